Source: an optimization exercise on an open RTL-to-GDS flow (aim: small area and a short achievable clock period). Production flows keep margins and buffers that such runs may drop.
RTL that was checked went through simulation tests only; none was proved equivalent to the original.
Order is by start time. A run may have started before the one above it ended, and the first run may already hold edits.
Some runs may be left out. An edit can pass the tests and still lose a function that they never use.
Only the layout flow was run in runs 2 to 5, 7, 9 to 13 and 15 to 18; the RTL was not checked for function there.
No driver is modelled on the clock port, so clocking that relies on it looks cheaper here than on a real chip.
No activity file was given, so power comes from the tool's default toggle rates.

==> design.v <==
`timescale 1ns / 1ps
module fulladder(
    input   A,
    input   B,
    input   Cin,
    output  S,
    output  Cout
);
    assign S	= A ^ B ^ Cin;
	assign Cout	= (A & B) | ((A ^ B) & Cin);
endmodule
`timescale 1ns / 1ps
module rca(
    input   [31 : 0] A,
    input   [31 : 0] B,
    input            Cin,
    output  [31 : 0] S,
    output           Cout
);
    logic [31 : 0] CO;
	fulladder U0 (.A(A[0 ]), .B(B[0 ]), .Cin(Cin   ), .S(S[0 ]), .Cout(CO[0 ]));
	fulladder U1 (.A(A[1 ]), .B(B[1 ]), .Cin(CO[0 ]), .S(S[1 ]), .Cout(CO[1 ]));
	fulladder U2 (.A(A[2 ]), .B(B[2 ]), .Cin(CO[1 ]), .S(S[2 ]), .Cout(CO[2 ]));
	fulladder U3 (.A(A[3 ]), .B(B[3 ]), .Cin(CO[2 ]), .S(S[3 ]), .Cout(CO[3 ]));
	fulladder U4 (.A(A[4 ]), .B(B[4 ]), .Cin(CO[3 ]), .S(S[4 ]), .Cout(CO[4 ]));
	fulladder U5 (.A(A[5 ]), .B(B[5 ]), .Cin(CO[4 ]), .S(S[5 ]), .Cout(CO[5 ]));
	fulladder U6 (.A(A[6 ]), .B(B[6 ]), .Cin(CO[5 ]), .S(S[6 ]), .Cout(CO[6 ]));
	fulladder U7 (.A(A[7 ]), .B(B[7 ]), .Cin(CO[6 ]), .S(S[7 ]), .Cout(CO[7 ]));
	fulladder U8 (.A(A[8 ]), .B(B[8 ]), .Cin(CO[7 ]), .S(S[8 ]), .Cout(CO[8 ]));
	fulladder U9 (.A(A[9 ]), .B(B[9 ]), .Cin(CO[8 ]), .S(S[9 ]), .Cout(CO[9 ]));
	fulladder U10(.A(A[10]), .B(B[10]), .Cin(CO[9 ]), .S(S[10]), .Cout(CO[10]));
	fulladder U11(.A(A[11]), .B(B[11]), .Cin(CO[10]), .S(S[11]), .Cout(CO[11]));
	fulladder U12(.A(A[12]), .B(B[12]), .Cin(CO[11]), .S(S[12]), .Cout(CO[12]));
	fulladder U13(.A(A[13]), .B(B[13]), .Cin(CO[12]), .S(S[13]), .Cout(CO[13]));
	fulladder U14(.A(A[14]), .B(B[14]), .Cin(CO[13]), .S(S[14]), .Cout(CO[14]));
	fulladder U15(.A(A[15]), .B(B[15]), .Cin(CO[14]), .S(S[15]), .Cout(CO[15]));
	fulladder U16(.A(A[16]), .B(B[16]), .Cin(CO[15]), .S(S[16]), .Cout(CO[16]));
	fulladder U17(.A(A[17]), .B(B[17]), .Cin(CO[16]), .S(S[17]), .Cout(CO[17]));
	fulladder U18(.A(A[18]), .B(B[18]), .Cin(CO[17]), .S(S[18]), .Cout(CO[18]));
	fulladder U19(.A(A[19]), .B(B[19]), .Cin(CO[18]), .S(S[19]), .Cout(CO[19]));
	fulladder U20(.A(A[20]), .B(B[20]), .Cin(CO[19]), .S(S[20]), .Cout(CO[20]));
	fulladder U21(.A(A[21]), .B(B[21]), .Cin(CO[20]), .S(S[21]), .Cout(CO[21]));
	fulladder U22(.A(A[22]), .B(B[22]), .Cin(CO[21]), .S(S[22]), .Cout(CO[22]));
	fulladder U23(.A(A[23]), .B(B[23]), .Cin(CO[22]), .S(S[23]), .Cout(CO[23]));
	fulladder U24(.A(A[24]), .B(B[24]), .Cin(CO[23]), .S(S[24]), .Cout(CO[24]));
	fulladder U25(.A(A[25]), .B(B[25]), .Cin(CO[24]), .S(S[25]), .Cout(CO[25]));
	fulladder U26(.A(A[26]), .B(B[26]), .Cin(CO[25]), .S(S[26]), .Cout(CO[26]));
	fulladder U27(.A(A[27]), .B(B[27]), .Cin(CO[26]), .S(S[27]), .Cout(CO[27]));
	fulladder U28(.A(A[28]), .B(B[28]), .Cin(CO[27]), .S(S[28]), .Cout(CO[28]));
	fulladder U29(.A(A[29]), .B(B[29]), .Cin(CO[28]), .S(S[29]), .Cout(CO[29]));
	fulladder U30(.A(A[30]), .B(B[30]), .Cin(CO[29]), .S(S[30]), .Cout(CO[30]));
	fulladder U31(.A(A[31]), .B(B[31]), .Cin(CO[30]), .S(S[31]), .Cout(CO[31]));
	assign Cout = CO[31];
endmodule
`timescale 1ns / 1ps
module alu(
    input        [31 : 0] A,
    input        [31 : 0] B,
    input        [3  : 0] aluop,
    output logic [31 : 0] alures,
    output logic          ZF,
    output logic          OF
);
    localparam	AND   =	4'b0000;
	localparam	OR    =	4'b0001;
	localparam	XOR   =	4'b0010;
	localparam	NAND  =	4'b0011;
	localparam	NOT   =	4'b0100;
	localparam	SLL   =	4'b0101;
	localparam	SRL   =	4'b0110;
	localparam	SRA   =	4'b0111;
	localparam	MULU  =	4'b1000;
	localparam	MUL   =	4'b1001;
	localparam	ADD   =	4'b1010;
	localparam	ADDU  =	4'b1011;
	localparam	SUB   =	4'b1100;
	localparam	SUBU  =	4'b1101;
	localparam	SLT   =	4'b1110;
	localparam	SLTU  =	4'b1111;
    logic [31 : 0]   A_mux, B_mux;
	logic [63 : 0]   Prod_tmp;
	logic [63 : 0]   Prod;
	assign A_mux    = (aluop == MUL) ? ((A[31]) ? (~A + 1) : A) : A;
	assign B_mux    = (aluop == MUL) ? ((B[31]) ? (~B + 1) : B) : B;
	assign Prod_tmp = A_mux * B_mux;
	assign Prod     = (aluop == MUL) ? ((A[31] ^ B[31]) ? (~Prod_tmp + 1): Prod_tmp) : Prod_tmp;
	logic 		    Sub_judge, Cout;
	logic [31 : 0] 	B_temp, S;
	assign Sub_judge = (aluop == SUB | aluop == SUBU) ? 1'b1 : 1'b0; 
	assign B_temp    = (aluop == SUB | aluop == SUBU) ? ~B : B; 
    rca U0( .A(A), .B(B_temp), .Cin(Sub_judge), .S(S), .Cout(Cout));
	always @(*) begin
		case(aluop)
			AND             : alures = { A & B };
			OR              : alures = { A | B };
			XOR             : alures = { A ^ B };
			NAND            : alures = { ~(A & B) };
			NOT             : alures = { ~A };
			SLL             : alures = { A << B[4 : 0] };
			SRL             : alures = { A >> B[4 : 0] };
			SRA             : alures = { $signed(A) >>> B[4 : 0] };
			MULU            : alures = Prod[31 : 0];
			MUL             : alures = Prod[31 : 0];
			ADD             : alures = { S };
			ADDU            : alures = { S };
			SUB             : alures = { S };
			SUBU            : alures = { S };
			SLT             : alures = ($signed(A) < $signed(B)) ? 8'b00000001 : 8'b00000000;
			SLTU            : alures = (A < B) ? 8'b00000001 : 8'b00000000;	
			default 		: alures = 8'b00000000;
		endcase
	end
	always @(*) begin
		if (!alures) ZF = 1'b1;
		else ZF = 1'b0;
		case(aluop)
			ADD: begin
                if(((!A[31] && !B[31]) && S[31]) || ((A[31] && B[31]) && (!S[31]))) OF = 1'b1;
                else OF = 1'b0;
            end
            SUB: begin
                if(((!A[31] && !B_temp[31]) && S[31]) || ((A[31] && B_temp[31]) && (!S[31]))) OF = 1'b1;
                else OF = 1'b0;
            end
            default : OF = 1'b0;
		endcase
	end
endmodule
`timescale 1ns / 1ps
module alu_top(
    input                 clk,
    input        [31 : 0] A,
    input        [31 : 0] B,
    input        [3  : 0] aluop,
    output logic [31 : 0] alures,
    output logic          ZF,
    output logic          OF
);
    logic [31 : 0] A_r, B_r;
    logic [3  : 0] aluop_r;
    logic [31 : 0] alures_w;
    logic          ZF_w, OF_w;
    always_ff @(posedge clk) begin
        A_r     <= A;
        B_r     <= B;
        aluop_r <= aluop;
    end
    alu U_alu(
        .A      (A_r),
        .B      (B_r),
        .aluop  (aluop_r),
        .alures (alures_w),
        .ZF     (ZF_w),
        .OF     (OF_w)
    );
    always_ff @(posedge clk) begin
        alures <= alures_w;
        ZF     <= ZF_w;
        OF     <= OF_w;
    end
endmodule
==> run.sh <==
#!/bin/bash
# synth_recipe.tcl (not shown) runs the flow's synth.tcl, then flattens the netlist and writes it again
# the make line also repeats each setting of config.mk as NAME=value (left out here)
make -C /OpenROAD-flow-scripts/flow DESIGN_CONFIG=/design/flow/config.mk WORK_HOME=/design/flow/orfs CLKGATE_MAP_FILE= SYNTH_SCRIPT=/design/flow/synth_recipe.tcl finish
==> config.mk <==
export PLATFORM = sky130hd
export DESIGN_NAME = alu_top
export DESIGN_NICKNAME = alu_top
export VERILOG_FILES = /design/flow/design.v
export SDC_FILE = /design/flow/constraint.sdc
export NUM_CORES = 4
export LEC_CHECK = 0
export CAP_MARGIN = 20
export CORE_MARGIN = 2
export CORE_UTILIZATION = 40
export SLEW_MARGIN = 20
==> constraint.sdc <==
create_clock -name core_clock -period 15.0 [get_ports {clk}]
set_input_delay 3.0000 -clock core_clock [delete_from_list [all_inputs] [get_ports {clk}]]
set_output_delay 3.0000 -clock core_clock [all_outputs]
set_load 0.01 [all_outputs]
==> results of run 1 <==
## cells in the mapped netlist (20+ instances only)
cell type  count
a211oi_1      30
a21oi_1      109
a31oi_1       23
and2_1        75
buf_1         24
buf_2         24
clkbuf_1     159
dfxtp_1      102
fa_1         438
ha_1         225
inv_1        611
mux2_2        20
mux2i_1       50
mux4_2        50
nand2_1      506
nand3_1       53
nor2_1       208
nor2b_1       30
nor3_1        37
o211ai_1      22
o21ai_0       76
o22ai_1       33
o31ai_1       29
xnor2_1      153
xor2_1        23
## cells by family (layout without fill, tap and decap cells)
kind of cell	after synthesis	count (layout)
muxes	123	123
DFF	102	102
buffers and inverters	837	841
other	0	2
and+or+nand+nor	1031	1031
AOI/OAI and AO/OA	503	503
xor gates and xnor gates	188	188
adders and majority gates	663	663
## final cells by class
cell class                      instances  share of cell area
Antenna cell                            2            0.000158
Clock buffer                            9             0.00712
Clock inverter                          7             0.00289
Inverter                              616              0.0731
Multi-Input combinational cell       2508               0.756
Sequential cell                       102              0.0649
Tap cell                              950              0.0376
Timing Repair Buffer                  209              0.0583
## state kept, by name, indices dropped and copies added (netlist names)
register and flops:
B_r 32, alures 32, OF 1, A_r 32, ZF 1, aluop_r 4
## tightest hold or removal path, stage by stage, from the launching register on
cell and delay (ns):
dfxtp_1 0.31, buf_4 0.21, and3_1 0.19
## through the flow
step / setup slack [ns] / utilization / hold WS (ns) / instance area, µm² / cells
after floorplan: 0.0141 / - / 0.644 / 28900 / 3447
after global placement: 0.387 / 0.438 / 0.756 / 31300 / 4384
after detailed placement: 0.342 / 0.438 / 0.753 / 31300 / 4384
after CTS: 0.332 / 0.443 / 0.752 / 31600 / 4400
after global routing: 0.0416 / 0.443 / 0.786 / 31600 / 4401
final: 0.531 / 0.443 / 0.757 / 31600 / 4403
## worst paths after layout
check        slack (ns)  endpoint       start
max                0.53        ZF  aluop_r[1]
min                0.76        OF  aluop_r[3]
max reg2reg        0.53        ZF  aluop_r[1]
min reg2reg        0.76        OF  aluop_r[3]
## what timing repair did
action	in CTS	in global routing
resized for setup	0	4
hold buffers	0	0
endpoints found under the hold margin	0	0
endpoints found under the setup margin	0	1
## routing by layer
metal	vias to the layer above	track usage
met5	-	0
met4	2	0.144
met3	259	0.0530
met2	1284	0.460
met1	12798	0.395
li1	11083	-
==> flow_metrics.py, run 1 <==
metrics = {
    "outcome": {
        "run_status": "finished clean",
    },
    "floorplanning": {
        "rows": 98,
        "die_area_mm2": 0.0742,
        "die_y_um": 272,
        "ios": 103,
        "start_util": 0.404,
        "dieWidth_um": 272,
        "core_mm2": 0.0714,
    },
    "sta": {
        "slew_headroom": 0.182,
        "fin_skew_ns": 0.0193,
        "finalCriticalPeriod_ns": 14.47,
        "max_freq_mhz": 69.1,
        "tightest_slew_ns": 1.22,
        "maxSlewViolCount": 0,
        "rsz0062_at_grt": "false",
        "hold_violations": 0,
        "post-route-period-util": 0.965,
        "tns_ns": 0,
        "setup_violations": 0,
    },
    "synthesis": {
        "synth_mux_area_frac": 0.0670,
        "yosysSeqAreaShare": 0.0709,
        "yosysTopAreaCellShare": 0.304,
        "syn_area_mm2": 0.0288,
        "yosys.area_share.simple": 0.164,
        "async_flop_share": 0,
        "synthFlopType": "dfxtp_1",
        "synth_top_area_cell": "fa_1",
        "synth_compound_area_frac": 0.121,
        "yosys_warnings": 2,
        "synth_seq_cells": 102,
        "ys_types": 109,
        "syn_inst": 3447,
        "synthTopCellsByArea": "fa_1 (30%), ha_1 (9.8%), inv_1 (8.0%)",
        "synthAdderAreaFrac": 0.402,
        "synth_edf_count": 0,
        "syn_area_per_cell_um2": 8.36,
        "synth_top_family_by_area": "adder cells",
        "synthXorXnorAreaFrac": 0.0628,
    },
    "drt": {
        "dr.max_layer_used": "met5",
        "vias": 25426,
        "vias_per_cell": 5.77,
        "wl_met1_um": 43900,
        "drt_iter0_drc": 2749,
        "wl_per_cell_um": 24.5,
        "firstDrtPassIters": 6,
        "wl_met3_um": 9860,
        "wl_met2_um": 48000,
        "wl_um": 108000,
        "ant_nets": 0,
        "drc_errors": 0,
    },
    "cts": {
        "cts_setup_buffers": 0,
        "clkSlewWorstSetupHoldPaths_ns": 0.08,
        "cts_num_sinks": 102,
        "clk_latency_ns": 0.41,
        "clock-root-buffer": "clkbuf_16",
        "cts_buffer_depth": 2,
        "numCtsBuffers": 9,
        "htreeDepth": 3,
        "cts_tree": "built",
    },
    "worst_setup_path": {
        "cp-end-kind": "flip-flop",
        "critical_path_cell_count": 40,
        "cpMaxStageDelayCell": "fa_1",
        "cp_common_cell": "fa_1",
        "crit_type": "flip-flop to flip-flop",
        "cp_num_buf_inv": 0,
        "worstPathArrival_ns": 14.78,
        "cp-start-kind": "flip-flop",
        "crit_family": "adder cells",
        "cpPeakStageDelay_ns": 0.45,
        "reg2reg_depth": 40,
        "cp.required_ns": 15.31,
        "crit_fanout": 6,
    },
    "grt": {
        "grt_usage": 0.295,
        "grt_first_pass_wirelength_um": 164000,
        "antenna_found_initial": 5,
        "grt_max_degree": 68,
        "grt_remaining_overflow": 0,
        "grt_pass1_vias": 25684,
    },
    "layout": {
        "area_delta_synth_final_pct": 9.81,
        "regArea_mm2": 0.00205,
        "mostFrequentLayoutCell": "inv_1",
        "fillers": 7218,
        "nNetsFinal": 4178,
        "layout-drive-gt1-share": 0.0820,
        "multiInputGateArea_mm2": 0.0239,
        "final_cell_mix": "inv_1 (610), nand2_1 (506), fa_1 (426), ha_1 (225), nor2_1 (208)",
    },
    "placed_design": {
        "port_buffers": 102,
        "hpwl_um": 81800,
        "gp_congestion": 1.02,
    },
    "hold_path": {
        "hp-class": "flip-flop to flip-flop",
        "hold_depth": 2,
    },
    "run": {
        "drv_cap": 0,
    },
}
Power of run 1 is not shown: default switching activity piles up to over one toggle a cycle in this logic, so the estimate is an artifact.
==> run 2: changes to the inputs <==
==> design.v (replaced) <==
`timescale 1ns / 1ps
module alu(
    input        [31 : 0] A,
    input        [31 : 0] B,
    input        [3  : 0] aluop,
    output logic [31 : 0] alures,
    output logic          ZF,
    output logic          OF
);
    logic [31 : 0] prod;
    assign prod = A * B;
    logic          sub;
    logic [31 : 0] bx, S;
    logic          cout;
    assign sub = aluop[2];
    assign bx  = B ^ {32{sub}};
    assign {cout, S} = {1'b0, A} + {1'b0, bx} + {32'b0, sub};
    logic ovf, slt, sltu;
    assign ovf  = (A[31] == bx[31]) & (S[31] != A[31]);
    assign slt  = S[31] ^ ovf;
    assign sltu = ~cout;
    logic [31 : 0] shin, shout, rev_a, rev_o;
    logic          fill;
    genvar i;
    generate for (i = 0; i < 32; i++) begin : g_rev
        assign rev_a[i] = A[31 - i];
        assign rev_o[i] = shout[31 - i];
    end endgenerate
    assign shin  = (aluop[1:0] == 2'b01) ? rev_a : A;
    assign fill  = aluop[1] & aluop[0] & A[31];
    assign shout = $signed({fill, shin}) >>> B[4:0];
    always_comb begin
        case (aluop)
            4'b0000: alures = A & B;
            4'b0001: alures = A | B;
            4'b0010: alures = A ^ B;
            4'b0011: alures = ~(A & B);
            4'b0100: alures = ~A;
            4'b0101: alures = rev_o;
            4'b0110: alures = shout;
            4'b0111: alures = shout;
            4'b1000: alures = prod;
            4'b1001: alures = prod;
            4'b1010: alures = S;
            4'b1011: alures = S;
            4'b1100: alures = S;
            4'b1101: alures = S;
            4'b1110: alures = {31'b0, slt};
            default: alures = {31'b0, sltu};
        endcase
    end
    assign ZF = (alures == 32'b0);
    assign OF = ((aluop == 4'b1010) | (aluop == 4'b1100)) & ovf;
endmodule
`timescale 1ns / 1ps
module alu_top(
    input                 clk,
    input        [31 : 0] A,
    input        [31 : 0] B,
    input        [3  : 0] aluop,
    output logic [31 : 0] alures,
    output logic          ZF,
    output logic          OF
);
    logic [31 : 0] A_r, B_r;
    logic [3  : 0] aluop_r;
    logic [31 : 0] alures_w;
    logic          ZF_w, OF_w;
    always_ff @(posedge clk) begin
        A_r     <= A;
        B_r     <= B;
        aluop_r <= aluop;
    end
    alu U_alu(
        .A      (A_r),
        .B      (B_r),
        .aluop  (aluop_r),
        .alures (alures_w),
        .ZF     (ZF_w),
        .OF     (OF_w)
    );
    always_ff @(posedge clk) begin
        alures <= alures_w;
        ZF     <= ZF_w;
        OF     <= OF_w;
    end
endmodule
==> run 2 against run 1 <==
- final cell count decreased by 16%
- fmax grew 47%
- first-iteration DRC count rose by 3.4%
- register-to-register slack better by 4.6 ns
- worst hold slack better by 0.26 ns
- via count fell by 12%
- wire length up 2.1%
- sequential share of layout area increased by 1.1 points
- count of clock-buffer cells in the layout unchanged
- non-clock buffer count fell by 35
==> flow_metrics.py, run 2 <==
metrics = {
    "worst_setup_path": {
        "reg2reg_depth": 27,
        "crit_end": "ZF",
        "timing.rr.start": "B_r[2]",
        "cp-start-kind": "flip-flop",
        "r2r_setup_slack_ns": 5.13,
        "crit_fanout": 41,
        "crit_start": "B_r[2]",
        "cp-end-kind": "flip-flop",
        "cp.required_ns": 15.31,
        "crit_type": "flip-flop to flip-flop",
        "r2r_end": "ZF",
        "worstPathArrival_ns": 10.18,
    },
    "synthesis": {
        "syn_area_mm2": 0.0246,
        "yosysSeqAreaShare": 0.0830,
        "syn_inst": 2902,
        "synth_top_area_cell": "fa_1",
        "synth_edf_count": 0,
        "synthFlopType": "dfxtp_1",
        "yosysTopAreaCellShare": 0.333,
        "ys_types": 80,
        "async_flop_share": 0,
        "synthTopCellsByArea": "fa_1 (33%), ha_1 (11%), dfxtp_1 (8.3%)",
        "yosys_warnings": 2,
        "syn_area_per_cell_um2": 8.48,
        "synth_common_cells": "inv_1 (449), fa_1 (409), nor2_1 (409)",
        "synth_most_common_cell": "inv_1",
        "synth_seq_cells": 102,
    },
    "outcome": {
        "run_status": "finished clean",
    },
    "placed_design": {
        "port_buffers": 102,
        "hpwl_um": 87000,
        "dpl_cell_area_mm2": 0.0265,
        "gp_congestion": 0.999,
    },
    "sta": {
        "tns_ns": 0,
        "maxSlewViolCount": 0,
        "finalCriticalPeriod_ns": 9.87,
        "post-route-period-util": 0.658,
        "setup_violations": 0,
        "max_freq_mhz": 101,
        "tightest_slew_ns": 1.08,
        "hold_violations": 0,
        "fin_skew_ns": 0.0335,
        "slew_headroom": 0.269,
        "rsz0062_at_grt": "false",
    },
    "cts": {
        "cts_tree": "built",
        "cts_buffer_depth": 2,
        "htreeDepth": 3,
        "clkSlewWorstSetupHoldPaths_ns": 0.08,
        "clk_latency_ns": 0.42,
        "cts_setup_buffers": 0,
        "cts_num_sinks": 102,
        "numCtsBuffers": 9,
        "cts_hold_buf": 0,
        "clock-root-buffer": "clkbuf_16",
        "cts_resized": 0,
    },
    "run": {
        "drv_cap": 0,
    },
    "floorplanning": {
        "dieWidth_um": 252,
        "ios": 103,
        "die_area_mm2": 0.0635,
        "start_util": 0.406,
        "rows": 90,
        "core_mm2": 0.0606,
        "die_y_um": 252,
    },
    "layout": {
        "design_area_mm2": 0.0268,
        "final_cell_mix": "inv_1 (449), nor2_1 (409), fa_1 (409), nand2_1 (314), ha_1 (218)",
        "nNetsFinal": 3618,
        "fin_util": 0.443,
        "area_delta_synth_final_pct": 9.04,
        "top_regs": "A_r (32), B_r (32), alures (32)",
        "mostFrequentLayoutCell": "inv_1",
        "layout-drive-gt1-share": 0.0605,
    },
    "drt": {
        "wl_per_cell_um": 29.6,
        "vias_per_cell": 6.04,
        "ant_nets": 0,
        "drt_iter0_drc": 2843,
        "drc_errors": 0,
        "firstDrtPassIters": 7,
        "vias": 22440,
        "wl_um": 110000,
    },
    "grt": {
        "antenna_found_initial": 12,
        "grt_usage": 0.351,
        "grt_pass1_vias": 23101,
        "grt_first_pass_wirelength_um": 160000,
        "grt_remaining_overflow": 0,
        "grt_max_degree": 42,
    },
    "hold_path": {
        "hp-class": "flip-flop to flip-flop",
    },
}
run 2: changes by cell type after synthesis, moves of 29 or more:
cell	delta
clkbuf_1	-39
xor2_1	+36
fa_1	-29
nor2_1	+201
and2_1	-68
nand2_1	-192
inv_1	-162
xnor2_1	-84
run 2: final cells by class:
cell class,count,area [µm²]
fill,6029,33700
multi-input combinational,2168,20200
sequential,102,2050
inverter,467,1750
timing repair buffer,174,1560
tap,782,978
clock buffer,9,225
clock inverter,7,73.8
antenna,6,15.0
run 2: logic make-up after synthesis:
group | synth area share
mux | 0.0612
xor+xnor | 0.0455
compound gates | 0.118
buf+inv | 0.0978
fa+ha+maj | 0.443
simple gates | 0.151
flops | 0.0830
run 2: worst min-delay path by stage:
| stage | start | end | slack, ns | cells past startpoint |
|---|---|---|---|---|
| finish | B_r[31] | OF | 1.02 | 3 |
| global route | aluop_r[0] | OF | 1.03 | 2 |
| CTS | aluop_r[0] | OF | 0.98 | 2 |
| detailed placement | aluop_r[0] | OF | 0.97 | 2 |
| global placement | B_r[31] | OF | 0.96 | 3 |
| floorplan | A_r[9] | alures[9] | 0.68 | 3 |
run 2: routing by layer:
| layer | track usage | up-vias | part of all wire |
|---|---|---|---|
| met5 | 0 | - | 0.00048 |
| met4 | 0.174 | 8 | 0.058 |
| met3 | 0.0793 | 332 | 0.10 |
| met2 | 0.538 | 1411 | 0.44 |
| met1 | 0.468 | 11254 | 0.40 |
| li1 | - | 9435 | - |
run 2: critical path, stage by stage, from the launching register on:
cell and delay, ns:
dfxtp_1 0.30, buf_4 0.25, inv_1 0.10, buf_4 0.50, nor2_1 0.16, fa_1 0.57, inv_1 0.05, fa_1 0.49
fa_1 0.46, fa_1 0.55, inv_1 0.05, fa_1 0.49, inv_1 0.05, fa_1 0.52, inv_1 0.07, fa_1 0.50
fa_1 0.47, ha_1 0.31, nor4_1 0.42, o21ai_0 0.14, nor4_1 0.83, o311ai_0 0.57, a21oi_1 0.40, o31ai_1 0.15
xnor2_1 0.15, o21ai_0 0.29, or4b_1 0.63, nor4b_2 0.21
run 2: through the flow:
stage / hold WS (ns) / instances / setup slack, ns
after floorplan: 0.676 / 2902 / 6.02
after global placement: 0.965 / 3693 / 5.33
after detailed placement: 0.968 / 3693 / 5.30
after CTS: 0.979 / 3709 / 5.27
after global routing: 1.03 / 3709 / 4.71
final: 1.02 / 3715 / 5.13
Power of run 2 is left out for the same reason.
==> run 3: changes to the inputs <==
--- a/design.v
+++ b/design.v
@@ -1,4 +1,631 @@
 `timescale 1ns / 1ps
+module fa(
+    input  x,
+    input  y,
+    input  z,
+    output s,
+    output c
+);
+    assign s = x ^ y ^ z;
+    assign c = (x & y) | (x & z) | (y & z);
+endmodule
+module ha(
+    input  x,
+    input  y,
+    output s,
+    output c
+);
+    assign s = x ^ y;
+    assign c = x & y;
+endmodule
+module benc(
+    input  b2,
+    input  b1,
+    input  b0,
+    output one,
+    output two,
+    output neg
+);
+    assign one = b1 ^ b0;
+    assign two = (b2 & ~b1 & ~b0) | (~b2 & b1 & b0);
+    assign neg = b2;
+endmodule
+module bpp(
+    input  one,
+    input  two,
+    input  neg,
+    input  a1,
+    input  a0,
+    output pp
+);
+    assign pp = ((one & a1) | (two & a0)) ^ neg;
+endmodule
+module mul32lo(
+    input  [31 : 0] a,
+    input  [31 : 0] b,
+    output [31 : 0] x,
+    output [31 : 0] y
+);
+    wire [15 : 0] one, two, neg;
+    wire pp1, pp2, pp3, pp4, pp5, pp6, pp7, pp8, pp9, pp10, pp11, pp12, pp13, pp14, pp15, pp16;
+    wire pp17, pp18, pp19, pp20, pp21, pp22, pp23, pp24, pp25, pp26, pp27, pp28, pp29, pp30, pp31, pp32;
+    wire pp33, pp34, pp35, pp36, pp37, pp38, pp39, pp40, pp41, pp42, pp43, pp44, pp45, pp46, pp47, pp48;
+    wire pp49, pp50, pp51, pp52, pp53, pp54, pp55, pp56, pp57, pp58, pp59, pp60, pp61, pp62, pp63, pp64;
+    wire pp65, pp66, pp67, pp68, pp69, pp70, pp71, pp72, pp73, pp74, pp75, pp76, pp77, pp78, pp79, pp80;
+    wire pp81, pp82, pp83, pp84, pp85, pp86, pp87, pp88, pp89, pp90, pp91, pp92, pp93, pp94, pp95, pp96;
+    wire pp97, pp98, pp99, pp100, pp101, pp102, pp103, pp104, pp105, pp106, pp107, pp108, pp109, pp110, pp111, pp112;
+    wire pp113, pp114, pp115, pp116, pp117, pp118, pp119, pp120, pp121, pp122, pp123, pp124, pp125, pp126, pp127, pp128;
+    wire pp129, pp130, pp131, pp132, pp133, pp134, pp135, pp136, pp137, pp138, pp139, pp140, pp141, pp142, pp143, pp144;
+    wire pp145, pp146, pp147, pp148, pp149, pp150, pp151, pp152, pp153, pp154, pp155, pp156, pp157, pp158, pp159, pp160;
+    wire pp161, pp162, pp163, pp164, pp165, pp166, pp167, pp168, pp169, pp170, pp171, pp172, pp173, pp174, pp175, pp176;
+    wire pp177, pp178, pp179, pp180, pp181, pp182, pp183, pp184, pp185, pp186, pp187, pp188, pp189, pp190, pp191, pp192;
+    wire pp193, pp194, pp195, pp196, pp197, pp198, pp199, pp200, pp201, pp202, pp203, pp204, pp205, pp206, pp207, pp208;
+    wire pp209, pp210, pp211, pp212, pp213, pp214, pp215, pp216, pp217, pp218, pp219, pp220, pp221, pp222, pp223, pp224;
+    wire pp225, pp226, pp227, pp228, pp229, pp230, pp231, pp232, pp233, pp234, pp235, pp236, pp237, pp238, pp239, pp240;
+    wire pp241, pp242, pp243, pp244, pp245, pp246, pp247, pp248, pp249, pp250, pp251, pp252, pp253, pp254, pp255, pp256;
+    wire pp257, pp258, pp259, pp260, pp261, pp262, pp263, pp264, pp265, pp266, pp267, pp268, pp269, pp270, pp271, pp272;
+    wire s273, c274, s275, c276, s277, c278, s279, c280, s281, c282, s283, c284, s285, c286, s287, c288;
+    wire s289, c290, s291, c292, s293, c294, s295, c296, s297, c298, s299, c300, s301, c302, s303, c304;
+    wire s305, s306, s307, s308, s309, c310, s311, c312, s313, c314, s315, c316, s317, c318, s319, c320;
+    wire s321, c322, s323, c324, s325, c326, s327, c328, s329, c330, s331, c332, s333, c334, s335, c336;
+    wire s337, c338, s339, c340, s341, c342, s343, c344, s345, c346, s347, c348, s349, c350, s351, c352;
+    wire s353, c354, s355, c356, s357, c358, s359, c360, s361, c362, s363, c364, s365, c366, s367, c368;
+    wire s369, c370, s371, c372, s373, c374, s375, c376, s377, c378, s379, c380, s381, c382, s383, c384;
+    wire s385, c386, s387, c388, s389, c390, s391, c392, s393, c394, s395, c396, s397, c398, s399, c400;
+    wire s401, c402, s403, c404, s405, s406, s407, s408, s409, c410, s411, c412, s413, c414, s415, c416;
+    wire s417, c418, s419, c420, s421, c422, s423, c424, s425, c426, s427, c428, s429, c430, s431, c432;
+    wire s433, c434, s435, c436, s437, c438, s439, c440, s441, c442, s443, c444, s445, c446, s447, c448;
+    wire s449, c450, s451, c452, s453, c454, s455, c456, s457, c458, s459, c460, s461, c462, s463, c464;
+    wire s465, c466, s467, c468, s469, c470, s471, c472, s473, c474, s475, c476, s477, c478, s479, c480;
+    wire s481, c482, s483, c484, s485, c486, s487, c488, s489, c490, s491, c492, s493, c494, s495, c496;
+    wire s497, c498, s499, c500, s501, c502, s503, c504, s505, c506, s507, c508, s509, c510, s511, c512;
+    wire s513, c514, s515, c516, s517, c518, s519, c520, s521, c522, s523, s524, s525, s526, c527, s528;
+    wire c529, s530, c531, s532, c533, s534, c535, s536, c537, s538, c539, s540, c541, s542, c543, s544;
+    wire c545, s546, c547, s548, c549, s550, c551, s552, c553, s554, c555, s556, c557, s558, c559, s560;
+    wire c561, s562, c563, s564, c565, s566, c567, s568, c569, s570, c571, s572, c573, s574, c575, s576;
+    wire c577, s578, c579, s580, c581, s582, c583, s584, c585, s586, c587, s588, c589, s590, c591, s592;
+    wire c593, s594, c595, s596, c597, s598, c599, s600, c601, s602, c603, s604, c605, s606, c607, s608;
+    wire c609, s610, c611, s612, c613, s614, c615, s616, c617, s618, c619, s620, c621, s622, s623, s624;
+    wire c625, s626, c627, s628, c629, s630, c631, s632, c633, s634, c635, s636, c637, s638, c639, s640;
+    wire c641, s642, c643, s644, c645, s646, c647, s648, c649, s650, c651, s652, c653, s654, c655, s656;
+    wire c657, s658, c659, s660, c661, s662, c663, s664, c665, s666, c667, s668, c669, s670, c671, s672;
+    wire c673, s674, c675, s676, c677, s678, s679, c680, s681, c682, s683, c684, s685, c686, s687, c688;
+    wire s689, c690, s691, c692, s693, c694, s695, c696, s697, c698, s699, c700, s701, c702, s703, c704;
+    wire s705, c706, s707, c708, s709, c710, s711, c712, s713, c714, s715, c716, s717, c718, s719, c720;
+    wire s721, c722, s723, c724, s725, c726, s727, c728, s729, c730, s731, c732, s733, c734, s735, c736;
+    wire s737;
+    benc E0(.b2(b[1]), .b1(b[0]), .b0(1'b0), .one(one[0]), .two(two[0]), .neg(neg[0]));
+    bpp P0_0(.one(one[0]), .two(two[0]), .neg(neg[0]), .a1(a[0]), .a0(1'b0), .pp(pp1));
+    bpp P0_1(.one(one[0]), .two(two[0]), .neg(neg[0]), .a1(a[1]), .a0(a[0]), .pp(pp2));
+    bpp P0_2(.one(one[0]), .two(two[0]), .neg(neg[0]), .a1(a[2]), .a0(a[1]), .pp(pp3));
+    bpp P0_3(.one(one[0]), .two(two[0]), .neg(neg[0]), .a1(a[3]), .a0(a[2]), .pp(pp4));
+    bpp P0_4(.one(one[0]), .two(two[0]), .neg(neg[0]), .a1(a[4]), .a0(a[3]), .pp(pp5));
+    bpp P0_5(.one(one[0]), .two(two[0]), .neg(neg[0]), .a1(a[5]), .a0(a[4]), .pp(pp6));
+    bpp P0_6(.one(one[0]), .two(two[0]), .neg(neg[0]), .a1(a[6]), .a0(a[5]), .pp(pp7));
+    bpp P0_7(.one(one[0]), .two(two[0]), .neg(neg[0]), .a1(a[7]), .a0(a[6]), .pp(pp8));
+    bpp P0_8(.one(one[0]), .two(two[0]), .neg(neg[0]), .a1(a[8]), .a0(a[7]), .pp(pp9));
+    bpp P0_9(.one(one[0]), .two(two[0]), .neg(neg[0]), .a1(a[9]), .a0(a[8]), .pp(pp10));
+    bpp P0_10(.one(one[0]), .two(two[0]), .neg(neg[0]), .a1(a[10]), .a0(a[9]), .pp(pp11));
+    bpp P0_11(.one(one[0]), .two(two[0]), .neg(neg[0]), .a1(a[11]), .a0(a[10]), .pp(pp12));
+    bpp P0_12(.one(one[0]), .two(two[0]), .neg(neg[0]), .a1(a[12]), .a0(a[11]), .pp(pp13));
+    bpp P0_13(.one(one[0]), .two(two[0]), .neg(neg[0]), .a1(a[13]), .a0(a[12]), .pp(pp14));
+    bpp P0_14(.one(one[0]), .two(two[0]), .neg(neg[0]), .a1(a[14]), .a0(a[13]), .pp(pp15));
+    bpp P0_15(.one(one[0]), .two(two[0]), .neg(neg[0]), .a1(a[15]), .a0(a[14]), .pp(pp16));
+    bpp P0_16(.one(one[0]), .two(two[0]), .neg(neg[0]), .a1(a[16]), .a0(a[15]), .pp(pp17));
+    bpp P0_17(.one(one[0]), .two(two[0]), .neg(neg[0]), .a1(a[17]), .a0(a[16]), .pp(pp18));
+    bpp P0_18(.one(one[0]), .two(two[0]), .neg(neg[0]), .a1(a[18]), .a0(a[17]), .pp(pp19));
+    bpp P0_19(.one(one[0]), .two(two[0]), .neg(neg[0]), .a1(a[19]), .a0(a[18]), .pp(pp20));
+    bpp P0_20(.one(one[0]), .two(two[0]), .neg(neg[0]), .a1(a[20]), .a0(a[19]), .pp(pp21));
+    bpp P0_21(.one(one[0]), .two(two[0]), .neg(neg[0]), .a1(a[21]), .a0(a[20]), .pp(pp22));
+    bpp P0_22(.one(one[0]), .two(two[0]), .neg(neg[0]), .a1(a[22]), .a0(a[21]), .pp(pp23));
+    bpp P0_23(.one(one[0]), .two(two[0]), .neg(neg[0]), .a1(a[23]), .a0(a[22]), .pp(pp24));
+    bpp P0_24(.one(one[0]), .two(two[0]), .neg(neg[0]), .a1(a[24]), .a0(a[23]), .pp(pp25));
+    bpp P0_25(.one(one[0]), .two(two[0]), .neg(neg[0]), .a1(a[25]), .a0(a[24]), .pp(pp26));
+    bpp P0_26(.one(one[0]), .two(two[0]), .neg(neg[0]), .a1(a[26]), .a0(a[25]), .pp(pp27));
+    bpp P0_27(.one(one[0]), .two(two[0]), .neg(neg[0]), .a1(a[27]), .a0(a[26]), .pp(pp28));
+    bpp P0_28(.one(one[0]), .two(two[0]), .neg(neg[0]), .a1(a[28]), .a0(a[27]), .pp(pp29));
+    bpp P0_29(.one(one[0]), .two(two[0]), .neg(neg[0]), .a1(a[29]), .a0(a[28]), .pp(pp30));
+    bpp P0_30(.one(one[0]), .two(two[0]), .neg(neg[0]), .a1(a[30]), .a0(a[29]), .pp(pp31));
+    bpp P0_31(.one(one[0]), .two(two[0]), .neg(neg[0]), .a1(a[31]), .a0(a[30]), .pp(pp32));
+    benc E1(.b2(b[3]), .b1(b[2]), .b0(b[1]), .one(one[1]), .two(two[1]), .neg(neg[1]));
+    bpp P1_0(.one(one[1]), .two(two[1]), .neg(neg[1]), .a1(a[0]), .a0(1'b0), .pp(pp33));
+    bpp P1_1(.one(one[1]), .two(two[1]), .neg(neg[1]), .a1(a[1]), .a0(a[0]), .pp(pp34));
+    bpp P1_2(.one(one[1]), .two(two[1]), .neg(neg[1]), .a1(a[2]), .a0(a[1]), .pp(pp35));
+    bpp P1_3(.one(one[1]), .two(two[1]), .neg(neg[1]), .a1(a[3]), .a0(a[2]), .pp(pp36));
+    bpp P1_4(.one(one[1]), .two(two[1]), .neg(neg[1]), .a1(a[4]), .a0(a[3]), .pp(pp37));
+    bpp P1_5(.one(one[1]), .two(two[1]), .neg(neg[1]), .a1(a[5]), .a0(a[4]), .pp(pp38));
+    bpp P1_6(.one(one[1]), .two(two[1]), .neg(neg[1]), .a1(a[6]), .a0(a[5]), .pp(pp39));
+    bpp P1_7(.one(one[1]), .two(two[1]), .neg(neg[1]), .a1(a[7]), .a0(a[6]), .pp(pp40));
+    bpp P1_8(.one(one[1]), .two(two[1]), .neg(neg[1]), .a1(a[8]), .a0(a[7]), .pp(pp41));
+    bpp P1_9(.one(one[1]), .two(two[1]), .neg(neg[1]), .a1(a[9]), .a0(a[8]), .pp(pp42));
+    bpp P1_10(.one(one[1]), .two(two[1]), .neg(neg[1]), .a1(a[10]), .a0(a[9]), .pp(pp43));
+    bpp P1_11(.one(one[1]), .two(two[1]), .neg(neg[1]), .a1(a[11]), .a0(a[10]), .pp(pp44));
+    bpp P1_12(.one(one[1]), .two(two[1]), .neg(neg[1]), .a1(a[12]), .a0(a[11]), .pp(pp45));
+    bpp P1_13(.one(one[1]), .two(two[1]), .neg(neg[1]), .a1(a[13]), .a0(a[12]), .pp(pp46));
+    bpp P1_14(.one(one[1]), .two(two[1]), .neg(neg[1]), .a1(a[14]), .a0(a[13]), .pp(pp47));
+    bpp P1_15(.one(one[1]), .two(two[1]), .neg(neg[1]), .a1(a[15]), .a0(a[14]), .pp(pp48));
+    bpp P1_16(.one(one[1]), .two(two[1]), .neg(neg[1]), .a1(a[16]), .a0(a[15]), .pp(pp49));
+    bpp P1_17(.one(one[1]), .two(two[1]), .neg(neg[1]), .a1(a[17]), .a0(a[16]), .pp(pp50));
+    bpp P1_18(.one(one[1]), .two(two[1]), .neg(neg[1]), .a1(a[18]), .a0(a[17]), .pp(pp51));
+    bpp P1_19(.one(one[1]), .two(two[1]), .neg(neg[1]), .a1(a[19]), .a0(a[18]), .pp(pp52));
+    bpp P1_20(.one(one[1]), .two(two[1]), .neg(neg[1]), .a1(a[20]), .a0(a[19]), .pp(pp53));
+    bpp P1_21(.one(one[1]), .two(two[1]), .neg(neg[1]), .a1(a[21]), .a0(a[20]), .pp(pp54));
+    bpp P1_22(.one(one[1]), .two(two[1]), .neg(neg[1]), .a1(a[22]), .a0(a[21]), .pp(pp55));
+    bpp P1_23(.one(one[1]), .two(two[1]), .neg(neg[1]), .a1(a[23]), .a0(a[22]), .pp(pp56));
+    bpp P1_24(.one(one[1]), .two(two[1]), .neg(neg[1]), .a1(a[24]), .a0(a[23]), .pp(pp57));
+    bpp P1_25(.one(one[1]), .two(two[1]), .neg(neg[1]), .a1(a[25]), .a0(a[24]), .pp(pp58));
+    bpp P1_26(.one(one[1]), .two(two[1]), .neg(neg[1]), .a1(a[26]), .a0(a[25]), .pp(pp59));
+    bpp P1_27(.one(one[1]), .two(two[1]), .neg(neg[1]), .a1(a[27]), .a0(a[26]), .pp(pp60));
+    bpp P1_28(.one(one[1]), .two(two[1]), .neg(neg[1]), .a1(a[28]), .a0(a[27]), .pp(pp61));
+    bpp P1_29(.one(one[1]), .two(two[1]), .neg(neg[1]), .a1(a[29]), .a0(a[28]), .pp(pp62));
+    benc E2(.b2(b[5]), .b1(b[4]), .b0(b[3]), .one(one[2]), .two(two[2]), .neg(neg[2]));
+    bpp P2_0(.one(one[2]), .two(two[2]), .neg(neg[2]), .a1(a[0]), .a0(1'b0), .pp(pp63));
+    bpp P2_1(.one(one[2]), .two(two[2]), .neg(neg[2]), .a1(a[1]), .a0(a[0]), .pp(pp64));
+    bpp P2_2(.one(one[2]), .two(two[2]), .neg(neg[2]), .a1(a[2]), .a0(a[1]), .pp(pp65));
+    bpp P2_3(.one(one[2]), .two(two[2]), .neg(neg[2]), .a1(a[3]), .a0(a[2]), .pp(pp66));
+    bpp P2_4(.one(one[2]), .two(two[2]), .neg(neg[2]), .a1(a[4]), .a0(a[3]), .pp(pp67));
+    bpp P2_5(.one(one[2]), .two(two[2]), .neg(neg[2]), .a1(a[5]), .a0(a[4]), .pp(pp68));
+    bpp P2_6(.one(one[2]), .two(two[2]), .neg(neg[2]), .a1(a[6]), .a0(a[5]), .pp(pp69));
+    bpp P2_7(.one(one[2]), .two(two[2]), .neg(neg[2]), .a1(a[7]), .a0(a[6]), .pp(pp70));
+    bpp P2_8(.one(one[2]), .two(two[2]), .neg(neg[2]), .a1(a[8]), .a0(a[7]), .pp(pp71));
+    bpp P2_9(.one(one[2]), .two(two[2]), .neg(neg[2]), .a1(a[9]), .a0(a[8]), .pp(pp72));
+    bpp P2_10(.one(one[2]), .two(two[2]), .neg(neg[2]), .a1(a[10]), .a0(a[9]), .pp(pp73));
+    bpp P2_11(.one(one[2]), .two(two[2]), .neg(neg[2]), .a1(a[11]), .a0(a[10]), .pp(pp74));
+    bpp P2_12(.one(one[2]), .two(two[2]), .neg(neg[2]), .a1(a[12]), .a0(a[11]), .pp(pp75));
+    bpp P2_13(.one(one[2]), .two(two[2]), .neg(neg[2]), .a1(a[13]), .a0(a[12]), .pp(pp76));
+    bpp P2_14(.one(one[2]), .two(two[2]), .neg(neg[2]), .a1(a[14]), .a0(a[13]), .pp(pp77));
+    bpp P2_15(.one(one[2]), .two(two[2]), .neg(neg[2]), .a1(a[15]), .a0(a[14]), .pp(pp78));
+    bpp P2_16(.one(one[2]), .two(two[2]), .neg(neg[2]), .a1(a[16]), .a0(a[15]), .pp(pp79));
+    bpp P2_17(.one(one[2]), .two(two[2]), .neg(neg[2]), .a1(a[17]), .a0(a[16]), .pp(pp80));
+    bpp P2_18(.one(one[2]), .two(two[2]), .neg(neg[2]), .a1(a[18]), .a0(a[17]), .pp(pp81));
+    bpp P2_19(.one(one[2]), .two(two[2]), .neg(neg[2]), .a1(a[19]), .a0(a[18]), .pp(pp82));
+    bpp P2_20(.one(one[2]), .two(two[2]), .neg(neg[2]), .a1(a[20]), .a0(a[19]), .pp(pp83));
+    bpp P2_21(.one(one[2]), .two(two[2]), .neg(neg[2]), .a1(a[21]), .a0(a[20]), .pp(pp84));
+    bpp P2_22(.one(one[2]), .two(two[2]), .neg(neg[2]), .a1(a[22]), .a0(a[21]), .pp(pp85));
+    bpp P2_23(.one(one[2]), .two(two[2]), .neg(neg[2]), .a1(a[23]), .a0(a[22]), .pp(pp86));
+    bpp P2_24(.one(one[2]), .two(two[2]), .neg(neg[2]), .a1(a[24]), .a0(a[23]), .pp(pp87));
+    bpp P2_25(.one(one[2]), .two(two[2]), .neg(neg[2]), .a1(a[25]), .a0(a[24]), .pp(pp88));
+    bpp P2_26(.one(one[2]), .two(two[2]), .neg(neg[2]), .a1(a[26]), .a0(a[25]), .pp(pp89));
+    bpp P2_27(.one(one[2]), .two(two[2]), .neg(neg[2]), .a1(a[27]), .a0(a[26]), .pp(pp90));
+    benc E3(.b2(b[7]), .b1(b[6]), .b0(b[5]), .one(one[3]), .two(two[3]), .neg(neg[3]));
+    bpp P3_0(.one(one[3]), .two(two[3]), .neg(neg[3]), .a1(a[0]), .a0(1'b0), .pp(pp91));
+    bpp P3_1(.one(one[3]), .two(two[3]), .neg(neg[3]), .a1(a[1]), .a0(a[0]), .pp(pp92));
+    bpp P3_2(.one(one[3]), .two(two[3]), .neg(neg[3]), .a1(a[2]), .a0(a[1]), .pp(pp93));
+    bpp P3_3(.one(one[3]), .two(two[3]), .neg(neg[3]), .a1(a[3]), .a0(a[2]), .pp(pp94));
+    bpp P3_4(.one(one[3]), .two(two[3]), .neg(neg[3]), .a1(a[4]), .a0(a[3]), .pp(pp95));
+    bpp P3_5(.one(one[3]), .two(two[3]), .neg(neg[3]), .a1(a[5]), .a0(a[4]), .pp(pp96));
+    bpp P3_6(.one(one[3]), .two(two[3]), .neg(neg[3]), .a1(a[6]), .a0(a[5]), .pp(pp97));
+    bpp P3_7(.one(one[3]), .two(two[3]), .neg(neg[3]), .a1(a[7]), .a0(a[6]), .pp(pp98));
+    bpp P3_8(.one(one[3]), .two(two[3]), .neg(neg[3]), .a1(a[8]), .a0(a[7]), .pp(pp99));
+    bpp P3_9(.one(one[3]), .two(two[3]), .neg(neg[3]), .a1(a[9]), .a0(a[8]), .pp(pp100));
+    bpp P3_10(.one(one[3]), .two(two[3]), .neg(neg[3]), .a1(a[10]), .a0(a[9]), .pp(pp101));
+    bpp P3_11(.one(one[3]), .two(two[3]), .neg(neg[3]), .a1(a[11]), .a0(a[10]), .pp(pp102));
+    bpp P3_12(.one(one[3]), .two(two[3]), .neg(neg[3]), .a1(a[12]), .a0(a[11]), .pp(pp103));
+    bpp P3_13(.one(one[3]), .two(two[3]), .neg(neg[3]), .a1(a[13]), .a0(a[12]), .pp(pp104));
+    bpp P3_14(.one(one[3]), .two(two[3]), .neg(neg[3]), .a1(a[14]), .a0(a[13]), .pp(pp105));
+    bpp P3_15(.one(one[3]), .two(two[3]), .neg(neg[3]), .a1(a[15]), .a0(a[14]), .pp(pp106));
+    bpp P3_16(.one(one[3]), .two(two[3]), .neg(neg[3]), .a1(a[16]), .a0(a[15]), .pp(pp107));
+    bpp P3_17(.one(one[3]), .two(two[3]), .neg(neg[3]), .a1(a[17]), .a0(a[16]), .pp(pp108));
+    bpp P3_18(.one(one[3]), .two(two[3]), .neg(neg[3]), .a1(a[18]), .a0(a[17]), .pp(pp109));
+    bpp P3_19(.one(one[3]), .two(two[3]), .neg(neg[3]), .a1(a[19]), .a0(a[18]), .pp(pp110));
+    bpp P3_20(.one(one[3]), .two(two[3]), .neg(neg[3]), .a1(a[20]), .a0(a[19]), .pp(pp111));
+    bpp P3_21(.one(one[3]), .two(two[3]), .neg(neg[3]), .a1(a[21]), .a0(a[20]), .pp(pp112));
+    bpp P3_22(.one(one[3]), .two(two[3]), .neg(neg[3]), .a1(a[22]), .a0(a[21]), .pp(pp113));
+    bpp P3_23(.one(one[3]), .two(two[3]), .neg(neg[3]), .a1(a[23]), .a0(a[22]), .pp(pp114));
+    bpp P3_24(.one(one[3]), .two(two[3]), .neg(neg[3]), .a1(a[24]), .a0(a[23]), .pp(pp115));
+    bpp P3_25(.one(one[3]), .two(two[3]), .neg(neg[3]), .a1(a[25]), .a0(a[24]), .pp(pp116));
+    benc E4(.b2(b[9]), .b1(b[8]), .b0(b[7]), .one(one[4]), .two(two[4]), .neg(neg[4]));
+    bpp P4_0(.one(one[4]), .two(two[4]), .neg(neg[4]), .a1(a[0]), .a0(1'b0), .pp(pp117));
+    bpp P4_1(.one(one[4]), .two(two[4]), .neg(neg[4]), .a1(a[1]), .a0(a[0]), .pp(pp118));
+    bpp P4_2(.one(one[4]), .two(two[4]), .neg(neg[4]), .a1(a[2]), .a0(a[1]), .pp(pp119));
+    bpp P4_3(.one(one[4]), .two(two[4]), .neg(neg[4]), .a1(a[3]), .a0(a[2]), .pp(pp120));
+    bpp P4_4(.one(one[4]), .two(two[4]), .neg(neg[4]), .a1(a[4]), .a0(a[3]), .pp(pp121));
+    bpp P4_5(.one(one[4]), .two(two[4]), .neg(neg[4]), .a1(a[5]), .a0(a[4]), .pp(pp122));
+    bpp P4_6(.one(one[4]), .two(two[4]), .neg(neg[4]), .a1(a[6]), .a0(a[5]), .pp(pp123));
+    bpp P4_7(.one(one[4]), .two(two[4]), .neg(neg[4]), .a1(a[7]), .a0(a[6]), .pp(pp124));
+    bpp P4_8(.one(one[4]), .two(two[4]), .neg(neg[4]), .a1(a[8]), .a0(a[7]), .pp(pp125));
+    bpp P4_9(.one(one[4]), .two(two[4]), .neg(neg[4]), .a1(a[9]), .a0(a[8]), .pp(pp126));
+    bpp P4_10(.one(one[4]), .two(two[4]), .neg(neg[4]), .a1(a[10]), .a0(a[9]), .pp(pp127));
+    bpp P4_11(.one(one[4]), .two(two[4]), .neg(neg[4]), .a1(a[11]), .a0(a[10]), .pp(pp128));
+    bpp P4_12(.one(one[4]), .two(two[4]), .neg(neg[4]), .a1(a[12]), .a0(a[11]), .pp(pp129));
+    bpp P4_13(.one(one[4]), .two(two[4]), .neg(neg[4]), .a1(a[13]), .a0(a[12]), .pp(pp130));
+    bpp P4_14(.one(one[4]), .two(two[4]), .neg(neg[4]), .a1(a[14]), .a0(a[13]), .pp(pp131));
+    bpp P4_15(.one(one[4]), .two(two[4]), .neg(neg[4]), .a1(a[15]), .a0(a[14]), .pp(pp132));
+    bpp P4_16(.one(one[4]), .two(two[4]), .neg(neg[4]), .a1(a[16]), .a0(a[15]), .pp(pp133));
+    bpp P4_17(.one(one[4]), .two(two[4]), .neg(neg[4]), .a1(a[17]), .a0(a[16]), .pp(pp134));
+    bpp P4_18(.one(one[4]), .two(two[4]), .neg(neg[4]), .a1(a[18]), .a0(a[17]), .pp(pp135));
+    bpp P4_19(.one(one[4]), .two(two[4]), .neg(neg[4]), .a1(a[19]), .a0(a[18]), .pp(pp136));
+    bpp P4_20(.one(one[4]), .two(two[4]), .neg(neg[4]), .a1(a[20]), .a0(a[19]), .pp(pp137));
+    bpp P4_21(.one(one[4]), .two(two[4]), .neg(neg[4]), .a1(a[21]), .a0(a[20]), .pp(pp138));
+    bpp P4_22(.one(one[4]), .two(two[4]), .neg(neg[4]), .a1(a[22]), .a0(a[21]), .pp(pp139));
+    bpp P4_23(.one(one[4]), .two(two[4]), .neg(neg[4]), .a1(a[23]), .a0(a[22]), .pp(pp140));
+    benc E5(.b2(b[11]), .b1(b[10]), .b0(b[9]), .one(one[5]), .two(two[5]), .neg(neg[5]));
+    bpp P5_0(.one(one[5]), .two(two[5]), .neg(neg[5]), .a1(a[0]), .a0(1'b0), .pp(pp141));
+    bpp P5_1(.one(one[5]), .two(two[5]), .neg(neg[5]), .a1(a[1]), .a0(a[0]), .pp(pp142));
+    bpp P5_2(.one(one[5]), .two(two[5]), .neg(neg[5]), .a1(a[2]), .a0(a[1]), .pp(pp143));
+    bpp P5_3(.one(one[5]), .two(two[5]), .neg(neg[5]), .a1(a[3]), .a0(a[2]), .pp(pp144));
+    bpp P5_4(.one(one[5]), .two(two[5]), .neg(neg[5]), .a1(a[4]), .a0(a[3]), .pp(pp145));
+    bpp P5_5(.one(one[5]), .two(two[5]), .neg(neg[5]), .a1(a[5]), .a0(a[4]), .pp(pp146));
+    bpp P5_6(.one(one[5]), .two(two[5]), .neg(neg[5]), .a1(a[6]), .a0(a[5]), .pp(pp147));
+    bpp P5_7(.one(one[5]), .two(two[5]), .neg(neg[5]), .a1(a[7]), .a0(a[6]), .pp(pp148));
+    bpp P5_8(.one(one[5]), .two(two[5]), .neg(neg[5]), .a1(a[8]), .a0(a[7]), .pp(pp149));
+    bpp P5_9(.one(one[5]), .two(two[5]), .neg(neg[5]), .a1(a[9]), .a0(a[8]), .pp(pp150));
+    bpp P5_10(.one(one[5]), .two(two[5]), .neg(neg[5]), .a1(a[10]), .a0(a[9]), .pp(pp151));
+    bpp P5_11(.one(one[5]), .two(two[5]), .neg(neg[5]), .a1(a[11]), .a0(a[10]), .pp(pp152));
+    bpp P5_12(.one(one[5]), .two(two[5]), .neg(neg[5]), .a1(a[12]), .a0(a[11]), .pp(pp153));
+    bpp P5_13(.one(one[5]), .two(two[5]), .neg(neg[5]), .a1(a[13]), .a0(a[12]), .pp(pp154));
+    bpp P5_14(.one(one[5]), .two(two[5]), .neg(neg[5]), .a1(a[14]), .a0(a[13]), .pp(pp155));
+    bpp P5_15(.one(one[5]), .two(two[5]), .neg(neg[5]), .a1(a[15]), .a0(a[14]), .pp(pp156));
+    bpp P5_16(.one(one[5]), .two(two[5]), .neg(neg[5]), .a1(a[16]), .a0(a[15]), .pp(pp157));
+    bpp P5_17(.one(one[5]), .two(two[5]), .neg(neg[5]), .a1(a[17]), .a0(a[16]), .pp(pp158));
+    bpp P5_18(.one(one[5]), .two(two[5]), .neg(neg[5]), .a1(a[18]), .a0(a[17]), .pp(pp159));
+    bpp P5_19(.one(one[5]), .two(two[5]), .neg(neg[5]), .a1(a[19]), .a0(a[18]), .pp(pp160));
+    bpp P5_20(.one(one[5]), .two(two[5]), .neg(neg[5]), .a1(a[20]), .a0(a[19]), .pp(pp161));
+    bpp P5_21(.one(one[5]), .two(two[5]), .neg(neg[5]), .a1(a[21]), .a0(a[20]), .pp(pp162));
+    benc E6(.b2(b[13]), .b1(b[12]), .b0(b[11]), .one(one[6]), .two(two[6]), .neg(neg[6]));
+    bpp P6_0(.one(one[6]), .two(two[6]), .neg(neg[6]), .a1(a[0]), .a0(1'b0), .pp(pp163));
+    bpp P6_1(.one(one[6]), .two(two[6]), .neg(neg[6]), .a1(a[1]), .a0(a[0]), .pp(pp164));
+    bpp P6_2(.one(one[6]), .two(two[6]), .neg(neg[6]), .a1(a[2]), .a0(a[1]), .pp(pp165));
+    bpp P6_3(.one(one[6]), .two(two[6]), .neg(neg[6]), .a1(a[3]), .a0(a[2]), .pp(pp166));
+    bpp P6_4(.one(one[6]), .two(two[6]), .neg(neg[6]), .a1(a[4]), .a0(a[3]), .pp(pp167));
+    bpp P6_5(.one(one[6]), .two(two[6]), .neg(neg[6]), .a1(a[5]), .a0(a[4]), .pp(pp168));
+    bpp P6_6(.one(one[6]), .two(two[6]), .neg(neg[6]), .a1(a[6]), .a0(a[5]), .pp(pp169));
+    bpp P6_7(.one(one[6]), .two(two[6]), .neg(neg[6]), .a1(a[7]), .a0(a[6]), .pp(pp170));
+    bpp P6_8(.one(one[6]), .two(two[6]), .neg(neg[6]), .a1(a[8]), .a0(a[7]), .pp(pp171));
+    bpp P6_9(.one(one[6]), .two(two[6]), .neg(neg[6]), .a1(a[9]), .a0(a[8]), .pp(pp172));
+    bpp P6_10(.one(one[6]), .two(two[6]), .neg(neg[6]), .a1(a[10]), .a0(a[9]), .pp(pp173));
+    bpp P6_11(.one(one[6]), .two(two[6]), .neg(neg[6]), .a1(a[11]), .a0(a[10]), .pp(pp174));
+    bpp P6_12(.one(one[6]), .two(two[6]), .neg(neg[6]), .a1(a[12]), .a0(a[11]), .pp(pp175));
+    bpp P6_13(.one(one[6]), .two(two[6]), .neg(neg[6]), .a1(a[13]), .a0(a[12]), .pp(pp176));
+    bpp P6_14(.one(one[6]), .two(two[6]), .neg(neg[6]), .a1(a[14]), .a0(a[13]), .pp(pp177));
+    bpp P6_15(.one(one[6]), .two(two[6]), .neg(neg[6]), .a1(a[15]), .a0(a[14]), .pp(pp178));
+    bpp P6_16(.one(one[6]), .two(two[6]), .neg(neg[6]), .a1(a[16]), .a0(a[15]), .pp(pp179));
+    bpp P6_17(.one(one[6]), .two(two[6]), .neg(neg[6]), .a1(a[17]), .a0(a[16]), .pp(pp180));
+    bpp P6_18(.one(one[6]), .two(two[6]), .neg(neg[6]), .a1(a[18]), .a0(a[17]), .pp(pp181));
+    bpp P6_19(.one(one[6]), .two(two[6]), .neg(neg[6]), .a1(a[19]), .a0(a[18]), .pp(pp182));
+    benc E7(.b2(b[15]), .b1(b[14]), .b0(b[13]), .one(one[7]), .two(two[7]), .neg(neg[7]));
+    bpp P7_0(.one(one[7]), .two(two[7]), .neg(neg[7]), .a1(a[0]), .a0(1'b0), .pp(pp183));
+    bpp P7_1(.one(one[7]), .two(two[7]), .neg(neg[7]), .a1(a[1]), .a0(a[0]), .pp(pp184));
+    bpp P7_2(.one(one[7]), .two(two[7]), .neg(neg[7]), .a1(a[2]), .a0(a[1]), .pp(pp185));
+    bpp P7_3(.one(one[7]), .two(two[7]), .neg(neg[7]), .a1(a[3]), .a0(a[2]), .pp(pp186));
+    bpp P7_4(.one(one[7]), .two(two[7]), .neg(neg[7]), .a1(a[4]), .a0(a[3]), .pp(pp187));
+    bpp P7_5(.one(one[7]), .two(two[7]), .neg(neg[7]), .a1(a[5]), .a0(a[4]), .pp(pp188));
+    bpp P7_6(.one(one[7]), .two(two[7]), .neg(neg[7]), .a1(a[6]), .a0(a[5]), .pp(pp189));
+    bpp P7_7(.one(one[7]), .two(two[7]), .neg(neg[7]), .a1(a[7]), .a0(a[6]), .pp(pp190));
+    bpp P7_8(.one(one[7]), .two(two[7]), .neg(neg[7]), .a1(a[8]), .a0(a[7]), .pp(pp191));
+    bpp P7_9(.one(one[7]), .two(two[7]), .neg(neg[7]), .a1(a[9]), .a0(a[8]), .pp(pp192));
+    bpp P7_10(.one(one[7]), .two(two[7]), .neg(neg[7]), .a1(a[10]), .a0(a[9]), .pp(pp193));
+    bpp P7_11(.one(one[7]), .two(two[7]), .neg(neg[7]), .a1(a[11]), .a0(a[10]), .pp(pp194));
+    bpp P7_12(.one(one[7]), .two(two[7]), .neg(neg[7]), .a1(a[12]), .a0(a[11]), .pp(pp195));
+    bpp P7_13(.one(one[7]), .two(two[7]), .neg(neg[7]), .a1(a[13]), .a0(a[12]), .pp(pp196));
+    bpp P7_14(.one(one[7]), .two(two[7]), .neg(neg[7]), .a1(a[14]), .a0(a[13]), .pp(pp197));
+    bpp P7_15(.one(one[7]), .two(two[7]), .neg(neg[7]), .a1(a[15]), .a0(a[14]), .pp(pp198));
+    bpp P7_16(.one(one[7]), .two(two[7]), .neg(neg[7]), .a1(a[16]), .a0(a[15]), .pp(pp199));
+    bpp P7_17(.one(one[7]), .two(two[7]), .neg(neg[7]), .a1(a[17]), .a0(a[16]), .pp(pp200));
+    benc E8(.b2(b[17]), .b1(b[16]), .b0(b[15]), .one(one[8]), .two(two[8]), .neg(neg[8]));
+    bpp P8_0(.one(one[8]), .two(two[8]), .neg(neg[8]), .a1(a[0]), .a0(1'b0), .pp(pp201));
+    bpp P8_1(.one(one[8]), .two(two[8]), .neg(neg[8]), .a1(a[1]), .a0(a[0]), .pp(pp202));
+    bpp P8_2(.one(one[8]), .two(two[8]), .neg(neg[8]), .a1(a[2]), .a0(a[1]), .pp(pp203));
+    bpp P8_3(.one(one[8]), .two(two[8]), .neg(neg[8]), .a1(a[3]), .a0(a[2]), .pp(pp204));
+    bpp P8_4(.one(one[8]), .two(two[8]), .neg(neg[8]), .a1(a[4]), .a0(a[3]), .pp(pp205));
+    bpp P8_5(.one(one[8]), .two(two[8]), .neg(neg[8]), .a1(a[5]), .a0(a[4]), .pp(pp206));
+    bpp P8_6(.one(one[8]), .two(two[8]), .neg(neg[8]), .a1(a[6]), .a0(a[5]), .pp(pp207));
+    bpp P8_7(.one(one[8]), .two(two[8]), .neg(neg[8]), .a1(a[7]), .a0(a[6]), .pp(pp208));
+    bpp P8_8(.one(one[8]), .two(two[8]), .neg(neg[8]), .a1(a[8]), .a0(a[7]), .pp(pp209));
+    bpp P8_9(.one(one[8]), .two(two[8]), .neg(neg[8]), .a1(a[9]), .a0(a[8]), .pp(pp210));
+    bpp P8_10(.one(one[8]), .two(two[8]), .neg(neg[8]), .a1(a[10]), .a0(a[9]), .pp(pp211));
+    bpp P8_11(.one(one[8]), .two(two[8]), .neg(neg[8]), .a1(a[11]), .a0(a[10]), .pp(pp212));
+    bpp P8_12(.one(one[8]), .two(two[8]), .neg(neg[8]), .a1(a[12]), .a0(a[11]), .pp(pp213));
+    bpp P8_13(.one(one[8]), .two(two[8]), .neg(neg[8]), .a1(a[13]), .a0(a[12]), .pp(pp214));
+    bpp P8_14(.one(one[8]), .two(two[8]), .neg(neg[8]), .a1(a[14]), .a0(a[13]), .pp(pp215));
+    bpp P8_15(.one(one[8]), .two(two[8]), .neg(neg[8]), .a1(a[15]), .a0(a[14]), .pp(pp216));
+    benc E9(.b2(b[19]), .b1(b[18]), .b0(b[17]), .one(one[9]), .two(two[9]), .neg(neg[9]));
+    bpp P9_0(.one(one[9]), .two(two[9]), .neg(neg[9]), .a1(a[0]), .a0(1'b0), .pp(pp217));
+    bpp P9_1(.one(one[9]), .two(two[9]), .neg(neg[9]), .a1(a[1]), .a0(a[0]), .pp(pp218));
+    bpp P9_2(.one(one[9]), .two(two[9]), .neg(neg[9]), .a1(a[2]), .a0(a[1]), .pp(pp219));
+    bpp P9_3(.one(one[9]), .two(two[9]), .neg(neg[9]), .a1(a[3]), .a0(a[2]), .pp(pp220));
+    bpp P9_4(.one(one[9]), .two(two[9]), .neg(neg[9]), .a1(a[4]), .a0(a[3]), .pp(pp221));
+    bpp P9_5(.one(one[9]), .two(two[9]), .neg(neg[9]), .a1(a[5]), .a0(a[4]), .pp(pp222));
+    bpp P9_6(.one(one[9]), .two(two[9]), .neg(neg[9]), .a1(a[6]), .a0(a[5]), .pp(pp223));
+    bpp P9_7(.one(one[9]), .two(two[9]), .neg(neg[9]), .a1(a[7]), .a0(a[6]), .pp(pp224));
+    bpp P9_8(.one(one[9]), .two(two[9]), .neg(neg[9]), .a1(a[8]), .a0(a[7]), .pp(pp225));
+    bpp P9_9(.one(one[9]), .two(two[9]), .neg(neg[9]), .a1(a[9]), .a0(a[8]), .pp(pp226));
+    bpp P9_10(.one(one[9]), .two(two[9]), .neg(neg[9]), .a1(a[10]), .a0(a[9]), .pp(pp227));
+    bpp P9_11(.one(one[9]), .two(two[9]), .neg(neg[9]), .a1(a[11]), .a0(a[10]), .pp(pp228));
+    bpp P9_12(.one(one[9]), .two(two[9]), .neg(neg[9]), .a1(a[12]), .a0(a[11]), .pp(pp229));
+    bpp P9_13(.one(one[9]), .two(two[9]), .neg(neg[9]), .a1(a[13]), .a0(a[12]), .pp(pp230));
+    benc E10(.b2(b[21]), .b1(b[20]), .b0(b[19]), .one(one[10]), .two(two[10]), .neg(neg[10]));
+    bpp P10_0(.one(one[10]), .two(two[10]), .neg(neg[10]), .a1(a[0]), .a0(1'b0), .pp(pp231));
+    bpp P10_1(.one(one[10]), .two(two[10]), .neg(neg[10]), .a1(a[1]), .a0(a[0]), .pp(pp232));
+    bpp P10_2(.one(one[10]), .two(two[10]), .neg(neg[10]), .a1(a[2]), .a0(a[1]), .pp(pp233));
+    bpp P10_3(.one(one[10]), .two(two[10]), .neg(neg[10]), .a1(a[3]), .a0(a[2]), .pp(pp234));
+    bpp P10_4(.one(one[10]), .two(two[10]), .neg(neg[10]), .a1(a[4]), .a0(a[3]), .pp(pp235));
+    bpp P10_5(.one(one[10]), .two(two[10]), .neg(neg[10]), .a1(a[5]), .a0(a[4]), .pp(pp236));
+    bpp P10_6(.one(one[10]), .two(two[10]), .neg(neg[10]), .a1(a[6]), .a0(a[5]), .pp(pp237));
+    bpp P10_7(.one(one[10]), .two(two[10]), .neg(neg[10]), .a1(a[7]), .a0(a[6]), .pp(pp238));
+    bpp P10_8(.one(one[10]), .two(two[10]), .neg(neg[10]), .a1(a[8]), .a0(a[7]), .pp(pp239));
+    bpp P10_9(.one(one[10]), .two(two[10]), .neg(neg[10]), .a1(a[9]), .a0(a[8]), .pp(pp240));
+    bpp P10_10(.one(one[10]), .two(two[10]), .neg(neg[10]), .a1(a[10]), .a0(a[9]), .pp(pp241));
+    bpp P10_11(.one(one[10]), .two(two[10]), .neg(neg[10]), .a1(a[11]), .a0(a[10]), .pp(pp242));
+    benc E11(.b2(b[23]), .b1(b[22]), .b0(b[21]), .one(one[11]), .two(two[11]), .neg(neg[11]));
+    bpp P11_0(.one(one[11]), .two(two[11]), .neg(neg[11]), .a1(a[0]), .a0(1'b0), .pp(pp243));
+    bpp P11_1(.one(one[11]), .two(two[11]), .neg(neg[11]), .a1(a[1]), .a0(a[0]), .pp(pp244));
+    bpp P11_2(.one(one[11]), .two(two[11]), .neg(neg[11]), .a1(a[2]), .a0(a[1]), .pp(pp245));
+    bpp P11_3(.one(one[11]), .two(two[11]), .neg(neg[11]), .a1(a[3]), .a0(a[2]), .pp(pp246));
+    bpp P11_4(.one(one[11]), .two(two[11]), .neg(neg[11]), .a1(a[4]), .a0(a[3]), .pp(pp247));
+    bpp P11_5(.one(one[11]), .two(two[11]), .neg(neg[11]), .a1(a[5]), .a0(a[4]), .pp(pp248));
+    bpp P11_6(.one(one[11]), .two(two[11]), .neg(neg[11]), .a1(a[6]), .a0(a[5]), .pp(pp249));
+    bpp P11_7(.one(one[11]), .two(two[11]), .neg(neg[11]), .a1(a[7]), .a0(a[6]), .pp(pp250));
+    bpp P11_8(.one(one[11]), .two(two[11]), .neg(neg[11]), .a1(a[8]), .a0(a[7]), .pp(pp251));
+    bpp P11_9(.one(one[11]), .two(two[11]), .neg(neg[11]), .a1(a[9]), .a0(a[8]), .pp(pp252));
+    benc E12(.b2(b[25]), .b1(b[24]), .b0(b[23]), .one(one[12]), .two(two[12]), .neg(neg[12]));
+    bpp P12_0(.one(one[12]), .two(two[12]), .neg(neg[12]), .a1(a[0]), .a0(1'b0), .pp(pp253));
+    bpp P12_1(.one(one[12]), .two(two[12]), .neg(neg[12]), .a1(a[1]), .a0(a[0]), .pp(pp254));
+    bpp P12_2(.one(one[12]), .two(two[12]), .neg(neg[12]), .a1(a[2]), .a0(a[1]), .pp(pp255));
+    bpp P12_3(.one(one[12]), .two(two[12]), .neg(neg[12]), .a1(a[3]), .a0(a[2]), .pp(pp256));
+    bpp P12_4(.one(one[12]), .two(two[12]), .neg(neg[12]), .a1(a[4]), .a0(a[3]), .pp(pp257));
+    bpp P12_5(.one(one[12]), .two(two[12]), .neg(neg[12]), .a1(a[5]), .a0(a[4]), .pp(pp258));
+    bpp P12_6(.one(one[12]), .two(two[12]), .neg(neg[12]), .a1(a[6]), .a0(a[5]), .pp(pp259));
+    bpp P12_7(.one(one[12]), .two(two[12]), .neg(neg[12]), .a1(a[7]), .a0(a[6]), .pp(pp260));
+    benc E13(.b2(b[27]), .b1(b[26]), .b0(b[25]), .one(one[13]), .two(two[13]), .neg(neg[13]));
+    bpp P13_0(.one(one[13]), .two(two[13]), .neg(neg[13]), .a1(a[0]), .a0(1'b0), .pp(pp261));
+    bpp P13_1(.one(one[13]), .two(two[13]), .neg(neg[13]), .a1(a[1]), .a0(a[0]), .pp(pp262));
+    bpp P13_2(.one(one[13]), .two(two[13]), .neg(neg[13]), .a1(a[2]), .a0(a[1]), .pp(pp263));
+    bpp P13_3(.one(one[13]), .two(two[13]), .neg(neg[13]), .a1(a[3]), .a0(a[2]), .pp(pp264));
+    bpp P13_4(.one(one[13]), .two(two[13]), .neg(neg[13]), .a1(a[4]), .a0(a[3]), .pp(pp265));
+    bpp P13_5(.one(one[13]), .two(two[13]), .neg(neg[13]), .a1(a[5]), .a0(a[4]), .pp(pp266));
+    benc E14(.b2(b[29]), .b1(b[28]), .b0(b[27]), .one(one[14]), .two(two[14]), .neg(neg[14]));
+    bpp P14_0(.one(one[14]), .two(two[14]), .neg(neg[14]), .a1(a[0]), .a0(1'b0), .pp(pp267));
+    bpp P14_1(.one(one[14]), .two(two[14]), .neg(neg[14]), .a1(a[1]), .a0(a[0]), .pp(pp268));
+    bpp P14_2(.one(one[14]), .two(two[14]), .neg(neg[14]), .a1(a[2]), .a0(a[1]), .pp(pp269));
+    bpp P14_3(.one(one[14]), .two(two[14]), .neg(neg[14]), .a1(a[3]), .a0(a[2]), .pp(pp270));
+    benc E15(.b2(b[31]), .b1(b[30]), .b0(b[29]), .one(one[15]), .two(two[15]), .neg(neg[15]));
+    bpp P15_0(.one(one[15]), .two(two[15]), .neg(neg[15]), .a1(a[0]), .a0(1'b0), .pp(pp271));
+    bpp P15_1(.one(one[15]), .two(two[15]), .neg(neg[15]), .a1(a[1]), .a0(a[0]), .pp(pp272));
+    ha H1(.x(neg[12]), .y(pp109), .s(s273), .c(c274));
+    ha H2(.x(pp110), .y(pp134), .s(s275), .c(c276));
+    fa F3(.x(neg[13]), .y(pp111), .z(pp135), .s(s277), .c(c278));
+    ha H4(.x(pp157), .y(pp177), .s(s279), .c(c280));
+    fa F5(.x(pp112), .y(pp136), .z(pp158), .s(s281), .c(c282));
+    ha H6(.x(pp178), .y(pp196), .s(s283), .c(c284));
+    fa F7(.x(neg[14]), .y(pp113), .z(pp137), .s(s285), .c(c286));
+    fa F8(.x(pp159), .y(pp179), .z(pp197), .s(s287), .c(c288));
+    ha H9(.x(pp213), .y(pp227), .s(s289), .c(c290));
+    fa F10(.x(pp114), .y(pp138), .z(pp160), .s(s291), .c(c292));
+    fa F11(.x(pp180), .y(pp198), .z(pp214), .s(s293), .c(c294));
+    ha H12(.x(pp228), .y(pp240), .s(s295), .c(c296));
+    fa F13(.x(neg[15]), .y(pp115), .z(pp139), .s(s297), .c(c298));
+    fa F14(.x(pp161), .y(pp181), .z(pp199), .s(s299), .c(c300));
+    fa F15(.x(pp215), .y(pp229), .z(pp241), .s(s301), .c(c302));
+    ha H16(.x(pp251), .y(pp259), .s(s303), .c(c304));
+    fa F17(.x(pp116), .y(pp140), .z(pp162), .s(s305), .c());
+    fa F18(.x(pp182), .y(pp200), .z(pp216), .s(s306), .c());
+    fa F19(.x(pp230), .y(pp242), .z(pp252), .s(s307), .c());
+    assign s308 = pp260 ^ pp266;
+    ha H20(.x(neg[8]), .y(pp101), .s(s309), .c(c310));
+    ha H21(.x(pp102), .y(pp126), .s(s311), .c(c312));
+    fa F22(.x(neg[9]), .y(pp103), .z(pp127), .s(s313), .c(c314));
+    ha H23(.x(pp149), .y(pp169), .s(s315), .c(c316));
+    fa F24(.x(pp104), .y(pp128), .z(pp150), .s(s317), .c(c318));
+    ha H25(.x(pp170), .y(pp188), .s(s319), .c(c320));
+    fa F26(.x(neg[10]), .y(pp105), .z(pp129), .s(s321), .c(c322));
+    fa F27(.x(pp151), .y(pp171), .z(pp189), .s(s323), .c(c324));
+    ha H28(.x(pp205), .y(pp21), .s(s325), .c(c326));
+    fa F29(.x(pp106), .y(pp130), .z(pp152), .s(s327), .c(c328));
+    fa F30(.x(pp172), .y(pp190), .z(pp206), .s(s329), .c(c330));
+    ha H31(.x(pp22), .y(pp220), .s(s331), .c(c332));
+    fa F32(.x(neg[11]), .y(pp107), .z(pp131), .s(s333), .c(c334));
+    fa F33(.x(pp153), .y(pp173), .z(pp191), .s(s335), .c(c336));
+    fa F34(.x(pp207), .y(pp221), .z(pp23), .s(s337), .c(c338));
+    ha H35(.x(pp233), .y(pp243), .s(s339), .c(c340));
+    fa F36(.x(pp108), .y(pp132), .z(pp154), .s(s341), .c(c342));
+    fa F37(.x(pp174), .y(pp192), .z(pp208), .s(s343), .c(c344));
+    fa F38(.x(pp222), .y(pp234), .z(pp24), .s(s345), .c(c346));
+    ha H39(.x(pp244), .y(pp54), .s(s347), .c(c348));
+    fa F40(.x(pp133), .y(pp155), .z(pp175), .s(s349), .c(c350));
+    fa F41(.x(pp193), .y(pp209), .z(pp223), .s(s351), .c(c352));
+    fa F42(.x(pp235), .y(pp245), .z(pp25), .s(s353), .c(c354));
+    fa F43(.x(pp253), .y(pp55), .z(pp83), .s(s355), .c(c356));
+    fa F44(.x(pp156), .y(pp176), .z(pp194), .s(s357), .c(c358));
+    fa F45(.x(pp210), .y(pp224), .z(pp236), .s(s359), .c(c360));
+    fa F46(.x(pp246), .y(pp254), .z(pp26), .s(s361), .c(c362));
+    fa F47(.x(pp56), .y(pp84), .z(c274), .s(s363), .c(c364));
+    fa F48(.x(pp195), .y(pp211), .z(pp225), .s(s365), .c(c366));
+    fa F49(.x(pp237), .y(pp247), .z(pp255), .s(s367), .c(c368));
+    fa F50(.x(pp261), .y(pp27), .z(pp57), .s(s369), .c(c370));
+    fa F51(.x(pp85), .y(c276), .z(s279), .s(s371), .c(c372));
+    fa F52(.x(pp212), .y(pp226), .z(pp238), .s(s373), .c(c374));
+    fa F53(.x(pp248), .y(pp256), .z(pp262), .s(s375), .c(c376));
+    fa F54(.x(pp28), .y(pp58), .z(pp86), .s(s377), .c(c378));
+    fa F55(.x(c280), .y(s283), .z(c278), .s(s379), .c(c380));
+    fa F56(.x(pp239), .y(pp249), .z(pp257), .s(s381), .c(c382));
+    fa F57(.x(pp263), .y(pp267), .z(pp29), .s(s383), .c(c384));
+    fa F58(.x(pp59), .y(pp87), .z(c284), .s(s385), .c(c386));
+    fa F59(.x(s289), .y(c282), .z(s285), .s(s387), .c(c388));
+    fa F60(.x(pp250), .y(pp258), .z(pp264), .s(s389), .c(c390));
+    fa F61(.x(pp268), .y(pp30), .z(pp60), .s(s391), .c(c392));
+    fa F62(.x(pp88), .y(c290), .z(s295), .s(s393), .c(c394));
+    fa F63(.x(c286), .y(c288), .z(s291), .s(s395), .c(c396));
+    fa F64(.x(pp265), .y(pp269), .z(pp271), .s(s397), .c(c398));
+    fa F65(.x(pp31), .y(pp61), .z(pp89), .s(s399), .c(c400));
+    fa F66(.x(c296), .y(s303), .z(c292), .s(s401), .c(c402));
+    fa F67(.x(c294), .y(s297), .z(s299), .s(s403), .c(c404));
+    fa F68(.x(pp270), .y(pp272), .z(pp32), .s(s405), .c());
+    fa F69(.x(pp62), .y(pp90), .z(c304), .s(s406), .c());
+    fa F70(.x(s308), .y(c298), .z(c300), .s(s407), .c());
+    fa F71(.x(c302), .y(s305), .z(s306), .s(s408), .c());
+    ha H72(.x(neg[5]), .y(pp11), .s(s409), .c(c410));
+    ha H73(.x(pp12), .y(pp120), .s(s411), .c(c412));
+    fa F74(.x(neg[6]), .y(pp121), .z(pp13), .s(s413), .c(c414));
+    ha H75(.x(pp143), .y(pp163), .s(s415), .c(c416));
+    fa F76(.x(pp122), .y(pp14), .z(pp144), .s(s417), .c(c418));
+    ha H77(.x(pp164), .y(pp44), .s(s419), .c(c420));
+    fa F78(.x(neg[7]), .y(pp123), .z(pp145), .s(s421), .c(c422));
+    fa F79(.x(pp15), .y(pp165), .z(pp183), .s(s423), .c(c424));
+    ha H80(.x(pp45), .y(pp73), .s(s425), .c(c426));
+    fa F81(.x(pp100), .y(pp124), .z(pp146), .s(s427), .c(c428));
+    fa F82(.x(pp16), .y(pp166), .z(pp184), .s(s429), .c(c430));
+    ha H83(.x(pp46), .y(pp74), .s(s431), .c(c432));
+    fa F84(.x(pp125), .y(pp147), .z(pp167), .s(s433), .c(c434));
+    fa F85(.x(pp17), .y(pp185), .z(pp201), .s(s435), .c(c436));
+    fa F86(.x(pp47), .y(pp75), .z(s309), .s(s437), .c(c438));
+    fa F87(.x(pp148), .y(pp168), .z(pp18), .s(s439), .c(c440));
+    fa F88(.x(pp186), .y(pp202), .z(pp48), .s(s441), .c(c442));
+    fa F89(.x(pp76), .y(c310), .z(s311), .s(s443), .c(c444));
+    fa F90(.x(pp187), .y(pp19), .z(pp203), .s(s445), .c(c446));
+    fa F91(.x(pp217), .y(pp49), .z(pp77), .s(s447), .c(c448));
+    fa F92(.x(c312), .y(s315), .z(s313), .s(s449), .c(c450));
+    fa F93(.x(pp20), .y(pp204), .z(pp218), .s(s451), .c(c452));
+    fa F94(.x(pp50), .y(pp78), .z(c316), .s(s453), .c(c454));
+    fa F95(.x(s319), .y(c314), .z(s317), .s(s455), .c(c456));
+    fa F96(.x(pp219), .y(pp231), .z(pp51), .s(s457), .c(c458));
+    fa F97(.x(pp79), .y(c320), .z(s325), .s(s459), .c(c460));
+    fa F98(.x(c318), .y(s321), .z(s323), .s(s461), .c(c462));
+    fa F99(.x(pp232), .y(pp52), .z(pp80), .s(s463), .c(c464));
+    fa F100(.x(c326), .y(s331), .z(c322), .s(s465), .c(c466));
+    fa F101(.x(c324), .y(s327), .z(s329), .s(s467), .c(c468));
+    fa F102(.x(pp53), .y(pp81), .z(c332), .s(s469), .c(c470));
+    fa F103(.x(s339), .y(c328), .z(c330), .s(s471), .c(c472));
+    fa F104(.x(s333), .y(s335), .z(s337), .s(s473), .c(c474));
+    fa F105(.x(pp82), .y(c340), .z(s347), .s(s475), .c(c476));
+    fa F106(.x(c334), .y(c336), .z(c338), .s(s477), .c(c478));
+    fa F107(.x(s341), .y(s343), .z(s345), .s(s479), .c(c480));
+    fa F108(.x(c348), .y(s273), .z(c342), .s(s481), .c(c482));
+    fa F109(.x(c344), .y(c346), .z(s349), .s(s483), .c(c484));
+    fa F110(.x(s351), .y(s353), .z(s355), .s(s485), .c(c486));
+    fa F111(.x(s275), .y(c350), .z(c352), .s(s487), .c(c488));
+    fa F112(.x(c354), .y(c356), .z(s357), .s(s489), .c(c490));
+    fa F113(.x(s359), .y(s361), .z(s363), .s(s491), .c(c492));
+    fa F114(.x(c358), .y(c360), .z(c362), .s(s493), .c(c494));
+    fa F115(.x(s277), .y(s365), .z(s367), .s(s495), .c(c496));
+    fa F116(.x(s369), .y(c364), .z(s371), .s(s497), .c(c498));
+    fa F117(.x(c366), .y(c368), .z(c370), .s(s499), .c(c500));
+    fa F118(.x(s281), .y(s373), .z(s375), .s(s501), .c(c502));
+    fa F119(.x(s377), .y(c372), .z(s379), .s(s503), .c(c504));
+    fa F120(.x(c374), .y(c376), .z(c378), .s(s505), .c(c506));
+    fa F121(.x(s287), .y(s381), .z(s383), .s(s507), .c(c508));
+    fa F122(.x(s385), .y(c380), .z(s387), .s(s509), .c(c510));
+    fa F123(.x(c382), .y(c384), .z(s293), .s(s511), .c(c512));
+    fa F124(.x(s389), .y(s391), .z(c386), .s(s513), .c(c514));
+    fa F125(.x(s393), .y(c388), .z(s395), .s(s515), .c(c516));
+    fa F126(.x(c390), .y(c392), .z(s301), .s(s517), .c(c518));
+    fa F127(.x(s397), .y(s399), .z(c394), .s(s519), .c(c520));
+    fa F128(.x(c396), .y(s401), .z(s403), .s(s521), .c(c522));
+    fa F129(.x(c398), .y(c400), .z(s307), .s(s523), .c());
+    fa F130(.x(s405), .y(s406), .z(c402), .s(s524), .c());
+    fa F131(.x(c404), .y(s407), .z(s408), .s(s525), .c());
+    ha H132(.x(neg[3]), .y(pp37), .s(s526), .c(c527));
+    ha H133(.x(pp38), .y(pp66), .s(s528), .c(c529));
+    fa F134(.x(neg[4]), .y(pp117), .z(pp39), .s(s530), .c(c531));
+    ha H135(.x(pp67), .y(pp9), .s(s532), .c(c533));
+    fa F136(.x(pp10), .y(pp118), .z(pp40), .s(s534), .c(c535));
+    ha H137(.x(pp68), .y(pp94), .s(s536), .c(c537));
+    fa F138(.x(pp119), .y(pp141), .z(pp41), .s(s538), .c(c539));
+    fa F139(.x(pp69), .y(pp95), .z(s409), .s(s540), .c(c541));
+    fa F140(.x(pp142), .y(pp42), .z(pp70), .s(s542), .c(c543));
+    fa F141(.x(pp96), .y(c410), .z(s411), .s(s544), .c(c545));
+    fa F142(.x(pp43), .y(pp71), .z(pp97), .s(s546), .c(c547));
+    fa F143(.x(c412), .y(s415), .z(s413), .s(s548), .c(c549));
+    fa F144(.x(pp72), .y(pp98), .z(c416), .s(s550), .c(c551));
+    fa F145(.x(s419), .y(c414), .z(s417), .s(s552), .c(c553));
+    fa F146(.x(pp99), .y(c420), .z(s425), .s(s554), .c(c555));
+    fa F147(.x(c418), .y(s421), .z(s423), .s(s556), .c(c557));
+    fa F148(.x(c426), .y(s431), .z(c422), .s(s558), .c(c559));
+    fa F149(.x(c424), .y(s427), .z(s429), .s(s560), .c(c561));
+    fa F150(.x(c432), .y(c428), .z(c430), .s(s562), .c(c563));
+    fa F151(.x(s433), .y(s435), .z(s437), .s(s564), .c(c565));
+    fa F152(.x(c434), .y(c436), .z(s439), .s(s566), .c(c567));
+    fa F153(.x(s441), .y(c438), .z(s443), .s(s568), .c(c569));
+    fa F154(.x(c440), .y(c442), .z(s445), .s(s570), .c(c571));
+    fa F155(.x(s447), .y(c444), .z(s449), .s(s572), .c(c573));
+    fa F156(.x(c446), .y(c448), .z(s451), .s(s574), .c(c575));
+    fa F157(.x(s453), .y(c450), .z(s455), .s(s576), .c(c577));
+    fa F158(.x(c452), .y(s457), .z(c454), .s(s578), .c(c579));
+    fa F159(.x(s459), .y(c456), .z(s461), .s(s580), .c(c581));
+    fa F160(.x(c458), .y(s463), .z(c460), .s(s582), .c(c583));
+    fa F161(.x(c462), .y(s465), .z(s467), .s(s584), .c(c585));
+    fa F162(.x(c464), .y(s469), .z(c466), .s(s586), .c(c587));
+    fa F163(.x(c468), .y(s471), .z(s473), .s(s588), .c(c589));
+    fa F164(.x(c470), .y(s475), .z(c472), .s(s590), .c(c591));
+    fa F165(.x(c474), .y(s477), .z(s479), .s(s592), .c(c593));
+    fa F166(.x(c476), .y(c478), .z(c480), .s(s594), .c(c595));
+    fa F167(.x(s481), .y(s483), .z(s485), .s(s596), .c(c597));
+    fa F168(.x(c482), .y(c484), .z(c486), .s(s598), .c(c599));
+    fa F169(.x(s487), .y(s489), .z(s491), .s(s600), .c(c601));
+    fa F170(.x(c488), .y(c490), .z(s493), .s(s602), .c(c603));
+    fa F171(.x(s495), .y(c492), .z(s497), .s(s604), .c(c605));
+    fa F172(.x(c494), .y(c496), .z(s499), .s(s606), .c(c607));
+    fa F173(.x(s501), .y(c498), .z(s503), .s(s608), .c(c609));
+    fa F174(.x(c500), .y(c502), .z(s505), .s(s610), .c(c611));
+    fa F175(.x(s507), .y(c504), .z(s509), .s(s612), .c(c613));
+    fa F176(.x(c506), .y(c508), .z(s511), .s(s614), .c(c615));
+    fa F177(.x(s513), .y(c510), .z(s515), .s(s616), .c(c617));
+    fa F178(.x(c512), .y(s517), .z(c514), .s(s618), .c(c619));
+    fa F179(.x(s519), .y(c516), .z(s521), .s(s620), .c(c621));
+    fa F180(.x(c518), .y(s523), .z(c520), .s(s622), .c());
+    fa F181(.x(s524), .y(c522), .z(s525), .s(s623), .c());
+    ha H182(.x(neg[2]), .y(pp35), .s(s624), .c(c625));
+    ha H183(.x(pp36), .y(pp6), .s(s626), .c(c627));
+    fa F184(.x(pp65), .y(pp7), .z(pp91), .s(s628), .c(c629));
+    fa F185(.x(pp8), .y(pp92), .z(c527), .s(s630), .c(c631));
+    fa F186(.x(pp93), .y(c529), .z(s532), .s(s632), .c(c633));
+    fa F187(.x(c533), .y(s536), .z(c531), .s(s634), .c(c635));
+    fa F188(.x(c537), .y(c535), .z(s538), .s(s636), .c(c637));
+    fa F189(.x(c539), .y(s542), .z(c541), .s(s638), .c(c639));
+    fa F190(.x(c543), .y(s546), .z(c545), .s(s640), .c(c641));
+    fa F191(.x(c547), .y(s550), .z(c549), .s(s642), .c(c643));
+    fa F192(.x(c551), .y(s554), .z(c553), .s(s644), .c(c645));
+    fa F193(.x(c555), .y(c557), .z(s558), .s(s646), .c(c647));
+    fa F194(.x(c559), .y(c561), .z(s562), .s(s648), .c(c649));
+    fa F195(.x(c563), .y(s566), .z(c565), .s(s650), .c(c651));
+    fa F196(.x(c567), .y(s570), .z(c569), .s(s652), .c(c653));
+    fa F197(.x(c571), .y(s574), .z(c573), .s(s654), .c(c655));
+    fa F198(.x(c575), .y(s578), .z(c577), .s(s656), .c(c657));
+    fa F199(.x(c579), .y(s582), .z(c581), .s(s658), .c(c659));
+    fa F200(.x(c583), .y(s586), .z(c585), .s(s660), .c(c661));
+    fa F201(.x(c587), .y(s590), .z(c589), .s(s662), .c(c663));
+    fa F202(.x(c591), .y(c593), .z(s594), .s(s664), .c(c665));
+    fa F203(.x(c595), .y(c597), .z(s598), .s(s666), .c(c667));
+    fa F204(.x(c599), .y(s602), .z(c601), .s(s668), .c(c669));
+    fa F205(.x(c603), .y(s606), .z(c605), .s(s670), .c(c671));
+    fa F206(.x(c607), .y(s610), .z(c609), .s(s672), .c(c673));
+    fa F207(.x(c611), .y(s614), .z(c613), .s(s674), .c(c675));
+    fa F208(.x(c615), .y(s618), .z(c617), .s(s676), .c(c677));
+    fa F209(.x(c619), .y(s622), .z(c621), .s(s678), .c());
+    ha H210(.x(neg[1]), .y(pp3), .s(s679), .c(c680));
+    ha H211(.x(pp34), .y(pp4), .s(s681), .c(c682));
+    fa F212(.x(pp5), .y(pp63), .z(s624), .s(s683), .c(c684));
+    fa F213(.x(pp64), .y(c625), .z(s626), .s(s685), .c(c686));
+    fa F214(.x(c627), .y(s526), .z(s628), .s(s687), .c(c688));
+    fa F215(.x(s528), .y(c629), .z(s630), .s(s689), .c(c690));
+    fa F216(.x(s530), .y(c631), .z(s632), .s(s691), .c(c692));
+    fa F217(.x(s534), .y(c633), .z(s634), .s(s693), .c(c694));
+    fa F218(.x(s540), .y(c635), .z(s636), .s(s695), .c(c696));
+    fa F219(.x(s544), .y(c637), .z(s638), .s(s697), .c(c698));
+    fa F220(.x(s548), .y(c639), .z(s640), .s(s699), .c(c700));
+    fa F221(.x(s552), .y(c641), .z(s642), .s(s701), .c(c702));
+    fa F222(.x(s556), .y(c643), .z(s644), .s(s703), .c(c704));
+    fa F223(.x(s560), .y(c645), .z(s646), .s(s705), .c(c706));
+    fa F224(.x(s564), .y(c647), .z(s648), .s(s707), .c(c708));
+    fa F225(.x(s568), .y(c649), .z(s650), .s(s709), .c(c710));
+    fa F226(.x(s572), .y(c651), .z(s652), .s(s711), .c(c712));
+    fa F227(.x(s576), .y(c653), .z(s654), .s(s713), .c(c714));
+    fa F228(.x(s580), .y(c655), .z(s656), .s(s715), .c(c716));
+    fa F229(.x(s584), .y(c657), .z(s658), .s(s717), .c(c718));
+    fa F230(.x(s588), .y(c659), .z(s660), .s(s719), .c(c720));
+    fa F231(.x(s592), .y(c661), .z(s662), .s(s721), .c(c722));
+    fa F232(.x(s596), .y(c663), .z(s664), .s(s723), .c(c724));
+    fa F233(.x(s600), .y(c665), .z(s666), .s(s725), .c(c726));
+    fa F234(.x(s604), .y(c667), .z(s668), .s(s727), .c(c728));
+    fa F235(.x(s608), .y(c669), .z(s670), .s(s729), .c(c730));
+    fa F236(.x(s612), .y(c671), .z(s672), .s(s731), .c(c732));
+    fa F237(.x(s616), .y(c673), .z(s674), .s(s733), .c(c734));
+    fa F238(.x(s620), .y(c675), .z(s676), .s(s735), .c(c736));
+    fa F239(.x(s623), .y(c677), .z(s678), .s(s737), .c());
+    assign x = {c736, c734, c732, c730, c728, c726, c724, c722, c720, c718, c716, c714, c712, c710, c708, c706, c704, c702, c700, c698, c696, c694, c692, c690, c688, c686, c684, c682, c680, s679, pp2, neg[0]};
+    assign y = {s737, s735, s733, s731, s729, s727, s725, s723, s721, s719, s717, s715, s713, s711, s709, s707, s705, s703, s701, s699, s697, s695, s693, s691, s689, s687, s685, s683, s681, pp33, 1'b0, pp1};
+endmodule
+`timescale 1ns / 1ps
 module alu(
     input        [31 : 0] A,
     input        [31 : 0] B,
@@ -7,8 +634,9 @@
     output logic          ZF,
     output logic          OF
 );
-    logic [31 : 0] prod;
-    assign prod = A * B;
+    logic [31 : 0] mx, my, prod;
+    mul32lo U_mul(.a(A), .b(B), .x(mx), .y(my));
+    assign prod = mx + my;
     logic          sub;
     logic [31 : 0] bx, S;
     logic          cout;
--- a/config.mk
+++ b/config.mk
@@ -9,3 +9,4 @@
 export CORE_MARGIN = 2
 export CORE_UTILIZATION = 40
 export SLEW_MARGIN = 20
+export SYNTH_HIERARCHICAL = 1
==> run 3 against run 2 <==
- still clean
- area after synthesis decreased by 3.8%
- first-iteration DRC count decreased by 17%
- critical path depth decreased by 6
- non-clock buffer count increased by 13
- sequential share of layout area increased by 0.46 points
- critical path type unchanged
==> flow_metrics.py, run 3 <==
metrics = {
    "placed_design": {
        "port_buffers": 102,
        "gp_congestion": 1.01,
        "dpl_cell_area_mm2": 0.0254,
        "hpwl_um": 73100,
    },
    "floorplanning": {
        "dieWidth_um": 247,
        "die_area_mm2": 0.0612,
        "core_mm2": 0.0588,
        "die_y_um": 247,
        "start_util": 0.403,
        "rows": 89,
        "ios": 103,
    },
    "synthesis": {
        "yosysSeqAreaShare": 0.0862,
        "synth_seq_cells": 102,
        "synth_edf_count": 0,
        "ys_types": 95,
        "syn_area_mm2": 0.0237,
        "yosys_warnings": 8,
        "synthTopCellsByArea": "fa_1 (18%), a22oi_2 (14%), xnor2_1 (11%)",
        "synth_top_area_cell": "fa_1",
        "syn_inst": 2495,
        "yosysTopAreaCellShare": 0.179,
        "synthFlopType": "dfxtp_1",
        "async_flop_share": 0,
        "syn_area_per_cell_um2": 9.49,
        "synth_common_cells": "xnor2_1 (294), a22oi_2 (272), fa_1 (212)",
        "synth_most_common_cell": "xnor2_1",
    },
    "drt": {
        "drt_iter0_drc": 2358,
        "vias": 21783,
        "wl_met2_um": 45600,
        "wl_met3_um": 9650,
        "firstDrtPassIters": 5,
        "wl_met1_um": 41100,
        "ant_nets": 0,
        "wl_per_cell_um": 30.8,
        "dr.max_layer_used": "met5",
        "vias_per_cell": 6.58,
        "wl_um": 102000,
        "drc_errors": 0,
    },
    "worst_setup_path": {
        "timing.rr.start": "B_r[7]",
        "cp_cell_sequence": "nand2b_1 > o22ai_4 > a22oi_2 > xnor2_1 > ha_1 > fa_1 > fa_1 > fa_1 > fa_1 > ha_1 > nand2_1 > o21ai_0 > nor2_1 > a2bb2oi_1 > nand3_1 > nand2_1 > a21oi_1 > and3b_1 > o21ai_0 > nor4bb_1 > and3_1",
        "cp-end-kind": "flip-flop",
        "crit_family": "adder cells",
        "cpMaxStageDelayCell": "dfxtp_2",
        "cp_common_cell": "fa_1",
        "worstPathArrival_ns": 8.50,
        "cp-start-kind": "flip-flop",
        "reg2reg_depth": 21,
        "cpPeakStageDelay_ns": 1.09,
        "crit_start": "B_r[7]",
        "r2r_end": "ZF",
        "cp.required_ns": 15.35,
        "cp_num_buf_inv": 0,
        "crit_fanout": 35,
        "crit_type": "flip-flop to flip-flop",
        "r2r_setup_slack_ns": 6.85,
    },
    "cts": {
        "cts_tree": "built",
        "clock-root-buffer": "clkbuf_16",
        "cts_hold_buf": 0,
        "cts_resized": 0,
        "numCtsBuffers": 9,
        "cts_buffer_depth": 2,
        "cts_setup_buffers": 0,
        "clkSlewWorstSetupHoldPaths_ns": 0.09,
        "htreeDepth": 3,
        "cts_num_sinks": 102,
        "clk_latency_ns": 0.42,
    },
    "grt": {
        "grt_max_degree": 68,
        "grt_first_pass_wirelength_um": 149000,
        "antenna_found_initial": 4,
        "grt_remaining_overflow": 0,
        "grt_usage": 0.333,
        "grt_pass1_vias": 21648,
    },
    "layout": {
        "top_regs": "A_r (32), B_r (32), alures (32)",
        "mostFrequentLayoutCell": "xnor2_1",
        "nNetsFinal": 2967,
        "layout-drive-gt1-share": 0.194,
        "antenna_cells": 0,
        "area_delta_synth_final_pct": 8.56,
        "final_cell_mix": "xnor2_1 (294), a22oi_2 (272), fa_1 (212), nand2_1 (165), ha_1 (155)",
        "design_area_mm2": 0.0257,
    },
    "sta": {
        "setup_violations": 0,
        "tightest_slew_ns": 1.14,
        "maxSlewViolCount": 0,
        "hold_violations": 0,
        "slew_headroom": 0.243,
        "post-route-period-util": 0.543,
        "max_freq_mhz": 123,
        "finalCriticalPeriod_ns": 8.15,
        "rsz0062_at_grt": "false",
        "tns_ns": 0,
        "fin_skew_ns": 0.0170,
    },
    "hold_path": {
        "hold_depth": 5,
        "hp-class": "flip-flop to flip-flop",
        "hp-start": "aluop_r[3]",
        "hold-path-endpoint": "alures[12]",
    },
    "outcome": {
        "run_status": "finished clean",
    },
    "run": {
        "drv_cap": 0,
    },
}
==> run 3: changes by cell type in the layout (fill, tap and decap cells not counted), moves of 149 or more <==
cell | before | now
nor2_1 | 409 | 103
a22oi_2 | 0 | 272
inv_1 | 449 | 87
nand2_1 | 314 | 165
xnor2_1 | 69 | 294
fa_1 | 409 | 212
==> run 3: cells by family (layout without fill, tap and decap cells) <==
| family | count (synthesis) | count (layout) | share of synthesized area |
|---|---|---|---|
| other | 1 | 20 | 0.000158 |
| muxes | 103 | 103 | 0.0543 |
| and+or+nand+nor | 506 | 506 | 0.106 |
| adders and majority gates | 367 | 367 | 0.261 |
| buffers and inverters | 269 | 291 | 0.0632 |
| AOI/OAI and AO/OA | 783 | 783 | 0.295 |
| xor gates and xnor gates | 364 | 364 | 0.135 |
| DFF | 102 | 102 | 0.0862 |
==> run 3: worst max-delay path by stage <==
stage | to | cells after the start | slack, ns
after floorplan | ZF | 22 | 7.17
after global placement | ZF | 20 | 7.16
after detailed placement | ZF | 21 | 6.95
after CTS | ZF | 21 | 6.91
after global routing | ZF | 21 | 6.49
final | ZF | 21 | 6.85
==> run 3: worst register-to-register path: cells and delay by family, from the launching register on <==
family          cells  cell delay (ns)
flops               1             1.09
xor+xnor            1             0.18
simple gates        8             1.63
fa+ha+maj           6             2.73
compound gates      6             2.47
==> run 3: area by class of cell <==
type / count / area (µm²)
fill: 5774 / 33100
multi-input combinational: 2143 / 20400
sequential: 102 / 2080
timing repair buffer: 187 / 1660
tap: 773 / 967
inverter: 88 / 330
clock buffer: 9 / 225
clock inverter: 7 / 66.3
==> run 3: per-stage QoR <==
stage	cells	setup slack (ns)	hold slack, ns	utilization
floorplan	2514	7.17	0.735	-
global route	3309	6.49	1.08	0.437
CTS	3309	6.91	0.998	0.437
detailed placement	3293	6.95	0.998	0.432
finish	3309	6.85	1.01	0.437
global placement	3293	7.16	1.02	0.432
==> run 3: modules after synthesis (local to each module, per instance) <==
module   copies in the design  cells  flip-flops and latches  cell area [µm²]
alu                         1   1464                       0            10200
alu_top                     1    102                     102             2040
benc                       16      5                       0             38.8
bpp                       272      2                       0             21.3
fa                        210      1                       0             20.0
ha                         29      1                       0             12.5
mul32lo                     1     66                       0              493
==> run 3: routing by layer <==
| metal | GRT usage | vias to the layer above |
|---|---|---|
| met1 | 0.427 | 11026 |
| met3 | 0.0781 | 289 |
| met2 | 0.521 | 1254 |
| met4 | 0.170 | 6 |
| met5 | 0 | - |
| li1 | - | 9208 |
Power of run 3 is left out for the same reason.
--- run 4: outline of the changes from run 3 ---
design.v: 715 -> 777 lines; modules unchanged: 4
  benc: edited, 12 -> 13 lines
  benc0: new, 12 lines
  mac32: new, 628 lines, shown in part
  alu: edited, 54 -> 60 lines
  removed: mul32lo
==> module benc as of run 4 <==
module benc(
    input  m,
    input  b2,
    input  b1,
    input  b0,
    output one,
    output two,
    output neg
);
    assign one = m & (b1 ^ b0);
    assign two = m & ((b2 & ~b1 & ~b0) | (~b2 & b1 & b0));
    assign neg = m & b2;
endmodule
==> module benc0 as of run 4 <==
module benc0(
    input  m,
    input  b2,
    input  b1,
    output one,
    output two,
    output neg
);
    assign one = ~m | b1;
    assign two = m & b2 & ~b1;
    assign neg = m & b2;
endmodule
==> module mac32 as of run 4, first 24 of 628 lines <==
module mac32(
    input  [31 : 0] a,
    input  [31 : 0] b,
    input           m,
    input           sub,
    output [31 : 0] x,
    output [31 : 0] y
);
    wire [15 : 0] one, two, neg;
    wire [31 : 0] r;
    wire cin;
    wire pp1, pp2, pp3, pp4, pp5, pp6, pp7, pp8, pp9, pp10, pp11, pp12, pp13, pp14, pp15, pp16;
    wire pp17, pp18, pp19, pp20, pp21, pp22, pp23, pp24, pp25, pp26, pp27, pp28, pp29, pp30, pp31, pp32;
    wire pp33, pp34, pp35, pp36, pp37, pp38, pp39, pp40, pp41, pp42, pp43, pp44, pp45, pp46, pp47, pp48;
    wire pp49, pp50, pp51, pp52, pp53, pp54, pp55, pp56, pp57, pp58, pp59, pp60, pp61, pp62, pp63, pp64;
    wire pp65, pp66, pp67, pp68, pp69, pp70, pp71, pp72, pp73, pp74, pp75, pp76, pp77, pp78, pp79, pp80;
    wire pp81, pp82, pp83, pp84, pp85, pp86, pp87, pp88, pp89, pp90, pp91, pp92, pp93, pp94, pp95, pp96;
    wire pp97, pp98, pp99, pp100, pp101, pp102, pp103, pp104, pp105, pp106, pp107, pp108, pp109, pp110, pp111, pp112;
    wire pp113, pp114, pp115, pp116, pp117, pp118, pp119, pp120, pp121, pp122, pp123, pp124, pp125, pp126, pp127, pp128;
    wire pp129, pp130, pp131, pp132, pp133, pp134, pp135, pp136, pp137, pp138, pp139, pp140, pp141, pp142, pp143, pp144;
    wire pp145, pp146, pp147, pp148, pp149, pp150, pp151, pp152, pp153, pp154, pp155, pp156, pp157, pp158, pp159, pp160;
    wire pp161, pp162, pp163, pp164, pp165, pp166, pp167, pp168, pp169, pp170, pp171, pp172, pp173, pp174, pp175, pp176;
    wire pp177, pp178, pp179, pp180, pp181, pp182, pp183, pp184, pp185, pp186, pp187, pp188, pp189, pp190, pp191, pp192;
    wire pp193, pp194, pp195, pp196, pp197, pp198, pp199, pp200, pp201, pp202, pp203, pp204, pp205, pp206, pp207, pp208;
==> module alu as of run 4 <==
module alu(
    input        [31 : 0] A,
    input        [31 : 0] B,
    input        [3  : 0] aluop,
    output logic [31 : 0] alures,
    output logic          ZF,
    output logic          OF
);
    logic          m, sub;
    logic [31 : 0] x, y, S;
    assign m   = (aluop[3:1] == 3'b100);
    assign sub = aluop[2];
    mac32 U_mac(.a(A), .b(B), .m(m), .sub(sub), .x(x), .y(y));
    assign S = x + y;
    logic [31 : 0] px, ox;
    logic          zS;
    assign px = x ^ y;
    assign ox = x | y;
    assign zS = ~px[0] & ((px[31 : 1] ^ ox[30 : 0]) == 31'b0);
    logic bx31, ovf, lt;
    assign bx31 = B[31] ^ sub;
    assign ovf  = (A[31] == bx31) & (S[31] != A[31]);
    assign lt   = (A[31] ^ B[31]) ? (aluop[0] ? B[31] : A[31]) : S[31];
    logic [31 : 0] shin, shout, rev_a, rev_o;
    logic          fill;
    genvar i;
    generate for (i = 0; i < 32; i++) begin : g_rev
        assign rev_a[i] = A[31 - i];
        assign rev_o[i] = shout[31 - i];
    end endgenerate
    assign shin  = (aluop[1:0] == 2'b01) ? rev_a : A;
    assign fill  = aluop[1] & aluop[0] & A[31];
    assign shout = $signed({fill, shin}) >>> B[4:0];
    logic [31 : 0] lres;
    always_comb begin
        case (aluop[2:0])
            3'b000:  lres = A & B;
            3'b001:  lres = A | B;
            3'b010:  lres = A ^ B;
            3'b011:  lres = ~(A & B);
            3'b100:  lres = ~A;
            3'b101:  lres = rev_o;
            default: lres = shout;
        endcase
    end
    logic selS, selL;
    assign selS = aluop[3] & ~(aluop[2] & aluop[1]);
    assign selL = aluop[3] & aluop[2] & aluop[1];
    always_comb begin
        if (selS)      alures = S;
        else if (selL) alures = {31'b0, lt};
        else           alures = lres;
    end
    always_comb begin
        if (selS)      ZF = zS;
        else if (selL) ZF = ~lt;
        else           ZF = (lres == 32'b0);
    end
    assign OF = ((aluop == 4'b1010) | (aluop == 4'b1100)) & ovf;
endmodule
==> run 4 against run 3 <==
- die area rose by 1.6%
- non-clock buffer count fell by 19
- final cell count fell by 2.2%
- largest cell class unchanged
- synthesized cell count fell by 2.2%
- still clean on timing, DRC and antenna
- setup slack got worse by 1.1 ns
==> flow_metrics.py, run 4 <==
metrics = {
    "outcome": {
        "run_status": "finished clean",
    },
    "cts": {
        "clock-root-buffer": "clkbuf_16",
        "cts_hold_buf": 0,
        "numCtsBuffers": 9,
        "cts_resized": 0,
        "cts_tree": "built",
        "cts_buffer_depth": 2,
        "htreeDepth": 3,
        "clk_latency_ns": 0.43,
        "cts_num_sinks": 102,
        "cts_setup_buffers": 0,
        "clkSlewWorstSetupHoldPaths_ns": 0.09,
    },
    "synthesis": {
        "synthFlopType": "dfxtp_1",
        "synth_most_common_cell": "xnor2_1",
        "synth_seq_cells": 102,
        "synth_common_cells": "xnor2_1 (333), a22oi_2 (272), fa_1 (242)",
        "yosysTopAreaCellShare": 0.201,
        "syn_inst": 2439,
        "ys_types": 97,
        "yosys_warnings": 8,
        "yosysSeqAreaShare": 0.0848,
        "synth_edf_count": 0,
        "synth_top_area_cell": "fa_1",
        "syn_area_per_cell_um2": 9.87,
        "syn_area_mm2": 0.0241,
        "async_flop_share": 0,
        "synthTopCellsByArea": "fa_1 (20%), a22oi_2 (14%), xnor2_1 (12%)",
    },
    "layout": {
        "fillers": 5705,
        "area_delta_synth_final_pct": 8.03,
        "nNetsFinal": 2926,
        "fin_util": 0.439,
        "top_regs": "A_r (32), B_r (32), alures (32)",
        "final_cell_mix": "xnor2_1 (333), a22oi_2 (272), fa_1 (242), ha_1 (157), inv_1 (150)",
        "layout-drive-gt1-share": 0.200,
        "mostFrequentLayoutCell": "xnor2_1",
    },
    "worst_setup_path": {
        "cpMaxStageDelayCell": "dfxtp_1",
        "cp_common_cell": "fa_1",
        "reg2reg_depth": 25,
        "worstPathArrival_ns": 9.58,
        "cp.required_ns": 15.32,
        "timing.rr.start": "aluop_r[3]",
        "crit_fanout": 42,
        "crit_type": "flip-flop to flip-flop",
        "cp-end-kind": "flip-flop",
        "r2r_setup_slack_ns": 5.74,
        "cp-start-kind": "flip-flop",
        "r2r_end": "alures[0]",
        "cpPeakStageDelay_ns": 0.97,
    },
    "sta": {
        "post-route-period-util": 0.618,
        "tns_ns": 0,
        "tightest_slew_ns": 1.20,
        "slew_headroom": 0.200,
        "fin_skew_ns": 0.0458,
        "max_freq_mhz": 108,
        "hold_violations": 0,
        "maxSlewViolCount": 0,
        "setup_violations": 0,
        "rsz0062_at_grt": "false",
        "finalCriticalPeriod_ns": 9.26,
    },
    "floorplanning": {
        "die_y_um": 249,
        "ios": 103,
        "rows": 89,
        "dieWidth_um": 249,
        "core_mm2": 0.0592,
        "die_area_mm2": 0.0622,
        "start_util": 0.406,
    },
    "hold_path": {
        "hold-path-endpoint": "OF",
        "hp-class": "flip-flop to flip-flop",
        "hp-start": "B_r[31]",
        "hold_depth": 3,
    },
    "drt": {
        "firstDrtPassIters": 5,
        "ant_nets": 0,
        "drc_errors": 0,
        "vias_per_cell": 6.44,
        "wl_per_cell_um": 29.5,
        "wl_um": 95600,
        "drt_iter0_drc": 2482,
        "vias": 20861,
    },
    "pwr": {
        "p_per_area_mw_per_mm2": 156,
        "p_leak_nw": 9.91,
        "ir_drop_uv": 175,
    },
    "grt": {
        "grt_remaining_overflow": 0,
        "grt_max_degree": 78,
        "grt_usage": 0.304,
        "antenna_found_initial": 0,
        "grt_pass1_vias": 20956,
        "grt_first_pass_wirelength_um": 142000,
    },
    "placed_design": {
        "gp_congestion": 0.984,
        "hpwl_um": 69000,
        "port_buffers": 102,
    },
    "run": {
        "drv_cap": 0,
    },
}
run 4: per-layer routing:
layer	track usage	wire length (µm)	up-vias
met5	0	0	-
li1	-	-	8833
met1	0.420	40000	10565
met3	0.0649	9540	220
met2	0.459	41800	1243
met4	0.127	4250	0
run 4: cell type report:
type / instances / area (µm²) / area share
Timing Repair Buffer: 168 / 1530 / 0.0587
Multi-Input combinational cell: 2021 / 20500 / 0.790
Inverter: 156 / 612 / 0.0235
Sequential cell: 102 / 2070 / 0.0796
Clock buffer: 10 / 239 / 0.00919
Tap cell: 773 / 967 / 0.0372
Antenna cell: 1 / 2.50 / 0.0000962
Clock inverter: 6 / 53.8 / 0.00207
run 4: through the flow:
step / std cells / hold slack [ns] / setup WS, ns / power (mW) / instance area [µm²]
2_1_floorplan: 2454 / 0.643 / 4.29 / 2.78 / 24100
3_3_place_gp: 3217 / 0.844 / 6.08 / 3.68 / 25700
3_5_place_dp: 3218 / 0.849 / 5.92 / 3.72 / 25700
4_1_cts: 3234 / 0.895 / 5.88 / 4.00 / 26000
5_1_grt: 3236 / 0.960 / 5.21 / 4.30 / 26000
6_report: 3237 / 0.909 / 5.74 / 4.06 / 26000
run 4: report_power, final:
| group | switching [mW] | leakage, nW | internal, mW | total [mW] |
|---|---|---|---|---|
| combinational | 2.08 | 8.90 | 1.34 | 3.42 |
| clock | 0.138 | 0.147 | 0.120 | 0.259 |
| sequential | 0.0487 | 0.860 | 0.330 | 0.379 |
run 4: kinds of logic (layout without fill, tap and decap cells):
| group | count (synthesis) | after routing | share of synthesized area |
|---|---|---|---|
| DFF | 102 | 102 | 0.0848 |
| AOI/OAI and AO/OA | 714 | 714 | 0.270 |
| xor gates and xnor gates | 377 | 377 | 0.137 |
| adders and majority gates | 399 | 399 | 0.283 |
| buffers and inverters | 331 | 340 | 0.0706 |
| other | 1 | 17 | 0.000156 |
| and+or+nand+nor | 389 | 389 | 0.0834 |
| muxes | 126 | 126 | 0.0713 |
run 4: how the worst max path moves through the flow:
stage,slack [ns],from,endpoint
final,5.74,aluop_r[3],alures[0]
after global routing,5.21,aluop_r[3],OF
after CTS,5.88,aluop_r[3],alures[0]
after detailed placement,5.92,aluop_r[3],alures[0]
after global placement,6.08,aluop_r[3],alures[0]
after floorplan,4.29,aluop_r[2],alures[30]
run 4: critical path, delay by kind of cell (launching register included):
kind            cells  cell delay (ns)
buf+inv             5             1.99
compound gates      5             1.31
simple gates        8             1.72
xor+xnor            1             0.19
flops               1             0.97
fa+ha+maj           6             2.95
run 4: modules after synthesis (local to each module, per instance), excerpt:
module  cell area [µm²]  flops+latches  cells
fa                 20.0              0      1
ha                 12.5              0      1
bpp                21.3              0      2
alu                9440              0   1289
mac32               995              0    139
benc               38.8              0      6
==> run 5: changes to the inputs <==
==> flow/run.sh (new file) <==
#!/bin/bash
# The standard layout (standard.sh, standard synthesis unchanged), with the
# timing repair after CTS and global routing aiming for a larger setup margin.
set -euo pipefail
bash standard.sh SETUP_SLACK_MARGIN=9 finish > flow.log 2>&1
==> standard.sh (new file) <==
#!/bin/bash
# synth_recipe.tcl (not shown) runs the flow's synth.tcl, then flattens the netlist and writes it again
# the make line also repeats each setting of config.mk as NAME=value (left out here)
make -C /OpenROAD-flow-scripts/flow DESIGN_CONFIG=/design/flow/config.mk WORK_HOME=/design/flow/orfs CLKGATE_MAP_FILE= SYNTH_SCRIPT=/design/flow/synth_recipe.tcl "${@:-finish}"
removed: run.sh
==> run 5 against run 4 <==
- non-clock buffer count up 158
- clock power increased by 13%
- synthesized cell count unchanged
- wire length rose by 10%
- largest cell class unchanged
- setup slack gained 2.4 ns
- sequential share of layout area decreased by 0.91 points
- critical path depth up 3
- flip-flop and latch count did not move
- final cell count grew 4.9%
==> flow_metrics.py, run 5 <==
metrics = {
    "outcome": {
        "run_status": "finished clean",
    },
    "synthesis": {
        "syn_inst": 2439,
        "ys_types": 97,
        "syn_area_per_cell_um2": 9.87,
        "yosysSeqAreaShare": 0.0848,
        "yosysTopAreaCellShare": 0.201,
        "synthTopCellsByArea": "fa_1 (20%), a22oi_2 (14%), xnor2_1 (12%)",
        "synthFlopType": "dfxtp_1",
        "syn_area_mm2": 0.0241,
        "synth_seq_cells": 102,
        "synth_common_cells": "xnor2_1 (333), a22oi_2 (272), fa_1 (242)",
        "async_flop_share": 0,
        "synth_most_common_cell": "xnor2_1",
        "synth_edf_count": 0,
        "yosys_warnings": 8,
        "synth_top_area_cell": "fa_1",
    },
    "grt": {
        "grt_remaining_overflow": 0,
        "grt_max_degree": 82,
        "top_usage_layer": "met2",
        "grtUsageMet2": 0.496,
        "grt_util_met3": 0.0506,
        "grt_first_pass_wirelength_um": 151000,
        "grt_pass1_vias": 21669,
        "grt_usage": 0.327,
        "use_met1": 0.461,
        "antenna_found_initial": 2,
    },
    "sta": {
        "maxSlewViolCount": 0,
        "fin_hold_ws_ns": 0.789,
        "setup_violations": 0,
        "hold_violations": 0,
        "finalCriticalPeriod_ns": 6.87,
        "max_freq_mhz": 146,
        "slew_headroom": 0.315,
        "rsz0062_at_grt": "true",
        "tns_ns": 0,
        "fin_skew_ns": 0.0385,
        "post-route-period-util": 0.458,
        "tightest_slew_ns": 1.03,
    },
    "layout": {
        "fillers": 5339,
        "top_regs": "A_r (32), B_r (32), alures (32)",
        "layout-drive-gt1-share": 0.339,
        "antenna_cells": 0,
        "stdcell_count": 3395,
        "nNetsFinal": 3085,
        "mostFrequentLayoutCell": "xnor2_1",
        "area_delta_synth_final_pct": 22.0,
        "design_area_mm2": 0.0294,
        "final_cell_mix": "xnor2_1 (282), a22oi_2 (272), fa_1 (188), buf_4 (165), inv_1 (132)",
    },
    "drt": {
        "wl_um": 105000,
        "vias_per_cell": 6.51,
        "vias": 22117,
        "firstDrtPassIters": 6,
        "ant_nets": 0,
        "drc_errors": 0,
        "drt_iter0_drc": 2862,
        "wl_per_cell_um": 31.0,
    },
    "placed_design": {
        "dpl_cell_area_mm2": 0.0260,
        "port_buffers": 102,
        "gp_congestion": 0.994,
        "placed_cells": 3223,
        "hpwl_um": 71400,
    },
    "pwr": {
        "p_leak_nw": 11.3,
        "p_per_area_mw_per_mm2": 199,
        "p_clk_frac": 0.050,
        "pwr-share-seq": 0.065,
        "internal_power_mw": 2.84,
        "p_sw_mw": 3.02,
        "p_sw_frac": 0.516,
        "ir_drop_uv": 349,
        "p_total_mw": 5.86,
        "comb_power_share": 0.885,
    },
    "hold_path": {
        "hp-class": "flip-flop to flip-flop",
        "hp-start": "aluop_r[3]",
        "hold-path-endpoint": "alures[22]",
        "hold_depth": 2,
    },
    "cts": {
        "clkSlewWorstSetupHoldPaths_ns": 0.09,
        "numCtsBuffers": 9,
        "clk_latency_ns": 0.43,
        "clock-root-buffer": "clkbuf_16",
        "cts_hold_buf": 0,
        "cts_num_sinks": 102,
        "htreeDepth": 3,
        "cts_tree": "built",
        "cts_buffer_depth": 2,
    },
    "worst_setup_path": {
        "crit_fanout": 7,
        "cpMaxStageDelayCell": "fa_2",
        "timing.rr.start": "aluop_r[2]",
        "reg2reg_depth": 28,
        "cp_common_cell": "fa_2",
        "cpPeakStageDelay_ns": 0.59,
        "r2r_end": "OF",
        "cp.required_ns": 15.33,
        "crit_type": "flip-flop to flip-flop",
        "cp-end-kind": "flip-flop",
        "cp-start-kind": "flip-flop",
        "worstPathArrival_ns": 7.20,
        "r2r_setup_slack_ns": 8.13,
    },
    "floorplanning": {
        "die_area_mm2": 0.0622,
        "ios": 103,
        "core_mm2": 0.0592,
        "rows": 89,
        "start_util": 0.406,
        "die_y_um": 249,
        "dieWidth_um": 249,
    },
    "run": {
        "drv_cap": 0,
    },
}
## run 5: routing by layer
metal | vias to the layer above | wire length, µm | share of wire
met5 | - | 13 | 0.00012
met4 | 2 | 5170 | 0.049
met3 | 269 | 10200 | 0.097
met2 | 1431 | 46100 | 0.44
met1 | 11235 | 43600 | 0.41
li1 | 9180 | - | -
## run 5: modules after synthesis, one instance, submodules excluded
module	copies in the design	cells inside
mac32	1	139
ha	31	1
benc0	1	3
alu_top	1	102
alu	1	1289
fa	241	1
benc	15	6
bpp	272	2
## run 5: how the worst max path moves through the flow
stage          slack (ns)  startpoint         end  depth (start not counted)
2_1_floorplan        7.45  aluop_r[2]  alures[30]                         27
3_3_place_gp         6.08  aluop_r[3]   alures[0]                         22
3_5_place_dp         5.92  aluop_r[3]   alures[0]                         24
4_1_cts              8.25  aluop_r[1]          OF                         28
5_1_grt              7.90  aluop_r[2]   alures[0]                         28
6_report             8.13  aluop_r[2]          OF                         28
## run 5: kinds of logic after synthesis
family | Yosys count | synth area share
adders and majority gates | 399 | 0.283
and+or+nand+nor | 389 | 0.0834
xor gates and xnor gates | 377 | 0.137
muxes | 126 | 0.0713
DFF | 102 | 0.0848
other | 1 | 0.000156
buffers and inverters | 331 | 0.0706
AOI/OAI and AO/OA | 714 | 0.270
## run 5: through the flow
step	worst slack, ns	utilization
floorplan	7.45	-
global placement	6.08	0.439
detailed placement	5.92	0.439
CTS	8.25	0.481
global route	7.90	0.496
finish	8.13	0.496
## run 5: critical path: cells and delay by family, from the launching register on
family	cells	cell delay, ns
and+or+nand+nor	8	1.14
adders and majority gates	6	2.79
DFF	1	0.36
AOI/OAI and AO/OA	7	1.46
buffers and inverters	6	0.83
xor gates and xnor gates	1	0.19
## run 5: timing repair
item | CTS | global route
cloned | 12 | 2
setup buffers | 91 | 51
setup endpoints to repair | 31 | 22
resized for setup | 221 | 88
pin swaps | 143 | 69
## run 5: cell type report
class                           instances  area (µm²)  area share
Multi-Input combinational cell       2022       22000       0.749
Timing Repair Buffer                  326        3370       0.115
Sequential cell                       102        2070      0.0705
Tap cell                              773         967      0.0329
Inverter                              156         634      0.0216
Clock buffer                           10         250     0.00852
Clock inverter                          6        83.8     0.00285
## run 5: power groups by stage
stage | sequential [mW] | clock (mW) | combinational (mW)
3_3_place_gp | 0.387 | 0 | 3.55
2_1_floorplan | 0.410 | 0 | 2.65
6_report | 0.381 | 0.293 | 5.19
3_5_place_dp | 0.389 | 0 | 3.58
5_1_grt | 0.386 | 0.309 | 5.41
4_1_cts | 0.381 | 0.302 | 4.52
==> run 6: changes to the inputs <==
--- a/design.v
+++ b/design.v
@@ -23,24 +23,14 @@
     input  b2,
     input  b1,
     input  b0,
+    input  f1,
+    input  f2,
     output one,
     output two,
     output neg
 );
-    assign one = m & (b1 ^ b0);
-    assign two = m & ((b2 & ~b1 & ~b0) | (~b2 & b1 & b0));
-    assign neg = m & b2;
-endmodule
-module benc0(
-    input  m,
-    input  b2,
-    input  b1,
-    output one,
-    output two,
-    output neg
-);
-    assign one = ~m | b1;
-    assign two = m & b2 & ~b1;
+    assign one = m ? (b1 ^ b0) : f1;
+    assign two = m ? ((b2 & ~b1 & ~b0) | (~b2 & b1 & b0)) : f2;
     assign neg = m & b2;
 endmodule
 module bpp(
@@ -57,13 +47,14 @@
     input  [31 : 0] a,
     input  [31 : 0] b,
     input           m,
-    input           sub,
+    input  [15 : 0] f1,
+    input  [15 : 0] f2,
+    input  [31 : 0] r,
+    input           cin,
     output [31 : 0] x,
     output [31 : 0] y
 );
     wire [15 : 0] one, two, neg;
-    wire [31 : 0] r;
-    wire cin;
     wire pp1, pp2, pp3, pp4, pp5, pp6, pp7, pp8, pp9, pp10, pp11, pp12, pp13, pp14, pp15, pp16;
     wire pp17, pp18, pp19, pp20, pp21, pp22, pp23, pp24, pp25, pp26, pp27, pp28, pp29, pp30, pp31, pp32;
     wire pp33, pp34, pp35, pp36, pp37, pp38, pp39, pp40, pp41, pp42, pp43, pp44, pp45, pp46, pp47, pp48;
@@ -115,9 +106,7 @@
     wire c769, s770, c771, s772, c773, s774, c775, s776, c777, s778, c779, s780, c781, s782, c783, s784;
     wire c785, s786, c787, s788, c789, s790, c791, s792, c793, s794, c795, s796, c797, s798, c799, s800;
     wire c801, s802;
-    assign r = {32{~m}} & (b ^ {32{sub}});
-    assign cin = ~m & sub;
-    benc0 E0(.m(m), .b2(b[1]), .b1(b[0]), .one(one[0]), .two(two[0]), .neg(neg[0]));
+    benc E0(.m(m), .b2(b[1]), .b1(b[0]), .b0(1'b0), .f1(f1[0]), .f2(f2[0]), .one(one[0]), .two(two[0]), .neg(neg[0]));
     bpp P0_0(.one(one[0]), .two(two[0]), .neg(neg[0]), .a1(a[0]), .a0(1'b0), .pp(pp1));
     bpp P0_1(.one(one[0]), .two(two[0]), .neg(neg[0]), .a1(a[1]), .a0(a[0]), .pp(pp2));
     bpp P0_2(.one(one[0]), .two(two[0]), .neg(neg[0]), .a1(a[2]), .a0(a[1]), .pp(pp3));
@@ -150,7 +139,7 @@
     bpp P0_29(.one(one[0]), .two(two[0]), .neg(neg[0]), .a1(a[29]), .a0(a[28]), .pp(pp30));
     bpp P0_30(.one(one[0]), .two(two[0]), .neg(neg[0]), .a1(a[30]), .a0(a[29]), .pp(pp31));
     bpp P0_31(.one(one[0]), .two(two[0]), .neg(neg[0]), .a1(a[31]), .a0(a[30]), .pp(pp32));
-    benc E1(.m(m), .b2(b[3]), .b1(b[2]), .b0(b[1]), .one(one[1]), .two(two[1]), .neg(neg[1]));
+    benc E1(.m(m), .b2(b[3]), .b1(b[2]), .b0(b[1]), .f1(f1[1]), .f2(f2[1]), .one(one[1]), .two(two[1]), .neg(neg[1]));
     bpp P1_0(.one(one[1]), .two(two[1]), .neg(neg[1]), .a1(a[0]), .a0(1'b0), .pp(pp33));
     bpp P1_1(.one(one[1]), .two(two[1]), .neg(neg[1]), .a1(a[1]), .a0(a[0]), .pp(pp34));
     bpp P1_2(.one(one[1]), .two(two[1]), .neg(neg[1]), .a1(a[2]), .a0(a[1]), .pp(pp35));
@@ -181,7 +170,7 @@
     bpp P1_27(.one(one[1]), .two(two[1]), .neg(neg[1]), .a1(a[27]), .a0(a[26]), .pp(pp60));
     bpp P1_28(.one(one[1]), .two(two[1]), .neg(neg[1]), .a1(a[28]), .a0(a[27]), .pp(pp61));
     bpp P1_29(.one(one[1]), .two(two[1]), .neg(neg[1]), .a1(a[29]), .a0(a[28]), .pp(pp62));
-    benc E2(.m(m), .b2(b[5]), .b1(b[4]), .b0(b[3]), .one(one[2]), .two(two[2]), .neg(neg[2]));
+    benc E2(.m(m), .b2(b[5]), .b1(b[4]), .b0(b[3]), .f1(f1[2]), .f2(f2[2]), .one(one[2]), .two(two[2]), .neg(neg[2]));
     bpp P2_0(.one(one[2]), .two(two[2]), .neg(neg[2]), .a1(a[0]), .a0(1'b0), .pp(pp63));
     bpp P2_1(.one(one[2]), .two(two[2]), .neg(neg[2]), .a1(a[1]), .a0(a[0]), .pp(pp64));
     bpp P2_2(.one(one[2]), .two(two[2]), .neg(neg[2]), .a1(a[2]), .a0(a[1]), .pp(pp65));
@@ -210,7 +199,7 @@
     bpp P2_25(.one(one[2]), .two(two[2]), .neg(neg[2]), .a1(a[25]), .a0(a[24]), .pp(pp88));
     bpp P2_26(.one(one[2]), .two(two[2]), .neg(neg[2]), .a1(a[26]), .a0(a[25]), .pp(pp89));
     bpp P2_27(.one(one[2]), .two(two[2]), .neg(neg[2]), .a1(a[27]), .a0(a[26]), .pp(pp90));
-    benc E3(.m(m), .b2(b[7]), .b1(b[6]), .b0(b[5]), .one(one[3]), .two(two[3]), .neg(neg[3]));
+    benc E3(.m(m), .b2(b[7]), .b1(b[6]), .b0(b[5]), .f1(f1[3]), .f2(f2[3]), .one(one[3]), .two(two[3]), .neg(neg[3]));
     bpp P3_0(.one(one[3]), .two(two[3]), .neg(neg[3]), .a1(a[0]), .a0(1'b0), .pp(pp91));
     bpp P3_1(.one(one[3]), .two(two[3]), .neg(neg[3]), .a1(a[1]), .a0(a[0]), .pp(pp92));
     bpp P3_2(.one(one[3]), .two(two[3]), .neg(neg[3]), .a1(a[2]), .a0(a[1]), .pp(pp93));
@@ -237,7 +226,7 @@
     bpp P3_23(.one(one[3]), .two(two[3]), .neg(neg[3]), .a1(a[23]), .a0(a[22]), .pp(pp114));
     bpp P3_24(.one(one[3]), .two(two[3]), .neg(neg[3]), .a1(a[24]), .a0(a[23]), .pp(pp115));
     bpp P3_25(.one(one[3]), .two(two[3]), .neg(neg[3]), .a1(a[25]), .a0(a[24]), .pp(pp116));
-    benc E4(.m(m), .b2(b[9]), .b1(b[8]), .b0(b[7]), .one(one[4]), .two(two[4]), .neg(neg[4]));
+    benc E4(.m(m), .b2(b[9]), .b1(b[8]), .b0(b[7]), .f1(f1[4]), .f2(f2[4]), .one(one[4]), .two(two[4]), .neg(neg[4]));
     bpp P4_0(.one(one[4]), .two(two[4]), .neg(neg[4]), .a1(a[0]), .a0(1'b0), .pp(pp117));
     bpp P4_1(.one(one[4]), .two(two[4]), .neg(neg[4]), .a1(a[1]), .a0(a[0]), .pp(pp118));
     bpp P4_2(.one(one[4]), .two(two[4]), .neg(neg[4]), .a1(a[2]), .a0(a[1]), .pp(pp119));
@@ -262,7 +251,7 @@
     bpp P4_21(.one(one[4]), .two(two[4]), .neg(neg[4]), .a1(a[21]), .a0(a[20]), .pp(pp138));
     bpp P4_22(.one(one[4]), .two(two[4]), .neg(neg[4]), .a1(a[22]), .a0(a[21]), .pp(pp139));
     bpp P4_23(.one(one[4]), .two(two[4]), .neg(neg[4]), .a1(a[23]), .a0(a[22]), .pp(pp140));
-    benc E5(.m(m), .b2(b[11]), .b1(b[10]), .b0(b[9]), .one(one[5]), .two(two[5]), .neg(neg[5]));
+    benc E5(.m(m), .b2(b[11]), .b1(b[10]), .b0(b[9]), .f1(f1[5]), .f2(f2[5]), .one(one[5]), .two(two[5]), .neg(neg[5]));
     bpp P5_0(.one(one[5]), .two(two[5]), .neg(neg[5]), .a1(a[0]), .a0(1'b0), .pp(pp141));
     bpp P5_1(.one(one[5]), .two(two[5]), .neg(neg[5]), .a1(a[1]), .a0(a[0]), .pp(pp142));
     bpp P5_2(.one(one[5]), .two(two[5]), .neg(neg[5]), .a1(a[2]), .a0(a[1]), .pp(pp143));
@@ -285,7 +274,7 @@
     bpp P5_19(.one(one[5]), .two(two[5]), .neg(neg[5]), .a1(a[19]), .a0(a[18]), .pp(pp160));
     bpp P5_20(.one(one[5]), .two(two[5]), .neg(neg[5]), .a1(a[20]), .a0(a[19]), .pp(pp161));
     bpp P5_21(.one(one[5]), .two(two[5]), .neg(neg[5]), .a1(a[21]), .a0(a[20]), .pp(pp162));
-    benc E6(.m(m), .b2(b[13]), .b1(b[12]), .b0(b[11]), .one(one[6]), .two(two[6]), .neg(neg[6]));
+    benc E6(.m(m), .b2(b[13]), .b1(b[12]), .b0(b[11]), .f1(f1[6]), .f2(f2[6]), .one(one[6]), .two(two[6]), .neg(neg[6]));
     bpp P6_0(.one(one[6]), .two(two[6]), .neg(neg[6]), .a1(a[0]), .a0(1'b0), .pp(pp163));
     bpp P6_1(.one(one[6]), .two(two[6]), .neg(neg[6]), .a1(a[1]), .a0(a[0]), .pp(pp164));
     bpp P6_2(.one(one[6]), .two(two[6]), .neg(neg[6]), .a1(a[2]), .a0(a[1]), .pp(pp165));
@@ -306,7 +295,7 @@
     bpp P6_17(.one(one[6]), .two(two[6]), .neg(neg[6]), .a1(a[17]), .a0(a[16]), .pp(pp180));
     bpp P6_18(.one(one[6]), .two(two[6]), .neg(neg[6]), .a1(a[18]), .a0(a[17]), .pp(pp181));
     bpp P6_19(.one(one[6]), .two(two[6]), .neg(neg[6]), .a1(a[19]), .a0(a[18]), .pp(pp182));
-    benc E7(.m(m), .b2(b[15]), .b1(b[14]), .b0(b[13]), .one(one[7]), .two(two[7]), .neg(neg[7]));
+    benc E7(.m(m), .b2(b[15]), .b1(b[14]), .b0(b[13]), .f1(f1[7]), .f2(f2[7]), .one(one[7]), .two(two[7]), .neg(neg[7]));
     bpp P7_0(.one(one[7]), .two(two[7]), .neg(neg[7]), .a1(a[0]), .a0(1'b0), .pp(pp183));
     bpp P7_1(.one(one[7]), .two(two[7]), .neg(neg[7]), .a1(a[1]), .a0(a[0]), .pp(pp184));
     bpp P7_2(.one(one[7]), .two(two[7]), .neg(neg[7]), .a1(a[2]), .a0(a[1]), .pp(pp185));
@@ -325,7 +314,7 @@
     bpp P7_15(.one(one[7]), .two(two[7]), .neg(neg[7]), .a1(a[15]), .a0(a[14]), .pp(pp198));
     bpp P7_16(.one(one[7]), .two(two[7]), .neg(neg[7]), .a1(a[16]), .a0(a[15]), .pp(pp199));
     bpp P7_17(.one(one[7]), .two(two[7]), .neg(neg[7]), .a1(a[17]), .a0(a[16]), .pp(pp200));
-    benc E8(.m(m), .b2(b[17]), .b1(b[16]), .b0(b[15]), .one(one[8]), .two(two[8]), .neg(neg[8]));
+    benc E8(.m(m), .b2(b[17]), .b1(b[16]), .b0(b[15]), .f1(f1[8]), .f2(f2[8]), .one(one[8]), .two(two[8]), .neg(neg[8]));
     bpp P8_0(.one(one[8]), .two(two[8]), .neg(neg[8]), .a1(a[0]), .a0(1'b0), .pp(pp201));
     bpp P8_1(.one(one[8]), .two(two[8]), .neg(neg[8]), .a1(a[1]), .a0(a[0]), .pp(pp202));
     bpp P8_2(.one(one[8]), .two(two[8]), .neg(neg[8]), .a1(a[2]), .a0(a[1]), .pp(pp203));
@@ -342,7 +331,7 @@
     bpp P8_13(.one(one[8]), .two(two[8]), .neg(neg[8]), .a1(a[13]), .a0(a[12]), .pp(pp214));
     bpp P8_14(.one(one[8]), .two(two[8]), .neg(neg[8]), .a1(a[14]), .a0(a[13]), .pp(pp215));
     bpp P8_15(.one(one[8]), .two(two[8]), .neg(neg[8]), .a1(a[15]), .a0(a[14]), .pp(pp216));
-    benc E9(.m(m), .b2(b[19]), .b1(b[18]), .b0(b[17]), .one(one[9]), .two(two[9]), .neg(neg[9]));
+    benc E9(.m(m), .b2(b[19]), .b1(b[18]), .b0(b[17]), .f1(f1[9]), .f2(f2[9]), .one(one[9]), .two(two[9]), .neg(neg[9]));
     bpp P9_0(.one(one[9]), .two(two[9]), .neg(neg[9]), .a1(a[0]), .a0(1'b0), .pp(pp217));
     bpp P9_1(.one(one[9]), .two(two[9]), .neg(neg[9]), .a1(a[1]), .a0(a[0]), .pp(pp218));
     bpp P9_2(.one(one[9]), .two(two[9]), .neg(neg[9]), .a1(a[2]), .a0(a[1]), .pp(pp219));
@@ -357,7 +346,7 @@
     bpp P9_11(.one(one[9]), .two(two[9]), .neg(neg[9]), .a1(a[11]), .a0(a[10]), .pp(pp228));
     bpp P9_12(.one(one[9]), .two(two[9]), .neg(neg[9]), .a1(a[12]), .a0(a[11]), .pp(pp229));
     bpp P9_13(.one(one[9]), .two(two[9]), .neg(neg[9]), .a1(a[13]), .a0(a[12]), .pp(pp230));
-    benc E10(.m(m), .b2(b[21]), .b1(b[20]), .b0(b[19]), .one(one[10]), .two(two[10]), .neg(neg[10]));
+    benc E10(.m(m), .b2(b[21]), .b1(b[20]), .b0(b[19]), .f1(f1[10]), .f2(f2[10]), .one(one[10]), .two(two[10]), .neg(neg[10]));
     bpp P10_0(.one(one[10]), .two(two[10]), .neg(neg[10]), .a1(a[0]), .a0(1'b0), .pp(pp231));
     bpp P10_1(.one(one[10]), .two(two[10]), .neg(neg[10]), .a1(a[1]), .a0(a[0]), .pp(pp232));
     bpp P10_2(.one(one[10]), .two(two[10]), .neg(neg[10]), .a1(a[2]), .a0(a[1]), .pp(pp233));
@@ -370,7 +359,7 @@
     bpp P10_9(.one(one[10]), .two(two[10]), .neg(neg[10]), .a1(a[9]), .a0(a[8]), .pp(pp240));
     bpp P10_10(.one(one[10]), .two(two[10]), .neg(neg[10]), .a1(a[10]), .a0(a[9]), .pp(pp241));
     bpp P10_11(.one(one[10]), .two(two[10]), .neg(neg[10]), .a1(a[11]), .a0(a[10]), .pp(pp242));
-    benc E11(.m(m), .b2(b[23]), .b1(b[22]), .b0(b[21]), .one(one[11]), .two(two[11]), .neg(neg[11]));
+    benc E11(.m(m), .b2(b[23]), .b1(b[22]), .b0(b[21]), .f1(f1[11]), .f2(f2[11]), .one(one[11]), .two(two[11]), .neg(neg[11]));
     bpp P11_0(.one(one[11]), .two(two[11]), .neg(neg[11]), .a1(a[0]), .a0(1'b0), .pp(pp243));
     bpp P11_1(.one(one[11]), .two(two[11]), .neg(neg[11]), .a1(a[1]), .a0(a[0]), .pp(pp244));
     bpp P11_2(.one(one[11]), .two(two[11]), .neg(neg[11]), .a1(a[2]), .a0(a[1]), .pp(pp245));
@@ -381,7 +370,7 @@
     bpp P11_7(.one(one[11]), .two(two[11]), .neg(neg[11]), .a1(a[7]), .a0(a[6]), .pp(pp250));
     bpp P11_8(.one(one[11]), .two(two[11]), .neg(neg[11]), .a1(a[8]), .a0(a[7]), .pp(pp251));
     bpp P11_9(.one(one[11]), .two(two[11]), .neg(neg[11]), .a1(a[9]), .a0(a[8]), .pp(pp252));
-    benc E12(.m(m), .b2(b[25]), .b1(b[24]), .b0(b[23]), .one(one[12]), .two(two[12]), .neg(neg[12]));
+    benc E12(.m(m), .b2(b[25]), .b1(b[24]), .b0(b[23]), .f1(f1[12]), .f2(f2[12]), .one(one[12]), .two(two[12]), .neg(neg[12]));
     bpp P12_0(.one(one[12]), .two(two[12]), .neg(neg[12]), .a1(a[0]), .a0(1'b0), .pp(pp253));
     bpp P12_1(.one(one[12]), .two(two[12]), .neg(neg[12]), .a1(a[1]), .a0(a[0]), .pp(pp254));
     bpp P12_2(.one(one[12]), .two(two[12]), .neg(neg[12]), .a1(a[2]), .a0(a[1]), .pp(pp255));
@@ -390,19 +379,19 @@
     bpp P12_5(.one(one[12]), .two(two[12]), .neg(neg[12]), .a1(a[5]), .a0(a[4]), .pp(pp258));
     bpp P12_6(.one(one[12]), .two(two[12]), .neg(neg[12]), .a1(a[6]), .a0(a[5]), .pp(pp259));
     bpp P12_7(.one(one[12]), .two(two[12]), .neg(neg[12]), .a1(a[7]), .a0(a[6]), .pp(pp260));
-    benc E13(.m(m), .b2(b[27]), .b1(b[26]), .b0(b[25]), .one(one[13]), .two(two[13]), .neg(neg[13]));
+    benc E13(.m(m), .b2(b[27]), .b1(b[26]), .b0(b[25]), .f1(f1[13]), .f2(f2[13]), .one(one[13]), .two(two[13]), .neg(neg[13]));
     bpp P13_0(.one(one[13]), .two(two[13]), .neg(neg[13]), .a1(a[0]), .a0(1'b0), .pp(pp261));
     bpp P13_1(.one(one[13]), .two(two[13]), .neg(neg[13]), .a1(a[1]), .a0(a[0]), .pp(pp262));
     bpp P13_2(.one(one[13]), .two(two[13]), .neg(neg[13]), .a1(a[2]), .a0(a[1]), .pp(pp263));
     bpp P13_3(.one(one[13]), .two(two[13]), .neg(neg[13]), .a1(a[3]), .a0(a[2]), .pp(pp264));
     bpp P13_4(.one(one[13]), .two(two[13]), .neg(neg[13]), .a1(a[4]), .a0(a[3]), .pp(pp265));
     bpp P13_5(.one(one[13]), .two(two[13]), .neg(neg[13]), .a1(a[5]), .a0(a[4]), .pp(pp266));
-    benc E14(.m(m), .b2(b[29]), .b1(b[28]), .b0(b[27]), .one(one[14]), .two(two[14]), .neg(neg[14]));
+    benc E14(.m(m), .b2(b[29]), .b1(b[28]), .b0(b[27]), .f1(f1[14]), .f2(f2[14]), .one(one[14]), .two(two[14]), .neg(neg[14]));
     bpp P14_0(.one(one[14]), .two(two[14]), .neg(neg[14]), .a1(a[0]), .a0(1'b0), .pp(pp267));
     bpp P14_1(.one(one[14]), .two(two[14]), .neg(neg[14]), .a1(a[1]), .a0(a[0]), .pp(pp268));
     bpp P14_2(.one(one[14]), .two(two[14]), .neg(neg[14]), .a1(a[2]), .a0(a[1]), .pp(pp269));
     bpp P14_3(.one(one[14]), .two(two[14]), .neg(neg[14]), .a1(a[3]), .a0(a[2]), .pp(pp270));
-    benc E15(.m(m), .b2(b[31]), .b1(b[30]), .b0(b[29]), .one(one[15]), .two(two[15]), .neg(neg[15]));
+    benc E15(.m(m), .b2(b[31]), .b1(b[30]), .b0(b[29]), .f1(f1[15]), .f2(f2[15]), .one(one[15]), .two(two[15]), .neg(neg[15]));
     bpp P15_0(.one(one[15]), .two(two[15]), .neg(neg[15]), .a1(a[0]), .a0(1'b0), .pp(pp271));
     bpp P15_1(.one(one[15]), .two(two[15]), .neg(neg[15]), .a1(a[1]), .a0(a[0]), .pp(pp272));
     ha H1(.x(neg[11]), .y(r[22]), .s(s273), .c(c274));
@@ -690,12 +679,32 @@
     output logic          ZF,
     output logic          OF
 );
-    logic          m, sub;
-    logic [31 : 0] x, y, S;
-    assign m   = (aluop[3:1] == 3'b100);
-    assign sub = aluop[2];
-    mac32 U_mac(.a(A), .b(B), .m(m), .sub(sub), .x(x), .y(y));
+    logic          m, addm, shm, rv, sub;
+    assign m    = (aluop[3:1] == 3'b100);
+    assign addm = aluop[3] & (aluop[2] | aluop[1]);
+    assign shm  = ~aluop[3] & aluop[2] & (aluop[1] | aluop[0]);
+    assign rv   = ~aluop[3] & aluop[2] & aluop[1];
+    assign sub  = aluop[2];
+    logic [4 : 0]  t;
+    logic [15 : 0] f1, f2;
+    assign t = shm ? B[4:0] : 5'b0;
+    genvar i;
+    generate for (i = 0; i < 16; i++) begin : g_dig
+        assign f1[i] = (t[4:1] == i) & ~t[0];
+        assign f2[i] = (t[4:1] == i) & t[0];
+    end endgenerate
+    logic [31 : 0] rev_a, ma, r;
+    generate for (i = 0; i < 32; i++) begin : g_rev
+        assign rev_a[i] = A[31 - i];
+    end endgenerate
+    assign ma = rv ? rev_a : A;
+    assign r  = {32{addm}} & (B ^ {32{sub}});
+    logic [31 : 0] x, y, S, rev_s;
+    mac32 U_mac(.a(ma), .b(B), .m(m), .f1(f1), .f2(f2), .r(r), .cin(addm & sub), .x(x), .y(y));
     assign S = x + y;
+    generate for (i = 0; i < 32; i++) begin : g_revs
+        assign rev_s[i] = S[31 - i];
+    end endgenerate
     logic [31 : 0] px, ox;
     logic          zS;
     assign px = x ^ y;
@@ -705,40 +714,41 @@
     assign bx31 = B[31] ^ sub;
     assign ovf  = (A[31] == bx31) & (S[31] != A[31]);
     assign lt   = (A[31] ^ B[31]) ? (aluop[0] ? B[31] : A[31]) : S[31];
-    logic [31 : 0] shin, shout, rev_a, rev_o;
-    logic          fill;
-    genvar i;
-    generate for (i = 0; i < 32; i++) begin : g_rev
-        assign rev_a[i] = A[31 - i];
-        assign rev_o[i] = shout[31 - i];
-    end endgenerate
-    assign shin  = (aluop[1:0] == 2'b01) ? rev_a : A;
-    assign fill  = aluop[1] & aluop[0] & A[31];
-    assign shout = $signed({fill, shin}) >>> B[4:0];
+    logic          sfill;
+    logic [31 : 0] fmask;
+    assign sfill = rv & aluop[0] & A[31];
+    assign fmask = {32{sfill}} & ~(32'hffffffff >> B[4:0]);
+    logic [3 : 0]  tt;
     logic [31 : 0] lres;
     always_comb begin
         case (aluop[2:0])
-            3'b000:  lres = A & B;
-            3'b001:  lres = A | B;
-            3'b010:  lres = A ^ B;
-            3'b011:  lres = ~(A & B);
-            3'b100:  lres = ~A;
-            3'b101:  lres = rev_o;
-            default: lres = shout;
+            3'b000:  tt = 4'b1000;
+            3'b001:  tt = 4'b1110;
+            3'b010:  tt = 4'b0110;
+            3'b011:  tt = 4'b0111;
+            default: tt = 4'b0011;
         endcase
     end
-    logic selS, selL;
-    assign selS = aluop[3] & ~(aluop[2] & aluop[1]);
-    assign selL = aluop[3] & aluop[2] & aluop[1];
+    generate for (i = 0; i < 32; i++) begin : g_log
+        assign lres[i] = A[i] ? (B[i] ? tt[3] : tt[2]) : (B[i] ? tt[1] : tt[0]);
+    end endgenerate
+    logic selS, selR, selL, selG;
+    assign selS = aluop[3] & ~(aluop[2] & aluop[1]);        
+    assign selL = aluop[3] & aluop[2] & aluop[1];           
+    assign selR = rv;                                       
+    assign selG = ~aluop[3] & ~(aluop[2] & (aluop[1] | aluop[0]));   
+    logic [31 : 0] other;
+    assign other = ({32{selG}} & lres) | fmask | {31'b0, selL & lt};
     always_comb begin
-        if (selS)      alures = S;
-        else if (selL) alures = {31'b0, lt};
-        else           alures = lres;
+        if (selS | (aluop == 4'b0101)) alures = S;
+        else if (selR)                 alures = rev_s | fmask;
+        else                           alures = other;
     end
     always_comb begin
-        if (selS)      ZF = zS;
-        else if (selL) ZF = ~lt;
-        else           ZF = (lres == 32'b0);
+        if (selS | (aluop == 4'b0101)) ZF = zS;
+        else if (selR)                 ZF = zS & ~sfill;
+        else if (selL)                 ZF = ~lt;
+        else                           ZF = (lres == 32'b0);
     end
     assign OF = ((aluop == 4'b1010) | (aluop == 4'b1100)) & ovf;
 endmodule
==> run.sh (new file) <==
#!/bin/bash
# synth_recipe.tcl (not shown) runs the flow's synth.tcl, then flattens the netlist and writes it again
# the make line also repeats each setting of config.mk as NAME=value (left out here)
make -C /OpenROAD-flow-scripts/flow DESIGN_CONFIG=/design/flow/config.mk WORK_HOME=/design/flow/orfs CLKGATE_MAP_FILE= SYNTH_SCRIPT=/design/flow/synth_recipe.tcl finish
removed: flow/run.sh
removed: standard.sh
==> run 6 against run 5 <==
- still clean
- cell area down 20%
- via count down 15%
- register-to-register slack worse by 2.6 ns
- fmax down 28%
- setup slack worse by 2.6 ns
- area after synthesis down 12%
- sequential share of layout area up 1.7 points
- first-iteration DRC count down 23%
==> flow_metrics.py, run 6 <==
metrics = {
    "cts": {
        "cts_hold_buf": 0,
        "cts_buffer_depth": 2,
        "cts_resized": 0,
        "cts_tree": "built",
        "clock-root-buffer": "clkbuf_16",
        "cts_setup_buffers": 0,
        "cts_num_sinks": 102,
        "clkSlewWorstSetupHoldPaths_ns": 0.09,
        "htreeDepth": 3,
        "numCtsBuffers": 9,
        "clk_latency_ns": 0.39,
    },
    "floorplanning": {
        "rows": 84,
        "die_area_mm2": 0.0549,
        "start_util": 0.404,
        "dieWidth_um": 234,
        "ios": 103,
        "core_mm2": 0.0526,
        "die_y_um": 234,
    },
    "sta": {
        "maxSlewViolCount": 0,
        "fin_skew_ns": 0.0160,
        "setup_violations": 0,
        "slew_headroom": 0.237,
        "tns_ns": 0,
        "tightest_slew_ns": 1.14,
        "max_freq_mhz": 105,
        "finalCriticalPeriod_ns": 9.52,
        "rsz0062_at_grt": "false",
        "post-route-period-util": 0.634,
        "hold_violations": 0,
    },
    "worst_setup_path": {
        "cp_common_cell": "fa_1",
        "cp-end-kind": "flip-flop",
        "cpPeakStageDelay_ns": 0.79,
        "crit_family": "adder cells",
        "reg2reg_depth": 26,
        "cp-start-kind": "flip-flop",
        "timing.rr.start": "aluop_r[2]",
        "critical_path_cell_count": 26,
        "r2r_end": "alures[0]",
        "cp_num_buf_inv": 5,
        "cpMaxStageDelayCell": "buf_4",
        "cp.required_ns": 15.28,
        "crit_fanout": 80,
        "crit_type": "flip-flop to flip-flop",
        "r2r_setup_slack_ns": 5.48,
        "worstPathArrival_ns": 9.80,
    },
    "drt": {
        "drc_errors": 0,
        "vias": 18710,
        "ant_nets": 0,
        "vias_per_cell": 6.32,
        "drt_iter0_drc": 2207,
        "wl_per_cell_um": 28.8,
        "wl_um": 85300,
        "firstDrtPassIters": 6,
    },
    "synthesis": {
        "ys_types": 82,
        "yosysTopAreaCellShare": 0.228,
        "syn_area_mm2": 0.0212,
        "synth_common_cells": "xnor2_1 (348), a22oi_2 (272), fa_1 (242)",
        "synth_top_area_cell": "fa_1",
        "synthFlopType": "dfxtp_1",
        "synth_seq_cells": 102,
        "synth_edf_count": 0,
        "yosysSeqAreaShare": 0.0962,
        "syn_inst": 2237,
        "yosys_warnings": 8,
        "syn_area_per_cell_um2": 9.48,
        "async_flop_share": 0,
        "synthTopCellsByArea": "fa_1 (23%), a22oi_2 (16%), xnor2_1 (14%)",
        "synth_most_common_cell": "xnor2_1",
    },
    "hold_path": {
        "hold-path-endpoint": "OF",
        "hp-start": "aluop_r[3]",
        "hold_depth": 3,
        "hp-class": "flip-flop to flip-flop",
    },
    "grt": {
        "grt_first_pass_wirelength_um": 125000,
        "grt_remaining_overflow": 0,
        "grt_usage": 0.312,
        "grt_max_degree": 81,
        "antenna_found_initial": 0,
        "grt_pass1_vias": 18735,
    },
    "layout": {
        "regArea_mm2": 0.00205,
        "fillers": 5119,
        "antenna_cells": 0,
        "area_delta_synth_final_pct": 10.1,
        "multiInputGateArea_mm2": 0.0183,
        "nNetsFinal": 2673,
        "layout-drive-gt1-share": 0.182,
        "top_regs": "A_r (32), B_r (32), alures (32)",
        "mostFrequentLayoutCell": "xnor2_1",
        "final_cell_mix": "xnor2_1 (348), a22oi_2 (272), fa_1 (242), nor2_1 (163), nand2_1 (141)",
    },
    "placed_design": {
        "port_buffers": 102,
        "gp_congestion": 1.03,
        "hpwl_um": 62800,
    },
    "outcome": {
        "run_status": "finished clean",
    },
    "run": {
        "drv_cap": 0,
    },
}
## run 6: cell count changes after synthesis, sizes merged, moves of 19 or more
| cell | change |
|---|---|
| mux2i | -36 |
| maj3 | +23 |
| o22ai | -22 |
| nor2 | +56 |
| a21oi | +22 |
| ha | -64 |
| nand2 | +65 |
| mux4 | -29 |
| mux2 | -58 |
| a21o | +34 |
| o31ai | -19 |
| nand3b | +25 |
| inv | -77 |
## run 6: layer usage
layer  wire [µm]  track usage
met5           0            0
met2       38100        0.490
met3        8450       0.0699
met1       34400        0.411
met4        4280        0.136
## run 6: area by class of cell
type / count / area share
clock buffer: 10 / 0.0102
clock inverter: 6 / 0.00311
inverter: 76 / 0.0122
multi-input combinational: 1913 / 0.784
sequential: 102 / 0.0876
tap: 688 / 0.0368
timing repair buffer: 167 / 0.0663
## run 6: worst max path at each step
stage	startpoint	end	slack, ns
floorplan	aluop_r[1]	ZF	4.03
global placement	aluop_r[2]	alures[0]	5.82
detailed placement	aluop_r[2]	alures[0]	5.65
CTS	aluop_r[2]	alures[0]	5.67
global route	aluop_r[2]	ZF	5.06
finish	aluop_r[2]	alures[0]	5.48
## run 6: cell families (layout without fill, tap and decap cells)
kind of cell / after synthesis / after routing / synth area share
other cells: 1 / 19 / 0.000177
fa+ha+maj: 358 / 358 / 0.294
simple gates: 509 / 509 / 0.117
flops: 102 / 102 / 0.0962
xor+xnor: 390 / 390 / 0.161
buf+inv: 240 / 259 / 0.0565
compound gates: 634 / 634 / 0.274
mux: 3 / 3 / 0.00142
## run 6: Yosys stat by module (local to each module, per instance)
module,flip-flops and latches,cell area [µm²],cells
alu,0,6880,1125
alu_top,102,2040,102
benc,0,50.0,8
bpp,0,21.3,2
fa,0,20.0,1
ha,0,12.5,1
mac32,0,493,66
## run 6: worst min-delay path, delay by kind of cell (launching register included)
family                 cells  cell delay, ns
buffers and inverters      1            0.19
AOI/OAI and AO/OA          1            0.04
DFF                        1            0.31
and+or+nand+nor            1            0.11
## run 6: through the flow
stage	setup slack [ns]	std cells	utilization	area, µm²	hold slack, ns
final	5.48	2962	0.445	23400	0.694
after global routing	5.06	2962	0.445	23400	0.719
after CTS	5.67	2960	0.444	23300	0.682
after detailed placement	5.65	2944	0.438	23000	0.679
after global placement	5.82	2944	0.438	23000	0.670
after floorplan	4.03	2255	-	21300	0.654
Power of run 6 is not shown: the default activity estimate is doubtful for this run.
==> run 7: changes to the inputs <==
--- a/design.v
+++ b/design.v
@@ -20,17 +20,19 @@
 endmodule
 module benc(
     input  m,
+    input  s,
     input  b2,
     input  b1,
     input  b0,
-    input  f1,
-    input  f2,
+    input  d1,
+    input  d2,
+    input  c1,
     output one,
     output two,
     output neg
 );
-    assign one = m ? (b1 ^ b0) : f1;
-    assign two = m ? ((b2 & ~b1 & ~b0) | (~b2 & b1 & b0)) : f2;
+    assign one = m ? (b1 ^ b0) : (s ? d1 : c1);
+    assign two = m ? ((b2 & ~b1 & ~b0) | (~b2 & b1 & b0)) : (s & d2);
     assign neg = m & b2;
 endmodule
 module bpp(
@@ -47,8 +49,9 @@
     input  [31 : 0] a,
     input  [31 : 0] b,
     input           m,
-    input  [15 : 0] f1,
-    input  [15 : 0] f2,
+    input           s,
+    input  [15 : 0] d1,
+    input  [15 : 0] d2,
     input  [31 : 0] r,
     input           cin,
     output [31 : 0] x,
@@ -106,7 +109,7 @@
     wire c769, s770, c771, s772, c773, s774, c775, s776, c777, s778, c779, s780, c781, s782, c783, s784;
     wire c785, s786, c787, s788, c789, s790, c791, s792, c793, s794, c795, s796, c797, s798, c799, s800;
     wire c801, s802;
-    benc E0(.m(m), .b2(b[1]), .b1(b[0]), .b0(1'b0), .f1(f1[0]), .f2(f2[0]), .one(one[0]), .two(two[0]), .neg(neg[0]));
+    benc E0(.m(m), .s(s), .b2(b[1]), .b1(b[0]), .b0(1'b0), .d1(d1[0]), .d2(d2[0]), .c1(1'b1), .one(one[0]), .two(two[0]), .neg(neg[0]));
     bpp P0_0(.one(one[0]), .two(two[0]), .neg(neg[0]), .a1(a[0]), .a0(1'b0), .pp(pp1));
     bpp P0_1(.one(one[0]), .two(two[0]), .neg(neg[0]), .a1(a[1]), .a0(a[0]), .pp(pp2));
     bpp P0_2(.one(one[0]), .two(two[0]), .neg(neg[0]), .a1(a[2]), .a0(a[1]), .pp(pp3));
@@ -139,7 +142,7 @@
     bpp P0_29(.one(one[0]), .two(two[0]), .neg(neg[0]), .a1(a[29]), .a0(a[28]), .pp(pp30));
     bpp P0_30(.one(one[0]), .two(two[0]), .neg(neg[0]), .a1(a[30]), .a0(a[29]), .pp(pp31));
     bpp P0_31(.one(one[0]), .two(two[0]), .neg(neg[0]), .a1(a[31]), .a0(a[30]), .pp(pp32));
-    benc E1(.m(m), .b2(b[3]), .b1(b[2]), .b0(b[1]), .f1(f1[1]), .f2(f2[1]), .one(one[1]), .two(two[1]), .neg(neg[1]));
+    benc E1(.m(m), .s(s), .b2(b[3]), .b1(b[2]), .b0(b[1]), .d1(d1[1]), .d2(d2[1]), .c1(1'b0), .one(one[1]), .two(two[1]), .neg(neg[1]));
     bpp P1_0(.one(one[1]), .two(two[1]), .neg(neg[1]), .a1(a[0]), .a0(1'b0), .pp(pp33));
     bpp P1_1(.one(one[1]), .two(two[1]), .neg(neg[1]), .a1(a[1]), .a0(a[0]), .pp(pp34));
     bpp P1_2(.one(one[1]), .two(two[1]), .neg(neg[1]), .a1(a[2]), .a0(a[1]), .pp(pp35));
@@ -170,7 +173,7 @@
     bpp P1_27(.one(one[1]), .two(two[1]), .neg(neg[1]), .a1(a[27]), .a0(a[26]), .pp(pp60));
     bpp P1_28(.one(one[1]), .two(two[1]), .neg(neg[1]), .a1(a[28]), .a0(a[27]), .pp(pp61));
     bpp P1_29(.one(one[1]), .two(two[1]), .neg(neg[1]), .a1(a[29]), .a0(a[28]), .pp(pp62));
-    benc E2(.m(m), .b2(b[5]), .b1(b[4]), .b0(b[3]), .f1(f1[2]), .f2(f2[2]), .one(one[2]), .two(two[2]), .neg(neg[2]));
+    benc E2(.m(m), .s(s), .b2(b[5]), .b1(b[4]), .b0(b[3]), .d1(d1[2]), .d2(d2[2]), .c1(1'b0), .one(one[2]), .two(two[2]), .neg(neg[2]));
     bpp P2_0(.one(one[2]), .two(two[2]), .neg(neg[2]), .a1(a[0]), .a0(1'b0), .pp(pp63));
     bpp P2_1(.one(one[2]), .two(two[2]), .neg(neg[2]), .a1(a[1]), .a0(a[0]), .pp(pp64));
     bpp P2_2(.one(one[2]), .two(two[2]), .neg(neg[2]), .a1(a[2]), .a0(a[1]), .pp(pp65));
@@ -199,7 +202,7 @@
     bpp P2_25(.one(one[2]), .two(two[2]), .neg(neg[2]), .a1(a[25]), .a0(a[24]), .pp(pp88));
     bpp P2_26(.one(one[2]), .two(two[2]), .neg(neg[2]), .a1(a[26]), .a0(a[25]), .pp(pp89));
     bpp P2_27(.one(one[2]), .two(two[2]), .neg(neg[2]), .a1(a[27]), .a0(a[26]), .pp(pp90));
-    benc E3(.m(m), .b2(b[7]), .b1(b[6]), .b0(b[5]), .f1(f1[3]), .f2(f2[3]), .one(one[3]), .two(two[3]), .neg(neg[3]));
+    benc E3(.m(m), .s(s), .b2(b[7]), .b1(b[6]), .b0(b[5]), .d1(d1[3]), .d2(d2[3]), .c1(1'b0), .one(one[3]), .two(two[3]), .neg(neg[3]));
     bpp P3_0(.one(one[3]), .two(two[3]), .neg(neg[3]), .a1(a[0]), .a0(1'b0), .pp(pp91));
     bpp P3_1(.one(one[3]), .two(two[3]), .neg(neg[3]), .a1(a[1]), .a0(a[0]), .pp(pp92));
     bpp P3_2(.one(one[3]), .two(two[3]), .neg(neg[3]), .a1(a[2]), .a0(a[1]), .pp(pp93));
@@ -226,7 +229,7 @@
     bpp P3_23(.one(one[3]), .two(two[3]), .neg(neg[3]), .a1(a[23]), .a0(a[22]), .pp(pp114));
     bpp P3_24(.one(one[3]), .two(two[3]), .neg(neg[3]), .a1(a[24]), .a0(a[23]), .pp(pp115));
     bpp P3_25(.one(one[3]), .two(two[3]), .neg(neg[3]), .a1(a[25]), .a0(a[24]), .pp(pp116));
-    benc E4(.m(m), .b2(b[9]), .b1(b[8]), .b0(b[7]), .f1(f1[4]), .f2(f2[4]), .one(one[4]), .two(two[4]), .neg(neg[4]));
+    benc E4(.m(m), .s(s), .b2(b[9]), .b1(b[8]), .b0(b[7]), .d1(d1[4]), .d2(d2[4]), .c1(1'b0), .one(one[4]), .two(two[4]), .neg(neg[4]));
     bpp P4_0(.one(one[4]), .two(two[4]), .neg(neg[4]), .a1(a[0]), .a0(1'b0), .pp(pp117));
     bpp P4_1(.one(one[4]), .two(two[4]), .neg(neg[4]), .a1(a[1]), .a0(a[0]), .pp(pp118));
     bpp P4_2(.one(one[4]), .two(two[4]), .neg(neg[4]), .a1(a[2]), .a0(a[1]), .pp(pp119));
@@ -251,7 +254,7 @@
     bpp P4_21(.one(one[4]), .two(two[4]), .neg(neg[4]), .a1(a[21]), .a0(a[20]), .pp(pp138));
     bpp P4_22(.one(one[4]), .two(two[4]), .neg(neg[4]), .a1(a[22]), .a0(a[21]), .pp(pp139));
     bpp P4_23(.one(one[4]), .two(two[4]), .neg(neg[4]), .a1(a[23]), .a0(a[22]), .pp(pp140));
-    benc E5(.m(m), .b2(b[11]), .b1(b[10]), .b0(b[9]), .f1(f1[5]), .f2(f2[5]), .one(one[5]), .two(two[5]), .neg(neg[5]));
+    benc E5(.m(m), .s(s), .b2(b[11]), .b1(b[10]), .b0(b[9]), .d1(d1[5]), .d2(d2[5]), .c1(1'b0), .one(one[5]), .two(two[5]), .neg(neg[5]));
     bpp P5_0(.one(one[5]), .two(two[5]), .neg(neg[5]), .a1(a[0]), .a0(1'b0), .pp(pp141));
     bpp P5_1(.one(one[5]), .two(two[5]), .neg(neg[5]), .a1(a[1]), .a0(a[0]), .pp(pp142));
     bpp P5_2(.one(one[5]), .two(two[5]), .neg(neg[5]), .a1(a[2]), .a0(a[1]), .pp(pp143));
@@ -274,7 +277,7 @@
     bpp P5_19(.one(one[5]), .two(two[5]), .neg(neg[5]), .a1(a[19]), .a0(a[18]), .pp(pp160));
     bpp P5_20(.one(one[5]), .two(two[5]), .neg(neg[5]), .a1(a[20]), .a0(a[19]), .pp(pp161));
     bpp P5_21(.one(one[5]), .two(two[5]), .neg(neg[5]), .a1(a[21]), .a0(a[20]), .pp(pp162));
-    benc E6(.m(m), .b2(b[13]), .b1(b[12]), .b0(b[11]), .f1(f1[6]), .f2(f2[6]), .one(one[6]), .two(two[6]), .neg(neg[6]));
+    benc E6(.m(m), .s(s), .b2(b[13]), .b1(b[12]), .b0(b[11]), .d1(d1[6]), .d2(d2[6]), .c1(1'b0), .one(one[6]), .two(two[6]), .neg(neg[6]));
     bpp P6_0(.one(one[6]), .two(two[6]), .neg(neg[6]), .a1(a[0]), .a0(1'b0), .pp(pp163));
     bpp P6_1(.one(one[6]), .two(two[6]), .neg(neg[6]), .a1(a[1]), .a0(a[0]), .pp(pp164));
     bpp P6_2(.one(one[6]), .two(two[6]), .neg(neg[6]), .a1(a[2]), .a0(a[1]), .pp(pp165));
@@ -295,7 +298,7 @@
     bpp P6_17(.one(one[6]), .two(two[6]), .neg(neg[6]), .a1(a[17]), .a0(a[16]), .pp(pp180));
     bpp P6_18(.one(one[6]), .two(two[6]), .neg(neg[6]), .a1(a[18]), .a0(a[17]), .pp(pp181));
     bpp P6_19(.one(one[6]), .two(two[6]), .neg(neg[6]), .a1(a[19]), .a0(a[18]), .pp(pp182));
-    benc E7(.m(m), .b2(b[15]), .b1(b[14]), .b0(b[13]), .f1(f1[7]), .f2(f2[7]), .one(one[7]), .two(two[7]), .neg(neg[7]));
+    benc E7(.m(m), .s(s), .b2(b[15]), .b1(b[14]), .b0(b[13]), .d1(d1[7]), .d2(d2[7]), .c1(1'b0), .one(one[7]), .two(two[7]), .neg(neg[7]));
     bpp P7_0(.one(one[7]), .two(two[7]), .neg(neg[7]), .a1(a[0]), .a0(1'b0), .pp(pp183));
     bpp P7_1(.one(one[7]), .two(two[7]), .neg(neg[7]), .a1(a[1]), .a0(a[0]), .pp(pp184));
     bpp P7_2(.one(one[7]), .two(two[7]), .neg(neg[7]), .a1(a[2]), .a0(a[1]), .pp(pp185));
@@ -314,7 +317,7 @@
     bpp P7_15(.one(one[7]), .two(two[7]), .neg(neg[7]), .a1(a[15]), .a0(a[14]), .pp(pp198));
     bpp P7_16(.one(one[7]), .two(two[7]), .neg(neg[7]), .a1(a[16]), .a0(a[15]), .pp(pp199));
     bpp P7_17(.one(one[7]), .two(two[7]), .neg(neg[7]), .a1(a[17]), .a0(a[16]), .pp(pp200));
-    benc E8(.m(m), .b2(b[17]), .b1(b[16]), .b0(b[15]), .f1(f1[8]), .f2(f2[8]), .one(one[8]), .two(two[8]), .neg(neg[8]));
+    benc E8(.m(m), .s(s), .b2(b[17]), .b1(b[16]), .b0(b[15]), .d1(d1[8]), .d2(d2[8]), .c1(1'b0), .one(one[8]), .two(two[8]), .neg(neg[8]));
     bpp P8_0(.one(one[8]), .two(two[8]), .neg(neg[8]), .a1(a[0]), .a0(1'b0), .pp(pp201));
     bpp P8_1(.one(one[8]), .two(two[8]), .neg(neg[8]), .a1(a[1]), .a0(a[0]), .pp(pp202));
     bpp P8_2(.one(one[8]), .two(two[8]), .neg(neg[8]), .a1(a[2]), .a0(a[1]), .pp(pp203));
@@ -331,7 +334,7 @@
     bpp P8_13(.one(one[8]), .two(two[8]), .neg(neg[8]), .a1(a[13]), .a0(a[12]), .pp(pp214));
     bpp P8_14(.one(one[8]), .two(two[8]), .neg(neg[8]), .a1(a[14]), .a0(a[13]), .pp(pp215));
     bpp P8_15(.one(one[8]), .two(two[8]), .neg(neg[8]), .a1(a[15]), .a0(a[14]), .pp(pp216));
-    benc E9(.m(m), .b2(b[19]), .b1(b[18]), .b0(b[17]), .f1(f1[9]), .f2(f2[9]), .one(one[9]), .two(two[9]), .neg(neg[9]));
+    benc E9(.m(m), .s(s), .b2(b[19]), .b1(b[18]), .b0(b[17]), .d1(d1[9]), .d2(d2[9]), .c1(1'b0), .one(one[9]), .two(two[9]), .neg(neg[9]));
     bpp P9_0(.one(one[9]), .two(two[9]), .neg(neg[9]), .a1(a[0]), .a0(1'b0), .pp(pp217));
     bpp P9_1(.one(one[9]), .two(two[9]), .neg(neg[9]), .a1(a[1]), .a0(a[0]), .pp(pp218));
     bpp P9_2(.one(one[9]), .two(two[9]), .neg(neg[9]), .a1(a[2]), .a0(a[1]), .pp(pp219));
@@ -346,7 +349,7 @@
     bpp P9_11(.one(one[9]), .two(two[9]), .neg(neg[9]), .a1(a[11]), .a0(a[10]), .pp(pp228));
     bpp P9_12(.one(one[9]), .two(two[9]), .neg(neg[9]), .a1(a[12]), .a0(a[11]), .pp(pp229));
     bpp P9_13(.one(one[9]), .two(two[9]), .neg(neg[9]), .a1(a[13]), .a0(a[12]), .pp(pp230));
-    benc E10(.m(m), .b2(b[21]), .b1(b[20]), .b0(b[19]), .f1(f1[10]), .f2(f2[10]), .one(one[10]), .two(two[10]), .neg(neg[10]));
+    benc E10(.m(m), .s(s), .b2(b[21]), .b1(b[20]), .b0(b[19]), .d1(d1[10]), .d2(d2[10]), .c1(1'b0), .one(one[10]), .two(two[10]), .neg(neg[10]));
     bpp P10_0(.one(one[10]), .two(two[10]), .neg(neg[10]), .a1(a[0]), .a0(1'b0), .pp(pp231));
     bpp P10_1(.one(one[10]), .two(two[10]), .neg(neg[10]), .a1(a[1]), .a0(a[0]), .pp(pp232));
     bpp P10_2(.one(one[10]), .two(two[10]), .neg(neg[10]), .a1(a[2]), .a0(a[1]), .pp(pp233));
@@ -359,7 +362,7 @@
     bpp P10_9(.one(one[10]), .two(two[10]), .neg(neg[10]), .a1(a[9]), .a0(a[8]), .pp(pp240));
     bpp P10_10(.one(one[10]), .two(two[10]), .neg(neg[10]), .a1(a[10]), .a0(a[9]), .pp(pp241));
     bpp P10_11(.one(one[10]), .two(two[10]), .neg(neg[10]), .a1(a[11]), .a0(a[10]), .pp(pp242));
-    benc E11(.m(m), .b2(b[23]), .b1(b[22]), .b0(b[21]), .f1(f1[11]), .f2(f2[11]), .one(one[11]), .two(two[11]), .neg(neg[11]));
+    benc E11(.m(m), .s(s), .b2(b[23]), .b1(b[22]), .b0(b[21]), .d1(d1[11]), .d2(d2[11]), .c1(1'b0), .one(one[11]), .two(two[11]), .neg(neg[11]));
     bpp P11_0(.one(one[11]), .two(two[11]), .neg(neg[11]), .a1(a[0]), .a0(1'b0), .pp(pp243));
     bpp P11_1(.one(one[11]), .two(two[11]), .neg(neg[11]), .a1(a[1]), .a0(a[0]), .pp(pp244));
     bpp P11_2(.one(one[11]), .two(two[11]), .neg(neg[11]), .a1(a[2]), .a0(a[1]), .pp(pp245));
@@ -370,7 +373,7 @@
     bpp P11_7(.one(one[11]), .two(two[11]), .neg(neg[11]), .a1(a[7]), .a0(a[6]), .pp(pp250));
     bpp P11_8(.one(one[11]), .two(two[11]), .neg(neg[11]), .a1(a[8]), .a0(a[7]), .pp(pp251));
     bpp P11_9(.one(one[11]), .two(two[11]), .neg(neg[11]), .a1(a[9]), .a0(a[8]), .pp(pp252));
-    benc E12(.m(m), .b2(b[25]), .b1(b[24]), .b0(b[23]), .f1(f1[12]), .f2(f2[12]), .one(one[12]), .two(two[12]), .neg(neg[12]));
+    benc E12(.m(m), .s(s), .b2(b[25]), .b1(b[24]), .b0(b[23]), .d1(d1[12]), .d2(d2[12]), .c1(1'b0), .one(one[12]), .two(two[12]), .neg(neg[12]));
     bpp P12_0(.one(one[12]), .two(two[12]), .neg(neg[12]), .a1(a[0]), .a0(1'b0), .pp(pp253));
     bpp P12_1(.one(one[12]), .two(two[12]), .neg(neg[12]), .a1(a[1]), .a0(a[0]), .pp(pp254));
     bpp P12_2(.one(one[12]), .two(two[12]), .neg(neg[12]), .a1(a[2]), .a0(a[1]), .pp(pp255));
@@ -379,19 +382,19 @@
     bpp P12_5(.one(one[12]), .two(two[12]), .neg(neg[12]), .a1(a[5]), .a0(a[4]), .pp(pp258));
     bpp P12_6(.one(one[12]), .two(two[12]), .neg(neg[12]), .a1(a[6]), .a0(a[5]), .pp(pp259));
     bpp P12_7(.one(one[12]), .two(two[12]), .neg(neg[12]), .a1(a[7]), .a0(a[6]), .pp(pp260));
-    benc E13(.m(m), .b2(b[27]), .b1(b[26]), .b0(b[25]), .f1(f1[13]), .f2(f2[13]), .one(one[13]), .two(two[13]), .neg(neg[13]));
+    benc E13(.m(m), .s(s), .b2(b[27]), .b1(b[26]), .b0(b[25]), .d1(d1[13]), .d2(d2[13]), .c1(1'b0), .one(one[13]), .two(two[13]), .neg(neg[13]));
     bpp P13_0(.one(one[13]), .two(two[13]), .neg(neg[13]), .a1(a[0]), .a0(1'b0), .pp(pp261));
     bpp P13_1(.one(one[13]), .two(two[13]), .neg(neg[13]), .a1(a[1]), .a0(a[0]), .pp(pp262));
     bpp P13_2(.one(one[13]), .two(two[13]), .neg(neg[13]), .a1(a[2]), .a0(a[1]), .pp(pp263));
     bpp P13_3(.one(one[13]), .two(two[13]), .neg(neg[13]), .a1(a[3]), .a0(a[2]), .pp(pp264));
     bpp P13_4(.one(one[13]), .two(two[13]), .neg(neg[13]), .a1(a[4]), .a0(a[3]), .pp(pp265));
     bpp P13_5(.one(one[13]), .two(two[13]), .neg(neg[13]), .a1(a[5]), .a0(a[4]), .pp(pp266));
-    benc E14(.m(m), .b2(b[29]), .b1(b[28]), .b0(b[27]), .f1(f1[14]), .f2(f2[14]), .one(one[14]), .two(two[14]), .neg(neg[14]));
+    benc E14(.m(m), .s(s), .b2(b[29]), .b1(b[28]), .b0(b[27]), .d1(d1[14]), .d2(d2[14]), .c1(1'b0), .one(one[14]), .two(two[14]), .neg(neg[14]));
     bpp P14_0(.one(one[14]), .two(two[14]), .neg(neg[14]), .a1(a[0]), .a0(1'b0), .pp(pp267));
     bpp P14_1(.one(one[14]), .two(two[14]), .neg(neg[14]), .a1(a[1]), .a0(a[0]), .pp(pp268));
     bpp P14_2(.one(one[14]), .two(two[14]), .neg(neg[14]), .a1(a[2]), .a0(a[1]), .pp(pp269));
     bpp P14_3(.one(one[14]), .two(two[14]), .neg(neg[14]), .a1(a[3]), .a0(a[2]), .pp(pp270));
-    benc E15(.m(m), .b2(b[31]), .b1(b[30]), .b0(b[29]), .f1(f1[15]), .f2(f2[15]), .one(one[15]), .two(two[15]), .neg(neg[15]));
+    benc E15(.m(m), .s(s), .b2(b[31]), .b1(b[30]), .b0(b[29]), .d1(d1[15]), .d2(d2[15]), .c1(1'b0), .one(one[15]), .two(two[15]), .neg(neg[15]));
     bpp P15_0(.one(one[15]), .two(two[15]), .neg(neg[15]), .a1(a[0]), .a0(1'b0), .pp(pp271));
     bpp P15_1(.one(one[15]), .two(two[15]), .neg(neg[15]), .a1(a[1]), .a0(a[0]), .pp(pp272));
     ha H1(.x(neg[11]), .y(r[22]), .s(s273), .c(c274));
@@ -680,18 +683,16 @@
     output logic          OF
 );
     logic          m, addm, shm, rv, sub;
-    assign m    = (aluop[3:1] == 3'b100);
+    assign m    = aluop[3] & ~aluop[2] & ~aluop[1];
     assign addm = aluop[3] & (aluop[2] | aluop[1]);
     assign shm  = ~aluop[3] & aluop[2] & (aluop[1] | aluop[0]);
     assign rv   = ~aluop[3] & aluop[2] & aluop[1];
     assign sub  = aluop[2];
-    logic [4 : 0]  t;
-    logic [15 : 0] f1, f2;
-    assign t = shm ? B[4:0] : 5'b0;
+    logic [15 : 0] d1, d2;
     genvar i;
     generate for (i = 0; i < 16; i++) begin : g_dig
-        assign f1[i] = (t[4:1] == i) & ~t[0];
-        assign f2[i] = (t[4:1] == i) & t[0];
+        assign d1[i] = (B[4:1] == i) & ~B[0];
+        assign d2[i] = (B[4:1] == i) & B[0];
     end endgenerate
     logic [31 : 0] rev_a, ma, r;
     generate for (i = 0; i < 32; i++) begin : g_rev
@@ -700,7 +701,7 @@
     assign ma = rv ? rev_a : A;
     assign r  = {32{addm}} & (B ^ {32{sub}});
     logic [31 : 0] x, y, S, rev_s;
-    mac32 U_mac(.a(ma), .b(B), .m(m), .f1(f1), .f2(f2), .r(r), .cin(addm & sub), .x(x), .y(y));
+    mac32 U_mac(.a(ma), .b(B), .m(m), .s(shm), .d1(d1), .d2(d2), .r(r), .cin(addm & sub), .x(x), .y(y));
     assign S = x + y;
     generate for (i = 0; i < 32; i++) begin : g_revs
         assign rev_s[i] = S[31 - i];
==> run 7 against run 6 <==
- synthesized cell count is 1.2% higher
- die area increased by 1.2%
- area after synthesis increased by 1.2%
- highest routed layer unchanged
- via count fell by 0.29%
- critical endpoint is now OF
- sequential share of layout area decreased by 0.12 points
- worst hold slack improved by 0.030 ns
==> flow_metrics.py, run 7 <==
metrics = {
    "sta": {
        "slew_headroom": 0.221,
        "hold_violations": 0,
        "setup_violations": 0,
        "tightest_slew_ns": 1.14,
        "finalCriticalPeriod_ns": 8.85,
        "setup_ws_ns": 6.15,
        "max_freq_mhz": 113,
        "fin_hold_ws_ns": 0.724,
        "tns_ns": 0,
        "maxSlewViolCount": 0,
        "post-route-period-util": 0.590,
        "fin_skew_ns": 0.0179,
        "rsz0062_at_grt": "false",
    },
    "synthesis": {
        "synth_most_common_cell": "xnor2_1",
        "yosysTopAreaCellShare": 0.226,
        "synth_edf_count": 0,
        "syn_inst": 2263,
        "yosysSeqAreaShare": 0.0951,
        "yosys_warnings": 8,
        "ys_types": 74,
        "synth_common_cells": "xnor2_1 (342), a22oi_2 (272), fa_1 (242)",
        "async_flop_share": 0,
        "syn_area_mm2": 0.0215,
        "synthTopCellsByArea": "fa_1 (23%), a22oi_2 (16%), xnor2_1 (14%)",
        "syn_area_per_cell_um2": 9.49,
        "synth_seq_cells": 102,
        "synthFlopType": "dfxtp_1",
        "synth_top_area_cell": "fa_1",
    },
    "worst_setup_path": {
        "reg2reg_depth": 22,
        "cp-start-kind": "flip-flop",
        "worstPathArrival_ns": 9.15,
        "crit_fanout": 64,
        "cp-end-kind": "flip-flop",
        "cp.required_ns": 15.31,
        "crit_type": "flip-flop to flip-flop",
    },
    "drt": {
        "wl_met2_um": 37500,
        "wl_met3_um": 7320,
        "vias_per_cell": 6.21,
        "vias": 18655,
        "firstDrtPassIters": 6,
        "dr.max_layer_used": "met4",
        "wl_met1_um": 34400,
        "drc_errors": 0,
        "ant_nets": 0,
        "drt_iter0_drc": 2122,
        "wl_um": 82100,
        "wl_per_cell_um": 27.3,
    },
    "layout": {
        "top_regs": "A_r (32), B_r (32), alures (32)",
        "area_delta_synth_final_pct": 10.5,
        "final_cell_mix": "xnor2_1 (342), a22oi_2 (272), fa_1 (242), nor2_1 (165), inv_1 (119)",
        "mostFrequentLayoutCell": "xnor2_1",
        "antenna_cells": 0,
        "nNetsFinal": 2716,
        "layout-drive-gt1-share": 0.188,
        "design_area_mm2": 0.0237,
    },
    "cts": {
        "clkSlewWorstSetupHoldPaths_ns": 0.08,
        "numCtsBuffers": 9,
        "clk_latency_ns": 0.38,
        "cts_resized": 0,
        "htreeDepth": 3,
        "cts_tree": "built",
        "cts_setup_buffers": 0,
        "cts_buffer_depth": 2,
        "cts_num_sinks": 102,
        "clock-root-buffer": "clkbuf_16",
        "cts_hold_buf": 0,
    },
    "grt": {
        "grt_remaining_overflow": 0,
        "grt_max_degree": 83,
        "antenna_found_initial": 0,
        "grt_usage": 0.294,
        "grt_pass1_vias": 18591,
        "grt_first_pass_wirelength_um": 123000,
    },
    "floorplanning": {
        "die_area_mm2": 0.0555,
        "die_y_um": 236,
        "ios": 103,
        "rows": 84,
        "dieWidth_um": 236,
        "core_mm2": 0.0528,
        "start_util": 0.407,
    },
    "placed_design": {
        "dp_slack_ns": 6.27,
        "hpwl_um": 61400,
        "dpl_cell_area_mm2": 0.0234,
        "port_buffers": 102,
        "gp_congestion": 0.944,
    },
    "hold_path": {
        "hold_depth": 2,
        "hp-class": "flip-flop to flip-flop",
    },
    "outcome": {
        "run_status": "finished clean",
    },
    "run": {
        "drv_cap": 0,
    },
}
[run 7: cell count changes in the layout (fill, tap and decap cells not counted), moves of 21 or more]
cell / before / now
mux2i_1: 3 / 24
nand2_1: 141 / 107
inv_1: 76 / 119
a21o_1: 58 / 17
nor3_1: 24 / 45
o22ai_1: 16 / 38
[run 7: worst max-delay path: stages, from the launching register on]
cell and delay, ns:
dfxtp_1 0.61, inv_1 0.36, nor3_2 0.18, buf_4 0.69, mux2i_4 1.02, a22oi_2 0.21
xnor2_1 0.19, fa_1 0.45, fa_1 0.58, fa_1 0.44, fa_1 0.43, fa_1 0.50
fa_1 0.59, inv_1 0.07, ha_1 0.55, a21oi_1 0.13, o21ai_0 0.35, and4bb_2 0.34
nand3_1 0.09, a21oi_1 0.12, nor2_1 0.31, mux2_2 0.37, o22ai_1 0.15
[run 7: metal layers]
metal | GRT usage | vias up
li1 | - | 8030
met1 | 0.401 | 9451
met2 | 0.472 | 1018
met3 | 0.0524 | 156
met4 | 0.0938 | 0
met5 | 0 | -
[run 7: worst paths after layout]
path                                  end       start  slack, ns
worst max register to register         OF  aluop_r[3]       6.15
worst max-delay path                   OF  aluop_r[3]       6.15
worst min-delay path            alures[0]  aluop_r[3]       0.72
worst min register to register  alures[0]  aluop_r[3]       0.72
[run 7: metrics by stage]
step | std cells | utilization
detailed placement | 2989 | 0.444
global route | 3005 | 0.450
global placement | 2989 | 0.444
CTS | 3005 | 0.450
floorplan | 2296 | -
finish | 3005 | 0.450
[run 7: area by class of cell]
| type | count | area, µm² |
|---|---|---|
| Timing Repair Buffer | 171 | 1540 |
| Tap cell | 688 | 861 |
| Inverter | 120 | 450 |
| Sequential cell | 102 | 2050 |
| Clock buffer | 10 | 229 |
| Fill cell | 5045 | 29000 |
| Clock inverter | 6 | 55.1 |
| Multi-Input combinational cell | 1908 | 18500 |
[run 7: logic make-up (layout without fill, tap and decap cells)]
group / after synthesis / count (layout) / synth area share
AND/OR/NAND/NOR: 450 / 450 / 0.101
other: 2 / 35 / 0.000350
XOR/XNOR: 385 / 385 / 0.157
AO/OA/AOI/OAI: 635 / 635 / 0.272
buffers and inverters: 286 / 307 / 0.0632
flip-flops: 102 / 102 / 0.0951
multiplexers: 37 / 37 / 0.0174
adder cells (fa/ha/maj): 366 / 366 / 0.294
[run 7: modules after synthesis (local to each module, per instance)]
| module | cells | flops+latches |
|---|---|---|
| alu | 1150 | 0 |
| alu_top | 102 | 102 |
| mac32 | 67 | 0 |
| benc | 8 | 0 |
| bpp | 2 | 0 |
| fa | 1 | 0 |
| ha | 1 | 0 |
Power of run 7 is not shown: default switching activity piles up to over one toggle a cycle in this logic, so the estimate is an artifact.
==> run 8: changes to the inputs <==
==> design.v: back to that of run 6 <==
==> flow/run.sh (new file) <==
#!/bin/bash
# The standard layout (standard.sh, standard synthesis unchanged), with the
# timing repair after CTS and global routing aiming for a larger setup margin on the
# worst path only.
set -euo pipefail
bash standard.sh SETUP_SLACK_MARGIN=9 TNS_END_PERCENT=0 finish > flow.log 2>&1
==> standard.sh (new file) <==
#!/bin/bash
# synth_recipe.tcl (not shown) runs the flow's synth.tcl, then flattens the netlist and writes it again
# the make line also repeats each setting of config.mk as NAME=value (left out here)
make -C /OpenROAD-flow-scripts/flow DESIGN_CONFIG=/design/flow/config.mk WORK_HOME=/design/flow/orfs CLKGATE_MAP_FILE= SYNTH_SCRIPT=/design/flow/synth_recipe.tcl "${@:-finish}"
removed: run.sh
==> run 8 against run 7 <==
- still clean
- fmax grew 25%
- die area decreased by 1.2%
- critical path depth is 4 higher
- sequential share of layout area is 0.76 points lower
- area after synthesis decreased by 1.2%
- final cell count grew 3.0%
- register-to-register slack improved by 1.8 ns
- count of clock-buffer cells in the layout is 1 lower
- setup slack better by 1.8 ns
- critical endpoint is now alures[0]
==> flow_metrics.py, run 8 <==
metrics = {
    "worst_setup_path": {
        "worstPathArrival_ns": 7.36,
        "crit_fanout": 22,
        "reg2reg_depth": 26,
        "cp-start-kind": "flip-flop",
        "cp.required_ns": 15.27,
        "crit_type": "flip-flop to flip-flop",
        "cp-end-kind": "flip-flop",
    },
    "hold_path": {
        "hp-class": "flip-flop to flip-flop",
        "hold_depth": 3,
    },
    "cts": {
        "clk_latency_ns": 0.39,
        "cts_tree": "built",
        "cts_buffer_depth": 2,
        "clkSlewWorstSetupHoldPaths_ns": 0.08,
        "cts_num_sinks": 102,
        "numCtsBuffers": 9,
        "clock-root-buffer": "clkbuf_16",
        "htreeDepth": 3,
    },
    "synthesis": {
        "ys_types": 82,
        "synth_most_common_cell": "xnor2_1",
        "syn_inst": 2237,
        "synth_top_area_cell": "fa_1",
        "synth_seq_cells": 102,
        "yosysSeqAreaShare": 0.0962,
        "yosysTopAreaCellShare": 0.228,
        "syn_area_per_cell_um2": 9.48,
        "async_flop_share": 0,
        "yosys_warnings": 8,
        "synthFlopType": "dfxtp_1",
        "synth_edf_count": 0,
        "synthTopCellsByArea": "fa_1 (23%), a22oi_2 (16%), xnor2_1 (14%)",
        "synth_common_cells": "xnor2_1 (348), a22oi_2 (272), fa_1 (242)",
        "syn_area_mm2": 0.0212,
    },
    "grt": {
        "grt_remaining_overflow": 0,
        "grt_max_degree": 55,
        "grt_pass1_vias": 19971,
        "grt_first_pass_wirelength_um": 132000,
        "antenna_found_initial": 1,
        "grt_usage": 0.330,
    },
    "placed_design": {
        "port_buffers": 102,
        "dp_slack_ns": 5.94,
        "gp_congestion": 1.06,
        "hpwl_um": 61900,
        "placed_cells": 2949,
    },
    "layout": {
        "fillers": 4798,
        "final_cell_mix": "xnor2_1 (339), a22oi_2 (273), fa_1 (207), nor2_1 (154), nand2_1 (127)",
        "top_regs": "A_r (32), B_r (32), alures (32)",
        "layout-drive-gt1-share": 0.275,
        "stdcell_count": 3094,
        "area_delta_synth_final_pct": 23.2,
        "nNetsFinal": 2805,
        "antenna_cells": 0,
        "mostFrequentLayoutCell": "xnor2_1",
    },
    "floorplanning": {
        "dieWidth_um": 234,
        "die_area_mm2": 0.0549,
        "start_util": 0.404,
        "ios": 103,
        "core_mm2": 0.0526,
        "die_y_um": 234,
        "rows": 84,
    },
    "sta": {
        "setup_ws_ns": 7.92,
        "tns_ns": 0,
        "post-route-period-util": 0.472,
        "rsz0062_at_grt": "true",
        "tightest_slew_ns": 0.974,
        "setup_violations": 0,
        "slew_headroom": 0.344,
        "finalCriticalPeriod_ns": 7.08,
        "max_freq_mhz": 141,
        "fin_skew_ns": 0.0160,
        "maxSlewViolCount": 0,
        "hold_violations": 0,
    },
    "run": {
        "drv_cap": 0,
    },
    "outcome": {
        "run_status": "finished clean",
    },
    "drt": {
        "drt_iter0_drc": 2564,
        "wl_um": 91700,
        "vias_per_cell": 6.47,
        "wl_per_cell_um": 29.6,
        "firstDrtPassIters": 8,
        "ant_nets": 0,
        "vias": 20009,
        "drc_errors": 0,
    },
}
==> run 8: Yosys stat by module, one instance, submodules excluded <==
module,times used,area [µm²]
alu,1,6880
alu_top,1,2040
benc,16,50.0
bpp,272,21.3
fa,241,20.0
ha,31,12.5
mac32,1,493
==> run 8: path summary, 6_finish.rpt <==
| path | startpoint | end | slack (ns) |
|---|---|---|---|
| setup / recovery | aluop_r[2] | alures[0] | 7.92 |
| hold / removal | aluop_r[3] | OF | 0.69 |
| setup reg to reg | aluop_r[2] | alures[0] | 7.92 |
| hold reg to reg | aluop_r[3] | OF | 0.69 |
==> run 8: kinds of logic (layout without fill, tap and decap cells) <==
group	count (synthesis)	after routing	synth area share
multiplexers	3	3	0.00142
XOR/XNOR	390	390	0.161
AND/OR/NAND/NOR	509	511	0.117
adder cells (fa/ha/maj)	358	358	0.294
flip-flops	102	102	0.0962
AO/OA/AOI/OAI	634	634	0.274
buffers and inverters	240	389	0.0565
other	1	19	0.000177
==> run 8: stage by stage <==
stage / utilization / hold WS (ns) / cell area (µm²)
2_1_floorplan: - / 0.654 / 21600
3_3_place_gp: 0.441 / 0.700 / 23200
3_5_place_dp: 0.441 / 0.710 / 23200
6_report: 0.497 / 0.692 / 26100
5_1_grt: 0.497 / 0.726 / 26100
4_1_cts: 0.482 / 0.728 / 25300
==> run 8: metal layers <==
metal,GRT usage,vias to the layer above,routed length [µm]
li1,-,8197,-
met1,0.425,10047,35300
met2,0.507,1379,40000
met3,0.0812,384,10400
met4,0.180,2,6070
met5,0,-,13
==> run 8: what timing repair did <==
item / CTS / global route
gates resized for setup: 194 / 54
hold buffers: 0 / 0
cloned: 17 / 8
pin swaps: 33 / 28
setup buffers: 65 / 39
setup endpoints to repair: 34 / 34
==> run 8: worst max-delay path: stages (launching register included) <==
cell and delay (ns):
dfxtp_4 0.39, buf_12 0.13, buf_4 0.12, nand2_2 0.13, nor2_4 0.29, buf_12 0.23, nand2_1 0.16, nand2_8 0.24
a22oi_2 0.13, xnor2_2 0.17, fa_1 0.60, fa_1 0.46, fa_1 0.51, fa_2 0.39, fa_1 0.50, fa_2 0.69
inv_2 0.07, ha_4 0.26, nand3_4 0.10, nor2_4 0.05, and2_4 0.14, a22oi_2 0.22, nand4_1 0.19, buf_4 0.18
a41oi_2 0.16, a2111oi_4 0.12, or3_1 0.32
==> run 8: final cells by class <==
cell class / count / area, µm² / area share
clock inverter: 7 / 56.3 / 0.00215
tap: 688 / 861 / 0.0329
multi-input combinational: 1915 / 19000 / 0.728
clock buffer: 9 / 225 / 0.00862
inverter: 76 / 288 / 0.0110
timing repair buffer: 297 / 3620 / 0.138
sequential: 102 / 2060 / 0.0788
Power of run 8 is not shown: the default activity estimate is doubtful for this run.
==> run 9: changes to the inputs <==
==> design.v: back to that of run 7 <==
==> flow/run.sh (replaced) <==
#!/bin/bash
# The standard layout (standard.sh, standard synthesis unchanged), with the
# timing repair after CTS and global routing aiming for a larger setup margin on the
# worst path only.
set -euo pipefail
bash standard.sh SETUP_SLACK_MARGIN=10 TNS_END_PERCENT=0 finish > flow.log 2>&1
==> run 9 against run 8 <==
- sequential share of layout area fell by 0.085 points
- fmax grew 0.25%
- count of clock-buffer cells in the layout increased by 1
- still clean on timing, DRC and antenna
- final cell count up 1.1%
- via count grew 0.64%
==> flow_metrics.py, run 9 <==
metrics = {
    "layout": {
        "antenna_cells": 0,
        "final_cell_mix": "xnor2_1 (332), a22oi_2 (272), fa_1 (199), nor2_1 (163), inv_1 (112)",
        "area_delta_synth_final_pct": 22.9,
        "mostFrequentLayoutCell": "xnor2_1",
        "layout-drive-gt1-share": 0.279,
        "fillers": 4746,
        "multiInputGateArea_mm2": 0.0193,
        "nNetsFinal": 2839,
        "regArea_mm2": 0.00206,
        "top_regs": "A_r (32), B_r (32), alures (32)",
    },
    "sta": {
        "setup_violations": 0,
        "tns_ns": 0,
        "max_freq_mhz": 142,
        "tightest_slew_ns": 1.12,
        "maxSlewViolCount": 0,
        "fin_skew_ns": 0.0238,
        "post-route-period-util": 0.471,
        "hold_violations": 0,
        "slew_headroom": 0.255,
        "finalCriticalPeriod_ns": 7.07,
        "rsz0062_at_grt": "true",
    },
    "synthesis": {
        "syn_inst": 2263,
        "yosys.area_share.simple": 0.101,
        "synth_most_common_cell": "xnor2_1",
        "synth_mux_area_frac": 0.0174,
        "synth_common_cells": "xnor2_1 (342), a22oi_2 (272), fa_1 (242)",
        "synthAdderAreaFrac": 0.294,
        "yosys_warnings": 8,
        "async_flop_share": 0,
        "synth_top_area_cell": "fa_1",
        "synthXorXnorAreaFrac": 0.157,
        "synthFlopType": "dfxtp_1",
        "yosysSeqAreaShare": 0.0951,
        "synth_compound_area_frac": 0.272,
        "synth_edf_count": 0,
        "syn_area_mm2": 0.0215,
        "syn_area_per_cell_um2": 9.49,
        "synth_top_family_by_area": "adder cells",
        "yosysTopAreaCellShare": 0.226,
        "synth_seq_cells": 102,
        "ys_types": 74,
        "synthTopCellsByArea": "fa_1 (23%), a22oi_2 (16%), xnor2_1 (14%)",
    },
    "grt": {
        "grt_remaining_overflow": 0,
        "grt_max_degree": 80,
        "grt_pass1_vias": 20452,
        "antenna_found_initial": 0,
        "grt_usage": 0.326,
        "grt_first_pass_wirelength_um": 135000,
    },
    "run": {
        "drv_cap": 0,
    },
    "drt": {
        "vias_per_cell": 6.44,
        "vias": 20138,
        "drc_errors": 0,
        "drt_iter0_drc": 2792,
        "wl_um": 91800,
        "wl_per_cell_um": 29.3,
        "firstDrtPassIters": 8,
        "ant_nets": 0,
    },
    "hold_path": {
        "hp-class": "flip-flop to flip-flop",
    },
    "worst_setup_path": {
        "worstPathArrival_ns": 7.38,
        "cp-start-kind": "flip-flop",
        "cp.required_ns": 15.31,
        "cp_common_cell": "fa_2",
        "cp-end-kind": "flip-flop",
        "cp_num_buf_inv": 7,
        "cpPeakStageDelay_ns": 0.64,
        "crit_type": "flip-flop to flip-flop",
        "crit_fanout": 8,
        "crit_family": "adder cells",
        "cpMaxStageDelayCell": "fa_2",
    },
    "floorplanning": {
        "core_mm2": 0.0528,
        "die_y_um": 236,
        "ios": 103,
        "dieWidth_um": 236,
        "rows": 84,
        "die_area_mm2": 0.0555,
        "start_util": 0.407,
    },
    "placed_design": {
        "hpwl_um": 61100,
        "gp_congestion": 1.01,
        "port_buffers": 102,
    },
    "cts": {
        "cts_buffer_depth": 2,
        "cts_tree": "built",
        "cts_hold_buf": 0,
        "clock-root-buffer": "clkbuf_16",
        "clkSlewWorstSetupHoldPaths_ns": 0.07,
        "htreeDepth": 3,
        "cts_num_sinks": 102,
        "clk_latency_ns": 0.39,
        "numCtsBuffers": 9,
    },
    "outcome": {
        "run_status": "finished clean",
    },
}
## run 9: changes by cell type after synthesis, moves of 16 or more
cell,previous run,this run
a21o_1,58,17
and2_1,21,3
inv_1,76,120
mux2i_1,3,35
nand2_1,144,107
nand4b_1,2,18
nor3_1,24,46
o21ai_0,63,87
o22ai_1,16,38
or3b_1,16,0
## run 9: worst paths after layout
kind	from	endpoint	slack, ns	depth (start not counted)
setup reg to reg	aluop_r[3]	ZF	7.93	25
hold / removal	A_r[31]	OF	0.75	3
setup / recovery	aluop_r[3]	ZF	7.93	25
hold reg to reg	A_r[31]	OF	0.75	3
## run 9: metal layers
metal  part of all wire  up-vias  global-route usage
met2               0.43     1487               0.500
met5                  0        -                   0
met3               0.12      387              0.0898
met1               0.38     9981               0.417
li1                   -     8283                   -
met4              0.065        0               0.175
## run 9: modules after synthesis (local to each module, per instance)
| module | area, µm² | cells | flops+latches | times used |
|---|---|---|---|---|
| alu | 6830 | 1150 | 0 | 1 |
| alu_top | 2040 | 102 | 102 | 1 |
| mac32 | 497 | 67 | 0 | 1 |
| bpp | 21.3 | 2 | 0 | 272 |
| ha | 12.5 | 1 | 0 | 31 |
| benc | 68.8 | 8 | 0 | 16 |
| fa | 20.0 | 1 | 0 | 241 |
## run 9: worst reg2reg max path, cell delays in order, from the launching register on
cell and delay, ns:
dfxtp_4 0.38, inv_4 0.04, buf_8 0.12, nor3_4 0.22
buf_12 0.19, buf_16 0.16, nand2_4 0.06, o311ai_4 0.31
buf_6 0.17, bufbuf_16 0.29, a22oi_2 0.08, xnor2_2 0.16
fa_2 0.50, fa_2 0.56, fa_2 0.44, fa_2 0.36
fa_2 0.44, fa_2 0.64, inv_2 0.07, ha_4 0.30
xor2_2 0.20, nand4_1 0.13, nor4_2 0.31, nand4_1 0.24
o41ai_4 0.49, a41o_1 0.15
## run 9: area by class of cell
type / count / share of cell area
clock buffer: 10 / 0.00905
tap: 688 / 0.0326
multi-input combinational: 1909 / 0.730
timing repair buffer: 293 / 0.131
clock inverter: 6 / 0.00166
inverter: 120 / 0.0176
sequential: 102 / 0.0780
## run 9: timing repair
item                                    CTS  global route
cloned                                   20             1
pin swaps                                61            15
resized for setup                       199            26
buffers inserted                         70            27
endpoints found under the hold margin     0             0
endpoints found under the setup margin   34            34
## run 9: per-stage QoR
step	util	hold slack [ns]	worst slack [ns]	cells	instance area (µm²)
final	0.500	0.755	7.93	3128	26400
after global routing	0.500	0.775	7.76	3128	26400
after CTS	0.494	0.734	8.07	3100	26100
after detailed placement	0.448	0.717	6.09	2994	23600
after global placement	0.448	0.719	6.10	2994	23600
after floorplan	-	0.568	5.69	2296	21900
## run 9: cells by family after synthesis
family | count (synthesis)
XOR/XNOR | 385
buffers and inverters | 286
flip-flops | 102
adder cells (fa/ha/maj) | 366
AND/OR/NAND/NOR | 450
other | 2
AO/OA/AOI/OAI | 635
multiplexers | 37
Power of run 9 is left out: the tool's default activity adds up to more than one toggle a clock period on the data nets, which glitch-free logic cannot reach.
==> run 10: changes to the inputs <==
==> flow/run.sh (replaced) <==
#!/bin/bash
# The standard layout (standard.sh, standard synthesis unchanged), with the
# timing repair after CTS and global routing aiming for a larger setup margin on the
# worst path only.
set -euo pipefail
bash standard.sh SETUP_SLACK_MARGIN=9 TNS_END_PERCENT=0 finish > flow.log 2>&1
==> run 10 against run 9 <==
- critical path depth did not move
- critical endpoint unchanged
- setup slack did not move
- largest cell class unchanged
- utilization did not move
==> flow_metrics.py, run 10 <==
metrics = {
    "synthesis": {
        "synth_top_area_cell": "fa_1",
        "synth_edf_count": 0,
        "synth_seq_cells": 102,
        "synthFlopType": "dfxtp_1",
        "syn_area_per_cell_um2": 9.49,
        "yosysSeqAreaShare": 0.0951,
        "yosysTopAreaCellShare": 0.226,
        "async_flop_share": 0,
        "synth_most_common_cell": "xnor2_1",
        "syn_area_mm2": 0.0215,
        "syn_inst": 2263,
        "ys_types": 74,
        "yosys_warnings": 8,
        "synth_common_cells": "xnor2_1 (342), a22oi_2 (272), fa_1 (242)",
        "synthTopCellsByArea": "fa_1 (23%), a22oi_2 (16%), xnor2_1 (14%)",
    },
    "cts": {
        "clk_latency_ns": 0.39,
        "cts_buffer_depth": 2,
        "clock-root-buffer": "clkbuf_16",
        "cts_tree": "built",
        "cts_hold_buf": 0,
        "cts_num_sinks": 102,
        "clkSlewWorstSetupHoldPaths_ns": 0.07,
        "htreeDepth": 3,
        "numCtsBuffers": 9,
    },
    "floorplanning": {
        "rows": 84,
        "core_mm2": 0.0528,
        "ios": 103,
        "die_y_um": 236,
        "die_area_mm2": 0.0555,
        "start_util": 0.407,
        "dieWidth_um": 236,
    },
    "layout": {
        "fillers": 4746,
        "area_delta_synth_final_pct": 22.9,
        "final_cell_mix": "xnor2_1 (332), a22oi_2 (272), fa_1 (199), nor2_1 (163), inv_1 (112)",
        "nNetsFinal": 2839,
        "fin_util": 0.500,
        "design_area_mm2": 0.0264,
        "mostFrequentLayoutCell": "xnor2_1",
        "antenna_cells": 0,
        "top_regs": "A_r (32), B_r (32), alures (32)",
        "layout-drive-gt1-share": 0.279,
    },
    "worst_setup_path": {
        "cp-end-kind": "flip-flop",
        "cp_num_buf_inv": 7,
        "crit_start": "aluop_r[3]",
        "worstPathArrival_ns": 7.38,
        "cpPeakStageDelay_ns": 0.64,
        "cp-start-kind": "flip-flop",
        "cp.required_ns": 15.31,
        "cpMaxStageDelayCell": "fa_2",
        "timing.rr.start": "aluop_r[3]",
        "crit_family": "adder cells",
        "crit_type": "flip-flop to flip-flop",
        "cp_common_cell": "fa_2",
        "crit_fanout": 8,
    },
    "run": {
        "drv_cap": 0,
    },
    "placed_design": {
        "dpl_cell_area_mm2": 0.0236,
        "hpwl_um": 61100,
        "gp_congestion": 1.01,
        "dp_slack_ns": 6.09,
        "port_buffers": 102,
    },
    "sta": {
        "tns_ns": 0,
        "post-route-period-util": 0.471,
        "fin_skew_ns": 0.0238,
        "setup_ws_ns": 7.93,
        "setup_violations": 0,
        "maxSlewViolCount": 0,
        "tightest_slew_ns": 1.12,
        "finalCriticalPeriod_ns": 7.07,
        "slew_headroom": 0.255,
        "rsz0062_at_grt": "true",
        "hold_violations": 0,
        "max_freq_mhz": 142,
    },
    "hold_path": {
        "hp-start": "A_r[31]",
        "hp-class": "flip-flop to flip-flop",
    },
    "grt": {
        "antenna_found_initial": 0,
        "grt_usage": 0.326,
        "grt_first_pass_wirelength_um": 135000,
        "grt_remaining_overflow": 0,
        "grt_pass1_vias": 20452,
        "grt_max_degree": 80,
    },
    "drt": {
        "drt_iter0_drc": 2792,
        "vias": 20138,
        "ant_nets": 0,
        "wl_um": 91800,
        "wl_per_cell_um": 29.3,
        "firstDrtPassIters": 8,
        "vias_per_cell": 6.44,
        "drc_errors": 0,
    },
    "outcome": {
        "run_status": "finished clean",
    },
}
## run 10: cell counts in the layout (fill, tap and decap cells not counted)
Identical to the previous run, type by type.
## run 10: kinds of logic (layout without fill, tap and decap cells)
logic type / Yosys count / count (layout) / share of synthesized area
compound gates: 635 / 635 / 0.272
simple gates: 450 / 451 / 0.101
xor+xnor: 385 / 385 / 0.157
fa+ha+maj: 366 / 366 / 0.294
buf+inv: 286 / 429 / 0.0632
flops: 102 / 102 / 0.0951
mux: 37 / 37 / 0.0174
other cells: 2 / 35 / 0.000350
## run 10: what timing repair did
item | 4_1_cts | 5_1_grt
gates cloned | 20 | 1
pin swaps | 61 | 15
gates resized for setup | 199 | 26
setup endpoints to repair | 34 | 34
buffers inserted | 70 | 27
## run 10: worst paths after layout
kind | to | slack (ns) | cells past startpoint
min reg2reg | OF | 0.75 | 3
max reg2reg | ZF | 7.93 | 25
max | ZF | 7.93 | 25
min | OF | 0.75 | 3
## run 10: area by class of cell
| class | count | area, µm² | area share |
|---|---|---|---|
| Sequential cell | 102 | 2060 | 0.0780 |
| Clock inverter | 6 | 43.8 | 0.00166 |
| Clock buffer | 10 | 239 | 0.00905 |
| Timing Repair Buffer | 293 | 3470 | 0.131 |
| Multi-Input combinational cell | 1909 | 19300 | 0.730 |
| Tap cell | 688 | 861 | 0.0326 |
| Inverter | 120 | 464 | 0.0176 |
## run 10: metal layers
layer,track usage,vias up,share of wire
met5,0,-,0
met3,0.0898,387,0.12
met1,0.417,9981,0.38
li1,-,8283,-
met2,0.500,1487,0.43
met4,0.175,0,0.065
## run 10: stage by stage
stage | cells | hold WS [ns]
CTS | 3100 | 0.734
global placement | 2994 | 0.719
global route | 3128 | 0.775
detailed placement | 2994 | 0.717
finish | 3128 | 0.755
floorplan | 2296 | 0.568
## run 10: worst register-to-register path: cells and delay by family, from the launching register on
kind | cells | cell delay, ns
adder cells (fa/ha/maj) | 7 | 3.24
buffers and inverters | 7 | 1.04
AO/OA/AOI/OAI | 4 | 1.03
AND/OR/NAND/NOR | 5 | 0.96
flip-flops | 1 | 0.38
XOR/XNOR | 2 | 0.36
## run 10: modules after synthesis, one instance, submodules excluded
module	area [µm²]	flip-flops and latches	cells	copies in the design
mac32	497	0	67	1
alu	6830	0	1150	1
ha	12.5	0	1	31
fa	20.0	0	1	241
bpp	21.3	0	2	272
alu_top	2040	102	102	1
benc	68.8	0	8	16
Power of run 10 is left out for the same reason.
==> run 11: changes to the inputs <==
--- a/design.v
+++ b/design.v
@@ -26,15 +26,30 @@
     input  b0,
     input  d1,
     input  d2,
-    input  c1,
     output one,
     output two,
     output neg
 );
-    assign one = m ? (b1 ^ b0) : (s ? d1 : c1);
+    assign one = m ? (b1 ^ b0) : (s & d1);
     assign two = m ? ((b2 & ~b1 & ~b0) | (~b2 & b1 & b0)) : (s & d2);
     assign neg = m & b2;
 endmodule
+module benc0(
+    input  m,
+    input  s,
+    input  b2,
+    input  b1,
+    input  d1,
+    input  d2,
+    input  c1,
+    output one,
+    output two,
+    output neg
+);
+    assign one = m ? b1 : (s ? d1 : c1);
+    assign two = m ? (b2 & ~b1) : (s & d2);
+    assign neg = m & b2;
+endmodule
 module bpp(
     input  one,
     input  two,
@@ -52,6 +67,7 @@
     input           s,
     input  [15 : 0] d1,
     input  [15 : 0] d2,
+    input           c1,
     input  [31 : 0] r,
     input           cin,
     output [31 : 0] x,
@@ -109,7 +125,7 @@
     wire c769, s770, c771, s772, c773, s774, c775, s776, c777, s778, c779, s780, c781, s782, c783, s784;
     wire c785, s786, c787, s788, c789, s790, c791, s792, c793, s794, c795, s796, c797, s798, c799, s800;
     wire c801, s802;
-    benc E0(.m(m), .s(s), .b2(b[1]), .b1(b[0]), .b0(1'b0), .d1(d1[0]), .d2(d2[0]), .c1(1'b1), .one(one[0]), .two(two[0]), .neg(neg[0]));
+    benc0 E0(.m(m), .s(s), .b2(b[1]), .b1(b[0]), .d1(d1[0]), .d2(d2[0]), .c1(c1), .one(one[0]), .two(two[0]), .neg(neg[0]));
     bpp P0_0(.one(one[0]), .two(two[0]), .neg(neg[0]), .a1(a[0]), .a0(1'b0), .pp(pp1));
     bpp P0_1(.one(one[0]), .two(two[0]), .neg(neg[0]), .a1(a[1]), .a0(a[0]), .pp(pp2));
     bpp P0_2(.one(one[0]), .two(two[0]), .neg(neg[0]), .a1(a[2]), .a0(a[1]), .pp(pp3));
@@ -142,7 +158,7 @@
     bpp P0_29(.one(one[0]), .two(two[0]), .neg(neg[0]), .a1(a[29]), .a0(a[28]), .pp(pp30));
     bpp P0_30(.one(one[0]), .two(two[0]), .neg(neg[0]), .a1(a[30]), .a0(a[29]), .pp(pp31));
     bpp P0_31(.one(one[0]), .two(two[0]), .neg(neg[0]), .a1(a[31]), .a0(a[30]), .pp(pp32));
-    benc E1(.m(m), .s(s), .b2(b[3]), .b1(b[2]), .b0(b[1]), .d1(d1[1]), .d2(d2[1]), .c1(1'b0), .one(one[1]), .two(two[1]), .neg(neg[1]));
+    benc E1(.m(m), .s(s), .b2(b[3]), .b1(b[2]), .b0(b[1]), .d1(d1[1]), .d2(d2[1]), .one(one[1]), .two(two[1]), .neg(neg[1]));
     bpp P1_0(.one(one[1]), .two(two[1]), .neg(neg[1]), .a1(a[0]), .a0(1'b0), .pp(pp33));
     bpp P1_1(.one(one[1]), .two(two[1]), .neg(neg[1]), .a1(a[1]), .a0(a[0]), .pp(pp34));
     bpp P1_2(.one(one[1]), .two(two[1]), .neg(neg[1]), .a1(a[2]), .a0(a[1]), .pp(pp35));
@@ -173,7 +189,7 @@
     bpp P1_27(.one(one[1]), .two(two[1]), .neg(neg[1]), .a1(a[27]), .a0(a[26]), .pp(pp60));
     bpp P1_28(.one(one[1]), .two(two[1]), .neg(neg[1]), .a1(a[28]), .a0(a[27]), .pp(pp61));
     bpp P1_29(.one(one[1]), .two(two[1]), .neg(neg[1]), .a1(a[29]), .a0(a[28]), .pp(pp62));
-    benc E2(.m(m), .s(s), .b2(b[5]), .b1(b[4]), .b0(b[3]), .d1(d1[2]), .d2(d2[2]), .c1(1'b0), .one(one[2]), .two(two[2]), .neg(neg[2]));
+    benc E2(.m(m), .s(s), .b2(b[5]), .b1(b[4]), .b0(b[3]), .d1(d1[2]), .d2(d2[2]), .one(one[2]), .two(two[2]), .neg(neg[2]));
     bpp P2_0(.one(one[2]), .two(two[2]), .neg(neg[2]), .a1(a[0]), .a0(1'b0), .pp(pp63));
     bpp P2_1(.one(one[2]), .two(two[2]), .neg(neg[2]), .a1(a[1]), .a0(a[0]), .pp(pp64));
     bpp P2_2(.one(one[2]), .two(two[2]), .neg(neg[2]), .a1(a[2]), .a0(a[1]), .pp(pp65));
@@ -202,7 +218,7 @@
     bpp P2_25(.one(one[2]), .two(two[2]), .neg(neg[2]), .a1(a[25]), .a0(a[24]), .pp(pp88));
     bpp P2_26(.one(one[2]), .two(two[2]), .neg(neg[2]), .a1(a[26]), .a0(a[25]), .pp(pp89));
     bpp P2_27(.one(one[2]), .two(two[2]), .neg(neg[2]), .a1(a[27]), .a0(a[26]), .pp(pp90));
-    benc E3(.m(m), .s(s), .b2(b[7]), .b1(b[6]), .b0(b[5]), .d1(d1[3]), .d2(d2[3]), .c1(1'b0), .one(one[3]), .two(two[3]), .neg(neg[3]));
+    benc E3(.m(m), .s(s), .b2(b[7]), .b1(b[6]), .b0(b[5]), .d1(d1[3]), .d2(d2[3]), .one(one[3]), .two(two[3]), .neg(neg[3]));
     bpp P3_0(.one(one[3]), .two(two[3]), .neg(neg[3]), .a1(a[0]), .a0(1'b0), .pp(pp91));
     bpp P3_1(.one(one[3]), .two(two[3]), .neg(neg[3]), .a1(a[1]), .a0(a[0]), .pp(pp92));
     bpp P3_2(.one(one[3]), .two(two[3]), .neg(neg[3]), .a1(a[2]), .a0(a[1]), .pp(pp93));
@@ -229,7 +245,7 @@
     bpp P3_23(.one(one[3]), .two(two[3]), .neg(neg[3]), .a1(a[23]), .a0(a[22]), .pp(pp114));
     bpp P3_24(.one(one[3]), .two(two[3]), .neg(neg[3]), .a1(a[24]), .a0(a[23]), .pp(pp115));
     bpp P3_25(.one(one[3]), .two(two[3]), .neg(neg[3]), .a1(a[25]), .a0(a[24]), .pp(pp116));
-    benc E4(.m(m), .s(s), .b2(b[9]), .b1(b[8]), .b0(b[7]), .d1(d1[4]), .d2(d2[4]), .c1(1'b0), .one(one[4]), .two(two[4]), .neg(neg[4]));
+    benc E4(.m(m), .s(s), .b2(b[9]), .b1(b[8]), .b0(b[7]), .d1(d1[4]), .d2(d2[4]), .one(one[4]), .two(two[4]), .neg(neg[4]));
     bpp P4_0(.one(one[4]), .two(two[4]), .neg(neg[4]), .a1(a[0]), .a0(1'b0), .pp(pp117));
     bpp P4_1(.one(one[4]), .two(two[4]), .neg(neg[4]), .a1(a[1]), .a0(a[0]), .pp(pp118));
     bpp P4_2(.one(one[4]), .two(two[4]), .neg(neg[4]), .a1(a[2]), .a0(a[1]), .pp(pp119));
@@ -254,7 +270,7 @@
     bpp P4_21(.one(one[4]), .two(two[4]), .neg(neg[4]), .a1(a[21]), .a0(a[20]), .pp(pp138));
     bpp P4_22(.one(one[4]), .two(two[4]), .neg(neg[4]), .a1(a[22]), .a0(a[21]), .pp(pp139));
     bpp P4_23(.one(one[4]), .two(two[4]), .neg(neg[4]), .a1(a[23]), .a0(a[22]), .pp(pp140));
-    benc E5(.m(m), .s(s), .b2(b[11]), .b1(b[10]), .b0(b[9]), .d1(d1[5]), .d2(d2[5]), .c1(1'b0), .one(one[5]), .two(two[5]), .neg(neg[5]));
+    benc E5(.m(m), .s(s), .b2(b[11]), .b1(b[10]), .b0(b[9]), .d1(d1[5]), .d2(d2[5]), .one(one[5]), .two(two[5]), .neg(neg[5]));
     bpp P5_0(.one(one[5]), .two(two[5]), .neg(neg[5]), .a1(a[0]), .a0(1'b0), .pp(pp141));
     bpp P5_1(.one(one[5]), .two(two[5]), .neg(neg[5]), .a1(a[1]), .a0(a[0]), .pp(pp142));
     bpp P5_2(.one(one[5]), .two(two[5]), .neg(neg[5]), .a1(a[2]), .a0(a[1]), .pp(pp143));
@@ -277,7 +293,7 @@
     bpp P5_19(.one(one[5]), .two(two[5]), .neg(neg[5]), .a1(a[19]), .a0(a[18]), .pp(pp160));
     bpp P5_20(.one(one[5]), .two(two[5]), .neg(neg[5]), .a1(a[20]), .a0(a[19]), .pp(pp161));
     bpp P5_21(.one(one[5]), .two(two[5]), .neg(neg[5]), .a1(a[21]), .a0(a[20]), .pp(pp162));
-    benc E6(.m(m), .s(s), .b2(b[13]), .b1(b[12]), .b0(b[11]), .d1(d1[6]), .d2(d2[6]), .c1(1'b0), .one(one[6]), .two(two[6]), .neg(neg[6]));
+    benc E6(.m(m), .s(s), .b2(b[13]), .b1(b[12]), .b0(b[11]), .d1(d1[6]), .d2(d2[6]), .one(one[6]), .two(two[6]), .neg(neg[6]));
     bpp P6_0(.one(one[6]), .two(two[6]), .neg(neg[6]), .a1(a[0]), .a0(1'b0), .pp(pp163));
     bpp P6_1(.one(one[6]), .two(two[6]), .neg(neg[6]), .a1(a[1]), .a0(a[0]), .pp(pp164));
     bpp P6_2(.one(one[6]), .two(two[6]), .neg(neg[6]), .a1(a[2]), .a0(a[1]), .pp(pp165));
@@ -298,7 +314,7 @@
     bpp P6_17(.one(one[6]), .two(two[6]), .neg(neg[6]), .a1(a[17]), .a0(a[16]), .pp(pp180));
     bpp P6_18(.one(one[6]), .two(two[6]), .neg(neg[6]), .a1(a[18]), .a0(a[17]), .pp(pp181));
     bpp P6_19(.one(one[6]), .two(two[6]), .neg(neg[6]), .a1(a[19]), .a0(a[18]), .pp(pp182));
-    benc E7(.m(m), .s(s), .b2(b[15]), .b1(b[14]), .b0(b[13]), .d1(d1[7]), .d2(d2[7]), .c1(1'b0), .one(one[7]), .two(two[7]), .neg(neg[7]));
+    benc E7(.m(m), .s(s), .b2(b[15]), .b1(b[14]), .b0(b[13]), .d1(d1[7]), .d2(d2[7]), .one(one[7]), .two(two[7]), .neg(neg[7]));
     bpp P7_0(.one(one[7]), .two(two[7]), .neg(neg[7]), .a1(a[0]), .a0(1'b0), .pp(pp183));
     bpp P7_1(.one(one[7]), .two(two[7]), .neg(neg[7]), .a1(a[1]), .a0(a[0]), .pp(pp184));
     bpp P7_2(.one(one[7]), .two(two[7]), .neg(neg[7]), .a1(a[2]), .a0(a[1]), .pp(pp185));
@@ -317,7 +333,7 @@
     bpp P7_15(.one(one[7]), .two(two[7]), .neg(neg[7]), .a1(a[15]), .a0(a[14]), .pp(pp198));
     bpp P7_16(.one(one[7]), .two(two[7]), .neg(neg[7]), .a1(a[16]), .a0(a[15]), .pp(pp199));
     bpp P7_17(.one(one[7]), .two(two[7]), .neg(neg[7]), .a1(a[17]), .a0(a[16]), .pp(pp200));
-    benc E8(.m(m), .s(s), .b2(b[17]), .b1(b[16]), .b0(b[15]), .d1(d1[8]), .d2(d2[8]), .c1(1'b0), .one(one[8]), .two(two[8]), .neg(neg[8]));
+    benc E8(.m(m), .s(s), .b2(b[17]), .b1(b[16]), .b0(b[15]), .d1(d1[8]), .d2(d2[8]), .one(one[8]), .two(two[8]), .neg(neg[8]));
     bpp P8_0(.one(one[8]), .two(two[8]), .neg(neg[8]), .a1(a[0]), .a0(1'b0), .pp(pp201));
     bpp P8_1(.one(one[8]), .two(two[8]), .neg(neg[8]), .a1(a[1]), .a0(a[0]), .pp(pp202));
     bpp P8_2(.one(one[8]), .two(two[8]), .neg(neg[8]), .a1(a[2]), .a0(a[1]), .pp(pp203));
@@ -334,7 +350,7 @@
     bpp P8_13(.one(one[8]), .two(two[8]), .neg(neg[8]), .a1(a[13]), .a0(a[12]), .pp(pp214));
     bpp P8_14(.one(one[8]), .two(two[8]), .neg(neg[8]), .a1(a[14]), .a0(a[13]), .pp(pp215));
     bpp P8_15(.one(one[8]), .two(two[8]), .neg(neg[8]), .a1(a[15]), .a0(a[14]), .pp(pp216));
-    benc E9(.m(m), .s(s), .b2(b[19]), .b1(b[18]), .b0(b[17]), .d1(d1[9]), .d2(d2[9]), .c1(1'b0), .one(one[9]), .two(two[9]), .neg(neg[9]));
+    benc E9(.m(m), .s(s), .b2(b[19]), .b1(b[18]), .b0(b[17]), .d1(d1[9]), .d2(d2[9]), .one(one[9]), .two(two[9]), .neg(neg[9]));
     bpp P9_0(.one(one[9]), .two(two[9]), .neg(neg[9]), .a1(a[0]), .a0(1'b0), .pp(pp217));
     bpp P9_1(.one(one[9]), .two(two[9]), .neg(neg[9]), .a1(a[1]), .a0(a[0]), .pp(pp218));
     bpp P9_2(.one(one[9]), .two(two[9]), .neg(neg[9]), .a1(a[2]), .a0(a[1]), .pp(pp219));
@@ -349,7 +365,7 @@
     bpp P9_11(.one(one[9]), .two(two[9]), .neg(neg[9]), .a1(a[11]), .a0(a[10]), .pp(pp228));
     bpp P9_12(.one(one[9]), .two(two[9]), .neg(neg[9]), .a1(a[12]), .a0(a[11]), .pp(pp229));
     bpp P9_13(.one(one[9]), .two(two[9]), .neg(neg[9]), .a1(a[13]), .a0(a[12]), .pp(pp230));
-    benc E10(.m(m), .s(s), .b2(b[21]), .b1(b[20]), .b0(b[19]), .d1(d1[10]), .d2(d2[10]), .c1(1'b0), .one(one[10]), .two(two[10]), .neg(neg[10]));
+    benc E10(.m(m), .s(s), .b2(b[21]), .b1(b[20]), .b0(b[19]), .d1(d1[10]), .d2(d2[10]), .one(one[10]), .two(two[10]), .neg(neg[10]));
     bpp P10_0(.one(one[10]), .two(two[10]), .neg(neg[10]), .a1(a[0]), .a0(1'b0), .pp(pp231));
     bpp P10_1(.one(one[10]), .two(two[10]), .neg(neg[10]), .a1(a[1]), .a0(a[0]), .pp(pp232));
     bpp P10_2(.one(one[10]), .two(two[10]), .neg(neg[10]), .a1(a[2]), .a0(a[1]), .pp(pp233));
@@ -362,7 +378,7 @@
     bpp P10_9(.one(one[10]), .two(two[10]), .neg(neg[10]), .a1(a[9]), .a0(a[8]), .pp(pp240));
     bpp P10_10(.one(one[10]), .two(two[10]), .neg(neg[10]), .a1(a[10]), .a0(a[9]), .pp(pp241));
     bpp P10_11(.one(one[10]), .two(two[10]), .neg(neg[10]), .a1(a[11]), .a0(a[10]), .pp(pp242));
-    benc E11(.m(m), .s(s), .b2(b[23]), .b1(b[22]), .b0(b[21]), .d1(d1[11]), .d2(d2[11]), .c1(1'b0), .one(one[11]), .two(two[11]), .neg(neg[11]));
+    benc E11(.m(m), .s(s), .b2(b[23]), .b1(b[22]), .b0(b[21]), .d1(d1[11]), .d2(d2[11]), .one(one[11]), .two(two[11]), .neg(neg[11]));
     bpp P11_0(.one(one[11]), .two(two[11]), .neg(neg[11]), .a1(a[0]), .a0(1'b0), .pp(pp243));
     bpp P11_1(.one(one[11]), .two(two[11]), .neg(neg[11]), .a1(a[1]), .a0(a[0]), .pp(pp244));
     bpp P11_2(.one(one[11]), .two(two[11]), .neg(neg[11]), .a1(a[2]), .a0(a[1]), .pp(pp245));
@@ -373,7 +389,7 @@
     bpp P11_7(.one(one[11]), .two(two[11]), .neg(neg[11]), .a1(a[7]), .a0(a[6]), .pp(pp250));
     bpp P11_8(.one(one[11]), .two(two[11]), .neg(neg[11]), .a1(a[8]), .a0(a[7]), .pp(pp251));
     bpp P11_9(.one(one[11]), .two(two[11]), .neg(neg[11]), .a1(a[9]), .a0(a[8]), .pp(pp252));
-    benc E12(.m(m), .s(s), .b2(b[25]), .b1(b[24]), .b0(b[23]), .d1(d1[12]), .d2(d2[12]), .c1(1'b0), .one(one[12]), .two(two[12]), .neg(neg[12]));
+    benc E12(.m(m), .s(s), .b2(b[25]), .b1(b[24]), .b0(b[23]), .d1(d1[12]), .d2(d2[12]), .one(one[12]), .two(two[12]), .neg(neg[12]));
     bpp P12_0(.one(one[12]), .two(two[12]), .neg(neg[12]), .a1(a[0]), .a0(1'b0), .pp(pp253));
     bpp P12_1(.one(one[12]), .two(two[12]), .neg(neg[12]), .a1(a[1]), .a0(a[0]), .pp(pp254));
     bpp P12_2(.one(one[12]), .two(two[12]), .neg(neg[12]), .a1(a[2]), .a0(a[1]), .pp(pp255));
@@ -382,19 +398,19 @@
     bpp P12_5(.one(one[12]), .two(two[12]), .neg(neg[12]), .a1(a[5]), .a0(a[4]), .pp(pp258));
     bpp P12_6(.one(one[12]), .two(two[12]), .neg(neg[12]), .a1(a[6]), .a0(a[5]), .pp(pp259));
     bpp P12_7(.one(one[12]), .two(two[12]), .neg(neg[12]), .a1(a[7]), .a0(a[6]), .pp(pp260));
-    benc E13(.m(m), .s(s), .b2(b[27]), .b1(b[26]), .b0(b[25]), .d1(d1[13]), .d2(d2[13]), .c1(1'b0), .one(one[13]), .two(two[13]), .neg(neg[13]));
+    benc E13(.m(m), .s(s), .b2(b[27]), .b1(b[26]), .b0(b[25]), .d1(d1[13]), .d2(d2[13]), .one(one[13]), .two(two[13]), .neg(neg[13]));
     bpp P13_0(.one(one[13]), .two(two[13]), .neg(neg[13]), .a1(a[0]), .a0(1'b0), .pp(pp261));
     bpp P13_1(.one(one[13]), .two(two[13]), .neg(neg[13]), .a1(a[1]), .a0(a[0]), .pp(pp262));
     bpp P13_2(.one(one[13]), .two(two[13]), .neg(neg[13]), .a1(a[2]), .a0(a[1]), .pp(pp263));
     bpp P13_3(.one(one[13]), .two(two[13]), .neg(neg[13]), .a1(a[3]), .a0(a[2]), .pp(pp264));
     bpp P13_4(.one(one[13]), .two(two[13]), .neg(neg[13]), .a1(a[4]), .a0(a[3]), .pp(pp265));
     bpp P13_5(.one(one[13]), .two(two[13]), .neg(neg[13]), .a1(a[5]), .a0(a[4]), .pp(pp266));
-    benc E14(.m(m), .s(s), .b2(b[29]), .b1(b[28]), .b0(b[27]), .d1(d1[14]), .d2(d2[14]), .c1(1'b0), .one(one[14]), .two(two[14]), .neg(neg[14]));
+    benc E14(.m(m), .s(s), .b2(b[29]), .b1(b[28]), .b0(b[27]), .d1(d1[14]), .d2(d2[14]), .one(one[14]), .two(two[14]), .neg(neg[14]));
     bpp P14_0(.one(one[14]), .two(two[14]), .neg(neg[14]), .a1(a[0]), .a0(1'b0), .pp(pp267));
     bpp P14_1(.one(one[14]), .two(two[14]), .neg(neg[14]), .a1(a[1]), .a0(a[0]), .pp(pp268));
     bpp P14_2(.one(one[14]), .two(two[14]), .neg(neg[14]), .a1(a[2]), .a0(a[1]), .pp(pp269));
     bpp P14_3(.one(one[14]), .two(two[14]), .neg(neg[14]), .a1(a[3]), .a0(a[2]), .pp(pp270));
-    benc E15(.m(m), .s(s), .b2(b[31]), .b1(b[30]), .b0(b[29]), .d1(d1[15]), .d2(d2[15]), .c1(1'b0), .one(one[15]), .two(two[15]), .neg(neg[15]));
+    benc E15(.m(m), .s(s), .b2(b[31]), .b1(b[30]), .b0(b[29]), .d1(d1[15]), .d2(d2[15]), .one(one[15]), .two(two[15]), .neg(neg[15]));
     bpp P15_0(.one(one[15]), .two(two[15]), .neg(neg[15]), .a1(a[0]), .a0(1'b0), .pp(pp271));
     bpp P15_1(.one(one[15]), .two(two[15]), .neg(neg[15]), .a1(a[1]), .a0(a[0]), .pp(pp272));
     ha H1(.x(neg[11]), .y(r[22]), .s(s273), .c(c274));
@@ -682,11 +698,12 @@
     output logic          ZF,
     output logic          OF
 );
-    logic          m, addm, shm, rv, sub;
+    logic m, addm, shm, rv, sub, lgm;
     assign m    = aluop[3] & ~aluop[2] & ~aluop[1];
     assign addm = aluop[3] & (aluop[2] | aluop[1]);
     assign shm  = ~aluop[3] & aluop[2] & (aluop[1] | aluop[0]);
     assign rv   = ~aluop[3] & aluop[2] & aluop[1];
+    assign lgm  = ~aluop[3] & ~(aluop[2] & (aluop[1] | aluop[0]));
     assign sub  = aluop[2];
     logic [15 : 0] d1, d2;
     genvar i;
@@ -694,64 +711,51 @@
         assign d1[i] = (B[4:1] == i) & ~B[0];
         assign d2[i] = (B[4:1] == i) & B[0];
     end endgenerate
+    logic [3 : 0]  tt;
+    logic [31 : 0] lres;
+    always_comb begin
+        case (aluop[2:0])
+            3'b000:  tt = 4'b1000;
+            3'b001:  tt = 4'b1110;
+            3'b010:  tt = 4'b0110;
+            3'b011:  tt = 4'b0111;
+            default: tt = 4'b0011;
+        endcase
+    end
+    generate for (i = 0; i < 32; i++) begin : g_log
+        assign lres[i] = A[i] ? (B[i] ? tt[3] : tt[2]) : (B[i] ? tt[1] : tt[0]);
+    end endgenerate
     logic [31 : 0] rev_a, ma, r;
     generate for (i = 0; i < 32; i++) begin : g_rev
         assign rev_a[i] = A[31 - i];
     end endgenerate
     assign ma = rv ? rev_a : A;
-    assign r  = {32{addm}} & (B ^ {32{sub}});
-    logic [31 : 0] x, y, S, rev_s;
-    mac32 U_mac(.a(ma), .b(B), .m(m), .s(shm), .d1(d1), .d2(d2), .r(r), .cin(addm & sub), .x(x), .y(y));
+    assign r  = ({32{addm}} & (B ^ {32{sub}})) | ({32{lgm}} & lres);
+    logic [31 : 0] x, y, S;
+    mac32 U_mac(.a(ma), .b(B), .m(m), .s(shm), .d1(d1), .d2(d2), .c1(addm), .r(r),
+                .cin(addm & sub), .x(x), .y(y));
     assign S = x + y;
-    generate for (i = 0; i < 32; i++) begin : g_revs
-        assign rev_s[i] = S[31 - i];
-    end endgenerate
     logic [31 : 0] px, ox;
     logic          zS;
     assign px = x ^ y;
     assign ox = x | y;
     assign zS = ~px[0] & ((px[31 : 1] ^ ox[30 : 0]) == 31'b0);
-    logic bx31, ovf, lt;
+    logic bx31, lt, lts;
     assign bx31 = B[31] ^ sub;
-    assign ovf  = (A[31] == bx31) & (S[31] != A[31]);
     assign lt   = (A[31] ^ B[31]) ? (aluop[0] ? B[31] : A[31]) : S[31];
+    assign lts  = aluop[3] & aluop[2] & aluop[1];           
     logic          sfill;
     logic [31 : 0] fmask;
     assign sfill = rv & aluop[0] & A[31];
     assign fmask = {32{sfill}} & ~(32'hffffffff >> B[4:0]);
-    logic [3 : 0]  tt;
-    logic [31 : 0] lres;
-    always_comb begin
-        case (aluop[2:0])
-            3'b000:  tt = 4'b1000;
-            3'b001:  tt = 4'b1110;
-            3'b010:  tt = 4'b0110;
-            3'b011:  tt = 4'b0111;
-            default: tt = 4'b0011;
-        endcase
-    end
-    generate for (i = 0; i < 32; i++) begin : g_log
-        assign lres[i] = A[i] ? (B[i] ? tt[3] : tt[2]) : (B[i] ? tt[1] : tt[0]);
+    generate for (i = 0; i < 32; i++) begin : g_res
+        if (i == 0)
+            assign alures[i] = lts ? lt : (rv ? S[31 - i] | fmask[i] : S[i]);
+        else
+            assign alures[i] = ~lts & (rv ? S[31 - i] | fmask[i] : S[i]);
     end endgenerate
-    logic selS, selR, selL, selG;
-    assign selS = aluop[3] & ~(aluop[2] & aluop[1]);        
-    assign selL = aluop[3] & aluop[2] & aluop[1];           
-    assign selR = rv;                                       
-    assign selG = ~aluop[3] & ~(aluop[2] & (aluop[1] | aluop[0]));   
-    logic [31 : 0] other;
-    assign other = ({32{selG}} & lres) | fmask | {31'b0, selL & lt};
-    always_comb begin
-        if (selS | (aluop == 4'b0101)) alures = S;
-        else if (selR)                 alures = rev_s | fmask;
-        else                           alures = other;
-    end
-    always_comb begin
-        if (selS | (aluop == 4'b0101)) ZF = zS;
-        else if (selR)                 ZF = zS & ~sfill;
-        else if (selL)                 ZF = ~lt;
-        else                           ZF = (lres == 32'b0);
-    end
-    assign OF = ((aluop == 4'b1010) | (aluop == 4'b1100)) & ovf;
+    assign ZF = lts ? ~lt : (zS & ~sfill);
+    assign OF = ((aluop == 4'b1010) | (aluop == 4'b1100)) & (A[31] == bx31) & (S[31] != A[31]);
 endmodule
 `timescale 1ns / 1ps
 module alu_top(
==> run 11 against run 10 <==
- still clean
- utilization shrank 0.64 points
- worst hold slack improved by 0.060 ns
- fmax shrank 1.5%
- flip-flop and latch count is the same
- die area shrank 5.5%
- wire length shrank 9.2%
- setup slack lost 0.11 ns
- sequential share of layout area increased by 0.54 points
- non-clock buffer count shrank 36
- count of clock-buffer cells in the layout up 2
==> flow_metrics.py, run 11 <==
metrics = {
    "cts": {
        "htreeDepth": 3,
        "cts_tree": "built",
        "cts_num_sinks": 102,
        "cts_buffer_depth": 2,
        "clock-root-buffer": "clkbuf_16",
        "clk_latency_ns": 0.39,
        "numCtsBuffers": 9,
        "clkSlewWorstSetupHoldPaths_ns": 0.07,
    },
    "synthesis": {
        "syn_area_mm2": 0.0203,
        "syn_inst": 2098,
        "synthTopCellsByArea": "fa_1 (24%), a22oi_2 (17%), xnor2_1 (13%)",
        "ys_types": 65,
        "synth_top_area_cell": "fa_1",
        "synth_edf_count": 0,
        "yosysSeqAreaShare": 0.101,
        "yosysTopAreaCellShare": 0.239,
        "synth_seq_cells": 102,
        "synth_most_common_cell": "xnor2_1",
        "yosys_warnings": 8,
        "synthFlopType": "dfxtp_1",
        "async_flop_share": 0,
        "synth_common_cells": "xnor2_1 (311), a22oi_2 (272), fa_1 (242)",
        "syn_area_per_cell_um2": 9.66,
    },
    "sta": {
        "fin_skew_ns": 0.0168,
        "hold_violations": 0,
        "max_freq_mhz": 139,
        "fin_hold_ws_ns": 0.815,
        "setup_ws_ns": 7.82,
        "tightest_slew_ns": 0.867,
        "post-route-period-util": 0.478,
        "tns_ns": 0,
        "setup_violations": 0,
        "rsz0062_at_grt": "true",
        "maxSlewViolCount": 0,
        "slew_headroom": 0.416,
        "finalCriticalPeriod_ns": 7.18,
    },
    "worst_setup_path": {
        "cp.required_ns": 15.27,
        "r2r_setup_slack_ns": 7.82,
        "worstPathArrival_ns": 7.45,
        "cp-start-kind": "flip-flop",
        "crit_type": "flip-flop to flip-flop",
        "cpPeakStageDelay_ns": 0.63,
        "cp_common_cell": "fa_1",
        "crit_fanout": 10,
        "cp-end-kind": "flip-flop",
        "r2r_end": "alures[0]",
        "cpMaxStageDelayCell": "fa_2",
        "reg2reg_depth": 31,
        "crit_end": "alures[0]",
        "timing.rr.start": "aluop_r[3]",
        "crit_start": "aluop_r[3]",
    },
    "run": {
        "drv_cap": 0,
    },
    "floorplanning": {
        "start_util": 0.405,
        "ios": 103,
        "rows": 82,
        "core_mm2": 0.0501,
        "die_y_um": 229,
        "die_area_mm2": 0.0525,
        "dieWidth_um": 229,
    },
    "drt": {
        "wl_per_cell_um": 28.7,
        "firstDrtPassIters": 6,
        "drt_iter0_drc": 2518,
        "wl_um": 83400,
        "vias": 18570,
        "drc_errors": 0,
        "vias_per_cell": 6.39,
        "ant_nets": 0,
    },
    "placed_design": {
        "hpwl_um": 53800,
        "dpl_cell_area_mm2": 0.0222,
        "placed_cells": 2799,
        "dp_slack_ns": 6.36,
        "gp_congestion": 0.979,
        "port_buffers": 102,
    },
    "layout": {
        "stdcell_count": 2907,
        "antenna_cells": 0,
        "final_cell_mix": "xnor2_1 (298), a22oi_2 (272), fa_1 (201), nand2_1 (163), a21oi_1 (145)",
        "mostFrequentLayoutCell": "xnor2_1",
        "design_area_mm2": 0.0247,
        "layout-drive-gt1-share": 0.278,
        "fin_util": 0.494,
        "nNetsFinal": 2634,
        "top_regs": "A_r (32), B_r (32), alures (32)",
        "area_delta_synth_final_pct": 22.0,
    },
    "outcome": {
        "run_status": "finished clean",
    },
    "pwr": {
        "ir_drop_uv": 285,
        "p_per_area_mw_per_mm2": 209,
        "p_total_mw": 5.17,
        "p_leak_nw": 9.17,
    },
    "grt": {
        "grt_max_degree": 36,
        "grt_first_pass_wirelength_um": 123000,
        "grt_usage": 0.314,
        "antenna_found_initial": 1,
        "grt_remaining_overflow": 0,
        "grt_pass1_vias": 18851,
    },
    "hold_path": {
        "hp-class": "flip-flop to flip-flop",
    },
}
==> run 11: changes by cell type in the layout (fill, tap and decap cells not counted), sizes merged, moves of 30 or more <==
| cell | delta |
|---|---|
| xnor2 | -31 |
| o21ai | -39 |
| buf | -30 |
| nor2 | -77 |
| maj3 | -31 |
| nand2 | +73 |
| a21oi | +60 |
| inv | -36 |
==> run 11: per-module statistics from Yosys, one instance, submodules excluded <==
module / flip-flops and latches / copies in the design / area [µm²] / cells inside
alu: 0 / 1 / 5760 / 987
alu_top: 102 / 1 / 2040 / 102
mac32: 0 / 1 / 493 / 66
benc: 0 / 15 / 62.6 / 8
benc0: 0 / 1 / 36.3 / 7
bpp: 0 / 272 / 21.3 / 2
fa: 0 / 241 / 20.0 / 1
ha: 0 / 31 / 12.5 / 1
==> run 11: how the worst min path moves through the flow <==
stage	start	endpoint	slack, ns	depth (start not counted)
after CTS	B_r[4]	alures[9]	0.82	3
final	B_r[4]	alures[9]	0.81	3
after global placement	B_r[4]	alures[9]	0.77	3
after detailed placement	B_r[4]	alures[9]	0.79	3
after floorplan	aluop_r[0]	alures[31]	0.70	3
after global routing	B_r[4]	alures[9]	0.85	3
==> run 11: report_power, final <==
group / total, mW / switching [mW] / internal, mW
Clock: 0.248 / 0.113 / 0.135
Combinational: 4.53 / 2.60 / 1.94
Sequential: 0.386 / 0.0401 / 0.346
Total: 5.17 / 2.75 / 2.42
==> run 11: per-layer routing <==
layer | vias up | wire, µm | track usage
li1 | 7690 | - | -
met1 | 9216 | 31700 | 0.396
met2 | 1314 | 36300 | 0.480
met3 | 350 | 9320 | 0.0847
met4 | 0 | 6070 | 0.185
met5 | - | 0 | 0
==> run 11: final cells by class <==
class / instances / area [µm²]
tap: 672 / 841
clock buffer: 12 / 246
multi-input combinational: 1774 / 18100
timing repair buffer: 257 / 3130
clock inverter: 4 / 55.1
fill: 4604 / 25300
sequential: 102 / 2060
inverter: 86 / 342
==> run 11: kinds of logic (layout without fill, tap and decap cells) <==
group	Yosys count	after routing	synth area share
buffers and inverters	238	359	0.0561
multiplexers	18	18	0.00895
adder cells (fa/ha/maj)	335	335	0.296
XOR/XNOR	347	347	0.150
AND/OR/NAND/NOR	401	402	0.0920
other	1	16	0.000185
flip-flops	102	102	0.101
AO/OA/AOI/OAI	656	656	0.296
==> run 11: repair_timing <==
| action | in CTS | in global routing |
|---|---|---|
| gates resized for setup | 223 | 32 |
| pin swaps | 78 | 35 |
| setup buffers | 68 | 4 |
| hold buffers | 0 | 0 |
| setup endpoints to repair | 34 | 34 |
| cloned | 20 | 0 |
==> run 11: critical path: cells and delay by family, from the launching register on <==
family	cells	cell delay [ns]
fa+ha+maj	7	3.21
mux	1	0.18
simple gates	4	0.65
xor+xnor	1	0.14
buf+inv	11	1.33
compound gates	7	1.17
flops	1	0.36
==> run 12: changes to the inputs <==
--- a/design.v
+++ b/design.v
@@ -19,8 +19,7 @@
     assign c = x & y;
 endmodule
 module benc(
-    input  m,
-    input  s,
+    input  [3 : 0] op,
     input  b2,
     input  b1,
     input  b0,
@@ -30,23 +29,26 @@
     output two,
     output neg
 );
+    wire m = op[3] & ~op[2] & ~op[1];
+    wire s = ~op[3] & op[2] & (op[1] | op[0]);
     assign one = m ? (b1 ^ b0) : (s & d1);
     assign two = m ? ((b2 & ~b1 & ~b0) | (~b2 & b1 & b0)) : (s & d2);
     assign neg = m & b2;
 endmodule
 module benc0(
-    input  m,
-    input  s,
+    input  [3 : 0] op,
     input  b2,
     input  b1,
     input  d1,
     input  d2,
-    input  c1,
     output one,
     output two,
     output neg
 );
-    assign one = m ? b1 : (s ? d1 : c1);
+    wire m = op[3] & ~op[2] & ~op[1];
+    wire s = ~op[3] & op[2] & (op[1] | op[0]);
+    wire c = op[3] & (op[2] | op[1]);
+    assign one = m ? b1 : (s ? d1 : c);
     assign two = m ? (b2 & ~b1) : (s & d2);
     assign neg = m & b2;
 endmodule
@@ -63,11 +65,9 @@
 module mac32(
     input  [31 : 0] a,
     input  [31 : 0] b,
-    input           m,
-    input           s,
+    input  [3 : 0]  op,
     input  [15 : 0] d1,
     input  [15 : 0] d2,
-    input           c1,
     input  [31 : 0] r,
     input           cin,
     output [31 : 0] x,
@@ -125,7 +125,7 @@
     wire c769, s770, c771, s772, c773, s774, c775, s776, c777, s778, c779, s780, c781, s782, c783, s784;
     wire c785, s786, c787, s788, c789, s790, c791, s792, c793, s794, c795, s796, c797, s798, c799, s800;
     wire c801, s802;
-    benc0 E0(.m(m), .s(s), .b2(b[1]), .b1(b[0]), .d1(d1[0]), .d2(d2[0]), .c1(c1), .one(one[0]), .two(two[0]), .neg(neg[0]));
+    benc0 E0(.op(op), .b2(b[1]), .b1(b[0]), .d1(d1[0]), .d2(d2[0]), .one(one[0]), .two(two[0]), .neg(neg[0]));
     bpp P0_0(.one(one[0]), .two(two[0]), .neg(neg[0]), .a1(a[0]), .a0(1'b0), .pp(pp1));
     bpp P0_1(.one(one[0]), .two(two[0]), .neg(neg[0]), .a1(a[1]), .a0(a[0]), .pp(pp2));
     bpp P0_2(.one(one[0]), .two(two[0]), .neg(neg[0]), .a1(a[2]), .a0(a[1]), .pp(pp3));
@@ -158,7 +158,7 @@
     bpp P0_29(.one(one[0]), .two(two[0]), .neg(neg[0]), .a1(a[29]), .a0(a[28]), .pp(pp30));
     bpp P0_30(.one(one[0]), .two(two[0]), .neg(neg[0]), .a1(a[30]), .a0(a[29]), .pp(pp31));
     bpp P0_31(.one(one[0]), .two(two[0]), .neg(neg[0]), .a1(a[31]), .a0(a[30]), .pp(pp32));
-    benc E1(.m(m), .s(s), .b2(b[3]), .b1(b[2]), .b0(b[1]), .d1(d1[1]), .d2(d2[1]), .one(one[1]), .two(two[1]), .neg(neg[1]));
+    benc E1(.op(op), .b2(b[3]), .b1(b[2]), .b0(b[1]), .d1(d1[1]), .d2(d2[1]), .one(one[1]), .two(two[1]), .neg(neg[1]));
     bpp P1_0(.one(one[1]), .two(two[1]), .neg(neg[1]), .a1(a[0]), .a0(1'b0), .pp(pp33));
     bpp P1_1(.one(one[1]), .two(two[1]), .neg(neg[1]), .a1(a[1]), .a0(a[0]), .pp(pp34));
     bpp P1_2(.one(one[1]), .two(two[1]), .neg(neg[1]), .a1(a[2]), .a0(a[1]), .pp(pp35));
@@ -189,7 +189,7 @@
     bpp P1_27(.one(one[1]), .two(two[1]), .neg(neg[1]), .a1(a[27]), .a0(a[26]), .pp(pp60));
     bpp P1_28(.one(one[1]), .two(two[1]), .neg(neg[1]), .a1(a[28]), .a0(a[27]), .pp(pp61));
     bpp P1_29(.one(one[1]), .two(two[1]), .neg(neg[1]), .a1(a[29]), .a0(a[28]), .pp(pp62));
-    benc E2(.m(m), .s(s), .b2(b[5]), .b1(b[4]), .b0(b[3]), .d1(d1[2]), .d2(d2[2]), .one(one[2]), .two(two[2]), .neg(neg[2]));
+    benc E2(.op(op), .b2(b[5]), .b1(b[4]), .b0(b[3]), .d1(d1[2]), .d2(d2[2]), .one(one[2]), .two(two[2]), .neg(neg[2]));
     bpp P2_0(.one(one[2]), .two(two[2]), .neg(neg[2]), .a1(a[0]), .a0(1'b0), .pp(pp63));
     bpp P2_1(.one(one[2]), .two(two[2]), .neg(neg[2]), .a1(a[1]), .a0(a[0]), .pp(pp64));
     bpp P2_2(.one(one[2]), .two(two[2]), .neg(neg[2]), .a1(a[2]), .a0(a[1]), .pp(pp65));
@@ -218,7 +218,7 @@
     bpp P2_25(.one(one[2]), .two(two[2]), .neg(neg[2]), .a1(a[25]), .a0(a[24]), .pp(pp88));
     bpp P2_26(.one(one[2]), .two(two[2]), .neg(neg[2]), .a1(a[26]), .a0(a[25]), .pp(pp89));
     bpp P2_27(.one(one[2]), .two(two[2]), .neg(neg[2]), .a1(a[27]), .a0(a[26]), .pp(pp90));
-    benc E3(.m(m), .s(s), .b2(b[7]), .b1(b[6]), .b0(b[5]), .d1(d1[3]), .d2(d2[3]), .one(one[3]), .two(two[3]), .neg(neg[3]));
+    benc E3(.op(op), .b2(b[7]), .b1(b[6]), .b0(b[5]), .d1(d1[3]), .d2(d2[3]), .one(one[3]), .two(two[3]), .neg(neg[3]));
     bpp P3_0(.one(one[3]), .two(two[3]), .neg(neg[3]), .a1(a[0]), .a0(1'b0), .pp(pp91));
     bpp P3_1(.one(one[3]), .two(two[3]), .neg(neg[3]), .a1(a[1]), .a0(a[0]), .pp(pp92));
     bpp P3_2(.one(one[3]), .two(two[3]), .neg(neg[3]), .a1(a[2]), .a0(a[1]), .pp(pp93));
@@ -245,7 +245,7 @@
     bpp P3_23(.one(one[3]), .two(two[3]), .neg(neg[3]), .a1(a[23]), .a0(a[22]), .pp(pp114));
     bpp P3_24(.one(one[3]), .two(two[3]), .neg(neg[3]), .a1(a[24]), .a0(a[23]), .pp(pp115));
     bpp P3_25(.one(one[3]), .two(two[3]), .neg(neg[3]), .a1(a[25]), .a0(a[24]), .pp(pp116));
-    benc E4(.m(m), .s(s), .b2(b[9]), .b1(b[8]), .b0(b[7]), .d1(d1[4]), .d2(d2[4]), .one(one[4]), .two(two[4]), .neg(neg[4]));
+    benc E4(.op(op), .b2(b[9]), .b1(b[8]), .b0(b[7]), .d1(d1[4]), .d2(d2[4]), .one(one[4]), .two(two[4]), .neg(neg[4]));
     bpp P4_0(.one(one[4]), .two(two[4]), .neg(neg[4]), .a1(a[0]), .a0(1'b0), .pp(pp117));
     bpp P4_1(.one(one[4]), .two(two[4]), .neg(neg[4]), .a1(a[1]), .a0(a[0]), .pp(pp118));
     bpp P4_2(.one(one[4]), .two(two[4]), .neg(neg[4]), .a1(a[2]), .a0(a[1]), .pp(pp119));
@@ -270,7 +270,7 @@
     bpp P4_21(.one(one[4]), .two(two[4]), .neg(neg[4]), .a1(a[21]), .a0(a[20]), .pp(pp138));
     bpp P4_22(.one(one[4]), .two(two[4]), .neg(neg[4]), .a1(a[22]), .a0(a[21]), .pp(pp139));
     bpp P4_23(.one(one[4]), .two(two[4]), .neg(neg[4]), .a1(a[23]), .a0(a[22]), .pp(pp140));
-    benc E5(.m(m), .s(s), .b2(b[11]), .b1(b[10]), .b0(b[9]), .d1(d1[5]), .d2(d2[5]), .one(one[5]), .two(two[5]), .neg(neg[5]));
+    benc E5(.op(op), .b2(b[11]), .b1(b[10]), .b0(b[9]), .d1(d1[5]), .d2(d2[5]), .one(one[5]), .two(two[5]), .neg(neg[5]));
     bpp P5_0(.one(one[5]), .two(two[5]), .neg(neg[5]), .a1(a[0]), .a0(1'b0), .pp(pp141));
     bpp P5_1(.one(one[5]), .two(two[5]), .neg(neg[5]), .a1(a[1]), .a0(a[0]), .pp(pp142));
     bpp P5_2(.one(one[5]), .two(two[5]), .neg(neg[5]), .a1(a[2]), .a0(a[1]), .pp(pp143));
@@ -293,7 +293,7 @@
     bpp P5_19(.one(one[5]), .two(two[5]), .neg(neg[5]), .a1(a[19]), .a0(a[18]), .pp(pp160));
     bpp P5_20(.one(one[5]), .two(two[5]), .neg(neg[5]), .a1(a[20]), .a0(a[19]), .pp(pp161));
     bpp P5_21(.one(one[5]), .two(two[5]), .neg(neg[5]), .a1(a[21]), .a0(a[20]), .pp(pp162));
-    benc E6(.m(m), .s(s), .b2(b[13]), .b1(b[12]), .b0(b[11]), .d1(d1[6]), .d2(d2[6]), .one(one[6]), .two(two[6]), .neg(neg[6]));
+    benc E6(.op(op), .b2(b[13]), .b1(b[12]), .b0(b[11]), .d1(d1[6]), .d2(d2[6]), .one(one[6]), .two(two[6]), .neg(neg[6]));
     bpp P6_0(.one(one[6]), .two(two[6]), .neg(neg[6]), .a1(a[0]), .a0(1'b0), .pp(pp163));
     bpp P6_1(.one(one[6]), .two(two[6]), .neg(neg[6]), .a1(a[1]), .a0(a[0]), .pp(pp164));
     bpp P6_2(.one(one[6]), .two(two[6]), .neg(neg[6]), .a1(a[2]), .a0(a[1]), .pp(pp165));
@@ -314,7 +314,7 @@
     bpp P6_17(.one(one[6]), .two(two[6]), .neg(neg[6]), .a1(a[17]), .a0(a[16]), .pp(pp180));
     bpp P6_18(.one(one[6]), .two(two[6]), .neg(neg[6]), .a1(a[18]), .a0(a[17]), .pp(pp181));
     bpp P6_19(.one(one[6]), .two(two[6]), .neg(neg[6]), .a1(a[19]), .a0(a[18]), .pp(pp182));
-    benc E7(.m(m), .s(s), .b2(b[15]), .b1(b[14]), .b0(b[13]), .d1(d1[7]), .d2(d2[7]), .one(one[7]), .two(two[7]), .neg(neg[7]));
+    benc E7(.op(op), .b2(b[15]), .b1(b[14]), .b0(b[13]), .d1(d1[7]), .d2(d2[7]), .one(one[7]), .two(two[7]), .neg(neg[7]));
     bpp P7_0(.one(one[7]), .two(two[7]), .neg(neg[7]), .a1(a[0]), .a0(1'b0), .pp(pp183));
     bpp P7_1(.one(one[7]), .two(two[7]), .neg(neg[7]), .a1(a[1]), .a0(a[0]), .pp(pp184));
     bpp P7_2(.one(one[7]), .two(two[7]), .neg(neg[7]), .a1(a[2]), .a0(a[1]), .pp(pp185));
@@ -333,7 +333,7 @@
     bpp P7_15(.one(one[7]), .two(two[7]), .neg(neg[7]), .a1(a[15]), .a0(a[14]), .pp(pp198));
     bpp P7_16(.one(one[7]), .two(two[7]), .neg(neg[7]), .a1(a[16]), .a0(a[15]), .pp(pp199));
     bpp P7_17(.one(one[7]), .two(two[7]), .neg(neg[7]), .a1(a[17]), .a0(a[16]), .pp(pp200));
-    benc E8(.m(m), .s(s), .b2(b[17]), .b1(b[16]), .b0(b[15]), .d1(d1[8]), .d2(d2[8]), .one(one[8]), .two(two[8]), .neg(neg[8]));
+    benc E8(.op(op), .b2(b[17]), .b1(b[16]), .b0(b[15]), .d1(d1[8]), .d2(d2[8]), .one(one[8]), .two(two[8]), .neg(neg[8]));
     bpp P8_0(.one(one[8]), .two(two[8]), .neg(neg[8]), .a1(a[0]), .a0(1'b0), .pp(pp201));
     bpp P8_1(.one(one[8]), .two(two[8]), .neg(neg[8]), .a1(a[1]), .a0(a[0]), .pp(pp202));
     bpp P8_2(.one(one[8]), .two(two[8]), .neg(neg[8]), .a1(a[2]), .a0(a[1]), .pp(pp203));
@@ -350,7 +350,7 @@
     bpp P8_13(.one(one[8]), .two(two[8]), .neg(neg[8]), .a1(a[13]), .a0(a[12]), .pp(pp214));
     bpp P8_14(.one(one[8]), .two(two[8]), .neg(neg[8]), .a1(a[14]), .a0(a[13]), .pp(pp215));
     bpp P8_15(.one(one[8]), .two(two[8]), .neg(neg[8]), .a1(a[15]), .a0(a[14]), .pp(pp216));
-    benc E9(.m(m), .s(s), .b2(b[19]), .b1(b[18]), .b0(b[17]), .d1(d1[9]), .d2(d2[9]), .one(one[9]), .two(two[9]), .neg(neg[9]));
+    benc E9(.op(op), .b2(b[19]), .b1(b[18]), .b0(b[17]), .d1(d1[9]), .d2(d2[9]), .one(one[9]), .two(two[9]), .neg(neg[9]));
     bpp P9_0(.one(one[9]), .two(two[9]), .neg(neg[9]), .a1(a[0]), .a0(1'b0), .pp(pp217));
     bpp P9_1(.one(one[9]), .two(two[9]), .neg(neg[9]), .a1(a[1]), .a0(a[0]), .pp(pp218));
     bpp P9_2(.one(one[9]), .two(two[9]), .neg(neg[9]), .a1(a[2]), .a0(a[1]), .pp(pp219));
@@ -365,7 +365,7 @@
     bpp P9_11(.one(one[9]), .two(two[9]), .neg(neg[9]), .a1(a[11]), .a0(a[10]), .pp(pp228));
     bpp P9_12(.one(one[9]), .two(two[9]), .neg(neg[9]), .a1(a[12]), .a0(a[11]), .pp(pp229));
     bpp P9_13(.one(one[9]), .two(two[9]), .neg(neg[9]), .a1(a[13]), .a0(a[12]), .pp(pp230));
-    benc E10(.m(m), .s(s), .b2(b[21]), .b1(b[20]), .b0(b[19]), .d1(d1[10]), .d2(d2[10]), .one(one[10]), .two(two[10]), .neg(neg[10]));
+    benc E10(.op(op), .b2(b[21]), .b1(b[20]), .b0(b[19]), .d1(d1[10]), .d2(d2[10]), .one(one[10]), .two(two[10]), .neg(neg[10]));
     bpp P10_0(.one(one[10]), .two(two[10]), .neg(neg[10]), .a1(a[0]), .a0(1'b0), .pp(pp231));
     bpp P10_1(.one(one[10]), .two(two[10]), .neg(neg[10]), .a1(a[1]), .a0(a[0]), .pp(pp232));
     bpp P10_2(.one(one[10]), .two(two[10]), .neg(neg[10]), .a1(a[2]), .a0(a[1]), .pp(pp233));
@@ -378,7 +378,7 @@
     bpp P10_9(.one(one[10]), .two(two[10]), .neg(neg[10]), .a1(a[9]), .a0(a[8]), .pp(pp240));
     bpp P10_10(.one(one[10]), .two(two[10]), .neg(neg[10]), .a1(a[10]), .a0(a[9]), .pp(pp241));
     bpp P10_11(.one(one[10]), .two(two[10]), .neg(neg[10]), .a1(a[11]), .a0(a[10]), .pp(pp242));
-    benc E11(.m(m), .s(s), .b2(b[23]), .b1(b[22]), .b0(b[21]), .d1(d1[11]), .d2(d2[11]), .one(one[11]), .two(two[11]), .neg(neg[11]));
+    benc E11(.op(op), .b2(b[23]), .b1(b[22]), .b0(b[21]), .d1(d1[11]), .d2(d2[11]), .one(one[11]), .two(two[11]), .neg(neg[11]));
     bpp P11_0(.one(one[11]), .two(two[11]), .neg(neg[11]), .a1(a[0]), .a0(1'b0), .pp(pp243));
     bpp P11_1(.one(one[11]), .two(two[11]), .neg(neg[11]), .a1(a[1]), .a0(a[0]), .pp(pp244));
     bpp P11_2(.one(one[11]), .two(two[11]), .neg(neg[11]), .a1(a[2]), .a0(a[1]), .pp(pp245));
@@ -389,7 +389,7 @@
     bpp P11_7(.one(one[11]), .two(two[11]), .neg(neg[11]), .a1(a[7]), .a0(a[6]), .pp(pp250));
     bpp P11_8(.one(one[11]), .two(two[11]), .neg(neg[11]), .a1(a[8]), .a0(a[7]), .pp(pp251));
     bpp P11_9(.one(one[11]), .two(two[11]), .neg(neg[11]), .a1(a[9]), .a0(a[8]), .pp(pp252));
-    benc E12(.m(m), .s(s), .b2(b[25]), .b1(b[24]), .b0(b[23]), .d1(d1[12]), .d2(d2[12]), .one(one[12]), .two(two[12]), .neg(neg[12]));
+    benc E12(.op(op), .b2(b[25]), .b1(b[24]), .b0(b[23]), .d1(d1[12]), .d2(d2[12]), .one(one[12]), .two(two[12]), .neg(neg[12]));
     bpp P12_0(.one(one[12]), .two(two[12]), .neg(neg[12]), .a1(a[0]), .a0(1'b0), .pp(pp253));
     bpp P12_1(.one(one[12]), .two(two[12]), .neg(neg[12]), .a1(a[1]), .a0(a[0]), .pp(pp254));
     bpp P12_2(.one(one[12]), .two(two[12]), .neg(neg[12]), .a1(a[2]), .a0(a[1]), .pp(pp255));
@@ -398,19 +398,19 @@
     bpp P12_5(.one(one[12]), .two(two[12]), .neg(neg[12]), .a1(a[5]), .a0(a[4]), .pp(pp258));
     bpp P12_6(.one(one[12]), .two(two[12]), .neg(neg[12]), .a1(a[6]), .a0(a[5]), .pp(pp259));
     bpp P12_7(.one(one[12]), .two(two[12]), .neg(neg[12]), .a1(a[7]), .a0(a[6]), .pp(pp260));
-    benc E13(.m(m), .s(s), .b2(b[27]), .b1(b[26]), .b0(b[25]), .d1(d1[13]), .d2(d2[13]), .one(one[13]), .two(two[13]), .neg(neg[13]));
+    benc E13(.op(op), .b2(b[27]), .b1(b[26]), .b0(b[25]), .d1(d1[13]), .d2(d2[13]), .one(one[13]), .two(two[13]), .neg(neg[13]));
     bpp P13_0(.one(one[13]), .two(two[13]), .neg(neg[13]), .a1(a[0]), .a0(1'b0), .pp(pp261));
     bpp P13_1(.one(one[13]), .two(two[13]), .neg(neg[13]), .a1(a[1]), .a0(a[0]), .pp(pp262));
     bpp P13_2(.one(one[13]), .two(two[13]), .neg(neg[13]), .a1(a[2]), .a0(a[1]), .pp(pp263));
     bpp P13_3(.one(one[13]), .two(two[13]), .neg(neg[13]), .a1(a[3]), .a0(a[2]), .pp(pp264));
     bpp P13_4(.one(one[13]), .two(two[13]), .neg(neg[13]), .a1(a[4]), .a0(a[3]), .pp(pp265));
     bpp P13_5(.one(one[13]), .two(two[13]), .neg(neg[13]), .a1(a[5]), .a0(a[4]), .pp(pp266));
-    benc E14(.m(m), .s(s), .b2(b[29]), .b1(b[28]), .b0(b[27]), .d1(d1[14]), .d2(d2[14]), .one(one[14]), .two(two[14]), .neg(neg[14]));
+    benc E14(.op(op), .b2(b[29]), .b1(b[28]), .b0(b[27]), .d1(d1[14]), .d2(d2[14]), .one(one[14]), .two(two[14]), .neg(neg[14]));
     bpp P14_0(.one(one[14]), .two(two[14]), .neg(neg[14]), .a1(a[0]), .a0(1'b0), .pp(pp267));
     bpp P14_1(.one(one[14]), .two(two[14]), .neg(neg[14]), .a1(a[1]), .a0(a[0]), .pp(pp268));
     bpp P14_2(.one(one[14]), .two(two[14]), .neg(neg[14]), .a1(a[2]), .a0(a[1]), .pp(pp269));
     bpp P14_3(.one(one[14]), .two(two[14]), .neg(neg[14]), .a1(a[3]), .a0(a[2]), .pp(pp270));
-    benc E15(.m(m), .s(s), .b2(b[31]), .b1(b[30]), .b0(b[29]), .d1(d1[15]), .d2(d2[15]), .one(one[15]), .two(two[15]), .neg(neg[15]));
+    benc E15(.op(op), .b2(b[31]), .b1(b[30]), .b0(b[29]), .d1(d1[15]), .d2(d2[15]), .one(one[15]), .two(two[15]), .neg(neg[15]));
     bpp P15_0(.one(one[15]), .two(two[15]), .neg(neg[15]), .a1(a[0]), .a0(1'b0), .pp(pp271));
     bpp P15_1(.one(one[15]), .two(two[15]), .neg(neg[15]), .a1(a[1]), .a0(a[0]), .pp(pp272));
     ha H1(.x(neg[11]), .y(r[22]), .s(s273), .c(c274));
@@ -698,10 +698,8 @@
     output logic          ZF,
     output logic          OF
 );
-    logic m, addm, shm, rv, sub, lgm;
-    assign m    = aluop[3] & ~aluop[2] & ~aluop[1];
+    logic addm, rv, sub, lgm;
     assign addm = aluop[3] & (aluop[2] | aluop[1]);
-    assign shm  = ~aluop[3] & aluop[2] & (aluop[1] | aluop[0]);
     assign rv   = ~aluop[3] & aluop[2] & aluop[1];
     assign lgm  = ~aluop[3] & ~(aluop[2] & (aluop[1] | aluop[0]));
     assign sub  = aluop[2];
@@ -732,8 +730,8 @@
     assign ma = rv ? rev_a : A;
     assign r  = ({32{addm}} & (B ^ {32{sub}})) | ({32{lgm}} & lres);
     logic [31 : 0] x, y, S;
-    mac32 U_mac(.a(ma), .b(B), .m(m), .s(shm), .d1(d1), .d2(d2), .c1(addm), .r(r),
-                .cin(addm & sub), .x(x), .y(y));
+    mac32 U_mac(.a(ma), .b(B), .op(aluop), .d1(d1), .d2(d2), .r(r), .cin(addm & sub),
+                .x(x), .y(y));
     assign S = x + y;
     logic [31 : 0] px, ox;
     logic          zS;
==> run 12 against run 11 <==
- cell area grew 11%
- total power grew 2.4%
- flip-flop and latch count is the same
- area after synthesis grew 2.5%
- die area grew 2.5%
- utilization grew 4.0 points
- clock skew grew 0.0023 ns
- non-clock buffer count grew 126
- critical endpoint is now OF
- largest power group unchanged
==> flow_metrics.py, run 12 <==
metrics = {
    "outcome": {
        "run_status": "finished clean",
    },
    "synthesis": {
        "synth_edf_count": 0,
        "synth_top_area_cell": "fa_1",
        "syn_area_mm2": 0.0208,
        "yosysSeqAreaShare": 0.0982,
        "synth_seq_cells": 102,
        "synthFlopType": "dfxtp_1",
        "yosys_warnings": 8,
        "syn_inst": 2163,
        "syn_area_per_cell_um2": 9.61,
        "yosysTopAreaCellShare": 0.233,
        "synth_most_common_cell": "xnor2_1",
        "ys_types": 74,
        "synthTopCellsByArea": "fa_1 (23%), a22oi_2 (16%), xnor2_1 (13%)",
        "async_flop_share": 0,
        "synth_common_cells": "xnor2_1 (315), a22oi_2 (272), fa_1 (242)",
    },
    "cts": {
        "numCtsBuffers": 9,
        "cts_num_sinks": 102,
        "cts_buffer_depth": 2,
        "cts_tree": "built",
        "clkSlewWorstSetupHoldPaths_ns": 0.07,
        "htreeDepth": 3,
        "clock-root-buffer": "clkbuf_16",
        "clk_latency_ns": 0.39,
        "cts_hold_buf": 0,
    },
    "floorplanning": {
        "ios": 103,
        "die_y_um": 232,
        "core_mm2": 0.0513,
        "die_area_mm2": 0.0538,
        "dieWidth_um": 232,
        "rows": 83,
        "start_util": 0.405,
    },
    "hold_path": {
        "hp-class": "flip-flop to flip-flop",
    },
    "drt": {
        "wl_um": 106000,
        "wl_per_cell_um": 33.8,
        "firstDrtPassIters": 7,
        "drc_errors": 0,
        "vias_per_cell": 6.69,
        "vias": 20987,
        "ant_nets": 0,
        "drt_iter0_drc": 2831,
    },
    "worst_setup_path": {
        "worstPathArrival_ns": 6.95,
        "crit_fanout": 7,
        "cp-end-kind": "flip-flop",
        "crit_type": "flip-flop to flip-flop",
        "cp-start-kind": "flip-flop",
        "cp.required_ns": 15.26,
    },
    "pwr": {
        "p_clk_frac": 0.051,
        "internal_power_mw": 2.49,
        "p_sw_mw": 2.80,
        "p_per_area_mw_per_mm2": 193,
        "comb_power_share": 0.875,
        "ir_drop_uv": 246,
        "pwr-share-seq": 0.074,
        "p_leak_nw": 10.5,
        "p_sw_frac": 0.530,
    },
    "sta": {
        "hold_violations": 0,
        "tns_ns": 0,
        "setup_violations": 0,
        "maxSlewViolCount": 0,
        "rsz0062_at_grt": "true",
        "post-route-period-util": 0.446,
        "max_freq_mhz": 150,
        "slew_headroom": 0.342,
        "tightest_slew_ns": 0.983,
        "finalCriticalPeriod_ns": 6.68,
        "fin_skew_ns": 0.0191,
    },
    "layout": {
        "stdcell_count": 3139,
        "antenna_cells": 0,
        "layout-drive-gt1-share": 0.356,
        "fin_util": 0.534,
        "design_area_mm2": 0.0274,
        "top_regs": "A_r (32), B_r (32), alures (32)",
        "mostFrequentLayoutCell": "xnor2_1",
        "area_delta_synth_final_pct": 31.8,
        "final_cell_mix": "xnor2_1 (301), a22oi_2 (272), buf_4 (204), fa_1 (202), a21oi_1 (137)",
        "nNetsFinal": 2858,
    },
    "placed_design": {
        "dpl_cell_area_mm2": 0.0226,
        "hpwl_um": 58500,
        "port_buffers": 102,
        "gp_congestion": 0.956,
        "placed_cells": 2839,
    },
    "run": {
        "drv_cap": 0,
    },
    "grt": {
        "grt_remaining_overflow": 0,
        "grt_max_degree": 49,
        "grt_pass1_vias": 20974,
        "grt_first_pass_wirelength_um": 149000,
        "grt_usage": 0.387,
        "antenna_found_initial": 1,
    },
}
[run 12: cell types whose count changed after synthesis, sizes merged, moves of 12 or more]
cell,delta
o311ai,-16
nor3b,+30
o22ai,+14
nand3b,-12
mux2i,-14
nand2b,+15
nand2,-17
a22o,+29
nand4b,-15
[run 12: cells by family after synthesis]
logic type | after synthesis | synth area share
muxes | 3 | 0.00144
adders and majority gates | 335 | 0.289
AOI/OAI and AO/OA | 710 | 0.303
other | 1 | 0.000180
xor gates and xnor gates | 342 | 0.144
and+or+nand+nor | 447 | 0.112
buffers and inverters | 223 | 0.0519
DFF | 102 | 0.0982
[run 12: through the flow]
step / worst slack, ns / hold WS (ns) / power (mW)
after global placement: 7.15 / 0.563 / 4.28
final: 8.32 / 0.724 / 5.29
after global routing: 8.14 / 0.745 / 5.60
after floorplan: 8.54 / 0.586 / 3.40
after CTS: 8.49 / 0.714 / 5.00
after detailed placement: 7.10 / 0.567 / 4.31
[run 12: critical path, stage by stage, from the launching register on]
cell and delay, ns:
dfxtp_4 0.48, buf_16 0.17, nor2_4 0.04, nor3b_4 0.25, buf_4 0.17, a22o_4 0.25
buf_12 0.14, buf_6 0.10, a22oi_2 0.08, xnor2_2 0.15, fa_2 0.41, fa_1 0.59
fa_1 0.46, fa_2 0.36, fa_1 0.49, fa_2 0.59, inv_2 0.06, ha_4 0.28
nand2_1 0.06, o21ai_2 0.12, nand4_1 0.13, a21oi_2 0.26, inv_1 0.10, a41o_1 0.28
o22a_1 0.21, or3_1 0.31
[run 12: layout make-up]
| cell class | count | area, µm² |
|---|---|---|
| Fill cell | 4559 | 23900 |
| Tap cell | 680 | 851 |
| Clock inverter | 5 | 82.6 |
| Inverter | 78 | 295 |
| Multi-Input combinational cell | 1880 | 19600 |
| Sequential cell | 102 | 2080 |
| Clock buffer | 11 | 243 |
| Timing Repair Buffer | 383 | 4220 |
[run 12: power groups by stage]
stage               Clock, mW  Sequential [mW]  Combinational (mW)
detailed placement          0            0.395                3.91
floorplan                   0            0.407                2.99
global route            0.279            0.396                4.92
global placement            0            0.394                3.89
finish                  0.270            0.391                4.63
CTS                     0.270            0.388                4.34
[run 12: timing repair]
action	CTS	global route
gates resized for setup	251	49
cloned	41	5
buffers inserted	191	47
setup endpoints to repair	34	34
pin swaps	69	41
[run 12: final timing paths]
| kind | start | to | slack, ns | cells after the start |
|---|---|---|---|---|
| max | aluop_r[1] | OF | 8.32 | 25 |
| min | aluop_r[3] | alures[27] | 0.72 | 2 |
| max reg2reg | aluop_r[1] | OF | 8.32 | 25 |
| min reg2reg | aluop_r[3] | alures[27] | 0.72 | 2 |
[run 12: routing by layer]
metal,global-route usage,up-vias,routed length [µm]
met4,0.283,0,11000
met2,0.579,1738,43700
met3,0.146,623,14400
met5,0.0239,-,0
li1,-,8375,-
met1,0.449,10251,37000
[run 12: per-module statistics from Yosys (local to each module, per instance), excerpt]
module   flip-flops and latches  cells  area (µm²)
benc0                         0      8        60.1
ha                            0      1        12.5
alu_top                     102    102        2040
mac32                         0     66         493
benc                          0     10        78.8
bpp                           0      2        21.3
==> run 13: changes to the inputs <==
--- a/design.v
+++ b/design.v
@@ -62,6 +62,14 @@
 );
     assign pp = ((one & a1) | (two & a0)) ^ neg;
 endmodule
+module bpp0(
+    input  one,
+    input  neg,
+    input  a1,
+    output pp
+);
+    assign pp = (one & a1) ^ neg;
+endmodule
 module mac32(
     input  [31 : 0] a,
     input  [31 : 0] b,
@@ -126,7 +134,7 @@
     wire c785, s786, c787, s788, c789, s790, c791, s792, c793, s794, c795, s796, c797, s798, c799, s800;
     wire c801, s802;
     benc0 E0(.op(op), .b2(b[1]), .b1(b[0]), .d1(d1[0]), .d2(d2[0]), .one(one[0]), .two(two[0]), .neg(neg[0]));
-    bpp P0_0(.one(one[0]), .two(two[0]), .neg(neg[0]), .a1(a[0]), .a0(1'b0), .pp(pp1));
+    bpp0 P0_0(.one(one[0]), .neg(neg[0]), .a1(a[0]), .pp(pp1));
     bpp P0_1(.one(one[0]), .two(two[0]), .neg(neg[0]), .a1(a[1]), .a0(a[0]), .pp(pp2));
     bpp P0_2(.one(one[0]), .two(two[0]), .neg(neg[0]), .a1(a[2]), .a0(a[1]), .pp(pp3));
     bpp P0_3(.one(one[0]), .two(two[0]), .neg(neg[0]), .a1(a[3]), .a0(a[2]), .pp(pp4));
@@ -159,7 +167,7 @@
     bpp P0_30(.one(one[0]), .two(two[0]), .neg(neg[0]), .a1(a[30]), .a0(a[29]), .pp(pp31));
     bpp P0_31(.one(one[0]), .two(two[0]), .neg(neg[0]), .a1(a[31]), .a0(a[30]), .pp(pp32));
     benc E1(.op(op), .b2(b[3]), .b1(b[2]), .b0(b[1]), .d1(d1[1]), .d2(d2[1]), .one(one[1]), .two(two[1]), .neg(neg[1]));
-    bpp P1_0(.one(one[1]), .two(two[1]), .neg(neg[1]), .a1(a[0]), .a0(1'b0), .pp(pp33));
+    bpp0 P1_0(.one(one[1]), .neg(neg[1]), .a1(a[0]), .pp(pp33));
     bpp P1_1(.one(one[1]), .two(two[1]), .neg(neg[1]), .a1(a[1]), .a0(a[0]), .pp(pp34));
     bpp P1_2(.one(one[1]), .two(two[1]), .neg(neg[1]), .a1(a[2]), .a0(a[1]), .pp(pp35));
     bpp P1_3(.one(one[1]), .two(two[1]), .neg(neg[1]), .a1(a[3]), .a0(a[2]), .pp(pp36));
@@ -190,7 +198,7 @@
     bpp P1_28(.one(one[1]), .two(two[1]), .neg(neg[1]), .a1(a[28]), .a0(a[27]), .pp(pp61));
     bpp P1_29(.one(one[1]), .two(two[1]), .neg(neg[1]), .a1(a[29]), .a0(a[28]), .pp(pp62));
     benc E2(.op(op), .b2(b[5]), .b1(b[4]), .b0(b[3]), .d1(d1[2]), .d2(d2[2]), .one(one[2]), .two(two[2]), .neg(neg[2]));
-    bpp P2_0(.one(one[2]), .two(two[2]), .neg(neg[2]), .a1(a[0]), .a0(1'b0), .pp(pp63));
+    bpp0 P2_0(.one(one[2]), .neg(neg[2]), .a1(a[0]), .pp(pp63));
     bpp P2_1(.one(one[2]), .two(two[2]), .neg(neg[2]), .a1(a[1]), .a0(a[0]), .pp(pp64));
     bpp P2_2(.one(one[2]), .two(two[2]), .neg(neg[2]), .a1(a[2]), .a0(a[1]), .pp(pp65));
     bpp P2_3(.one(one[2]), .two(two[2]), .neg(neg[2]), .a1(a[3]), .a0(a[2]), .pp(pp66));
@@ -219,7 +227,7 @@
     bpp P2_26(.one(one[2]), .two(two[2]), .neg(neg[2]), .a1(a[26]), .a0(a[25]), .pp(pp89));
     bpp P2_27(.one(one[2]), .two(two[2]), .neg(neg[2]), .a1(a[27]), .a0(a[26]), .pp(pp90));
     benc E3(.op(op), .b2(b[7]), .b1(b[6]), .b0(b[5]), .d1(d1[3]), .d2(d2[3]), .one(one[3]), .two(two[3]), .neg(neg[3]));
-    bpp P3_0(.one(one[3]), .two(two[3]), .neg(neg[3]), .a1(a[0]), .a0(1'b0), .pp(pp91));
+    bpp0 P3_0(.one(one[3]), .neg(neg[3]), .a1(a[0]), .pp(pp91));
     bpp P3_1(.one(one[3]), .two(two[3]), .neg(neg[3]), .a1(a[1]), .a0(a[0]), .pp(pp92));
     bpp P3_2(.one(one[3]), .two(two[3]), .neg(neg[3]), .a1(a[2]), .a0(a[1]), .pp(pp93));
     bpp P3_3(.one(one[3]), .two(two[3]), .neg(neg[3]), .a1(a[3]), .a0(a[2]), .pp(pp94));
@@ -246,7 +254,7 @@
     bpp P3_24(.one(one[3]), .two(two[3]), .neg(neg[3]), .a1(a[24]), .a0(a[23]), .pp(pp115));
     bpp P3_25(.one(one[3]), .two(two[3]), .neg(neg[3]), .a1(a[25]), .a0(a[24]), .pp(pp116));
     benc E4(.op(op), .b2(b[9]), .b1(b[8]), .b0(b[7]), .d1(d1[4]), .d2(d2[4]), .one(one[4]), .two(two[4]), .neg(neg[4]));
-    bpp P4_0(.one(one[4]), .two(two[4]), .neg(neg[4]), .a1(a[0]), .a0(1'b0), .pp(pp117));
+    bpp0 P4_0(.one(one[4]), .neg(neg[4]), .a1(a[0]), .pp(pp117));
     bpp P4_1(.one(one[4]), .two(two[4]), .neg(neg[4]), .a1(a[1]), .a0(a[0]), .pp(pp118));
     bpp P4_2(.one(one[4]), .two(two[4]), .neg(neg[4]), .a1(a[2]), .a0(a[1]), .pp(pp119));
     bpp P4_3(.one(one[4]), .two(two[4]), .neg(neg[4]), .a1(a[3]), .a0(a[2]), .pp(pp120));
@@ -271,7 +279,7 @@
     bpp P4_22(.one(one[4]), .two(two[4]), .neg(neg[4]), .a1(a[22]), .a0(a[21]), .pp(pp139));
     bpp P4_23(.one(one[4]), .two(two[4]), .neg(neg[4]), .a1(a[23]), .a0(a[22]), .pp(pp140));
     benc E5(.op(op), .b2(b[11]), .b1(b[10]), .b0(b[9]), .d1(d1[5]), .d2(d2[5]), .one(one[5]), .two(two[5]), .neg(neg[5]));
-    bpp P5_0(.one(one[5]), .two(two[5]), .neg(neg[5]), .a1(a[0]), .a0(1'b0), .pp(pp141));
+    bpp0 P5_0(.one(one[5]), .neg(neg[5]), .a1(a[0]), .pp(pp141));
     bpp P5_1(.one(one[5]), .two(two[5]), .neg(neg[5]), .a1(a[1]), .a0(a[0]), .pp(pp142));
     bpp P5_2(.one(one[5]), .two(two[5]), .neg(neg[5]), .a1(a[2]), .a0(a[1]), .pp(pp143));
     bpp P5_3(.one(one[5]), .two(two[5]), .neg(neg[5]), .a1(a[3]), .a0(a[2]), .pp(pp144));
@@ -294,7 +302,7 @@
     bpp P5_20(.one(one[5]), .two(two[5]), .neg(neg[5]), .a1(a[20]), .a0(a[19]), .pp(pp161));
     bpp P5_21(.one(one[5]), .two(two[5]), .neg(neg[5]), .a1(a[21]), .a0(a[20]), .pp(pp162));
     benc E6(.op(op), .b2(b[13]), .b1(b[12]), .b0(b[11]), .d1(d1[6]), .d2(d2[6]), .one(one[6]), .two(two[6]), .neg(neg[6]));
-    bpp P6_0(.one(one[6]), .two(two[6]), .neg(neg[6]), .a1(a[0]), .a0(1'b0), .pp(pp163));
+    bpp0 P6_0(.one(one[6]), .neg(neg[6]), .a1(a[0]), .pp(pp163));
     bpp P6_1(.one(one[6]), .two(two[6]), .neg(neg[6]), .a1(a[1]), .a0(a[0]), .pp(pp164));
     bpp P6_2(.one(one[6]), .two(two[6]), .neg(neg[6]), .a1(a[2]), .a0(a[1]), .pp(pp165));
     bpp P6_3(.one(one[6]), .two(two[6]), .neg(neg[6]), .a1(a[3]), .a0(a[2]), .pp(pp166));
@@ -315,7 +323,7 @@
     bpp P6_18(.one(one[6]), .two(two[6]), .neg(neg[6]), .a1(a[18]), .a0(a[17]), .pp(pp181));
     bpp P6_19(.one(one[6]), .two(two[6]), .neg(neg[6]), .a1(a[19]), .a0(a[18]), .pp(pp182));
     benc E7(.op(op), .b2(b[15]), .b1(b[14]), .b0(b[13]), .d1(d1[7]), .d2(d2[7]), .one(one[7]), .two(two[7]), .neg(neg[7]));
-    bpp P7_0(.one(one[7]), .two(two[7]), .neg(neg[7]), .a1(a[0]), .a0(1'b0), .pp(pp183));
+    bpp0 P7_0(.one(one[7]), .neg(neg[7]), .a1(a[0]), .pp(pp183));
     bpp P7_1(.one(one[7]), .two(two[7]), .neg(neg[7]), .a1(a[1]), .a0(a[0]), .pp(pp184));
     bpp P7_2(.one(one[7]), .two(two[7]), .neg(neg[7]), .a1(a[2]), .a0(a[1]), .pp(pp185));
     bpp P7_3(.one(one[7]), .two(two[7]), .neg(neg[7]), .a1(a[3]), .a0(a[2]), .pp(pp186));
@@ -334,7 +342,7 @@
     bpp P7_16(.one(one[7]), .two(two[7]), .neg(neg[7]), .a1(a[16]), .a0(a[15]), .pp(pp199));
     bpp P7_17(.one(one[7]), .two(two[7]), .neg(neg[7]), .a1(a[17]), .a0(a[16]), .pp(pp200));
     benc E8(.op(op), .b2(b[17]), .b1(b[16]), .b0(b[15]), .d1(d1[8]), .d2(d2[8]), .one(one[8]), .two(two[8]), .neg(neg[8]));
-    bpp P8_0(.one(one[8]), .two(two[8]), .neg(neg[8]), .a1(a[0]), .a0(1'b0), .pp(pp201));
+    bpp0 P8_0(.one(one[8]), .neg(neg[8]), .a1(a[0]), .pp(pp201));
     bpp P8_1(.one(one[8]), .two(two[8]), .neg(neg[8]), .a1(a[1]), .a0(a[0]), .pp(pp202));
     bpp P8_2(.one(one[8]), .two(two[8]), .neg(neg[8]), .a1(a[2]), .a0(a[1]), .pp(pp203));
     bpp P8_3(.one(one[8]), .two(two[8]), .neg(neg[8]), .a1(a[3]), .a0(a[2]), .pp(pp204));
@@ -351,7 +359,7 @@
     bpp P8_14(.one(one[8]), .two(two[8]), .neg(neg[8]), .a1(a[14]), .a0(a[13]), .pp(pp215));
     bpp P8_15(.one(one[8]), .two(two[8]), .neg(neg[8]), .a1(a[15]), .a0(a[14]), .pp(pp216));
     benc E9(.op(op), .b2(b[19]), .b1(b[18]), .b0(b[17]), .d1(d1[9]), .d2(d2[9]), .one(one[9]), .two(two[9]), .neg(neg[9]));
-    bpp P9_0(.one(one[9]), .two(two[9]), .neg(neg[9]), .a1(a[0]), .a0(1'b0), .pp(pp217));
+    bpp0 P9_0(.one(one[9]), .neg(neg[9]), .a1(a[0]), .pp(pp217));
     bpp P9_1(.one(one[9]), .two(two[9]), .neg(neg[9]), .a1(a[1]), .a0(a[0]), .pp(pp218));
     bpp P9_2(.one(one[9]), .two(two[9]), .neg(neg[9]), .a1(a[2]), .a0(a[1]), .pp(pp219));
     bpp P9_3(.one(one[9]), .two(two[9]), .neg(neg[9]), .a1(a[3]), .a0(a[2]), .pp(pp220));
@@ -366,7 +374,7 @@
     bpp P9_12(.one(one[9]), .two(two[9]), .neg(neg[9]), .a1(a[12]), .a0(a[11]), .pp(pp229));
     bpp P9_13(.one(one[9]), .two(two[9]), .neg(neg[9]), .a1(a[13]), .a0(a[12]), .pp(pp230));
     benc E10(.op(op), .b2(b[21]), .b1(b[20]), .b0(b[19]), .d1(d1[10]), .d2(d2[10]), .one(one[10]), .two(two[10]), .neg(neg[10]));
-    bpp P10_0(.one(one[10]), .two(two[10]), .neg(neg[10]), .a1(a[0]), .a0(1'b0), .pp(pp231));
+    bpp0 P10_0(.one(one[10]), .neg(neg[10]), .a1(a[0]), .pp(pp231));
     bpp P10_1(.one(one[10]), .two(two[10]), .neg(neg[10]), .a1(a[1]), .a0(a[0]), .pp(pp232));
     bpp P10_2(.one(one[10]), .two(two[10]), .neg(neg[10]), .a1(a[2]), .a0(a[1]), .pp(pp233));
     bpp P10_3(.one(one[10]), .two(two[10]), .neg(neg[10]), .a1(a[3]), .a0(a[2]), .pp(pp234));
@@ -379,7 +387,7 @@
     bpp P10_10(.one(one[10]), .two(two[10]), .neg(neg[10]), .a1(a[10]), .a0(a[9]), .pp(pp241));
     bpp P10_11(.one(one[10]), .two(two[10]), .neg(neg[10]), .a1(a[11]), .a0(a[10]), .pp(pp242));
     benc E11(.op(op), .b2(b[23]), .b1(b[22]), .b0(b[21]), .d1(d1[11]), .d2(d2[11]), .one(one[11]), .two(two[11]), .neg(neg[11]));
-    bpp P11_0(.one(one[11]), .two(two[11]), .neg(neg[11]), .a1(a[0]), .a0(1'b0), .pp(pp243));
+    bpp0 P11_0(.one(one[11]), .neg(neg[11]), .a1(a[0]), .pp(pp243));
     bpp P11_1(.one(one[11]), .two(two[11]), .neg(neg[11]), .a1(a[1]), .a0(a[0]), .pp(pp244));
     bpp P11_2(.one(one[11]), .two(two[11]), .neg(neg[11]), .a1(a[2]), .a0(a[1]), .pp(pp245));
     bpp P11_3(.one(one[11]), .two(two[11]), .neg(neg[11]), .a1(a[3]), .a0(a[2]), .pp(pp246));
@@ -390,7 +398,7 @@
     bpp P11_8(.one(one[11]), .two(two[11]), .neg(neg[11]), .a1(a[8]), .a0(a[7]), .pp(pp251));
     bpp P11_9(.one(one[11]), .two(two[11]), .neg(neg[11]), .a1(a[9]), .a0(a[8]), .pp(pp252));
     benc E12(.op(op), .b2(b[25]), .b1(b[24]), .b0(b[23]), .d1(d1[12]), .d2(d2[12]), .one(one[12]), .two(two[12]), .neg(neg[12]));
-    bpp P12_0(.one(one[12]), .two(two[12]), .neg(neg[12]), .a1(a[0]), .a0(1'b0), .pp(pp253));
+    bpp0 P12_0(.one(one[12]), .neg(neg[12]), .a1(a[0]), .pp(pp253));
     bpp P12_1(.one(one[12]), .two(two[12]), .neg(neg[12]), .a1(a[1]), .a0(a[0]), .pp(pp254));
     bpp P12_2(.one(one[12]), .two(two[12]), .neg(neg[12]), .a1(a[2]), .a0(a[1]), .pp(pp255));
     bpp P12_3(.one(one[12]), .two(two[12]), .neg(neg[12]), .a1(a[3]), .a0(a[2]), .pp(pp256));
@@ -399,19 +407,19 @@
     bpp P12_6(.one(one[12]), .two(two[12]), .neg(neg[12]), .a1(a[6]), .a0(a[5]), .pp(pp259));
     bpp P12_7(.one(one[12]), .two(two[12]), .neg(neg[12]), .a1(a[7]), .a0(a[6]), .pp(pp260));
     benc E13(.op(op), .b2(b[27]), .b1(b[26]), .b0(b[25]), .d1(d1[13]), .d2(d2[13]), .one(one[13]), .two(two[13]), .neg(neg[13]));
-    bpp P13_0(.one(one[13]), .two(two[13]), .neg(neg[13]), .a1(a[0]), .a0(1'b0), .pp(pp261));
+    bpp0 P13_0(.one(one[13]), .neg(neg[13]), .a1(a[0]), .pp(pp261));
     bpp P13_1(.one(one[13]), .two(two[13]), .neg(neg[13]), .a1(a[1]), .a0(a[0]), .pp(pp262));
     bpp P13_2(.one(one[13]), .two(two[13]), .neg(neg[13]), .a1(a[2]), .a0(a[1]), .pp(pp263));
     bpp P13_3(.one(one[13]), .two(two[13]), .neg(neg[13]), .a1(a[3]), .a0(a[2]), .pp(pp264));
     bpp P13_4(.one(one[13]), .two(two[13]), .neg(neg[13]), .a1(a[4]), .a0(a[3]), .pp(pp265));
     bpp P13_5(.one(one[13]), .two(two[13]), .neg(neg[13]), .a1(a[5]), .a0(a[4]), .pp(pp266));
     benc E14(.op(op), .b2(b[29]), .b1(b[28]), .b0(b[27]), .d1(d1[14]), .d2(d2[14]), .one(one[14]), .two(two[14]), .neg(neg[14]));
-    bpp P14_0(.one(one[14]), .two(two[14]), .neg(neg[14]), .a1(a[0]), .a0(1'b0), .pp(pp267));
+    bpp0 P14_0(.one(one[14]), .neg(neg[14]), .a1(a[0]), .pp(pp267));
     bpp P14_1(.one(one[14]), .two(two[14]), .neg(neg[14]), .a1(a[1]), .a0(a[0]), .pp(pp268));
     bpp P14_2(.one(one[14]), .two(two[14]), .neg(neg[14]), .a1(a[2]), .a0(a[1]), .pp(pp269));
     bpp P14_3(.one(one[14]), .two(two[14]), .neg(neg[14]), .a1(a[3]), .a0(a[2]), .pp(pp270));
     benc E15(.op(op), .b2(b[31]), .b1(b[30]), .b0(b[29]), .d1(d1[15]), .d2(d2[15]), .one(one[15]), .two(two[15]), .neg(neg[15]));
-    bpp P15_0(.one(one[15]), .two(two[15]), .neg(neg[15]), .a1(a[0]), .a0(1'b0), .pp(pp271));
+    bpp0 P15_0(.one(one[15]), .neg(neg[15]), .a1(a[0]), .pp(pp271));
     bpp P15_1(.one(one[15]), .two(two[15]), .neg(neg[15]), .a1(a[1]), .a0(a[0]), .pp(pp272));
     ha H1(.x(neg[11]), .y(r[22]), .s(s273), .c(c274));
     ha H2(.x(r[23]), .y(pp108), .s(s275), .c(c276));
@@ -709,26 +717,29 @@
         assign d1[i] = (B[4:1] == i) & ~B[0];
         assign d2[i] = (B[4:1] == i) & B[0];
     end endgenerate
-    logic [3 : 0]  tt;
-    logic [31 : 0] lres;
+    logic [3 : 0] tt;
     always_comb begin
-        case (aluop[2:0])
-            3'b000:  tt = 4'b1000;
-            3'b001:  tt = 4'b1110;
-            3'b010:  tt = 4'b0110;
-            3'b011:  tt = 4'b0111;
-            default: tt = 4'b0011;
-        endcase
+        if (addm)
+            tt = sub ? 4'b0101 : 4'b1010;
+        else if (lgm) begin
+            case (aluop[2:0])
+                3'b000:  tt = 4'b1000;
+                3'b001:  tt = 4'b1110;
+                3'b010:  tt = 4'b0110;
+                3'b011:  tt = 4'b0111;
+                default: tt = 4'b0011;
+            endcase
+        end else
+            tt = 4'b0000;
     end
-    generate for (i = 0; i < 32; i++) begin : g_log
-        assign lres[i] = A[i] ? (B[i] ? tt[3] : tt[2]) : (B[i] ? tt[1] : tt[0]);
-    end endgenerate
     logic [31 : 0] rev_a, ma, r;
     generate for (i = 0; i < 32; i++) begin : g_rev
         assign rev_a[i] = A[31 - i];
     end endgenerate
     assign ma = rv ? rev_a : A;
-    assign r  = ({32{addm}} & (B ^ {32{sub}})) | ({32{lgm}} & lres);
+    generate for (i = 0; i < 32; i++) begin : g_r
+        assign r[i] = A[i] ? (B[i] ? tt[3] : tt[2]) : (B[i] ? tt[1] : tt[0]);
+    end endgenerate
     logic [31 : 0] x, y, S;
     mac32 U_mac(.a(ma), .b(B), .op(aluop), .d1(d1), .d2(d2), .r(r), .cin(addm & sub),
                 .x(x), .y(y));
==> flow/run.sh (replaced) <==
#!/bin/bash
# The standard layout (standard.sh, standard synthesis unchanged), with the
# timing repair after CTS and global routing aiming for a larger setup margin on the
# worst path only, and the smallest buffer as the buffer on each port.
set -euo pipefail
bash standard.sh SETUP_SLACK_MARGIN=8 TNS_END_PERCENT=0 \
    "BUFFER_PORTS_ARGS=-buffer_cell sky130_fd_sc_hd__buf_1" finish > flow.log 2>&1
==> run 13 against run 12 <==
- still clean on timing, DRC and antenna
- critical path type unchanged
- non-clock buffer count decreased by 78
- via count decreased by 9.1%
- count of clock-buffer cells in the layout decreased by 2
- first-iteration DRC count decreased by 25%
- clock power decreased by 8.9%
- critical endpoint is now alures[0]
- critical path depth increased by 3
- register-to-register slack got worse by 0.36 ns
- setup slack got worse by 0.36 ns
- worst hold slack got worse by 0.016 ns
- fmax decreased by 5.1%
- clock skew decreased by 0.0022 ns
- largest cell class unchanged
==> flow_metrics.py, run 13 <==
metrics = {
    "synthesis": {
        "synth_edf_count": 0,
        "synth_seq_cells": 102,
        "async_flop_share": 0,
        "synth_top_area_cell": "fa_1",
        "ys_types": 74,
        "synthFlopType": "dfxtp_1",
        "syn_inst": 2166,
        "synthTopCellsByArea": "fa_1 (23%), a22oi_2 (15%), xnor2_1 (13%)",
        "yosysTopAreaCellShare": 0.233,
        "yosys_warnings": 8,
        "syn_area_per_cell_um2": 9.58,
        "yosysSeqAreaShare": 0.0984,
        "synth_most_common_cell": "xnor2_1",
        "synth_common_cells": "xnor2_1 (298), a22oi_2 (256), fa_1 (242)",
        "syn_area_mm2": 0.0208,
    },
    "drt": {
        "firstDrtPassIters": 5,
        "ant_nets": 0,
        "wl_per_cell_um": 27.2,
        "wl_um": 82100,
        "drc_errors": 0,
        "vias_per_cell": 6.32,
        "vias": 19079,
        "drt_iter0_drc": 2134,
    },
    "worst_setup_path": {
        "cp_common_cell": "fa_1",
        "cpMaxStageDelayCell": "fa_1",
        "cp_num_buf_inv": 8,
        "crit_type": "flip-flop to flip-flop",
        "crit_fanout": 13,
        "cp.required_ns": 15.30,
        "crit_family": "adder cells",
        "cp-start-kind": "flip-flop",
        "cpPeakStageDelay_ns": 0.64,
        "worstPathArrival_ns": 7.34,
        "cp-end-kind": "flip-flop",
    },
    "sta": {
        "tns_ns": 0,
        "finalCriticalPeriod_ns": 7.04,
        "rsz0062_at_grt": "true",
        "tightest_slew_ns": 1.11,
        "slew_headroom": 0.259,
        "max_freq_mhz": 142,
        "post-route-period-util": 0.469,
        "hold_violations": 0,
        "setup_ws_ns": 7.96,
        "fin_skew_ns": 0.0169,
        "maxSlewViolCount": 0,
        "setup_violations": 0,
    },
    "cts": {
        "cts_tree": "built",
        "numCtsBuffers": 9,
        "cts_num_sinks": 102,
        "clock-root-buffer": "clkbuf_16",
        "clkSlewWorstSetupHoldPaths_ns": 0.08,
        "htreeDepth": 3,
        "cts_buffer_depth": 2,
        "clk_latency_ns": 0.42,
    },
    "placed_design": {
        "gp_congestion": 0.956,
        "port_buffers": 102,
        "hpwl_um": 52400,
        "dp_slack_ns": 6.15,
    },
    "pwr": {
        "ir_drop_uv": 274,
        "p_per_area_mw_per_mm2": 189,
        "p_leak_nw": 9.22,
    },
    "grt": {
        "grt_first_pass_wirelength_um": 117000,
        "grt_usage": 0.290,
        "grt_pass1_vias": 18370,
        "grt_max_degree": 71,
        "antenna_found_initial": 2,
        "grt_remaining_overflow": 0,
    },
    "layout": {
        "antenna_cells": 0,
        "area_delta_synth_final_pct": 18.3,
        "top_regs": "A_r (32), B_r (32), alures (32)",
        "final_cell_mix": "xnor2_1 (285), a22oi_2 (256), fa_1 (225), nand2_1 (148), buf_4 (146)",
        "fillers": 4776,
        "nNetsFinal": 2738,
        "layout-drive-gt1-share": 0.291,
        "mostFrequentLayoutCell": "xnor2_1",
    },
    "floorplanning": {
        "dieWidth_um": 232,
        "start_util": 0.405,
        "core_mm2": 0.0513,
        "rows": 83,
        "die_y_um": 232,
        "die_area_mm2": 0.0537,
        "ios": 103,
    },
    "outcome": {
        "run_status": "finished clean",
    },
    "run": {
        "drv_cap": 0,
    },
    "hold_path": {
        "hp-class": "flip-flop to flip-flop",
    },
}
==> run 13: Yosys stat by module (local to each module, per instance) <==
module,copies in the design,cell area (µm²),flip-flops and latches,cells
alu,1,6130,0,1025
mac32,1,489,0,65
alu_top,1,2040,102,102
bpp,256,21.3,0,2
benc,15,78.8,0,10
ha,31,12.5,0,1
bpp0,16,12.5,0,2
benc0,1,60.1,0,8
fa,241,20.0,0,1
==> run 13: tightest hold or removal path: stages (launching register included) <==
cell and delay [ns]:
dfxtp_1 0.33, buf_12 0.18, nand2_1 0.07, a31oi_1 0.07
==> run 13: area by class of cell <==
| type | instances | area [µm²] | area share |
|---|---|---|---|
| repair buffers | 305 | 2480 | 0.101 |
| inverters | 96 | 360 | 0.0147 |
| well taps | 680 | 851 | 0.0347 |
| clock buffers | 9 | 225 | 0.00917 |
| multi-input cells | 1820 | 18500 | 0.754 |
| flip-flops and latches | 102 | 2060 | 0.0841 |
| clock inverters | 7 | 61.3 | 0.00250 |
==> run 13: logic make-up after synthesis <==
kind of cell             count (synthesis)  share of synthesized area
AND/OR/NAND/NOR                        408                      0.102
XOR/XNOR                               349                      0.147
flip-flops                             102                     0.0984
multiplexers                             2                    0.00115
AO/OA/AOI/OAI                          715                      0.301
buffers and inverters                  255                     0.0610
adder cells (fa/ha/maj)                335                      0.289
==> run 13: layer usage <==
metal | share of wire | vias to the layer above | global-route usage
met4 | 0.060 | 4 | 0.150
met1 | 0.39 | 9508 | 0.373
met3 | 0.11 | 280 | 0.0663
met5 | 0.00037 | - | 0
met2 | 0.45 | 1235 | 0.454
li1 | - | 8052 | -
==> run 13: timing repair <==
item                                    in CTS  in global routing
endpoints found under the setup margin      34                 26
hold buffers                                 0                  0
resized for setup                          107                104
gates cloned                                10                  7
buffers inserted                            79                 81
pin swaps                                   31                 49
==> run 13: worst paths after layout <==
path | startpoint | to | slack [ns] | cells after the start
hold reg to reg | B_r[4] | alures[4] | 0.71 | 3
hold / removal | B_r[4] | alures[4] | 0.71 | 3
setup reg to reg | aluop_r[3] | alures[0] | 7.96 | 28
setup / recovery | aluop_r[3] | alures[0] | 7.96 | 28
==> run 13: per-stage QoR <==
stage | instances | hold WS [ns] | util | area, µm² | total power, mW
2_1_floorplan | 2166 | 0.680 | - | 21100 | 3.04
3_3_place_gp | 2826 | 0.757 | 0.423 | 21700 | 3.77
3_5_place_dp | 2826 | 0.775 | 0.423 | 21700 | 3.81
4_1_cts | 2931 | 0.729 | 0.455 | 23300 | 4.33
5_1_grt | 3019 | 0.756 | 0.479 | 24500 | 4.91
6_report | 3019 | 0.708 | 0.479 | 24500 | 4.64
==> run 13: power by group <==
part           switching, mW  total, mW  leakage [nW]  internal [mW]
Combinational           2.36       4.01          8.21           1.65
Clock                  0.130      0.246         0.143          0.116
Sequential            0.0402      0.390         0.862          0.349
==> run 14: changes to the inputs <==
--- a/design.v
+++ b/design.v
@@ -717,29 +717,26 @@
         assign d1[i] = (B[4:1] == i) & ~B[0];
         assign d2[i] = (B[4:1] == i) & B[0];
     end endgenerate
-    logic [3 : 0] tt;
+    logic [3 : 0]  tt;
+    logic [31 : 0] lres;
     always_comb begin
-        if (addm)
-            tt = sub ? 4'b0101 : 4'b1010;
-        else if (lgm) begin
-            case (aluop[2:0])
-                3'b000:  tt = 4'b1000;
-                3'b001:  tt = 4'b1110;
-                3'b010:  tt = 4'b0110;
-                3'b011:  tt = 4'b0111;
-                default: tt = 4'b0011;
-            endcase
-        end else
-            tt = 4'b0000;
+        case (aluop[2:0])
+            3'b000:  tt = 4'b1000;
+            3'b001:  tt = 4'b1110;
+            3'b010:  tt = 4'b0110;
+            3'b011:  tt = 4'b0111;
+            default: tt = 4'b0011;
+        endcase
     end
+    generate for (i = 0; i < 32; i++) begin : g_log
+        assign lres[i] = A[i] ? (B[i] ? tt[3] : tt[2]) : (B[i] ? tt[1] : tt[0]);
+    end endgenerate
     logic [31 : 0] rev_a, ma, r;
     generate for (i = 0; i < 32; i++) begin : g_rev
         assign rev_a[i] = A[31 - i];
     end endgenerate
     assign ma = rv ? rev_a : A;
-    generate for (i = 0; i < 32; i++) begin : g_r
-        assign r[i] = A[i] ? (B[i] ? tt[3] : tt[2]) : (B[i] ? tt[1] : tt[0]);
-    end endgenerate
+    assign r  = ({32{addm}} & (B ^ {32{sub}})) | ({32{lgm}} & lres);
     logic [31 : 0] x, y, S;
     mac32 U_mac(.a(ma), .b(B), .op(aluop), .d1(d1), .d2(d2), .r(r), .cin(addm & sub),
                 .x(x), .y(y));
==> flow/run.sh (replaced) <==
#!/bin/bash
# The standard layout (standard.sh, standard synthesis unchanged), with the
# timing repair after CTS and global routing aiming for a larger setup margin on the
# worst path only, and the smallest buffer as the buffer on each port.
set -euo pipefail
bash standard.sh SETUP_SLACK_MARGIN=9 TNS_END_PERCENT=0 \
    "BUFFER_PORTS_ARGS=-buffer_cell sky130_fd_sc_hd__buf_1" finish > flow.log 2>&1
==> run 14 against run 13 <==
- still clean on timing, DRC and antenna
- total power rose by 10%
- via count rose by 5.7%
- critical path depth fell by 8
- flip-flop and latch count did not move
- synthesized cell count fell by 0.18%
- clock power fell by 2%
- fmax rose by 5.4%
- area after synthesis fell by 0.57%
- largest cell class unchanged
==> flow_metrics.py, run 14 <==
metrics = {
    "grt": {
        "grt_pass1_vias": 20273,
        "grt_max_degree": 55,
        "antenna_found_initial": 0,
        "grt_first_pass_wirelength_um": 142000,
        "grt_remaining_overflow": 0,
        "grt_usage": 0.368,
    },
    "floorplanning": {
        "start_util": 0.403,
        "die_area_mm2": 0.0534,
        "ios": 103,
        "core_mm2": 0.0512,
        "dieWidth_um": 231,
        "rows": 83,
        "die_y_um": 231,
    },
    "sta": {
        "rsz0062_at_grt": "true",
        "fin_skew_ns": 0.0130,
        "tns_ns": 0,
        "post-route-period-util": 0.445,
        "maxSlewViolCount": 0,
        "slew_headroom": 0.423,
        "hold_violations": 0,
        "finalCriticalPeriod_ns": 6.68,
        "tightest_slew_ns": 0.857,
        "setup_violations": 0,
        "max_freq_mhz": 150,
    },
    "pwr": {
        "p_clk_frac": 0.047,
        "internal_power_mw": 2.32,
        "p_leak_nw": 9.44,
        "ir_drop_uv": 177,
        "pwr-share-seq": 0.077,
        "p_sw_mw": 2.80,
        "p_total_mw": 5.13,
        "p_per_area_mw_per_mm2": 201,
        "p_sw_frac": 0.547,
        "comb_power_share": 0.877,
    },
    "drt": {
        "vias": 20172,
        "dr.max_layer_used": "met4",
        "wl_um": 98200,
        "ant_nets": 0,
        "vias_per_cell": 6.69,
        "drc_errors": 0,
        "wl_met1_um": 34700,
        "firstDrtPassIters": 6,
        "wl_met2_um": 41700,
        "drt_iter0_drc": 2419,
        "wl_per_cell_um": 32.6,
        "wl_met3_um": 13000,
    },
    "worst_setup_path": {
        "cp_common_cell": "fa_1",
        "cp-start-kind": "flip-flop",
        "cp-end-kind": "flip-flop",
        "crit_type": "flip-flop to flip-flop",
        "crit_fanout": 10,
        "crit_family": "adder cells",
        "cpPeakStageDelay_ns": 0.64,
        "worstPathArrival_ns": 6.95,
        "cp_cell_sequence": "nand2_1 > o22ai_2 > a22o_4 > buf_12 > a22oi_2 > xnor2_2 > fa_1 > fa_1 > fa_1 > fa_2 > fa_1 > fa_2 > inv_1 > ha_4 > nand4_1 > a21oi_2 > inv_1 > a41o_1 > o22a_1 > or3_1",
        "cpMaxStageDelayCell": "fa_2",
        "cp.required_ns": 15.27,
        "cp_num_buf_inv": 3,
    },
    "layout": {
        "layout-drive-gt1-share": 0.333,
        "top_regs": "A_r (32), B_r (32), alures (32)",
        "stdcell_count": 3017,
        "nNetsFinal": 2736,
        "fillers": 4646,
        "mostFrequentLayoutCell": "xnor2_1",
        "area_delta_synth_final_pct": 23.9,
        "antenna_cells": 0,
        "final_cell_mix": "xnor2_1 (299), a22oi_2 (256), fa_1 (201), a21oi_1 (133), buf_4 (118)",
    },
    "synthesis": {
        "synth_top_area_cell": "fa_1",
        "yosysTopAreaCellShare": 0.235,
        "syn_area_mm2": 0.0206,
        "syn_area_per_cell_um2": 9.55,
        "synth_common_cells": "xnor2_1 (315), a22oi_2 (256), fa_1 (242)",
        "syn_inst": 2162,
        "synthFlopType": "dfxtp_1",
        "synth_most_common_cell": "xnor2_1",
        "ys_types": 73,
        "yosys_warnings": 8,
        "async_flop_share": 0,
        "synthTopCellsByArea": "fa_1 (23%), a22oi_2 (16%), xnor2_1 (13%)",
        "synth_seq_cells": 102,
        "yosysSeqAreaShare": 0.0989,
        "synth_edf_count": 0,
    },
    "cts": {
        "clkSlewWorstSetupHoldPaths_ns": 0.08,
        "numCtsBuffers": 9,
        "htreeDepth": 3,
        "clk_latency_ns": 0.39,
        "cts_buffer_depth": 2,
        "clock-root-buffer": "clkbuf_16",
        "cts_num_sinks": 102,
        "cts_tree": "built",
        "cts_hold_buf": 0,
    },
    "placed_design": {
        "hpwl_um": 57500,
        "port_buffers": 102,
        "placed_cells": 2822,
        "gp_congestion": 0.984,
    },
    "hold_path": {
        "hp-class": "flip-flop to flip-flop",
    },
    "outcome": {
        "run_status": "finished clean",
    },
    "run": {
        "drv_cap": 0,
    },
}
==> run 14: Yosys stat by module, one instance, submodules excluded, a selection <==
module	cells inside	times used
benc	10	15
fa	1	241
bpp0	2	16
alu_top	102	1
alu	1021	1
bpp	2	256
ha	1	31
==> run 14: what timing repair did <==
item / 4_1_cts / 5_1_grt
resized for setup: 216 / 34
endpoints found under the setup margin: 34 / 34
cloned: 37 / 0
pin swaps: 66 / 15
hold endpoints to repair: 0 / 0
buffers inserted: 129 / 13
==> run 14: worst register-to-register path, cell delays in order (launching register included) <==
cell	delay [ns]
dfxtp_1	0.62
nand2_1	0.12
o22ai_2	0.46
a22o_4	0.30
buf_12	0.18
a22oi_2	0.09
xnor2_2	0.16
fa_1	0.58
fa_1	0.44
fa_1	0.47
fa_2	0.36
fa_1	0.47
fa_2	0.64
inv_1	0.10
ha_4	0.31
nand4_1	0.14
a21oi_2	0.25
inv_1	0.13
a41o_1	0.28
o22a_1	0.21
or3_1	0.29
==> run 14: path summary, 6_finish.rpt <==
check / cells past startpoint / startpoint / slack (ns) / to
max: 20 / B_r[7] / 8.32 / OF
min: 2 / B_r[4] / 0.73 / alures[10]
max reg2reg: 20 / B_r[7] / 8.32 / OF
min reg2reg: 2 / B_r[4] / 0.73 / alures[10]
==> run 14: logic make-up (layout without fill, tap and decap cells) <==
kind of cell,Yosys count,after routing,synth area share
DFF,102,102,0.0989
adders and majority gates,335,335,0.291
and+or+nand+nor,463,478,0.116
AOI/OAI and AO/OA,694,706,0.296
xor gates and xnor gates,342,342,0.145
buffers and inverters,223,371,0.0523
muxes,3,3,0.00145
==> run 14: final cells by class <==
type	count	area (µm²)	area share
Timing Repair Buffer	277	2490	0.0974
Multi-Input combinational cell	1864	19600	0.765
Clock buffer	10	239	0.00935
Inverter	78	305	0.0119
Clock inverter	6	52.6	0.00205
Tap cell	680	851	0.0333
Sequential cell	102	2080	0.0812
==> run 14: metrics by stage <==
stage	util	cell area, µm²	worst slack, ns	hold slack [ns]
after floorplan	-	21700	8.63	0.589
after global placement	0.431	22100	7.34	0.683
after detailed placement	0.431	22100	7.29	0.685
after CTS	0.494	25300	8.50	0.723
after global routing	0.499	25600	8.21	0.750
final	0.499	25600	8.32	0.729
==> run 14: power by group through the flow <==
| stage | Clock [mW] | Combinational (mW) | Sequential, mW |
|---|---|---|---|
| floorplan | 0 | 2.98 | 0.408 |
| global placement | 0 | 3.79 | 0.398 |
| detailed placement | 0 | 3.82 | 0.398 |
| CTS | 0.245 | 4.24 | 0.391 |
| global route | 0.253 | 4.78 | 0.397 |
| finish | 0.241 | 4.49 | 0.393 |
==> run 14: routing by layer <==
metal	track usage	vias to the layer above
li1	-	8110
met1	0.433	9976
met2	0.555	1627
met3	0.137	459
met4	0.256	0
met5	0	-
==> run 15: changes to the inputs <==
--- a/design.v
+++ b/design.v
@@ -717,33 +717,54 @@
         assign d1[i] = (B[4:1] == i) & ~B[0];
         assign d2[i] = (B[4:1] == i) & B[0];
     end endgenerate
-    logic [3 : 0]  tt;
-    logic [31 : 0] lres;
+    logic [3 : 0] tt;
     always_comb begin
-        case (aluop[2:0])
-            3'b000:  tt = 4'b1000;
-            3'b001:  tt = 4'b1110;
-            3'b010:  tt = 4'b0110;
-            3'b011:  tt = 4'b0111;
-            default: tt = 4'b0011;
-        endcase
+        if (addm)
+            tt = sub ? 4'b0101 : 4'b1010;
+        else if (lgm) begin
+            case (aluop[2:0])
+                3'b000:  tt = 4'b1000;
+                3'b001:  tt = 4'b1110;
+                3'b010:  tt = 4'b0110;
+                3'b011:  tt = 4'b0111;
+                default: tt = 4'b0011;
+            endcase
+        end else
+            tt = 4'b0000;
     end
-    generate for (i = 0; i < 32; i++) begin : g_log
-        assign lres[i] = A[i] ? (B[i] ? tt[3] : tt[2]) : (B[i] ? tt[1] : tt[0]);
-    end endgenerate
     logic [31 : 0] rev_a, ma, r;
     generate for (i = 0; i < 32; i++) begin : g_rev
         assign rev_a[i] = A[31 - i];
     end endgenerate
     assign ma = rv ? rev_a : A;
-    assign r  = ({32{addm}} & (B ^ {32{sub}})) | ({32{lgm}} & lres);
+    generate for (i = 0; i < 32; i++) begin : g_r
+        assign r[i] = A[i] ? (B[i] ? tt[3] : tt[2]) : (B[i] ? tt[1] : tt[0]);
+    end endgenerate
     logic [31 : 0] x, y, S;
     mac32 U_mac(.a(ma), .b(B), .op(aluop), .d1(d1), .d2(d2), .r(r), .cin(addm & sub),
                 .x(x), .y(y));
-    assign S = x + y;
-    logic [31 : 0] px, ox;
-    logic          zS;
+    logic [31 : 0] px, gx, ox;
+    logic [31 : 0] pg [0 : 5];
+    logic [31 : 0] gg [0 : 5];
     assign px = x ^ y;
+    assign gx = x & y;
+    assign pg[0] = px;
+    assign gg[0] = gx;
+    genvar l;
+    generate for (l = 0; l < 5; l++) begin : g_lvl
+        for (i = 0; i < 32; i++) begin : g_bit
+            if (i & (1 << l)) begin : g_node
+                localparam integer J = ((i >> l) << l) - 1;
+                assign gg[l + 1][i] = gg[l][i] | (pg[l][i] & gg[l][J]);
+                assign pg[l + 1][i] = pg[l][i] & pg[l][J];
+            end else begin : g_pass
+                assign gg[l + 1][i] = gg[l][i];
+                assign pg[l + 1][i] = pg[l][i];
+            end
+        end
+    end endgenerate
+    assign S = px ^ {gg[5][30 : 0], 1'b0};
+    logic          zS;
     assign ox = x | y;
     assign zS = ~px[0] & ((px[31 : 1] ^ ox[30 : 0]) == 31'b0);
     logic bx31, lt, lts;
==> flow/run.sh (replaced) <==
#!/bin/bash
# The standard layout (standard.sh, standard synthesis unchanged), with the
# timing repair after CTS and global routing aiming for a larger setup margin on the
# worst path only, and the smallest buffer as the buffer on each port.
set -euo pipefail
bash standard.sh SETUP_SLACK_MARGIN=8 TNS_END_PERCENT=0 \
    "BUFFER_PORTS_ARGS=-buffer_cell sky130_fd_sc_hd__buf_1" finish > flow.log 2>&1
--- a/config.mk
+++ b/config.mk
@@ -7,6 +7,7 @@
 export LEC_CHECK = 0
 export CAP_MARGIN = 20
 export CORE_MARGIN = 2
-export CORE_UTILIZATION = 40
+export CORE_UTILIZATION = 60
+export PLACE_DENSITY = 0.7
 export SLEW_MARGIN = 20
 export SYNTH_HIERARCHICAL = 1
==> run 15 against run 14 <==
- still clean on timing, DRC and antenna
- sequential power is 2% lower
- flip-flop and latch count unchanged
- wire length fell by 13%
- clock skew rose by 0.0040 ns
- register-to-register slack got worse by 0.70 ns
- non-clock buffer count rose by 54
- area after synthesis shrank 1.9%
- synthesized cell count fell by 4.2%
- clock power up 21%
- final cell count shrank 9.0%
- combinational power shrank 25%
- largest power group unchanged
==> flow_metrics.py, run 15 <==
metrics = {
    "floorplanning": {
        "start_util": 0.607,
        "core_mm2": 0.0334,
        "rows": 67,
        "die_area_mm2": 0.0352,
        "die_y_um": 188,
        "ios": 103,
        "dieWidth_um": 188,
    },
    "drt": {
        "dr.max_layer_used": "met5",
        "wl_met2_um": 35700,
        "vias": 19782,
        "wl_um": 85600,
        "vias_per_cell": 7.21,
        "ant_nets": 0,
        "firstDrtPassIters": 9,
        "wl_met1_um": 28700,
        "drt_iter0_drc": 3067,
        "wl_met3_um": 13100,
        "wl_per_cell_um": 31.2,
        "drc_errors": 0,
    },
    "cts": {
        "htreeDepth": 3,
        "cts_hold_buf": 0,
        "clock-root-buffer": "clkbuf_16",
        "cts_num_sinks": 102,
        "clk_latency_ns": 0.39,
        "cts_tree": "built",
        "cts_buffer_depth": 2,
        "numCtsBuffers": 9,
        "clkSlewWorstSetupHoldPaths_ns": 0.08,
    },
    "synthesis": {
        "yosysTopAreaCellShare": 0.243,
        "yosysSeqAreaShare": 0.101,
        "syn_area_mm2": 0.0202,
        "synthFlopType": "dfxtp_1",
        "async_flop_share": 0,
        "synth_common_cells": "xnor2_1 (314), a22oi_2 (256), fa_1 (246)",
        "synth_most_common_cell": "xnor2_1",
        "yosys_warnings": 10,
        "synthTopCellsByArea": "fa_1 (24%), a22oi_2 (16%), xnor2_1 (14%)",
        "ys_types": 71,
        "syn_area_per_cell_um2": 9.77,
        "synth_top_area_cell": "fa_1",
        "synth_edf_count": 0,
        "synth_seq_cells": 102,
        "syn_inst": 2072,
    },
    "worst_setup_path": {
        "cp-end-kind": "flip-flop",
        "worstPathArrival_ns": 7.67,
        "crit_fanout": 25,
        "crit_type": "flip-flop to flip-flop",
        "r2r_setup_slack_ns": 7.62,
        "cp-start-kind": "flip-flop",
        "cp.required_ns": 15.29,
    },
    "layout": {
        "area_delta_synth_final_pct": 19.9,
        "layout-drive-gt1-share": 0.298,
        "nNetsFinal": 2697,
        "design_area_mm2": 0.0243,
        "final_cell_mix": "xnor2_1 (302), a22oi_2 (256), fa_1 (243), buf_4 (166), o21ai_0 (133)",
        "fin_util": 0.728,
        "multiInputGateArea_mm2": 0.0181,
        "mostFrequentLayoutCell": "xnor2_1",
        "regArea_mm2": 0.00206,
        "top_regs": "A_r (32), B_r (32), alures (32)",
        "fillers": 2423,
    },
    "placed_design": {
        "gp_congestion": 0.994,
        "dp_slack_ns": 6.50,
        "hpwl_um": 49700,
        "port_buffers": 102,
        "dpl_cell_area_mm2": 0.0210,
    },
    "pwr": {
        "comb_power_share": 0.832,
        "p_leak_nw": 9.32,
        "internal_power_mw": 1.83,
        "p_per_area_mw_per_mm2": 166,
        "p_sw_mw": 2.20,
        "ir_drop_uv": 214,
        "pwr-share-seq": 0.096,
        "p_sw_frac": 0.547,
        "p_clk_frac": 0.072,
    },
    "sta": {
        "maxSlewViolCount": 0,
        "hold_violations": 0,
        "slew_headroom": 0.337,
        "rsz0062_at_grt": "false",
        "post-route-period-util": 0.492,
        "tightest_slew_ns": 0.994,
        "fin_hold_ws_ns": 0.718,
        "setup_violations": 0,
        "finalCriticalPeriod_ns": 7.38,
        "fin_skew_ns": 0.0170,
        "tns_ns": 0,
        "setup_ws_ns": 7.62,
        "max_freq_mhz": 136,
    },
    "grt": {
        "grt_pass1_vias": 18741,
        "grt_max_degree": 67,
        "grt_remaining_overflow": 0,
        "antenna_found_initial": 3,
        "grt_usage": 0.446,
        "grt_first_pass_wirelength_um": 117000,
    },
    "outcome": {
        "run_status": "finished clean",
    },
    "hold_path": {
        "hp-class": "flip-flop to flip-flop",
    },
    "run": {
        "drv_cap": 0,
    },
}
## run 15: power by group through the flow
| stage | logic, mW | registers [mW] | clock network [mW] |
|---|---|---|---|
| floorplan | 2.37 | 0.408 | 0 |
| global placement | 2.95 | 0.392 | 0 |
| detailed placement | 3.01 | 0.394 | 0 |
| CTS | 3.09 | 0.383 | 0.290 |
| global route | 3.53 | 0.391 | 0.303 |
| finish | 3.35 | 0.385 | 0.291 |
## run 15: per-layer routing
metal,global-route usage,vias up
met1,0.551,9434
li1,-,7829
met5,0,-
met2,0.678,1874
met3,0.130,643
met4,0.297,2
## run 15: layout make-up
type / instances / area share
multi-input combinational: 1750 / 0.745
clock buffer: 9 / 0.00928
antenna: 2 / 0.000206
tap: 448 / 0.0231
timing repair buffer: 331 / 0.118
clock inverter: 7 / 0.00531
inverter: 96 / 0.0149
sequential: 102 / 0.0848
## run 15: per-module statistics from Yosys, one instance, submodules excluded, excerpt
module / cells / times used
alu_top: 102 / 1
mac32: 65 / 1
benc: 10 / 15
alu: 931 / 1
ha: 1 / 31
benc0: 8 / 1
bpp0: 2 / 16
fa: 1 / 241
## run 15: path summary, 6_finish.rpt
check / cells past startpoint / from / endpoint
setup / recovery: 22 / B_r[4] / ZF
hold / removal: 2 / A_r[31] / alures[0]
setup reg to reg: 22 / B_r[4] / ZF
hold reg to reg: 2 / A_r[31] / alures[0]
## run 15: cell families after synthesis
logic type / synth area share
buffers and inverters: 0.0572
DFF: 0.101
xor gates and xnor gates: 0.149
and+or+nand+nor: 0.0940
adders and majority gates: 0.301
muxes: 0.000494
AOI/OAI and AO/OA: 0.298
## run 15: worst max-delay path, cell delays in order, from the launching register on
cell,delay [ns]
dfxtp_1,0.36
buf_12,0.21
or3b_2,0.55
nor2_2,0.27
a22o_4,0.29
a22oi_2,0.10
xnor2_2,0.18
fa_1,0.80
fa_1,0.63
fa_1,0.49
fa_1,0.50
fa_1,0.57
inv_1,0.06
ha_2,0.34
a21oi_2,0.16
o21ai_2,0.09
a311o_1,0.36
a21oi_4,0.21
a211oi_4,0.11
o31a_1,0.33
nor3_4,0.25
o21ai_1,0.14
a31o_1,0.24
## run 15: timing repair
action                     in CTS  in global routing
gates resized for setup       112                 85
buffers inserted              105                 76
pin swaps                      26                 28
setup endpoints to repair      34                 18
cloned                         18                  9
## run 15: metrics by stage
step | total power, mW | std cells
2_1_floorplan | 2.77 | 2072
3_3_place_gp | 3.34 | 2519
6_report | 4.03 | 2745
4_1_cts | 3.77 | 2658
3_5_place_dp | 3.40 | 2519
5_1_grt | 4.23 | 2743
--- run 16: outline of the changes from run 15 ---
design.v: 819 -> 835 lines; modules unchanged: 7
  bpp: edited, 10 -> 12 lines
  bsel: new, 9 lines
  bneg: new, 7 lines
  mac32: edited, 627 -> 625 lines, shown in part
==> module bpp as of run 16 <==
module bpp(
    input  one,
    input  two,
    input  neg,
    input  a1,
    input  a0,
    output pp
);
    wire m;
    bsel U_sel(.one(one), .two(two), .a1(a1), .a0(a0), .y(m));
    bneg U_neg(.y(m), .neg(neg), .pp(pp));
endmodule
==> module bsel as of run 16 <==
module bsel(
    input  one,
    input  two,
    input  a1,
    input  a0,
    output y
);
    assign y = (one & a1) | (two & a0);
endmodule
==> module bneg as of run 16 <==
module bneg(
    input  y,
    input  neg,
    output pp
);
    assign pp = y ^ neg;
endmodule
==> module mac32 as of run 16, first 26 of 625 lines <==
module mac32(
    input  [31 : 0] a,
    input  [31 : 0] b,
    input  [3 : 0]  op,
    input  [15 : 0] d1,
    input  [15 : 0] d2,
    input  [31 : 0] r,
    input           cin,
    output [31 : 0] x,
    output [31 : 0] y
);
    wire [15 : 0] one, two, neg;
    wire [31 : 0] rr;
    wire pp1, pp2, pp3, pp4, pp5, pp6, pp7, pp8, pp9, pp10, pp11, pp12, pp13, pp14, pp15, pp16;
    wire pp17, pp18, pp19, pp20, pp21, pp22, pp23, pp24, pp25, pp26, pp27, pp28, pp29, pp30, pp31, pp32;
    wire pp33, pp34, pp35, pp36, pp37, pp38, pp39, pp40, pp41, pp42, pp43, pp44, pp45, pp46, pp47, pp48;
    wire pp49, pp50, pp51, pp52, pp53, pp54, pp55, pp56, pp57, pp58, pp59, pp60, pp61, pp62, pp63, pp64;
    wire pp65, pp66, pp67, pp68, pp69, pp70, pp71, pp72, pp73, pp74, pp75, pp76, pp77, pp78, pp79, pp80;
    wire pp81, pp82, pp83, pp84, pp85, pp86, pp87, pp88, pp89, pp90, pp91, pp92, pp93, pp94, pp95, pp96;
    wire pp97, pp98, pp99, pp100, pp101, pp102, pp103, pp104, pp105, pp106, pp107, pp108, pp109, pp110, pp111, pp112;
    wire pp113, pp114, pp115, pp116, pp117, pp118, pp119, pp120, pp121, pp122, pp123, pp124, pp125, pp126, pp127, pp128;
    wire pp129, pp130, pp131, pp132, pp133, pp134, pp135, pp136, pp137, pp138, pp139, pp140, pp141, pp142, pp143, pp144;
    wire pp145, pp146, pp147, pp148, pp149, pp150, pp151, pp152, pp153, pp154, pp155, pp156, pp157, pp158, pp159, pp160;
    wire pp161, pp162, pp163, pp164, pp165, pp166, pp167, pp168, pp169, pp170, pp171, pp172, pp173, pp174, pp175, pp176;
    wire pp177, pp178, pp179, pp180, pp181, pp182, pp183, pp184, pp185, pp186, pp187, pp188, pp189, pp190, pp191, pp192;
    wire pp193, pp194, pp195, pp196, pp197, pp198, pp199, pp200, pp201, pp202, pp203, pp204, pp205, pp206, pp207, pp208;
--- a/config.mk
+++ b/config.mk
@@ -7,7 +7,6 @@
 export LEC_CHECK = 0
 export CAP_MARGIN = 20
 export CORE_MARGIN = 2
-export CORE_UTILIZATION = 60
-export PLACE_DENSITY = 0.7
+export CORE_UTILIZATION = 40
 export SLEW_MARGIN = 20
 export SYNTH_HIERARCHICAL = 1
==> run 16 against run 15 <==
- die area grew 39%
- critical endpoint is now alures[4]
- fmax rose by 4.9%
- global-route usage shrank 14 points
- count of clock-buffer cells in the layout unchanged
- still clean on timing, DRC and antenna
- via count fell by 8.4%
- largest power group unchanged
- flip-flop and latch count did not move
- cell area shrank 6.8%
- critical path depth unchanged
- wire length shrank 8.0%
==> flow_metrics.py, run 16 <==
metrics = {
    "sta": {
        "maxSlewViolCount": 0,
        "finalCriticalPeriod_ns": 7.03,
        "max_freq_mhz": 142,
        "fin_skew_ns": 0.0109,
        "setup_violations": 0,
        "fin_hold_ws_ns": 0.711,
        "post-route-period-util": 0.469,
        "tns_ns": 0,
        "slew_headroom": 0.418,
        "rsz0062_at_grt": "false",
        "tightest_slew_ns": 0.863,
        "hold_violations": 0,
    },
    "layout": {
        "nNetsFinal": 2588,
        "mostFrequentLayoutCell": "xor2_1",
        "design_area_mm2": 0.0226,
        "final_cell_mix": "xor2_1 (285), a22o_1 (256), fa_1 (192), o21ai_0 (128), nand2_1 (125)",
        "top_regs": "A_r (32), B_r (32), alures (32)",
        "fillers": 4368,
        "antenna_cells": 0,
        "area_delta_synth_final_pct": 19.7,
        "layout-drive-gt1-share": 0.182,
        "fin_util": 0.485,
    },
    "placed_design": {
        "dpl_cell_area_mm2": 0.0197,
        "gp_congestion": 0.963,
        "hpwl_um": 50300,
        "port_buffers": 102,
    },
    "worst_setup_path": {
        "cp-start-kind": "flip-flop",
        "worstPathArrival_ns": 7.32,
        "cp.required_ns": 15.28,
        "cp_num_buf_inv": 4,
        "crit_end": "alures[4]",
        "timing.rr.start": "B_r[1]",
        "r2r_end": "alures[4]",
        "r2r_setup_slack_ns": 7.97,
        "crit_type": "flip-flop to flip-flop",
        "crit_fanout": 19,
        "crit_start": "B_r[1]",
        "cp-end-kind": "flip-flop",
        "reg2reg_depth": 22,
        "crit_family": "adder cells",
        "cp_common_cell": "fa_1",
        "critical_path_cell_count": 22,
        "cp_cell_sequence": "buf_12 > or3_4 > nor3b_2 > a22o_4 > bufbuf_16 > a22o_1 > xor2_2 > fa_1 > fa_1 > fa_1 > fa_1 > fa_2 > inv_1 > ha_2 > nand4_1 > inv_1 > a221oi_2 > o211ai_4 > a2111oi_1 > nor3_1 > xnor2_1 > a221oi_1",
        "cpPeakStageDelay_ns": 0.64,
        "cpMaxStageDelayCell": "fa_2",
    },
    "floorplanning": {
        "die_area_mm2": 0.0491,
        "ios": 103,
        "start_util": 0.406,
        "core_mm2": 0.0467,
        "die_y_um": 221,
        "dieWidth_um": 221,
        "rows": 79,
    },
    "pwr": {
        "p_clk_frac": 0.062,
        "pwr-share-seq": 0.096,
        "p_sw_frac": 0.530,
        "p_sw_mw": 2.13,
        "comb_power_share": 0.843,
        "ir_drop_uv": 206,
        "p_per_area_mw_per_mm2": 178,
        "p_leak_nw": 10.6,
        "internal_power_mw": 1.89,
    },
    "cts": {
        "cts_tree": "built",
        "clk_latency_ns": 0.40,
        "cts_hold_buf": 0,
        "clock-root-buffer": "clkbuf_16",
        "cts_num_sinks": 102,
        "numCtsBuffers": 9,
        "clkSlewWorstSetupHoldPaths_ns": 0.07,
        "htreeDepth": 3,
        "cts_buffer_depth": 2,
    },
    "synthesis": {
        "synth_seq_cells": 102,
        "yosys_warnings": 10,
        "syn_area_per_cell_um2": 9.14,
        "synthAdderAreaFrac": 0.296,
        "synth_compound_area_frac": 0.269,
        "async_flop_share": 0,
        "synth_top_area_cell": "fa_1",
        "yosysSeqAreaShare": 0.108,
        "synth_most_common_cell": "xor2_1",
        "yosys.area_share.simple": 0.105,
        "synth_mux_area_frac": 0.00106,
        "synth_top_family_by_area": "adder cells",
        "synthFlopType": "dfxtp_1",
        "syn_inst": 2071,
        "synth_common_cells": "xor2_1 (302), a22o_1 (271), fa_1 (231)",
        "syn_area_mm2": 0.0189,
        "synthTopCellsByArea": "fa_1 (24%), xor2_1 (14%), a22o_1 (13%)",
        "yosysTopAreaCellShare": 0.244,
        "ys_types": 65,
        "synthXorXnorAreaFrac": 0.160,
        "synth_edf_count": 0,
    },
    "grt": {
        "antenna_found_initial": 2,
        "grt_max_degree": 58,
        "grt_first_pass_wirelength_um": 113000,
        "grt_usage": 0.304,
        "grt_pass1_vias": 17362,
        "grt_remaining_overflow": 0,
    },
    "drt": {
        "drt_iter0_drc": 2174,
        "firstDrtPassIters": 17,
        "vias": 18120,
        "ant_nets": 0,
        "drc_errors": 0,
        "wl_um": 78800,
        "wl_per_cell_um": 27.9,
        "vias_per_cell": 6.42,
    },
    "run": {
        "drv_cap": 0,
    },
    "hold_path": {
        "hp-class": "flip-flop to flip-flop",
        "hp-start": "B_r[2]",
    },
    "outcome": {
        "run_status": "finished clean",
    },
}
## run 16: changes by cell type after synthesis, moves of 6 or more
| cell | change |
|---|---|
| a22o_1 | +256 |
| a22oi_2 | -256 |
| nor2_1 | +11 |
| xor2_1 | +272 |
| ha_1 | -15 |
| o22ai_1 | +6 |
| nand2_1 | -7 |
| or2_1 | +16 |
| a21oi_1 | -6 |
| xnor2_1 | -273 |
| nand4_1 | +8 |
| o21ai_0 | -7 |
| fa_1 | -15 |
## run 16: kinds of logic after synthesis
logic type | after synthesis
XOR/XNOR | 344
flip-flops | 102
AND/OR/NAND/NOR | 378
multiplexers | 2
buffers and inverters | 244
adder cells (fa/ha/maj) | 309
AO/OA/AOI/OAI | 692
## run 16: power groups by stage
stage | Clock (mW) | Combinational (mW) | Sequential [mW]
2_1_floorplan | 0 | 2.22 | 0.407
5_1_grt | 0.266 | 3.61 | 0.392
4_1_cts | 0.258 | 3.09 | 0.385
3_3_place_gp | 0 | 2.86 | 0.395
6_report | 0.249 | 3.39 | 0.385
3_5_place_dp | 0 | 2.90 | 0.396
## run 16: per-stage QoR
stage | cells | power (mW) | setup slack [ns]
after floorplan | 2071 | 2.62 | 8.01
after global placement | 2676 | 3.25 | 6.45
after detailed placement | 2676 | 3.30 | 6.36
after CTS | 2754 | 3.73 | 8.00
after global routing | 2823 | 4.26 | 7.83
final | 2823 | 4.03 | 7.97
## run 16: area by class of cell
| class | count | area (µm²) | share of cell area |
|---|---|---|---|
| Clock buffer | 9 | 225 | 0.00995 |
| Clock inverter | 7 | 81.3 | 0.00359 |
| Tap cell | 607 | 759 | 0.0335 |
| Sequential cell | 102 | 2070 | 0.0914 |
| Timing Repair Buffer | 258 | 2200 | 0.0973 |
| Multi-Input combinational cell | 1740 | 16900 | 0.747 |
| Inverter | 100 | 379 | 0.0167 |
## run 16: worst min path at each step
stage	to	slack [ns]	cells past startpoint
after floorplan	alures[30]	0.68	3
after global placement	alures[2]	0.77	3
after detailed placement	alures[5]	0.79	3
after CTS	alures[2]	0.73	3
after global routing	alures[2]	0.76	3
final	alures[2]	0.71	3
## run 16: routing by layer
metal	up-vias	share of wire	global-route usage
li1	7634	-	-
met1	8925	0.39	0.396
met2	1291	0.44	0.470
met3	268	0.13	0.0843
met4	2	0.053	0.139
met5	-	0.000063	0
## run 16: per-module statistics from Yosys, one instance, submodules excluded, a selection
module,copies in the design,area (µm²)
ha,16,12.5
alu,1,5650
bsel,256,8.76
bpp0,16,12.5
alu_top,1,2040
fa,226,20.0
mac32,1,581
benc0,1,60.1
bneg,256,8.76
benc,15,78.8
## run 16: repair_timing
item | in CTS | in global routing
buffers inserted | 46 | 60
resized for setup | 140 | 133
setup endpoints to repair | 34 | 18
cloned | 16 | 9
pin swaps | 43 | 88
## run 16: tightest hold or removal path, delay by kind of cell (launching register included)
kind | cells | cell delay, ns
AO/OA/AOI/OAI | 1 | 0.08
flip-flops | 1 | 0.33
buffers and inverters | 1 | 0.18
AND/OR/NAND/NOR | 1 | 0.08
==> run 17: changes to the inputs <==
==> flow/run.sh (replaced) <==
#!/bin/bash
# The standard layout (standard.sh, standard synthesis unchanged), with the
# timing repair after CTS and global routing aiming for a larger setup margin on the
# worst path only, and the smallest buffer as the buffer on each port.
set -euo pipefail
bash standard.sh SETUP_SLACK_MARGIN=9 TNS_END_PERCENT=0 \
    "BUFFER_PORTS_ARGS=-buffer_cell sky130_fd_sc_hd__buf_1" finish > flow.log 2>&1
==> run 17 against run 16 <==
- critical path depth is 1 lower
- sequential share of layout area shrank 0.15 points
- still clean on timing, DRC and antenna
- critical endpoint is now alures[0]
- non-clock buffer count rose by 17
- area after synthesis is the same
- final cell count rose by 0.96%
- count of clock-buffer cells in the layout unchanged
- setup slack improved by 0.30 ns
- clock skew shrank 0.0026 ns
- largest power group unchanged
- wire length is 2.4% higher
==> flow_metrics.py, run 17 <==
metrics = {
    "synthesis": {
        "ys_types": 65,
        "synth_common_cells": "xor2_1 (302), a22o_1 (271), fa_1 (231)",
        "yosysTopAreaCellShare": 0.244,
        "syn_area_per_cell_um2": 9.14,
        "async_flop_share": 0,
        "syn_inst": 2071,
        "synth_top_area_cell": "fa_1",
        "syn_area_mm2": 0.0189,
        "synthTopCellsByArea": "fa_1 (24%), xor2_1 (14%), a22o_1 (13%)",
        "synthFlopType": "dfxtp_1",
        "synth_seq_cells": 102,
        "synth_edf_count": 0,
        "yosysSeqAreaShare": 0.108,
        "yosys_warnings": 10,
        "synth_most_common_cell": "xor2_1",
    },
    "worst_setup_path": {
        "cp-start-kind": "flip-flop",
        "cpPeakStageDelay_ns": 0.60,
        "cpMaxStageDelayCell": "fa_2",
        "crit_family": "adder cells",
        "cp_common_cell": "fa_2",
        "worstPathArrival_ns": 7.01,
        "crit_type": "flip-flop to flip-flop",
        "r2r_end": "alures[0]",
        "reg2reg_depth": 21,
        "cp_cell_sequence": "or2_2 > nor2_1 > o21a_1 > o22a_4 > a22o_1 > xor2_1 > fa_2 > fa_2 > fa_2 > fa_2 > fa_1 > inv_2 > ha_4 > a21o_1 > a21o_1 > a2111oi_4 > nor3_4 > a221oi_4 > xor2_2 > o21a_2 > o31a_1",
        "r2r_setup_slack_ns": 8.26,
        "crit_fanout": 19,
        "crit_start": "B_r[3]",
        "cp_num_buf_inv": 1,
        "cp-end-kind": "flip-flop",
        "timing.rr.start": "B_r[3]",
        "cp.required_ns": 15.27,
    },
    "floorplanning": {
        "start_util": 0.406,
        "dieWidth_um": 221,
        "die_area_mm2": 0.0491,
        "ios": 103,
        "core_mm2": 0.0467,
        "die_y_um": 221,
        "rows": 79,
    },
    "drt": {
        "drc_errors": 0,
        "ant_nets": 0,
        "wl_per_cell_um": 28.3,
        "vias": 18479,
        "firstDrtPassIters": 23,
        "wl_um": 80700,
        "vias_per_cell": 6.48,
        "drt_iter0_drc": 2430,
    },
    "layout": {
        "area_delta_synth_final_pct": 22.0,
        "top_regs": "A_r (32), B_r (32), alures (32)",
        "fillers": 4288,
        "layout-drive-gt1-share": 0.201,
        "mostFrequentLayoutCell": "xor2_1",
        "final_cell_mix": "xor2_1 (293), a22o_1 (258), fa_1 (191), o21ai_0 (128), nand2_1 (120)",
        "nNetsFinal": 2614,
        "fin_util": 0.495,
    },
    "cts": {
        "htreeDepth": 3,
        "cts_buffer_depth": 2,
        "cts_num_sinks": 102,
        "clkSlewWorstSetupHoldPaths_ns": 0.08,
        "cts_hold_buf": 0,
        "clk_latency_ns": 0.38,
        "clock-root-buffer": "clkbuf_16",
        "cts_tree": "built",
        "numCtsBuffers": 9,
    },
    "grt": {
        "grtUsageMet2": 0.471,
        "top_usage_layer": "met2",
        "grt_first_pass_wirelength_um": 117000,
        "grt_pass1_vias": 17883,
        "grt_util_met3": 0.118,
        "grt_usage": 0.316,
        "use_met1": 0.398,
        "grt_remaining_overflow": 0,
        "grt_max_degree": 61,
        "antenna_found_initial": 2,
    },
    "pwr": {
        "p_per_area_mw_per_mm2": 184,
        "ir_drop_uv": 185,
        "p_total_mw": 4.24,
        "p_leak_nw": 10.8,
    },
    "sta": {
        "setup_violations": 0,
        "hold_violations": 0,
        "tns_ns": 0,
        "tightest_slew_ns": 1.07,
        "finalCriticalPeriod_ns": 6.74,
        "rsz0062_at_grt": "true",
        "fin_hold_ws_ns": 0.771,
        "post-route-period-util": 0.449,
        "slew_headroom": 0.285,
        "max_freq_mhz": 148,
        "fin_skew_ns": 0.00826,
        "maxSlewViolCount": 0,
    },
    "hold_path": {
        "hp-class": "flip-flop to flip-flop",
        "hold_depth": 3,
        "hold-path-endpoint": "alures[0]",
        "hp-start": "aluop_r[2]",
    },
    "outcome": {
        "run_status": "finished clean",
    },
    "placed_design": {
        "gp_congestion": 0.979,
        "hpwl_um": 47800,
        "port_buffers": 102,
    },
    "run": {
        "drv_cap": 0,
    },
}
run 17: layer usage:
metal / share of wire / wire length (µm)
met1: 0.37 / 29900
met2: 0.42 / 34300
met3: 0.14 / 11500
met4: 0.062 / 5010
met5: 0 / 0
run 17: Yosys stat by module (local to each module, per instance), a selection:
module	cells	times used	flops+latches
bneg	1	256	0
alu	945	1	0
ha	1	16	0
bsel	1	256	0
benc	10	15	0
benc0	8	1	0
mac32	80	1	0
bpp0	2	16	0
fa	1	226	0
alu_top	102	1	102
run 17: cells by family (layout without fill, tap and decap cells):
kind of cell	count (synthesis)	after routing	synth area share
compound gates	692	712	0.269
other cells	0	1	0
mux	2	2	0.00106
buf+inv	244	391	0.0614
simple gates	378	382	0.105
flops	102	102	0.108
xor+xnor	344	344	0.160
fa+ha+maj	309	309	0.296
run 17: worst max path at each step:
stage	to	slack (ns)	cells after the start
2_1_floorplan	alures[0]	8.56	26
3_3_place_gp	alures[0]	6.84	22
3_5_place_dp	alures[0]	6.70	22
4_1_cts	alures[0]	8.40	23
5_1_grt	alures[0]	8.14	23
6_report	alures[0]	8.26	21
run 17: cell type report:
cell class	instances	area, µm²	area share
antenna	1	2.50	0.000108
multi-input combinational	1749	17200	0.745
timing repair buffer	275	2350	0.102
inverter	100	379	0.0164
clock buffer	9	225	0.00976
clock inverter	7	87.6	0.00379
tap	607	759	0.0329
sequential	102	2080	0.0899
run 17: repair_timing:
action | in CTS | in global routing
endpoints found under the hold margin | 0 | 0
resized for setup | 152 | 49
gates cloned | 26 | 6
pin swaps | 64 | 52
setup endpoints to repair | 34 | 34
buffers inserted | 116 | 23
run 17: metrics by stage:
step | std cells | instance area (µm²) | setup WS (ns)
6_report | 2850 | 23100 | 8.26
5_1_grt | 2849 | 23100 | 8.14
4_1_cts | 2820 | 22500 | 8.40
3_5_place_dp | 2662 | 20000 | 6.70
3_3_place_gp | 2662 | 20000 | 6.84
2_1_floorplan | 2071 | 19600 | 8.56
run 17: where the power goes:
group / internal [mW] / switching (mW) / leakage, nW
combinational: 1.56 / 2.04 / 9.80
sequential: 0.348 / 0.0383 / 0.863
clock: 0.133 / 0.120 / 0.156
total: 2.04 / 2.19 / 10.8
run 17: worst register-to-register path: cells and delay by family, from the launching register on:
kind / cells / cell delay, ns
fa+ha+maj: 6 / 2.78
compound gates: 9 / 2.30
simple gates: 3 / 0.60
flops: 1 / 0.55
xor+xnor: 2 / 0.34
buf+inv: 1 / 0.06
==> run 18: changes to the inputs <==
--- a/design.v
+++ b/design.v
@@ -19,7 +19,8 @@
     assign c = x & y;
 endmodule
 module benc(
-    input  [3 : 0] op,
+    input  m,
+    input  s,
     input  b2,
     input  b1,
     input  b0,
@@ -29,14 +30,14 @@
     output two,
     output neg
 );
-    wire m = op[3] & ~op[2] & ~op[1];
-    wire s = ~op[3] & op[2] & (op[1] | op[0]);
     assign one = m ? (b1 ^ b0) : (s & d1);
     assign two = m ? ((b2 & ~b1 & ~b0) | (~b2 & b1 & b0)) : (s & d2);
     assign neg = m & b2;
 endmodule
 module benc0(
-    input  [3 : 0] op,
+    input  m,
+    input  s,
+    input  c,
     input  b2,
     input  b1,
     input  d1,
@@ -45,9 +46,6 @@
     output two,
     output neg
 );
-    wire m = op[3] & ~op[2] & ~op[1];
-    wire s = ~op[3] & op[2] & (op[1] | op[0]);
-    wire c = op[3] & (op[2] | op[1]);
     assign one = m ? b1 : (s ? d1 : c);
     assign two = m ? (b2 & ~b1) : (s & d2);
     assign neg = m & b2;
@@ -91,7 +89,9 @@
 module mac32(
     input  [31 : 0] a,
     input  [31 : 0] b,
-    input  [3 : 0]  op,
+    input           m,
+    input           s,
+    input           c,
     input  [15 : 0] d1,
     input  [15 : 0] d2,
     input  [31 : 0] r,
@@ -180,7 +180,7 @@
     assign rr[29] = r[29];
     assign rr[30] = r[30] | neg[15];
     assign rr[31] = r[31];
-    benc0 E0(.op(op), .b2(b[1]), .b1(b[0]), .d1(d1[0]), .d2(d2[0]), .one(one[0]), .two(two[0]), .neg(neg[0]));
+    benc0 E0(.m(m), .s(s), .c(c), .b2(b[1]), .b1(b[0]), .d1(d1[0]), .d2(d2[0]), .one(one[0]), .two(two[0]), .neg(neg[0]));
     bpp0 P0_0(.one(one[0]), .neg(neg[0]), .a1(a[0]), .pp(pp1));
     bpp P0_1(.one(one[0]), .two(two[0]), .neg(neg[0]), .a1(a[1]), .a0(a[0]), .pp(pp2));
     bpp P0_2(.one(one[0]), .two(two[0]), .neg(neg[0]), .a1(a[2]), .a0(a[1]), .pp(pp3));
@@ -213,7 +213,7 @@
     bpp P0_29(.one(one[0]), .two(two[0]), .neg(neg[0]), .a1(a[29]), .a0(a[28]), .pp(pp30));
     bpp P0_30(.one(one[0]), .two(two[0]), .neg(neg[0]), .a1(a[30]), .a0(a[29]), .pp(pp31));
     bpp P0_31(.one(one[0]), .two(two[0]), .neg(neg[0]), .a1(a[31]), .a0(a[30]), .pp(pp32));
-    benc E1(.op(op), .b2(b[3]), .b1(b[2]), .b0(b[1]), .d1(d1[1]), .d2(d2[1]), .one(one[1]), .two(two[1]), .neg(neg[1]));
+    benc E1(.m(m), .s(s), .b2(b[3]), .b1(b[2]), .b0(b[1]), .d1(d1[1]), .d2(d2[1]), .one(one[1]), .two(two[1]), .neg(neg[1]));
     bpp0 P1_0(.one(one[1]), .neg(neg[1]), .a1(a[0]), .pp(pp33));
     bpp P1_1(.one(one[1]), .two(two[1]), .neg(neg[1]), .a1(a[1]), .a0(a[0]), .pp(pp34));
     bpp P1_2(.one(one[1]), .two(two[1]), .neg(neg[1]), .a1(a[2]), .a0(a[1]), .pp(pp35));
@@ -244,7 +244,7 @@
     bpp P1_27(.one(one[1]), .two(two[1]), .neg(neg[1]), .a1(a[27]), .a0(a[26]), .pp(pp60));
     bpp P1_28(.one(one[1]), .two(two[1]), .neg(neg[1]), .a1(a[28]), .a0(a[27]), .pp(pp61));
     bpp P1_29(.one(one[1]), .two(two[1]), .neg(neg[1]), .a1(a[29]), .a0(a[28]), .pp(pp62));
-    benc E2(.op(op), .b2(b[5]), .b1(b[4]), .b0(b[3]), .d1(d1[2]), .d2(d2[2]), .one(one[2]), .two(two[2]), .neg(neg[2]));
+    benc E2(.m(m), .s(s), .b2(b[5]), .b1(b[4]), .b0(b[3]), .d1(d1[2]), .d2(d2[2]), .one(one[2]), .two(two[2]), .neg(neg[2]));
     bpp0 P2_0(.one(one[2]), .neg(neg[2]), .a1(a[0]), .pp(pp63));
     bpp P2_1(.one(one[2]), .two(two[2]), .neg(neg[2]), .a1(a[1]), .a0(a[0]), .pp(pp64));
     bpp P2_2(.one(one[2]), .two(two[2]), .neg(neg[2]), .a1(a[2]), .a0(a[1]), .pp(pp65));
@@ -273,7 +273,7 @@
     bpp P2_25(.one(one[2]), .two(two[2]), .neg(neg[2]), .a1(a[25]), .a0(a[24]), .pp(pp88));
     bpp P2_26(.one(one[2]), .two(two[2]), .neg(neg[2]), .a1(a[26]), .a0(a[25]), .pp(pp89));
     bpp P2_27(.one(one[2]), .two(two[2]), .neg(neg[2]), .a1(a[27]), .a0(a[26]), .pp(pp90));
-    benc E3(.op(op), .b2(b[7]), .b1(b[6]), .b0(b[5]), .d1(d1[3]), .d2(d2[3]), .one(one[3]), .two(two[3]), .neg(neg[3]));
+    benc E3(.m(m), .s(s), .b2(b[7]), .b1(b[6]), .b0(b[5]), .d1(d1[3]), .d2(d2[3]), .one(one[3]), .two(two[3]), .neg(neg[3]));
     bpp0 P3_0(.one(one[3]), .neg(neg[3]), .a1(a[0]), .pp(pp91));
     bpp P3_1(.one(one[3]), .two(two[3]), .neg(neg[3]), .a1(a[1]), .a0(a[0]), .pp(pp92));
     bpp P3_2(.one(one[3]), .two(two[3]), .neg(neg[3]), .a1(a[2]), .a0(a[1]), .pp(pp93));
@@ -300,7 +300,7 @@
     bpp P3_23(.one(one[3]), .two(two[3]), .neg(neg[3]), .a1(a[23]), .a0(a[22]), .pp(pp114));
     bpp P3_24(.one(one[3]), .two(two[3]), .neg(neg[3]), .a1(a[24]), .a0(a[23]), .pp(pp115));
     bpp P3_25(.one(one[3]), .two(two[3]), .neg(neg[3]), .a1(a[25]), .a0(a[24]), .pp(pp116));
-    benc E4(.op(op), .b2(b[9]), .b1(b[8]), .b0(b[7]), .d1(d1[4]), .d2(d2[4]), .one(one[4]), .two(two[4]), .neg(neg[4]));
+    benc E4(.m(m), .s(s), .b2(b[9]), .b1(b[8]), .b0(b[7]), .d1(d1[4]), .d2(d2[4]), .one(one[4]), .two(two[4]), .neg(neg[4]));
     bpp0 P4_0(.one(one[4]), .neg(neg[4]), .a1(a[0]), .pp(pp117));
     bpp P4_1(.one(one[4]), .two(two[4]), .neg(neg[4]), .a1(a[1]), .a0(a[0]), .pp(pp118));
     bpp P4_2(.one(one[4]), .two(two[4]), .neg(neg[4]), .a1(a[2]), .a0(a[1]), .pp(pp119));
@@ -325,7 +325,7 @@
     bpp P4_21(.one(one[4]), .two(two[4]), .neg(neg[4]), .a1(a[21]), .a0(a[20]), .pp(pp138));
     bpp P4_22(.one(one[4]), .two(two[4]), .neg(neg[4]), .a1(a[22]), .a0(a[21]), .pp(pp139));
     bpp P4_23(.one(one[4]), .two(two[4]), .neg(neg[4]), .a1(a[23]), .a0(a[22]), .pp(pp140));
-    benc E5(.op(op), .b2(b[11]), .b1(b[10]), .b0(b[9]), .d1(d1[5]), .d2(d2[5]), .one(one[5]), .two(two[5]), .neg(neg[5]));
+    benc E5(.m(m), .s(s), .b2(b[11]), .b1(b[10]), .b0(b[9]), .d1(d1[5]), .d2(d2[5]), .one(one[5]), .two(two[5]), .neg(neg[5]));
     bpp0 P5_0(.one(one[5]), .neg(neg[5]), .a1(a[0]), .pp(pp141));
     bpp P5_1(.one(one[5]), .two(two[5]), .neg(neg[5]), .a1(a[1]), .a0(a[0]), .pp(pp142));
     bpp P5_2(.one(one[5]), .two(two[5]), .neg(neg[5]), .a1(a[2]), .a0(a[1]), .pp(pp143));
@@ -348,7 +348,7 @@
     bpp P5_19(.one(one[5]), .two(two[5]), .neg(neg[5]), .a1(a[19]), .a0(a[18]), .pp(pp160));
     bpp P5_20(.one(one[5]), .two(two[5]), .neg(neg[5]), .a1(a[20]), .a0(a[19]), .pp(pp161));
     bpp P5_21(.one(one[5]), .two(two[5]), .neg(neg[5]), .a1(a[21]), .a0(a[20]), .pp(pp162));
-    benc E6(.op(op), .b2(b[13]), .b1(b[12]), .b0(b[11]), .d1(d1[6]), .d2(d2[6]), .one(one[6]), .two(two[6]), .neg(neg[6]));
+    benc E6(.m(m), .s(s), .b2(b[13]), .b1(b[12]), .b0(b[11]), .d1(d1[6]), .d2(d2[6]), .one(one[6]), .two(two[6]), .neg(neg[6]));
     bpp0 P6_0(.one(one[6]), .neg(neg[6]), .a1(a[0]), .pp(pp163));
     bpp P6_1(.one(one[6]), .two(two[6]), .neg(neg[6]), .a1(a[1]), .a0(a[0]), .pp(pp164));
     bpp P6_2(.one(one[6]), .two(two[6]), .neg(neg[6]), .a1(a[2]), .a0(a[1]), .pp(pp165));
@@ -369,7 +369,7 @@
     bpp P6_17(.one(one[6]), .two(two[6]), .neg(neg[6]), .a1(a[17]), .a0(a[16]), .pp(pp180));
     bpp P6_18(.one(one[6]), .two(two[6]), .neg(neg[6]), .a1(a[18]), .a0(a[17]), .pp(pp181));
     bpp P6_19(.one(one[6]), .two(two[6]), .neg(neg[6]), .a1(a[19]), .a0(a[18]), .pp(pp182));
-    benc E7(.op(op), .b2(b[15]), .b1(b[14]), .b0(b[13]), .d1(d1[7]), .d2(d2[7]), .one(one[7]), .two(two[7]), .neg(neg[7]));
+    benc E7(.m(m), .s(s), .b2(b[15]), .b1(b[14]), .b0(b[13]), .d1(d1[7]), .d2(d2[7]), .one(one[7]), .two(two[7]), .neg(neg[7]));
     bpp0 P7_0(.one(one[7]), .neg(neg[7]), .a1(a[0]), .pp(pp183));
     bpp P7_1(.one(one[7]), .two(two[7]), .neg(neg[7]), .a1(a[1]), .a0(a[0]), .pp(pp184));
     bpp P7_2(.one(one[7]), .two(two[7]), .neg(neg[7]), .a1(a[2]), .a0(a[1]), .pp(pp185));
@@ -388,7 +388,7 @@
     bpp P7_15(.one(one[7]), .two(two[7]), .neg(neg[7]), .a1(a[15]), .a0(a[14]), .pp(pp198));
     bpp P7_16(.one(one[7]), .two(two[7]), .neg(neg[7]), .a1(a[16]), .a0(a[15]), .pp(pp199));
     bpp P7_17(.one(one[7]), .two(two[7]), .neg(neg[7]), .a1(a[17]), .a0(a[16]), .pp(pp200));
-    benc E8(.op(op), .b2(b[17]), .b1(b[16]), .b0(b[15]), .d1(d1[8]), .d2(d2[8]), .one(one[8]), .two(two[8]), .neg(neg[8]));
+    benc E8(.m(m), .s(s), .b2(b[17]), .b1(b[16]), .b0(b[15]), .d1(d1[8]), .d2(d2[8]), .one(one[8]), .two(two[8]), .neg(neg[8]));
     bpp0 P8_0(.one(one[8]), .neg(neg[8]), .a1(a[0]), .pp(pp201));
     bpp P8_1(.one(one[8]), .two(two[8]), .neg(neg[8]), .a1(a[1]), .a0(a[0]), .pp(pp202));
     bpp P8_2(.one(one[8]), .two(two[8]), .neg(neg[8]), .a1(a[2]), .a0(a[1]), .pp(pp203));
@@ -405,7 +405,7 @@
     bpp P8_13(.one(one[8]), .two(two[8]), .neg(neg[8]), .a1(a[13]), .a0(a[12]), .pp(pp214));
     bpp P8_14(.one(one[8]), .two(two[8]), .neg(neg[8]), .a1(a[14]), .a0(a[13]), .pp(pp215));
     bpp P8_15(.one(one[8]), .two(two[8]), .neg(neg[8]), .a1(a[15]), .a0(a[14]), .pp(pp216));
-    benc E9(.op(op), .b2(b[19]), .b1(b[18]), .b0(b[17]), .d1(d1[9]), .d2(d2[9]), .one(one[9]), .two(two[9]), .neg(neg[9]));
+    benc E9(.m(m), .s(s), .b2(b[19]), .b1(b[18]), .b0(b[17]), .d1(d1[9]), .d2(d2[9]), .one(one[9]), .two(two[9]), .neg(neg[9]));
     bpp0 P9_0(.one(one[9]), .neg(neg[9]), .a1(a[0]), .pp(pp217));
     bpp P9_1(.one(one[9]), .two(two[9]), .neg(neg[9]), .a1(a[1]), .a0(a[0]), .pp(pp218));
     bpp P9_2(.one(one[9]), .two(two[9]), .neg(neg[9]), .a1(a[2]), .a0(a[1]), .pp(pp219));
@@ -420,7 +420,7 @@
     bpp P9_11(.one(one[9]), .two(two[9]), .neg(neg[9]), .a1(a[11]), .a0(a[10]), .pp(pp228));
     bpp P9_12(.one(one[9]), .two(two[9]), .neg(neg[9]), .a1(a[12]), .a0(a[11]), .pp(pp229));
     bpp P9_13(.one(one[9]), .two(two[9]), .neg(neg[9]), .a1(a[13]), .a0(a[12]), .pp(pp230));
-    benc E10(.op(op), .b2(b[21]), .b1(b[20]), .b0(b[19]), .d1(d1[10]), .d2(d2[10]), .one(one[10]), .two(two[10]), .neg(neg[10]));
+    benc E10(.m(m), .s(s), .b2(b[21]), .b1(b[20]), .b0(b[19]), .d1(d1[10]), .d2(d2[10]), .one(one[10]), .two(two[10]), .neg(neg[10]));
     bpp0 P10_0(.one(one[10]), .neg(neg[10]), .a1(a[0]), .pp(pp231));
     bpp P10_1(.one(one[10]), .two(two[10]), .neg(neg[10]), .a1(a[1]), .a0(a[0]), .pp(pp232));
     bpp P10_2(.one(one[10]), .two(two[10]), .neg(neg[10]), .a1(a[2]), .a0(a[1]), .pp(pp233));
@@ -433,7 +433,7 @@
     bpp P10_9(.one(one[10]), .two(two[10]), .neg(neg[10]), .a1(a[9]), .a0(a[8]), .pp(pp240));
     bpp P10_10(.one(one[10]), .two(two[10]), .neg(neg[10]), .a1(a[10]), .a0(a[9]), .pp(pp241));
     bpp P10_11(.one(one[10]), .two(two[10]), .neg(neg[10]), .a1(a[11]), .a0(a[10]), .pp(pp242));
-    benc E11(.op(op), .b2(b[23]), .b1(b[22]), .b0(b[21]), .d1(d1[11]), .d2(d2[11]), .one(one[11]), .two(two[11]), .neg(neg[11]));
+    benc E11(.m(m), .s(s), .b2(b[23]), .b1(b[22]), .b0(b[21]), .d1(d1[11]), .d2(d2[11]), .one(one[11]), .two(two[11]), .neg(neg[11]));
     bpp0 P11_0(.one(one[11]), .neg(neg[11]), .a1(a[0]), .pp(pp243));
     bpp P11_1(.one(one[11]), .two(two[11]), .neg(neg[11]), .a1(a[1]), .a0(a[0]), .pp(pp244));
     bpp P11_2(.one(one[11]), .two(two[11]), .neg(neg[11]), .a1(a[2]), .a0(a[1]), .pp(pp245));
@@ -444,7 +444,7 @@
     bpp P11_7(.one(one[11]), .two(two[11]), .neg(neg[11]), .a1(a[7]), .a0(a[6]), .pp(pp250));
     bpp P11_8(.one(one[11]), .two(two[11]), .neg(neg[11]), .a1(a[8]), .a0(a[7]), .pp(pp251));
     bpp P11_9(.one(one[11]), .two(two[11]), .neg(neg[11]), .a1(a[9]), .a0(a[8]), .pp(pp252));
-    benc E12(.op(op), .b2(b[25]), .b1(b[24]), .b0(b[23]), .d1(d1[12]), .d2(d2[12]), .one(one[12]), .two(two[12]), .neg(neg[12]));
+    benc E12(.m(m), .s(s), .b2(b[25]), .b1(b[24]), .b0(b[23]), .d1(d1[12]), .d2(d2[12]), .one(one[12]), .two(two[12]), .neg(neg[12]));
     bpp0 P12_0(.one(one[12]), .neg(neg[12]), .a1(a[0]), .pp(pp253));
     bpp P12_1(.one(one[12]), .two(two[12]), .neg(neg[12]), .a1(a[1]), .a0(a[0]), .pp(pp254));
     bpp P12_2(.one(one[12]), .two(two[12]), .neg(neg[12]), .a1(a[2]), .a0(a[1]), .pp(pp255));
@@ -453,19 +453,19 @@
     bpp P12_5(.one(one[12]), .two(two[12]), .neg(neg[12]), .a1(a[5]), .a0(a[4]), .pp(pp258));
     bpp P12_6(.one(one[12]), .two(two[12]), .neg(neg[12]), .a1(a[6]), .a0(a[5]), .pp(pp259));
     bpp P12_7(.one(one[12]), .two(two[12]), .neg(neg[12]), .a1(a[7]), .a0(a[6]), .pp(pp260));
-    benc E13(.op(op), .b2(b[27]), .b1(b[26]), .b0(b[25]), .d1(d1[13]), .d2(d2[13]), .one(one[13]), .two(two[13]), .neg(neg[13]));
+    benc E13(.m(m), .s(s), .b2(b[27]), .b1(b[26]), .b0(b[25]), .d1(d1[13]), .d2(d2[13]), .one(one[13]), .two(two[13]), .neg(neg[13]));
     bpp0 P13_0(.one(one[13]), .neg(neg[13]), .a1(a[0]), .pp(pp261));
     bpp P13_1(.one(one[13]), .two(two[13]), .neg(neg[13]), .a1(a[1]), .a0(a[0]), .pp(pp262));
     bpp P13_2(.one(one[13]), .two(two[13]), .neg(neg[13]), .a1(a[2]), .a0(a[1]), .pp(pp263));
     bpp P13_3(.one(one[13]), .two(two[13]), .neg(neg[13]), .a1(a[3]), .a0(a[2]), .pp(pp264));
     bpp P13_4(.one(one[13]), .two(two[13]), .neg(neg[13]), .a1(a[4]), .a0(a[3]), .pp(pp265));
     bpp P13_5(.one(one[13]), .two(two[13]), .neg(neg[13]), .a1(a[5]), .a0(a[4]), .pp(pp266));
-    benc E14(.op(op), .b2(b[29]), .b1(b[28]), .b0(b[27]), .d1(d1[14]), .d2(d2[14]), .one(one[14]), .two(two[14]), .neg(neg[14]));
+    benc E14(.m(m), .s(s), .b2(b[29]), .b1(b[28]), .b0(b[27]), .d1(d1[14]), .d2(d2[14]), .one(one[14]), .two(two[14]), .neg(neg[14]));
     bpp0 P14_0(.one(one[14]), .neg(neg[14]), .a1(a[0]), .pp(pp267));
     bpp P14_1(.one(one[14]), .two(two[14]), .neg(neg[14]), .a1(a[1]), .a0(a[0]), .pp(pp268));
     bpp P14_2(.one(one[14]), .two(two[14]), .neg(neg[14]), .a1(a[2]), .a0(a[1]), .pp(pp269));
     bpp P14_3(.one(one[14]), .two(two[14]), .neg(neg[14]), .a1(a[3]), .a0(a[2]), .pp(pp270));
-    benc E15(.op(op), .b2(b[31]), .b1(b[30]), .b0(b[29]), .d1(d1[15]), .d2(d2[15]), .one(one[15]), .two(two[15]), .neg(neg[15]));
+    benc E15(.m(m), .s(s), .b2(b[31]), .b1(b[30]), .b0(b[29]), .d1(d1[15]), .d2(d2[15]), .one(one[15]), .two(two[15]), .neg(neg[15]));
     bpp0 P15_0(.one(one[15]), .neg(neg[15]), .a1(a[0]), .pp(pp271));
     bpp P15_1(.one(one[15]), .two(two[15]), .neg(neg[15]), .a1(a[1]), .a0(a[0]), .pp(pp272));
     ha H1(.x(rr[24]), .y(pp109), .s(s273), .c(c274));
@@ -757,32 +757,16 @@
         assign r[i] = A[i] ? (B[i] ? tt[3] : tt[2]) : (B[i] ? tt[1] : tt[0]);
     end endgenerate
     logic [31 : 0] x, y, S;
-    mac32 U_mac(.a(ma), .b(B), .op(aluop), .d1(d1), .d2(d2), .r(r), .cin(addm & sub),
-                .x(x), .y(y));
-    logic [31 : 0] px, gx, ox;
-    logic [31 : 0] pg [0 : 5];
-    logic [31 : 0] gg [0 : 5];
-    assign px = x ^ y;
-    assign gx = x & y;
-    assign pg[0] = px;
-    assign gg[0] = gx;
-    genvar l;
-    generate for (l = 0; l < 5; l++) begin : g_lvl
-        for (i = 0; i < 32; i++) begin : g_bit
-            if (i & (1 << l)) begin : g_node
-                localparam integer J = ((i >> l) << l) - 1;
-                assign gg[l + 1][i] = gg[l][i] | (pg[l][i] & gg[l][J]);
-                assign pg[l + 1][i] = pg[l][i] & pg[l][J];
-            end else begin : g_pass
-                assign gg[l + 1][i] = gg[l][i];
-                assign pg[l + 1][i] = pg[l][i];
-            end
-        end
-    end endgenerate
-    assign S = px ^ {gg[5][30 : 0], 1'b0};
+    logic m, shm;
+    assign m   = aluop[3] & ~aluop[2] & ~aluop[1];
+    assign shm = ~aluop[3] & aluop[2] & (aluop[1] | aluop[0]);
+    mac32 U_mac(.a(ma), .b(B), .m(m), .s(shm), .c(addm), .d1(d1), .d2(d2), .r(r),
+                .cin(addm & sub), .x(x), .y(y));
+    logic [31 : 0] px, gx;
     logic          zS;
-    assign ox = x | y;
-    assign zS = ~px[0] & ((px[31 : 1] ^ ox[30 : 0]) == 31'b0);
+    pgen  U_pg (.x(x), .y(y), .p(px), .g(gx));
+    sksum U_sum(.p(px), .g(gx), .s(S));
+    zdet  U_z  (.p(px), .g(gx), .z(zS));
     logic bx31, lt, lts;
     assign bx31 = B[31] ^ sub;
     assign lt   = (A[31] ^ B[31]) ? (aluop[0] ? B[31] : A[31]) : S[31];
@@ -800,6 +784,46 @@
     assign ZF = lts ? ~lt : (zS & ~sfill);
     assign OF = ((aluop == 4'b1010) | (aluop == 4'b1100)) & (A[31] == bx31) & (S[31] != A[31]);
 endmodule
+module pgen(
+    input  [31 : 0] x,
+    input  [31 : 0] y,
+    output [31 : 0] p,
+    output [31 : 0] g
+);
+    assign p = x ^ y;
+    assign g = x & y;
+endmodule
+module sksum(
+    input  [31 : 0] p,
+    input  [31 : 0] g,
+    output [31 : 0] s
+);
+    logic [31 : 0] pg [0 : 5];
+    logic [31 : 0] gg [0 : 5];
+    assign pg[0] = p;
+    assign gg[0] = g;
+    genvar l, i;
+    generate for (l = 0; l < 5; l++) begin : g_lvl
+        for (i = 0; i < 32; i++) begin : g_bit
+            if (i & (1 << l)) begin : g_node
+                localparam integer J = ((i >> l) << l) - 1;
+                assign gg[l + 1][i] = gg[l][i] | (pg[l][i] & gg[l][J]);
+                assign pg[l + 1][i] = pg[l][i] & pg[l][J];
+            end else begin : g_pass
+                assign gg[l + 1][i] = gg[l][i];
+                assign pg[l + 1][i] = pg[l][i];
+            end
+        end
+    end endgenerate
+    assign s = p ^ {gg[5][30 : 0], 1'b0};
+endmodule
+module zdet(
+    input  [31 : 0] p,
+    input  [31 : 0] g,
+    output          z
+);
+    assign z = ~p[0] & ((p[31 : 1] ^ (g[30 : 0] | p[30 : 0])) == 31'b0);
+endmodule
 `timescale 1ns / 1ps
 module alu_top(
     input                 clk,
==> run 18 against run 17 <==
- first-iteration DRC count is 12% lower
- total power grew 8.3%
- utilization is 2.9 points lower
- combinational power is 9.7% higher
- register-to-register slack worse by 0.19 ns
- synthesized cell count down 4.9%
- highest routed layer unchanged
- sequential share of layout area up 0.77 points
- wire length decreased by 9.1%
- largest power group unchanged
==> flow_metrics.py, run 18 <==
metrics = {
    "worst_setup_path": {
        "r2r_end": "ZF",
        "r2r_setup_slack_ns": 8.07,
        "crit_type": "flip-flop to flip-flop",
        "worstPathArrival_ns": 7.24,
        "timing.rr.start": "B_r[4]",
        "cp-end-kind": "flip-flop",
        "reg2reg_depth": 25,
        "cp-start-kind": "flip-flop",
        "cp.required_ns": 15.31,
        "crit_fanout": 16,
    },
    "layout": {
        "mostFrequentLayoutCell": "xor2_1",
        "fillers": 4295,
        "layout-drive-gt1-share": 0.144,
        "regArea_mm2": 0.00205,
        "multiInputGateArea_mm2": 0.0159,
        "final_cell_mix": "xor2_1 (263), a22o_1 (256), fa_1 (192), nand2_1 (158), buf_1 (102)",
        "stdcell_count": 2680,
        "nNetsFinal": 2423,
        "area_delta_synth_final_pct": 15.2,
        "antenna_cells": 0,
        "top_regs": "A_r (32), B_r (32), alures (32)",
        "design_area_mm2": 0.0210,
    },
    "synthesis": {
        "synthTopCellsByArea": "fa_1 (25%), xor2_1 (13%), a22o_1 (12%)",
        "synth_most_common_cell": "xor2_1",
        "syn_inst": 1969,
        "yosysSeqAreaShare": 0.112,
        "async_flop_share": 0,
        "syn_area_mm2": 0.0183,
        "syn_area_per_cell_um2": 9.27,
        "synth_common_cells": "xor2_1 (268), a22o_1 (256), fa_1 (226)",
        "yosys_warnings": 11,
        "synth_edf_count": 0,
        "synth_seq_cells": 102,
        "synth_top_area_cell": "fa_1",
        "ys_types": 73,
        "synthFlopType": "dfxtp_1",
        "yosysTopAreaCellShare": 0.248,
    },
    "placed_design": {
        "dpl_cell_area_mm2": 0.0195,
        "placed_cells": 2606,
        "gp_congestion": 0.967,
        "hpwl_um": 51500,
        "port_buffers": 102,
    },
    "drt": {
        "wl_met1_um": 28400,
        "vias_per_cell": 6.47,
        "firstDrtPassIters": 6,
        "wl_met3_um": 8240,
        "wl_per_cell_um": 27.4,
        "drc_errors": 0,
        "wl_met2_um": 32000,
        "dr.max_layer_used": "met4",
        "drt_iter0_drc": 2145,
        "vias": 17327,
        "ant_nets": 0,
        "wl_um": 73300,
    },
    "pwr": {
        "p_per_area_mw_per_mm2": 218,
        "p_leak_nw": 9.92,
        "ir_drop_uv": 286,
        "p_total_mw": 4.59,
    },
    "cts": {
        "cts_tree": "built",
        "clk_latency_ns": 0.42,
        "cts_num_sinks": 102,
        "numCtsBuffers": 9,
        "cts_buffer_depth": 2,
        "htreeDepth": 3,
        "clkSlewWorstSetupHoldPaths_ns": 0.08,
        "clock-root-buffer": "clkbuf_16",
    },
    "grt": {
        "antenna_found_initial": 0,
        "grt_max_degree": 75,
        "grt_usage": 0.310,
        "grt_remaining_overflow": 0,
        "grt_pass1_vias": 16941,
        "grt_first_pass_wirelength_um": 109000,
    },
    "sta": {
        "finalCriticalPeriod_ns": 6.93,
        "tns_ns": 0,
        "max_freq_mhz": 144,
        "tightest_slew_ns": 0.966,
        "fin_skew_ns": 0.0175,
        "post-route-period-util": 0.462,
        "setup_violations": 0,
        "hold_violations": 0,
        "rsz0062_at_grt": "true",
        "maxSlewViolCount": 0,
        "fin_hold_ws_ns": 0.688,
        "slew_headroom": 0.349,
    },
    "floorplanning": {
        "ios": 103,
        "core_mm2": 0.0452,
        "die_y_um": 218,
        "rows": 78,
        "start_util": 0.404,
        "dieWidth_um": 218,
        "die_area_mm2": 0.0474,
    },
    "outcome": {
        "run_status": "finished clean",
    },
    "hold_path": {
        "hold_depth": 2,
        "hp-class": "flip-flop to flip-flop",
        "hp-start": "A_r[31]",
        "hold-path-endpoint": "OF",
    },
    "run": {
        "drv_cap": 0,
    },
}
[run 18: cell types whose count changed after synthesis, moves of 26 or more]
cell and delta:
clkbuf_1 -33, nand2_1 +29, a22oi_1 +29, a211oi_1 -47, inv_1 -48, xor2_1 -34
nor3b_2 -30, buf_2 +26, o21ai_0 -57
[run 18: timing repair]
action	in CTS	in global routing
resized for setup	111	13
setup endpoints to repair	34	34
cloned	10	1
buffers inserted	46	1
hold buffers	0	0
pin swaps	44	1
[run 18: logic make-up after synthesis]
family	share of synthesized area
adders and majority gates	0.284
buffers and inverters	0.0570
DFF	0.112
xor gates and xnor gates	0.159
and+or+nand+nor	0.108
muxes	0.00939
AOI/OAI and AO/OA	0.271
[run 18: area by class of cell]
type,instances,area share
clock buffer,9,0.0107
clock inverter,7,0.00387
inverter,52,0.0109
timing repair buffer,230,0.0851
multi-input combinational,1680,0.756
sequential,102,0.0976
tap,600,0.0357
[run 18: through the flow]
step	utilization	setup WS (ns)
6_report	0.465	8.07
5_1_grt	0.465	7.94
4_1_cts	0.463	8.16
3_3_place_gp	0.432	6.88
2_1_floorplan	-	6.83
3_5_place_dp	0.432	6.70
[run 18: Yosys stat by module, one instance, submodules excluded, a selection]
module | times used | flops+latches
sksum | 1 | 0
mac32 | 1 | 0
zdet | 1 | 0
pgen | 1 | 0
benc | 15 | 0
benc0 | 1 | 0
fa | 226 | 0
ha | 16 | 0
bsel | 256 | 0
[run 18: routing by layer]
metal | vias to the layer above | global-route usage
met1 | 8581 | 0.407
met4 | 0 | 0.182
met5 | - | 0
li1 | 7337 | -
met3 | 245 | 0.0709
met2 | 1164 | 0.467
[run 18: worst max path at each step]
stage | from | end | slack (ns) | cells after the start
3_3_place_gp | aluop_r[3] | alures[0] | 6.88 | 24
2_1_floorplan | aluop_r[1] | ZF | 6.83 | 25
5_1_grt | aluop_r[3] | ZF | 7.94 | 26
3_5_place_dp | aluop_r[3] | alures[0] | 6.70 | 24
6_report | B_r[4] | ZF | 8.07 | 25
4_1_cts | aluop_r[3] | ZF | 8.16 | 26
[run 18: critical path, cell delays in order, from the launching register on]
cell and delay, ns:
dfxtp_1 0.32, buf_4 0.27, clkinvlp_4 0.24, nand2_4 0.22
nor2_1 0.08, nand3b_1 0.14, o311ai_4 0.13, buf_6 0.16
bufbuf_16 0.27, a22o_1 0.23, xor2_2 0.16, fa_1 0.57
fa_1 0.43, fa_1 0.51, fa_2 0.36, fa_1 0.52
fa_1 0.46, ha_4 0.32, inv_1 0.08, or3_1 0.34
a211o_4 0.33, o311ai_4 0.12, nor2b_1 0.18, a211o_1 0.13
nand2_1 0.06, a21bo_2 0.19
[run 18: where the power goes]
group,leakage (nW),switching [mW],internal (mW)
clock,0.150,0.133,0.120
sequential,0.860,0.0393,0.344
combinational,8.91,2.32,1.63
==> run 19: changes to the inputs <==
--- a/design.v
+++ b/design.v
@@ -19,8 +19,7 @@
     assign c = x & y;
 endmodule
 module benc(
-    input  m,
-    input  s,
+    input  [3 : 0] op,
     input  b2,
     input  b1,
     input  b0,
@@ -30,14 +29,14 @@
     output two,
     output neg
 );
+    wire m = op[3] & ~op[2] & ~op[1];
+    wire s = ~op[3] & op[2] & (op[1] | op[0]);
     assign one = m ? (b1 ^ b0) : (s & d1);
     assign two = m ? ((b2 & ~b1 & ~b0) | (~b2 & b1 & b0)) : (s & d2);
     assign neg = m & b2;
 endmodule
 module benc0(
-    input  m,
-    input  s,
-    input  c,
+    input  [3 : 0] op,
     input  b2,
     input  b1,
     input  d1,
@@ -46,6 +45,9 @@
     output two,
     output neg
 );
+    wire m = op[3] & ~op[2] & ~op[1];
+    wire s = ~op[3] & op[2] & (op[1] | op[0]);
+    wire c = op[3] & (op[2] | op[1]);
     assign one = m ? b1 : (s ? d1 : c);
     assign two = m ? (b2 & ~b1) : (s & d2);
     assign neg = m & b2;
@@ -89,9 +91,7 @@
 module mac32(
     input  [31 : 0] a,
     input  [31 : 0] b,
-    input           m,
-    input           s,
-    input           c,
+    input  [3 : 0]  op,
     input  [15 : 0] d1,
     input  [15 : 0] d2,
     input  [31 : 0] r,
@@ -180,7 +180,7 @@
     assign rr[29] = r[29];
     assign rr[30] = r[30] | neg[15];
     assign rr[31] = r[31];
-    benc0 E0(.m(m), .s(s), .c(c), .b2(b[1]), .b1(b[0]), .d1(d1[0]), .d2(d2[0]), .one(one[0]), .two(two[0]), .neg(neg[0]));
+    benc0 E0(.op(op), .b2(b[1]), .b1(b[0]), .d1(d1[0]), .d2(d2[0]), .one(one[0]), .two(two[0]), .neg(neg[0]));
     bpp0 P0_0(.one(one[0]), .neg(neg[0]), .a1(a[0]), .pp(pp1));
     bpp P0_1(.one(one[0]), .two(two[0]), .neg(neg[0]), .a1(a[1]), .a0(a[0]), .pp(pp2));
     bpp P0_2(.one(one[0]), .two(two[0]), .neg(neg[0]), .a1(a[2]), .a0(a[1]), .pp(pp3));
@@ -213,7 +213,7 @@
     bpp P0_29(.one(one[0]), .two(two[0]), .neg(neg[0]), .a1(a[29]), .a0(a[28]), .pp(pp30));
     bpp P0_30(.one(one[0]), .two(two[0]), .neg(neg[0]), .a1(a[30]), .a0(a[29]), .pp(pp31));
     bpp P0_31(.one(one[0]), .two(two[0]), .neg(neg[0]), .a1(a[31]), .a0(a[30]), .pp(pp32));
-    benc E1(.m(m), .s(s), .b2(b[3]), .b1(b[2]), .b0(b[1]), .d1(d1[1]), .d2(d2[1]), .one(one[1]), .two(two[1]), .neg(neg[1]));
+    benc E1(.op(op), .b2(b[3]), .b1(b[2]), .b0(b[1]), .d1(d1[1]), .d2(d2[1]), .one(one[1]), .two(two[1]), .neg(neg[1]));
     bpp0 P1_0(.one(one[1]), .neg(neg[1]), .a1(a[0]), .pp(pp33));
     bpp P1_1(.one(one[1]), .two(two[1]), .neg(neg[1]), .a1(a[1]), .a0(a[0]), .pp(pp34));
     bpp P1_2(.one(one[1]), .two(two[1]), .neg(neg[1]), .a1(a[2]), .a0(a[1]), .pp(pp35));
@@ -244,7 +244,7 @@
     bpp P1_27(.one(one[1]), .two(two[1]), .neg(neg[1]), .a1(a[27]), .a0(a[26]), .pp(pp60));
     bpp P1_28(.one(one[1]), .two(two[1]), .neg(neg[1]), .a1(a[28]), .a0(a[27]), .pp(pp61));
     bpp P1_29(.one(one[1]), .two(two[1]), .neg(neg[1]), .a1(a[29]), .a0(a[28]), .pp(pp62));
-    benc E2(.m(m), .s(s), .b2(b[5]), .b1(b[4]), .b0(b[3]), .d1(d1[2]), .d2(d2[2]), .one(one[2]), .two(two[2]), .neg(neg[2]));
+    benc E2(.op(op), .b2(b[5]), .b1(b[4]), .b0(b[3]), .d1(d1[2]), .d2(d2[2]), .one(one[2]), .two(two[2]), .neg(neg[2]));
     bpp0 P2_0(.one(one[2]), .neg(neg[2]), .a1(a[0]), .pp(pp63));
     bpp P2_1(.one(one[2]), .two(two[2]), .neg(neg[2]), .a1(a[1]), .a0(a[0]), .pp(pp64));
     bpp P2_2(.one(one[2]), .two(two[2]), .neg(neg[2]), .a1(a[2]), .a0(a[1]), .pp(pp65));
@@ -273,7 +273,7 @@
     bpp P2_25(.one(one[2]), .two(two[2]), .neg(neg[2]), .a1(a[25]), .a0(a[24]), .pp(pp88));
     bpp P2_26(.one(one[2]), .two(two[2]), .neg(neg[2]), .a1(a[26]), .a0(a[25]), .pp(pp89));
     bpp P2_27(.one(one[2]), .two(two[2]), .neg(neg[2]), .a1(a[27]), .a0(a[26]), .pp(pp90));
-    benc E3(.m(m), .s(s), .b2(b[7]), .b1(b[6]), .b0(b[5]), .d1(d1[3]), .d2(d2[3]), .one(one[3]), .two(two[3]), .neg(neg[3]));
+    benc E3(.op(op), .b2(b[7]), .b1(b[6]), .b0(b[5]), .d1(d1[3]), .d2(d2[3]), .one(one[3]), .two(two[3]), .neg(neg[3]));
     bpp0 P3_0(.one(one[3]), .neg(neg[3]), .a1(a[0]), .pp(pp91));
     bpp P3_1(.one(one[3]), .two(two[3]), .neg(neg[3]), .a1(a[1]), .a0(a[0]), .pp(pp92));
     bpp P3_2(.one(one[3]), .two(two[3]), .neg(neg[3]), .a1(a[2]), .a0(a[1]), .pp(pp93));
@@ -300,7 +300,7 @@
     bpp P3_23(.one(one[3]), .two(two[3]), .neg(neg[3]), .a1(a[23]), .a0(a[22]), .pp(pp114));
     bpp P3_24(.one(one[3]), .two(two[3]), .neg(neg[3]), .a1(a[24]), .a0(a[23]), .pp(pp115));
     bpp P3_25(.one(one[3]), .two(two[3]), .neg(neg[3]), .a1(a[25]), .a0(a[24]), .pp(pp116));
-    benc E4(.m(m), .s(s), .b2(b[9]), .b1(b[8]), .b0(b[7]), .d1(d1[4]), .d2(d2[4]), .one(one[4]), .two(two[4]), .neg(neg[4]));
+    benc E4(.op(op), .b2(b[9]), .b1(b[8]), .b0(b[7]), .d1(d1[4]), .d2(d2[4]), .one(one[4]), .two(two[4]), .neg(neg[4]));
     bpp0 P4_0(.one(one[4]), .neg(neg[4]), .a1(a[0]), .pp(pp117));
     bpp P4_1(.one(one[4]), .two(two[4]), .neg(neg[4]), .a1(a[1]), .a0(a[0]), .pp(pp118));
     bpp P4_2(.one(one[4]), .two(two[4]), .neg(neg[4]), .a1(a[2]), .a0(a[1]), .pp(pp119));
@@ -325,7 +325,7 @@
     bpp P4_21(.one(one[4]), .two(two[4]), .neg(neg[4]), .a1(a[21]), .a0(a[20]), .pp(pp138));
     bpp P4_22(.one(one[4]), .two(two[4]), .neg(neg[4]), .a1(a[22]), .a0(a[21]), .pp(pp139));
     bpp P4_23(.one(one[4]), .two(two[4]), .neg(neg[4]), .a1(a[23]), .a0(a[22]), .pp(pp140));
-    benc E5(.m(m), .s(s), .b2(b[11]), .b1(b[10]), .b0(b[9]), .d1(d1[5]), .d2(d2[5]), .one(one[5]), .two(two[5]), .neg(neg[5]));
+    benc E5(.op(op), .b2(b[11]), .b1(b[10]), .b0(b[9]), .d1(d1[5]), .d2(d2[5]), .one(one[5]), .two(two[5]), .neg(neg[5]));
     bpp0 P5_0(.one(one[5]), .neg(neg[5]), .a1(a[0]), .pp(pp141));
     bpp P5_1(.one(one[5]), .two(two[5]), .neg(neg[5]), .a1(a[1]), .a0(a[0]), .pp(pp142));
     bpp P5_2(.one(one[5]), .two(two[5]), .neg(neg[5]), .a1(a[2]), .a0(a[1]), .pp(pp143));
@@ -348,7 +348,7 @@
     bpp P5_19(.one(one[5]), .two(two[5]), .neg(neg[5]), .a1(a[19]), .a0(a[18]), .pp(pp160));
     bpp P5_20(.one(one[5]), .two(two[5]), .neg(neg[5]), .a1(a[20]), .a0(a[19]), .pp(pp161));
     bpp P5_21(.one(one[5]), .two(two[5]), .neg(neg[5]), .a1(a[21]), .a0(a[20]), .pp(pp162));
-    benc E6(.m(m), .s(s), .b2(b[13]), .b1(b[12]), .b0(b[11]), .d1(d1[6]), .d2(d2[6]), .one(one[6]), .two(two[6]), .neg(neg[6]));
+    benc E6(.op(op), .b2(b[13]), .b1(b[12]), .b0(b[11]), .d1(d1[6]), .d2(d2[6]), .one(one[6]), .two(two[6]), .neg(neg[6]));
     bpp0 P6_0(.one(one[6]), .neg(neg[6]), .a1(a[0]), .pp(pp163));
     bpp P6_1(.one(one[6]), .two(two[6]), .neg(neg[6]), .a1(a[1]), .a0(a[0]), .pp(pp164));
     bpp P6_2(.one(one[6]), .two(two[6]), .neg(neg[6]), .a1(a[2]), .a0(a[1]), .pp(pp165));
@@ -369,7 +369,7 @@
     bpp P6_17(.one(one[6]), .two(two[6]), .neg(neg[6]), .a1(a[17]), .a0(a[16]), .pp(pp180));
     bpp P6_18(.one(one[6]), .two(two[6]), .neg(neg[6]), .a1(a[18]), .a0(a[17]), .pp(pp181));
     bpp P6_19(.one(one[6]), .two(two[6]), .neg(neg[6]), .a1(a[19]), .a0(a[18]), .pp(pp182));
-    benc E7(.m(m), .s(s), .b2(b[15]), .b1(b[14]), .b0(b[13]), .d1(d1[7]), .d2(d2[7]), .one(one[7]), .two(two[7]), .neg(neg[7]));
+    benc E7(.op(op), .b2(b[15]), .b1(b[14]), .b0(b[13]), .d1(d1[7]), .d2(d2[7]), .one(one[7]), .two(two[7]), .neg(neg[7]));
     bpp0 P7_0(.one(one[7]), .neg(neg[7]), .a1(a[0]), .pp(pp183));
     bpp P7_1(.one(one[7]), .two(two[7]), .neg(neg[7]), .a1(a[1]), .a0(a[0]), .pp(pp184));
     bpp P7_2(.one(one[7]), .two(two[7]), .neg(neg[7]), .a1(a[2]), .a0(a[1]), .pp(pp185));
@@ -388,7 +388,7 @@
     bpp P7_15(.one(one[7]), .two(two[7]), .neg(neg[7]), .a1(a[15]), .a0(a[14]), .pp(pp198));
     bpp P7_16(.one(one[7]), .two(two[7]), .neg(neg[7]), .a1(a[16]), .a0(a[15]), .pp(pp199));
     bpp P7_17(.one(one[7]), .two(two[7]), .neg(neg[7]), .a1(a[17]), .a0(a[16]), .pp(pp200));
-    benc E8(.m(m), .s(s), .b2(b[17]), .b1(b[16]), .b0(b[15]), .d1(d1[8]), .d2(d2[8]), .one(one[8]), .two(two[8]), .neg(neg[8]));
+    benc E8(.op(op), .b2(b[17]), .b1(b[16]), .b0(b[15]), .d1(d1[8]), .d2(d2[8]), .one(one[8]), .two(two[8]), .neg(neg[8]));
     bpp0 P8_0(.one(one[8]), .neg(neg[8]), .a1(a[0]), .pp(pp201));
     bpp P8_1(.one(one[8]), .two(two[8]), .neg(neg[8]), .a1(a[1]), .a0(a[0]), .pp(pp202));
     bpp P8_2(.one(one[8]), .two(two[8]), .neg(neg[8]), .a1(a[2]), .a0(a[1]), .pp(pp203));
@@ -405,7 +405,7 @@
     bpp P8_13(.one(one[8]), .two(two[8]), .neg(neg[8]), .a1(a[13]), .a0(a[12]), .pp(pp214));
     bpp P8_14(.one(one[8]), .two(two[8]), .neg(neg[8]), .a1(a[14]), .a0(a[13]), .pp(pp215));
     bpp P8_15(.one(one[8]), .two(two[8]), .neg(neg[8]), .a1(a[15]), .a0(a[14]), .pp(pp216));
-    benc E9(.m(m), .s(s), .b2(b[19]), .b1(b[18]), .b0(b[17]), .d1(d1[9]), .d2(d2[9]), .one(one[9]), .two(two[9]), .neg(neg[9]));
+    benc E9(.op(op), .b2(b[19]), .b1(b[18]), .b0(b[17]), .d1(d1[9]), .d2(d2[9]), .one(one[9]), .two(two[9]), .neg(neg[9]));
     bpp0 P9_0(.one(one[9]), .neg(neg[9]), .a1(a[0]), .pp(pp217));
     bpp P9_1(.one(one[9]), .two(two[9]), .neg(neg[9]), .a1(a[1]), .a0(a[0]), .pp(pp218));
     bpp P9_2(.one(one[9]), .two(two[9]), .neg(neg[9]), .a1(a[2]), .a0(a[1]), .pp(pp219));
@@ -420,7 +420,7 @@
     bpp P9_11(.one(one[9]), .two(two[9]), .neg(neg[9]), .a1(a[11]), .a0(a[10]), .pp(pp228));
     bpp P9_12(.one(one[9]), .two(two[9]), .neg(neg[9]), .a1(a[12]), .a0(a[11]), .pp(pp229));
     bpp P9_13(.one(one[9]), .two(two[9]), .neg(neg[9]), .a1(a[13]), .a0(a[12]), .pp(pp230));
-    benc E10(.m(m), .s(s), .b2(b[21]), .b1(b[20]), .b0(b[19]), .d1(d1[10]), .d2(d2[10]), .one(one[10]), .two(two[10]), .neg(neg[10]));
+    benc E10(.op(op), .b2(b[21]), .b1(b[20]), .b0(b[19]), .d1(d1[10]), .d2(d2[10]), .one(one[10]), .two(two[10]), .neg(neg[10]));
     bpp0 P10_0(.one(one[10]), .neg(neg[10]), .a1(a[0]), .pp(pp231));
     bpp P10_1(.one(one[10]), .two(two[10]), .neg(neg[10]), .a1(a[1]), .a0(a[0]), .pp(pp232));
     bpp P10_2(.one(one[10]), .two(two[10]), .neg(neg[10]), .a1(a[2]), .a0(a[1]), .pp(pp233));
@@ -433,7 +433,7 @@
     bpp P10_9(.one(one[10]), .two(two[10]), .neg(neg[10]), .a1(a[9]), .a0(a[8]), .pp(pp240));
     bpp P10_10(.one(one[10]), .two(two[10]), .neg(neg[10]), .a1(a[10]), .a0(a[9]), .pp(pp241));
     bpp P10_11(.one(one[10]), .two(two[10]), .neg(neg[10]), .a1(a[11]), .a0(a[10]), .pp(pp242));
-    benc E11(.m(m), .s(s), .b2(b[23]), .b1(b[22]), .b0(b[21]), .d1(d1[11]), .d2(d2[11]), .one(one[11]), .two(two[11]), .neg(neg[11]));
+    benc E11(.op(op), .b2(b[23]), .b1(b[22]), .b0(b[21]), .d1(d1[11]), .d2(d2[11]), .one(one[11]), .two(two[11]), .neg(neg[11]));
     bpp0 P11_0(.one(one[11]), .neg(neg[11]), .a1(a[0]), .pp(pp243));
     bpp P11_1(.one(one[11]), .two(two[11]), .neg(neg[11]), .a1(a[1]), .a0(a[0]), .pp(pp244));
     bpp P11_2(.one(one[11]), .two(two[11]), .neg(neg[11]), .a1(a[2]), .a0(a[1]), .pp(pp245));
@@ -444,7 +444,7 @@
     bpp P11_7(.one(one[11]), .two(two[11]), .neg(neg[11]), .a1(a[7]), .a0(a[6]), .pp(pp250));
     bpp P11_8(.one(one[11]), .two(two[11]), .neg(neg[11]), .a1(a[8]), .a0(a[7]), .pp(pp251));
     bpp P11_9(.one(one[11]), .two(two[11]), .neg(neg[11]), .a1(a[9]), .a0(a[8]), .pp(pp252));
-    benc E12(.m(m), .s(s), .b2(b[25]), .b1(b[24]), .b0(b[23]), .d1(d1[12]), .d2(d2[12]), .one(one[12]), .two(two[12]), .neg(neg[12]));
+    benc E12(.op(op), .b2(b[25]), .b1(b[24]), .b0(b[23]), .d1(d1[12]), .d2(d2[12]), .one(one[12]), .two(two[12]), .neg(neg[12]));
     bpp0 P12_0(.one(one[12]), .neg(neg[12]), .a1(a[0]), .pp(pp253));
     bpp P12_1(.one(one[12]), .two(two[12]), .neg(neg[12]), .a1(a[1]), .a0(a[0]), .pp(pp254));
     bpp P12_2(.one(one[12]), .two(two[12]), .neg(neg[12]), .a1(a[2]), .a0(a[1]), .pp(pp255));
@@ -453,19 +453,19 @@
     bpp P12_5(.one(one[12]), .two(two[12]), .neg(neg[12]), .a1(a[5]), .a0(a[4]), .pp(pp258));
     bpp P12_6(.one(one[12]), .two(two[12]), .neg(neg[12]), .a1(a[6]), .a0(a[5]), .pp(pp259));
     bpp P12_7(.one(one[12]), .two(two[12]), .neg(neg[12]), .a1(a[7]), .a0(a[6]), .pp(pp260));
-    benc E13(.m(m), .s(s), .b2(b[27]), .b1(b[26]), .b0(b[25]), .d1(d1[13]), .d2(d2[13]), .one(one[13]), .two(two[13]), .neg(neg[13]));
+    benc E13(.op(op), .b2(b[27]), .b1(b[26]), .b0(b[25]), .d1(d1[13]), .d2(d2[13]), .one(one[13]), .two(two[13]), .neg(neg[13]));
     bpp0 P13_0(.one(one[13]), .neg(neg[13]), .a1(a[0]), .pp(pp261));
     bpp P13_1(.one(one[13]), .two(two[13]), .neg(neg[13]), .a1(a[1]), .a0(a[0]), .pp(pp262));
     bpp P13_2(.one(one[13]), .two(two[13]), .neg(neg[13]), .a1(a[2]), .a0(a[1]), .pp(pp263));
     bpp P13_3(.one(one[13]), .two(two[13]), .neg(neg[13]), .a1(a[3]), .a0(a[2]), .pp(pp264));
     bpp P13_4(.one(one[13]), .two(two[13]), .neg(neg[13]), .a1(a[4]), .a0(a[3]), .pp(pp265));
     bpp P13_5(.one(one[13]), .two(two[13]), .neg(neg[13]), .a1(a[5]), .a0(a[4]), .pp(pp266));
-    benc E14(.m(m), .s(s), .b2(b[29]), .b1(b[28]), .b0(b[27]), .d1(d1[14]), .d2(d2[14]), .one(one[14]), .two(two[14]), .neg(neg[14]));
+    benc E14(.op(op), .b2(b[29]), .b1(b[28]), .b0(b[27]), .d1(d1[14]), .d2(d2[14]), .one(one[14]), .two(two[14]), .neg(neg[14]));
     bpp0 P14_0(.one(one[14]), .neg(neg[14]), .a1(a[0]), .pp(pp267));
     bpp P14_1(.one(one[14]), .two(two[14]), .neg(neg[14]), .a1(a[1]), .a0(a[0]), .pp(pp268));
     bpp P14_2(.one(one[14]), .two(two[14]), .neg(neg[14]), .a1(a[2]), .a0(a[1]), .pp(pp269));
     bpp P14_3(.one(one[14]), .two(two[14]), .neg(neg[14]), .a1(a[3]), .a0(a[2]), .pp(pp270));
-    benc E15(.m(m), .s(s), .b2(b[31]), .b1(b[30]), .b0(b[29]), .d1(d1[15]), .d2(d2[15]), .one(one[15]), .two(two[15]), .neg(neg[15]));
+    benc E15(.op(op), .b2(b[31]), .b1(b[30]), .b0(b[29]), .d1(d1[15]), .d2(d2[15]), .one(one[15]), .two(two[15]), .neg(neg[15]));
     bpp0 P15_0(.one(one[15]), .neg(neg[15]), .a1(a[0]), .pp(pp271));
     bpp P15_1(.one(one[15]), .two(two[15]), .neg(neg[15]), .a1(a[1]), .a0(a[0]), .pp(pp272));
     ha H1(.x(rr[24]), .y(pp109), .s(s273), .c(c274));
@@ -757,11 +757,8 @@
         assign r[i] = A[i] ? (B[i] ? tt[3] : tt[2]) : (B[i] ? tt[1] : tt[0]);
     end endgenerate
     logic [31 : 0] x, y, S;
-    logic m, shm;
-    assign m   = aluop[3] & ~aluop[2] & ~aluop[1];
-    assign shm = ~aluop[3] & aluop[2] & (aluop[1] | aluop[0]);
-    mac32 U_mac(.a(ma), .b(B), .m(m), .s(shm), .c(addm), .d1(d1), .d2(d2), .r(r),
-                .cin(addm & sub), .x(x), .y(y));
+    mac32 U_mac(.a(ma), .b(B), .op(aluop), .d1(d1), .d2(d2), .r(r), .cin(addm & sub),
+                .x(x), .y(y));
     logic [31 : 0] px, gx;
     logic          zS;
     pgen  U_pg (.x(x), .y(y), .p(px), .g(gx));
==> flow/run.sh (replaced) <==
#!/bin/bash
# The standard layout (standard.sh, standard synthesis unchanged), with the
# timing repair after CTS and global routing aiming for a larger setup margin on the
# worst path only, and the smallest buffer as the buffer on each port.
set -euo pipefail
bash standard.sh SETUP_SLACK_MARGIN=8 TNS_END_PERCENT=0 \
    "BUFFER_PORTS_ARGS=-buffer_cell sky130_fd_sc_hd__buf_1" finish > flow.log 2>&1
==> run 19 against run 18 <==
- still clean on timing, DRC and antenna
- synthesized cell count rose by 0.81%
- non-clock buffer count fell by 16
- cell area fell by 0.15%
- setup slack improved by 0.079 ns
- critical endpoint unchanged
==> flow_metrics.py, run 19 <==
metrics = {
    "sta": {
        "max_freq_mhz": 146,
        "rsz0062_at_grt": "false",
        "slew_headroom": 0.338,
        "post-route-period-util": 0.457,
        "hold_violations": 0,
        "tns_ns": 0,
        "maxSlewViolCount": 0,
        "setup_violations": 0,
        "tightest_slew_ns": 0.982,
        "setup_ws_ns": 8.15,
        "finalCriticalPeriod_ns": 6.85,
        "fin_skew_ns": 0.0107,
    },
    "cts": {
        "clock-root-buffer": "clkbuf_16",
        "clk_latency_ns": 0.37,
        "clkSlewWorstSetupHoldPaths_ns": 0.08,
        "cts_hold_buf": 0,
        "numCtsBuffers": 9,
        "cts_num_sinks": 102,
        "cts_tree": "built",
        "cts_buffer_depth": 2,
        "htreeDepth": 3,
    },
    "worst_setup_path": {
        "worstPathArrival_ns": 7.17,
        "cp.required_ns": 15.32,
        "crit_fanout": 25,
        "cp-start-kind": "flip-flop",
        "cpPeakStageDelay_ns": 0.70,
        "crit_type": "flip-flop to flip-flop",
        "cp_cell_sequence": "buf_16 > nor3b_4 > and2_1 > buf_4 > xor2_1 > fa_1 > fa_1 > fa_1 > fa_1 > fa_1 > fa_1 > ha_4 > xor2_1 > o41ai_2 > nand4_1 > nor4_4 > o21ai_0 > nand2_1",
        "cpMaxStageDelayCell": "fa_1",
        "cp-end-kind": "flip-flop",
        "cp_common_cell": "fa_1",
        "crit_family": "adder cells",
        "cp_num_buf_inv": 2,
    },
    "floorplanning": {
        "core_mm2": 0.0454,
        "dieWidth_um": 218,
        "ios": 103,
        "rows": 78,
        "die_y_um": 218,
        "start_util": 0.405,
        "die_area_mm2": 0.0477,
    },
    "grt": {
        "antenna_found_initial": 1,
        "grt_usage": 0.300,
        "grt_max_degree": 77,
        "grt_pass1_vias": 16760,
        "grt_remaining_overflow": 0,
        "grt_first_pass_wirelength_um": 107000,
    },
    "pwr": {
        "internal_power_mw": 1.75,
        "comb_power_share": 0.841,
        "ir_drop_uv": 275,
        "p_leak_nw": 9.98,
        "p_per_area_mw_per_mm2": 186,
        "p_sw_mw": 2.15,
        "p_clk_frac": 0.061,
        "p_sw_frac": 0.550,
        "pwr-share-seq": 0.098,
    },
    "synthesis": {
        "synth_most_common_cell": "xor2_1",
        "synthFlopType": "dfxtp_1",
        "syn_area_per_cell_um2": 9.26,
        "synth_seq_cells": 102,
        "syn_inst": 1985,
        "yosys_warnings": 11,
        "yosysTopAreaCellShare": 0.246,
        "async_flop_share": 0,
        "synthTopCellsByArea": "fa_1 (25%), xor2_1 (14%), a22o_1 (13%)",
        "synth_common_cells": "xor2_1 (298), a22o_1 (271), fa_1 (226)",
        "ys_types": 73,
        "yosysSeqAreaShare": 0.111,
        "syn_area_mm2": 0.0184,
        "synth_top_area_cell": "fa_1",
        "synth_edf_count": 0,
    },
    "drt": {
        "drc_errors": 0,
        "vias": 17491,
        "wl_um": 75500,
        "wl_per_cell_um": 28.1,
        "firstDrtPassIters": 6,
        "drt_iter0_drc": 2260,
        "ant_nets": 0,
        "vias_per_cell": 6.51,
    },
    "layout": {
        "area_delta_synth_final_pct": 14.3,
        "mostFrequentLayoutCell": "xor2_1",
        "regArea_mm2": 0.00206,
        "nNetsFinal": 2431,
        "multiInputGateArea_mm2": 0.0161,
        "layout-drive-gt1-share": 0.136,
        "fillers": 4268,
        "fin_util": 0.463,
        "final_cell_mix": "xor2_1 (296), a22o_1 (264), fa_1 (226), nand2_1 (159), buf_1 (102)",
        "top_regs": "A_r (32), B_r (32), alures (32)",
        "antenna_cells": 0,
    },
    "run": {
        "drv_cap": 0,
    },
    "outcome": {
        "run_status": "finished clean",
    },
    "placed_design": {
        "dp_slack_ns": 6.14,
        "hpwl_um": 49000,
        "gp_congestion": 0.919,
        "port_buffers": 102,
    },
    "hold_path": {
        "hp-class": "flip-flop to flip-flop",
    },
}
run 19: cell count changes in the layout (fill, tap and decap cells not counted), sizes merged, moves of 17 or more:
cell    previous run  this run
o22a              26         1
nand2            162       190
nand3b            31         8
buf              224       206
and2               0        17
nor3b              4        30
xor2             268       298
inv               47        19
a22o             256       290
run 19: what timing repair did:
action,CTS,global route
gates resized for setup,104,89
endpoints found under the setup margin,34,17
pin swaps,7,23
endpoints found under the hold margin,0,0
buffers inserted,11,58
gates cloned,5,10
run 19: worst paths after layout:
| check | startpoint | to | slack [ns] | cells after the start |
|---|---|---|---|---|
| worst max-delay path | aluop_r[3] | ZF | 8.15 | 18 |
| worst max register to register | aluop_r[3] | ZF | 8.15 | 18 |
| worst min-delay path | B_r[3] | alures[2] | 0.70 | 3 |
| worst min register to register | B_r[3] | alures[2] | 0.70 | 3 |
run 19: metal layers:
| metal | wire (µm) | share of wire | GRT usage |
|---|---|---|---|
| met4 | 5230 | 0.069 | 0.174 |
| met5 | 11 | 0.00015 | 0 |
| met3 | 9450 | 0.13 | 0.0827 |
| met1 | 28800 | 0.38 | 0.392 |
| met2 | 32000 | 0.42 | 0.444 |
run 19: final cells by class:
type | count | share of cell area
multi-input combinational | 1738 | 0.768
tap | 600 | 0.0357
sequential | 102 | 0.0982
inverter | 18 | 0.00369
clock buffer | 9 | 0.0107
timing repair buffer | 214 | 0.0804
clock inverter | 7 | 0.00316
run 19: cell families (layout without fill, tap and decap cells):
logic type | count (synthesis) | after routing | share of synthesized area
DFF | 102 | 102 | 0.111
muxes | 1 | 1 | 0.000545
buffers and inverters | 153 | 248 | 0.0494
adders and majority gates | 292 | 292 | 0.289
xor gates and xnor gates | 345 | 345 | 0.164
and+or+nand+nor | 470 | 474 | 0.130
AOI/OAI and AO/OA | 622 | 626 | 0.255
run 19: worst register-to-register path, stage by stage (launching register included):
cell	delay [ns]
dfxtp_4	0.43
buf_16	0.19
nor3b_4	0.51
and2_1	0.22
buf_4	0.45
xor2_1	0.28
fa_1	0.48
fa_1	0.62
fa_1	0.46
fa_1	0.43
fa_1	0.50
fa_1	0.70
ha_4	0.29
xor2_1	0.15
o41ai_2	0.33
nand4_1	0.21
nor4_4	0.27
o21ai_0	0.19
nand2_1	0.08
run 19: through the flow:
stage	instances	cell area (µm²)	hold WS (ns)	power, mW
5_1_grt	2688	21000	0.743	4.15
2_1_floorplan	1985	18400	0.641	2.62
4_1_cts	2620	19900	0.668	3.72
6_report	2688	21000	0.699	3.90
3_5_place_dp	2588	19000	0.723	3.32
3_3_place_gp	2587	19000	0.716	3.30
run 19: power by group through the flow:
stage | combinational, mW | sequential, mW | clock (mW)
after CTS | 3.09 | 0.384 | 0.241
after global routing | 3.51 | 0.388 | 0.254
after floorplan | 2.21 | 0.403 | 0
after detailed placement | 2.93 | 0.392 | 0
after global placement | 2.91 | 0.389 | 0
final | 3.28 | 0.384 | 0.236
run 19: Yosys stat by module (local to each module, per instance), excerpt:
module	times used	cell area, µm²
benc0	1	60.1
sksum	1	957
bpp0	16	12.5
benc	15	78.8
alu	1	3270
alu_top	1	2040
fa	226	20.0
bsel	256	8.76
ha	16	12.5
mac32	1	581
bneg	256	8.76
zdet	1	468
pgen	1	400
==> run 20: changes to the inputs <==
--- a/design.v
+++ b/design.v
@@ -753,8 +753,11 @@
         assign rev_a[i] = A[31 - i];
     end endgenerate
     assign ma = rv ? rev_a : A;
+    logic sfill;
+    assign sfill = rv & aluop[0] & A[31];
     generate for (i = 0; i < 32; i++) begin : g_r
-        assign r[i] = A[i] ? (B[i] ? tt[3] : tt[2]) : (B[i] ? tt[1] : tt[0]);
+        assign r[i] = (A[i] ? (B[i] ? tt[3] : tt[2]) : (B[i] ? tt[1] : tt[0]))
+                    | (sfill & (B[4:0] > i));
     end endgenerate
     logic [31 : 0] x, y, S;
     mac32 U_mac(.a(ma), .b(B), .op(aluop), .d1(d1), .d2(d2), .r(r), .cin(addm & sub),
@@ -768,17 +771,13 @@
     assign bx31 = B[31] ^ sub;
     assign lt   = (A[31] ^ B[31]) ? (aluop[0] ? B[31] : A[31]) : S[31];
     assign lts  = aluop[3] & aluop[2] & aluop[1];           
-    logic          sfill;
-    logic [31 : 0] fmask;
-    assign sfill = rv & aluop[0] & A[31];
-    assign fmask = {32{sfill}} & ~(32'hffffffff >> B[4:0]);
     generate for (i = 0; i < 32; i++) begin : g_res
         if (i == 0)
-            assign alures[i] = lts ? lt : (rv ? S[31 - i] | fmask[i] : S[i]);
+            assign alures[i] = lts ? lt : (rv ? S[31 - i] : S[i]);
         else
-            assign alures[i] = ~lts & (rv ? S[31 - i] | fmask[i] : S[i]);
+            assign alures[i] = ~lts & (rv ? S[31 - i] : S[i]);
     end endgenerate
-    assign ZF = lts ? ~lt : (zS & ~sfill);
+    assign ZF = lts ? ~lt : zS;
     assign OF = ((aluop == 4'b1010) | (aluop == 4'b1100)) & (A[31] == bx31) & (S[31] != A[31]);
 endmodule
 module pgen(
==> run 20 against run 19 <==
- still clean on timing, DRC and antenna
- final cell count fell by 0.93%
- worst hold slack gained 0.059 ns
- global-route usage up 1.0 points
- flip-flop and latch count stayed put
- die area increased by 0.79%
- critical path depth up 6
- largest power group unchanged
==> flow_metrics.py, run 20 <==
metrics = {
    "drt": {
        "wl_met2_um": 33700,
        "drc_errors": 0,
        "wl_um": 81200,
        "dr.max_layer_used": "met4",
        "firstDrtPassIters": 9,
        "vias_per_cell": 6.72,
        "ant_nets": 0,
        "vias": 17901,
        "wl_per_cell_um": 30.5,
        "drt_iter0_drc": 2721,
        "wl_met1_um": 30200,
        "wl_met3_um": 10800,
    },
    "pwr": {
        "internal_power_mw": 2.10,
        "comb_power_share": 0.856,
        "pwr-share-seq": 0.088,
        "p_clk_frac": 0.056,
        "p_sw_frac": 0.531,
        "p_per_area_mw_per_mm2": 201,
        "ir_drop_uv": 333,
        "p_total_mw": 4.46,
        "p_leak_nw": 10.5,
        "p_sw_mw": 2.37,
    },
    "cts": {
        "clk_latency_ns": 0.39,
        "cts_hold_buf": 0,
        "htreeDepth": 3,
        "cts_buffer_depth": 2,
        "clock-root-buffer": "clkbuf_16",
        "cts_num_sinks": 102,
        "numCtsBuffers": 9,
        "clkSlewWorstSetupHoldPaths_ns": 0.09,
        "cts_tree": "built",
    },
    "placed_design": {
        "gp_congestion": 0.934,
        "port_buffers": 102,
        "dpl_cell_area_mm2": 0.0191,
        "hpwl_um": 47200,
        "dp_slack_ns": 6.63,
    },
    "grt": {
        "antenna_found_initial": 3,
        "grt_usage": 0.311,
        "grt_pass1_vias": 16834,
        "grt_remaining_overflow": 0,
        "grt_first_pass_wirelength_um": 111000,
        "grt_max_degree": 69,
    },
    "sta": {
        "maxSlewViolCount": 0,
        "slew_headroom": 0.344,
        "rsz0062_at_grt": "false",
        "post-route-period-util": 0.456,
        "tightest_slew_ns": 0.969,
        "max_freq_mhz": 146,
        "hold_violations": 0,
        "finalCriticalPeriod_ns": 6.84,
        "setup_violations": 0,
        "tns_ns": 0,
        "fin_skew_ns": 0.0154,
        "setup_ws_ns": 8.16,
    },
    "synthesis": {
        "syn_area_mm2": 0.0185,
        "synthTopCellsByArea": "fa_1 (24%), a22o_1 (14%), xor2_1 (13%)",
        "yosysTopAreaCellShare": 0.244,
        "async_flop_share": 0,
        "synth_edf_count": 0,
        "syn_inst": 1903,
        "ys_types": 76,
        "synth_top_area_cell": "fa_1",
        "yosysSeqAreaShare": 0.110,
        "synth_seq_cells": 102,
        "syn_area_per_cell_um2": 9.73,
        "yosys_warnings": 11,
        "synth_most_common_cell": "a22o_1",
        "synthFlopType": "dfxtp_1",
        "synth_common_cells": "a22o_1 (302), xor2_1 (283), fa_1 (226)",
    },
    "layout": {
        "mostFrequentLayoutCell": "a22o_1",
        "fin_util": 0.486,
        "final_cell_mix": "a22o_1 (295), xor2_1 (267), fa_1 (209), buf_1 (102), buf_4 (100)",
        "top_regs": "A_r (32), B_r (32), alures (32)",
        "layout-drive-gt1-share": 0.194,
        "fillers": 4179,
        "area_delta_synth_final_pct": 19.7,
        "nNetsFinal": 2404,
        "design_area_mm2": 0.0222,
    },
    "worst_setup_path": {
        "cpPeakStageDelay_ns": 0.61,
        "worstPathArrival_ns": 7.14,
        "crit_type": "flip-flop to flip-flop",
        "crit_fanout": 12,
        "cp-end-kind": "flip-flop",
        "cp_common_cell": "fa_1",
        "crit_family": "adder cells",
        "cp_cell_sequence": "and3b_4 > buf_12 > buf_16 > mux2_4 > buf_4 > a22o_1 > xor2_1 > fa_1 > fa_1 > fa_1 > fa_1 > fa_1 > ha_4 > a21oi_2 > o21bai_4 > a21oi_1 > o21bai_2 > a211o_2 > o311ai_4 > buf_12 > nor2b_1 > o21ai_1 > o21ai_0 > mux2_2",
        "cp-start-kind": "flip-flop",
        "cp_num_buf_inv": 4,
        "cp.required_ns": 15.30,
        "cpMaxStageDelayCell": "fa_1",
    },
    "run": {
        "drv_cap": 0,
    },
    "floorplanning": {
        "die_y_um": 219,
        "rows": 78,
        "core_mm2": 0.0456,
        "start_util": 0.406,
        "dieWidth_um": 219,
        "die_area_mm2": 0.0480,
        "ios": 103,
    },
    "outcome": {
        "run_status": "finished clean",
    },
    "hold_path": {
        "hp-class": "flip-flop to flip-flop",
    },
}
## run 20: changes by cell type in the layout (fill, tap and decap cells not counted), sizes merged, moves of 12 or more
cell | previous run | this run
buf | 206 | 244
a22o | 290 | 323
maj3 | 13 | 0
mux2 | 0 | 31
o31a | 17 | 0
nor3 | 34 | 15
o211ai | 6 | 18
xor2 | 298 | 283
o22a | 1 | 23
a21oi | 76 | 54
o21ai | 90 | 51
mux2i | 1 | 24
nand2 | 190 | 91
a31oi | 19 | 4
## run 20: area by class of cell
type | instances | area [µm²] | share of cell area
Timing Repair Buffer | 254 | 2160 | 0.0975
Antenna cell | 2 | 5.00 | 0.000226
Clock inverter | 7 | 83.8 | 0.00378
Sequential cell | 102 | 2070 | 0.0933
Multi-Input combinational cell | 1662 | 16800 | 0.756
Tap cell | 600 | 751 | 0.0339
Inverter | 27 | 113 | 0.00508
Clock buffer | 9 | 225 | 0.0102
## run 20: timing repair
item                                    4_1_cts  5_1_grt
resized for setup                           110      137
setup buffers                                48       64
pin swaps                                    14       49
cloned                                       16       14
endpoints found under the setup margin       30        6
## run 20: per-layer routing
| layer | vias up | global-route usage |
|---|---|---|
| met5 | - | 0 |
| met4 | 0 | 0.166 |
| met3 | 416 | 0.0839 |
| met2 | 1460 | 0.468 |
| met1 | 8752 | 0.405 |
| li1 | 7273 | - |
## run 20: stage by stage
step	hold slack, ns	instances
detailed placement	0.867	2503
global placement	0.849	2503
floorplan	0.769	1903
finish	0.758	2663
global route	0.800	2661
CTS	0.852	2583
## run 20: modules after synthesis, one instance, submodules excluded, a selection
module / flops+latches / cells / copies in the design
zdet: 0 / 70 / 1
alu_top: 102 / 102 / 1
ha: 0 / 1 / 16
bneg: 0 / 1 / 256
sksum: 0 / 146 / 1
pgen: 0 / 32 / 1
benc0: 0 / 8 / 1
alu: 0 / 529 / 1
mac32: 0 / 80 / 1
benc: 0 / 10 / 15
bpp0: 0 / 2 / 16
## run 20: cell families after synthesis
logic type,Yosys count,share of synthesized area
multiplexers,49,0.0282
AND/OR/NAND/NOR,390,0.117
flip-flops,102,0.110
XOR/XNOR,332,0.157
buffers and inverters,158,0.0504
AO/OA/AOI/OAI,593,0.257
adder cells (fa/ha/maj),279,0.280
## run 20: worst reg2reg max path: cells and delay by family (launching register included)
family                   cells  cell delay (ns)
buffers and inverters        4             0.73
XOR/XNOR                     1             0.15
AO/OA/AOI/OAI                9             1.50
adder cells (fa/ha/maj)      6             2.85
AND/OR/NAND/NOR              2             0.49
multiplexers                 2             0.66
flip-flops                   1             0.38
## run 20: path summary, 6_finish.rpt
check	end	slack (ns)	from	cells after the start
setup / recovery	ZF	8.16	aluop_r[3]	24
setup reg to reg	ZF	8.16	aluop_r[3]	24
hold / removal	OF	0.76	A_r[31]	2
hold reg to reg	OF	0.76	A_r[31]	2
## run 20: power groups by stage
stage | Sequential (mW) | Clock (mW) | Combinational, mW
3_3_place_gp | 0.393 | 0 | 3.09
5_1_grt | 0.395 | 0.265 | 4.04
4_1_cts | 0.387 | 0.255 | 3.45
3_5_place_dp | 0.395 | 0 | 3.14
6_report | 0.391 | 0.250 | 3.82
2_1_floorplan | 0.407 | 0 | 2.33
==> run 21: changes to the inputs <==
==> flow/run.sh (replaced) <==
#!/bin/bash
# The standard layout (standard.sh, standard synthesis unchanged), with the
# timing repair after CTS and global routing aiming for a larger setup margin on the
# worst path only, and the smallest buffer as the buffer on each port.
set -euo pipefail
bash standard.sh SETUP_SLACK_MARGIN=9 TNS_END_PERCENT=0 \
    "BUFFER_PORTS_ARGS=-buffer_cell sky130_fd_sc_hd__buf_1" finish > flow.log 2>&1
==> run 21 against run 20 <==
- the flow now stops in 5_1_grt
- synthesized cell count did not move
- area after synthesis unchanged
==> flow_metrics.py, run 21 <==
metrics = {
    "outcome": {
        "run_status": "did not finish",
        "stop_stage": "5_1_grt",
        "firstError": "[ERROR GRT-0232] Routing congestion too high. Check the congestion heatmap in the GUI.",
    },
    "synthesis": {
        "ys_types": 76,
        "synth_top_area_cell": "fa_1",
        "synthTopCellsByArea": "fa_1 (24%), a22o_1 (14%), xor2_1 (13%)",
        "synth_common_cells": "a22o_1 (302), xor2_1 (283), fa_1 (226)",
        "syn_inst": 1903,
        "yosysTopAreaCellShare": 0.244,
        "yosysSeqAreaShare": 0.110,
        "async_flop_share": 0,
        "synth_most_common_cell": "a22o_1",
        "synth_edf_count": 0,
        "synthFlopType": "dfxtp_1",
        "synth_seq_cells": 102,
        "syn_area_mm2": 0.0185,
        "yosys_warnings": 11,
        "syn_area_per_cell_um2": 9.73,
    },
    "sta": {
        "endpoint_type": "register input",
        "crit_endpoint": "ZF$_DFF_P_/D",
    },
    "cts": {
        "cts_num_sinks": 102,
        "cts_buffer_depth": 2,
        "cts_hold_buf": 0,
        "numCtsBuffers": 9,
        "clock-root-buffer": "clkbuf_16",
        "htreeDepth": 3,
    },
    "placed_design": {
        "gp_congestion": 0.938,
        "hpwl_um": 47600,
        "dpl_cell_area_mm2": 0.0195,
        "dp_slack_ns": 6.77,
        "port_buffers": 102,
    },
    "floorplanning": {
        "ios": 103,
        "die_y_um": 219,
        "rows": 78,
        "dieWidth_um": 219,
        "start_util": 0.406,
    },
    "grt": {
        "grt_usage": 0.347,
        "grt_max_degree": 54,
        "grt_remaining_overflow": 1,
    },
}
==> run 21: cell counts after synthesis <==
No cell type changed its count.
==> run 21: worst max path at each step <==
stage | endpoint | start | cells past startpoint | slack [ns]
CTS | ZF | B_r[1] | 24 | 8.23
detailed placement | ZF | aluop_r[2] | 23 | 6.77
global placement | ZF | aluop_r[2] | 23 | 6.88
floorplan | ZF | aluop_r[3] | 23 | 8.54
==> run 21: through the flow <==
| step | utilization | std cells |
|---|---|---|
| 2_1_floorplan | - | 1903 |
| 3_3_place_gp | 0.427 | 2496 |
| 4_1_cts | 0.479 | 2635 |
| 3_5_place_dp | 0.427 | 2496 |
==> run 21: metal layers <==
metal,overflow,global-route usage
met1,0,0.419
met2,0,0.507
met3,0,0.138
met4,1,0.233
met5,0,0.0104
==> run 21: kinds of logic after synthesis <==
family,share of synthesized area
fa+ha+maj,0.280
flops,0.110
simple gates,0.117
xor+xnor,0.157
compound gates,0.257
mux,0.0282
buf+inv,0.0504
==> run 21: repair_timing <==
action / in CTS
pin swaps: 40
setup buffers: 97
gates resized for setup: 143
setup endpoints to repair: 34
cloned: 26
==> run 21: modules after synthesis (local to each module, per instance), a selection <==
module,times used,cells
alu,1,529
alu_top,1,102
benc,15,10
benc0,1,8
bneg,256,1
fa,226,1
ha,16,1
zdet,1,70
==> run 22: changes to the inputs <==
==> flow/run.sh (replaced) <==
#!/bin/bash
# The standard layout (standard.sh, standard synthesis unchanged) with:
# - after CTS, flow/skew.tcl instead of the standard timing repair: the result registers'
#   clock is delayed (useful skew for the register-to-register paths), then setup and
#   hold repair;
# - timing repair after global routing aiming for a larger setup margin, on the worst
#   path only;
# - the smallest buffer as the buffer on each port.
set -euo pipefail
bash standard.sh SETUP_SLACK_MARGIN=10 TNS_END_PERCENT=0 \
    "BUFFER_PORTS_ARGS=-buffer_cell sky130_fd_sc_hd__buf_1" \
    SKIP_CTS_REPAIR_TIMING=1 "POST_CTS_TCL=$PWD/flow/skew.tcl" finish > flow.log 2>&1
==> flow/skew.tcl (new file) <==
set skew_block [ord::get_db_block]
set skew_db [ord::get_db]
set skew_chain [list sky130_fd_sc_hd__dlygate4sd3_1 sky130_fd_sc_hd__dlygate4sd3_1 \
  sky130_fd_sc_hd__clkbuf_8]
# setup repair aims for this slack (the clock period less the period it aims for)
set skew_setup_margin 10

set skew_groups [dict create]
foreach inst [$skew_block getInsts] {
  if { [regexp {^(alures\\?\[[0-9]+\\?\]|ZF|OF)\$_DFF_P_$} [$inst getName]] } {
    set net [[$inst findITerm CLK] getNet]
    dict lappend skew_groups [$net getName] $inst
  }
}
set k 0
foreach netname [dict keys $skew_groups] {
  set insts [dict get $skew_groups $netname]
  set sx 0
  set sy 0
  foreach inst $insts {
    lassign [$inst getLocation] x y
    set sx [expr { $sx + $x }]
    set sy [expr { $sy + $y }]
  }
  set cx [expr { int($sx / [llength $insts]) }]
  set cy [expr { int($sy / [llength $insts]) }]
  set prev [$skew_block findNet $netname]
  set j 0
  foreach mname $skew_chain {
    set master [$skew_db findMaster $mname]
    set cell [odb::dbInst_create $skew_block $master "skew_${k}_${j}"]
    set out [odb::dbNet_create $skew_block "skew_net_${k}_${j}"]
    $out setSigType CLOCK
    set in_term ""
    set out_term ""
    foreach mt [$master getMTerms] {
      if { [$mt getSigType] != "SIGNAL" } { continue }
      if { [$mt getIoType] == "INPUT" } { set in_term [$mt getName] }
      if { [$mt getIoType] == "OUTPUT" } { set out_term [$mt getName] }
    }
    [$cell findITerm $in_term] connect $prev
    [$cell findITerm $out_term] connect $out
    $cell setLocation $cx $cy
    $cell setPlacementStatus PLACED
    set prev $out
    incr j
  }
  foreach inst $insts {
    set ck [$inst findITerm CLK]
    $ck disconnect
    $ck connect $prev
  }
  puts "skew: [llength $insts] result registers on $netname now behind [llength $skew_chain] cells"
  incr k
}

detailed_placement
estimate_parasitics -placement
report_clock_skew
repair_timing -setup -setup_margin $skew_setup_margin -repair_tns 0 -match_cell_footprint -verbose
# hold repair may use setup slack only down to just below what setup repair reached
set skew_wns [sta::worst_slack -max]
puts "skew: worst setup slack $skew_wns"
repair_timing -hold -setup_margin [expr { $skew_wns - 0.05 }] -hold_margin 0.2 -match_cell_footprint -verbose
detailed_placement
estimate_parasitics -placement

# Hold paths left: put a delay cell in front of the input pin nearest the endpoint
# that lies on no setup-critical path.
set skew_n 0
for { set it 0 } { $it < 8 } { incr it } {
  set pes [find_timing_paths -path_delay min -group_path_count 100 -slack_max 0.15]
  if { [llength $pes] == 0 } { break }
  set done_pins [dict create]
  foreach pe $pes {
    set need [expr { 0.15 - [get_property $pe slack] }]
    set pts [lreverse [get_property $pe points]]
    foreach pt [lrange $pts 1 end] {
      set pin [get_property $pt pin]
      if { [get_property $pin direction] != "input" } { continue }
      if { [get_property $pin slack_max] < $skew_wns + $need + 0.5 } { continue }
      set pname [get_full_name $pin]
      if { [dict exists $done_pins $pname] } { break }
      dict set done_pins $pname 1
      set slash [string last "/" $pname]
      set inst [$skew_block findInst [string range $pname 0 [expr { $slash - 1 }]]]
      set iterm [$inst findITerm [string range $pname [expr { $slash + 1 }] end]]
      set net [$iterm getNet]
      set mname sky130_fd_sc_hd__dlygate4sd1_1
      if { $need > 0.35 } { set mname sky130_fd_sc_hd__dlygate4sd3_1 }
      set master [$skew_db findMaster $mname]
      set cell [odb::dbInst_create $skew_block $master "holdfix_$skew_n"]
      set out [odb::dbNet_create $skew_block "holdfix_net_$skew_n"]
      $iterm disconnect
      [$cell findITerm A] connect $net
      [$cell findITerm X] connect $out
      $iterm connect $out
      lassign [$inst getLocation] x y
      $cell setLocation $x $y
      $cell setPlacementStatus PLACED
      puts "skew: hold delay $mname in front of $pname (needed [format %.3f $need])"
      incr skew_n
      break
    }
  }
  detailed_placement
  estimate_parasitics -placement
}
check_placement -verbose
report_clock_skew
report_checks -path_delay max -format end -group_path_count 5
report_checks -path_delay min -format end -group_path_count 5
==> run 22 against run 21 <==
- now clean on timing, DRC and antenna
- synthesized cell count is the same
- area after synthesis did not move
==> flow_metrics.py, run 22 <==
metrics = {
    "grt": {
        "antenna_found_initial": 3,
        "grt_first_pass_wirelength_um": 119000,
        "grt_remaining_overflow": 0,
        "grt_pass1_vias": 17934,
        "grt_max_degree": 53,
        "grt_usage": 0.340,
    },
    "run": {
        "drv_cap": 0,
    },
    "drt": {
        "drt_iter0_drc": 3058,
        "ant_nets": 0,
        "wl_um": 84600,
        "wl_per_cell_um": 31.2,
        "drc_errors": 0,
        "vias": 18428,
        "firstDrtPassIters": 10,
        "vias_per_cell": 6.80,
    },
    "layout": {
        "fillers": 4099,
        "final_cell_mix": "a22o_1 (286), xor2_1 (269), fa_1 (189), buf_4 (109), buf_1 (102)",
        "layout-drive-gt1-share": 0.223,
        "area_delta_synth_final_pct": 23.9,
        "design_area_mm2": 0.0229,
        "regArea_mm2": 0.00207,
        "multiInputGateArea_mm2": 0.0171,
        "nNetsFinal": 2450,
        "top_regs": "A_r (32), B_r (32), alures (32)",
        "mostFrequentLayoutCell": "a22o_1",
    },
    "floorplanning": {
        "core_mm2": 0.0456,
        "start_util": 0.406,
        "die_area_mm2": 0.0480,
        "dieWidth_um": 219,
        "rows": 78,
        "die_y_um": 219,
        "ios": 103,
    },
    "pwr": {
        "p_per_area_mw_per_mm2": 201,
        "ir_drop_uv": 358,
        "p_total_mw": 4.62,
        "p_leak_nw": 10.7,
    },
    "hold_path": {
        "hp-class": "flip-flop to flip-flop",
    },
    "placed_design": {
        "port_buffers": 102,
        "hpwl_um": 47600,
        "gp_congestion": 0.938,
        "dpl_cell_area_mm2": 0.0195,
    },
    "worst_setup_path": {
        "cp.required_ns": 16.54,
        "cp-end-kind": "flip-flop",
        "crit_fanout": 14,
        "crit_type": "flip-flop to flip-flop",
        "worstPathArrival_ns": 7.21,
        "cp-start-kind": "flip-flop",
    },
    "sta": {
        "tightest_slew_ns": 1.01,
        "post-route-period-util": 0.378,
        "hold_violations": 0,
        "slew_headroom": 0.327,
        "setup_violations": 0,
        "finalCriticalPeriod_ns": 5.66,
        "fin_skew_ns": 1.25,
        "maxSlewViolCount": 0,
        "rsz0062_at_grt": "true",
        "max_freq_mhz": 177,
        "tns_ns": 0,
    },
    "synthesis": {
        "synth_edf_count": 0,
        "syn_area_per_cell_um2": 9.73,
        "ys_types": 76,
        "syn_area_mm2": 0.0185,
        "syn_inst": 1903,
        "yosysTopAreaCellShare": 0.244,
        "synthFlopType": "dfxtp_1",
        "synth_seq_cells": 102,
        "synth_top_area_cell": "fa_1",
        "synth_common_cells": "a22o_1 (302), xor2_1 (283), fa_1 (226)",
        "yosysSeqAreaShare": 0.110,
        "synthTopCellsByArea": "fa_1 (24%), a22o_1 (14%), xor2_1 (13%)",
        "yosys_warnings": 11,
        "async_flop_share": 0,
        "synth_most_common_cell": "a22o_1",
    },
    "cts": {
        "cts_num_sinks": 102,
        "clkSlewWorstSetupHoldPaths_ns": 0.08,
        "clk_latency_ns": 1.65,
        "cts_tree": "built",
    },
    "outcome": {
        "run_status": "finished clean",
    },
}
==> run 22: layer usage <==
metal  wire, µm  GRT usage  vias to the layer above
li1           -          -                     7403
met5        152    0.00729                        -
met1      30100      0.411                     8846
met3      12300      0.135                      554
met2      34200      0.500                     1617
met4       7820      0.215                        8
==> run 22: worst paths after layout <==
check / start / end / slack [ns] / depth (start not counted)
worst max-delay path: B_r[1] / ZF / 9.34 / 23
worst min-delay path: aluop_r[3] / alures[0] / 0.24 / 6
worst max register to register: B_r[1] / ZF / 9.34 / 23
worst min register to register: aluop_r[3] / alures[0] / 0.24 / 6
==> run 22: power breakdown <==
part	switching, mW	total (mW)	leakage, nW	internal (mW)
combinational	2.18	3.90	9.65	1.72
clock	0.143	0.325	0.229	0.182
sequential	0.0419	0.388	0.862	0.347
==> run 22: logic make-up (layout without fill, tap and decap cells) <==
logic type | after synthesis | in the layout | synth area share
buffers and inverters | 158 | 339 | 0.0504
DFF | 102 | 102 | 0.110
AOI/OAI and AO/OA | 593 | 610 | 0.257
adders and majority gates | 279 | 279 | 0.280
muxes | 49 | 52 | 0.0282
and+or+nand+nor | 390 | 393 | 0.117
other | 0 | 2 | 0
xor gates and xnor gates | 332 | 332 | 0.157
==> run 22: per-stage QoR <==
stage | utilization | worst slack, ns | hold WS [ns] | std cells
floorplan | - | 8.54 | 0.775 | 1903
global placement | 0.427 | 6.88 | 0.914 | 2496
detailed placement | 0.427 | 6.77 | 0.918 | 2496
global route | 0.503 | 9.31 | 0.214 | 2708
finish | 0.503 | 9.34 | 0.235 | 2709
==> run 22: per-module statistics from Yosys (local to each module, per instance), excerpt <==
module	flops+latches	cell area (µm²)	cells	times used
bneg	0	8.76	1	256
bpp0	0	12.5	2	16
sksum	0	957	146	1
benc	0	78.8	10	15
zdet	0	468	70	1
alu	0	3420	529	1
==> run 22: critical path, cell delays in order, from the launching register on <==
cell and delay (ns):
dfxtp_4 0.38, buf_12 0.15, or3_4 0.46, nor2_4 0.16, a22o_4 0.22, buf_12 0.17, a22o_1 0.16, xor2_1 0.21
fa_1 0.48, fa_1 0.53, fa_2 0.39, fa_2 0.42, fa_1 0.58, fa_1 0.47, ha_4 0.33, inv_1 0.08
or3_1 0.33, a211o_4 0.33, o311ai_4 0.09, buf_12 0.17, nor2b_1 0.06, o21ai_1 0.19, o21ai_1 0.14, mux2_2 0.28
==> run 22: layout make-up, without the clock buffers <==
| type | count | share of cell area |
|---|---|---|
| Multi-Input combinational cell | 1666 | 0.744 |
| Sequential cell | 102 | 0.0904 |
| Antenna cell | 2 | 0.000218 |
| Timing Repair Buffer | 281 | 0.107 |
| Tap cell | 600 | 0.0327 |
| Clock inverter | 7 | 0.00376 |
| Inverter | 27 | 0.00458 |
| Buffer | 15 | 0.00736 |
==> run 23: changes to the inputs <==
--- a/flow/skew.tcl
+++ b/flow/skew.tcl
@@ -1,7 +1,7 @@
 set skew_block [ord::get_db_block]
 set skew_db [ord::get_db]
 set skew_chain [list sky130_fd_sc_hd__dlygate4sd3_1 sky130_fd_sc_hd__dlygate4sd3_1 \
-  sky130_fd_sc_hd__clkbuf_8]
+  sky130_fd_sc_hd__dlygate4sd1_1 sky130_fd_sc_hd__clkbuf_8]
 # setup repair aims for this slack (the clock period less the period it aims for)
 set skew_setup_margin 10
 
==> run 23 against run 22 <==
- die area stayed put
- first-iteration DRC count is 9.5% lower
- highest routed layer unchanged
- cell area is 0.29% lower
- critical endpoint unchanged
- still clean on timing, DRC and antenna
- clock skew is 0.20 ns higher
- largest cell class unchanged
- largest power group unchanged
- critical path type unchanged
- area after synthesis stayed put
==> flow_metrics.py, run 23 <==
metrics = {
    "worst_setup_path": {
        "cp.required_ns": 16.73,
        "cp_common_cell": "fa_1",
        "reg2reg_depth": 24,
        "crit_fanout": 26,
        "r2r_end": "ZF",
        "cp-end-kind": "flip-flop",
        "cp-start-kind": "flip-flop",
        "cpMaxStageDelayCell": "dlygate4sd3_1",
        "cp_cell_sequence": "buf_16 > clkinvlp_4 > buf_4 > dlygate4sd3_1 > buf_4 > o221ai_1 > a21o_1 > fa_1 > fa_1 > fa_1 > fa_1 > ha_4 > and3_4 > and4_1 > a221o_1 > o21a_1 > o21ba_4 > a211o_4 > o311ai_4 > buf_12 > nor2b_1 > o21ai_1 > o21ai_1 > mux2_2",
        "worstPathArrival_ns": 7.18,
        "crit_type": "flip-flop to flip-flop",
        "timing.rr.start": "aluop_r[3]",
        "cpPeakStageDelay_ns": 0.58,
        "r2r_setup_slack_ns": 9.54,
    },
    "drt": {
        "firstDrtPassIters": 7,
        "drt_iter0_drc": 2768,
        "wl_per_cell_um": 30.9,
        "vias": 18324,
        "vias_per_cell": 6.76,
        "wl_um": 83800,
        "drc_errors": 0,
        "ant_nets": 0,
    },
    "synthesis": {
        "async_flop_share": 0,
        "synth_edf_count": 0,
        "yosys_warnings": 11,
        "synth_seq_cells": 102,
        "syn_area_per_cell_um2": 9.73,
        "synthTopCellsByArea": "fa_1 (24%), a22o_1 (14%), xor2_1 (13%)",
        "ys_types": 76,
        "yosysSeqAreaShare": 0.110,
        "yosysTopAreaCellShare": 0.244,
        "synth_top_area_cell": "fa_1",
        "synth_most_common_cell": "a22o_1",
        "synthFlopType": "dfxtp_1",
        "syn_inst": 1903,
        "synth_common_cells": "a22o_1 (302), xor2_1 (283), fa_1 (226)",
        "syn_area_mm2": 0.0185,
    },
    "layout": {
        "fillers": 4117,
        "fin_util": 0.502,
        "multiInputGateArea_mm2": 0.0170,
        "area_delta_synth_final_pct": 23.5,
        "top_regs": "A_r (32), B_r (32), alures (32)",
        "layout-drive-gt1-share": 0.218,
        "final_cell_mix": "a22o_1 (288), xor2_1 (271), fa_1 (195), buf_4 (99), nor2_1 (94)",
        "mostFrequentLayoutCell": "a22o_1",
        "regArea_mm2": 0.00207,
        "nNetsFinal": 2452,
    },
    "placed_design": {
        "port_buffers": 102,
        "gp_congestion": 0.938,
        "dp_slack_ns": 6.77,
        "hpwl_um": 47600,
    },
    "grt": {
        "grt_max_degree": 53,
        "antenna_found_initial": 2,
        "grt_usage": 0.340,
        "grt_first_pass_wirelength_um": 119000,
        "grt_pass1_vias": 17846,
        "grt_remaining_overflow": 0,
    },
    "floorplanning": {
        "die_area_mm2": 0.0480,
        "core_mm2": 0.0456,
        "start_util": 0.406,
        "rows": 78,
        "ios": 103,
        "dieWidth_um": 219,
        "die_y_um": 219,
    },
    "sta": {
        "tns_ns": 0,
        "tightest_slew_ns": 0.957,
        "hold_violations": 0,
        "finalCriticalPeriod_ns": 5.46,
        "post-route-period-util": 0.364,
        "setup_violations": 0,
        "rsz0062_at_grt": "true",
        "setup_ws_ns": 9.54,
        "max_freq_mhz": 183,
        "maxSlewViolCount": 0,
        "slew_headroom": 0.362,
        "fin_skew_ns": 1.46,
    },
    "pwr": {
        "ir_drop_uv": 355,
        "p_sw_mw": 2.35,
        "p_per_area_mw_per_mm2": 202,
        "internal_power_mw": 2.26,
        "pwr-share-seq": 0.084,
        "p_clk_frac": 0.074,
        "p_leak_nw": 10.8,
        "comb_power_share": 0.842,
        "p_sw_frac": 0.509,
    },
    "hold_path": {
        "hp-class": "flip-flop to flip-flop",
        "hp-start": "A_r[3]",
        "hold-path-endpoint": "alures[28]",
        "hold_depth": 6,
    },
    "cts": {
        "clkSlewWorstSetupHoldPaths_ns": 0.08,
        "cts_tree": "built",
        "cts_num_sinks": 102,
        "clk_latency_ns": 1.85,
    },
    "run": {
        "drv_cap": 0,
    },
    "outcome": {
        "run_status": "finished clean",
    },
}
## run 23: cell counts after synthesis
Identical to the previous run, type by type.
## run 23: power groups by stage
stage | sequential (mW) | clock [mW] | combinational (mW)
3_5_place_dp | 0.397 | 0 | 3.42
3_3_place_gp | 0.395 | 0 | 3.39
2_1_floorplan | 0.407 | 0 | 2.60
5_1_grt | 0.394 | 0.362 | 4.15
6_report | 0.389 | 0.341 | 3.88
## run 23: cell type report, without the clock buffers
| type | instances | area share |
|---|---|---|
| sequential | 102 | 0.0905 |
| buffer | 20 | 0.00930 |
| antenna | 2 | 0.000219 |
| clock inverter | 7 | 0.00377 |
| inverter | 27 | 0.00476 |
| multi-input combinational | 1666 | 0.741 |
| timing repair buffer | 278 | 0.108 |
| tap | 600 | 0.0328 |
## run 23: critical path: cells and delay by family, from the launching register on
kind	cells	cell delay (ns)
compound gates	9	1.96
simple gates	3	0.41
flops	1	0.39
buf+inv	6	1.41
fa+ha+maj	5	2.30
mux	1	0.29
## run 23: how the worst max path moves through the flow
stage / start / slack (ns) / depth (start not counted) / endpoint
floorplan: aluop_r[3] / 8.54 / 23 / ZF
global placement: aluop_r[2] / 6.88 / 23 / ZF
detailed placement: aluop_r[2] / 6.77 / 23 / ZF
global route: B_r[1] / 9.48 / 23 / ZF
finish: aluop_r[3] / 9.54 / 24 / ZF
## run 23: per-stage QoR
stage	area [µm²]	cells	power, mW	hold slack (ns)
2_1_floorplan	19100	1903	3.00	0.775
3_3_place_gp	19500	2496	3.79	0.914
3_5_place_dp	19500	2496	3.81	0.918
5_1_grt	22900	2709	4.90	0.271
6_report	22900	2711	4.61	0.293
## run 23: per-module statistics from Yosys, one instance, submodules excluded, a selection
| module | cell area, µm² | times used |
|---|---|---|
| alu | 3420 | 1 |
| alu_top | 2040 | 1 |
| benc | 78.8 | 15 |
| benc0 | 60.1 | 1 |
| bneg | 8.76 | 256 |
| bpp0 | 12.5 | 16 |
| bsel | 8.76 | 256 |
| fa | 20.0 | 226 |
| ha | 12.5 | 16 |
| mac32 | 581 | 1 |
| pgen | 400 | 1 |
| sksum | 957 | 1 |
| zdet | 468 | 1 |
## run 23: per-layer routing
metal	part of all wire	up-vias	global-route usage
met2	0.41	1588	0.499
met3	0.14	503	0.137
li1	-	7406	-
met4	0.086	4	0.207
met1	0.37	8823	0.415
met5	0.0020	-	0.0188
## run 23: kinds of logic after synthesis
group | after synthesis | synth area share
flops | 102 | 0.110
mux | 49 | 0.0282
xor+xnor | 332 | 0.157
buf+inv | 158 | 0.0504
compound gates | 593 | 0.257
fa+ha+maj | 279 | 0.280
simple gates | 390 | 0.117
==> run 24: changes to the inputs <==
--- a/flow/skew.tcl
+++ b/flow/skew.tcl
@@ -1,7 +1,7 @@
 set skew_block [ord::get_db_block]
 set skew_db [ord::get_db]
 set skew_chain [list sky130_fd_sc_hd__dlygate4sd3_1 sky130_fd_sc_hd__dlygate4sd3_1 \
-  sky130_fd_sc_hd__dlygate4sd1_1 sky130_fd_sc_hd__clkbuf_8]
+  sky130_fd_sc_hd__dlygate4sd2_1 sky130_fd_sc_hd__clkbuf_8]
 # setup repair aims for this slack (the clock period less the period it aims for)
 set skew_setup_margin 10
 
==> run 24 against run 23 <==
- via count is essentially flat
- register-to-register slack barely moved
- worst hold slack better by 0.016 ns
- wire length hardly changed
- final cell count is 0.81% lower
- critical path type unchanged
- largest cell class unchanged
==> flow_metrics.py, run 24 <==
metrics = {
    "outcome": {
        "run_status": "finished clean",
    },
    "placed_design": {
        "port_buffers": 102,
        "hpwl_um": 47600,
        "gp_congestion": 0.938,
    },
    "grt": {
        "grt_first_pass_wirelength_um": 117000,
        "grt_pass1_vias": 17592,
        "grt_remaining_overflow": 0,
        "grt_max_degree": 80,
        "antenna_found_initial": 3,
        "grt_usage": 0.333,
    },
    "layout": {
        "final_cell_mix": "a22o_1 (290), xor2_1 (276), fa_1 (193), dfxtp_1 (94), nor2_1 (94)",
        "area_delta_synth_final_pct": 22.1,
        "top_regs": "A_r (32), B_r (32), alures (32)",
        "layout-drive-gt1-share": 0.207,
        "mostFrequentLayoutCell": "a22o_1",
        "fillers": 4143,
        "nNetsFinal": 2430,
    },
    "floorplanning": {
        "die_y_um": 219,
        "die_area_mm2": 0.0480,
        "dieWidth_um": 219,
        "rows": 78,
        "ios": 103,
        "start_util": 0.406,
        "core_mm2": 0.0456,
    },
    "synthesis": {
        "synth_edf_count": 0,
        "synth_top_area_cell": "fa_1",
        "yosysTopAreaCellShare": 0.244,
        "synthTopCellsByArea": "fa_1 (24%), a22o_1 (14%), xor2_1 (13%)",
        "synth_common_cells": "a22o_1 (302), xor2_1 (283), fa_1 (226)",
        "synth_most_common_cell": "a22o_1",
        "synth_seq_cells": 102,
        "syn_area_mm2": 0.0185,
        "ys_types": 76,
        "syn_inst": 1903,
        "async_flop_share": 0,
        "yosys_warnings": 11,
        "yosysSeqAreaShare": 0.110,
        "syn_area_per_cell_um2": 9.73,
        "synthFlopType": "dfxtp_1",
    },
    "worst_setup_path": {
        "crit_family": "adder cells",
        "cpMaxStageDelayCell": "fa_1",
        "crit_type": "flip-flop to flip-flop",
        "worstPathArrival_ns": 7.21,
        "critical_path_cell_count": 23,
        "cp-start-kind": "flip-flop",
        "cp_num_buf_inv": 4,
        "cp-end-kind": "flip-flop",
        "reg2reg_depth": 23,
        "cp_common_cell": "fa_1",
        "cp_cell_sequence": "buf_12 > or3_4 > nor2_1 > a22o_1 > buf_12 > a22o_1 > xor2_1 > fa_1 > fa_1 > fa_1 > fa_2 > fa_1 > fa_1 > ha_4 > inv_1 > or3_1 > a211o_4 > o311ai_4 > buf_12 > nor2b_1 > o21ai_1 > o21ai_1 > mux2_2",
        "cpPeakStageDelay_ns": 0.54,
        "crit_fanout": 33,
        "cp.required_ns": 16.74,
    },
    "drt": {
        "ant_nets": 0,
        "wl_um": 83800,
        "wl_per_cell_um": 31.2,
        "vias": 18338,
        "firstDrtPassIters": 7,
        "vias_per_cell": 6.82,
        "drc_errors": 0,
        "drt_iter0_drc": 2818,
    },
    "sta": {
        "hold_violations": 0,
        "slew_headroom": 0.385,
        "fin_skew_ns": 1.47,
        "finalCriticalPeriod_ns": 5.46,
        "tns_ns": 0,
        "post-route-period-util": 0.364,
        "maxSlewViolCount": 0,
        "rsz0062_at_grt": "true",
        "tightest_slew_ns": 0.923,
        "max_freq_mhz": 183,
        "setup_violations": 0,
    },
    "run": {
        "drv_cap": 0,
    },
    "pwr": {
        "p_per_area_mw_per_mm2": 205,
        "ir_drop_uv": 353,
        "p_total_mw": 4.64,
        "p_leak_nw": 10.6,
    },
    "cts": {
        "cts_tree": "built",
        "cts_num_sinks": 102,
        "clk_latency_ns": 1.86,
        "clkSlewWorstSetupHoldPaths_ns": 0.08,
    },
    "hold_path": {
        "hold_depth": 5,
        "hp-class": "flip-flop to flip-flop",
    },
}
==> run 24: cell counts after synthesis <==
Identical to the previous run, type by type.
==> run 24: power breakdown <==
part / internal [mW] / total [mW] / switching, mW
sequential: 0.347 / 0.390 / 0.0428
combinational: 1.74 / 3.91 / 2.17
clock: 0.195 / 0.341 / 0.146
==> run 24: metrics by stage <==
step                 util  setup slack [ns]  instance area (µm²)  hold slack [ns]  cells
finish              0.496              9.54                22600            0.309   2689
global route        0.496              9.45                22600            0.261   2689
detailed placement  0.427              6.77                19500            0.918   2496
global placement    0.427              6.88                19500            0.914   2496
floorplan               -              8.54                19100            0.775   1903
==> run 24: Yosys stat by module, one instance, submodules excluded, excerpt <==
module	copies in the design	cells inside
mac32	1	80
fa	226	1
benc	15	10
alu	1	529
ha	16	1
bpp0	16	2
pgen	1	32
alu_top	1	102
bneg	256	1
==> run 24: layout make-up, without the clock buffers <==
class | count | area, µm² | area share
Inverter | 27 | 105 | 0.00465
Multi-Input combinational cell | 1670 | 17000 | 0.753
Sequential cell | 102 | 2070 | 0.0914
Clock inverter | 7 | 86.3 | 0.00382
Antenna cell | 2 | 5.00 | 0.000221
Timing Repair Buffer | 252 | 2140 | 0.0947
Tap cell | 600 | 751 | 0.0332
Buffer | 20 | 213 | 0.00941
==> run 24: cell families after synthesis <==
| family | Yosys count | share of synthesized area |
|---|---|---|
| compound gates | 593 | 0.257 |
| simple gates | 390 | 0.117 |
| mux | 49 | 0.0282 |
| fa+ha+maj | 279 | 0.280 |
| buf+inv | 158 | 0.0504 |
| xor+xnor | 332 | 0.157 |
| flops | 102 | 0.110 |
==> run 24: final timing paths <==
check,start,end,slack [ns]
hold reg to reg,B_r[31],alures[0],0.31
setup reg to reg,B_r[4],ZF,9.54
setup / recovery,B_r[4],ZF,9.54
hold / removal,B_r[31],alures[0],0.31
==> run 24: layer usage <==
layer  up-vias  wire, µm  GRT usage
li1       7378         -          -
met3       533     12100      0.121
met5         -       202          0
met4         8      7510      0.205
met2      1620     33600      0.489
met1      8799     30400      0.416
==> run 24: worst reg2reg max path: cells and delay by family, from the launching register on <==
kind	cells	cell delay, ns
DFF	1	0.33
buffers and inverters	4	0.63
muxes	1	0.28
adders and majority gates	7	3.19
AOI/OAI and AO/OA	6	1.13
xor gates and xnor gates	1	0.20
and+or+nand+nor	4	1.05
==> run 25: changes to the inputs <==
--- a/flow/run.sh
+++ b/flow/run.sh
@@ -7,6 +7,6 @@
 #   path only;
 # - the smallest buffer as the buffer on each port.
 set -euo pipefail
-bash standard.sh SETUP_SLACK_MARGIN=10 TNS_END_PERCENT=0 \
+bash standard.sh SETUP_SLACK_MARGIN=9.5 TNS_END_PERCENT=0 \
     "BUFFER_PORTS_ARGS=-buffer_cell sky130_fd_sc_hd__buf_1" \
     SKIP_CTS_REPAIR_TIMING=1 "POST_CTS_TCL=$PWD/flow/skew.tcl" finish > flow.log 2>&1
--- a/flow/skew.tcl
+++ b/flow/skew.tcl
@@ -3,7 +3,7 @@
 set skew_chain [list sky130_fd_sc_hd__dlygate4sd3_1 sky130_fd_sc_hd__dlygate4sd3_1 \
   sky130_fd_sc_hd__dlygate4sd2_1 sky130_fd_sc_hd__clkbuf_8]
 # setup repair aims for this slack (the clock period less the period it aims for)
-set skew_setup_margin 10
+set skew_setup_margin 9.5
 
 set skew_groups [dict create]
 foreach inst [$skew_block getInsts] {
==> run 25 against run 24 <==
- sequential share of layout area is 0.18 points higher
- clock power hardly changed
- area after synthesis stayed put
- synthesized cell count stayed put
- die area stayed put
- setup slack worse by 0.085 ns
- combinational power is 2% lower
- cell area is 2.0% lower
- worst hold slack worse by 0.13 ns
- highest routed layer unchanged
- largest power group unchanged
- global-route usage is 2.1 points lower
==> flow_metrics.py, run 25 <==
metrics = {
    "cts": {
        "clkSlewWorstSetupHoldPaths_ns": 0.08,
        "cts_num_sinks": 102,
        "clk_latency_ns": 1.87,
        "cts_tree": "built",
    },
    "synthesis": {
        "yosysSeqAreaShare": 0.110,
        "syn_area_mm2": 0.0185,
        "syn_area_per_cell_um2": 9.73,
        "yosysTopAreaCellShare": 0.244,
        "syn_inst": 1903,
        "synth_top_area_cell": "fa_1",
        "synthTopCellsByArea": "fa_1 (24%), a22o_1 (14%), xor2_1 (13%)",
        "yosys_warnings": 11,
        "synth_seq_cells": 102,
        "synth_most_common_cell": "a22o_1",
        "synthFlopType": "dfxtp_1",
        "async_flop_share": 0,
        "ys_types": 76,
        "synth_edf_count": 0,
        "synth_common_cells": "a22o_1 (302), xor2_1 (283), fa_1 (226)",
    },
    "worst_setup_path": {
        "critical_path_cell_count": 23,
        "crit_end": "ZF",
        "r2r_setup_slack_ns": 9.45,
        "timing.rr.start": "aluop_r[3]",
        "cp_common_cell": "fa_1",
        "r2r_end": "ZF",
        "reg2reg_depth": 23,
        "crit_family": "adder cells",
        "cpPeakStageDelay_ns": 0.60,
        "cp_cell_sequence": "and3b_4 > buf_16 > buf_12 > nand2_2 > o21ai_4 > a22o_1 > xor2_1 > fa_1 > fa_1 > fa_1 > fa_1 > fa_1 > ha_4 > o21a_1 > a211o_2 > o21ba_4 > a211o_4 > o311ai_4 > buf_12 > nor2b_1 > o21ai_1 > o21ai_1 > mux2_2",
        "cp_num_buf_inv": 3,
        "cpMaxStageDelayCell": "fa_1",
        "crit_start": "aluop_r[3]",
        "crit_fanout": 11,
        "cp-end-kind": "flip-flop",
        "cp-start-kind": "flip-flop",
        "crit_type": "flip-flop to flip-flop",
        "cp.required_ns": 16.75,
        "worstPathArrival_ns": 7.29,
    },
    "grt": {
        "grt_max_degree": 78,
        "grt_pass1_vias": 16946,
        "grt_first_pass_wirelength_um": 111000,
        "grt_usage": 0.312,
        "antenna_found_initial": 1,
        "grt_remaining_overflow": 0,
    },
    "hold_path": {
        "hp-class": "flip-flop to flip-flop",
        "hp-start": "aluop_r[2]",
    },
    "sta": {
        "slew_headroom": 0.358,
        "setup_ws_ns": 9.45,
        "maxSlewViolCount": 0,
        "hold_violations": 0,
        "finalCriticalPeriod_ns": 5.55,
        "tns_ns": 0,
        "fin_skew_ns": 1.47,
        "rsz0062_at_grt": "true",
        "max_freq_mhz": 180,
        "post-route-period-util": 0.370,
        "setup_violations": 0,
        "tightest_slew_ns": 0.953,
    },
    "layout": {
        "top_regs": "A_r (32), B_r (32), alures (32)",
        "fillers": 4199,
        "final_cell_mix": "a22o_1 (290), xor2_1 (279), fa_1 (196), buf_1 (102), nor2_1 (96)",
        "mostFrequentLayoutCell": "a22o_1",
        "nNetsFinal": 2404,
        "layout-drive-gt1-share": 0.179,
        "area_delta_synth_final_pct": 19.7,
    },
    "drt": {
        "firstDrtPassIters": 9,
        "ant_nets": 0,
        "vias_per_cell": 6.72,
        "drc_errors": 0,
        "drt_iter0_drc": 2615,
        "wl_per_cell_um": 30.3,
        "wl_um": 80700,
        "vias": 17905,
    },
    "outcome": {
        "run_status": "finished clean",
    },
    "placed_design": {
        "port_buffers": 102,
        "gp_congestion": 0.938,
        "hpwl_um": 47600,
        "dp_slack_ns": 6.77,
    },
    "floorplanning": {
        "dieWidth_um": 219,
        "ios": 103,
        "die_y_um": 219,
        "die_area_mm2": 0.0480,
        "start_util": 0.406,
        "core_mm2": 0.0456,
        "rows": 78,
    },
    "pwr": {
        "p_total_mw": 4.57,
        "pwr-share-seq": 0.085,
        "p_sw_frac": 0.513,
        "p_per_area_mw_per_mm2": 206,
        "p_sw_mw": 2.34,
        "ir_drop_uv": 388,
        "p_leak_nw": 10.4,
        "internal_power_mw": 2.23,
        "p_clk_frac": 0.075,
        "comb_power_share": 0.840,
    },
    "run": {
        "drv_cap": 0,
    },
}
-- run 25: cell counts after synthesis --
No cell type changed its count.
-- run 25: power groups by stage --
| stage | Sequential, mW | Clock [mW] | Combinational [mW] |
|---|---|---|---|
| 5_1_grt | 0.393 | 0.362 | 4.08 |
| 6_report | 0.388 | 0.342 | 3.84 |
| 3_3_place_gp | 0.395 | 0 | 3.39 |
| 2_1_floorplan | 0.407 | 0 | 2.60 |
| 3_5_place_dp | 0.397 | 0 | 3.42 |
-- run 25: metal layers --
layer  track usage  vias to the layer above  routed length, µm
met5             0                        -                127
met4         0.173                        6               6630
met3        0.0923                      458              10800
met2         0.467                     1480              33200
met1         0.402                     8677              30000
li1              -                     7284                  -
-- run 25: worst min-delay path by stage --
stage / end / slack [ns] / cells past startpoint
floorplan: OF / 0.77 / 3
global placement: alures[0] / 0.91 / 2
detailed placement: alures[0] / 0.92 / 2
global route: alures[0] / 0.17 / 4
finish: ZF / 0.18 / 5
-- run 25: area by class of cell, without the clock buffers --
class | instances | area (µm²) | share of cell area
buffer | 20 | 213 | 0.00960
antenna | 2 | 5.00 | 0.000226
timing repair buffer | 232 | 1870 | 0.0845
tap | 600 | 751 | 0.0339
inverter | 27 | 109 | 0.00491
clock inverter | 7 | 86.3 | 0.00389
sequential | 102 | 2070 | 0.0932
multi-input combinational | 1664 | 16800 | 0.760
-- run 25: stage by stage --
step / hold WS, ns / utilization / cells / cell area (µm²)
after detailed placement: 0.918 / 0.427 / 2496 / 19500
after global placement: 0.914 / 0.427 / 2496 / 19500
final: 0.183 / 0.486 / 2663 / 22200
after floorplan: 0.775 / - / 1903 / 19100
after global routing: 0.168 / 0.486 / 2661 / 22200
-- run 25: logic make-up after synthesis --
family                   Yosys count  synth area share
AO/OA/AOI/OAI                    593             0.257
XOR/XNOR                         332             0.157
adder cells (fa/ha/maj)          279             0.280
buffers and inverters            158            0.0504
flip-flops                       102             0.110
multiplexers                      49            0.0282
AND/OR/NAND/NOR                  390             0.117
-- run 25: modules after synthesis (local to each module, per instance), a selection --
module,copies in the design,flip-flops and latches,cells,area [µm²]
alu,1,0,529,3420
bpp0,16,0,2,12.5
fa,226,0,1,20.0
ha,16,0,1,12.5
mac32,1,0,80,581
sksum,1,0,146,957
-- run 25: worst reg2reg max path: stages (launching register included) --
cell      delay, ns
dfxtp_4        0.38
and3b_4        0.46
buf_16         0.21
buf_12         0.12
nand2_2        0.21
o21ai_4        0.27
a22o_1         0.26
xor2_1         0.22
fa_1           0.48
fa_1           0.49
fa_1           0.45
fa_1           0.46
fa_1           0.61
ha_4           0.24
o21a_1         0.19
a211o_2        0.34
o21ba_4        0.27
a211o_4        0.34
o311ai_4       0.09
buf_12         0.17
nor2b_1        0.05
o21ai_1        0.17
o21ai_1        0.14
mux2_2         0.28
==> run 26: changes to the inputs <==
--- a/design.v
+++ b/design.v
@@ -765,12 +765,18 @@
     logic [31 : 0] px, gx;
     logic          zS;
     pgen  U_pg (.x(x), .y(y), .p(px), .g(gx));
-    sksum U_sum(.p(px), .g(gx), .s(S));
+    logic          c31;
+    sksum U_sum(.p(px), .g(gx), .s(S), .c31(c31));
     zdet  U_z  (.p(px), .g(gx), .z(zS));
-    logic bx31, lt, lts;
+    logic bx31, lt, lt0, lt1, lts, ofc, of0, of1;
     assign bx31 = B[31] ^ sub;
-    assign lt   = (A[31] ^ B[31]) ? (aluop[0] ? B[31] : A[31]) : S[31];
+    assign lt0  = (A[31] ^ B[31]) ? (aluop[0] ? B[31] : A[31]) : px[31];
+    assign lt1  = (A[31] ^ B[31]) ? (aluop[0] ? B[31] : A[31]) : ~px[31];
+    assign lt   = c31 ? lt1 : lt0;
     assign lts  = aluop[3] & aluop[2] & aluop[1];           
+    assign ofc  = ((aluop == 4'b1010) | (aluop == 4'b1100)) & (A[31] == bx31);
+    assign of0  = ofc & (px[31] != A[31]);
+    assign of1  = ofc & (px[31] == A[31]);
     generate for (i = 0; i < 32; i++) begin : g_res
         if (i == 0)
             assign alures[i] = lts ? lt : (rv ? S[31 - i] : S[i]);
@@ -778,7 +784,7 @@
             assign alures[i] = ~lts & (rv ? S[31 - i] : S[i]);
     end endgenerate
     assign ZF = lts ? ~lt : zS;
-    assign OF = ((aluop == 4'b1010) | (aluop == 4'b1100)) & (A[31] == bx31) & (S[31] != A[31]);
+    assign OF = c31 ? of1 : of0;
 endmodule
 module pgen(
     input  [31 : 0] x,
@@ -792,7 +798,8 @@
 module sksum(
     input  [31 : 0] p,
     input  [31 : 0] g,
-    output [31 : 0] s
+    output [31 : 0] s,
+    output          c31
 );
     logic [31 : 0] pg [0 : 5];
     logic [31 : 0] gg [0 : 5];
@@ -811,7 +818,8 @@
             end
         end
     end endgenerate
-    assign s = p ^ {gg[5][30 : 0], 1'b0};
+    assign s   = p ^ {gg[5][30 : 0], 1'b0};
+    assign c31 = gg[5][30];
 endmodule
 module zdet(
     input  [31 : 0] p,
==> run 26 against run 25 <==
- still clean
- die area grew 0.50%
- setup slack better by 0.033 ns
- clock power grew 2%
- flip-flop and latch count stayed put
- final cell count increased by 2.6%
- synthesized cell count up 3.5%
- wire length shrank 1.8%
- sequential power hardly changed
- critical path type is now flip-flop to primary output
- largest cell class unchanged
==> flow_metrics.py, run 26 <==
metrics = {
    "outcome": {
        "run_status": "finished clean",
    },
    "drt": {
        "vias": 17900,
        "vias_per_cell": 6.55,
        "wl_per_cell_um": 29.0,
        "ant_nets": 0,
        "firstDrtPassIters": 7,
        "drc_errors": 0,
        "wl_um": 79300,
        "drt_iter0_drc": 2748,
    },
    "synthesis": {
        "synth_top_family_by_area": "adder cells",
        "async_flop_share": 0,
        "yosysSeqAreaShare": 0.110,
        "yosys.area_share.simple": 0.128,
        "synth_edf_count": 0,
        "synth_top_area_cell": "fa_1",
        "synthXorXnorAreaFrac": 0.164,
        "synth_common_cells": "xor2_1 (287), a22o_1 (271), fa_1 (226)",
        "ys_types": 78,
        "synthTopCellsByArea": "fa_1 (24%), xor2_1 (14%), a22o_1 (13%)",
        "synthFlopType": "dfxtp_1",
        "synth_most_common_cell": "xor2_1",
        "synth_mux_area_frac": 0.0187,
        "yosysTopAreaCellShare": 0.243,
        "syn_area_per_cell_um2": 9.45,
        "synth_seq_cells": 102,
        "syn_inst": 1970,
        "synthAdderAreaFrac": 0.289,
        "yosys_warnings": 11,
        "synth_compound_area_frac": 0.242,
        "syn_area_mm2": 0.0186,
    },
    "sta": {
        "tightest_slew_ns": 0.961,
        "maxSlewViolCount": 0,
        "rsz0062_at_grt": "true",
        "post-route-period-util": 0.368,
        "finalCriticalPeriod_ns": 5.51,
        "fin_hold_ws_ns": 0.101,
        "setup_violations": 0,
        "slew_headroom": 0.357,
        "fin_skew_ns": 1.54,
        "hold_violations": 0,
        "tns_ns": 0,
        "max_freq_mhz": 181,
    },
    "worst_setup_path": {
        "cp.required_ns": 12.00,
        "cp-start-kind": "flip-flop",
        "crit_family": "flip-flops",
        "cpPeakStageDelay_ns": 0.40,
        "crit_fanout": 1,
        "cp_cell_sequence": "buf_1",
        "cp-end-kind": "primary output",
        "cpMaxStageDelayCell": "dfxtp_1",
        "worstPathArrival_ns": 2.51,
        "crit_type": "flip-flop to primary output",
        "cp_num_buf_inv": 1,
    },
    "placed_design": {
        "hpwl_um": 47600,
        "port_buffers": 102,
        "gp_congestion": 0.934,
    },
    "layout": {
        "multiInputGateArea_mm2": 0.0168,
        "mostFrequentLayoutCell": "xor2_1",
        "fin_util": 0.475,
        "nNetsFinal": 2467,
        "area_delta_synth_final_pct": 18.0,
        "regArea_mm2": 0.00207,
        "layout-drive-gt1-share": 0.159,
        "top_regs": "A_r (32), B_r (32), alures (32)",
        "final_cell_mix": "xor2_1 (281), a22o_1 (263), fa_1 (215), nand2_1 (146), buf_1 (102)",
        "fillers": 4385,
    },
    "grt": {
        "grt_remaining_overflow": 0,
        "grt_first_pass_wirelength_um": 112000,
        "antenna_found_initial": 2,
        "grt_pass1_vias": 16879,
        "grt_max_degree": 80,
        "grt_usage": 0.313,
    },
    "pwr": {
        "ir_drop_uv": 256,
        "p_per_area_mw_per_mm2": 197,
        "p_leak_nw": 10.3,
    },
    "floorplanning": {
        "ios": 103,
        "dieWidth_um": 220,
        "rows": 79,
        "core_mm2": 0.0463,
        "die_y_um": 220,
        "start_util": 0.402,
        "die_area_mm2": 0.0483,
    },
    "cts": {
        "cts_tree": "built",
        "clkSlewWorstSetupHoldPaths_ns": 0.09,
        "clk_latency_ns": 1.92,
        "cts_num_sinks": 102,
    },
    "hold_path": {
        "hp-class": "flip-flop to flip-flop",
    },
    "run": {
        "drv_cap": 0,
    },
}
==> run 26: cell count changes in the layout (fill, tap and decap cells not counted), sizes merged, moves of 20 or more <==
cell / before / now
nand2: 91 / 150
o21ai: 52 / 97
a22o: 325 / 294
mux2i: 24 / 1
o22a: 23 / 2
maj3: 0 / 20
==> run 26: cell families after synthesis <==
| kind of cell | Yosys count |
|---|---|
| simple gates | 455 |
| flops | 102 |
| xor+xnor | 348 |
| compound gates | 584 |
| buf+inv | 151 |
| fa+ha+maj | 299 |
| mux | 31 |
==> run 26: where the power goes <==
part	leakage, nW	switching [mW]	internal, mW	total [mW]
logic	9.21	2.11	1.48	3.59
registers	0.862	0.0418	0.346	0.388
clock network	0.256	0.155	0.195	0.350
==> run 26: per-layer routing <==
| metal | vias up | part of all wire | global-route usage |
|---|---|---|---|
| met5 | - | 0 | 0 |
| met4 | 0 | 0.076 | 0.182 |
| met3 | 372 | 0.14 | 0.0859 |
| met2 | 1452 | 0.41 | 0.455 |
| met1 | 8646 | 0.38 | 0.415 |
| li1 | 7430 | - | - |
==> run 26: path summary, 6_finish.rpt <==
path	start	end	slack, ns	cells after the start
max	ZF	ZF	9.49	1
min	A_r[31]	ZF	0.10	4
max reg2reg	aluop_r[0]	ZF	9.49	19
min reg2reg	A_r[31]	ZF	0.10	4
==> run 26: through the flow <==
step           std cells  setup slack (ns)  total power, mW  area, µm²
2_1_floorplan       1970              8.46             2.86      19000
3_3_place_gp        2575              6.95             3.59      19500
3_5_place_dp        2575              6.91             3.62      19500
5_1_grt             2731              9.40             4.62      22000
6_report            2733              9.49             4.32      22000
==> run 26: layout make-up, without the clock buffers <==
class,count,area share
sequential,102,0.0941
clock inverter,7,0.00382
tap,607,0.0346
timing repair buffer,230,0.0806
antenna,2,0.000228
buffer,20,0.00969
multi-input combinational,1737,0.763
inverter,19,0.00342
==> run 26: modules after synthesis, one instance, submodules excluded, excerpt <==
module   flip-flops and latches  area [µm²]
zdet                          0         468
ha                            0        12.5
bsel                          0        8.76
sksum                         0         876
benc0                         0        60.1
benc                          0        78.8
bpp0                          0        12.5
alu_top                     102        2040
mac32                         0         581
pgen                          0         400
fa                            0        20.0
bneg                          0        8.76
alu                           0        3600
==> run 27: changes to the inputs <==
--- a/flow/skew.tcl
+++ b/flow/skew.tcl
@@ -71,7 +71,9 @@
 for { set it 0 } { $it < 8 } { incr it } {
   set pes [find_timing_paths -path_delay min -group_path_count 100 -slack_max 0.15]
   if { [llength $pes] == 0 } { break }
+  # choose all the pins first: editing the netlist invalidates the paths found
   set done_pins [dict create]
+  set fixes [list]
   foreach pe $pes {
     set need [expr { 0.15 - [get_property $pe slack] }]
     set pts [lreverse [get_property $pe points]]
@@ -82,26 +84,30 @@
       set pname [get_full_name $pin]
       if { [dict exists $done_pins $pname] } { break }
       dict set done_pins $pname 1
-      set slash [string last "/" $pname]
-      set inst [$skew_block findInst [string range $pname 0 [expr { $slash - 1 }]]]
-      set iterm [$inst findITerm [string range $pname [expr { $slash + 1 }] end]]
-      set net [$iterm getNet]
-      set mname sky130_fd_sc_hd__dlygate4sd1_1
-      if { $need > 0.35 } { set mname sky130_fd_sc_hd__dlygate4sd3_1 }
-      set master [$skew_db findMaster $mname]
-      set cell [odb::dbInst_create $skew_block $master "holdfix_$skew_n"]
-      set out [odb::dbNet_create $skew_block "holdfix_net_$skew_n"]
-      $iterm disconnect
-      [$cell findITerm A] connect $net
-      [$cell findITerm X] connect $out
-      $iterm connect $out
-      lassign [$inst getLocation] x y
-      $cell setLocation $x $y
-      $cell setPlacementStatus PLACED
-      puts "skew: hold delay $mname in front of $pname (needed [format %.3f $need])"
-      incr skew_n
+      lappend fixes [list $pname $need]
       break
     }
+  }
+  foreach fix $fixes {
+    lassign $fix pname need
+    set slash [string last "/" $pname]
+    set inst [$skew_block findInst [string range $pname 0 [expr { $slash - 1 }]]]
+    set iterm [$inst findITerm [string range $pname [expr { $slash + 1 }] end]]
+    set net [$iterm getNet]
+    set mname sky130_fd_sc_hd__dlygate4sd1_1
+    if { $need > 0.35 } { set mname sky130_fd_sc_hd__dlygate4sd3_1 }
+    set master [$skew_db findMaster $mname]
+    set cell [odb::dbInst_create $skew_block $master "holdfix_$skew_n"]
+    set out [odb::dbNet_create $skew_block "holdfix_net_$skew_n"]
+    $iterm disconnect
+    [$cell findITerm A] connect $net
+    [$cell findITerm X] connect $out
+    $iterm connect $out
+    lassign [$inst getLocation] x y
+    $cell setLocation $x $y
+    $cell setPlacementStatus PLACED
+    puts "skew: hold delay $mname in front of $pname (needed [format %.3f $need])"
+    incr skew_n
   }
   detailed_placement
   estimate_parasitics -placement
==> run 27 against run 26 <==
- flip-flop and latch count stayed put
- register-to-register slack barely moved
- final cell count unchanged
- sequential share of layout area unchanged
- highest routed layer unchanged
- synthesized cell count unchanged
- critical endpoint unchanged
- die area unchanged
- critical path depth is the same
- fmax unchanged
- area after synthesis stayed put
- utilization did not move
- setup slack unchanged
==> flow_metrics.py, run 27 <==
metrics = {
    "synthesis": {
        "synth_common_cells": "xor2_1 (287), a22o_1 (271), fa_1 (226)",
        "yosys.area_share.simple": 0.128,
        "yosysSeqAreaShare": 0.110,
        "synth_most_common_cell": "xor2_1",
        "ys_types": 78,
        "synth_edf_count": 0,
        "synth_seq_cells": 102,
        "syn_inst": 1970,
        "syn_area_per_cell_um2": 9.45,
        "syn_area_mm2": 0.0186,
        "yosysTopAreaCellShare": 0.243,
        "synthTopCellsByArea": "fa_1 (24%), xor2_1 (14%), a22o_1 (13%)",
        "synthAdderAreaFrac": 0.289,
        "synth_compound_area_frac": 0.242,
        "yosys_warnings": 11,
        "synthXorXnorAreaFrac": 0.164,
        "synth_top_family_by_area": "adder cells",
        "synth_mux_area_frac": 0.0187,
        "synth_top_area_cell": "fa_1",
        "async_flop_share": 0,
        "synthFlopType": "dfxtp_1",
    },
    "sta": {
        "finalCriticalPeriod_ns": 5.51,
        "slew_headroom": 0.357,
        "tightest_slew_ns": 0.961,
        "hold_violations": 0,
        "max_freq_mhz": 181,
        "rsz0062_at_grt": "true",
        "fin_skew_ns": 1.54,
        "setup_violations": 0,
        "post-route-period-util": 0.368,
        "maxSlewViolCount": 0,
        "tns_ns": 0,
    },
    "worst_setup_path": {
        "cp.required_ns": 12.00,
        "worstPathArrival_ns": 2.51,
        "cpPeakStageDelay_ns": 0.40,
        "cpMaxStageDelayCell": "dfxtp_1",
        "cp-end-kind": "primary output",
        "crit_type": "flip-flop to primary output",
        "crit_fanout": 1,
        "cp_cell_sequence": "buf_1",
        "cp_num_buf_inv": 1,
        "crit_family": "flip-flops",
        "cp-start-kind": "flip-flop",
    },
    "grt": {
        "use_met1": 0.415,
        "top_usage_layer": "met2",
        "grt_usage": 0.313,
        "grt_remaining_overflow": 0,
        "grt_util_met3": 0.0859,
        "grt_max_degree": 80,
        "grt_first_pass_wirelength_um": 112000,
        "grtUsageMet2": 0.455,
        "grt_pass1_vias": 16879,
        "antenna_found_initial": 2,
    },
    "pwr": {
        "p_per_area_mw_per_mm2": 197,
        "p_leak_nw": 10.3,
        "ir_drop_uv": 256,
    },
    "placed_design": {
        "hpwl_um": 47600,
        "placed_cells": 2575,
        "gp_congestion": 0.934,
        "port_buffers": 102,
    },
    "layout": {
        "final_cell_mix": "xor2_1 (281), a22o_1 (263), fa_1 (215), nand2_1 (146), buf_1 (102)",
        "regArea_mm2": 0.00207,
        "stdcell_count": 2733,
        "fin_util": 0.475,
        "fillers": 4385,
        "multiInputGateArea_mm2": 0.0168,
        "top_regs": "A_r (32), B_r (32), alures (32)",
        "area_delta_synth_final_pct": 18.0,
        "layout-drive-gt1-share": 0.159,
        "mostFrequentLayoutCell": "xor2_1",
        "nNetsFinal": 2467,
    },
    "floorplanning": {
        "dieWidth_um": 220,
        "die_y_um": 220,
        "ios": 103,
        "start_util": 0.402,
        "rows": 79,
        "core_mm2": 0.0463,
        "die_area_mm2": 0.0483,
    },
    "drt": {
        "vias_per_cell": 6.55,
        "drt_iter0_drc": 2748,
        "vias": 17900,
        "drc_errors": 0,
        "ant_nets": 0,
        "wl_per_cell_um": 29.0,
        "wl_um": 79300,
        "firstDrtPassIters": 7,
    },
    "outcome": {
        "run_status": "finished clean",
    },
    "cts": {
        "clkSlewWorstSetupHoldPaths_ns": 0.09,
        "cts_num_sinks": 102,
        "cts_tree": "built",
        "clk_latency_ns": 1.92,
    },
    "run": {
        "drv_cap": 0,
    },
    "hold_path": {
        "hp-class": "flip-flop to flip-flop",
    },
}
[run 27: cell counts after synthesis]
Identical to the previous run, type by type.
[run 27: logic make-up after synthesis]
kind of cell | after synthesis
compound gates | 584
xor+xnor | 348
fa+ha+maj | 299
buf+inv | 151
flops | 102
mux | 31
simple gates | 455
[run 27: worst reg2reg max path, delay by kind of cell (launching register included)]
kind | cells | cell delay, ns
compound gates | 5 | 0.70
simple gates | 4 | 0.87
flops | 1 | 0.45
xor+xnor | 1 | 0.18
fa+ha+maj | 6 | 3.15
buf+inv | 3 | 1.63
[run 27: modules after synthesis, one instance, submodules excluded, a selection]
module  copies in the design  flops+latches  cell area (µm²)  cells inside
bpp0                      16              0             12.5             2
benc0                      1              0             60.1             8
ha                        16              0             12.5             1
bsel                     256              0             8.76             1
pgen                       1              0              400            32
sksum                      1              0              876           130
zdet                       1              0              468            70
bneg                     256              0             8.76             1
benc                      15              0             78.8            10
alu                        1              0             3600           612
mac32                      1              0              581            80
[run 27: power breakdown]
| group | total [mW] | internal [mW] | switching, mW |
|---|---|---|---|
| Combinational | 3.59 | 1.48 | 2.11 |
| Sequential | 0.388 | 0.346 | 0.0418 |
| Clock | 0.350 | 0.195 | 0.155 |
[run 27: routing by layer]
metal	share of wire	wire length, µm	vias to the layer above
met5	0	0	-
met4	0.076	6020	0
met3	0.14	10800	372
met2	0.41	32400	1452
met1	0.38	30100	8646
li1	-	-	7430
[run 27: worst paths after layout]
check | to | from | depth (start not counted) | slack, ns
worst max-delay path | ZF | ZF | 1 | 9.49
worst min-delay path | ZF | A_r[31] | 4 | 0.10
worst max register to register | ZF | aluop_r[0] | 19 | 9.49
worst min register to register | ZF | A_r[31] | 4 | 0.10
[run 27: layout make-up, without the clock buffers]
| class | count | share of cell area |
|---|---|---|
| flip-flops and latches | 102 | 0.0941 |
| inverters | 19 | 0.00342 |
| diodes | 2 | 0.000228 |
| repair buffers | 230 | 0.0806 |
| clock inverters | 7 | 0.00382 |
| well taps | 607 | 0.0346 |
| plain buffers | 20 | 0.00969 |
| multi-input cells | 1737 | 0.763 |
[run 27: metrics by stage]
step / power (mW) / hold slack, ns / worst slack [ns] / cell area (µm²)
floorplan: 2.86 / 0.742 / 8.46 / 19000
global placement: 3.59 / 0.893 / 6.95 / 19500
detailed placement: 3.62 / 0.904 / 6.91 / 19500
global route: 4.62 / 0.0791 / 9.40 / 22000
finish: 4.32 / 0.101 / 9.49 / 22000

[separate check: timing with driven ports]
How much do the figures lean on ideal ports? The routed layouts below were timed once more, with nothing changed but the port constraints.
Step 1: set_driving_cell puts a clkbuf_16 on clk and a buf_2 on each other input, an assumption about the parent block.
Step 2, shift: input delay + t, output delay - t, t = (earliest + latest rising clock arrival at the registers) / 2. This alone moves slack from input paths to output paths.
Slacks: no drivers / after step 1 / after step 2; pairs: no drivers / after step 1.
| run | t (ns) | slack for setup (ns) | worst setup path after step 2 | clock arrival spread, ns | worst register clock-pin slew, ns | pins driven straight from the clock port |
|---|---|---|---|---|---|---|
| run 1 | 0.450 | 0.531 / 0.531 / 0.531 | register to register | 0.019 / 0.019 | 0.09 / 0.09 | 1 |
| run 2 | 0.463 | 5.128 / 5.128 / 5.128 | register to register | 0.033 / 0.034 | 0.10 / 0.10 | 1 |
| run 3 | 0.465 | 6.848 / 6.848 / 6.848 | register to register | 0.017 / 0.017 | 0.09 / 0.09 | 1 |
| run 4 | 0.462 | 5.736 / 5.736 / 5.736 | register to register | 0.047 / 0.047 | 0.12 / 0.12 | 1 |
| run 5 | 0.471 | 8.129 / 8.129 / 8.129 | register to register | 0.039 / 0.039 | 0.11 / 0.11 | 1 |
| run 6 | 0.438 | 5.484 / 5.484 / 5.484 | register to register | 0.017 / 0.017 | 0.09 / 0.09 | 1 |
| run 7 | 0.418 | 6.155 / 6.155 / 6.155 | register to register | 0.019 / 0.019 | 0.09 / 0.09 | 1 |
| run 8 | 0.436 | 7.917 / 7.917 / 7.917 | register to register | 0.016 / 0.016 | 0.09 / 0.09 | 1 |
| run 9 | 0.422 | 7.934 / 7.934 / 7.934 | register to register | 0.026 / 0.026 | 0.09 / 0.09 | 1 |
| run 10 | 0.422 | 7.934 / 7.934 / 7.934 | register to register | 0.026 / 0.026 | 0.09 / 0.09 | 1 |
| run 11 | 0.433 | 7.825 / 7.825 / 7.825 | register to register | 0.019 / 0.019 | 0.08 / 0.08 | 1 |
| run 12 | 0.440 | 8.317 / 8.317 / 8.317 | register to register | 0.021 / 0.021 | 0.08 / 0.08 | 1 |
| run 13 | 0.468 | 7.960 / 7.960 / 7.960 | register to register | 0.021 / 0.020 | 0.09 / 0.09 | 1 |
| run 14 | 0.437 | 8.320 / 8.320 / 8.320 | register to register | 0.015 / 0.014 | 0.08 / 0.08 | 1 |
| run 15 | 0.434 | 7.624 / 7.624 / 7.624 | register to register | 0.017 / 0.017 | 0.08 / 0.08 | 1 |
| run 16 | 0.444 | 7.967 / 7.967 / 7.967 | register to register | 0.011 / 0.011 | 0.08 / 0.08 | 1 |
| run 17 | 0.430 | 8.263 / 8.263 / 8.263 | register to register | 0.008 / 0.009 | 0.08 / 0.08 | 1 |
| run 18 | 0.462 | 8.069 / 8.069 / 8.069 | register to register | 0.026 / 0.026 | 0.10 / 0.10 | 1 |
| run 19 | 0.416 | 8.148 / 8.148 / 8.148 | register to register | 0.010 / 0.011 | 0.08 / 0.08 | 1 |
| run 20 | 0.441 | 8.158 / 8.158 / 8.158 | register to register | 0.023 / 0.023 | 0.09 / 0.09 | 1 |
| run 22 | 1.068 | 9.336 / 9.336 / 9.336 | register to register | 1.255 / 1.255 | 0.08 / 0.08 | 1 |
| run 23 | 1.172 | 9.545 / 9.545 / 9.545 | register to register | 1.458 / 1.458 | 0.08 / 0.08 | 1 |
| run 24 | 1.177 | 9.538 / 9.538 / 9.538 | register to register | 1.473 / 1.473 | 0.08 / 0.08 | 1 |
| run 25 | 1.182 | 9.453 / 9.453 / 9.453 | register to register | 1.470 / 1.470 | 0.08 / 0.08 | 1 |
| run 26 | 1.211 | 9.486 / 9.429 / 9.495 | register to register | 1.536 / 1.536 | 0.11 / 0.11 | 1 |
| run 27 | 1.211 | 9.486 / 9.429 / 9.495 | register to register | 1.536 / 1.536 | 0.11 / 0.11 | 1 |
In 6 of these runs the clock reaches the registers at very different times; t lies between them, and the last value is a rough guide only.
